From an optimization exercise on the open Yosys and OpenROAD flow, aimed at small area and a short achievable clock period; shortcuts taken in it are not production practice.
At most, simulation tests tie the RTL to the original design; equivalence was not proved.
The runs stand in the order in which they began. Some may have run side by side, so a run need not build on the results above it, and the first need not be the original design.
Not every run is shown, and edits may drop behaviour that the tests do not exercise.
Only the layout flow was run in runs 3, 7, 8, 10, 11, 14, 15, 18 and 20; the RTL was not checked for function there.
Power is estimated from default activity; no workload was simulated.

==> flow/design.v <==
module d_ff #(
    parameter width = 12,
    parameter reset_value = 0
) (
    input [width-1:0] a,input clk,rst_n,
    output reg [width-1:0] q,
    output [width-1:0]qbar
);
    always @(posedge clk or negedge rst_n) begin
        if (!rst_n) begin
            q <= 0;  
        end else begin
            q <= a;  
        end
    end
    assign qbar = ~q;  
endmodule
module mux2_1 #(
    parameter width = 12
) (
    input [width-1:0] a, b,
    input sel,
    output [width-1:0] out
);
    assign out = sel ? b : a;  
endmodule
module buffer #(
    parameter buffer_size = 8,
    parameter width = 12
) (
    input clk,rst_n,input signed [width-1:0] data_in,
    output signed [width-1:0] data_out
);  
    wire signed [width-1:0] buffer_data[0:buffer_size-1];
    generate
        genvar i;
        for (i = 0; i < buffer_size; i = i + 1) begin : buffer_gen
            if (i==0) begin
                d_ff #(
                .width(width),
                .reset_value(0)
            ) dffi (
                .a(data_in),
                .clk(clk),
                .rst_n(rst_n),
                .q(buffer_data[i]),
                .qbar()  
            );
            end
            else if(i!= buffer_size-1)begin
            d_ff #(
                .width(width),
                .reset_value(0)
            ) dffi (
                .a(buffer_data[i-1]),
                .clk(clk),
                .rst_n(rst_n),
                .q(buffer_data[i]),
                .qbar()  
            );
            end else begin
                d_ff #(
                    .width(width),
                    .reset_value(0)
                ) dffo (
                    .a(buffer_data[i-1]),
                    .clk(clk),
                    .rst_n(rst_n),
                    .q(data_out),
                    .qbar()  
                );
            end
        end
    endgenerate
endmodule
module butterfly #(
    parameter width = 12,
    parameter stage = "stage1"
) (
    input signed [width-1:0]a,b,output reg signed [width-1:0] sum,difference
    );
    wire signed [width:0] s,diff;
    reg signed [width:0] shrs,shrd,rounds,roundd;
    reg rs,rd,ls,ld;
    assign s = a + b;
    assign diff = a - b;
    always @(*) begin
        case (stage)
            "stage1","stage3": begin
                shrs=s>>>1;  
                shrd=diff>>>1;  
                sum = shrs[width-1:0]; 
                difference = shrd[width-1:0];
            end
            "stage2","stage4": begin
                sum = s[width-1:0]; 
                difference = diff[width-1:0]; 
            end
            default: begin
                sum = 0;
                difference = 0;
            end
        endcase
    end
endmodule
module multiplier #(
    parameter width = 12,
    parameter stage = "stage1"
) (
    input signed[width-1:0] a, b,
    output signed [width*2-1:0] product
);
    wire signed [width*2-1:0] p;
    assign product = a * b;
endmodule
module rotator #(
    parameter width = 12,
    parameter stage = "stage1"
)(
    input signed [width-1:0] line1, line2,c,s,
    input sel_1,clk,rst_n,
    output signed [width-1:0] line1_out,
    output reg signed [width-1:0] line2_out
);
    wire signed [2*width-1:0] line2_c, line2_s,line2_s_reg,line2_s_s0,line2_s_s1,line2_s_s00, line2_s_s11,line2_s_s11_reg;
    d_ff #(
        .width(width),
        .reset_value(0)
    ) d1 (
        .a(line1), 
        .clk(clk),
        .rst_n(rst_n),
        .q(line1_out)
    );
    multiplier #(
        .width(width),
        .stage(stage)
    ) mc(
        .a(line2),
        .b(c),
        .product(line2_c)
    );
    multiplier #(
        .width(width),
        .stage(stage)
    ) ms(
        .a(line2),
        .b(s),
        .product(line2_s)
    );
    mux2_1 #(
        .width(2*width)
    ) mux1 (
        .b(line2_c),
        .a(line2_s),
        .sel(sel_1),
        .out(line2_s_s0)
    );
    mux2_1 #(
        .width(2*width)
    ) mux2 (
        .b(line2_s),
        .a(line2_c),
        .sel(sel_1),
        .out(line2_s_s1)
    );
    d_ff #(
        .width(2*width),
        .reset_value(0)
    ) d2 (
        .a(line2_s_s1), 
        .clk(clk),
        .rst_n(rst_n),
        .q(line2_s_reg)
    );
    mux2_1 #(
        .width(2*width)
    ) mux3 (
        .b(line2_s_reg),
        .a(line2_s_s0),
        .sel(sel_1),
        .out(line2_s_s00)
    );
    mux2_1 #(
        .width(2*width)
    ) mux4 (
        .b(line2_s_s0),
        .a(line2_s_reg),
        .sel(sel_1),
        .out(line2_s_s11)
    );
    d_ff #(
        .width(2*width),
        .reset_value(0)
    ) d3 (
        .a(line2_s_s11), 
        .clk(clk),
        .rst_n(rst_n),
        .q(line2_s_s11_reg)
    );
    reg signed [2*width:0]s_ext,sht_ext;
    always @(*) begin
        case (stage)
           "stage1","stage2","stage3":begin
            if (sel_1) begin
                s_ext=line2_s_s11_reg+line2_s_s00;
                sht_ext=s_ext>>>10;
                line2_out=sht_ext[width-1:0];
            end
            else begin
                s_ext=line2_s_s11_reg-line2_s_s00;
                sht_ext=s_ext>>>10;
                line2_out=sht_ext[width-1:0];
            end
           end
        endcase
    end
endmodule
module memc#(
    parameter stage = "stage1",
    parameter width = 12
) (
    input clk,
    input step,  
    input reset,enable,
    output reg signed [width-1:0] mem_out  
);
    reg [2:0] addr;  
    always @(posedge clk or negedge reset) begin
        if (!reset) begin
            addr <= 0;  
        end else if(step && enable)begin
            addr <= addr + 1;  
        end
    end
    always @(*) begin
        case (stage)
            "stage1": begin
                case (addr)
                    3'd0: mem_out = 12'b010000000000;
                    3'd1: mem_out = 12'b001011010100;
                    3'd2: mem_out = 12'b000000000000;
                    3'd3: mem_out = 12'b110100101011;
                    3'd4: mem_out = 12'b001110110010;
                    3'd5: mem_out = 12'b000110000111;
                    3'd6: mem_out = 12'b111001111000;
                    3'd7: mem_out = 12'b110001001101;
                    default: mem_out = 12'b000000000000;
                endcase
            end
            "stage2": begin
                case (addr)
                    3'd0: mem_out = 12'b010000000000;
                    3'd1: mem_out = 12'b000000000000;
                    3'd2: mem_out = 12'b010000000000;
                    3'd3: mem_out = 12'b000000000000;
                    3'd4: mem_out = 12'b001011010100;
                    3'd5: mem_out = 12'b110100101011;
                    3'd6: mem_out = 12'b001011010100;
                    3'd7: mem_out = 12'b110100101011;
                    default: mem_out = 12'b000000000000;
                endcase
            end
            "stage3": begin
                case (addr)
                    3'd0, 3'd1, 3'd2, 3'd3: mem_out = 12'b010000000000;
                    3'd4, 3'd5, 3'd6, 3'd7: mem_out = 12'b000000000000;
                    default: mem_out = 12'b000000000000;
                endcase
            end
            default: mem_out = 12'b000000000000;  
        endcase
    end
endmodule
module mems#(
    parameter stage = "stage1",
    parameter width = 12
) (
    input clk,
    input step,  
    input reset,enable,
    output reg signed [width-1:0] mem_out
);
    reg [2:0] addr;  
    always @(posedge clk or negedge reset) begin
        if (!reset) begin
            addr <= 0;  
        end else if(step && enable) begin
            addr <= addr + 1;  
        end
    end
    always @(*) begin
        case (stage)
            "stage1": begin
                case (addr)
                    3'd0: mem_out = 12'b000000000000;
                    3'd1: mem_out = 12'b110100101011;
                    3'd2: mem_out = 12'b110000000000;
                    3'd3: mem_out = 12'b110100101011;
                    3'd4: mem_out = 12'b111001111000;
                    3'd5: mem_out = 12'b110001001101;
                    3'd6: mem_out = 12'b110001001101;
                    3'd7: mem_out = 12'b111001111000;
                    default: mem_out = 12'b000000000000;
                endcase
            end
            "stage2": begin
                case (addr)
                    3'd0: mem_out = 12'b000000000000;
                    3'd1: mem_out = 12'b110000000000;
                    3'd2: mem_out = 12'b000000000000;
                    3'd3: mem_out = 12'b110000000000;
                    default: mem_out = 12'b110100101011;
                endcase
            end
            "stage3": begin
                case (addr)
                    3'd0: mem_out = 12'b000000000000;
                    3'd1: mem_out = 12'b000000000000;
                    3'd2: mem_out = 12'b000000000000;
                    3'd3: mem_out = 12'b000000000000;
                    default: mem_out = 12'b110000000000;
                endcase
            end
            default: mem_out = 12'b000000000000;
        endcase
    end
endmodule
module control_unit (
    input clk,
    input rst_n,
    output sel_1,
    output reg sel_2,sel_3,sel_4
);
    reg [3:0]counter;
    always @(posedge clk or negedge rst_n) begin
        if (!rst_n) begin
            counter<=0;
        end else begin
            counter<=counter+1;
        end
    end
    always @(posedge clk or negedge rst_n ) begin
        if (!rst_n) begin
            sel_4 <= 0;
            sel_3 <= 0;
            sel_2 <= 0;
        end
        else begin
            sel_4 <= counter[3];  
            sel_3 <= counter[2];  
            sel_2 <= counter[1];  
        end
    end
    assign sel_1 = counter[0];  
endmodule
module input_phase #(
    parameter width = 12  
) (
    input signed [width-1:0] R, I,
    input clk, rst_n,sel_1,
    output signed [width-1:0]  line2,
    output signed [width-1:0]  line1_reg
);
    wire signed [width-1:0] I_reg, line1;
    d_ff #(
        .width(width),
        .reset_value(0)
    ) d1 (
        .a(I), 
        .clk(clk),
        .rst_n(rst_n),
        .q(I_reg)
    );
    mux2_1 #(
        .width(width)
    ) mux1 (
        .a(R),
        .b(I_reg),
        .sel(sel_1),
        .out(line1)
    );
    mux2_1 #(
        .width(width)
    ) mux2 (
        .a(I_reg),
        .b(R),
        .sel(sel_1),
        .out(line2)
    );
    d_ff #(
        .width(width),
        .reset_value(0)
    ) d2 (
        .a(line1), 
        .clk(clk),
        .rst_n(rst_n),
        .q(line1_reg)
    );
endmodule
module output_phase #(
    parameter width = 12  
) (
    input signed [width-1:0] line1, line2,
    input clk, rst_n,sel_1,
    output signed [width-1:0]  I,
    output signed [width-1:0]  R_reg
);
    wire signed [width-1:0] line2_reg, R;
    d_ff #(
        .width(width),
        .reset_value(0)
    ) d1 (
        .a(line2), 
        .clk(clk),
        .rst_n(rst_n),
        .q(line2_reg)
    );
    mux2_1 #(
        .width(width)
    ) mux1 (
        .a(line1),
        .b(line2_reg),
        .sel(sel_1),
        .out(R)
    );
    mux2_1 #(
        .width(width)
    ) mux2 (
        .a(line2_reg),
        .b(line1),
        .sel(sel_1),
        .out(I)
    );
    d_ff #(
        .width(width),
        .reset_value(0)
    ) d2 (
        .a(R), 
        .clk(clk),
        .rst_n(rst_n),
        .q(R_reg)
    );
endmodule
module stage0 #(
    parameter width = 12  
) (
    input clk,rst_n,sel_4,
    input signed [width-1:0] line1,line2,
    output signed [width-1:0] line1_0,line2_0
);
    wire signed [width-1:0] line2_reg,line1_sel;
    buffer #(
        .width(width)
    ) b1 (
        .data_in(line2),
        .data_out(line2_reg),
        .clk(clk),
        .rst_n(rst_n)
    );
    mux2_1 #(
        .width(width)
    ) m1 (
        .a(line1),
        .b(line2_reg),
        .sel(sel_4),
        .out(line1_sel)
    );
    mux2_1 #(
        .width(width)
    ) m2 (
        .a(line2_reg),
        .b(line1),
        .sel(sel_4),
        .out(line2_0)
    );
    buffer #(
        .width(width)
    ) b2 (
        .data_in(line1_sel),
        .data_out(line1_0),
        .clk(clk),
        .rst_n(rst_n)
    );
endmodule
module stage1 #(
    parameter width = 12,
    parameter buffer_size = 4
) (
    input clk,rst_n,sel_3,sel_1,
    input signed [width-1:0] line1,line2,
    output signed [width-1:0] line1_1,line2_1
);
    wire signed [width-1:0] line1_fly,line2_fly;
    wire signed [width-1:0] line1_fly_rot,line2_fly_rot;
    wire signed [width-1:0] line2_fly_rot_reg;
    wire signed [width-1:0] line1_not_reg;
    wire enable;
    wire signed [width-1:0] c,s;
    reg sel;
    always @(posedge clk or negedge rst_n) begin
        if (!rst_n) begin
            sel <= 0;
        end else begin
            sel <= sel_3;
        end
    end
    reg [3:0]counter;
    always @(posedge clk or negedge rst_n) begin
        if (!rst_n) begin
            counter <= 0;
        end else if (counter !=11) begin
            counter <= counter + 1;
        end
    end
    assign enable = counter[3] & counter[1];  
    butterfly #(
        .width(width),
        .stage("stage1")
    ) b1 (
        .a(line1),
        .b(line2),
        .sum(line1_fly),
        .difference(line2_fly)
    );
    memc #(
        .stage("stage1"),
        .width(width)
    ) m1 (
        .clk(clk),
        .step(~sel_1),
        .reset(rst_n),
        .enable(enable),
        .mem_out(c)
    );
    mems #(
        .stage("stage1"),
        .width(width)
    ) m2 (
        .clk(clk),
        .step(~sel_1),
        .reset(rst_n),
        .enable(enable),
        .mem_out(s)
    );
    rotator #(
        .width(width),
        .stage("stage1")
    ) r1 (
        .line1(line1_fly),
        .line2(line2_fly),
        .c(c),
        .s(s),
        .sel_1(sel_1),
        .clk(clk),
        .rst_n(rst_n),
        .line1_out(line1_fly_rot),
        .line2_out(line2_fly_rot)
    );
    buffer #(
        .width(width),
        .buffer_size(buffer_size)
    ) buf1 (
        .data_in(line2_fly_rot),
        .data_out(line2_fly_rot_reg),
        .clk(clk),
        .rst_n(rst_n)
    );
    mux2_1 #(
        .width(width)
    ) mux1 (
        .a(line1_fly_rot),
        .b(line2_fly_rot_reg),
        .sel(sel),
        .out(line1_not_reg)
    );
    mux2_1 #(
        .width(width)
    ) mux2 (
        .a(line2_fly_rot_reg),
        .b(line1_fly_rot),
        .sel(sel),
        .out(line2_1)
    );
    buffer #(
        .width(width),
        .buffer_size(buffer_size)
    ) buf2 (
        .data_in(line1_not_reg),
        .data_out(line1_1),
        .clk(clk),
        .rst_n(rst_n)
    );
endmodule
module stage2 #(
    parameter width = 12,
    parameter buffer_size = 2
) (
    input clk,rst_n,sel_2,sel_1,
    input signed [width-1:0] line1,line2,
    output signed [width-1:0] line1_2,line2_2
);
    wire signed [width-1:0] line1_fly,line2_fly;
    wire signed [width-1:0] line1_fly_rot,line2_fly_rot;
    wire signed [width-1:0] line2_fly_rot_reg;
    wire signed [width-1:0] line1_not_reg;
    reg enable;
    wire signed [width-1:0] c,s;
    reg [3:0]counter;
    always @(posedge clk or negedge rst_n) begin
        if (!rst_n) begin
            counter <= 0;
        end else if (counter !=14) begin
            counter <= counter + 1;
        end
    end
    always @(*) begin
        enable<=counter[3]&counter[2]&counter[1]&!counter[0];
    end
    butterfly #(
        .width(width),
        .stage("stage2")
    ) b1 (
        .a(line1),
        .b(line2),
        .sum(line1_fly),
        .difference(line2_fly)
    );
    memc #(
        .stage("stage2"),
        .width(width)
    ) m1 (
        .clk(clk),
        .step(sel_1),
        .reset(rst_n),
        .enable(enable),
        .mem_out(c)
    );
    mems #(
        .stage("stage2"),
        .width(width)
    ) m2 (
        .clk(clk),
        .step(sel_1),
        .reset(rst_n),
        .enable(enable),
        .mem_out(s)
    );
    rotator #(
        .width(width),
        .stage("stage2")
    ) r1 (
        .line1(line1_fly),
        .line2(line2_fly),
        .c(c),
        .s(s),
        .sel_1(~sel_1),
        .clk(clk),
        .rst_n(rst_n),
        .line1_out(line1_fly_rot),
        .line2_out(line2_fly_rot)
    );
    buffer #(
        .width(width),
        .buffer_size(buffer_size)
    ) buf1 (
        .data_in(line2_fly_rot),
        .data_out(line2_fly_rot_reg),
        .clk(clk),
        .rst_n(rst_n)
    );
    mux2_1 #(
        .width(width)
    ) mux1 (
        .b(line1_fly_rot),
        .a(line2_fly_rot_reg),
        .sel(sel_2),
        .out(line1_not_reg)
    );
    mux2_1 #(
        .width(width)
    ) mux2 (
        .b(line2_fly_rot_reg),
        .a(line1_fly_rot),
        .sel(sel_2),
        .out(line2_2)
    );
    buffer #(
        .width(width),
        .buffer_size(buffer_size)
    ) buf2 (
        .data_in(line1_not_reg),
        .data_out(line1_2),
        .clk(clk),
        .rst_n(rst_n)
    );
endmodule
module stage3 #(
    parameter width = 12,
    parameter buffer_size = 8
) (
    input clk, rst_n,
    input signed [width-1:0] line1_2, line2_2,
    input sel_3,sel_1,
    output signed [width-1:0] line1_3, line2_3
);
    wire signed [width-1:0] line1_fly, line2_fly;
    wire signed [width-1:0] line1_fly_rot, line2_fly_rot;
    wire signed [width-1:0] line2_fly_rot_reg;
    wire signed [width-1:0] line1_not_reg;
    wire signed [width-1:0] c, s;
    reg [4:0]counter;
    reg enable;
    always @(posedge clk or negedge rst_n) begin
        if (!rst_n) begin
            counter <= 0;
        end else if (counter !=17) begin
            counter <= counter + 1;
        end
    end
    always @(*) begin
        enable<=counter[4]&counter[0];
    end
    reg sel_3_reg;
    always @(posedge clk or negedge rst_n) begin
        if (!rst_n) begin
            sel_3_reg<=0;
        end
        else begin
            sel_3_reg<=sel_3;
        end
    end
    butterfly #(
        .width(width),
        .stage("stage3")
    ) b1 (
        .a(line1_2),
        .b(line2_2),
        .sum(line1_fly),
        .difference(line2_fly)
    );
    memc #(
        .stage("stage3"),
        .width(width)
    ) m1 (
        .clk(clk),
        .step(~sel_1),
        .reset(rst_n),
        .mem_out(c),
        .enable(enable)
    );
    mems #(
        .stage("stage3"),
        .width(width)
    ) m2 (
        .clk(clk),
        .step(~sel_1),
        .reset(rst_n),
        .mem_out(s),
        .enable(enable)
    );
    rotator #(
        .width(width)
    ) r1 (
        .line1(line1_fly),
        .line2(line2_fly),
        .c(c),
        .s(s),
        .sel_1(sel_1),
        .clk(clk),
        .rst_n(rst_n),
        .line1_out(line1_fly_rot),
        .line2_out(line2_fly_rot)
    );
    buffer #(
        .width(width)
    ) buf1 (
        .data_in(line2_fly_rot),
        .data_out(line2_fly_rot_reg),
        .clk(clk),
        .rst_n(rst_n)
    );
    mux2_1 #(
        .width(width)
    ) mux1 (
        .a(line1_fly_rot),
        .b(line2_fly_rot_reg),
        .sel(sel_3_reg),
        .out(line1_not_reg)
    );
    mux2_1 #(
        .width(width)
    ) mux2 (
        .a(line2_fly_rot_reg),
        .b(line1_fly_rot),
        .sel(sel_3_reg),
        .out(line2_3)
    );
    buffer #(
        .width(width)
    ) buf2 (
        .data_in(line1_not_reg),
        .data_out(line1_3),
        .clk(clk),
        .rst_n(rst_n)
    );
endmodule
module stage4 #(
    parameter width = 12
) (
    input signed [width-1:0] line1,line2,
    output signed [width-1:0] line1_4,line2_4
);
    butterfly #(
        .width(width),
        .stage("stage4")
    ) b1 (
        .a(line1),
        .b(line2),
        .sum(line1_4),
        .difference(line2_4)
    );
endmodule
module SDC_fft #(
    parameter width = 12
) (
    input clk, rst_n,
    input signed[width-1:0] R,I,
    output signed[width-1:0] R_out, I_out,
    output done
);
    reg [4:0] count;
    always @(posedge clk or negedge rst_n) begin
        if (!rst_n) begin
            count <= 0;
        end
        else if(count!=27 ) begin
            count <= count + 1;
        end
        else begin
            count <= count;
        end
    end
    assign done = count[4]&count[3]&~count[2]&count[1]&count[0];
    wire sel_1,sel_2,sel_3,sel_4;
    control_unit cu (
        .clk(clk),
        .rst_n(rst_n),
        .sel_1(sel_1),
        .sel_4(sel_4),
        .sel_2(sel_2),
        .sel_3(sel_3)
    );
    wire signed [width-1:0] line1,line2;
    wire signed [width-1:0] line1_0,line2_0;
    wire signed [width-1:0] line1_1,line2_1;
    wire signed [width-1:0] line1_2,line2_2;
    wire signed [width-1:0] line1_3,line2_3;
    wire signed [width-1:0] line1_4,line2_4;
    input_phase #(
        .width(width)
    ) ip (
        .R(R),
        .I(I),
        .clk(clk),
        .rst_n(rst_n),
        .sel_1(sel_1),
        .line1_reg(line1),
        .line2(line2)
    );
    stage0 #(
        .width(width)
    ) s0 (
        .clk(clk),
        .rst_n(rst_n),
        .sel_4(sel_4),
        .line1(line1),
        .line2(line2),
        .line1_0(line1_0),
        .line2_0(line2_0)
    );
    stage1 #(
        .width(width),
        .buffer_size(4)
    ) s1 (
        .clk(clk),
        .rst_n(rst_n),
        .sel_1(sel_1),
        .sel_3(sel_3),
        .line1(line1_0),
        .line2(line2_0),
        .line1_1(line1_1),
        .line2_1(line2_1)
    );
    stage2 #(
        .width(width),
        .buffer_size(2)
    ) s2 (
        .clk(clk),
        .rst_n(rst_n),
        .sel_2(sel_2),
        .sel_1(sel_1),
        .line1(line1_1),
        .line2(line2_1),
        .line1_2(line1_2),
        .line2_2(line2_2)
    );
    stage3 #(
        .width(width),
        .buffer_size(8)
    ) s3 (
        .clk(clk),
        .rst_n(rst_n),
        .sel_1(sel_1),
        .sel_3(sel_4),
        .line1_2(line1_2),
        .line2_2(line2_2),
        .line1_3(line1_3),
        .line2_3(line2_3)
    );
    stage4 #(
        .width(width)
    ) s4 (
        .line1(line1_3),
        .line2(line2_3),
        .line1_4(line1_4),
        .line2_4(line2_4)
    );
    output_phase #(
        .width(width)
    ) op (
        .clk(clk),
        .rst_n(rst_n),
        .sel_1(sel_1),
        .line1(line1_4),
        .line2(line2_4),
        .R_reg(R_out),
        .I(I_out)
    );
endmodule
==> flow/run.sh <==
#!/bin/bash
# synth_recipe.tcl (not shown) runs the flow's synth.tcl, then flattens the netlist and writes it again
# the make line also repeats each setting of config.mk as NAME=value (left out here)
make -C /OpenROAD-flow-scripts/flow DESIGN_CONFIG=/design/flow/config.mk WORK_HOME=/design/flow/orfs CLKGATE_MAP_FILE= SYNTH_SCRIPT=/design/flow/synth_recipe.tcl finish
==> flow/config.mk <==
export PLATFORM = sky130hd
export DESIGN_NAME = SDC_fft
export DESIGN_NICKNAME = SDC_fft
export VERILOG_FILES = /design/flow/design.v
export SDC_FILE = /design/flow/constraint.sdc
export NUM_CORES = 4
export LEC_CHECK = 0
export CAP_MARGIN = 20
export CORE_MARGIN = 2
export CORE_UTILIZATION = 40
export SLEW_MARGIN = 20
==> flow/constraint.sdc <==
create_clock -name core_clock -period 10.0 [get_ports {clk}]
set_input_delay 2.0000 -clock core_clock [delete_from_list [all_inputs] [get_ports {clk}]]
set_output_delay 2.0000 -clock core_clock [all_outputs]
set_load 0.01 [all_outputs]
==> results.cfg, run 1 <==
[timing]
slew_headroom_pct = 36.17
period_needed_ns = 9.394
fin_crit_sh_pct = 93.94
rsz0062_at_grt = false
hold_violations = 0
finalMaxSlewViolations = 0
fin_tns_setup_ns = 0
max_clock_freq_mhz = 106.5
setup_viol = 0
tightest_slew_ns = 0.9575
skew_ns = 0.04855

[global_routing]
antenna_found_initial = 3
grt_util_met2_pct = 32.03
busiest_layer = met2
grt_max_degree = 181
grtUsageTotal_pct = 17.28
use_met3_pct = 2.297
grt.met1_usage_pct = 20.31
grt_pass1_wl_mm = 172.8
grt_pass1_vias = 32970
overflow = 0

[floorplan]
fp-row-count = 128
dieArea_um2 = 126000
start_util_pct = 40.38
die_w_um = 355.0
coreArea_um2 = 122000
die_height_um = 355.0
io_pins = 51

[run]
maxCapViolations = 0

[clock_tree]
cts_root_buf = clkbuf_16
cts.clk_slew.worst_paths_ns = 0.06
clkLatencyLatePin_ns = 0.70
cts_tree = done
ctsHoldBuffers = 0
htreeDepth = 3
cts_buffer_depth = 3
cts_inserted_buffers = 84
clock_sinks = 769

[finish]
multi_input_area_um2 = 26870
layout-drive-gt1-share_pct = 9.576
register_area_um2 = 19250
nets = 5500
n_fill_cell = 11380
area_delta_synth_final_pct = 12.17

[synth]
ys_seq_elements = 769
syn_area_per_cell_um2 = 11.05
yosys.area.top_type_share_pct = 39.05
synth-compound-area-share_pct = 6.941
yosys_most_used_dff = dfrtp_1
yosys_warnings = 23
ys_async_sr_fraction_pct = 100.0
synthMostInstantiatedCell = dfrtp_1
synth_nets = 5382
synth_edf_count = 0
seq_area_frac_synth_pct = 39.05
synthCells = 4459
synth_top_family_by_area = adder cells
synth_fa_ha_area_share_pct = 29.08
synth-simple-area-share_pct = 8.195
synth_largest_area_cell = dfrtp_1
synth_area_leaders = dfrtp_1 (39%), fa_1 (17%), ha_1 (12%)
syn_area_um2 = 49280
synthTopCellsByCount = dfrtp_1 (769), inv_1 (746), ha_1 (483)
yosys.cell_types.count = 90
muxShareOfSynthArea_pct = 4.651
yosys.area_share.xor_xnor_pct = 5.459

[drt]
drc = 0
vias = 30300
drtIter0Drc = 1440
first_pass_iters = 5
routed_wl_mm = 104.4
routedWlPerCell_um = 16.64
viasPerCell = 4.830
route.antenna.remaining_nets = 0

[setup_path]
critPathSlowestCell = fa_1
crit_fanout = 19
reg2reg_depth = 38
r2r_setup_slack_ns = 0.61
cp_num_buf_inv = 5
path_delay_family = adder cells
crit_path_end_kind = flip-flop
cp-start-kind = flip-flop
crit_type = flip-flop to flip-flop
reg2reg_from = cu.sel_4
cp.required_ns = 10.63
r2r_end = s1.buf1.buffer_gen[0].genblk1.dffi.q[11]
crit_arrival_ns = 10.02
slowest_delay_ns = 0.53

[hold_path]
hold_end = s0.b1.buffer_gen[3].genblk1.genblk1.dffi.q[9]
hp-start = s0.b1.buffer_gen[2].genblk1.genblk1.dffi.q[9]
hold-path-cell-count = 0
hold_path.class = flip-flop to flip-flop

[placement]
portBuffers = 50
hpwlAfterDp_mm = 82.90
gp_congestion = 0.9236

[status]
status = finished clean
what timing repair did:
item                                    in CTS  in global routing
endpoints found under the setup margin       0                  4
setup buffers                                0                  3
gates resized for setup                      0                 22
how the worst max path moves through the flow:
| stage | end | depth (start not counted) | slack, ns | start |
|---|---|---|---|---|
| after floorplan | s1.buf1.buffer_gen[0].genblk1.dffi.q[11] | 42 | 0.46 | cu.sel_4 |
| after global placement | s1.buf1.buffer_gen[0].genblk1.dffi.q[11] | 41 | 0.22 | cu.sel_4 |
| after detailed placement | s1.buf1.buffer_gen[0].genblk1.dffi.q[11] | 41 | 0.08 | cu.sel_4 |
| after CTS | s1.buf1.buffer_gen[0].genblk1.dffi.q[11] | 41 | 0.07 | cu.sel_4 |
| after global routing | s1.buf1.buffer_gen[0].genblk1.dffi.q[11] | 39 | 0.02 | cu.sel_4 |
| final | s1.buf1.buffer_gen[0].genblk1.dffi.q[11] | 38 | 0.61 | cu.sel_4 |
cell families after synthesis:
group,Yosys count
xor+xnor,305
fa+ha+maj,897
compound gates,518
flops,769
buf+inv,859
simple gates,900
mux,211
routing by layer:
layer  vias up  wire (um)
met5         -          0
met1     15140      42800
met4         0       3486
met2       491      54820
li1      14470          -
met3       195       3279
area by class of cell:
type / count / share of cell area (%)
diodes: 1 / 0.004527
clock buffers: 117 / 4.443
clock inverters: 39 / 1.071
inverters: 749 / 5.090
multi-input cells: 2831 / 48.62
flip-flops and latches: 769 / 34.82
well taps: 1625 / 3.678
repair buffers: 142 / 2.277
stage by stage:
stage          setup slack, ns  area, um^2  hold WS (ns)  std cells  util [%]
3_5_place_dp           0.08017       52110        0.3347       6113     42.70
4_1_cts                0.07011       55160        0.3202       6269     45.20
6_report                0.6062       55280        0.3178       6273     45.30
3_3_place_gp            0.2248       52110        0.3312       6113     42.70
5_1_grt                0.01903       55280        0.3302       6272     45.30
2_1_floorplan           0.4646       49280        0.3312       4459         -
layout by cell type (no fill, tap or decap), drive strengths merged, types with 87 or more instances in the layout:
cell type / instances
nor3: 87
dfrtp: 769
mux2: 141
clkbuf: 117
buf: 93
ha: 483
xnor2: 201
a21oi: 130
inv: 757
fa: 414
nor2: 304
xor2: 104
nand2: 287
o21ai: 135
Power of run 1 is not shown: default switching activity piles up to over one toggle a cycle in this logic, so the estimate is an artifact.
==> run 2: changes to the inputs <==
==> flow/design.v (replaced) <==
module SDC_fft #(
    parameter width = 12
) (
    input clk, rst_n,
    input signed [width-1:0] R, I,
    output signed [width-1:0] R_out, I_out,
    output done
);
    reg [4:0] count;
    always @(posedge clk or negedge rst_n) begin
        if (!rst_n) count <= 0;
        else if (count != 27) count <= count + 1'b1;
    end
    assign done = count[4] & count[3] & ~count[2] & count[1] & count[0];
    reg [3:0] ph;
    always @(posedge clk or negedge rst_n) begin
        if (!rst_n) ph <= 4'hf;
        else ph <= ph + 1'b1;
    end
    reg signed [11:0] xr, xi;
    always @(posedge clk) begin
        xr <= R;
        xi <= I;
    end
    reg signed [11:0] d1r [0:7];
    reg signed [11:0] d1i [0:7];
    wire s1bf = ph[3];
    wire signed [12:0] s1sr = d1r[7] + xr, s1dr = d1r[7] - xr;
    wire signed [12:0] s1si = d1i[7] + xi, s1di = d1i[7] - xi;
    wire signed [11:0] s1or = s1bf ? s1sr[12:1] : d1r[7];
    wire signed [11:0] s1oi = s1bf ? s1si[12:1] : d1i[7];
    wire signed [11:0] d1inr = s1bf ? s1dr[12:1] : xr;
    wire signed [11:0] d1ini = s1bf ? s1di[12:1] : xi;
    wire [3:0] r1w = ph - 4'd15;    
    wire [2:0] r1t = r1w[3] ? 3'd0 : r1w[2:0];
    wire signed [11:0] r1or, r1oi;
    rot16 u_r1 (.vr(d1r[6]), .vi(d1i[6]), .t(r1t), .or_(r1or), .oi(r1oi));
    integer k;
    always @(posedge clk) begin
        d1r[0] <= d1inr; d1i[0] <= d1ini;
        for (k = 1; k < 7; k = k + 1) begin
            d1r[k] <= d1r[k-1]; d1i[k] <= d1i[k-1];
        end
        d1r[7] <= r1or; d1i[7] <= r1oi;
    end
    reg signed [11:0] p1r, p1i;
    always @(posedge clk) begin
        p1r <= s1or; p1i <= s1oi;
    end
    wire [3:0] e2 = ph - 4'd9;
    reg signed [11:0] d2r [0:3];
    reg signed [11:0] d2i [0:3];
    wire s2bf = e2[2];
    wire signed [11:0] s2sr = d2r[3] + p1r, s2dr = d2r[3] - p1r;
    wire signed [11:0] s2si = d2i[3] + p1i, s2di = d2i[3] - p1i;
    wire signed [11:0] s2or = s2bf ? s2sr : d2r[3];
    wire signed [11:0] s2oi = s2bf ? s2si : d2i[3];
    wire signed [11:0] d2inr = s2bf ? s2dr : p1r;
    wire signed [11:0] d2ini = s2bf ? s2di : p1i;
    wire [3:0] r2w = e2 - 4'd3;
    wire [1:0] r2m = r2w[2] ? r2w[1:0] : 2'd0;
    wire signed [11:0] r2or, r2oi;
    rot8 u_r2 (.vr(d2r[2]), .vi(d2i[2]), .m(r2m), .or_(r2or), .oi(r2oi));
    always @(posedge clk) begin
        d2r[0] <= d2inr; d2i[0] <= d2ini;
        d2r[1] <= d2r[0]; d2i[1] <= d2i[0];
        d2r[2] <= d2r[1]; d2i[2] <= d2i[1];
        d2r[3] <= r2or;   d2i[3] <= r2oi;
    end
    reg signed [11:0] p2r, p2i;
    always @(posedge clk) begin
        p2r <= s2or; p2i <= s2oi;
    end
    wire [3:0] e3 = ph - 4'd14;
    reg signed [11:0] d3r [0:1];
    reg signed [11:0] d3i [0:1];
    wire s3bf = e3[1];
    wire signed [12:0] s3sr = d3r[1] + p2r, s3dr = d3r[1] - p2r;
    wire signed [12:0] s3si = d3i[1] + p2i, s3di = d3i[1] - p2i;
    wire signed [11:0] s3or = s3bf ? s3sr[12:1] : d3r[1];
    wire signed [11:0] s3oi = s3bf ? s3si[12:1] : d3i[1];
    wire signed [11:0] d3inr = s3bf ? s3dr[12:1] : p2r;
    wire signed [11:0] d3ini = s3bf ? s3di[12:1] : p2i;
    always @(posedge clk) begin
        d3r[0] <= d3inr; d3i[0] <= d3ini;
        d3r[1] <= d3r[0]; d3i[1] <= d3i[0];
    end
    reg signed [11:0] p3r, p3i;
    always @(posedge clk) begin
        p3r <= s3or; p3i <= s3oi;
    end
    wire [3:0] e4 = ph - 4'd1;
    reg signed [11:0] d4r, d4i;
    wire s4bf = e4[0];
    wire s4j = e4[1];
    wire signed [11:0] br = s4j ? p3i : p3r;
    wire signed [11:0] bi = s4j ? p3r : p3i;
    wire signed [11:0] s4sr = d4r + br;
    wire signed [11:0] s4dr = d4r - br;
    wire signed [11:0] s4si = s4j ? d4i - bi : d4i + bi;
    wire signed [11:0] s4di = s4j ? d4i + bi : d4i - bi;
    wire signed [11:0] s4or = s4bf ? s4sr : d4r;
    wire signed [11:0] s4oi = s4bf ? s4si : d4i;
    always @(posedge clk) begin
        d4r <= s4bf ? s4dr : p3r;
        d4i <= s4bf ? s4di : p3i;
    end
    reg signed [11:0] p4r, p4i;
    always @(posedge clk) begin
        p4r <= s4or; p4i <= s4oi;
    end
    wire [3:0] e5 = ph - 4'd3;
    wire x1 = e5[2] & ~e5[1];
    reg signed [11:0] b1r [0:1];
    reg signed [11:0] b1i [0:1];
    wire signed [11:0] w1r = x1 ? p4r : b1r[1];
    wire signed [11:0] w1i = x1 ? p4i : b1i[1];
    always @(posedge clk) begin
        b1r[0] <= x1 ? b1r[1] : p4r;
        b1i[0] <= x1 ? b1i[1] : p4i;
        b1r[1] <= b1r[0]; b1i[1] <= b1i[0];
    end
    wire [3:0] e6 = ph - 4'd5;
    wire x2 = e6[3] & ~e6[2];
    reg signed [11:0] b2r [0:3];
    reg signed [11:0] b2i [0:3];
    reg signed [11:0] outr, outi;
    always @(posedge clk) begin
        b2r[0] <= x2 ? b2r[3] : w1r;
        b2i[0] <= x2 ? b2i[3] : w1i;
        for (k = 1; k < 4; k = k + 1) begin
            b2r[k] <= b2r[k-1]; b2i[k] <= b2i[k-1];
        end
        outr <= x2 ? w1r : b2r[3];
        outi <= x2 ? w1i : b2i[3];
    end
    assign R_out = outr;
    assign I_out = outi;
endmodule
module rot16 (
    input signed [11:0] vr, vi,
    input [2:0] t,
    output signed [11:0] or_, oi
);
    wire [1:0] tl = t[1:0];
    wire hi = t[2];
    wire sw = (tl == 2'd3);
    wire k7 = (tl == 2'd2);
    wire signed [21:0] p = sw ? vi : vr;
    wire signed [21:0] q = sw ? vr : vi;
    wire signed [21:0] xr = vr, xi = vi;
    function [21:0] mA(input [21:0] x, input s);
        mA = (x << 10) - (x << 4) - (s ? (x << 8) + (x << 5) : (x << 6))
             + (s ? (x << 2) : (x << 1));
    endfunction
    function [21:0] mB(input [21:0] x, input s);
        mB = (((x << 9) - (x << 7)) << s)
             + (s ? (x << 2) - (x << 5) - (x << 4) : (x << 3) - x);
    endfunction
    wire [21:0] E = mA(p, k7) + mB(q, k7);
    wire [21:0] F1 = mA(q, k7) - mB(p, k7);
    reg [21:0] re, im;
    always @(*) begin
        if (!hi) re = E + xi;
        else if (!sw) re = F1 - xr + xi;
        else re = -(F1 + xr - xi);
        if (hi) im = -(E + xr + xi);
        else if (!sw) im = F1 - xr;
        else im = -(F1 + xr);
    end
    assign or_ = (t == 3'd0) ? vr : (t == 3'd4) ? vi : re[21:10];
    assign oi = (t == 3'd0) ? vi : (t == 3'd4) ? -vr : im[21:10];
endmodule
module rot8 (
    input signed [11:0] vr, vi,
    input [1:0] m,
    output signed [11:0] or_, oi
);
    wire signed [21:0] xr = vr, xi = vi;
    wire [21:0] A = xr + xi;
    wire [21:0] B = xi - xr;
    wire [21:0] P = (A << 10) - (A << 8) - (A << 5) - (A << 4) + (A << 2);
    wire [21:0] Q = (B << 10) - (B << 8) - (B << 5) - (B << 4) + (B << 2);
    wire [21:0] re = m[1] ? Q + B : P + xi;
    wire [21:0] im = m[1] ? -(P + A) : Q - xr;
    assign or_ = (m == 2'd0) ? vr : (m == 2'd2) ? vi : re[21:10];
    assign oi = (m == 2'd0) ? vi : (m == 2'd2) ? -vr : im[21:10];
endmodule
==> run 2 against run 1 <==
  * Now fails the layout checks on setup timing
  * Routed wire length up 31%
  * Count of clock-buffer cells in the layout shrank 32
  * Global-route usage is 4.3 points higher
  * Area after synthesis is 1.1% lower
  * Via count rose by 30%
  * Design area increased by 4.9%
  * Core utilization rose by 2.5 points
  * Hold slack lost 0.038 ns
  * Clock skew increased by 0.012 ns
  * Largest cell class unchanged
  * Highest routed layer unchanged
==> results.cfg, run 2 <==
[setup_path]
endpoint = d1r[7][11]
reg2reg_depth = 48
r2r_end = d1r[7][11]
reg2reg_from = ph[0]
crit_type = flip-flop to flip-flop
cp-start-kind = flip-flop
slowest_delay_ns = 0.56
cp.required_ns = 10.57
crit_path_end_kind = flip-flop
crit_fanout = 4
crit_arrival_ns = 10.66
r2r_setup_slack_ns = -0.09
critPathSlowestCell = fa_1
crit_start = ph[0]

[timing]
finalMaxSlewViolations = 0
setup_viol = 1
setup_slack_ns = -0.08728
max_clock_freq_mhz = 99.13
hold_violations = 0
skew_ns = 0.06067
fin_crit_sh_pct = 100.9
slew_headroom_pct = 29.87
tightest_slew_ns = 1.044
holdWs_ns = 0.2793
period_needed_ns = 10.09
rsz0062_at_grt = true

[floorplan]
start_util_pct = 40.13
die_w_um = 353
fp-row-count = 128
io_pins = 51
die_height_um = 353
coreArea_um2 = 121400
dieArea_um2 = 124600

[placement]
gp_congestion = 0.9476
place_inst = 7536
portBuffers = 50
hpwlAfterDp_mm = 110.6

[clock_tree]
clock_sinks = 657
htreeDepth = 3
clkLatencyLatePin_ns = 0.64
cts_root_buf = clkbuf_16
cts_inserted_buffers = 67
cts_buffer_depth = 3
cts_tree = done
cts.clk_slew.worst_paths_ns = 0.07

[synth]
syn_area_um2 = 48720
seq_area_frac_synth_pct = 27.10
syn_area_per_cell_um2 = 8.761
synthCells = 5561
yosys_warnings = 22
yosys.cell_types.count = 100
synth_nets = 6447
synthMostInstantiatedCell = inv_1
synth_largest_area_cell = dfxtp_1
synthTopCellsByCount = inv_1 (675), dfxtp_1 (648), ha_1 (621)
synth_edf_count = 0
synth_area_leaders = dfxtp_1 (27%), ha_1 (16%), fa_1 (9.8%)
ys_async_sr_fraction_pct = 1.370
yosys_most_used_dff = dfxtp_1
ys_seq_elements = 657
yosys.area.top_type_share_pct = 26.63

[finish]
finish.utilization_pct = 47.76
final_cell_mix = inv_1 (664), dfxtp_1 (648), ha_1 (603), buf_4 (477), a21oi_1 (432)
layout_commonest_cell = inv_1
fin_cells = 7694
nets = 6904
layout-drive-gt1-share_pct = 14.99
reg_top3 = d1i (96), d1r (96)
area_delta_synth_final_pct = 19.00

[status]
so_faults = setup timing
status = complete, but fails checks

[global_routing]
grt_pass1_vias = 38460
antenna_found_initial = 4
grt_pass1_wl_mm = 213.4
overflow = 0
grtUsageTotal_pct = 21.58
grt_max_degree = 97

[drt]
first_pass_iters = 5
routedWlPerCell_um = 17.81
vias = 39530
route.antenna.remaining_nets = 0
viasPerCell = 5.137
drtIter0Drc = 2780
drc = 0
routed_wl_mm = 137.0

[hold_path]
hold_path.class = flip-flop to flip-flop
hp-start = d1i[1][9]

[run]
maxCapViolations = 0
-- run 2: worst max-delay path, delay by kind of cell, from the launching register on --
kind / cells / cell delay [ns]
AO/OA/AOI/OAI: 19 / 3.37
XOR/XNOR: 4 / 0.84
adder cells (fa/ha/maj): 9 / 3.00
buffers and inverters: 4 / 0.30
flip-flops: 1 / 0.54
multiplexers: 2 / 0.32
AND/OR/NAND/NOR: 10 / 1.62
-- run 2: cell type report --
| class | count | area, um^2 |
|---|---|---|
| Antenna cell | 3 | 7.507 |
| Fill cell | 11660 | 63420 |
| Timing Repair Buffer | 540 | 4277 |
| Multi-Input combinational cell | 4070 | 33570 |
| Tap cell | 1625 | 2033 |
| Inverter | 682 | 2565 |
| Clock buffer | 85 | 1866 |
| Clock inverter | 32 | 455.4 |
| Sequential cell | 657 | 13210 |
-- run 2: per-stage QoR --
| step | TNS [ns] | setup slack [ns] | area (um^2) |
|---|---|---|---|
| after global routing | -1.589 | -0.4505 | 57970 |
| after floorplan | -0.1367 | -0.1131 | 49090 |
| after CTS | 0 | 0.004879 | 57050 |
| after global placement | -0.6827 | -0.2247 | 54450 |
| final | -0.08728 | -0.08728 | 57980 |
| after detailed placement | -1.441 | -0.3382 | 54450 |
-- run 2: kinds of logic after synthesis --
group | count (synthesis) | share of synthesized area (%)
flip-flops | 657 | 27.10
buffers and inverters | 834 | 6.479
multiplexers | 112 | 2.694
AO/OA/AOI/OAI | 1423 | 18.04
XOR/XNOR | 481 | 8.732
adder cells (fa/ha/maj) | 860 | 25.77
AND/OR/NAND/NOR | 1194 | 11.19
-- run 2: repair_timing --
| action | 4_1_cts | 5_1_grt |
|---|---|---|
| hold buffers | 0 | 0 |
| setup endpoints to repair | 10 | 16 |
| cloned | 0 | 1 |
| pin swaps | 31 | 89 |
| setup buffers | 13 | 24 |
| resized for setup | 38 | 153 |
-- run 2: layer usage --
layer | share of wire (%) | global-route usage (%)
met5 | 0 | 0
met1 | 49 | 31.35
met2 | 43 | 33.12
met4 | 2.4 | 5.991
met3 | 5.4 | 3.256
-- run 2: worst min-delay path by stage --
| stage | to | cells past startpoint |
|---|---|---|
| floorplan | b1i[1][0] | 0 |
| global placement | d1r[3][8] | 0 |
| detailed placement | b1r[1][4] | 0 |
| CTS | d1i[2][9] | 0 |
| global route | d1i[2][9] | 0 |
| finish | d1i[2][9] | 0 |
Power of run 2 is left out for the same reason.
==> run 3: changes to the inputs <==
--- a/flow/design.v
+++ b/flow/design.v
@@ -137,52 +137,1045 @@
     assign R_out = outr;
     assign I_out = outi;
 endmodule
-module rot16 (
-    input signed [11:0] vr, vi,
-    input [2:0] t,
-    output signed [11:0] or_, oi
-);
-    wire [1:0] tl = t[1:0];
-    wire hi = t[2];
-    wire sw = (tl == 2'd3);
-    wire k7 = (tl == 2'd2);
-    wire signed [21:0] p = sw ? vi : vr;
-    wire signed [21:0] q = sw ? vr : vi;
-    wire signed [21:0] xr = vr, xi = vi;
-    function [21:0] mA(input [21:0] x, input s);
-        mA = (x << 10) - (x << 4) - (s ? (x << 8) + (x << 5) : (x << 6))
-             + (s ? (x << 2) : (x << 1));
-    endfunction
-    function [21:0] mB(input [21:0] x, input s);
-        mB = (((x << 9) - (x << 7)) << s)
-             + (s ? (x << 2) - (x << 5) - (x << 4) : (x << 3) - x);
-    endfunction
-    wire [21:0] E = mA(p, k7) + mB(q, k7);
-    wire [21:0] F1 = mA(q, k7) - mB(p, k7);
-    reg [21:0] re, im;
-    always @(*) begin
-        if (!hi) re = E + xi;
-        else if (!sw) re = F1 - xr + xi;
-        else re = -(F1 + xr - xi);
-        if (hi) im = -(E + xr + xi);
-        else if (!sw) im = F1 - xr;
-        else im = -(F1 + xr);
-    end
-    assign or_ = (t == 3'd0) ? vr : (t == 3'd4) ? vi : re[21:10];
-    assign oi = (t == 3'd0) ? vi : (t == 3'd4) ? -vr : im[21:10];
+module rot16 (input signed [11:0] vr, vi, input [2:0] t, output signed [11:0] or_, oi);
+  wire signed [12:0] a = vr + vi;
+  wire signed [12:0] b = vi - vr;
+  wire d0 = (t == 3'd0);
+  wire d1 = (t == 3'd1);
+  wire d2 = (t == 3'd2);
+  wire d3 = (t == 3'd3);
+  wire d4 = (t == 3'd4);
+  wire d5 = (t == 3'd5);
+  wire d6 = (t == 3'd6);
+  wire d7 = (t == 3'd7);
+  wire r1 = (d0 & vr[0]) | (d1 & vr[0]) | (d2 & a[0]) | (d3 & vi[0]) | (d4 & vi[0]) | (d5 & vi[0]) | (d6 & b[0]) | (d7 & ~vr[0]);
+  wire r2 = (d0 & vr[1]) | (d1 & vr[1]) | (d2 & a[1]) | (d3 & vi[1]) | (d4 & vi[1]) | (d5 & vi[1]) | (d6 & b[1]) | (d7 & ~vr[1]);
+  wire r3 = (d0 & vr[2]) | (d1 & vr[2]) | (d2 & a[2]) | (d3 & vi[2]) | (d4 & vi[2]) | (d5 & vi[2]) | (d6 & b[2]) | (d7 & ~vr[2]);
+  wire r4 = (d0 & vr[3]) | (d1 & vr[3]) | (d2 & a[3]) | (d3 & vi[3]) | (d4 & vi[3]) | (d5 & vi[3]) | (d6 & b[3]) | (d7 & ~vr[3]);
+  wire r5 = (d0 & vr[4]) | (d1 & vr[4]) | (d2 & a[4]) | (d3 & vi[4]) | (d4 & vi[4]) | (d5 & vi[4]) | (d6 & b[4]) | (d7 & ~vr[4]);
+  wire r6 = (d0 & vr[5]) | (d1 & vr[5]) | (d2 & a[5]) | (d3 & vi[5]) | (d4 & vi[5]) | (d5 & vi[5]) | (d6 & b[5]) | (d7 & ~vr[5]);
+  wire r7 = (d0 & vr[6]) | (d1 & vr[6]) | (d2 & a[6]) | (d3 & vi[6]) | (d4 & vi[6]) | (d5 & vi[6]) | (d6 & b[6]) | (d7 & ~vr[6]);
+  wire r8 = (d0 & vr[7]) | (d1 & vr[7]) | (d2 & a[7]) | (d3 & vi[7]) | (d4 & vi[7]) | (d5 & vi[7]) | (d6 & b[7]) | (d7 & ~vr[7]);
+  wire r9 = (d0 & vr[8]) | (d1 & vr[8]) | (d2 & a[8]) | (d3 & vi[8]) | (d4 & vi[8]) | (d5 & vi[8]) | (d6 & b[8]) | (d7 & ~vr[8]);
+  wire r10 = (d0 & vr[9]) | (d1 & vr[9]) | (d2 & a[9]) | (d3 & vi[9]) | (d4 & vi[9]) | (d5 & vi[9]) | (d6 & b[9]) | (d7 & ~vr[9]);
+  wire r11 = (d0 & vr[10]) | (d1 & vr[10]) | (d2 & a[10]) | (d3 & vi[10]) | (d4 & vi[10]) | (d5 & vi[10]) | (d6 & b[10]) | (d7 & ~vr[10]);
+  wire r12 = (d0 & ~vr[11]) | (d1 & ~vr[11]) | (d2 & a[11]) | (d3 & ~vi[11]) | (d4 & ~vi[11]) | (d5 & ~vi[11]) | (d6 & b[11]) | (d7 & vr[11]);
+  wire r13 = (d2 & ~a[0]) | (d6 & ~b[0]);
+  wire r14 = (d1 & vi[0]) | (d2 & ~a[1]) | (d3 & vr[0]) | (d5 & ~vr[0]) | (d6 & ~b[1]) | (d7 & vi[0]);
+  wire r15 = (d1 & vi[1]) | (d2 & ~a[2]) | (d3 & vr[1]) | (d5 & ~vr[1]) | (d6 & ~b[2]) | (d7 & vi[1]);
+  wire r16 = (d1 & vi[2]) | (d2 & ~a[3]) | (d3 & vr[2]) | (d5 & ~vr[2]) | (d6 & ~b[3]) | (d7 & vi[2]);
+  wire r17 = (d1 & vi[3]) | (d2 & ~a[4]) | (d3 & vr[3]) | (d5 & ~vr[3]) | (d6 & ~b[4]) | (d7 & vi[3]);
+  wire r18 = (d1 & vi[4]) | (d2 & ~a[5]) | (d3 & vr[4]) | (d5 & ~vr[4]) | (d6 & ~b[5]) | (d7 & vi[4]);
+  wire r19 = (d1 & vi[5]) | (d2 & ~a[6]) | (d3 & vr[5]) | (d5 & ~vr[5]) | (d6 & ~b[6]) | (d7 & vi[5]);
+  wire r20 = (d1 & vi[6]) | (d2 & ~a[7]) | (d3 & vr[6]) | (d5 & ~vr[6]) | (d6 & ~b[7]) | (d7 & vi[6]);
+  wire r21 = (d1 & vi[7]) | (d2 & ~a[8]) | (d3 & vr[7]) | (d5 & ~vr[7]) | (d6 & ~b[8]) | (d7 & vi[7]);
+  wire r22 = (d1 & vi[8]) | (d2 & ~a[9]) | (d3 & vr[8]) | (d5 & ~vr[8]) | (d6 & ~b[9]) | (d7 & vi[8]);
+  wire r23 = (d1 & vi[9]) | (d2 & ~a[10]) | (d3 & vr[9]) | (d5 & ~vr[9]) | (d6 & ~b[10]) | (d7 & vi[9]);
+  wire r24 = (d1 & vi[10]) | (d2 & ~a[11]) | (d3 & vr[10]) | (d5 & ~vr[10]) | (d6 & ~b[11]) | (d7 & vi[10]);
+  wire r25 = (d1 & ~vi[11]) | (d2 & a[12]) | (d3 & ~vr[11]) | (d5 & vr[11]) | (d6 & b[12]) | (d7 & ~vi[11]);
+  wire r26 = (d2 & ~a[0]) | (d6 & ~b[0]);
+  wire r27 = (d1 & ~vi[0]) | (d2 & ~a[1]) | (d3 & ~vr[0]) | (d5 & vr[0]) | (d6 & ~b[1]) | (d7 & ~vi[0]);
+  wire r28 = (d1 & ~vi[1]) | (d2 & ~a[2]) | (d3 & ~vr[1]) | (d5 & vr[1]) | (d6 & ~b[2]) | (d7 & ~vi[1]);
+  wire r29 = (d1 & ~vi[2]) | (d2 & ~a[3]) | (d3 & ~vr[2]) | (d5 & vr[2]) | (d6 & ~b[3]) | (d7 & ~vi[2]);
+  wire r30 = (d1 & ~vi[3]) | (d2 & ~a[4]) | (d3 & ~vr[3]) | (d5 & vr[3]) | (d6 & ~b[4]) | (d7 & ~vi[3]);
+  wire r31 = (d1 & ~vi[4]) | (d2 & ~a[5]) | (d3 & ~vr[4]) | (d5 & vr[4]) | (d6 & ~b[5]) | (d7 & ~vi[4]);
+  wire r32 = (d1 & ~vi[5]) | (d2 & ~a[6]) | (d3 & ~vr[5]) | (d5 & vr[5]) | (d6 & ~b[6]) | (d7 & ~vi[5]);
+  wire r33 = (d1 & ~vi[6]) | (d2 & ~a[7]) | (d3 & ~vr[6]) | (d5 & vr[6]) | (d6 & ~b[7]) | (d7 & ~vi[6]);
+  wire r34 = (d1 & ~vi[7]) | (d2 & ~a[8]) | (d3 & ~vr[7]) | (d5 & vr[7]) | (d6 & ~b[8]) | (d7 & ~vi[7]);
+  wire r35 = (d1 & ~vi[8]) | (d2 & ~a[9]) | (d3 & ~vr[8]) | (d5 & vr[8]) | (d6 & ~b[9]) | (d7 & ~vi[8]);
+  wire r36 = (d1 & ~vi[9]) | (d2 & ~a[10]) | (d3 & ~vr[9]) | (d5 & vr[9]) | (d6 & ~b[10]) | (d7 & ~vi[9]);
+  wire r37 = (d1 & ~vi[10]) | (d2 & ~a[11]) | (d3 & ~vr[10]) | (d5 & vr[10]) | (d6 & ~b[11]) | (d7 & ~vi[10]);
+  wire r38 = (d1 & vi[11]) | (d2 & a[12]) | (d3 & vr[11]) | (d5 & ~vr[11]) | (d6 & b[12]) | (d7 & vi[11]);
+  wire r39 = (d2 & a[0]) | (d6 & b[0]);
+  wire r40 = (d2 & a[1]) | (d6 & b[1]);
+  wire r41 = (d1 & ~vr[0]) | (d2 & a[2]) | (d3 & ~vi[0]) | (d5 & ~vi[0]) | (d6 & b[2]) | (d7 & vr[0]);
+  wire r42 = (d1 & ~vr[1]) | (d2 & a[3]) | (d3 & ~vi[1]) | (d5 & ~vi[1]) | (d6 & b[3]) | (d7 & vr[1]);
+  wire r43 = (d1 & ~vr[2]) | (d2 & a[4]) | (d3 & ~vi[2]) | (d5 & ~vi[2]) | (d6 & b[4]) | (d7 & vr[2]);
+  wire r44 = (d1 & ~vr[3]) | (d2 & a[5]) | (d3 & ~vi[3]) | (d5 & ~vi[3]) | (d6 & b[5]) | (d7 & vr[3]);
+  wire r45 = (d1 & ~vr[4]) | (d2 & a[6]) | (d3 & ~vi[4]) | (d5 & ~vi[4]) | (d6 & b[6]) | (d7 & vr[4]);
+  wire r46 = (d1 & ~vr[5]) | (d2 & a[7]) | (d3 & ~vi[5]) | (d5 & ~vi[5]) | (d6 & b[7]) | (d7 & vr[5]);
+  wire r47 = (d1 & ~vr[6]) | (d2 & a[8]) | (d3 & ~vi[6]) | (d5 & ~vi[6]) | (d6 & b[8]) | (d7 & vr[6]);
+  wire r48 = (d1 & ~vr[7]) | (d2 & a[9]) | (d3 & ~vi[7]) | (d5 & ~vi[7]) | (d6 & b[9]) | (d7 & vr[7]);
+  wire r49 = (d1 & ~vr[8]) | (d2 & a[10]) | (d3 & ~vi[8]) | (d5 & ~vi[8]) | (d6 & b[10]) | (d7 & vr[8]);
+  wire r50 = (d1 & ~vr[9]) | (d2 & a[11]) | (d3 & ~vi[9]) | (d5 & ~vi[9]) | (d6 & b[11]) | (d7 & vr[9]);
+  wire r51 = (d1 & ~vr[10]) | (d2 & ~a[12]) | (d3 & ~vi[10]) | (d5 & ~vi[10]) | (d6 & ~b[12]) | (d7 & vr[10]);
+  wire r52 = (d1 & vr[11]) | (d3 & vi[11]) | (d5 & vi[11]) | (d7 & ~vr[11]);
+  wire r53 = (d2 & a[0]) | (d6 & b[0]);
+  wire r54 = (d2 & a[1]) | (d6 & b[1]);
+  wire r55 = (d1 & ~vr[0]) | (d2 & a[2]) | (d3 & ~vi[0]) | (d5 & ~vi[0]) | (d6 & b[2]) | (d7 & vr[0]);
+  wire r56 = (d1 & ~vr[1]) | (d2 & a[3]) | (d3 & ~vi[1]) | (d5 & ~vi[1]) | (d6 & b[3]) | (d7 & vr[1]);
+  wire r57 = (d1 & ~vr[2]) | (d2 & a[4]) | (d3 & ~vi[2]) | (d5 & ~vi[2]) | (d6 & b[4]) | (d7 & vr[2]);
+  wire r58 = (d1 & ~vr[3]) | (d2 & a[5]) | (d3 & ~vi[3]) | (d5 & ~vi[3]) | (d6 & b[5]) | (d7 & vr[3]);
+  wire r59 = (d1 & ~vr[4]) | (d2 & a[6]) | (d3 & ~vi[4]) | (d5 & ~vi[4]) | (d6 & b[6]) | (d7 & vr[4]);
+  wire r60 = (d1 & ~vr[5]) | (d2 & a[7]) | (d3 & ~vi[5]) | (d5 & ~vi[5]) | (d6 & b[7]) | (d7 & vr[5]);
+  wire r61 = (d1 & ~vr[6]) | (d2 & a[8]) | (d3 & ~vi[6]) | (d5 & ~vi[6]) | (d6 & b[8]) | (d7 & vr[6]);
+  wire r62 = (d1 & ~vr[7]) | (d2 & a[9]) | (d3 & ~vi[7]) | (d5 & ~vi[7]) | (d6 & b[9]) | (d7 & vr[7]);
+  wire r63 = (d1 & ~vr[8]) | (d2 & a[10]) | (d3 & ~vi[8]) | (d5 & ~vi[8]) | (d6 & b[10]) | (d7 & vr[8]);
+  wire r64 = (d1 & ~vr[9]) | (d2 & a[11]) | (d3 & ~vi[9]) | (d5 & ~vi[9]) | (d6 & b[11]) | (d7 & vr[9]);
+  wire r65 = (d1 & ~vr[10]) | (d2 & ~a[12]) | (d3 & ~vi[10]) | (d5 & ~vi[10]) | (d6 & ~b[12]) | (d7 & vr[10]);
+  wire r66 = (d1 & vr[11]) | (d3 & vi[11]) | (d5 & vi[11]) | (d7 & ~vr[11]);
+  wire r67 = (d2 & vi[0]) | (d6 & b[0]);
+  wire r68 = (d2 & vi[1]) | (d6 & b[1]);
+  wire r69 = (d2 & vi[2]) | (d6 & b[2]);
+  wire r70 = (d1 & vi[0]) | (d2 & vi[3]) | (d3 & vr[0]) | (d5 & ~vr[0]) | (d6 & b[3]) | (d7 & vi[0]);
+  wire r71 = (d1 & vi[1]) | (d2 & vi[4]) | (d3 & vr[1]) | (d5 & ~vr[1]) | (d6 & b[4]) | (d7 & vi[1]);
+  wire r72 = (d1 & vi[2]) | (d2 & vi[5]) | (d3 & vr[2]) | (d5 & ~vr[2]) | (d6 & b[5]) | (d7 & vi[2]);
+  wire r73 = (d1 & vi[3]) | (d2 & vi[6]) | (d3 & vr[3]) | (d5 & ~vr[3]) | (d6 & b[6]) | (d7 & vi[3]);
+  wire r74 = (d1 & vi[4]) | (d2 & vi[7]) | (d3 & vr[4]) | (d5 & ~vr[4]) | (d6 & b[7]) | (d7 & vi[4]);
+  wire r75 = (d1 & vi[5]) | (d2 & vi[8]) | (d3 & vr[5]) | (d5 & ~vr[5]) | (d6 & b[8]) | (d7 & vi[5]);
+  wire r76 = (d1 & vi[6]) | (d2 & vi[9]) | (d3 & vr[6]) | (d5 & ~vr[6]) | (d6 & b[9]) | (d7 & vi[6]);
+  wire r77 = (d1 & vi[7]) | (d2 & vi[10]) | (d3 & vr[7]) | (d5 & ~vr[7]) | (d6 & b[10]) | (d7 & vi[7]);
+  wire r78 = (d1 & vi[8]) | (d2 & ~vi[11]) | (d3 & vr[8]) | (d5 & ~vr[8]) | (d6 & b[11]) | (d7 & vi[8]);
+  wire r79 = (d1 & vi[9]) | (d3 & vr[9]) | (d5 & ~vr[9]) | (d6 & ~b[12]) | (d7 & vi[9]);
+  wire r80 = (d1 & vi[10]) | (d3 & vr[10]) | (d5 & ~vr[10]) | (d7 & vi[10]);
+  wire r81 = (d1 & ~vi[11]) | (d3 & ~vr[11]) | (d5 & vr[11]) | (d7 & ~vi[11]);
+  wire r82 = (d1 & vr[0]);
+  wire r83 = (d1 & vr[1]) | (d3 & vi[0]) | (d5 & vi[0]) | (d7 & ~vr[0]);
+  wire r84 = (d1 & vr[2]) | (d3 & vi[1]) | (d5 & vi[1]) | (d7 & ~vr[1]);
+  wire r85 = (d1 & vr[3]) | (d3 & vi[2]) | (d5 & vi[2]) | (d7 & ~vr[2]);
+  wire r86 = (d1 & vr[4]) | (d3 & vi[3]) | (d5 & vi[3]) | (d7 & ~vr[3]);
+  wire r87 = (d1 & vr[5]) | (d3 & vi[4]) | (d5 & vi[4]) | (d7 & ~vr[4]);
+  wire r88 = (d1 & vr[6]) | (d3 & vi[5]) | (d5 & vi[5]) | (d7 & ~vr[5]);
+  wire r89 = (d1 & vr[7]) | (d3 & vi[6]) | (d5 & vi[6]) | (d7 & ~vr[6]);
+  wire r90 = (d1 & vr[8]) | (d3 & vi[7]) | (d5 & vi[7]) | (d7 & ~vr[7]);
+  wire r91 = (d1 & vr[9]) | (d3 & vi[8]) | (d5 & vi[8]) | (d7 & ~vr[8]);
+  wire r92 = (d1 & vr[10]) | (d3 & vi[9]) | (d5 & vi[9]) | (d7 & ~vr[9]);
+  wire r93 = (d1 & ~vr[11]) | (d3 & vi[10]) | (d5 & vi[10]) | (d7 & ~vr[10]);
+  wire r94 = (d3 & ~vi[11]) | (d5 & ~vi[11]) | (d7 & vr[11]);
+  wire r95 = (d3 & ~a[0]) | (d5 & ~vi[0]) | (d7 & vr[0]);
+  wire r96 = (d3 & ~a[1]) | (d5 & ~vi[1]) | (d7 & vr[1]);
+  wire r97 = (d3 & ~a[2]) | (d5 & ~vi[2]) | (d7 & vr[2]);
+  wire r98 = (d3 & ~a[3]) | (d5 & ~vi[3]) | (d7 & vr[3]);
+  wire r99 = (d3 & ~a[4]) | (d5 & ~vi[4]) | (d7 & vr[4]);
+  wire r100 = (d3 & ~a[5]) | (d5 & ~vi[5]) | (d7 & vr[5]);
+  wire r101 = (d3 & ~a[6]) | (d5 & ~vi[6]) | (d7 & vr[6]);
+  wire r102 = (d3 & ~a[7]) | (d5 & ~vi[7]) | (d7 & vr[7]);
+  wire r103 = (d3 & ~a[8]) | (d5 & ~vi[8]) | (d7 & vr[8]);
+  wire r104 = (d3 & ~a[9]) | (d5 & ~vi[9]) | (d7 & vr[9]);
+  wire r105 = (d3 & ~a[10]) | (d5 & ~vi[10]) | (d7 & vr[10]);
+  wire r106 = (d3 & ~a[11]) | (d5 & vi[11]) | (d7 & ~vr[11]);
+  wire r107 = (d3 & a[12]);
+  wire k108 = (d3) | (d5);
+  wire k109 = (d7);
+  wire k110 = (d5);
+  wire k111 = (d1) | (d3) | (d5);
+  wire k112 = (d1) | (d2) | (d3) | (d5) | (d6);
+  wire k113 = (d1) | (d3) | (d7);
+  wire k114 = (d2) | (d6);
+  wire k115 = (d5);
+  wire k116 = (d7);
+  wire k117 = (d2) | (d5) | (d7);
+  wire k118 = (d1) | (d2) | (d3) | (d5) | (d6) | (d7);
+  wire k119 = (d1) | (d2) | (d6);
+  wire k120 = (d2) | (d6);
+  wire k121 = (d1) | (d3) | (d5) | (d7);
+  wire k122 = (d2) | (d6);
+  wire k123 = (d1) | (d2) | (d3) | (d5) | (d6) | (d7);
+  wire k124 = (d0) | (d2) | (d4) | (d6);
+  wire s125 = r67 ^ r95 ^ k108;
+  wire c126 = (r67 & r95) | (r67 & k108) | (r95 & k108);
+  wire s127 = r68 ^ r82 ^ r96;
+  wire c128 = (r68 & r82) | (r68 & r96) | (r82 & r96);
+  wire s129 = r53 ^ r69 ^ r83;
+  wire c130 = (r53 & r69) | (r53 & r83) | (r69 & r83);
+  wire s131 = r54 ^ r70 ^ r84;
+  wire c132 = (r54 & r70) | (r54 & r84) | (r70 & r84);
+  wire s133 = r39 ^ r55 ^ r71;
+  wire c134 = (r39 & r55) | (r39 & r71) | (r55 & r71);
+  wire s135 = r85 ^ r99 ^ k111;
+  wire c136 = (r85 & r99) | (r85 & k111) | (r99 & k111);
+  wire s137 = r40 ^ r56 ^ r72;
+  wire c138 = (r40 & r56) | (r40 & r72) | (r56 & r72);
+  wire s139 = r26 ^ r41 ^ r57;
+  wire c140 = (r26 & r41) | (r26 & r57) | (r41 & r57);
+  wire s141 = r73 ^ r87 ^ r101;
+  wire c142 = (r73 & r87) | (r73 & r101) | (r87 & r101);
+  wire s143 = r27 ^ r42 ^ r58;
+  wire c144 = (r27 & r42) | (r27 & r58) | (r42 & r58);
+  wire s145 = r74 ^ r88 ^ r102;
+  wire c146 = (r74 & r88) | (r74 & r102) | (r88 & r102);
+  wire s147 = r13 ^ r28 ^ r43;
+  wire c148 = (r13 & r28) | (r13 & r43) | (r28 & r43);
+  wire s149 = r59 ^ r75 ^ r89;
+  wire c150 = (r59 & r75) | (r59 & r89) | (r75 & r89);
+  wire s151 = r14 ^ r29 ^ r44;
+  wire c152 = (r14 & r29) | (r14 & r44) | (r29 & r44);
+  wire s153 = r60 ^ r76 ^ r90;
+  wire c154 = (r60 & r76) | (r60 & r90) | (r76 & r90);
+  wire s155 = r1 ^ r15 ^ r30;
+  wire c156 = (r1 & r15) | (r1 & r30) | (r15 & r30);
+  wire s157 = r45 ^ r61 ^ r77;
+  wire c158 = (r45 & r61) | (r45 & r77) | (r61 & r77);
+  wire s159 = r91 ^ r105 ^ k116;
+  wire c160 = (r91 & r105) | (r91 & k116) | (r105 & k116);
+  wire s161 = r2 ^ r16 ^ r31;
+  wire c162 = (r2 & r16) | (r2 & r31) | (r16 & r31);
+  wire s163 = r46 ^ r62 ^ r78;
+  wire c164 = (r46 & r62) | (r46 & r78) | (r62 & r78);
+  wire s165 = r92 ^ r106 ^ k117;
+  wire c166 = (r92 & r106) | (r92 & k117) | (r106 & k117);
+  wire s167 = r3 ^ r17 ^ r32;
+  wire c168 = (r3 & r17) | (r3 & r32) | (r17 & r32);
+  wire s169 = r47 ^ r63 ^ r79;
+  wire c170 = (r47 & r63) | (r47 & r79) | (r63 & r79);
+  wire s171 = r93 ^ r107 ^ k118;
+  wire c172 = (r93 & r107) | (r93 & k118) | (r107 & k118);
+  wire s173 = r4 ^ r18 ^ r33;
+  wire c174 = (r4 & r18) | (r4 & r33) | (r18 & r33);
+  wire s175 = r48 ^ r64 ^ r80;
+  wire c176 = (r48 & r64) | (r48 & r80) | (r64 & r80);
+  wire s177 = r5 ^ r19 ^ r34;
+  wire c178 = (r5 & r19) | (r5 & r34) | (r19 & r34);
+  wire s179 = r49 ^ r65 ^ r81;
+  wire c180 = (r49 & r65) | (r49 & r81) | (r65 & r81);
+  wire s181 = r6 ^ r20 ^ r35;
+  wire c182 = (r6 & r20) | (r6 & r35) | (r20 & r35);
+  wire s183 = r50 ^ r66 ^ k120;
+  wire c184 = (r50 & r66) | (r50 & k120) | (r66 & k120);
+  wire s185 = r7 ^ r21 ^ r36;
+  wire c186 = (r7 & r21) | (r7 & r36) | (r21 & r36);
+  wire s187 = r8 ^ r22 ^ r37;
+  wire c188 = (r8 & r22) | (r8 & r37) | (r22 & r37);
+  wire s189 = r9 ^ r23 ^ r38;
+  wire c190 = (r9 & r23) | (r9 & r38) | (r23 & r38);
+  wire s191 = r10 ^ r24 ^ k123;
+  wire c192 = (r10 & r24) | (r10 & k123) | (r24 & k123);
+  wire s193 = c128 ^ s129 ^ r97;
+  wire c194 = (c128 & s129) | (c128 & r97) | (s129 & r97);
+  wire s195 = c130 ^ s131 ^ r98;
+  wire c196 = (c130 & s131) | (c130 & r98) | (s131 & r98);
+  wire s197 = c132 ^ s133 ^ s135;
+  wire c198 = (c132 & s133) | (c132 & s135) | (s133 & s135);
+  wire s199 = c134 ^ c136 ^ s137;
+  wire c200 = (c134 & c136) | (c134 & s137) | (c136 & s137);
+  wire s201 = c138 ^ s139 ^ s141;
+  wire c202 = (c138 & s139) | (c138 & s141) | (s139 & s141);
+  wire s203 = c140 ^ c142 ^ s143;
+  wire c204 = (c140 & c142) | (c140 & s143) | (c142 & s143);
+  wire s205 = c144 ^ c146 ^ s147;
+  wire c206 = (c144 & c146) | (c144 & s147) | (c146 & s147);
+  wire s207 = s149 ^ r103 ^ k114;
+  wire c208 = (s149 & r103) | (s149 & k114) | (r103 & k114);
+  wire s209 = c148 ^ c150 ^ s151;
+  wire c210 = (c148 & c150) | (c148 & s151) | (c150 & s151);
+  wire s211 = s153 ^ r104 ^ k115;
+  wire c212 = (s153 & r104) | (s153 & k115) | (r104 & k115);
+  wire s213 = c152 ^ c154 ^ s155;
+  wire c214 = (c152 & c154) | (c152 & s155) | (c154 & s155);
+  wire s215 = c156 ^ c158 ^ c160;
+  wire c216 = (c156 & c158) | (c156 & c160) | (c158 & c160);
+  wire s217 = s161 ^ s163 ^ s165;
+  wire c218 = (s161 & s163) | (s161 & s165) | (s163 & s165);
+  wire s219 = c162 ^ c164 ^ c166;
+  wire c220 = (c162 & c164) | (c162 & c166) | (c164 & c166);
+  wire s221 = s167 ^ s169 ^ s171;
+  wire c222 = (s167 & s169) | (s167 & s171) | (s169 & s171);
+  wire s223 = c168 ^ c170 ^ c172;
+  wire c224 = (c168 & c170) | (c168 & c172) | (c170 & c172);
+  wire s225 = s173 ^ s175 ^ r94;
+  wire c226 = (s173 & s175) | (s173 & r94) | (s175 & r94);
+  wire s227 = c174 ^ c176 ^ s177;
+  wire c228 = (c174 & c176) | (c174 & s177) | (c176 & s177);
+  wire s229 = c178 ^ c180 ^ s181;
+  wire c230 = (c178 & c180) | (c178 & s181) | (c180 & s181);
+  wire s231 = c182 ^ c184 ^ s185;
+  wire c232 = (c182 & c184) | (c182 & s185) | (c184 & s185);
+  wire s233 = c186 ^ s187 ^ r52;
+  wire c234 = (c186 & s187) | (c186 & r52) | (s187 & r52);
+  wire s235 = c192 ^ r11 ^ r25;
+  wire c236 = (c192 & r11) | (c192 & r25) | (r11 & r25);
+  wire s237 = c194 ^ s195 ^ k110;
+  wire c238 = (c194 & s195) | (c194 & k110) | (s195 & k110);
+  wire s239 = c198 ^ s199 ^ r86;
+  wire c240 = (c198 & s199) | (c198 & r86) | (s199 & r86);
+  wire s241 = c200 ^ s201 ^ k112;
+  wire c242 = (c200 & s201) | (c200 & k112) | (s201 & k112);
+  wire s243 = c202 ^ s203 ^ s145;
+  wire c244 = (c202 & s203) | (c202 & s145) | (s203 & s145);
+  wire s245 = c204 ^ s205 ^ s207;
+  wire c246 = (c204 & s205) | (c204 & s207) | (s205 & s207);
+  wire s247 = c206 ^ c208 ^ s209;
+  wire c248 = (c206 & c208) | (c206 & s209) | (c208 & s209);
+  wire s249 = c210 ^ c212 ^ s213;
+  wire c250 = (c210 & c212) | (c210 & s213) | (c212 & s213);
+  wire s251 = c214 ^ s215 ^ s217;
+  wire c252 = (c214 & s215) | (c214 & s217) | (s215 & s217);
+  wire s253 = c216 ^ c218 ^ s219;
+  wire c254 = (c216 & c218) | (c216 & s219) | (c218 & s219);
+  wire s255 = c220 ^ c222 ^ s223;
+  wire c256 = (c220 & c222) | (c220 & s223) | (c222 & s223);
+  wire s257 = c224 ^ c226 ^ s227;
+  wire c258 = (c224 & c226) | (c224 & s227) | (c226 & s227);
+  wire s259 = c228 ^ s229 ^ s183;
+  wire c260 = (c228 & s229) | (c228 & s183) | (s229 & s183);
+  wire s261 = c230 ^ s231 ^ r51;
+  wire c262 = (c230 & s231) | (c230 & r51) | (s231 & r51);
+  wire s263 = c232 ^ s233 ^ k122;
+  wire c264 = (c232 & s233) | (c232 & k122) | (s233 & k122);
+  wire s265 = c234 ^ c188 ^ s189;
+  wire c266 = (c234 & c188) | (c234 & s189) | (c188 & s189);
+  wire s267 = c236 ^ r12 ^ k124;
+  wire s269 = c238 ^ c196 ^ s197;
+  wire c270 = (c238 & c196) | (c238 & s197) | (c196 & s197);
+  wire s271 = c242 ^ s243 ^ k113;
+  wire c272 = (c242 & s243) | (c242 & k113) | (s243 & k113);
+  wire s273 = c246 ^ s247 ^ s211;
+  wire c274 = (c246 & s247) | (c246 & s211) | (s247 & s211);
+  wire s275 = c248 ^ s249 ^ s157;
+  wire c276 = (c248 & s249) | (c248 & s157) | (s249 & s157);
+  wire s277 = c252 ^ s253 ^ s221;
+  wire c278 = (c252 & s253) | (c252 & s221) | (s253 & s221);
+  wire s279 = c254 ^ s255 ^ s225;
+  wire c280 = (c254 & s255) | (c254 & s225) | (s255 & s225);
+  wire s281 = c256 ^ s257 ^ s179;
+  wire c282 = (c256 & s257) | (c256 & s179) | (s257 & s179);
+  wire s283 = c260 ^ s261 ^ k121;
+  wire c284 = (c260 & s261) | (c260 & k121) | (s261 & k121);
+  wire s285 = c266 ^ c190 ^ s191;
+  wire c286 = (c266 & c190) | (c266 & s191) | (c190 & s191);
+  wire s287 = c270 ^ s239 ^ r100;
+  wire c288 = (c270 & s239) | (c270 & r100) | (s239 & r100);
+  wire s289 = c272 ^ c244 ^ s245;
+  wire c290 = (c272 & c244) | (c272 & s245) | (c244 & s245);
+  wire s291 = c274 ^ s275 ^ s159;
+  wire c292 = (c274 & s275) | (c274 & s159) | (s275 & s159);
+  wire s293 = c276 ^ c250 ^ s251;
+  wire c294 = (c276 & c250) | (c276 & s251) | (c250 & s251);
+  wire s295 = c278 ^ s279 ^ k119;
+  wire c296 = (c278 & s279) | (c278 & k119) | (s279 & k119);
+  wire s297 = c282 ^ c258 ^ s259;
+  wire c298 = (c282 & c258) | (c282 & s259) | (c258 & s259);
+  wire s299 = c284 ^ c262 ^ s263;
+  wire c300 = (c284 & c262) | (c284 & s263) | (c262 & s263);
+  wire s301 = c288 ^ c240 ^ s241;
+  wire c302 = (c288 & c240) | (c288 & s241) | (c240 & s241);
+  wire s303 = c296 ^ c280 ^ s281;
+  wire c304 = (c296 & c280) | (c296 & s281) | (c280 & s281);
+  wire s305 = c300 ^ c264 ^ s265;
+  wire c306 = (c300 & c264) | (c300 & s265) | (c264 & s265);
+  wire [21:0] A307 = {s267, c286, c306, s305, s299, c298, c304, s303, s295, c294, c292, s291, c290, s289, c302, s301, s287, s269, s237, s193, c126, s125};
+  wire [21:0] B308 = {1'b0, s235, s285, 1'b0, 1'b0, s283, s297, 1'b0, 1'b0, s277, s293, 1'b0, s273, 1'b0, s271, 1'b0, 1'b0, 1'b0, 1'b0, k109, s127, 1'b0};
+  wire [21:0] S309 = A307 + B308;
+  assign or_ = S309[21:10];
+  wire r310 = (d0 & vi[0]) | (d1 & vi[0]) | (d2 & b[0]) | (d3 & ~vr[0]) | (d4 & ~vr[0]) | (d5 & ~vr[0]) | (d6 & ~a[0]) | (d7 & ~vi[0]);
+  wire r311 = (d0 & vi[1]) | (d1 & vi[1]) | (d2 & b[1]) | (d3 & ~vr[1]) | (d4 & ~vr[1]) | (d5 & ~vr[1]) | (d6 & ~a[1]) | (d7 & ~vi[1]);
+  wire r312 = (d0 & vi[2]) | (d1 & vi[2]) | (d2 & b[2]) | (d3 & ~vr[2]) | (d4 & ~vr[2]) | (d5 & ~vr[2]) | (d6 & ~a[2]) | (d7 & ~vi[2]);
+  wire r313 = (d0 & vi[3]) | (d1 & vi[3]) | (d2 & b[3]) | (d3 & ~vr[3]) | (d4 & ~vr[3]) | (d5 & ~vr[3]) | (d6 & ~a[3]) | (d7 & ~vi[3]);
+  wire r314 = (d0 & vi[4]) | (d1 & vi[4]) | (d2 & b[4]) | (d3 & ~vr[4]) | (d4 & ~vr[4]) | (d5 & ~vr[4]) | (d6 & ~a[4]) | (d7 & ~vi[4]);
+  wire r315 = (d0 & vi[5]) | (d1 & vi[5]) | (d2 & b[5]) | (d3 & ~vr[5]) | (d4 & ~vr[5]) | (d5 & ~vr[5]) | (d6 & ~a[5]) | (d7 & ~vi[5]);
+  wire r316 = (d0 & vi[6]) | (d1 & vi[6]) | (d2 & b[6]) | (d3 & ~vr[6]) | (d4 & ~vr[6]) | (d5 & ~vr[6]) | (d6 & ~a[6]) | (d7 & ~vi[6]);
+  wire r317 = (d0 & vi[7]) | (d1 & vi[7]) | (d2 & b[7]) | (d3 & ~vr[7]) | (d4 & ~vr[7]) | (d5 & ~vr[7]) | (d6 & ~a[7]) | (d7 & ~vi[7]);
+  wire r318 = (d0 & vi[8]) | (d1 & vi[8]) | (d2 & b[8]) | (d3 & ~vr[8]) | (d4 & ~vr[8]) | (d5 & ~vr[8]) | (d6 & ~a[8]) | (d7 & ~vi[8]);
+  wire r319 = (d0 & vi[9]) | (d1 & vi[9]) | (d2 & b[9]) | (d3 & ~vr[9]) | (d4 & ~vr[9]) | (d5 & ~vr[9]) | (d6 & ~a[9]) | (d7 & ~vi[9]);
+  wire r320 = (d0 & vi[10]) | (d1 & vi[10]) | (d2 & b[10]) | (d3 & ~vr[10]) | (d4 & ~vr[10]) | (d5 & ~vr[10]) | (d6 & ~a[10]) | (d7 & ~vi[10]);
+  wire r321 = (d0 & ~vi[11]) | (d1 & ~vi[11]) | (d2 & b[11]) | (d3 & vr[11]) | (d4 & vr[11]) | (d5 & vr[11]) | (d6 & ~a[11]) | (d7 & vi[11]);
+  wire r322 = (d2 & ~b[0]) | (d6 & a[0]);
+  wire r323 = (d1 & ~vr[0]) | (d2 & ~b[1]) | (d3 & vi[0]) | (d5 & ~vi[0]) | (d6 & a[1]) | (d7 & ~vr[0]);
+  wire r324 = (d1 & ~vr[1]) | (d2 & ~b[2]) | (d3 & vi[1]) | (d5 & ~vi[1]) | (d6 & a[2]) | (d7 & ~vr[1]);
+  wire r325 = (d1 & ~vr[2]) | (d2 & ~b[3]) | (d3 & vi[2]) | (d5 & ~vi[2]) | (d6 & a[3]) | (d7 & ~vr[2]);
+  wire r326 = (d1 & ~vr[3]) | (d2 & ~b[4]) | (d3 & vi[3]) | (d5 & ~vi[3]) | (d6 & a[4]) | (d7 & ~vr[3]);
+  wire r327 = (d1 & ~vr[4]) | (d2 & ~b[5]) | (d3 & vi[4]) | (d5 & ~vi[4]) | (d6 & a[5]) | (d7 & ~vr[4]);
+  wire r328 = (d1 & ~vr[5]) | (d2 & ~b[6]) | (d3 & vi[5]) | (d5 & ~vi[5]) | (d6 & a[6]) | (d7 & ~vr[5]);
+  wire r329 = (d1 & ~vr[6]) | (d2 & ~b[7]) | (d3 & vi[6]) | (d5 & ~vi[6]) | (d6 & a[7]) | (d7 & ~vr[6]);
+  wire r330 = (d1 & ~vr[7]) | (d2 & ~b[8]) | (d3 & vi[7]) | (d5 & ~vi[7]) | (d6 & a[8]) | (d7 & ~vr[7]);
+  wire r331 = (d1 & ~vr[8]) | (d2 & ~b[9]) | (d3 & vi[8]) | (d5 & ~vi[8]) | (d6 & a[9]) | (d7 & ~vr[8]);
+  wire r332 = (d1 & ~vr[9]) | (d2 & ~b[10]) | (d3 & vi[9]) | (d5 & ~vi[9]) | (d6 & a[10]) | (d7 & ~vr[9]);
+  wire r333 = (d1 & ~vr[10]) | (d2 & ~b[11]) | (d3 & vi[10]) | (d5 & ~vi[10]) | (d6 & a[11]) | (d7 & ~vr[10]);
+  wire r334 = (d1 & vr[11]) | (d2 & b[12]) | (d3 & ~vi[11]) | (d5 & vi[11]) | (d6 & ~a[12]) | (d7 & vr[11]);
+  wire r335 = (d2 & ~b[0]) | (d6 & a[0]);
+  wire r336 = (d1 & vr[0]) | (d2 & ~b[1]) | (d3 & ~vi[0]) | (d5 & vi[0]) | (d6 & a[1]) | (d7 & vr[0]);
+  wire r337 = (d1 & vr[1]) | (d2 & ~b[2]) | (d3 & ~vi[1]) | (d5 & vi[1]) | (d6 & a[2]) | (d7 & vr[1]);
+  wire r338 = (d1 & vr[2]) | (d2 & ~b[3]) | (d3 & ~vi[2]) | (d5 & vi[2]) | (d6 & a[3]) | (d7 & vr[2]);
+  wire r339 = (d1 & vr[3]) | (d2 & ~b[4]) | (d3 & ~vi[3]) | (d5 & vi[3]) | (d6 & a[4]) | (d7 & vr[3]);
+  wire r340 = (d1 & vr[4]) | (d2 & ~b[5]) | (d3 & ~vi[4]) | (d5 & vi[4]) | (d6 & a[5]) | (d7 & vr[4]);
+  wire r341 = (d1 & vr[5]) | (d2 & ~b[6]) | (d3 & ~vi[5]) | (d5 & vi[5]) | (d6 & a[6]) | (d7 & vr[5]);
+  wire r342 = (d1 & vr[6]) | (d2 & ~b[7]) | (d3 & ~vi[6]) | (d5 & vi[6]) | (d6 & a[7]) | (d7 & vr[6]);
+  wire r343 = (d1 & vr[7]) | (d2 & ~b[8]) | (d3 & ~vi[7]) | (d5 & vi[7]) | (d6 & a[8]) | (d7 & vr[7]);
+  wire r344 = (d1 & vr[8]) | (d2 & ~b[9]) | (d3 & ~vi[8]) | (d5 & vi[8]) | (d6 & a[9]) | (d7 & vr[8]);
+  wire r345 = (d1 & vr[9]) | (d2 & ~b[10]) | (d3 & ~vi[9]) | (d5 & vi[9]) | (d6 & a[10]) | (d7 & vr[9]);
+  wire r346 = (d1 & vr[10]) | (d2 & ~b[11]) | (d3 & ~vi[10]) | (d5 & vi[10]) | (d6 & a[11]) | (d7 & vr[10]);
+  wire r347 = (d1 & ~vr[11]) | (d2 & b[12]) | (d3 & vi[11]) | (d5 & ~vi[11]) | (d6 & ~a[12]) | (d7 & ~vr[11]);
+  wire r348 = (d2 & b[0]) | (d6 & ~a[0]);
+  wire r349 = (d2 & b[1]) | (d6 & ~a[1]);
+  wire r350 = (d1 & ~vi[0]) | (d2 & b[2]) | (d3 & vr[0]) | (d5 & vr[0]) | (d6 & ~a[2]) | (d7 & vi[0]);
+  wire r351 = (d1 & ~vi[1]) | (d2 & b[3]) | (d3 & vr[1]) | (d5 & vr[1]) | (d6 & ~a[3]) | (d7 & vi[1]);
+  wire r352 = (d1 & ~vi[2]) | (d2 & b[4]) | (d3 & vr[2]) | (d5 & vr[2]) | (d6 & ~a[4]) | (d7 & vi[2]);
+  wire r353 = (d1 & ~vi[3]) | (d2 & b[5]) | (d3 & vr[3]) | (d5 & vr[3]) | (d6 & ~a[5]) | (d7 & vi[3]);
+  wire r354 = (d1 & ~vi[4]) | (d2 & b[6]) | (d3 & vr[4]) | (d5 & vr[4]) | (d6 & ~a[6]) | (d7 & vi[4]);
+  wire r355 = (d1 & ~vi[5]) | (d2 & b[7]) | (d3 & vr[5]) | (d5 & vr[5]) | (d6 & ~a[7]) | (d7 & vi[5]);
+  wire r356 = (d1 & ~vi[6]) | (d2 & b[8]) | (d3 & vr[6]) | (d5 & vr[6]) | (d6 & ~a[8]) | (d7 & vi[6]);
+  wire r357 = (d1 & ~vi[7]) | (d2 & b[9]) | (d3 & vr[7]) | (d5 & vr[7]) | (d6 & ~a[9]) | (d7 & vi[7]);
+  wire r358 = (d1 & ~vi[8]) | (d2 & b[10]) | (d3 & vr[8]) | (d5 & vr[8]) | (d6 & ~a[10]) | (d7 & vi[8]);
+  wire r359 = (d1 & ~vi[9]) | (d2 & b[11]) | (d3 & vr[9]) | (d5 & vr[9]) | (d6 & ~a[11]) | (d7 & vi[9]);
+  wire r360 = (d1 & ~vi[10]) | (d2 & ~b[12]) | (d3 & vr[10]) | (d5 & vr[10]) | (d6 & a[12]) | (d7 & vi[10]);
+  wire r361 = (d1 & vi[11]) | (d3 & ~vr[11]) | (d5 & ~vr[11]) | (d7 & ~vi[11]);
+  wire r362 = (d2 & b[0]) | (d6 & ~a[0]);
+  wire r363 = (d2 & b[1]) | (d6 & ~a[1]);
+  wire r364 = (d1 & ~vi[0]) | (d2 & b[2]) | (d3 & vr[0]) | (d5 & vr[0]) | (d6 & ~a[2]) | (d7 & vi[0]);
+  wire r365 = (d1 & ~vi[1]) | (d2 & b[3]) | (d3 & vr[1]) | (d5 & vr[1]) | (d6 & ~a[3]) | (d7 & vi[1]);
+  wire r366 = (d1 & ~vi[2]) | (d2 & b[4]) | (d3 & vr[2]) | (d5 & vr[2]) | (d6 & ~a[4]) | (d7 & vi[2]);
+  wire r367 = (d1 & ~vi[3]) | (d2 & b[5]) | (d3 & vr[3]) | (d5 & vr[3]) | (d6 & ~a[5]) | (d7 & vi[3]);
+  wire r368 = (d1 & ~vi[4]) | (d2 & b[6]) | (d3 & vr[4]) | (d5 & vr[4]) | (d6 & ~a[6]) | (d7 & vi[4]);
+  wire r369 = (d1 & ~vi[5]) | (d2 & b[7]) | (d3 & vr[5]) | (d5 & vr[5]) | (d6 & ~a[7]) | (d7 & vi[5]);
+  wire r370 = (d1 & ~vi[6]) | (d2 & b[8]) | (d3 & vr[6]) | (d5 & vr[6]) | (d6 & ~a[8]) | (d7 & vi[6]);
+  wire r371 = (d1 & ~vi[7]) | (d2 & b[9]) | (d3 & vr[7]) | (d5 & vr[7]) | (d6 & ~a[9]) | (d7 & vi[7]);
+  wire r372 = (d1 & ~vi[8]) | (d2 & b[10]) | (d3 & vr[8]) | (d5 & vr[8]) | (d6 & ~a[10]) | (d7 & vi[8]);
+  wire r373 = (d1 & ~vi[9]) | (d2 & b[11]) | (d3 & vr[9]) | (d5 & vr[9]) | (d6 & ~a[11]) | (d7 & vi[9]);
+  wire r374 = (d1 & ~vi[10]) | (d2 & ~b[12]) | (d3 & vr[10]) | (d5 & vr[10]) | (d6 & a[12]) | (d7 & vi[10]);
+  wire r375 = (d1 & vi[11]) | (d3 & ~vr[11]) | (d5 & ~vr[11]) | (d7 & ~vi[11]);
+  wire r376 = (d2 & ~vr[0]) | (d6 & ~a[0]);
+  wire r377 = (d2 & ~vr[1]) | (d6 & ~a[1]);
+  wire r378 = (d2 & ~vr[2]) | (d6 & ~a[2]);
+  wire r379 = (d1 & ~vr[0]) | (d2 & ~vr[3]) | (d3 & vi[0]) | (d5 & ~vi[0]) | (d6 & ~a[3]) | (d7 & ~vr[0]);
+  wire r380 = (d1 & ~vr[1]) | (d2 & ~vr[4]) | (d3 & vi[1]) | (d5 & ~vi[1]) | (d6 & ~a[4]) | (d7 & ~vr[1]);
+  wire r381 = (d1 & ~vr[2]) | (d2 & ~vr[5]) | (d3 & vi[2]) | (d5 & ~vi[2]) | (d6 & ~a[5]) | (d7 & ~vr[2]);
+  wire r382 = (d1 & ~vr[3]) | (d2 & ~vr[6]) | (d3 & vi[3]) | (d5 & ~vi[3]) | (d6 & ~a[6]) | (d7 & ~vr[3]);
+  wire r383 = (d1 & ~vr[4]) | (d2 & ~vr[7]) | (d3 & vi[4]) | (d5 & ~vi[4]) | (d6 & ~a[7]) | (d7 & ~vr[4]);
+  wire r384 = (d1 & ~vr[5]) | (d2 & ~vr[8]) | (d3 & vi[5]) | (d5 & ~vi[5]) | (d6 & ~a[8]) | (d7 & ~vr[5]);
+  wire r385 = (d1 & ~vr[6]) | (d2 & ~vr[9]) | (d3 & vi[6]) | (d5 & ~vi[6]) | (d6 & ~a[9]) | (d7 & ~vr[6]);
+  wire r386 = (d1 & ~vr[7]) | (d2 & ~vr[10]) | (d3 & vi[7]) | (d5 & ~vi[7]) | (d6 & ~a[10]) | (d7 & ~vr[7]);
+  wire r387 = (d1 & ~vr[8]) | (d2 & vr[11]) | (d3 & vi[8]) | (d5 & ~vi[8]) | (d6 & ~a[11]) | (d7 & ~vr[8]);
+  wire r388 = (d1 & ~vr[9]) | (d3 & vi[9]) | (d5 & ~vi[9]) | (d6 & a[12]) | (d7 & ~vr[9]);
+  wire r389 = (d1 & ~vr[10]) | (d3 & vi[10]) | (d5 & ~vi[10]) | (d7 & ~vr[10]);
+  wire r390 = (d1 & vr[11]) | (d3 & ~vi[11]) | (d5 & vi[11]) | (d7 & vr[11]);
+  wire r391 = (d1 & vi[0]);
+  wire r392 = (d1 & vi[1]) | (d3 & ~vr[0]) | (d5 & ~vr[0]) | (d7 & ~vi[0]);
+  wire r393 = (d1 & vi[2]) | (d3 & ~vr[1]) | (d5 & ~vr[1]) | (d7 & ~vi[1]);
+  wire r394 = (d1 & vi[3]) | (d3 & ~vr[2]) | (d5 & ~vr[2]) | (d7 & ~vi[2]);
+  wire r395 = (d1 & vi[4]) | (d3 & ~vr[3]) | (d5 & ~vr[3]) | (d7 & ~vi[3]);
+  wire r396 = (d1 & vi[5]) | (d3 & ~vr[4]) | (d5 & ~vr[4]) | (d7 & ~vi[4]);
+  wire r397 = (d1 & vi[6]) | (d3 & ~vr[5]) | (d5 & ~vr[5]) | (d7 & ~vi[5]);
+  wire r398 = (d1 & vi[7]) | (d3 & ~vr[6]) | (d5 & ~vr[6]) | (d7 & ~vi[6]);
+  wire r399 = (d1 & vi[8]) | (d3 & ~vr[7]) | (d5 & ~vr[7]) | (d7 & ~vi[7]);
+  wire r400 = (d1 & vi[9]) | (d3 & ~vr[8]) | (d5 & ~vr[8]) | (d7 & ~vi[8]);
+  wire r401 = (d1 & vi[10]) | (d3 & ~vr[9]) | (d5 & ~vr[9]) | (d7 & ~vi[9]);
+  wire r402 = (d1 & ~vi[11]) | (d3 & ~vr[10]) | (d5 & ~vr[10]) | (d7 & ~vi[10]);
+  wire r403 = (d3 & vr[11]) | (d5 & vr[11]) | (d7 & vi[11]);
+  wire r404 = (d3 & ~b[0]) | (d5 & vr[0]) | (d7 & vi[0]);
+  wire r405 = (d3 & ~b[1]) | (d5 & vr[1]) | (d7 & vi[1]);
+  wire r406 = (d3 & ~b[2]) | (d5 & vr[2]) | (d7 & vi[2]);
+  wire r407 = (d3 & ~b[3]) | (d5 & vr[3]) | (d7 & vi[3]);
+  wire r408 = (d3 & ~b[4]) | (d5 & vr[4]) | (d7 & vi[4]);
+  wire r409 = (d3 & ~b[5]) | (d5 & vr[5]) | (d7 & vi[5]);
+  wire r410 = (d3 & ~b[6]) | (d5 & vr[6]) | (d7 & vi[6]);
+  wire r411 = (d3 & ~b[7]) | (d5 & vr[7]) | (d7 & vi[7]);
+  wire r412 = (d3 & ~b[8]) | (d5 & vr[8]) | (d7 & vi[8]);
+  wire r413 = (d3 & ~b[9]) | (d5 & vr[9]) | (d7 & vi[9]);
+  wire r414 = (d3 & ~b[10]) | (d5 & vr[10]) | (d7 & vi[10]);
+  wire r415 = (d3 & ~b[11]) | (d5 & ~vr[11]) | (d7 & ~vi[11]);
+  wire r416 = (d3 & b[12]);
+  wire k417 = (d2) | (d3) | (d6);
+  wire k418 = (d3) | (d5) | (d6) | (d7);
+  wire k419 = (d1) | (d5) | (d7);
+  wire k420 = (d1) | (d6);
+  wire k421 = (d1) | (d2);
+  wire k422 = (d3);
+  wire k423 = (d2);
+  wire k424 = (d1) | (d5) | (d7);
+  wire k425 = (d3) | (d4) | (d5) | (d6) | (d7);
+  wire k426 = (d2) | (d5) | (d7);
+  wire k427 = (d1) | (d2) | (d3) | (d5) | (d6) | (d7);
+  wire k428 = (d1) | (d2) | (d6);
+  wire k429 = (d2) | (d6);
+  wire k430 = (d1) | (d3) | (d5) | (d7);
+  wire k431 = (d2) | (d6);
+  wire k432 = (d1) | (d2) | (d3) | (d5) | (d6) | (d7);
+  wire k433 = (d0) | (d2) | (d4) | (d6);
+  wire s434 = r376 ^ r404 ^ k417;
+  wire c435 = (r376 & r404) | (r376 & k417) | (r404 & k417);
+  wire s436 = r377 ^ r391 ^ r405;
+  wire c437 = (r377 & r391) | (r377 & r405) | (r391 & r405);
+  wire s438 = r362 ^ r378 ^ r392;
+  wire c439 = (r362 & r378) | (r362 & r392) | (r378 & r392);
+  wire s440 = r363 ^ r379 ^ r393;
+  wire c441 = (r363 & r379) | (r363 & r393) | (r379 & r393);
+  wire s442 = r348 ^ r364 ^ r380;
+  wire c443 = (r348 & r364) | (r348 & r380) | (r364 & r380);
+  wire s444 = r394 ^ r408 ^ k420;
+  wire c445 = (r394 & r408) | (r394 & k420) | (r408 & k420);
+  wire s446 = r349 ^ r365 ^ r381;
+  wire c447 = (r349 & r365) | (r349 & r381) | (r365 & r381);
+  wire s448 = r335 ^ r350 ^ r366;
+  wire c449 = (r335 & r350) | (r335 & r366) | (r350 & r366);
+  wire s450 = r382 ^ r396 ^ r410;
+  wire c451 = (r382 & r396) | (r382 & r410) | (r396 & r410);
+  wire s452 = r336 ^ r351 ^ r367;
+  wire c453 = (r336 & r351) | (r336 & r367) | (r351 & r367);
+  wire s454 = r383 ^ r397 ^ r411;
+  wire c455 = (r383 & r397) | (r383 & r411) | (r397 & r411);
+  wire s456 = r322 ^ r337 ^ r352;
+  wire c457 = (r322 & r337) | (r322 & r352) | (r337 & r352);
+  wire s458 = r368 ^ r384 ^ r398;
+  wire c459 = (r368 & r384) | (r368 & r398) | (r384 & r398);
+  wire s460 = r323 ^ r338 ^ r353;
+  wire c461 = (r323 & r338) | (r323 & r353) | (r338 & r353);
+  wire s462 = r369 ^ r385 ^ r399;
+  wire c463 = (r369 & r385) | (r369 & r399) | (r385 & r399);
+  wire s464 = r310 ^ r324 ^ r339;
+  wire c465 = (r310 & r324) | (r310 & r339) | (r324 & r339);
+  wire s466 = r354 ^ r370 ^ r386;
+  wire c467 = (r354 & r370) | (r354 & r386) | (r370 & r386);
+  wire s468 = r400 ^ r414 ^ k425;
+  wire c469 = (r400 & r414) | (r400 & k425) | (r414 & k425);
+  wire s470 = r311 ^ r325 ^ r340;
+  wire c471 = (r311 & r325) | (r311 & r340) | (r325 & r340);
+  wire s472 = r355 ^ r371 ^ r387;
+  wire c473 = (r355 & r371) | (r355 & r387) | (r371 & r387);
+  wire s474 = r401 ^ r415 ^ k426;
+  wire c475 = (r401 & r415) | (r401 & k426) | (r415 & k426);
+  wire s476 = r312 ^ r326 ^ r341;
+  wire c477 = (r312 & r326) | (r312 & r341) | (r326 & r341);
+  wire s478 = r356 ^ r372 ^ r388;
+  wire c479 = (r356 & r372) | (r356 & r388) | (r372 & r388);
+  wire s480 = r402 ^ r416 ^ k427;
+  wire c481 = (r402 & r416) | (r402 & k427) | (r416 & k427);
+  wire s482 = r313 ^ r327 ^ r342;
+  wire c483 = (r313 & r327) | (r313 & r342) | (r327 & r342);
+  wire s484 = r357 ^ r373 ^ r389;
+  wire c485 = (r357 & r373) | (r357 & r389) | (r373 & r389);
+  wire s486 = r314 ^ r328 ^ r343;
+  wire c487 = (r314 & r328) | (r314 & r343) | (r328 & r343);
+  wire s488 = r358 ^ r374 ^ r390;
+  wire c489 = (r358 & r374) | (r358 & r390) | (r374 & r390);
+  wire s490 = r315 ^ r329 ^ r344;
+  wire c491 = (r315 & r329) | (r315 & r344) | (r329 & r344);
+  wire s492 = r359 ^ r375 ^ k429;
+  wire c493 = (r359 & r375) | (r359 & k429) | (r375 & k429);
+  wire s494 = r316 ^ r330 ^ r345;
+  wire c495 = (r316 & r330) | (r316 & r345) | (r330 & r345);
+  wire s496 = r317 ^ r331 ^ r346;
+  wire c497 = (r317 & r331) | (r317 & r346) | (r331 & r346);
+  wire s498 = r318 ^ r332 ^ r347;
+  wire c499 = (r318 & r332) | (r318 & r347) | (r332 & r347);
+  wire s500 = r319 ^ r333 ^ k432;
+  wire c501 = (r319 & r333) | (r319 & k432) | (r333 & k432);
+  wire s502 = c437 ^ s438 ^ r406;
+  wire c503 = (c437 & s438) | (c437 & r406) | (s438 & r406);
+  wire s504 = c439 ^ s440 ^ r407;
+  wire c505 = (c439 & s440) | (c439 & r407) | (s440 & r407);
+  wire s506 = c441 ^ s442 ^ s444;
+  wire c507 = (c441 & s442) | (c441 & s444) | (s442 & s444);
+  wire s508 = c443 ^ c445 ^ s446;
+  wire c509 = (c443 & c445) | (c443 & s446) | (c445 & s446);
+  wire s510 = c447 ^ s448 ^ s450;
+  wire c511 = (c447 & s448) | (c447 & s450) | (s448 & s450);
+  wire s512 = c449 ^ c451 ^ s452;
+  wire c513 = (c449 & c451) | (c449 & s452) | (c451 & s452);
+  wire s514 = c453 ^ c455 ^ s456;
+  wire c515 = (c453 & c455) | (c453 & s456) | (c455 & s456);
+  wire s516 = s458 ^ r412 ^ k423;
+  wire c517 = (s458 & r412) | (s458 & k423) | (r412 & k423);
+  wire s518 = c457 ^ c459 ^ s460;
+  wire c519 = (c457 & c459) | (c457 & s460) | (c459 & s460);
+  wire s520 = s462 ^ r413 ^ k424;
+  wire c521 = (s462 & r413) | (s462 & k424) | (r413 & k424);
+  wire s522 = c461 ^ c463 ^ s464;
+  wire c523 = (c461 & c463) | (c461 & s464) | (c463 & s464);
+  wire s524 = c465 ^ c467 ^ c469;
+  wire c525 = (c465 & c467) | (c465 & c469) | (c467 & c469);
+  wire s526 = s470 ^ s472 ^ s474;
+  wire c527 = (s470 & s472) | (s470 & s474) | (s472 & s474);
+  wire s528 = c471 ^ c473 ^ c475;
+  wire c529 = (c471 & c473) | (c471 & c475) | (c473 & c475);
+  wire s530 = s476 ^ s478 ^ s480;
+  wire c531 = (s476 & s478) | (s476 & s480) | (s478 & s480);
+  wire s532 = c477 ^ c479 ^ c481;
+  wire c533 = (c477 & c479) | (c477 & c481) | (c479 & c481);
+  wire s534 = s482 ^ s484 ^ r403;
+  wire c535 = (s482 & s484) | (s482 & r403) | (s484 & r403);
+  wire s536 = c483 ^ c485 ^ s486;
+  wire c537 = (c483 & c485) | (c483 & s486) | (c485 & s486);
+  wire s538 = c487 ^ c489 ^ s490;
+  wire c539 = (c487 & c489) | (c487 & s490) | (c489 & s490);
+  wire s540 = c491 ^ c493 ^ s494;
+  wire c541 = (c491 & c493) | (c491 & s494) | (c493 & s494);
+  wire s542 = c495 ^ s496 ^ r361;
+  wire c543 = (c495 & s496) | (c495 & r361) | (s496 & r361);
+  wire s544 = c501 ^ r320 ^ r334;
+  wire c545 = (c501 & r320) | (c501 & r334) | (r320 & r334);
+  wire s546 = c503 ^ s504 ^ k419;
+  wire c547 = (c503 & s504) | (c503 & k419) | (s504 & k419);
+  wire s548 = c507 ^ s508 ^ r395;
+  wire c549 = (c507 & s508) | (c507 & r395) | (s508 & r395);
+  wire s550 = c509 ^ s510 ^ k421;
+  wire c551 = (c509 & s510) | (c509 & k421) | (s510 & k421);
+  wire s552 = c511 ^ s512 ^ s454;
+  wire c553 = (c511 & s512) | (c511 & s454) | (s512 & s454);
+  wire s554 = c513 ^ s514 ^ s516;
+  wire c555 = (c513 & s514) | (c513 & s516) | (s514 & s516);
+  wire s556 = c515 ^ c517 ^ s518;
+  wire c557 = (c515 & c517) | (c515 & s518) | (c517 & s518);
+  wire s558 = c519 ^ c521 ^ s522;
+  wire c559 = (c519 & c521) | (c519 & s522) | (c521 & s522);
+  wire s560 = c523 ^ s524 ^ s526;
+  wire c561 = (c523 & s524) | (c523 & s526) | (s524 & s526);
+  wire s562 = c525 ^ c527 ^ s528;
+  wire c563 = (c525 & c527) | (c525 & s528) | (c527 & s528);
+  wire s564 = c529 ^ c531 ^ s532;
+  wire c565 = (c529 & c531) | (c529 & s532) | (c531 & s532);
+  wire s566 = c533 ^ c535 ^ s536;
+  wire c567 = (c533 & c535) | (c533 & s536) | (c535 & s536);
+  wire s568 = c537 ^ s538 ^ s492;
+  wire c569 = (c537 & s538) | (c537 & s492) | (s538 & s492);
+  wire s570 = c539 ^ s540 ^ r360;
+  wire c571 = (c539 & s540) | (c539 & r360) | (s540 & r360);
+  wire s572 = c541 ^ s542 ^ k431;
+  wire c573 = (c541 & s542) | (c541 & k431) | (s542 & k431);
+  wire s574 = c543 ^ c497 ^ s498;
+  wire c575 = (c543 & c497) | (c543 & s498) | (c497 & s498);
+  wire s576 = c545 ^ r321 ^ k433;
+  wire s578 = c547 ^ c505 ^ s506;
+  wire c579 = (c547 & c505) | (c547 & s506) | (c505 & s506);
+  wire s580 = c551 ^ s552 ^ k422;
+  wire c581 = (c551 & s552) | (c551 & k422) | (s552 & k422);
+  wire s582 = c555 ^ s556 ^ s520;
+  wire c583 = (c555 & s556) | (c555 & s520) | (s556 & s520);
+  wire s584 = c557 ^ s558 ^ s466;
+  wire c585 = (c557 & s558) | (c557 & s466) | (s558 & s466);
+  wire s586 = c561 ^ s562 ^ s530;
+  wire c587 = (c561 & s562) | (c561 & s530) | (s562 & s530);
+  wire s588 = c563 ^ s564 ^ s534;
+  wire c589 = (c563 & s564) | (c563 & s534) | (s564 & s534);
+  wire s590 = c565 ^ s566 ^ s488;
+  wire c591 = (c565 & s566) | (c565 & s488) | (s566 & s488);
+  wire s592 = c569 ^ s570 ^ k430;
+  wire c593 = (c569 & s570) | (c569 & k430) | (s570 & k430);
+  wire s594 = c575 ^ c499 ^ s500;
+  wire c595 = (c575 & c499) | (c575 & s500) | (c499 & s500);
+  wire s596 = c579 ^ s548 ^ r409;
+  wire c597 = (c579 & s548) | (c579 & r409) | (s548 & r409);
+  wire s598 = c581 ^ c553 ^ s554;
+  wire c599 = (c581 & c553) | (c581 & s554) | (c553 & s554);
+  wire s600 = c583 ^ s584 ^ s468;
+  wire c601 = (c583 & s584) | (c583 & s468) | (s584 & s468);
+  wire s602 = c585 ^ c559 ^ s560;
+  wire c603 = (c585 & c559) | (c585 & s560) | (c559 & s560);
+  wire s604 = c587 ^ s588 ^ k428;
+  wire c605 = (c587 & s588) | (c587 & k428) | (s588 & k428);
+  wire s606 = c591 ^ c567 ^ s568;
+  wire c607 = (c591 & c567) | (c591 & s568) | (c567 & s568);
+  wire s608 = c593 ^ c571 ^ s572;
+  wire c609 = (c593 & c571) | (c593 & s572) | (c571 & s572);
+  wire s610 = c597 ^ c549 ^ s550;
+  wire c611 = (c597 & c549) | (c597 & s550) | (c549 & s550);
+  wire s612 = c605 ^ c589 ^ s590;
+  wire c613 = (c605 & c589) | (c605 & s590) | (c589 & s590);
+  wire s614 = c609 ^ c573 ^ s574;
+  wire c615 = (c609 & c573) | (c609 & s574) | (c573 & s574);
+  wire [21:0] A616 = {s576, c595, c615, s614, s608, c607, c613, s612, s604, c603, c601, s600, c599, s598, c611, s610, s596, s578, s546, s502, c435, s434};
+  wire [21:0] B617 = {1'b0, s544, s594, 1'b0, 1'b0, s592, s606, 1'b0, 1'b0, s586, s602, 1'b0, s582, 1'b0, s580, 1'b0, 1'b0, 1'b0, 1'b0, k418, s436, 1'b0};
+  wire [21:0] S618 = A616 + B617;
+  assign oi = S618[21:10];
 endmodule
-module rot8 (
-    input signed [11:0] vr, vi,
-    input [1:0] m,
-    output signed [11:0] or_, oi
-);
-    wire signed [21:0] xr = vr, xi = vi;
-    wire [21:0] A = xr + xi;
-    wire [21:0] B = xi - xr;
-    wire [21:0] P = (A << 10) - (A << 8) - (A << 5) - (A << 4) + (A << 2);
-    wire [21:0] Q = (B << 10) - (B << 8) - (B << 5) - (B << 4) + (B << 2);
-    wire [21:0] re = m[1] ? Q + B : P + xi;
-    wire [21:0] im = m[1] ? -(P + A) : Q - xr;
-    assign or_ = (m == 2'd0) ? vr : (m == 2'd2) ? vi : re[21:10];
-    assign oi = (m == 2'd0) ? vi : (m == 2'd2) ? -vr : im[21:10];
+module rot8 (input signed [11:0] vr, vi, input [1:0] m, output signed [11:0] or_, oi);
+  wire signed [12:0] a = vr + vi;
+  wire signed [12:0] b = vi - vr;
+  wire d0 = (m == 2'd0);
+  wire d1 = (m == 2'd1);
+  wire d2 = (m == 2'd2);
+  wire d3 = (m == 2'd3);
+  wire r1 = (d0 & vr[0]) | (d1 & a[0]) | (d2 & vi[0]) | (d3 & b[0]);
+  wire r2 = (d0 & vr[1]) | (d1 & a[1]) | (d2 & vi[1]) | (d3 & b[1]);
+  wire r3 = (d0 & vr[2]) | (d1 & a[2]) | (d2 & vi[2]) | (d3 & b[2]);
+  wire r4 = (d0 & vr[3]) | (d1 & a[3]) | (d2 & vi[3]) | (d3 & b[3]);
+  wire r5 = (d0 & vr[4]) | (d1 & a[4]) | (d2 & vi[4]) | (d3 & b[4]);
+  wire r6 = (d0 & vr[5]) | (d1 & a[5]) | (d2 & vi[5]) | (d3 & b[5]);
+  wire r7 = (d0 & vr[6]) | (d1 & a[6]) | (d2 & vi[6]) | (d3 & b[6]);
+  wire r8 = (d0 & vr[7]) | (d1 & a[7]) | (d2 & vi[7]) | (d3 & b[7]);
+  wire r9 = (d0 & vr[8]) | (d1 & a[8]) | (d2 & vi[8]) | (d3 & b[8]);
+  wire r10 = (d0 & vr[9]) | (d1 & a[9]) | (d2 & vi[9]) | (d3 & b[9]);
+  wire r11 = (d0 & vr[10]) | (d1 & a[10]) | (d2 & vi[10]) | (d3 & b[10]);
+  wire r12 = (d0 & ~vr[11]) | (d1 & a[11]) | (d2 & ~vi[11]) | (d3 & b[11]);
+  wire r13 = (d1 & ~a[0]) | (d3 & ~b[0]);
+  wire r14 = (d1 & ~a[1]) | (d3 & ~b[1]);
+  wire r15 = (d1 & ~a[2]) | (d3 & ~b[2]);
+  wire r16 = (d1 & ~a[3]) | (d3 & ~b[3]);
+  wire r17 = (d1 & ~a[4]) | (d3 & ~b[4]);
+  wire r18 = (d1 & ~a[5]) | (d3 & ~b[5]);
+  wire r19 = (d1 & ~a[6]) | (d3 & ~b[6]);
+  wire r20 = (d1 & ~a[7]) | (d3 & ~b[7]);
+  wire r21 = (d1 & ~a[8]) | (d3 & ~b[8]);
+  wire r22 = (d1 & ~a[9]) | (d3 & ~b[9]);
+  wire r23 = (d1 & ~a[10]) | (d3 & ~b[10]);
+  wire r24 = (d1 & ~a[11]) | (d3 & ~b[11]);
+  wire r25 = (d1 & a[12]) | (d3 & b[12]);
+  wire r26 = (d1 & ~a[0]) | (d3 & ~b[0]);
+  wire r27 = (d1 & ~a[1]) | (d3 & ~b[1]);
+  wire r28 = (d1 & ~a[2]) | (d3 & ~b[2]);
+  wire r29 = (d1 & ~a[3]) | (d3 & ~b[3]);
+  wire r30 = (d1 & ~a[4]) | (d3 & ~b[4]);
+  wire r31 = (d1 & ~a[5]) | (d3 & ~b[5]);
+  wire r32 = (d1 & ~a[6]) | (d3 & ~b[6]);
+  wire r33 = (d1 & ~a[7]) | (d3 & ~b[7]);
+  wire r34 = (d1 & ~a[8]) | (d3 & ~b[8]);
+  wire r35 = (d1 & ~a[9]) | (d3 & ~b[9]);
+  wire r36 = (d1 & ~a[10]) | (d3 & ~b[10]);
+  wire r37 = (d1 & ~a[11]) | (d3 & ~b[11]);
+  wire r38 = (d1 & a[12]) | (d3 & b[12]);
+  wire r39 = (d1 & a[0]) | (d3 & b[0]);
+  wire r40 = (d1 & a[1]) | (d3 & b[1]);
+  wire r41 = (d1 & a[2]) | (d3 & b[2]);
+  wire r42 = (d1 & a[3]) | (d3 & b[3]);
+  wire r43 = (d1 & a[4]) | (d3 & b[4]);
+  wire r44 = (d1 & a[5]) | (d3 & b[5]);
+  wire r45 = (d1 & a[6]) | (d3 & b[6]);
+  wire r46 = (d1 & a[7]) | (d3 & b[7]);
+  wire r47 = (d1 & a[8]) | (d3 & b[8]);
+  wire r48 = (d1 & a[9]) | (d3 & b[9]);
+  wire r49 = (d1 & a[10]) | (d3 & b[10]);
+  wire r50 = (d1 & a[11]) | (d3 & b[11]);
+  wire r51 = (d1 & ~a[12]) | (d3 & ~b[12]);
+  wire r52 = (d1 & a[0]) | (d3 & b[0]);
+  wire r53 = (d1 & a[1]) | (d3 & b[1]);
+  wire r54 = (d1 & a[2]) | (d3 & b[2]);
+  wire r55 = (d1 & a[3]) | (d3 & b[3]);
+  wire r56 = (d1 & a[4]) | (d3 & b[4]);
+  wire r57 = (d1 & a[5]) | (d3 & b[5]);
+  wire r58 = (d1 & a[6]) | (d3 & b[6]);
+  wire r59 = (d1 & a[7]) | (d3 & b[7]);
+  wire r60 = (d1 & a[8]) | (d3 & b[8]);
+  wire r61 = (d1 & a[9]) | (d3 & b[9]);
+  wire r62 = (d1 & a[10]) | (d3 & b[10]);
+  wire r63 = (d1 & a[11]) | (d3 & b[11]);
+  wire r64 = (d1 & ~a[12]) | (d3 & ~b[12]);
+  wire r65 = (d1 & vi[0]) | (d3 & b[0]);
+  wire r66 = (d1 & vi[1]) | (d3 & b[1]);
+  wire r67 = (d1 & vi[2]) | (d3 & b[2]);
+  wire r68 = (d1 & vi[3]) | (d3 & b[3]);
+  wire r69 = (d1 & vi[4]) | (d3 & b[4]);
+  wire r70 = (d1 & vi[5]) | (d3 & b[5]);
+  wire r71 = (d1 & vi[6]) | (d3 & b[6]);
+  wire r72 = (d1 & vi[7]) | (d3 & b[7]);
+  wire r73 = (d1 & vi[8]) | (d3 & b[8]);
+  wire r74 = (d1 & vi[9]) | (d3 & b[9]);
+  wire r75 = (d1 & vi[10]) | (d3 & b[10]);
+  wire r76 = (d1 & ~vi[11]) | (d3 & b[11]);
+  wire r77 = (d3 & ~b[12]);
+  wire k78 = (d1) | (d3);
+  wire k79 = (d1) | (d3);
+  wire k80 = (d1);
+  wire k81 = (d1) | (d3);
+  wire k82 = (d1) | (d3);
+  wire k83 = (d1) | (d3);
+  wire k84 = (d1) | (d3);
+  wire k85 = (d1) | (d3);
+  wire k86 = (d0) | (d1) | (d2) | (d3);
+  wire s87 = r39 ^ r54 ^ r69;
+  wire c88 = (r39 & r54) | (r39 & r69) | (r54 & r69);
+  wire s89 = r40 ^ r55 ^ r70;
+  wire c90 = (r40 & r55) | (r40 & r70) | (r55 & r70);
+  wire s91 = r26 ^ r41 ^ r56;
+  wire c92 = (r26 & r41) | (r26 & r56) | (r41 & r56);
+  wire s93 = r27 ^ r42 ^ r57;
+  wire c94 = (r27 & r42) | (r27 & r57) | (r42 & r57);
+  wire s95 = r13 ^ r28 ^ r43;
+  wire c96 = (r13 & r28) | (r13 & r43) | (r28 & r43);
+  wire s97 = r58 ^ r73 ^ k79;
+  wire c98 = (r58 & r73) | (r58 & k79) | (r73 & k79);
+  wire s99 = r14 ^ r29 ^ r44;
+  wire c100 = (r14 & r29) | (r14 & r44) | (r29 & r44);
+  wire s101 = r1 ^ r15 ^ r30;
+  wire c102 = (r1 & r15) | (r1 & r30) | (r15 & r30);
+  wire s103 = r45 ^ r60 ^ r75;
+  wire c104 = (r45 & r60) | (r45 & r75) | (r60 & r75);
+  wire s105 = r2 ^ r16 ^ r31;
+  wire c106 = (r2 & r16) | (r2 & r31) | (r16 & r31);
+  wire s107 = r46 ^ r61 ^ r76;
+  wire c108 = (r46 & r61) | (r46 & r76) | (r61 & r76);
+  wire s109 = r3 ^ r17 ^ r32;
+  wire c110 = (r3 & r17) | (r3 & r32) | (r17 & r32);
+  wire s111 = r47 ^ r62 ^ r77;
+  wire c112 = (r47 & r62) | (r47 & r77) | (r62 & r77);
+  wire s113 = r4 ^ r18 ^ r33;
+  wire c114 = (r4 & r18) | (r4 & r33) | (r18 & r33);
+  wire s115 = r48 ^ r63 ^ k82;
+  wire c116 = (r48 & r63) | (r48 & k82) | (r63 & k82);
+  wire s117 = r5 ^ r19 ^ r34;
+  wire c118 = (r5 & r19) | (r5 & r34) | (r19 & r34);
+  wire s119 = r6 ^ r20 ^ r35;
+  wire c120 = (r6 & r20) | (r6 & r35) | (r20 & r35);
+  wire s121 = r7 ^ r21 ^ r36;
+  wire c122 = (r7 & r21) | (r7 & r36) | (r21 & r36);
+  wire s123 = r8 ^ r22 ^ r37;
+  wire c124 = (r8 & r22) | (r8 & r37) | (r22 & r37);
+  wire s125 = r9 ^ r23 ^ r38;
+  wire c126 = (r9 & r23) | (r9 & r38) | (r23 & r38);
+  wire s127 = r10 ^ r24 ^ k85;
+  wire c128 = (r10 & r24) | (r10 & k85) | (r24 & k85);
+  wire s129 = c90 ^ s91 ^ r71;
+  wire c130 = (c90 & s91) | (c90 & r71) | (s91 & r71);
+  wire s131 = c92 ^ s93 ^ r72;
+  wire c132 = (c92 & s93) | (c92 & r72) | (s93 & r72);
+  wire s133 = c94 ^ s95 ^ s97;
+  wire c134 = (c94 & s95) | (c94 & s97) | (s95 & s97);
+  wire s135 = c96 ^ c98 ^ s99;
+  wire c136 = (c96 & c98) | (c96 & s99) | (c98 & s99);
+  wire s137 = c100 ^ s101 ^ s103;
+  wire c138 = (c100 & s101) | (c100 & s103) | (s101 & s103);
+  wire s139 = c102 ^ c104 ^ s105;
+  wire c140 = (c102 & c104) | (c102 & s105) | (c104 & s105);
+  wire s141 = c106 ^ c108 ^ s109;
+  wire c142 = (c106 & c108) | (c106 & s109) | (c108 & s109);
+  wire s143 = c110 ^ c112 ^ s113;
+  wire c144 = (c110 & c112) | (c110 & s113) | (c112 & s113);
+  wire s145 = c114 ^ c116 ^ s117;
+  wire c146 = (c114 & c116) | (c114 & s117) | (c116 & s117);
+  wire s147 = c118 ^ s119 ^ r50;
+  wire c148 = (c118 & s119) | (c118 & r50) | (s119 & r50);
+  wire s149 = c120 ^ s121 ^ r51;
+  wire c150 = (c120 & s121) | (c120 & r51) | (s121 & r51);
+  wire s151 = c122 ^ s123 ^ k84;
+  wire c152 = (c122 & s123) | (c122 & k84) | (s123 & k84);
+  wire s153 = c128 ^ r11 ^ r25;
+  wire c154 = (c128 & r11) | (c128 & r25) | (r11 & r25);
+  wire s155 = c134 ^ s135 ^ r59;
+  wire c156 = (c134 & s135) | (c134 & r59) | (s135 & r59);
+  wire s157 = c138 ^ s139 ^ s107;
+  wire c158 = (c138 & s139) | (c138 & s107) | (s139 & s107);
+  wire s159 = c140 ^ s141 ^ s111;
+  wire c160 = (c140 & s141) | (c140 & s111) | (s141 & s111);
+  wire s161 = c142 ^ s143 ^ s115;
+  wire c162 = (c142 & s143) | (c142 & s115) | (s143 & s115);
+  wire s163 = c144 ^ s145 ^ r49;
+  wire c164 = (c144 & s145) | (c144 & r49) | (s145 & r49);
+  wire s165 = c146 ^ s147 ^ k83;
+  wire c166 = (c146 & s147) | (c146 & k83) | (s147 & k83);
+  wire s167 = c152 ^ c124 ^ s125;
+  wire c168 = (c152 & c124) | (c152 & s125) | (c124 & s125);
+  wire s169 = c154 ^ r12 ^ k86;
+  wire s171 = c156 ^ c136 ^ s137;
+  wire c172 = (c156 & c136) | (c156 & s137) | (c136 & s137);
+  wire s173 = c158 ^ s159 ^ k81;
+  wire c174 = (c158 & s159) | (c158 & k81) | (s159 & k81);
+  wire s175 = c162 ^ s163 ^ r64;
+  wire c176 = (c162 & s163) | (c162 & r64) | (s163 & r64);
+  wire s177 = c166 ^ c148 ^ s149;
+  wire c178 = (c166 & c148) | (c166 & s149) | (c148 & s149);
+  wire s179 = c168 ^ c126 ^ s127;
+  wire c180 = (c168 & c126) | (c168 & s127) | (c126 & s127);
+  wire s181 = c172 ^ s157 ^ k80;
+  wire c182 = (c172 & s157) | (c172 & k80) | (s157 & k80);
+  wire s183 = c174 ^ c160 ^ s161;
+  wire c184 = (c174 & c160) | (c174 & s161) | (c160 & s161);
+  wire s185 = c176 ^ c164 ^ s165;
+  wire c186 = (c176 & c164) | (c176 & s165) | (c164 & s165);
+  wire s187 = c178 ^ c150 ^ s151;
+  wire c188 = (c178 & c150) | (c178 & s151) | (c150 & s151);
+  wire [21:0] A189 = {s169, c180, s179, c188, s187, c186, s185, c184, s183, c182, s181, s171, s155, c132, c130, s129, c88, s87, r53, r52, r66, r65};
+  wire [21:0] B190 = {1'b0, s153, 1'b0, s167, 1'b0, s177, 1'b0, s175, 1'b0, s173, 1'b0, 1'b0, r74, s133, s131, k78, s89, 1'b0, r68, r67, 1'b0, 1'b0};
+  wire [21:0] S191 = A189 + B190;
+  assign or_ = S191[21:10];
+  wire r192 = (d0 & vi[0]) | (d1 & b[0]) | (d2 & ~vr[0]) | (d3 & ~a[0]);
+  wire r193 = (d0 & vi[1]) | (d1 & b[1]) | (d2 & ~vr[1]) | (d3 & ~a[1]);
+  wire r194 = (d0 & vi[2]) | (d1 & b[2]) | (d2 & ~vr[2]) | (d3 & ~a[2]);
+  wire r195 = (d0 & vi[3]) | (d1 & b[3]) | (d2 & ~vr[3]) | (d3 & ~a[3]);
+  wire r196 = (d0 & vi[4]) | (d1 & b[4]) | (d2 & ~vr[4]) | (d3 & ~a[4]);
+  wire r197 = (d0 & vi[5]) | (d1 & b[5]) | (d2 & ~vr[5]) | (d3 & ~a[5]);
+  wire r198 = (d0 & vi[6]) | (d1 & b[6]) | (d2 & ~vr[6]) | (d3 & ~a[6]);
+  wire r199 = (d0 & vi[7]) | (d1 & b[7]) | (d2 & ~vr[7]) | (d3 & ~a[7]);
+  wire r200 = (d0 & vi[8]) | (d1 & b[8]) | (d2 & ~vr[8]) | (d3 & ~a[8]);
+  wire r201 = (d0 & vi[9]) | (d1 & b[9]) | (d2 & ~vr[9]) | (d3 & ~a[9]);
+  wire r202 = (d0 & vi[10]) | (d1 & b[10]) | (d2 & ~vr[10]) | (d3 & ~a[10]);
+  wire r203 = (d0 & ~vi[11]) | (d1 & b[11]) | (d2 & vr[11]) | (d3 & ~a[11]);
+  wire r204 = (d1 & ~b[0]) | (d3 & a[0]);
+  wire r205 = (d1 & ~b[1]) | (d3 & a[1]);
+  wire r206 = (d1 & ~b[2]) | (d3 & a[2]);
+  wire r207 = (d1 & ~b[3]) | (d3 & a[3]);
+  wire r208 = (d1 & ~b[4]) | (d3 & a[4]);
+  wire r209 = (d1 & ~b[5]) | (d3 & a[5]);
+  wire r210 = (d1 & ~b[6]) | (d3 & a[6]);
+  wire r211 = (d1 & ~b[7]) | (d3 & a[7]);
+  wire r212 = (d1 & ~b[8]) | (d3 & a[8]);
+  wire r213 = (d1 & ~b[9]) | (d3 & a[9]);
+  wire r214 = (d1 & ~b[10]) | (d3 & a[10]);
+  wire r215 = (d1 & ~b[11]) | (d3 & a[11]);
+  wire r216 = (d1 & b[12]) | (d3 & ~a[12]);
+  wire r217 = (d1 & ~b[0]) | (d3 & a[0]);
+  wire r218 = (d1 & ~b[1]) | (d3 & a[1]);
+  wire r219 = (d1 & ~b[2]) | (d3 & a[2]);
+  wire r220 = (d1 & ~b[3]) | (d3 & a[3]);
+  wire r221 = (d1 & ~b[4]) | (d3 & a[4]);
+  wire r222 = (d1 & ~b[5]) | (d3 & a[5]);
+  wire r223 = (d1 & ~b[6]) | (d3 & a[6]);
+  wire r224 = (d1 & ~b[7]) | (d3 & a[7]);
+  wire r225 = (d1 & ~b[8]) | (d3 & a[8]);
+  wire r226 = (d1 & ~b[9]) | (d3 & a[9]);
+  wire r227 = (d1 & ~b[10]) | (d3 & a[10]);
+  wire r228 = (d1 & ~b[11]) | (d3 & a[11]);
+  wire r229 = (d1 & b[12]) | (d3 & ~a[12]);
+  wire r230 = (d1 & b[0]) | (d3 & ~a[0]);
+  wire r231 = (d1 & b[1]) | (d3 & ~a[1]);
+  wire r232 = (d1 & b[2]) | (d3 & ~a[2]);
+  wire r233 = (d1 & b[3]) | (d3 & ~a[3]);
+  wire r234 = (d1 & b[4]) | (d3 & ~a[4]);
+  wire r235 = (d1 & b[5]) | (d3 & ~a[5]);
+  wire r236 = (d1 & b[6]) | (d3 & ~a[6]);
+  wire r237 = (d1 & b[7]) | (d3 & ~a[7]);
+  wire r238 = (d1 & b[8]) | (d3 & ~a[8]);
+  wire r239 = (d1 & b[9]) | (d3 & ~a[9]);
+  wire r240 = (d1 & b[10]) | (d3 & ~a[10]);
+  wire r241 = (d1 & b[11]) | (d3 & ~a[11]);
+  wire r242 = (d1 & ~b[12]) | (d3 & a[12]);
+  wire r243 = (d1 & b[0]) | (d3 & ~a[0]);
+  wire r244 = (d1 & b[1]) | (d3 & ~a[1]);
+  wire r245 = (d1 & b[2]) | (d3 & ~a[2]);
+  wire r246 = (d1 & b[3]) | (d3 & ~a[3]);
+  wire r247 = (d1 & b[4]) | (d3 & ~a[4]);
+  wire r248 = (d1 & b[5]) | (d3 & ~a[5]);
+  wire r249 = (d1 & b[6]) | (d3 & ~a[6]);
+  wire r250 = (d1 & b[7]) | (d3 & ~a[7]);
+  wire r251 = (d1 & b[8]) | (d3 & ~a[8]);
+  wire r252 = (d1 & b[9]) | (d3 & ~a[9]);
+  wire r253 = (d1 & b[10]) | (d3 & ~a[10]);
+  wire r254 = (d1 & b[11]) | (d3 & ~a[11]);
+  wire r255 = (d1 & ~b[12]) | (d3 & a[12]);
+  wire r256 = (d1 & ~vr[0]) | (d3 & ~a[0]);
+  wire r257 = (d1 & ~vr[1]) | (d3 & ~a[1]);
+  wire r258 = (d1 & ~vr[2]) | (d3 & ~a[2]);
+  wire r259 = (d1 & ~vr[3]) | (d3 & ~a[3]);
+  wire r260 = (d1 & ~vr[4]) | (d3 & ~a[4]);
+  wire r261 = (d1 & ~vr[5]) | (d3 & ~a[5]);
+  wire r262 = (d1 & ~vr[6]) | (d3 & ~a[6]);
+  wire r263 = (d1 & ~vr[7]) | (d3 & ~a[7]);
+  wire r264 = (d1 & ~vr[8]) | (d3 & ~a[8]);
+  wire r265 = (d1 & ~vr[9]) | (d3 & ~a[9]);
+  wire r266 = (d1 & ~vr[10]) | (d3 & ~a[10]);
+  wire r267 = (d1 & vr[11]) | (d3 & ~a[11]);
+  wire r268 = (d3 & a[12]);
+  wire k269 = (d1) | (d3);
+  wire k270 = (d3);
+  wire k271 = (d3);
+  wire k272 = (d1);
+  wire k273 = (d1);
+  wire k274 = (d2) | (d3);
+  wire k275 = (d1);
+  wire k276 = (d1) | (d3);
+  wire k277 = (d1) | (d3);
+  wire k278 = (d1) | (d3);
+  wire k279 = (d1) | (d3);
+  wire k280 = (d1) | (d3);
+  wire k281 = (d0) | (d1) | (d2) | (d3);
+  wire s282 = r243 ^ r258 ^ k270;
+  wire c283 = (r243 & r258) | (r243 & k270) | (r258 & k270);
+  wire s284 = r230 ^ r245 ^ r260;
+  wire c285 = (r230 & r245) | (r230 & r260) | (r245 & r260);
+  wire s286 = r231 ^ r246 ^ r261;
+  wire c287 = (r231 & r246) | (r231 & r261) | (r246 & r261);
+  wire s288 = r217 ^ r232 ^ r247;
+  wire c289 = (r217 & r232) | (r217 & r247) | (r232 & r247);
+  wire s290 = r218 ^ r233 ^ r248;
+  wire c291 = (r218 & r233) | (r218 & r248) | (r233 & r248);
+  wire s292 = r204 ^ r219 ^ r234;
+  wire c293 = (r204 & r219) | (r204 & r234) | (r219 & r234);
+  wire s294 = r249 ^ r264 ^ k273;
+  wire c295 = (r249 & r264) | (r249 & k273) | (r264 & k273);
+  wire s296 = r205 ^ r220 ^ r235;
+  wire c297 = (r205 & r220) | (r205 & r235) | (r220 & r235);
+  wire s298 = r192 ^ r206 ^ r221;
+  wire c299 = (r192 & r206) | (r192 & r221) | (r206 & r221);
+  wire s300 = r236 ^ r251 ^ r266;
+  wire c301 = (r236 & r251) | (r236 & r266) | (r251 & r266);
+  wire s302 = r193 ^ r207 ^ r222;
+  wire c303 = (r193 & r207) | (r193 & r222) | (r207 & r222);
+  wire s304 = r237 ^ r252 ^ r267;
+  wire c305 = (r237 & r252) | (r237 & r267) | (r252 & r267);
+  wire s306 = r194 ^ r208 ^ r223;
+  wire c307 = (r194 & r208) | (r194 & r223) | (r208 & r223);
+  wire s308 = r238 ^ r253 ^ r268;
+  wire c309 = (r238 & r253) | (r238 & r268) | (r253 & r268);
+  wire s310 = r195 ^ r209 ^ r224;
+  wire c311 = (r195 & r209) | (r195 & r224) | (r209 & r224);
+  wire s312 = r239 ^ r254 ^ k277;
+  wire c313 = (r239 & r254) | (r239 & k277) | (r254 & k277);
+  wire s314 = r196 ^ r210 ^ r225;
+  wire c315 = (r196 & r210) | (r196 & r225) | (r210 & r225);
+  wire s316 = r197 ^ r211 ^ r226;
+  wire c317 = (r197 & r211) | (r197 & r226) | (r211 & r226);
+  wire s318 = r198 ^ r212 ^ r227;
+  wire c319 = (r198 & r212) | (r198 & r227) | (r212 & r227);
+  wire s320 = r199 ^ r213 ^ r228;
+  wire c321 = (r199 & r213) | (r199 & r228) | (r213 & r228);
+  wire s322 = r200 ^ r214 ^ r229;
+  wire c323 = (r200 & r214) | (r200 & r229) | (r214 & r229);
+  wire s324 = r201 ^ r215 ^ k280;
+  wire c325 = (r201 & r215) | (r201 & k280) | (r215 & k280);
+  wire s326 = c283 ^ r244 ^ r259;
+  wire c327 = (c283 & r244) | (c283 & r259) | (r244 & r259);
+  wire s328 = c287 ^ s288 ^ r262;
+  wire c329 = (c287 & s288) | (c287 & r262) | (s288 & r262);
+  wire s330 = c289 ^ s290 ^ r263;
+  wire c331 = (c289 & s290) | (c289 & r263) | (s290 & r263);
+  wire s332 = c291 ^ s292 ^ s294;
+  wire c333 = (c291 & s292) | (c291 & s294) | (s292 & s294);
+  wire s334 = c293 ^ c295 ^ s296;
+  wire c335 = (c293 & c295) | (c293 & s296) | (c295 & s296);
+  wire s336 = c297 ^ s298 ^ s300;
+  wire c337 = (c297 & s298) | (c297 & s300) | (s298 & s300);
+  wire s338 = c299 ^ c301 ^ s302;
+  wire c339 = (c299 & c301) | (c299 & s302) | (c301 & s302);
+  wire s340 = c303 ^ c305 ^ s306;
+  wire c341 = (c303 & c305) | (c303 & s306) | (c305 & s306);
+  wire s342 = c307 ^ c309 ^ s310;
+  wire c343 = (c307 & c309) | (c307 & s310) | (c309 & s310);
+  wire s344 = c311 ^ c313 ^ s314;
+  wire c345 = (c311 & c313) | (c311 & s314) | (c313 & s314);
+  wire s346 = c315 ^ s316 ^ r241;
+  wire c347 = (c315 & s316) | (c315 & r241) | (s316 & r241);
+  wire s348 = c317 ^ s318 ^ r242;
+  wire c349 = (c317 & s318) | (c317 & r242) | (s318 & r242);
+  wire s350 = c319 ^ s320 ^ k279;
+  wire c351 = (c319 & s320) | (c319 & k279) | (s320 & k279);
+  wire s352 = c325 ^ r202 ^ r216;
+  wire c353 = (c325 & r202) | (c325 & r216) | (r202 & r216);
+  wire s354 = c327 ^ s284 ^ k271;
+  wire c355 = (c327 & s284) | (c327 & k271) | (s284 & k271);
+  wire s356 = c333 ^ s334 ^ r250;
+  wire c357 = (c333 & s334) | (c333 & r250) | (s334 & r250);
+  wire s358 = c335 ^ s336 ^ k274;
+  wire c359 = (c335 & s336) | (c335 & k274) | (s336 & k274);
+  wire s360 = c337 ^ s338 ^ s304;
+  wire c361 = (c337 & s338) | (c337 & s304) | (s338 & s304);
+  wire s362 = c339 ^ s340 ^ s308;
+  wire c363 = (c339 & s340) | (c339 & s308) | (s340 & s308);
+  wire s364 = c341 ^ s342 ^ s312;
+  wire c365 = (c341 & s342) | (c341 & s312) | (s342 & s312);
+  wire s366 = c343 ^ s344 ^ r240;
+  wire c367 = (c343 & s344) | (c343 & r240) | (s344 & r240);
+  wire s368 = c345 ^ s346 ^ k278;
+  wire c369 = (c345 & s346) | (c345 & k278) | (s346 & k278);
+  wire s370 = c351 ^ c321 ^ s322;
+  wire c371 = (c351 & c321) | (c351 & s322) | (c321 & s322);
+  wire s372 = c353 ^ r203 ^ k281;
+  wire s374 = c355 ^ c285 ^ s286;
+  wire c375 = (c355 & c285) | (c355 & s286) | (c285 & s286);
+  wire s376 = c359 ^ s360 ^ k275;
+  wire c377 = (c359 & s360) | (c359 & k275) | (s360 & k275);
+  wire s378 = c361 ^ s362 ^ k276;
+  wire c379 = (c361 & s362) | (c361 & k276) | (s362 & k276);
+  wire s380 = c365 ^ s366 ^ r255;
+  wire c381 = (c365 & s366) | (c365 & r255) | (s366 & r255);
+  wire s382 = c369 ^ c347 ^ s348;
+  wire c383 = (c369 & c347) | (c369 & s348) | (c347 & s348);
+  wire s384 = c371 ^ c323 ^ s324;
+  wire c385 = (c371 & c323) | (c371 & s324) | (c323 & s324);
+  wire s386 = c375 ^ s328 ^ k272;
+  wire c387 = (c375 & s328) | (c375 & k272) | (s328 & k272);
+  wire s388 = c379 ^ c363 ^ s364;
+  wire c389 = (c379 & c363) | (c379 & s364) | (c363 & s364);
+  wire s390 = c381 ^ c367 ^ s368;
+  wire c391 = (c381 & c367) | (c381 & s368) | (c367 & s368);
+  wire s392 = c383 ^ c349 ^ s350;
+  wire c393 = (c383 & c349) | (c383 & s350) | (c349 & s350);
+  wire s394 = c387 ^ c329 ^ s330;
+  wire c395 = (c387 & c329) | (c387 & s330) | (c329 & s330);
+  wire s396 = c395 ^ c331 ^ s332;
+  wire c397 = (c395 & c331) | (c395 & s332) | (c331 & s332);
+  wire s398 = c397 ^ s356 ^ r265;
+  wire c399 = (c397 & s356) | (c397 & r265) | (s356 & r265);
+  wire s400 = c399 ^ c357 ^ s358;
+  wire c401 = (c399 & c357) | (c399 & s358) | (c357 & s358);
+  wire [21:0] A402 = {s372, c385, s384, c393, s392, c391, s390, c389, s388, c377, c401, s400, s398, s396, s394, s386, s374, s354, s326, s282, r257, r256};
+  wire [21:0] B403 = {1'b0, s352, 1'b0, s370, 1'b0, s382, 1'b0, s380, 1'b0, s378, s376, 1'b0, 1'b0, 1'b0, 1'b0, 1'b0, 1'b0, 1'b0, 1'b0, 1'b0, 1'b0, k269};
+  wire [21:0] S404 = A402 + B403;
+  assign oi = S404[21:10];
 endmodule
==> run 3 against run 2 <==
  * Now clean on timing, DRC and antenna
  * Clock skew is 0.021 ns lower
  * Via count is 20% lower
  * Cell count down 23%
  * Design area decreased by 22%
  * Area after synthesis decreased by 16%
  * Setup slack gained 1.1 ns
  * Critical path depth fell by 22
  * Register-to-register slack better by 1.1 ns
  * Core utilization fell by 3.4 points
  * Count of clock-buffer cells in the layout up 13
  * First-iteration DRC count is 22% higher
  * Die area shrank 16%
  * Critical path type unchanged
  * Critical endpoint unchanged
==> results.cfg, run 3 <==
[clock_tree]
cts.clk_slew.worst_paths_ns = 0.06
cts_inserted_buffers = 72
post_cts_buffers = 0
clkLatencyLatePin_ns = 0.65
htreeDepth = 3
cts_tree = done
ctsHoldBuffers = 0
cts_buffer_depth = 3
cts_root_buf = clkbuf_16
post_cts_resized = 0
clock_sinks = 657

[timing]
finalMaxSlewViolations = 0
hold_violations = 0
fin_crit_sh_pct = 89.46
fin_tns_setup_ns = 0
period_needed_ns = 8.946
skew_ns = 0.04005
rsz0062_at_grt = false
setup_viol = 0
tightest_slew_ns = 1.018
max_clock_freq_mhz = 111.8
slew_headroom_pct = 31.95

[global_routing]
grt_pass1_wl_mm = 176.1
grtUsageTotal_pct = 21.47
grt_pass1_vias = 30730
antenna_found_initial = 6
overflow = 0
grt_max_degree = 97

[finish]
nets = 5081
area_delta_synth_final_pct = 10.38
n_fill_cell = 9738
layout-drive-gt1-share_pct = 6.033
reg_top3 = d1i (96), d1r (96)
fin_cells = 5912
layout_commonest_cell = dfxtp_1
multi_input_area_um2 = 24630
register_area_um2 = 13200
final_cell_mix = dfxtp_1 (648), inv_1 (530), nand2_1 (428), nor2_1 (356), a21oi_1 (314)

[synth]
synthTopCellsByCount = dfxtp_1 (648), inv_1 (532), nand2_1 (428)
synth_edf_count = 0
ys_seq_elements = 657
seq_area_frac_synth_pct = 32.41
synth_nets = 5136
synthMostInstantiatedCell = dfxtp_1
syn_area_per_cell_um2 = 8.972
yosys_warnings = 21
syn_area_um2 = 40730
synth_area_leaders = dfxtp_1 (32%), fa_1 (15%), ha_1 (8.2%)
yosys_most_used_dff = dfxtp_1
yosys.area.top_type_share_pct = 31.85
synth_largest_area_cell = dfxtp_1
yosys.cell_types.count = 106
ys_async_sr_fraction_pct = 1.370
synthCells = 4540

[drt]
first_pass_iters = 7
viasPerCell = 5.324
vias = 31470
route.antenna.remaining_nets = 0
routedWlPerCell_um = 18.78
drc = 0
routed_wl_mm = 111.0
drtIter0Drc = 3399

[floorplan]
start_util_pct = 40.15
coreArea_um2 = 101400
fp-row-count = 117
dieArea_um2 = 104400
die_height_um = 323.1
io_pins = 51
die_w_um = 323.1

[placement]
portBuffers = 50
place_inst = 5779
hpwlAfterDp_mm = 83.20
gp_congestion = 0.9398

[run]
maxCapViolations = 0

[setup_path]
crit_arrival_ns = 9.46
crit_path_end_kind = flip-flop
cp-start-kind = flip-flop
cp.required_ns = 10.51
crit_fanout = 43
crit_type = flip-flop to flip-flop

[status]
status = finished clean

[hold_path]
hold_path.class = flip-flop to flip-flop
==> run 3: cell count changes after synthesis, moves of 77 or more <==
cell,delta
ha_1,-355
a21oi_1,-144
xnor2_1,-222
clkbuf_1,+87
o21ai_0,-77
o21bai_1,-81
inv_1,-143
==> run 3: per-layer routing <==
layer,up-vias,routed length [um],global-route usage [%]
met3,259,8279,4.489
met4,2,4027,7.762
li1,15210,-,-
met2,1190,46960,32.14
met1,14820,51740,30.46
met5,-,12,0
==> run 3: final timing paths <==
kind | slack (ns) | to | from | cells past startpoint
min | 0.30 | d1i[4][4] | d1i[3][4] | 0
min in group asynchronous | 1.74 | count[3] | rst_n | 1
max reg2reg | 1.05 | d1r[7][11] | ph[1] | 26
max in group asynchronous | 7.85 | ph[1] | rst_n | 1
max | 1.05 | d1r[7][11] | ph[1] | 26
min reg2reg | 0.30 | d1i[4][4] | d1i[3][4] | 0
==> run 3: metrics by stage <==
stage | util (%) | hold WS (ns) | worst slack [ns] | instance area (um^2)
floorplan | - | 0.3096 | 1.997 | 40730
global placement | 41.95 | 0.3098 | 1.291 | 42560
detailed placement | 41.95 | 0.3121 | 1.109 | 42560
CTS | 44.31 | 0.3037 | 1.139 | 44960
global route | 44.31 | 0.3089 | 0.6008 | 44960
finish | 44.32 | 0.3035 | 1.054 | 44960
==> run 3: logic make-up after synthesis <==
logic type                 count (synthesis)  share of synthesized area, %
adders and majority gates                570                         23.11
muxes                                     77                         1.993
buffers and inverters                    784                         7.304
xor gates and xnor gates                 219                         4.853
and+or+nand+nor                         1071                         11.53
DFF                                      657                         32.41
AOI/OAI and AO/OA                       1162                         18.80
==> run 3: layout make-up <==
cell class	count	area share, %
Tap cell	1368	3.807
Antenna cell	2	0.01113
Clock buffer	98	4.492
Sequential cell	657	29.37
Inverter	542	4.525
Timing Repair Buffer	113	2.165
Clock inverter	33	0.8432
Multi-Input combinational cell	3099	54.79
==> run 3: worst max-delay path, cell delays in order (launching register included) <==
cell and delay, ns:
dfstp_2 0.83, inv_1 0.48, ha_4 0.78, and4bb_2 0.37, a22oi_2 0.09, buf_4 0.31
inv_1 0.53, buf_4 0.54, a22oi_1 0.19, nand2_1 0.16, inv_1 0.07, fa_1 0.53
inv_1 0.05, fa_1 0.41, fa_1 0.51, inv_1 0.05, fa_1 0.50, inv_1 0.05
fa_1 0.61, inv_1 0.07, a2111oi_2 0.33, a22oi_4 0.12, o22ai_2 0.30, a41oi_2 0.20
nor2_2 0.23, a221oi_2 0.10, xnor3_1 0.34
Power of run 3 is left out for the same reason.
## Run 4: large edit since run 3, in outline
flow/design.v: 1181 -> 1198 lines; modules unchanged: 0
  SDC_fft: edited, 139 -> 162 lines
  rot16a: new, 625 lines, shown in part
  rot8a: new, 411 lines, not shown
  removed: rot16, rot8
==> module SDC_fft as of run 4 <==
module SDC_fft #(
    parameter width = 12
) (
    input clk, rst_n,
    input signed [width-1:0] R, I,
    output signed [width-1:0] R_out, I_out,
    output done
);
    reg [4:0] count;
    always @(posedge clk or negedge rst_n) begin
        if (!rst_n) count <= 0;
        else if (count != 27) count <= count + 1'b1;
    end
    assign done = count[4] & count[3] & ~count[2] & count[1] & count[0];
    reg [3:0] ph;
    always @(posedge clk or negedge rst_n) begin
        if (!rst_n) ph <= 4'hf;
        else ph <= ph + 1'b1;
    end
    wire [3:0] pn = ph + 1'b1;
    wire [3:0] t1n = pn - 4'd14;        
    wire [3:0] t2n = pn - 4'd11;        
    wire [3:0] e2n = pn - 4'd9, e3n = pn - 4'd14, e4n = pn - 4'd1;
    wire [3:0] e5n = pn - 4'd3, e6n = pn - 4'd5;
    reg [7:0] sel1;
    reg [3:0] sel2;
    reg s1bf, s2bf, s3bf, s4bf, s4j, x1, x2;
    always @(posedge clk) begin
        sel1 <= t1n[3] ? 8'd1 : (8'd1 << t1n[2:0]);
        sel2 <= t2n[2] ? (4'd1 << t2n[1:0]) : 4'd1;
        s1bf <= pn[3];
        s2bf <= e2n[2];
        s3bf <= e3n[1];
        s4bf <= e4n[0];
        s4j <= e4n[1];
        x1 <= e5n[2] & ~e5n[1];
        x2 <= e6n[3] & ~e6n[2];
    end
    reg signed [11:0] xr, xi;
    always @(posedge clk) begin
        xr <= R;
        xi <= I;
    end
    reg signed [11:0] d1r [0:5];
    reg signed [11:0] d1i [0:5];
    reg signed [12:0] d1a, d1b;           
    reg [11:0] d1rs, d1rc, d1is, d1ic;    
    reg d1rl, d1il;
    reg signed [11:0] d1r7, d1i7;
    wire signed [12:0] s1sr = d1r7 + xr, s1dr = d1r7 - xr;
    wire signed [12:0] s1si = d1i7 + xi, s1di = d1i7 - xi;
    wire signed [11:0] s1or = s1bf ? s1sr[12:1] : d1r7;
    wire signed [11:0] s1oi = s1bf ? s1si[12:1] : d1i7;
    wire signed [11:0] d1inr = s1bf ? s1dr[12:1] : xr;
    wire signed [11:0] d1ini = s1bf ? s1di[12:1] : xi;
    wire [11:0] r1rs, r1rc, r1is, r1ic;
    wire r1rl, r1il;
    rot16a u_r1 (.vr(d1r[5]), .vi(d1i[5]), .a(d1a), .b(d1b), .d(sel1),
                 .res(r1rs), .rec(r1rc), .rel(r1rl), .ims(r1is), .imc(r1ic), .iml(r1il));
    integer k;
    always @(posedge clk) begin
        d1r[0] <= d1inr; d1i[0] <= d1ini;
        for (k = 1; k < 6; k = k + 1) begin
            d1r[k] <= d1r[k-1]; d1i[k] <= d1i[k-1];
        end
        d1a <= d1r[4] + d1i[4];
        d1b <= d1i[4] - d1r[4];
        d1rs <= r1rs; d1rc <= r1rc; d1rl <= r1rl;
        d1is <= r1is; d1ic <= r1ic; d1il <= r1il;
        d1r7 <= d1rs + d1rc + d1rl;
        d1i7 <= d1is + d1ic + d1il;
    end
    reg signed [11:0] p1r, p1i;
    always @(posedge clk) begin
        p1r <= s1or; p1i <= s1oi;
    end
    reg signed [11:0] d2r0, d2i0, d2r1, d2i1;
    reg signed [12:0] d2a, d2b;
    reg [11:0] d2rs, d2rc, d2is, d2ic;
    reg d2rl, d2il;
    reg signed [11:0] d2r3, d2i3;
    wire signed [11:0] s2sr = d2r3 + p1r, s2dr = d2r3 - p1r;
    wire signed [11:0] s2si = d2i3 + p1i, s2di = d2i3 - p1i;
    wire signed [11:0] s2or = s2bf ? s2sr : d2r3;
    wire signed [11:0] s2oi = s2bf ? s2si : d2i3;
    wire signed [11:0] d2inr = s2bf ? s2dr : p1r;
    wire signed [11:0] d2ini = s2bf ? s2di : p1i;
    wire [11:0] r2rs, r2rc, r2is, r2ic;
    wire r2rl, r2il;
    rot8a u_r2 (.vr(d2r1), .vi(d2i1), .a(d2a), .b(d2b), .d(sel2),
                .res(r2rs), .rec(r2rc), .rel(r2rl), .ims(r2is), .imc(r2ic), .iml(r2il));
    always @(posedge clk) begin
        d2r0 <= d2inr; d2i0 <= d2ini;
        d2r1 <= d2r0; d2i1 <= d2i0;
        d2a <= d2r0 + d2i0;
        d2b <= d2i0 - d2r0;
        d2rs <= r2rs; d2rc <= r2rc; d2rl <= r2rl;
        d2is <= r2is; d2ic <= r2ic; d2il <= r2il;
        d2r3 <= d2rs + d2rc + d2rl;
        d2i3 <= d2is + d2ic + d2il;
    end
    reg signed [11:0] p2r, p2i;
    always @(posedge clk) begin
        p2r <= s2or; p2i <= s2oi;
    end
    reg signed [11:0] d3r [0:1];
    reg signed [11:0] d3i [0:1];
    wire signed [12:0] s3sr = d3r[1] + p2r, s3dr = d3r[1] - p2r;
    wire signed [12:0] s3si = d3i[1] + p2i, s3di = d3i[1] - p2i;
    wire signed [11:0] s3or = s3bf ? s3sr[12:1] : d3r[1];
    wire signed [11:0] s3oi = s3bf ? s3si[12:1] : d3i[1];
    wire signed [11:0] d3inr = s3bf ? s3dr[12:1] : p2r;
    wire signed [11:0] d3ini = s3bf ? s3di[12:1] : p2i;
    always @(posedge clk) begin
        d3r[0] <= d3inr; d3i[0] <= d3ini;
        d3r[1] <= d3r[0]; d3i[1] <= d3i[0];
    end
    reg signed [11:0] p3r, p3i;
    always @(posedge clk) begin
        p3r <= s3or; p3i <= s3oi;
    end
    reg signed [11:0] d4r, d4i;
    wire signed [11:0] br = s4j ? p3i : p3r;
    wire signed [11:0] bi = s4j ? p3r : p3i;
    wire signed [11:0] s4sr = d4r + br;
    wire signed [11:0] s4dr = d4r - br;
    wire signed [11:0] s4si = s4j ? d4i - bi : d4i + bi;
    wire signed [11:0] s4di = s4j ? d4i + bi : d4i - bi;
    wire signed [11:0] s4or = s4bf ? s4sr : d4r;
    wire signed [11:0] s4oi = s4bf ? s4si : d4i;
    always @(posedge clk) begin
        d4r <= s4bf ? s4dr : p3r;
        d4i <= s4bf ? s4di : p3i;
    end
    reg signed [11:0] p4r, p4i;
    always @(posedge clk) begin
        p4r <= s4or; p4i <= s4oi;
    end
    reg signed [11:0] b1r [0:1];
    reg signed [11:0] b1i [0:1];
    wire signed [11:0] w1r = x1 ? p4r : b1r[1];
    wire signed [11:0] w1i = x1 ? p4i : b1i[1];
    always @(posedge clk) begin
        b1r[0] <= x1 ? b1r[1] : p4r;
        b1i[0] <= x1 ? b1i[1] : p4i;
        b1r[1] <= b1r[0]; b1i[1] <= b1i[0];
    end
    reg signed [11:0] b2r [0:3];
    reg signed [11:0] b2i [0:3];
    reg signed [11:0] outr, outi;
    always @(posedge clk) begin
        b2r[0] <= x2 ? b2r[3] : w1r;
        b2i[0] <= x2 ? b2i[3] : w1i;
        for (k = 1; k < 4; k = k + 1) begin
            b2r[k] <= b2r[k-1]; b2i[k] <= b2i[k-1];
        end
        outr <= x2 ? w1r : b2r[3];
        outi <= x2 ? w1i : b2i[3];
    end
    assign R_out = outr;
    assign I_out = outi;
endmodule
==> module rot16a as of run 4, first 13 of 625 lines <==
module rot16a (input signed [11:0] vr, vi, input signed [12:0] a, b, input [7:0] d,
    output [11:0] res, rec, ims, imc, output rel, iml);
  wire r1 = (d[0] & vr[0]) | (d[1] & vr[0]) | (d[2] & a[0]) | (d[3] & vi[0]) | (d[4] & vi[0]) | (d[5] & vi[0]) | (d[6] & b[0]) | (d[7] & ~vr[0]);
  wire r2 = (d[0] & vr[1]) | (d[1] & vr[1]) | (d[2] & a[1]) | (d[3] & vi[1]) | (d[4] & vi[1]) | (d[5] & vi[1]) | (d[6] & b[1]) | (d[7] & ~vr[1]);
  wire r3 = (d[0] & vr[2]) | (d[1] & vr[2]) | (d[2] & a[2]) | (d[3] & vi[2]) | (d[4] & vi[2]) | (d[5] & vi[2]) | (d[6] & b[2]) | (d[7] & ~vr[2]);
  wire r4 = (d[0] & vr[3]) | (d[1] & vr[3]) | (d[2] & a[3]) | (d[3] & vi[3]) | (d[4] & vi[3]) | (d[5] & vi[3]) | (d[6] & b[3]) | (d[7] & ~vr[3]);
  wire r5 = (d[0] & vr[4]) | (d[1] & vr[4]) | (d[2] & a[4]) | (d[3] & vi[4]) | (d[4] & vi[4]) | (d[5] & vi[4]) | (d[6] & b[4]) | (d[7] & ~vr[4]);
  wire r6 = (d[0] & vr[5]) | (d[1] & vr[5]) | (d[2] & a[5]) | (d[3] & vi[5]) | (d[4] & vi[5]) | (d[5] & vi[5]) | (d[6] & b[5]) | (d[7] & ~vr[5]);
  wire r7 = (d[0] & vr[6]) | (d[1] & vr[6]) | (d[2] & a[6]) | (d[3] & vi[6]) | (d[4] & vi[6]) | (d[5] & vi[6]) | (d[6] & b[6]) | (d[7] & ~vr[6]);
  wire r8 = (d[0] & vr[7]) | (d[1] & vr[7]) | (d[2] & a[7]) | (d[3] & vi[7]) | (d[4] & vi[7]) | (d[5] & vi[7]) | (d[6] & b[7]) | (d[7] & ~vr[7]);
  wire r9 = (d[0] & vr[8]) | (d[1] & vr[8]) | (d[2] & a[8]) | (d[3] & vi[8]) | (d[4] & vi[8]) | (d[5] & vi[8]) | (d[6] & b[8]) | (d[7] & ~vr[8]);
  wire r10 = (d[0] & vr[9]) | (d[1] & vr[9]) | (d[2] & a[9]) | (d[3] & vi[9]) | (d[4] & vi[9]) | (d[5] & vi[9]) | (d[6] & b[9]) | (d[7] & ~vr[9]);
  wire r11 = (d[0] & vr[10]) | (d[1] & vr[10]) | (d[2] & a[10]) | (d[3] & vi[10]) | (d[4] & vi[10]) | (d[5] & vi[10]) | (d[6] & b[10]) | (d[7] & ~vr[10]);
==> run 4 against run 3 <==
  * Still clean
  * Maximum frequency rose by 46%
  * Die area up 2.8%
  * Critical path depth fell by 13
  * Global-route usage shrank 0.27 points
  * Count of clock-buffer cells in the layout is 10 higher
  * Core utilization grew 0.38 points
  * Clock skew decreased by 0.0010 ns
  * Synthesized cell count fell by 2.7%
  * Register-to-register slack gained 2.8 ns
  * Design area increased by 3.0%
  * Flip-flop and latch count rose by 96
  * Hold slack better by 0.0072 ns
==> results.cfg, run 4 <==
[clock_tree]
cts_inserted_buffers = 81
cts_buffer_depth = 3
cts_root_buf = clkbuf_16
clkLatencyLatePin_ns = 0.66
cts_tree = done
cts.clk_slew.worst_paths_ns = 0.08
ctsHoldBuffers = 0
clock_sinks = 753
htreeDepth = 3
post_cts_buffers = 0
post_cts_resized = 0

[synth]
synth_area_leaders = dfxtp_1 (36%), fa_1 (15%), ha_1 (8.1%)
syn_area_um2 = 41900
ys_async_sr_fraction_pct = 1.195
synthMostInstantiatedCell = dfxtp_1
seq_area_frac_synth_pct = 36.10
synth_edf_count = 0
yosys_warnings = 17
yosys_most_used_dff = dfxtp_1
synth_fa_ha_area_share_pct = 22.89
ys_seq_elements = 753
synth-simple-area-share_pct = 9.836
synth_nets = 5022
yosys.cell_types.count = 91
synth-compound-area-share_pct = 15.90
synthCells = 4416
yosys.area.top_type_share_pct = 35.55
synthTopCellsByCount = dfxtp_1 (744), inv_1 (627), nor2_1 (346)
muxShareOfSynthArea_pct = 3.559
synth_largest_area_cell = dfxtp_1
syn_area_per_cell_um2 = 9.489
synth_top_family_by_area = adder cells
yosys.area_share.xor_xnor_pct = 4.139

[setup_path]
slowest_delay_ns = 1.06
path_delay_family = adder cells
crit_fanout = 55
crit_path_end_kind = flip-flop
cp_num_buf_inv = 3
crit_type = flip-flop to flip-flop
crit_chain = buf_4 -> clkinv_1 -> nand2_1 -> nand2_1 -> o211ai_1 -> nor2_1 -> fa_1 -> fa_1 -> inv_1 -> fa_1 -> fa_1 -> fa_1 -> fa_1
critPathSlowestCell = clkinv_1
cp-start-kind = flip-flop
cp.required_ns = 10.53
worst_path_most_repeated_cell = fa_1
crit_arrival_ns = 6.66

[placement]
gp_congestion = 0.9700
portBuffers = 50
hpwlAfterDp_mm = 85.72

[global_routing]
grt_pass1_wl_mm = 177.5
grt_pass1_vias = 30350
grt_max_degree = 79
overflow = 0
grtUsageTotal_pct = 21.21
antenna_found_initial = 4

[finish]
final_cell_mix = dfxtp_1 (734), inv_1 (627), nor2_1 (344), a21oi_1 (310), fa_1 (308)
nets = 4978
layout_commonest_cell = dfxtp_1
reg_top3 = d1i (72), d1r (72)
area_delta_synth_final_pct = 10.56
layout-drive-gt1-share_pct = 5.978

[floorplan]
io_pins = 51
die_w_um = 327.7
start_util_pct = 40.43
die_height_um = 327.7
coreArea_um2 = 103600
dieArea_um2 = 107400
fp-row-count = 118

[drt]
routed_wl_mm = 112.7
vias = 30670
wl_met3_mm = 8.414
highest_layer = met5
viasPerCell = 5.276
drc = 0
wl_met1_mm = 52.39
routedWlPerCell_um = 19.38
drtIter0Drc = 2581
route.antenna.remaining_nets = 0
met2_length_mm = 46.93
first_pass_iters = 6

[timing]
max_clock_freq_mhz = 163.2
fin_tns_setup_ns = 0
fin_crit_sh_pct = 61.28
setup_viol = 0
tightest_slew_ns = 1.083
rsz0062_at_grt = false
finalMaxSlewViolations = 0
slew_headroom_pct = 27.35
hold_violations = 0
skew_ns = 0.03901
period_needed_ns = 6.128

[run]
maxCapViolations = 0

[hold_path]
hold_path.class = flip-flop to flip-flop

[status]
status = finished clean
==> run 4: changes by cell type after synthesis, sizes merged, moves of 32 or more <==
cell / previous run / this run
clkbuf: 201 / 150
dfxtp: 648 / 744
nand2: 429 / 211
a211oi: 47 / 15
mux2i: 47 / 95
inv: 535 / 627
o21ai: 285 / 172
==> run 4: per-stage QoR <==
step	hold slack [ns]	instances	util, %	cell area, um^2	worst slack [ns]
after detailed placement	0.3121	5669	42.03	43560	4.129
after global routing	0.3222	5813	44.70	46330	3.724
after floorplan	0.3096	4416	-	41900	5.284
final	0.3107	5814	44.70	46330	3.872
after CTS	0.3138	5813	44.70	46320	4.096
after global placement	0.3096	5669	42.03	43560	4.170
==> run 4: metal layers <==
layer / track usage (%) / up-vias
met5: 0 / -
met4: 8.895 / 4
met3: 5.344 / 249
met2: 30.91 / 1033
met1: 29.78 / 14700
li1: - / 14680
==> run 4: final timing paths <==
path	cells after the start	startpoint	slack [ns]	endpoint
hold reg to reg	0	d1r[0][5]	0.31	d1r[1][5]
setup / recovery	13	sel1[7]	3.87	d1rs[8]
setup reg to reg	13	sel1[7]	3.87	d1rs[8]
hold / removal	0	d1r[0][5]	0.31	d1r[1][5]
max in group asynchronous	1	rst_n	7.93	count[2]
min in group asynchronous	1	rst_n	1.72	count[3]
==> run 4: final cells by class <==
cell class | instances | area, um^2
Antenna cell | 1 | 2.502
Clock buffer | 108 | 2322
Clock inverter | 36 | 441.7
Fill cell | 9858 | 57320
Inverter | 630 | 2365
Multi-Input combinational cell | 2826 | 23610
Sequential cell | 753 | 15140
Tap cell | 1380 | 1727
Timing Repair Buffer | 80 | 725.7
==> run 4: kinds of logic (layout without fill, tap and decap cells) <==
| group | count (synthesis) | in the layout |
|---|---|---|
| and+or+nand+nor | 891 | 891 |
| adders and majority gates | 582 | 582 |
| muxes | 143 | 143 |
| buffers and inverters | 837 | 854 |
| DFF | 753 | 753 |
| AOI/OAI and AO/OA | 1012 | 1012 |
| other | 0 | 1 |
| xor gates and xnor gates | 198 | 198 |
Power of run 4 is not shown: the default activity estimate is doubtful for this run.
==> run 5: changes to the inputs <==
--- a/flow/config.mk
+++ b/flow/config.mk
@@ -5,7 +5,9 @@
 export SDC_FILE = /design/flow/constraint.sdc
 export NUM_CORES = 4
 export LEC_CHECK = 0
+export ABC_CLOCK_PERIOD_IN_PS = 3500
 export CAP_MARGIN = 20
 export CORE_MARGIN = 2
 export CORE_UTILIZATION = 40
+export SETUP_SLACK_MARGIN = 5
 export SLEW_MARGIN = 20
==> run 5 against run 4 <==
  * Routed wire length increased by 0.62%
  * Via count up 0.52%
  * Sequential share of layout area shrank 0.21 points
  * Clock skew increased by 0.0014 ns
  * Flip-flop and latch count unchanged
  * Still clean
  * Die area did not move
  * Maximum frequency up 24%
  * Synthesized cell count did not move
  * Area after synthesis did not move
==> results.cfg, run 5 <==
[status]
status = finished clean

[timing]
fin_crit_sh_pct = 49.25
finalMaxSlewViolations = 0
hold_violations = 0
max_clock_freq_mhz = 203.0
tightest_slew_ns = 1.001
fin_tns_setup_ns = 0
period_needed_ns = 4.925
slew_headroom_pct = 33.25
skew_ns = 0.04044
setup_viol = 0
rsz0062_at_grt = true

[floorplan]
fp-row-count = 118
die_w_um = 327.7
coreArea_um2 = 103600
start_util_pct = 40.43
dieArea_um2 = 107400
io_pins = 51
die_height_um = 327.7

[synth]
synthMostInstantiatedCell = dfxtp_1
synth_edf_count = 0
synthCells = 4416
seq_area_frac_synth_pct = 36.10
syn_area_um2 = 41900
yosys_warnings = 17
synth_nets = 5022
ys_seq_elements = 753
yosys.cell_types.count = 91
synth_area_leaders = dfxtp_1 (36%), fa_1 (15%), ha_1 (8.1%)
synth_largest_area_cell = dfxtp_1
yosys.area.top_type_share_pct = 35.55
synthTopCellsByCount = dfxtp_1 (744), inv_1 (627), nor2_1 (346)
ys_async_sr_fraction_pct = 1.195
syn_area_per_cell_um2 = 9.489
yosys_most_used_dff = dfxtp_1

[finish]
n_fill_cell = 9824
area_delta_synth_final_pct = 11.30
register_area_um2 = 15140
final_cell_mix = dfxtp_1 (733), inv_1 (625), nor2_1 (343), a21oi_1 (309), fa_1 (308)
layout-drive-gt1-share_pct = 6.589
nets = 4992
reg_top3 = d1i (72), d1r (72)
multi_input_area_um2 = 23670
layout_commonest_cell = dfxtp_1

[drt]
vias = 30830
drtIter0Drc = 2626
route.antenna.remaining_nets = 0
first_pass_iters = 7
drc = 0
viasPerCell = 5.290
routedWlPerCell_um = 19.45
routed_wl_mm = 113.4

[setup_path]
slowest_delay_ns = 0.54
critPathSlowestCell = fa_1
crit_fanout = 59
crit_type = flip-flop to flip-flop
crit_path_end_kind = flip-flop
worst_path_most_repeated_cell = fa_1
cp-start-kind = flip-flop
crit_chain = buf_8 -> clkinvlp_4 -> buf_4 -> o21ai_0 -> nor3_1 -> fa_1 -> fa_1 -> inv_1 -> fa_1 -> fa_1 -> fa_1 -> fa_1
cp_num_buf_inv = 4
path_delay_family = adder cells
crit_arrival_ns = 5.45
cp.required_ns = 10.52

[run]
maxCapViolations = 0

[clock_tree]
clkLatencyLatePin_ns = 0.66
cts_tree = done
htreeDepth = 3
cts.clk_slew.worst_paths_ns = 0.08
clock_sinks = 753
cts_buffer_depth = 3
cts_root_buf = clkbuf_16
cts_inserted_buffers = 81

[global_routing]
antenna_found_initial = 4
grtUsageTotal_pct = 21.23
grt_pass1_wl_mm = 177.5
overflow = 0
grt_pass1_vias = 30350
grt_max_degree = 79

[placement]
hpwlAfterDp_mm = 85.72
gp_congestion = 0.9700
portBuffers = 50

[hold_path]
hold_path.class = flip-flop to flip-flop
==> run 5: cell counts after synthesis <==
No cell type changed its count.
==> run 5: path summary, 6_finish.rpt <==
path                            startpoint   endpoint  slack, ns  cells past startpoint
worst max-delay path               sel1[2]    d1is[8]       5.07                     12
worst min-delay path             d1r[0][5]  d1r[1][5]       0.31                      0
worst max register to register     sel1[2]    d1is[8]       5.07                     12
worst min register to register   d1r[0][5]  d1r[1][5]       0.31                      0
max in group asynchronous            rst_n   count[2]       7.93                      1
min in group asynchronous            rst_n   count[3]       1.71                      1
==> run 5: worst reg2reg max path: stages (launching register included) <==
cell,delay (ns)
dfxtp_2,0.33
buf_8,0.36
clkinvlp_4,0.29
buf_4,0.25
o21ai_0,0.46
nor3_1,0.21
fa_1,0.49
fa_1,0.54
inv_1,0.05
fa_1,0.46
fa_1,0.41
fa_1,0.46
fa_1,0.48
==> run 5: through the flow <==
| stage | setup slack (ns) | util [%] | area (um^2) | hold slack [ns] | std cells |
|---|---|---|---|---|---|
| after floorplan | 5.284 | - | 41900 | 0.3096 | 4416 |
| after global placement | 4.170 | 42.03 | 43560 | 0.3096 | 5669 |
| after detailed placement | 4.129 | 42.03 | 43560 | 0.3121 | 5669 |
| after CTS | 5.007 | 44.78 | 46410 | 0.3138 | 5817 |
| after global routing | 4.989 | 44.99 | 46630 | 0.3222 | 5827 |
| final | 5.075 | 44.99 | 46630 | 0.3110 | 5828 |
==> run 5: timing repair <==
action / CTS / global route
pin swaps: 1 / 0
setup buffers: 3 / 9
endpoints found under the setup margin: 27 / 12
hold endpoints to repair: 0 / 0
gates cloned: 1 / 1
hold buffers: 0 / 0
resized for setup: 20 / 30
==> run 5: cells by family (layout without fill, tap and decap cells) <==
logic type	Yosys count	in the layout	share of synthesized area (%)
buffers and inverters	837	868	7.582
adder cells (fa/ha/maj)	582	582	22.89
XOR/XNOR	198	198	4.139
other	0	1	0
AO/OA/AOI/OAI	1012	1012	15.90
flip-flops	753	753	36.10
AND/OR/NAND/NOR	891	891	9.836
multiplexers	143	143	3.559
==> run 5: final cells by class <==
class / count / area share (%)
Clock inverter: 36 / 0.9471
Timing Repair Buffer: 93 / 2.010
Tap cell: 1380 / 3.703
Multi-Input combinational cell: 2826 / 50.76
Timing Repair inverter: 1 / 0.01610
Sequential cell: 753 / 32.47
Clock buffer: 108 / 4.980
Inverter: 630 / 5.111
Antenna cell: 1 / 0.005366
==> run 5: routing by layer <==
metal  routed length [um]  GRT usage [%]
met5                   21              0
met4                 4975          9.134
met2                47050          30.87
met3                 8828          5.308
met1                52510          29.82
Power of run 5 is not shown: the default activity estimate is doubtful for this run.
## Run 6: large edit since run 5, in outline
flow/design.v: 1198 -> 1210 lines; modules unchanged: 0
  SDC_fft: edited, 162 -> 168 lines
  rot16a: edited, 625 -> 626 lines, shown in part
  rot8a: edited, 411 -> 416 lines, not shown
==> module SDC_fft, changes in run 6 <==
@@ -22,12 +22,18 @@
     wire [3:0] t2n = pn - 4'd11;        
     wire [3:0] e2n = pn - 4'd9, e3n = pn - 4'd14, e4n = pn - 4'd1;
     wire [3:0] e5n = pn - 4'd3, e6n = pn - 4'd5;
-    reg [7:0] sel1;
-    reg [3:0] sel2;
+    reg [7:0] sel1a, sel1b, sel1c, sel1d;
+    reg [3:0] sel2a, sel2b, sel2c, sel2d;
     reg s1bf, s2bf, s3bf, s4bf, s4j, x1, x2;
     always @(posedge clk) begin
-        sel1 <= t1n[3] ? 8'd1 : (8'd1 << t1n[2:0]);
-        sel2 <= t2n[2] ? (4'd1 << t2n[1:0]) : 4'd1;
+        sel1a <= t1n[3] ? 8'd1 : (8'd1 << t1n[2:0]);
+        sel1b <= t1n[3] ? 8'd1 : (8'd1 << t1n[2:0]);
+        sel1c <= t1n[3] ? 8'd1 : (8'd1 << t1n[2:0]);
+        sel1d <= t1n[3] ? 8'd1 : (8'd1 << t1n[2:0]);
+        sel2a <= t2n[2] ? (4'd1 << t2n[1:0]) : 4'd1;
+        sel2b <= t2n[2] ? (4'd1 << t2n[1:0]) : 4'd1;
+        sel2c <= t2n[2] ? (4'd1 << t2n[1:0]) : 4'd1;
+        sel2d <= t2n[2] ? (4'd1 << t2n[1:0]) : 4'd1;
         s1bf <= pn[3];
         s2bf <= e2n[2];
         s3bf <= e3n[1];
@@ -44,8 +50,7 @@
     reg signed [11:0] d1r [0:5];
     reg signed [11:0] d1i [0:5];
     reg signed [12:0] d1a, d1b;           
-    reg [11:0] d1rs, d1rc, d1is, d1ic;    
-    reg d1rl, d1il;
+    reg [21:0] d1rs, d1rc, d1is, d1ic;    
     reg signed [11:0] d1r7, d1i7;
     wire signed [12:0] s1sr = d1r7 + xr, s1dr = d1r7 - xr;
     wire signed [12:0] s1si = d1i7 + xi, s1di = d1i7 - xi;
@@ -53,10 +58,11 @@
     wire signed [11:0] s1oi = s1bf ? s1si[12:1] : d1i7;
     wire signed [11:0] d1inr = s1bf ? s1dr[12:1] : xr;
     wire signed [11:0] d1ini = s1bf ? s1di[12:1] : xi;
-    wire [11:0] r1rs, r1rc, r1is, r1ic;
-    wire r1rl, r1il;
-    rot16a u_r1 (.vr(d1r[5]), .vi(d1i[5]), .a(d1a), .b(d1b), .d(sel1),
-                 .res(r1rs), .rec(r1rc), .rel(r1rl), .ims(r1is), .imc(r1ic), .iml(r1il));
+    wire [21:0] r1rs, r1rc, r1is, r1ic;
+    rot16a u_r1 (.vr(d1r[5]), .vi(d1i[5]), .a(d1a), .b(d1b),
+                 .d0(sel1a), .d1(sel1b), .d2(sel1c), .d3(sel1d),
+                 .res(r1rs), .rec(r1rc), .ims(r1is), .imc(r1ic));
+    wire [21:0] r1rt = d1rs + d1rc, r1it = d1is + d1ic;
     integer k;
     always @(posedge clk) begin
         d1r[0] <= d1inr; d1i[0] <= d1ini;
@@ -65,10 +71,10 @@
         end
         d1a <= d1r[4] + d1i[4];
         d1b <= d1i[4] - d1r[4];
-        d1rs <= r1rs; d1rc <= r1rc; d1rl <= r1rl;
-        d1is <= r1is; d1ic <= r1ic; d1il <= r1il;
-        d1r7 <= d1rs + d1rc + d1rl;
-        d1i7 <= d1is + d1ic + d1il;
+        d1rs <= r1rs; d1rc <= r1rc;
+        d1is <= r1is; d1ic <= r1ic;
+        d1r7 <= r1rt[21:10];
+        d1i7 <= r1it[21:10];
     end
     reg signed [11:0] p1r, p1i;
     always @(posedge clk) begin
@@ -76,8 +82,7 @@
     end
     reg signed [11:0] d2r0, d2i0, d2r1, d2i1;
     reg signed [12:0] d2a, d2b;
-    reg [11:0] d2rs, d2rc, d2is, d2ic;
-    reg d2rl, d2il;
+    reg [21:0] d2rs, d2rc, d2is, d2ic;
     reg signed [11:0] d2r3, d2i3;
     wire signed [11:0] s2sr = d2r3 + p1r, s2dr = d2r3 - p1r;
     wire signed [11:0] s2si = d2i3 + p1i, s2di = d2i3 - p1i;
@@ -85,19 +90,20 @@
     wire signed [11:0] s2oi = s2bf ? s2si : d2i3;
     wire signed [11:0] d2inr = s2bf ? s2dr : p1r;
     wire signed [11:0] d2ini = s2bf ? s2di : p1i;
-    wire [11:0] r2rs, r2rc, r2is, r2ic;
-    wire r2rl, r2il;
-    rot8a u_r2 (.vr(d2r1), .vi(d2i1), .a(d2a), .b(d2b), .d(sel2),
-                .res(r2rs), .rec(r2rc), .rel(r2rl), .ims(r2is), .imc(r2ic), .iml(r2il));
+    wire [21:0] r2rs, r2rc, r2is, r2ic;
+    rot8a u_r2 (.vr(d2r1), .vi(d2i1), .a(d2a), .b(d2b),
+                .d0(sel2a), .d1(sel2b), .d2(sel2c), .d3(sel2d),
+                .res(r2rs), .rec(r2rc), .ims(r2is), .imc(r2ic));
+    wire [21:0] r2rt = d2rs + d2rc, r2it = d2is + d2ic;
     always @(posedge clk) begin
         d2r0 <= d2inr; d2i0 <= d2ini;
         d2r1 <= d2r0; d2i1 <= d2i0;
         d2a <= d2r0 + d2i0;
         d2b <= d2i0 - d2r0;
-        d2rs <= r2rs; d2rc <= r2rc; d2rl <= r2rl;
-        d2is <= r2is; d2ic <= r2ic; d2il <= r2il;
-        d2r3 <= d2rs + d2rc + d2rl;
-        d2i3 <= d2is + d2ic + d2il;
+        d2rs <= r2rs; d2rc <= r2rc;
+        d2is <= r2is; d2ic <= r2ic;
+        d2r3 <= r2rt[21:10];
+        d2i3 <= r2it[21:10];
     end
     reg signed [11:0] p2r, p2i;
     always @(posedge clk) begin
==> module rot16a as of run 6, first 13 of 626 lines <==
module rot16a (input signed [11:0] vr, vi, input signed [12:0] a, b,
    input [7:0] d0, d1, d2, d3,
    output [21:0] res, rec, ims, imc);
  wire r1 = (d0[0] & vr[0]) | (d0[1] & vr[0]) | (d0[2] & a[0]) | (d0[3] & vi[0]) | (d0[4] & vi[0]) | (d0[5] & vi[0]) | (d0[6] & b[0]) | (d0[7] & ~vr[0]);
  wire r2 = (d0[0] & vr[1]) | (d0[1] & vr[1]) | (d0[2] & a[1]) | (d0[3] & vi[1]) | (d0[4] & vi[1]) | (d0[5] & vi[1]) | (d0[6] & b[1]) | (d0[7] & ~vr[1]);
  wire r3 = (d0[0] & vr[2]) | (d0[1] & vr[2]) | (d0[2] & a[2]) | (d0[3] & vi[2]) | (d0[4] & vi[2]) | (d0[5] & vi[2]) | (d0[6] & b[2]) | (d0[7] & ~vr[2]);
  wire r4 = (d0[0] & vr[3]) | (d0[1] & vr[3]) | (d0[2] & a[3]) | (d0[3] & vi[3]) | (d0[4] & vi[3]) | (d0[5] & vi[3]) | (d0[6] & b[3]) | (d0[7] & ~vr[3]);
  wire r5 = (d0[0] & vr[4]) | (d0[1] & vr[4]) | (d0[2] & a[4]) | (d0[3] & vi[4]) | (d0[4] & vi[4]) | (d0[5] & vi[4]) | (d0[6] & b[4]) | (d0[7] & ~vr[4]);
  wire r6 = (d0[0] & vr[5]) | (d0[1] & vr[5]) | (d0[2] & a[5]) | (d0[3] & vi[5]) | (d0[4] & vi[5]) | (d0[5] & vi[5]) | (d0[6] & b[5]) | (d0[7] & ~vr[5]);
  wire r7 = (d0[0] & vr[6]) | (d0[1] & vr[6]) | (d0[2] & a[6]) | (d0[3] & vi[6]) | (d0[4] & vi[6]) | (d0[5] & vi[6]) | (d0[6] & b[6]) | (d0[7] & ~vr[6]);
  wire r8 = (d0[0] & vr[7]) | (d0[1] & vr[7]) | (d0[2] & a[7]) | (d0[3] & vi[7]) | (d0[4] & vi[7]) | (d0[5] & vi[7]) | (d0[6] & b[7]) | (d0[7] & ~vr[7]);
  wire r9 = (d0[0] & vr[8]) | (d0[1] & vr[8]) | (d0[2] & a[8]) | (d0[3] & vi[8]) | (d0[4] & vi[8]) | (d0[5] & vi[8]) | (d0[6] & b[8]) | (d0[7] & ~vr[8]);
  wire r10 = (d0[0] & vr[9]) | (d0[1] & vr[9]) | (d0[2] & a[9]) | (d0[3] & vi[9]) | (d0[4] & vi[9]) | (d0[5] & vi[9]) | (d0[6] & b[9]) | (d0[7] & ~vr[9]);
==> run 6 against run 5 <==
  * Still clean
  * Area after synthesis grew 4.9%
  * Synthesized cell count increased by 3.4%
  * Non-clock buffer count fell by 16
  * Routed wire length rose by 0.62%
  * Hold slack lost 0.045 ns
  * Count of clock-buffer cells in the layout rose by 18
  * First-iteration DRC count decreased by 2.4%
  * Sequential share of layout area rose by 2.5 points
  * Register-to-register slack better by 0.23 ns
  * Core utilization down 0.19 points
  * Cell count grew 3.7%
  * Design area up 4.7%
  * Largest cell class unchanged
==> results.cfg, run 6 <==
[status]
status = finished clean

[clock_tree]
cts_tree = done
cts.clk_slew.worst_paths_ns = 0.06
clkLatencyLatePin_ns = 0.69
cts_root_buf = clkbuf_16
cts_inserted_buffers = 94
ctsHoldBuffers = 0
clock_sinks = 849
cts_buffer_depth = 3
post_cts_resized = 0
post_cts_buffers = 0
htreeDepth = 3

[timing]
max_clock_freq_mhz = 213.0
holdWs_ns = 0.2660
rsz0062_at_grt = false
finalMaxSlewViolations = 0
tightest_slew_ns = 0.9179
setup_viol = 0
period_needed_ns = 4.694
slew_headroom_pct = 38.81
skew_ns = 0.06808
fin_crit_sh_pct = 46.94
fin_tns_setup_ns = 0
hold_violations = 0

[setup_path]
r2r_setup_slack_ns = 5.31
crit_path_end_kind = flip-flop
crit_arrival_ns = 5.26
cp-start-kind = flip-flop
crit_fanout = 41
cp.required_ns = 10.56
crit_type = flip-flop to flip-flop

[drt]
viasPerCell = 5.215
routed_wl_mm = 114.1
vias = 31520
routedWlPerCell_um = 18.88
first_pass_iters = 9
drc = 0
route.antenna.remaining_nets = 0
drtIter0Drc = 2564

[floorplan]
start_util_pct = 40.34
io_pins = 51
die_w_um = 335.5
die_height_um = 335.5
fp-row-count = 121
dieArea_um2 = 112600
coreArea_um2 = 109000

[finish]
nets = 5202
final_cell_mix = dfxtp_1 (833), inv_1 (609), ha_1 (356), nor2_1 (353), a21oi_1 (331)
diodes = 0
layout-drive-gt1-share_pct = 5.745
layout_commonest_cell = dfxtp_1
fin_area_um2 = 48840
finish.utilization_pct = 44.80
n_fill_cell = 10350
reg_top3 = d1i (72), d1r (72)
area_delta_synth_final_pct = 11.07

[synth]
synthTopCellsByCount = dfxtp_1 (840), inv_1 (610), ha_1 (356)
ys_async_sr_fraction_pct = 1.060
syn_area_um2 = 43970
synth_area_leaders = dfxtp_1 (38%), fa_1 (12%), ha_1 (10%)
seq_area_frac_synth_pct = 38.77
synthCells = 4564
ys_seq_elements = 849
yosys.cell_types.count = 76
yosys_warnings = 17
synth_edf_count = 0
yosys_most_used_dff = dfxtp_1
synthMostInstantiatedCell = dfxtp_1
synth_nets = 5213
syn_area_per_cell_um2 = 9.633
yosys.area.top_type_share_pct = 38.25
synth_largest_area_cell = dfxtp_1

[placement]
gp_congestion = 0.9605
portBuffers = 50
placed_cell_area_um2 = 45760
hpwlAfterDp_mm = 86.93

[global_routing]
antenna_found_initial = 8
grt_pass1_wl_mm = 178.8
grt_pass1_vias = 31170
overflow = 0
grtUsageTotal_pct = 20.28
grt_max_degree = 88

[hold_path]
hold_path.class = flip-flop to flip-flop

[run]
maxCapViolations = 0
[run 6: metal layers]
layer | GRT usage [%] | part of all wire [%]
met3 | 3.332 | 6.1
met5 | 0 | 0
met2 | 31.03 | 43
met1 | 28.77 | 47
met4 | 7.299 | 3.5
[run 6: critical path, cell delays in order, from the launching register on]
cell and delay [ns]:
dfxtp_1 0.29, buf_4 0.28, nor2_1 0.16, buf_4 0.28, inv_1 0.29, nor2_1 0.57
nor2_1 0.09, a2111oi_1 0.64, fa_1 0.54, fa_1 0.47, fa_1 0.51, inv_1 0.05
fa_1 0.44
[run 6: final timing paths]
| path | from | endpoint | cells after the start |
|---|---|---|---|
| min in group asynchronous | rst_n | count[0] | 1 |
| hold / removal | d1i[1][0] | d1i[2][0] | 0 |
| setup reg to reg | sel1d[3] | d1ic[14] | 12 |
| setup / recovery | sel1d[3] | d1ic[14] | 12 |
| hold reg to reg | d1i[1][0] | d1i[2][0] | 0 |
| max in group asynchronous | rst_n | ph[1] | 1 |
[run 6: cells by family after synthesis]
| kind of cell | Yosys count | share of synthesized area, % |
|---|---|---|
| flops | 849 | 38.77 |
| fa+ha+maj | 623 | 22.29 |
| simple gates | 881 | 9.115 |
| buf+inv | 806 | 6.884 |
| mux | 152 | 3.603 |
| xor+xnor | 211 | 4.203 |
| compound gates | 1042 | 15.14 |
[run 6: area by class of cell]
| cell class | count | area, um^2 | area share [%] |
|---|---|---|---|
| multi-input combinational | 2909 | 23900 | 48.93 |
| sequential | 849 | 17060 | 34.93 |
| timing repair buffer | 77 | 703.2 | 1.440 |
| clock inverter | 47 | 498.0 | 1.020 |
| inverter | 622 | 2338 | 4.788 |
| clock buffer | 126 | 2572 | 5.268 |
| tap | 1414 | 1769 | 3.623 |
[run 6: through the flow]
| stage | instances | setup slack (ns) |
|---|---|---|
| 6_report | 6044 | 5.306 |
| 4_1_cts | 6044 | 5.206 |
| 3_5_place_dp | 5871 | 5.145 |
| 2_1_floorplan | 4564 | 6.087 |
| 3_3_place_gp | 5871 | 5.226 |
| 5_1_grt | 6044 | 5.125 |
Power of run 6 is not shown: the default activity estimate is doubtful for this run.
## Run 7: large edit since run 6, in outline
flow/design.v: 1210 -> 1220 lines; modules unchanged: 0
  SDC_fft: edited, 168 -> 170 lines
  rot16a: edited, 626 -> 630 lines, shown in part
  rot8a: edited, 416 -> 420 lines, not shown
==> module SDC_fft, changes in run 7 <==
@@ -50,7 +50,8 @@
     reg signed [11:0] d1r [0:5];
     reg signed [11:0] d1i [0:5];
     reg signed [12:0] d1a, d1b;           
-    reg [21:0] d1rs, d1rc, d1is, d1ic;    
+    reg [11:0] d1rs, d1rc, d1is, d1ic;    
+    reg d1rl, d1il;
     reg signed [11:0] d1r7, d1i7;
     wire signed [12:0] s1sr = d1r7 + xr, s1dr = d1r7 - xr;
     wire signed [12:0] s1si = d1i7 + xi, s1di = d1i7 - xi;
@@ -58,11 +59,11 @@
     wire signed [11:0] s1oi = s1bf ? s1si[12:1] : d1i7;
     wire signed [11:0] d1inr = s1bf ? s1dr[12:1] : xr;
     wire signed [11:0] d1ini = s1bf ? s1di[12:1] : xi;
-    wire [21:0] r1rs, r1rc, r1is, r1ic;
+    wire [11:0] r1rs, r1rc, r1is, r1ic;
+    wire r1rl, r1il;
     rot16a u_r1 (.vr(d1r[5]), .vi(d1i[5]), .a(d1a), .b(d1b),
                  .d0(sel1a), .d1(sel1b), .d2(sel1c), .d3(sel1d),
-                 .res(r1rs), .rec(r1rc), .ims(r1is), .imc(r1ic));
-    wire [21:0] r1rt = d1rs + d1rc, r1it = d1is + d1ic;
+                 .res(r1rs), .rec(r1rc), .rel(r1rl), .ims(r1is), .imc(r1ic), .iml(r1il));
     integer k;
     always @(posedge clk) begin
         d1r[0] <= d1inr; d1i[0] <= d1ini;
@@ -71,10 +72,10 @@
         end
         d1a <= d1r[4] + d1i[4];
         d1b <= d1i[4] - d1r[4];
-        d1rs <= r1rs; d1rc <= r1rc;
-        d1is <= r1is; d1ic <= r1ic;
-        d1r7 <= r1rt[21:10];
-        d1i7 <= r1it[21:10];
+        d1rs <= r1rs; d1rc <= r1rc; d1rl <= r1rl;
+        d1is <= r1is; d1ic <= r1ic; d1il <= r1il;
+        d1r7 <= d1rs + d1rc + d1rl;
+        d1i7 <= d1is + d1ic + d1il;
     end
     reg signed [11:0] p1r, p1i;
     always @(posedge clk) begin
@@ -82,7 +83,8 @@
     end
     reg signed [11:0] d2r0, d2i0, d2r1, d2i1;
     reg signed [12:0] d2a, d2b;
-    reg [21:0] d2rs, d2rc, d2is, d2ic;
+    reg [11:0] d2rs, d2rc, d2is, d2ic;
+    reg d2rl, d2il;
     reg signed [11:0] d2r3, d2i3;
     wire signed [11:0] s2sr = d2r3 + p1r, s2dr = d2r3 - p1r;
     wire signed [11:0] s2si = d2i3 + p1i, s2di = d2i3 - p1i;
@@ -90,20 +92,20 @@
     wire signed [11:0] s2oi = s2bf ? s2si : d2i3;
     wire signed [11:0] d2inr = s2bf ? s2dr : p1r;
     wire signed [11:0] d2ini = s2bf ? s2di : p1i;
-    wire [21:0] r2rs, r2rc, r2is, r2ic;
+    wire [11:0] r2rs, r2rc, r2is, r2ic;
+    wire r2rl, r2il;
     rot8a u_r2 (.vr(d2r1), .vi(d2i1), .a(d2a), .b(d2b),
                 .d0(sel2a), .d1(sel2b), .d2(sel2c), .d3(sel2d),
-                .res(r2rs), .rec(r2rc), .ims(r2is), .imc(r2ic));
-    wire [21:0] r2rt = d2rs + d2rc, r2it = d2is + d2ic;
+                .res(r2rs), .rec(r2rc), .rel(r2rl), .ims(r2is), .imc(r2ic), .iml(r2il));
     always @(posedge clk) begin
         d2r0 <= d2inr; d2i0 <= d2ini;
         d2r1 <= d2r0; d2i1 <= d2i0;
         d2a <= d2r0 + d2i0;
         d2b <= d2i0 - d2r0;
-        d2rs <= r2rs; d2rc <= r2rc;
-        d2is <= r2is; d2ic <= r2ic;
-        d2r3 <= r2rt[21:10];
-        d2i3 <= r2it[21:10];
+        d2rs <= r2rs; d2rc <= r2rc; d2rl <= r2rl;
+        d2is <= r2is; d2ic <= r2ic; d2il <= r2il;
+        d2r3 <= d2rs + d2rc + d2rl;
+        d2i3 <= d2is + d2ic + d2il;
     end
     reg signed [11:0] p2r, p2i;
     always @(posedge clk) begin
==> module rot16a as of run 7, first 13 of 630 lines <==
module rot16a (input signed [11:0] vr, vi, input signed [12:0] a, b,
    input [7:0] d0, d1, d2, d3,
    output [11:0] res, rec, ims, imc, output rel, iml);
  wire r1 = (d0[0] & vr[0]) | (d0[1] & vr[0]) | (d0[2] & a[0]) | (d0[3] & vi[0]) | (d0[4] & vi[0]) | (d0[5] & vi[0]) | (d0[6] & b[0]) | (d0[7] & ~vr[0]);
  wire r2 = (d0[0] & vr[1]) | (d0[1] & vr[1]) | (d0[2] & a[1]) | (d0[3] & vi[1]) | (d0[4] & vi[1]) | (d0[5] & vi[1]) | (d0[6] & b[1]) | (d0[7] & ~vr[1]);
  wire r3 = (d0[0] & vr[2]) | (d0[1] & vr[2]) | (d0[2] & a[2]) | (d0[3] & vi[2]) | (d0[4] & vi[2]) | (d0[5] & vi[2]) | (d0[6] & b[2]) | (d0[7] & ~vr[2]);
  wire r4 = (d0[0] & vr[3]) | (d0[1] & vr[3]) | (d0[2] & a[3]) | (d0[3] & vi[3]) | (d0[4] & vi[3]) | (d0[5] & vi[3]) | (d0[6] & b[3]) | (d0[7] & ~vr[3]);
  wire r5 = (d0[0] & vr[4]) | (d0[1] & vr[4]) | (d0[2] & a[4]) | (d0[3] & vi[4]) | (d0[4] & vi[4]) | (d0[5] & vi[4]) | (d0[6] & b[4]) | (d0[7] & ~vr[4]);
  wire r6 = (d0[0] & vr[5]) | (d0[1] & vr[5]) | (d0[2] & a[5]) | (d0[3] & vi[5]) | (d0[4] & vi[5]) | (d0[5] & vi[5]) | (d0[6] & b[5]) | (d0[7] & ~vr[5]);
  wire r7 = (d0[0] & vr[6]) | (d0[1] & vr[6]) | (d0[2] & a[6]) | (d0[3] & vi[6]) | (d0[4] & vi[6]) | (d0[5] & vi[6]) | (d0[6] & b[6]) | (d0[7] & ~vr[6]);
  wire r8 = (d0[0] & vr[7]) | (d0[1] & vr[7]) | (d0[2] & a[7]) | (d0[3] & vi[7]) | (d0[4] & vi[7]) | (d0[5] & vi[7]) | (d0[6] & b[7]) | (d0[7] & ~vr[7]);
  wire r9 = (d0[0] & vr[8]) | (d0[1] & vr[8]) | (d0[2] & a[8]) | (d0[3] & vi[8]) | (d0[4] & vi[8]) | (d0[5] & vi[8]) | (d0[6] & b[8]) | (d0[7] & ~vr[8]);
  wire r10 = (d0[0] & vr[9]) | (d0[1] & vr[9]) | (d0[2] & a[9]) | (d0[3] & vi[9]) | (d0[4] & vi[9]) | (d0[5] & vi[9]) | (d0[6] & b[9]) | (d0[7] & ~vr[9]);
removed: flow/run.sh
==> flow/flow/run.sh (new file) <==
#!/bin/bash
set -o pipefail
export SETUP_SLACK_MARGIN=6.6
bash standard.sh > standard.log 2>&1
==> flow/standard.sh (new file) <==
#!/bin/bash
# synth_recipe.tcl (not shown) runs the flow's synth.tcl, then flattens the netlist and writes it again
# the make line also repeats each setting of config.mk as NAME=value (left out here)
make -C /OpenROAD-flow-scripts/flow DESIGN_CONFIG=/design/flow/config.mk WORK_HOME=/design/flow/orfs CLKGATE_MAP_FILE= SYNTH_SCRIPT=/design/flow/synth_recipe.tcl "${@:-finish}"
==> flow/config.mk (replaced) <==
export PLATFORM = sky130hd
export DESIGN_NAME = SDC_fft
export DESIGN_NICKNAME = SDC_fft
export VERILOG_FILES = /design/flow/design.v
export SDC_FILE = /design/flow/constraint.sdc
export NUM_CORES = 4
export LEC_CHECK = 0
export ABC_CLOCK_PERIOD_IN_PS = 3400
export CAP_MARGIN = 20
export CORE_MARGIN = 2
export CORE_UTILIZATION = 40
export SLEW_MARGIN = 20
==> run 7 against run 6 <==
  * Highest routed layer unchanged
  * Largest cell class unchanged
  * Register-to-register slack gained 0.82 ns
  * Count of clock-buffer cells in the layout shrank 4
  * Design area up 3.6%
  * Synthesized cell count is 1.1% lower
  * Sequential share of layout area is 3.9 points lower
  * First-iteration DRC count grew 22%
  * Hold slack improved by 0.045 ns
  * Maximum frequency rose by 21%
  * Critical path depth down 1
  * Area after synthesis decreased by 2.7%
  * Core utilization rose by 3.1 points
  * Flip-flop and latch count down 71
==> results.cfg, run 7 <==
[status]
status = finished clean

[setup_path]
cp_num_buf_inv = 2
crit_path_end_kind = flip-flop
critPathSlowestCell = dfxtp_1
crit_chain = inv_1 -> a211oi_2 -> fa_1 -> fa_2 -> inv_1 -> fa_1 -> ha_2 -> a2111oi_4 -> o21ai_1 -> o2111ai_1 -> nand2_1
crit_fanout = 11
cp.required_ns = 10.54
crit_type = flip-flop to flip-flop
cp-start-kind = flip-flop
crit_arrival_ns = 4.41
slowest_delay_ns = 0.67
path_delay_family = adder cells

[global_routing]
antenna_found_initial = 0
overflow = 0
grt_max_degree = 79
grt_pass1_vias = 31520
grt_pass1_wl_mm = 182.3
grtUsageTotal_pct = 21.39

[floorplan]
die_height_um = 331.1
coreArea_um2 = 105700
fp-row-count = 119
die_w_um = 331.1
start_util_pct = 40.49
io_pins = 51
dieArea_um2 = 109600

[clock_tree]
cts_root_buf = clkbuf_16
cts_buffer_depth = 3
clock_sinks = 778
ctsHoldBuffers = 0
htreeDepth = 3
cts_tree = done
clkLatencyLatePin_ns = 0.68
cts.clk_slew.worst_paths_ns = 0.06
cts_inserted_buffers = 87

[synth]
syn_area_per_cell_um2 = 9.479
yosys_most_used_dff = dfxtp_1
ys_async_sr_fraction_pct = 1.157
yosys.area.top_type_share_pct = 35.97
seq_area_frac_synth_pct = 36.51
synth_nets = 5167
ys_seq_elements = 778
yosys.cell_types.count = 92
synth_edf_count = 0
synthTopCellsByCount = dfxtp_1 (769), inv_1 (653), ha_1 (354)
syn_area_um2 = 42800
yosys_warnings = 17
synth_largest_area_cell = dfxtp_1
synthMostInstantiatedCell = dfxtp_1
synth_area_leaders = dfxtp_1 (36%), fa_1 (13%), ha_1 (10%)
synthCells = 4515

[timing]
hold_violations = 0
fin_crit_sh_pct = 38.76
period_needed_ns = 3.876
max_clock_freq_mhz = 258.0
setup_viol = 0
setup_slack_ns = 6.124
finalMaxSlewViolations = 0
fin_tns_setup_ns = 0
slew_headroom_pct = 45.31
skew_ns = 0.03348
tightest_slew_ns = 0.8118
rsz0062_at_grt = true

[placement]
dp_slack_ns = 5.007
hpwlAfterDp_mm = 83.81
gp_congestion = 0.9431
portBuffers = 50

[finish]
n_fill_cell = 9821
reg_top3 = d1i (72), d1r (72)
layout-drive-gt1-share_pct = 14.01
final_cell_mix = dfxtp_1 (730), inv_1 (626), ha_1 (345), nor2_1 (327), a21oi_1 (323)
layout_commonest_cell = dfxtp_1
nets = 5285
area_delta_synth_final_pct = 18.25

[drt]
routedWlPerCell_um = 19.49
vias = 32440
drtIter0Drc = 3139
first_pass_iters = 11
viasPerCell = 5.320
drc = 0
route.antenna.remaining_nets = 0
routed_wl_mm = 118.8

[run]
maxCapViolations = 0

[hold_path]
hold_path.class = flip-flop to flip-flop
run 7: cell types whose count changed in the layout (fill, tap and decap cells not counted), moves of 17 or more:
cell / before / now
nor2_1: 353 / 327
inv_1: 609 / 626
o22ai_1: 63 / 45
buf_12: 0 / 25
clkdlybuf4s50_1: 50 / 25
dlygate4sd2_1: 0 / 24
fa_2: 0 / 27
dfxtp_1: 833 / 730
o21ai_1: 48 / 21
buf_4: 27 / 113
dfxtp_2: 6 / 24
fa_1: 267 / 245
run 7: cell type report:
| cell class | count | area (um^2) | share of cell area, % |
|---|---|---|---|
| multi-input cells | 2884 | 24940 | 49.29 |
| flip-flops and latches | 778 | 15710 | 31.04 |
| repair buffers | 226 | 2676 | 5.288 |
| clock buffers | 122 | 2571 | 5.080 |
| inverters | 656 | 2569 | 5.075 |
| well taps | 1391 | 1740 | 3.439 |
| clock inverters | 39 | 394.1 | 0.7787 |
| diodes | 2 | 5.005 | 0.009889 |
run 7: final timing paths:
path,startpoint,to,depth (start not counted),slack (ns)
max,d1r[5][4],d1il,11,6.12
min,d1r[1][4],d1r[2][4],0,0.31
max reg2reg,d1r[5][4],d1il,11,6.12
min reg2reg,d1r[1][4],d1r[2][4],0,0.31
max in group asynchronous,rst_n,ph[1],1,8.00
min in group asynchronous,rst_n,count[0],1,1.67
run 7: repair_timing:
action / 4_1_cts / 5_1_grt
buffers inserted: 85 / 42
resized for setup: 247 / 128
setup endpoints to repair: 112 / 59
pin swaps: 48 / 67
gates cloned: 18 / 5
run 7: metal layers:
metal  track usage, %  part of all wire (%)  vias up
li1                 -                     -    15350
met1            29.77                    45    15290
met2            32.13                    42     1383
met3            4.670                   8.2      423
met4            8.696                   4.7        0
met5                0                     0        -
run 7: cell families (layout without fill, tap and decap cells):
| group | count (synthesis) | after routing | share of synthesized area [%] |
|---|---|---|---|
| AOI/OAI and AO/OA | 1039 | 1039 | 15.83 |
| muxes | 152 | 152 | 3.701 |
| DFF | 778 | 778 | 36.51 |
| buffers and inverters | 853 | 1043 | 7.592 |
| xor gates and xnor gates | 215 | 215 | 4.417 |
| other | 0 | 2 | 0 |
| adders and majority gates | 627 | 627 | 23.09 |
| and+or+nand+nor | 851 | 851 | 8.861 |
run 7: through the flow:
step / hold WS (ns) / instance area, um^2 / instances / utilization (%)
finish: 0.3106 / 50610 / 6098 / 47.88
global placement: 0.3095 / 44600 / 5785 / 42.19
global route: 0.3281 / 50610 / 6096 / 47.87
CTS: 0.3109 / 49620 / 6049 / 46.93
detailed placement: 0.3121 / 44600 / 5785 / 42.19
floorplan: 0.3096 / 43160 / 4515 / -
Power of run 7 is not shown: the default activity estimate is doubtful for this run.
## Run 8: large edit since run 7, in outline
flow/design.v: 1220 -> 716 lines; modules unchanged: 0
  SDC_fft: edited, 170 -> 182 lines
  rotA16: new, 317 lines, shown in part
  rot8: new, 217 lines, not shown
  removed: rot16a, rot8a
==> module SDC_fft as of run 8 <==
module SDC_fft #(
    parameter width = 12
) (
    input clk, rst_n,
    input signed [width-1:0] R, I,
    output signed [width-1:0] R_out, I_out,
    output done
);
    reg [4:0] count;
    always @(posedge clk or negedge rst_n) begin
        if (!rst_n) count <= 0;
        else if (count != 27) count <= count + 1'b1;
    end
    assign done = count[4] & count[3] & ~count[2] & count[1] & count[0];
    reg [3:0] cu;
    reg sel_2, sel_3, sel_4;
    always @(posedge clk or negedge rst_n) begin
        if (!rst_n) begin
            cu <= 0; sel_2 <= 0; sel_3 <= 0; sel_4 <= 0;
        end else begin
            cu <= cu + 1'b1;
            sel_4 <= cu[3]; sel_3 <= cu[2]; sel_2 <= cu[1];
        end
    end
    wire sel_1 = cu[0];
    reg [3:0] c1; reg [2:0] a1; reg s1sel;
    always @(posedge clk or negedge rst_n) begin
        if (!rst_n) begin
            c1 <= 0; a1 <= 0; s1sel <= 0;
        end else begin
            if (c1 != 11) c1 <= c1 + 1'b1;
            if (~sel_1 & c1[3] & c1[1]) a1 <= a1 + 1'b1;
            s1sel <= sel_3;
        end
    end
    reg [3:0] c2; reg [2:0] a2;
    always @(posedge clk or negedge rst_n) begin
        if (!rst_n) begin
            c2 <= 0; a2 <= 0;
        end else begin
            if (c2 != 14) c2 <= c2 + 1'b1;
            if (sel_1 & (c2 == 4'd14)) a2 <= a2 + 1'b1;
        end
    end
    reg [4:0] c3; reg [2:0] a3; reg s3sel;
    always @(posedge clk or negedge rst_n) begin
        if (!rst_n) begin
            c3 <= 0; a3 <= 0; s3sel <= 0;
        end else begin
            if (c3 != 17) c3 <= c3 + 1'b1;
            if (~sel_1 & c3[4] & c3[0]) a3 <= a3 + 1'b1;
            s3sel <= sel_4;
        end
    end
    integer k;
    reg signed [11:0] ireg, l1reg;
    wire signed [11:0] ip1 = sel_1 ? ireg : R;
    wire signed [11:0] ip2 = sel_1 ? R : ireg;
    always @(posedge clk) begin
        ireg <= I;
        l1reg <= ip1;
    end
    reg signed [11:0] b01 [0:7];
    reg signed [11:0] b02 [0:7];
    wire signed [11:0] s0l1sel = sel_4 ? b01[7] : l1reg;
    wire signed [11:0] line2_0 = sel_4 ? l1reg : b01[7];
    wire signed [11:0] line1_0 = b02[7];
    always @(posedge clk) begin
        b01[0] <= ip2; b02[0] <= s0l1sel;
        for (k = 1; k < 8; k = k + 1) begin
            b01[k] <= b01[k-1]; b02[k] <= b02[k-1];
        end
    end
    wire signed [12:0] s1s = line1_0 + line2_0, s1d = line1_0 - line2_0;
    wire signed [11:0] f11 = s1s[12:1], f12 = s1d[12:1];
    reg signed [11:0] d11;                   
    reg signed [11:0] r1vr;                  
    reg signed [11:0] p1r, p1i;              
    reg signed [12:0] p1a, p1b;              
    reg [2:0] p1t;                           
    reg [15:0] q1a, q1b;                     
    reg [11:0] g1s, g1c; reg g1l;            
    reg signed [11:0] h1, h1d;               
    wire [2:0] t1 = {a1[1:0], a1[2]};        
    wire [15:0] o1re = 16'd1 << t1;
    wire [15:0] o1im = 16'd256 << p1t;
    wire [11:0] r1s, r1c; wire r1l;
    rotA16 u_r1 (.vr(p1r), .vi(p1i), .a(p1a), .b(p1b), .d0(q1a), .d1(q1b),
                 .os(r1s), .oc(r1c), .ol(r1l));
    always @(posedge clk) begin
        d11 <= f11;
        r1vr <= f12;
        if (!sel_1) begin
            p1r <= r1vr; p1i <= f12;
            p1a <= r1vr + f12; p1b <= f12 - r1vr;
            p1t <= t1;
        end
        q1a <= sel_1 ? o1im : o1re;
        q1b <= sel_1 ? o1im : o1re;
        g1s <= r1s; g1c <= r1c; g1l <= r1l;
        h1 <= g1s + g1c + g1l;
        h1d <= h1;
    end
    wire signed [11:0] s1nr = s1sel ? h1d : d11;
    wire signed [11:0] line2_1 = s1sel ? d11 : h1d;
    reg signed [11:0] b12 [0:3];
    always @(posedge clk) begin
        b12[0] <= s1nr;
        for (k = 1; k < 4; k = k + 1) b12[k] <= b12[k-1];
    end
    wire signed [11:0] line1_1 = b12[3];
    wire signed [11:0] f21 = line1_1 + line2_1, f22 = line1_1 - line2_1;
    wire rs2 = ~sel_1;
    reg signed [11:0] d21;
    reg signed [11:0] r2vr;
    reg signed [11:0] p2r, p2i;
    reg signed [12:0] p2a, p2b;
    reg [1:0] p2m;
    reg [7:0] q2a, q2b;
    reg signed [11:0] h2;
    wire [1:0] m2 = {a2[0], a2[2]};          
    wire [7:0] o2re = 8'd1 << m2;
    wire [7:0] o2im = 8'd16 << p2m;
    wire [11:0] r2o;
    rot8 u_r2 (.vr(p2r), .vi(p2i), .a(p2a), .b(p2b), .d0(q2a), .d1(q2b), .o(r2o));
    always @(posedge clk) begin
        d21 <= f21;
        r2vr <= f22;
        if (!rs2) begin
            p2r <= r2vr; p2i <= f22;
            p2a <= r2vr + f22; p2b <= f22 - r2vr;
            p2m <= m2;
        end
        q2a <= rs2 ? o2im : o2re;
        q2b <= rs2 ? o2im : o2re;
        h2 <= r2o;
    end
    wire signed [11:0] s2nr = sel_2 ? d21 : h2;
    wire signed [11:0] line2_2 = sel_2 ? h2 : d21;
    reg signed [11:0] b22 [0:1];
    always @(posedge clk) begin
        b22[0] <= s2nr; b22[1] <= b22[0];
    end
    wire signed [11:0] line1_2 = b22[1];
    wire signed [12:0] s3s = line1_2 + line2_2, s3d = line1_2 - line2_2;
    wire signed [11:0] f31 = s3s[12:1], f32 = s3d[12:1];
    reg signed [11:0] d31;
    reg signed [11:0] r3vr;
    reg signed [11:0] p3r, p3i;
    reg p3j;                                 
    reg signed [11:0] h3 [0:6];
    always @(posedge clk) begin
        d31 <= f31;
        r3vr <= f32;
        if (!sel_1) begin
            p3r <= r3vr; p3i <= f32; p3j <= a3[2];
        end
        h3[0] <= sel_1 ? (p3j ? p3i : p3r) : (p3j ? -p3r : p3i);
        for (k = 1; k < 7; k = k + 1) h3[k] <= h3[k-1];
    end
    wire signed [11:0] s3nr = s3sel ? h3[6] : d31;
    wire signed [11:0] line2_3 = s3sel ? d31 : h3[6];
    reg signed [11:0] b32 [0:7];
    always @(posedge clk) begin
        b32[0] <= s3nr;
        for (k = 1; k < 8; k = k + 1) b32[k] <= b32[k-1];
    end
    wire signed [11:0] line1_3 = b32[7];
    wire signed [11:0] line1_3n = b32[6];
    wire signed [11:0] line2_3n = sel_4 ? f31 : h3[5];
    wire signed [11:0] l14 = line1_3 + line2_3;
    wire signed [11:0] l24 = line1_3 - line2_3;
    wire signed [11:0] l14n = line1_3n + line2_3n;
    reg signed [11:0] l2ro, rreg, ioreg;
    always @(posedge clk) begin
        l2ro <= l24;
        rreg <= sel_1 ? l2ro : l14;
        ioreg <= sel_1 ? l24 : l14n;
    end
    assign R_out = rreg;
    assign I_out = ioreg;
endmodule
==> module rotA16 as of run 8, first 8 of 317 lines <==
module rotA16 (input signed [11:0] vr, vi, input signed [12:0] a, b,
    input [15:0] d0, d1,
    output [11:0] os, oc, output ol);
  wire r1 = (d0[0] & vr[0]) | (d0[8] & vi[0]) | (d0[1] & vr[0]) | (d0[9] & vi[0]) | (d0[2] & a[0]) | (d0[10] & b[0]) | (d0[3] & vi[0]) | (d0[11] & ~vr[0]) | (d0[4] & vi[0]) | (d0[12] & ~vr[0]) | (d0[5] & vi[0]) | (d0[13] & ~vr[0]) | (d0[6] & b[0]) | (d0[14] & ~a[0]) | (d0[7] & ~vr[0]) | (d0[15] & ~vi[0]);
  wire r2 = (d0[0] & vr[1]) | (d0[8] & vi[1]) | (d0[1] & vr[1]) | (d0[9] & vi[1]) | (d0[2] & a[1]) | (d0[10] & b[1]) | (d0[3] & vi[1]) | (d0[11] & ~vr[1]) | (d0[4] & vi[1]) | (d0[12] & ~vr[1]) | (d0[5] & vi[1]) | (d0[13] & ~vr[1]) | (d0[6] & b[1]) | (d0[14] & ~a[1]) | (d0[7] & ~vr[1]) | (d0[15] & ~vi[1]);
  wire r3 = (d0[0] & vr[2]) | (d0[8] & vi[2]) | (d0[1] & vr[2]) | (d0[9] & vi[2]) | (d0[2] & a[2]) | (d0[10] & b[2]) | (d0[3] & vi[2]) | (d0[11] & ~vr[2]) | (d0[4] & vi[2]) | (d0[12] & ~vr[2]) | (d0[5] & vi[2]) | (d0[13] & ~vr[2]) | (d0[6] & b[2]) | (d0[14] & ~a[2]) | (d0[7] & ~vr[2]) | (d0[15] & ~vi[2]);
  wire r4 = (d0[0] & vr[3]) | (d0[8] & vi[3]) | (d0[1] & vr[3]) | (d0[9] & vi[3]) | (d0[2] & a[3]) | (d0[10] & b[3]) | (d0[3] & vi[3]) | (d0[11] & ~vr[3]) | (d0[4] & vi[3]) | (d0[12] & ~vr[3]) | (d0[5] & vi[3]) | (d0[13] & ~vr[3]) | (d0[6] & b[3]) | (d0[14] & ~a[3]) | (d0[7] & ~vr[3]) | (d0[15] & ~vi[3]);
  wire r5 = (d0[0] & vr[4]) | (d0[8] & vi[4]) | (d0[1] & vr[4]) | (d0[9] & vi[4]) | (d0[2] & a[4]) | (d0[10] & b[4]) | (d0[3] & vi[4]) | (d0[11] & ~vr[4]) | (d0[4] & vi[4]) | (d0[12] & ~vr[4]) | (d0[5] & vi[4]) | (d0[13] & ~vr[4]) | (d0[6] & b[4]) | (d0[14] & ~a[4]) | (d0[7] & ~vr[4]) | (d0[15] & ~vi[4]);
removed: flow/flow/run.sh
removed: flow/standard.sh
==> flow/run.sh (new file) <==
#!/bin/bash
# synth_recipe.tcl (not shown) runs the flow's synth.tcl, then flattens the netlist and writes it again
# the make line also repeats each setting of config.mk as NAME=value (left out here)
make -C /OpenROAD-flow-scripts/flow DESIGN_CONFIG=/design/flow/config.mk WORK_HOME=/design/flow/orfs CLKGATE_MAP_FILE= SYNTH_SCRIPT=/design/flow/synth_recipe.tcl finish
--- a/flow/config.mk
+++ b/flow/config.mk
@@ -5,8 +5,9 @@
 export SDC_FILE = /design/flow/constraint.sdc
 export NUM_CORES = 4
 export LEC_CHECK = 0
-export ABC_CLOCK_PERIOD_IN_PS = 3400
+export ABC_CLOCK_PERIOD_IN_PS = 3600
 export CAP_MARGIN = 20
 export CORE_MARGIN = 2
 export CORE_UTILIZATION = 40
+export SETUP_SLACK_MARGIN = 5
 export SLEW_MARGIN = 20
==> run 8 against run 7 <==
  * Setup slack worse by 1.6 ns
  * Area after synthesis fell by 17%
  * Largest cell class is now sequential cells
  * Sequential share of layout area rose by 13 points
  * Via count decreased by 31%
  * Hold slack better by 0.0047 ns
  * Design area fell by 20%
==> results.cfg, run 8 <==
[status]
status = finished clean

[global_routing]
antenna_found_initial = 0
overflow = 0
grt_pass1_vias = 21860
grt_pass1_wl_mm = 117.0
grtUsageTotal_pct = 16.24
grt_max_degree = 85

[timing]
hold_violations = 0
rsz0062_at_grt = true
finalMaxSlewViolations = 0
fin_crit_sh_pct = 55.08
setup_slack_ns = 4.492
slew_headroom_pct = 31.57
period_needed_ns = 5.508
setup_viol = 0
skew_ns = 0.02113
max_clock_freq_mhz = 181.6
fin_tns_setup_ns = 0
tightest_slew_ns = 1.001

[drt]
vias = 22230
viasPerCell = 4.937
route.antenna.remaining_nets = 0
drtIter0Drc = 1400
routed_wl_mm = 73.82
routedWlPerCell_um = 16.40
drc = 0
first_pass_iters = 6

[power_and_ir_drop]
power_w = 0.01195
peakVddDrop_uv = 167.0
power_density_nw_per_um2 = 294.7
leakage_nw = 17.71

[setup_path]
slowest_delay_ns = 0.40
cp_num_buf_inv = 36
cp-start-kind = flip-flop
worst_path_most_repeated_cell = buf_4
path_delay_family = buffers and inverters
crit_fanout = 6
crit_arrival_ns = 6.02
crit_type = flip-flop to flip-flop
reg2reg_from = q2b[3]
critPathSlowestCell = dfxtp_4
crit_start = q2b[3]
cp.required_ns = 10.51
crit_path_end_kind = flip-flop

[synth]
yosys.cell_types.count = 69
ys_async_sr_fraction_pct = 4.369
synth_area_leaders = dfxtp_1 (37%), edfxtp_1 (11%), fa_1 (7.9%)
ys_seq_elements = 824
synth_largest_area_cell = dfxtp_1
synthMostInstantiatedCell = dfxtp_1
synth_edf_count = 128
seq_area_frac_synth_pct = 50.69
syn_area_um2 = 35430
yosys.area.top_type_share_pct = 37.30
syn_area_per_cell_um2 = 11.14
synth_nets = 3570
synthTopCellsByCount = dfxtp_1 (660), inv_1 (360), ha_1 (224)
yosys_warnings = 7
synthCells = 3180
yosys_most_used_dff = dfxtp_1

[clock_tree]
htreeDepth = 3
clkLatencyLatePin_ns = 0.64
cts.clk_slew.worst_paths_ns = 0.06
cts_root_buf = clkbuf_16
cts_buffer_depth = 3
cts_inserted_buffers = 80
clock_sinks = 824
cts_tree = done
ctsHoldBuffers = 0

[placement]
gp_congestion = 0.9295
portBuffers = 50
dp_slack_ns = 3.850
hpwlAfterDp_mm = 54.50

[hold_path]
hp-start = b02[5][2]
hold_path.class = flip-flop to flip-flop

[floorplan]
dieArea_um2 = 90960
coreArea_um2 = 88100
fp-row-count = 109
start_util_pct = 40.21
io_pins = 51
die_height_um = 301.6
die_w_um = 301.6

[finish]
final_cell_mix = dfxtp_1 (654), inv_1 (352), ha_1 (221), nor2_1 (176), nand2_1 (163)
nets = 3659
finish.utilization_pct = 46.02
n_fill_cell = 8144
diodes = 0
layout-drive-gt1-share_pct = 11.69
reg_top3 = b01 (96), b02 (96), b32 (96)
layout_commonest_cell = dfxtp_1
area_delta_synth_final_pct = 14.46

[run]
maxCapViolations = 0
==> run 8: cell count changes after synthesis, sizes merged, moves of 42 or more <==
cell / delta
o21ai: -82
a21oi: -179
buf: -42
nor2: -169
dfxtp: -109
edfxtp: +128
inv: -294
nand2: -63
mux2: +67
ha: -130
xnor2: -50
fa: -132
==> run 8: through the flow <==
stage	hold slack (ns)	cell area [um^2]	std cells
after floorplan	0.3096	35500	3180
after global routing	0.3245	40550	4502
after CTS	0.3105	40290	4485
after detailed placement	0.3121	37130	4293
final	0.3153	40550	4502
after global placement	0.3096	37130	4293
==> run 8: worst register-to-register path: cells and delay by family (launching register included) <==
family | cells | cell delay [ns]
buffers and inverters | 36 | 3.98
AO/OA/AOI/OAI | 3 | 0.45
AND/OR/NAND/NOR | 5 | 0.43
flip-flops | 1 | 0.40
XOR/XNOR | 1 | 0.12
==> run 8: layer usage <==
metal / vias up / share of wire [%] / wire length, um / global-route usage (%)
li1: 11000 / - / - / -
met3: 157 / 4.8 / 3572 / 2.694
met4: 0 / 3.3 / 2445 / 6.271
met5: - / 0 / 0 / 0
met2: 584 / 46 / 34110 / 26.94
met1: 10490 / 46 / 33690 / 21.19
==> run 8: logic make-up after synthesis <==
kind of cell / synth area share [%]
buffers and inverters: 5.139
and+or+nand+nor: 7.502
muxes: 5.997
adders and majority gates: 15.82
AOI/OAI and AO/OA: 10.86
xor gates and xnor gates: 3.994
DFF: 50.69
==> run 8: final cells by class <==
type	instances	area, um^2	share of cell area, %
Multi-Input combinational cell	1872	15820	39.02
Sequential cell	824	17970	44.33
Timing Repair Buffer	129	1164	2.870
Tap cell	1165	1458	3.595
Inverter	362	1375	3.391
Clock inverter	34	384.1	0.9473
Clock buffer	116	2374	5.854
==> run 8: report_power, final <==
group | internal, W | total (W) | leakage [nW] | switching (W)
combinational | 0.00187 | 0.00439 | 9.13 | 0.00252
sequential | 0.00416 | 0.00451 | 7.21 | 0.000354
clock | 0.00178 | 0.00305 | 1.36 | 0.00127
==> run 8: final timing paths <==
| check | depth (start not counted) | slack, ns | to |
|---|---|---|---|
| hold reg to reg | 0 | 0.32 | b02[6][2] |
| hold / removal | 0 | 0.32 | b02[6][2] |
| min in group asynchronous | 1 | 1.50 | count[3] |
| setup / recovery | 45 | 4.49 | h2[5] |
| max in group asynchronous | 1 | 7.83 | cu[0] |
| setup reg to reg | 45 | 4.49 | h2[5] |
==> run 8: repair_timing <==
action / 4_1_cts / 5_1_grt
gates resized for setup: 24 / 35
hold endpoints to repair: 0 / 0
pin swaps: 17 / 12
setup buffers: 42 / 17
setup endpoints to repair: 10 / 23
==> run 9: changes to the inputs <==
==> flow/design.v: back to that of run 6 <==
==> flow/flow/run.sh (new file) <==
#!/bin/bash
set -o pipefail
export SETUP_SLACK_MARGIN=6.6
bash standard.sh > standard.log 2>&1
==> flow/standard.sh (new file) <==
#!/bin/bash
# synth_recipe.tcl (not shown) runs the flow's synth.tcl, then flattens the netlist and writes it again
# the make line also repeats each setting of config.mk as NAME=value (left out here)
make -C /OpenROAD-flow-scripts/flow DESIGN_CONFIG=/design/flow/config.mk WORK_HOME=/design/flow/orfs CLKGATE_MAP_FILE= SYNTH_SCRIPT=/design/flow/synth_recipe.tcl "${@:-finish}"
==> flow/config.mk (replaced) <==
export PLATFORM = sky130hd
export DESIGN_NAME = SDC_fft
export DESIGN_NICKNAME = SDC_fft
export VERILOG_FILES = /design/flow/design.v
export SDC_FILE = /design/flow/constraint.sdc
export NUM_CORES = 4
export LEC_CHECK = 0
export ABC_CLOCK_PERIOD_IN_PS = 3400
export CAP_MARGIN = 20
export CORE_MARGIN = 2
export CORE_UTILIZATION = 40
export SLEW_MARGIN = 20
removed: flow/run.sh
==> run 9 against run 8 <==
  * Non-clock buffer count rose by 53
  * Critical path type unchanged
  * Still clean on timing, DRC and antenna
  * Synthesized cell count rose by 44%
  * Critical path depth fell by 35
  * Hold slack got worse by 0.013 ns
==> results.cfg, run 9 <==
[timing]
finalMaxSlewViolations = 0
holdWs_ns = 0.3025
max_clock_freq_mhz = 277.4
setup_viol = 0
slew_headroom_pct = 39.23
rsz0062_at_grt = true
fin_crit_sh_pct = 36.05
period_needed_ns = 3.605
hold_violations = 0
tightest_slew_ns = 0.9116
skew_ns = 0.03252
fin_tns_setup_ns = 0

[setup_path]
critPathSlowestCell = dfxtp_1
cp.required_ns = 10.57
crit_fanout = 5
r2r_setup_slack_ns = 6.39
crit_path_end_kind = flip-flop
r2r_end = d1ic[15]
reg2reg_from = d1a[5]
crit_arrival_ns = 4.18
crit_type = flip-flop to flip-flop
crit_chain = nor2_4 -> a21oi_2 -> buf_4 -> o211ai_1 -> fa_1 -> inv_2 -> fa_2 -> fa_1 -> inv_2 -> fa_2
cp-start-kind = flip-flop
slowest_delay_ns = 0.82
reg2reg_depth = 10

[synth]
synthCells = 4564
yosys_most_used_dff = dfxtp_1
synth_area_leaders = dfxtp_1 (38%), fa_1 (12%), ha_1 (10%)
synthTopCellsByCount = dfxtp_1 (840), inv_1 (610), ha_1 (356)
syn_area_per_cell_um2 = 9.633
syn_area_um2 = 43970
ys_seq_elements = 849
yosys_warnings = 17
synth_edf_count = 0
ys_async_sr_fraction_pct = 1.060
yosys.cell_types.count = 76
synth_nets = 5213
synth_largest_area_cell = dfxtp_1
seq_area_frac_synth_pct = 38.77
synthMostInstantiatedCell = dfxtp_1
yosys.area.top_type_share_pct = 38.25

[placement]
hpwlAfterDp_mm = 85.30
portBuffers = 50
gp_congestion = 0.9858
placed_cell_area_um2 = 45800

[finish]
layout-drive-gt1-share_pct = 13.05
area_delta_synth_final_pct = 18.22
reg_top3 = d1i (72), d1r (72)
nets = 5308
layout_commonest_cell = dfxtp_1
final_cell_mix = dfxtp_1 (804), inv_1 (584), ha_1 (354), nor2_1 (331), a21oi_1 (322)
n_fill_cell = 10030
fin_area_um2 = 51980
finish.utilization_pct = 47.68

[clock_tree]
htreeDepth = 3
cts_tree = done
cts.clk_slew.worst_paths_ns = 0.06
cts_inserted_buffers = 93
cts_buffer_depth = 3
clock_sinks = 849
cts_root_buf = clkbuf_16
ctsHoldBuffers = 0
clkLatencyLatePin_ns = 0.70

[drt]
vias = 32760
first_pass_iters = 11
route.antenna.remaining_nets = 0
routedWlPerCell_um = 19.86
drtIter0Drc = 3327
drc = 0
routed_wl_mm = 122.2
viasPerCell = 5.325

[floorplan]
fp-row-count = 121
start_util_pct = 40.34
die_w_um = 335.5
die_height_um = 335.5
io_pins = 51
dieArea_um2 = 112600
coreArea_um2 = 109000

[power_and_ir_drop]
power_density_nw_per_um2 = 363.9
leakage_nw = 23.11
power_w = 0.01891
peakVddDrop_uv = 187.9

[status]
status = finished clean

[hold_path]
hp-start = d1r[3][6]
hold_path.class = flip-flop to flip-flop
hold_end = d1r[4][6]
hold-path-cell-count = 0

[global_routing]
grt_max_degree = 88
grt_pass1_vias = 32190
grtUsageTotal_pct = 21.48
grt_pass1_wl_mm = 188.0
overflow = 0
antenna_found_initial = 3

[run]
maxCapViolations = 0
run 9: cell families (layout without fill, tap and decap cells):
kind of cell             after synthesis  count (layout)  share of synthesized area [%]
AO/OA/AOI/OAI                       1042            1042                          15.14
XOR/XNOR                             211             211                          4.203
adder cells (fa/ha/maj)              623             623                          22.29
buffers and inverters                806             977                          6.884
flip-flops                           849             849                          38.77
multiplexers                         152             152                          3.603
other                                  0               3                              0
AND/OR/NAND/NOR                      881             882                          9.115
run 9: metrics by stage:
step	worst slack (ns)	instances
after floorplan	6.600	4564
after CTS	6.439	6121
after global routing	6.372	6150
after global placement	5.499	5868
final	6.395	6153
after detailed placement	5.436	5868
run 9: worst max-delay path by stage:
stage | startpoint | end
2_1_floorplan | sel1d[2] | d1ic[12]
3_3_place_gp | sel1d[1] | d1rc[10]
3_5_place_dp | sel1d[1] | d1rc[10]
4_1_cts | count[3] | done
5_1_grt | sel1d[7] | d1ic[7]
6_report | d1a[5] | d1ic[15]
run 9: power breakdown:
part	leakage, nW	total [W]	internal [W]	switching, W
Clock	1.63	0.00368	0.00218	0.00150
Sequential	7.17	0.00605	0.00496	0.00109
Combinational	14.3	0.00918	0.00398	0.00520
Total	23.1	0.0189	0.0111	0.00779
run 9: critical path, delay by kind of cell, from the launching register on:
family | cells | cell delay [ns]
flops | 1 | 0.82
fa+ha+maj | 4 | 1.96
buf+inv | 3 | 0.28
simple gates | 1 | 0.05
compound gates | 2 | 0.36
run 9: layer usage:
layer	global-route usage, %	up-vias	wire, um
li1	-	15550	-
met1	29.31	15350	54130
met2	31.56	1403	50740
met3	6.329	463	11330
met4	8.988	4	5873
met5	0	-	99
run 9: layout make-up:
type / count / area (um^2) / area share [%]
multi-input cells: 2910 / 24980 / 48.05
flip-flops and latches: 849 / 17110 / 32.92
clock buffers: 113 / 2552 / 4.911
inverters: 622 / 2417 / 4.651
repair buffers: 182 / 2325 / 4.472
well taps: 1414 / 1769 / 3.404
clock inverters: 59 / 808.3 / 1.555
repair inverters: 1 / 8.758 / 0.01685
diodes: 3 / 7.507 / 0.01444
run 9: what timing repair did:
| action | 4_1_cts | 5_1_grt |
|---|---|---|
| buffers inserted | 60 | 26 |
| gates cloned | 21 | 3 |
| resized for setup | 258 | 160 |
| pin swaps | 43 | 74 |
| endpoints found under the setup margin | 144 | 76 |
==> run 10: changes to the inputs <==
==> flow/design.v (replaced) <==
module SDC_fft #(
    parameter width = 12
) (
    input clk, rst_n,
    input signed [width-1:0] R, I,
    output signed [width-1:0] R_out, I_out,
    output done
);
    reg [4:0] count;
    always @(posedge clk or negedge rst_n) begin
        if (!rst_n) count <= 0;
        else if (count != 27) count <= count + 1'b1;
    end
    assign done = count[4] & count[3] & ~count[2] & count[1] & count[0];
    reg [3:0] cu;
    reg sel_2, sel_3, sel_4;
    always @(posedge clk or negedge rst_n) begin
        if (!rst_n) begin
            cu <= 0; sel_2 <= 0; sel_3 <= 0; sel_4 <= 0;
        end else begin
            cu <= cu + 1'b1;
            sel_4 <= cu[3]; sel_3 <= cu[2]; sel_2 <= cu[1];
        end
    end
    wire sel_1 = cu[0];
    reg [3:0] c1; reg [2:0] a1; reg s1sel;
    always @(posedge clk or negedge rst_n) begin
        if (!rst_n) begin
            c1 <= 0; a1 <= 0; s1sel <= 0;
        end else begin
            if (c1 != 11) c1 <= c1 + 1'b1;
            if (~sel_1 & c1[3] & c1[1]) a1 <= a1 + 1'b1;
            s1sel <= sel_3;
        end
    end
    reg [3:0] c2; reg [2:0] a2;
    always @(posedge clk or negedge rst_n) begin
        if (!rst_n) begin
            c2 <= 0; a2 <= 0;
        end else begin
            if (c2 != 14) c2 <= c2 + 1'b1;
            if (sel_1 & (c2 == 4'd14)) a2 <= a2 + 1'b1;
        end
    end
    reg [4:0] c3; reg [2:0] a3; reg s3sel;
    always @(posedge clk or negedge rst_n) begin
        if (!rst_n) begin
            c3 <= 0; a3 <= 0; s3sel <= 0;
        end else begin
            if (c3 != 17) c3 <= c3 + 1'b1;
            if (~sel_1 & c3[4] & c3[0]) a3 <= a3 + 1'b1;
            s3sel <= sel_4;
        end
    end
    integer k;
    reg signed [11:0] ireg, l1reg;
    wire signed [11:0] ip1 = sel_1 ? ireg : R;
    wire signed [11:0] ip2 = sel_1 ? R : ireg;
    always @(posedge clk) begin
        ireg <= I;
        l1reg <= ip1;
    end
    reg signed [11:0] b01 [0:7];
    reg signed [11:0] b02 [0:7];
    wire signed [11:0] s0l1sel = sel_4 ? b01[7] : l1reg;
    wire signed [11:0] line2_0 = sel_4 ? l1reg : b01[7];
    wire signed [11:0] line1_0 = b02[7];
    always @(posedge clk) begin
        b01[0] <= ip2; b02[0] <= s0l1sel;
        for (k = 1; k < 8; k = k + 1) begin
            b01[k] <= b01[k-1]; b02[k] <= b02[k-1];
        end
    end
    wire signed [12:0] s1s = line1_0 + line2_0, s1d = line1_0 - line2_0;
    wire signed [11:0] f11 = s1s[12:1], f12 = s1d[12:1];
    reg signed [11:0] d11;                   
    reg signed [11:0] r1vr;                  
    reg signed [11:0] e1r, e1i;              
    reg [2:0] e1t;                           
    reg signed [11:0] p1r, p1i;              
    reg signed [12:0] p1a, p1b;              
    reg [2:0] p1t;
    reg [15:0] q1a, q1b;                     
    reg [11:0] g1s, g1c; reg g1l;            
    reg signed [11:0] h1;                    
    wire [2:0] t1 = {a1[1:0], a1[2]};        
    wire [15:0] o1re = 16'd1 << e1t;
    wire [15:0] o1im = 16'd256 << p1t;
    wire [11:0] r1s, r1c; wire r1l;
    rotA16 u_r1 (.vr(p1r), .vi(p1i), .a(p1a), .b(p1b), .d0(q1a), .d1(q1b),
                 .os(r1s), .oc(r1c), .ol(r1l));
    always @(posedge clk) begin
        d11 <= f11;
        r1vr <= f12;
        if (!sel_1) begin
            e1r <= r1vr; e1i <= f12; e1t <= t1;
        end
        if (sel_1) begin
            p1r <= e1r; p1i <= e1i; p1t <= e1t;
            p1a <= e1r + e1i; p1b <= e1i - e1r;
        end
        q1a <= sel_1 ? o1re : o1im;
        q1b <= sel_1 ? o1re : o1im;
        g1s <= r1s; g1c <= r1c; g1l <= r1l;
        h1 <= g1s + g1c + g1l;
    end
    wire signed [11:0] s1nr = s1sel ? h1 : d11;
    wire signed [11:0] line2_1 = s1sel ? d11 : h1;
    reg signed [11:0] b12 [0:3];
    always @(posedge clk) begin
        b12[0] <= s1nr;
        for (k = 1; k < 4; k = k + 1) b12[k] <= b12[k-1];
    end
    wire signed [11:0] line1_1 = b12[3];
    wire signed [11:0] f21 = line1_1 + line2_1, f22 = line1_1 - line2_1;
    wire rs2 = ~sel_1;
    reg signed [11:0] d21;
    reg signed [11:0] r2vr;
    reg signed [11:0] p2r, p2i;
    reg signed [12:0] p2a, p2b;
    reg [1:0] p2m;
    reg signed [11:0] h2;
    wire [1:0] m2 = {a2[0], a2[2]};          
    wire nim = rs2;
    wire [1:0] nm = rs2 ? p2m : m2;
    reg xb, ng, ny, byp;
    reg [1:0] ysel, zsel;
    wire [11:0] r2o;
    rot8b u_r2 (.vr(p2r), .vi(p2i), .a(p2a), .b(p2b), .xb(xb), .ng(ng), .ny(ny),
                .ysel(ysel), .byp(byp), .zsel(zsel), .o(r2o));
    always @(posedge clk) begin
        d21 <= f21;
        r2vr <= f22;
        if (!rs2) begin
            p2r <= r2vr; p2i <= f22;
            p2a <= r2vr + f22; p2b <= f22 - r2vr;
            p2m <= m2;
        end
        xb <= (!nim & (nm == 2'd3)) | (nim & (nm == 2'd1));
        ng <= nim & (nm == 2'd3);
        ny <= nim;
        ysel <= !nim ? ((nm == 2'd1) ? 2'd0 : 2'd1) : ((nm == 2'd1) ? 2'd2 : 2'd3);
        byp <= !nm[0];
        zsel <= !nim ? ((nm == 2'd0) ? 2'd0 : 2'd1) : ((nm == 2'd0) ? 2'd1 : 2'd2);
        h2 <= r2o;
    end
    wire signed [11:0] s2nr = sel_2 ? d21 : h2;
    wire signed [11:0] line2_2 = sel_2 ? h2 : d21;
    reg signed [11:0] b22 [0:1];
    always @(posedge clk) begin
        b22[0] <= s2nr; b22[1] <= b22[0];
    end
    wire signed [11:0] line1_2 = b22[1];
    wire signed [12:0] s3s = line1_2 + line2_2, s3d = line1_2 - line2_2;
    wire signed [11:0] f31 = s3s[12:1], f32 = s3d[12:1];
    reg signed [11:0] d31;
    reg signed [11:0] z1, z2;                
    reg jd;
    reg signed [11:0] h3 [0:7];
    wire signed [11:0] rot3 = sel_1 ? (jd ? -z2 : z1) : (a3[2] ? f32 : z1);
    always @(posedge clk) begin
        d31 <= f31;
        z1 <= f32; z2 <= z1; jd <= a3[2];
        h3[0] <= rot3;
        for (k = 1; k < 8; k = k + 1) h3[k] <= h3[k-1];
    end
    wire signed [11:0] s3nr = s3sel ? h3[7] : d31;
    wire signed [11:0] line2_3 = s3sel ? d31 : h3[7];
    reg signed [11:0] b32 [0:7];
    always @(posedge clk) begin
        b32[0] <= s3nr;
        for (k = 1; k < 8; k = k + 1) b32[k] <= b32[k-1];
    end
    wire signed [11:0] line1_3 = b32[7];
    wire signed [11:0] line1_3n = b32[6];
    wire signed [11:0] line2_3n = sel_4 ? f31 : h3[6];
    wire signed [11:0] l14 = line1_3 + line2_3;
    wire signed [11:0] l24 = line1_3 - line2_3;
    wire signed [11:0] l14n = line1_3n + line2_3n;
    reg signed [11:0] l2ro, rreg, ioreg;
    always @(posedge clk) begin
        l2ro <= l24;
        rreg <= sel_1 ? l2ro : l14;
        ioreg <= sel_1 ? l24 : l14n;
    end
    assign R_out = rreg;
    assign I_out = ioreg;
endmodule
module rotA16 (input signed [11:0] vr, vi, input signed [12:0] a, b,
    input [15:0] d0, d1,
    output [11:0] os, oc, output ol);
  wire r1 = (d0[0] & vr[0]) | (d0[8] & vi[0]) | (d0[1] & vr[0]) | (d0[9] & vi[0]) | (d0[2] & a[0]) | (d0[10] & b[0]) | (d0[3] & vi[0]) | (d0[11] & ~vr[0]) | (d0[4] & vi[0]) | (d0[12] & ~vr[0]) | (d0[5] & vi[0]) | (d0[13] & ~vr[0]) | (d0[6] & b[0]) | (d0[14] & ~a[0]) | (d0[7] & ~vr[0]) | (d0[15] & ~vi[0]);
  wire r2 = (d0[0] & vr[1]) | (d0[8] & vi[1]) | (d0[1] & vr[1]) | (d0[9] & vi[1]) | (d0[2] & a[1]) | (d0[10] & b[1]) | (d0[3] & vi[1]) | (d0[11] & ~vr[1]) | (d0[4] & vi[1]) | (d0[12] & ~vr[1]) | (d0[5] & vi[1]) | (d0[13] & ~vr[1]) | (d0[6] & b[1]) | (d0[14] & ~a[1]) | (d0[7] & ~vr[1]) | (d0[15] & ~vi[1]);
  wire r3 = (d0[0] & vr[2]) | (d0[8] & vi[2]) | (d0[1] & vr[2]) | (d0[9] & vi[2]) | (d0[2] & a[2]) | (d0[10] & b[2]) | (d0[3] & vi[2]) | (d0[11] & ~vr[2]) | (d0[4] & vi[2]) | (d0[12] & ~vr[2]) | (d0[5] & vi[2]) | (d0[13] & ~vr[2]) | (d0[6] & b[2]) | (d0[14] & ~a[2]) | (d0[7] & ~vr[2]) | (d0[15] & ~vi[2]);
  wire r4 = (d0[0] & vr[3]) | (d0[8] & vi[3]) | (d0[1] & vr[3]) | (d0[9] & vi[3]) | (d0[2] & a[3]) | (d0[10] & b[3]) | (d0[3] & vi[3]) | (d0[11] & ~vr[3]) | (d0[4] & vi[3]) | (d0[12] & ~vr[3]) | (d0[5] & vi[3]) | (d0[13] & ~vr[3]) | (d0[6] & b[3]) | (d0[14] & ~a[3]) | (d0[7] & ~vr[3]) | (d0[15] & ~vi[3]);
  wire r5 = (d0[0] & vr[4]) | (d0[8] & vi[4]) | (d0[1] & vr[4]) | (d0[9] & vi[4]) | (d0[2] & a[4]) | (d0[10] & b[4]) | (d0[3] & vi[4]) | (d0[11] & ~vr[4]) | (d0[4] & vi[4]) | (d0[12] & ~vr[4]) | (d0[5] & vi[4]) | (d0[13] & ~vr[4]) | (d0[6] & b[4]) | (d0[14] & ~a[4]) | (d0[7] & ~vr[4]) | (d0[15] & ~vi[4]);
  wire r6 = (d0[0] & vr[5]) | (d0[8] & vi[5]) | (d0[1] & vr[5]) | (d0[9] & vi[5]) | (d0[2] & a[5]) | (d0[10] & b[5]) | (d0[3] & vi[5]) | (d0[11] & ~vr[5]) | (d0[4] & vi[5]) | (d0[12] & ~vr[5]) | (d0[5] & vi[5]) | (d0[13] & ~vr[5]) | (d0[6] & b[5]) | (d0[14] & ~a[5]) | (d0[7] & ~vr[5]) | (d0[15] & ~vi[5]);
  wire r7 = (d0[0] & vr[6]) | (d0[8] & vi[6]) | (d0[1] & vr[6]) | (d0[9] & vi[6]) | (d0[2] & a[6]) | (d0[10] & b[6]) | (d0[3] & vi[6]) | (d0[11] & ~vr[6]) | (d0[4] & vi[6]) | (d0[12] & ~vr[6]) | (d0[5] & vi[6]) | (d0[13] & ~vr[6]) | (d0[6] & b[6]) | (d0[14] & ~a[6]) | (d0[7] & ~vr[6]) | (d0[15] & ~vi[6]);
  wire r8 = (d0[0] & vr[7]) | (d0[8] & vi[7]) | (d0[1] & vr[7]) | (d0[9] & vi[7]) | (d0[2] & a[7]) | (d0[10] & b[7]) | (d0[3] & vi[7]) | (d0[11] & ~vr[7]) | (d0[4] & vi[7]) | (d0[12] & ~vr[7]) | (d0[5] & vi[7]) | (d0[13] & ~vr[7]) | (d0[6] & b[7]) | (d0[14] & ~a[7]) | (d0[7] & ~vr[7]) | (d0[15] & ~vi[7]);
  wire r9 = (d0[0] & vr[8]) | (d0[8] & vi[8]) | (d0[1] & vr[8]) | (d0[9] & vi[8]) | (d0[2] & a[8]) | (d0[10] & b[8]) | (d0[3] & vi[8]) | (d0[11] & ~vr[8]) | (d0[4] & vi[8]) | (d0[12] & ~vr[8]) | (d0[5] & vi[8]) | (d0[13] & ~vr[8]) | (d0[6] & b[8]) | (d0[14] & ~a[8]) | (d0[7] & ~vr[8]) | (d0[15] & ~vi[8]);
  wire r10 = (d0[0] & vr[9]) | (d0[8] & vi[9]) | (d0[1] & vr[9]) | (d0[9] & vi[9]) | (d0[2] & a[9]) | (d0[10] & b[9]) | (d0[3] & vi[9]) | (d0[11] & ~vr[9]) | (d0[4] & vi[9]) | (d0[12] & ~vr[9]) | (d0[5] & vi[9]) | (d0[13] & ~vr[9]) | (d0[6] & b[9]) | (d0[14] & ~a[9]) | (d0[7] & ~vr[9]) | (d0[15] & ~vi[9]);
  wire r11 = (d0[0] & vr[10]) | (d0[8] & vi[10]) | (d0[1] & vr[10]) | (d0[9] & vi[10]) | (d0[2] & a[10]) | (d0[10] & b[10]) | (d0[3] & vi[10]) | (d0[11] & ~vr[10]) | (d0[4] & vi[10]) | (d0[12] & ~vr[10]) | (d0[5] & vi[10]) | (d0[13] & ~vr[10]) | (d0[6] & b[10]) | (d0[14] & ~a[10]) | (d0[7] & ~vr[10]) | (d0[15] & ~vi[10]);
  wire r12 = (d0[0] & ~vr[11]) | (d0[8] & ~vi[11]) | (d0[1] & ~vr[11]) | (d0[9] & ~vi[11]) | (d0[2] & a[11]) | (d0[10] & b[11]) | (d0[3] & ~vi[11]) | (d0[11] & vr[11]) | (d0[4] & ~vi[11]) | (d0[12] & vr[11]) | (d0[5] & ~vi[11]) | (d0[13] & vr[11]) | (d0[6] & b[11]) | (d0[14] & ~a[11]) | (d0[7] & vr[11]) | (d0[15] & vi[11]);
  wire r13 = (d0[2] & ~a[0]) | (d0[10] & ~b[0]) | (d0[6] & ~b[0]) | (d0[14] & a[0]);
  wire r14 = (d0[1] & vi[0]) | (d0[9] & ~vr[0]) | (d0[2] & ~a[1]) | (d0[10] & ~b[1]) | (d0[3] & vr[0]) | (d0[11] & vi[0]) | (d0[5] & ~vr[0]) | (d0[13] & ~vi[0]) | (d0[6] & ~b[1]) | (d0[14] & a[1]) | (d0[7] & vi[0]) | (d0[15] & ~vr[0]);
  wire r15 = (d0[1] & vi[1]) | (d0[9] & ~vr[1]) | (d0[2] & ~a[2]) | (d0[10] & ~b[2]) | (d0[3] & vr[1]) | (d0[11] & vi[1]) | (d0[5] & ~vr[1]) | (d0[13] & ~vi[1]) | (d0[6] & ~b[2]) | (d0[14] & a[2]) | (d0[7] & vi[1]) | (d0[15] & ~vr[1]);
  wire r16 = (d0[1] & vi[2]) | (d0[9] & ~vr[2]) | (d0[2] & ~a[3]) | (d0[10] & ~b[3]) | (d0[3] & vr[2]) | (d0[11] & vi[2]) | (d0[5] & ~vr[2]) | (d0[13] & ~vi[2]) | (d0[6] & ~b[3]) | (d0[14] & a[3]) | (d0[7] & vi[2]) | (d0[15] & ~vr[2]);
  wire r17 = (d0[1] & vi[3]) | (d0[9] & ~vr[3]) | (d0[2] & ~a[4]) | (d0[10] & ~b[4]) | (d0[3] & vr[3]) | (d0[11] & vi[3]) | (d0[5] & ~vr[3]) | (d0[13] & ~vi[3]) | (d0[6] & ~b[4]) | (d0[14] & a[4]) | (d0[7] & vi[3]) | (d0[15] & ~vr[3]);
  wire r18 = (d0[1] & vi[4]) | (d0[9] & ~vr[4]) | (d0[2] & ~a[5]) | (d0[10] & ~b[5]) | (d0[3] & vr[4]) | (d0[11] & vi[4]) | (d0[5] & ~vr[4]) | (d0[13] & ~vi[4]) | (d0[6] & ~b[5]) | (d0[14] & a[5]) | (d0[7] & vi[4]) | (d0[15] & ~vr[4]);
  wire r19 = (d0[1] & vi[5]) | (d0[9] & ~vr[5]) | (d0[2] & ~a[6]) | (d0[10] & ~b[6]) | (d0[3] & vr[5]) | (d0[11] & vi[5]) | (d0[5] & ~vr[5]) | (d0[13] & ~vi[5]) | (d0[6] & ~b[6]) | (d0[14] & a[6]) | (d0[7] & vi[5]) | (d0[15] & ~vr[5]);
  wire r20 = (d0[1] & vi[6]) | (d0[9] & ~vr[6]) | (d0[2] & ~a[7]) | (d0[10] & ~b[7]) | (d0[3] & vr[6]) | (d0[11] & vi[6]) | (d0[5] & ~vr[6]) | (d0[13] & ~vi[6]) | (d0[6] & ~b[7]) | (d0[14] & a[7]) | (d0[7] & vi[6]) | (d0[15] & ~vr[6]);
  wire r21 = (d0[1] & vi[7]) | (d0[9] & ~vr[7]) | (d0[2] & ~a[8]) | (d0[10] & ~b[8]) | (d0[3] & vr[7]) | (d0[11] & vi[7]) | (d0[5] & ~vr[7]) | (d0[13] & ~vi[7]) | (d0[6] & ~b[8]) | (d0[14] & a[8]) | (d0[7] & vi[7]) | (d0[15] & ~vr[7]);
  wire r22 = (d0[1] & vi[8]) | (d0[9] & ~vr[8]) | (d0[2] & ~a[9]) | (d0[10] & ~b[9]) | (d0[3] & vr[8]) | (d0[11] & vi[8]) | (d0[5] & ~vr[8]) | (d0[13] & ~vi[8]) | (d0[6] & ~b[9]) | (d0[14] & a[9]) | (d0[7] & vi[8]) | (d0[15] & ~vr[8]);
  wire r23 = (d0[1] & vi[9]) | (d0[9] & ~vr[9]) | (d0[2] & ~a[10]) | (d0[10] & ~b[10]) | (d0[3] & vr[9]) | (d0[11] & vi[9]) | (d0[5] & ~vr[9]) | (d0[13] & ~vi[9]) | (d0[6] & ~b[10]) | (d0[14] & a[10]) | (d0[7] & vi[9]) | (d0[15] & ~vr[9]);
  wire r24 = (d0[1] & vi[10]) | (d0[9] & ~vr[10]) | (d0[2] & ~a[11]) | (d0[10] & ~b[11]) | (d0[3] & vr[10]) | (d0[11] & vi[10]) | (d0[5] & ~vr[10]) | (d0[13] & ~vi[10]) | (d0[6] & ~b[11]) | (d0[14] & a[11]) | (d0[7] & vi[10]) | (d0[15] & ~vr[10]);
  wire r25 = (d0[1] & ~vi[11]) | (d0[9] & vr[11]) | (d0[2] & a[12]) | (d0[10] & b[12]) | (d0[3] & ~vr[11]) | (d0[11] & ~vi[11]) | (d0[5] & vr[11]) | (d0[13] & vi[11]) | (d0[6] & b[12]) | (d0[14] & ~a[12]) | (d0[7] & ~vi[11]) | (d0[15] & vr[11]);
  wire r26 = (d0[2] & ~a[0]) | (d0[10] & ~b[0]) | (d0[6] & ~b[0]) | (d0[14] & a[0]);
  wire r27 = (d0[1] & ~vi[0]) | (d0[9] & vr[0]) | (d0[2] & ~a[1]) | (d0[10] & ~b[1]) | (d0[3] & ~vr[0]) | (d0[11] & ~vi[0]) | (d0[5] & vr[0]) | (d0[13] & vi[0]) | (d0[6] & ~b[1]) | (d0[14] & a[1]) | (d0[7] & ~vi[0]) | (d0[15] & vr[0]);
  wire r28 = (d0[1] & ~vi[1]) | (d0[9] & vr[1]) | (d0[2] & ~a[2]) | (d0[10] & ~b[2]) | (d0[3] & ~vr[1]) | (d0[11] & ~vi[1]) | (d0[5] & vr[1]) | (d0[13] & vi[1]) | (d0[6] & ~b[2]) | (d0[14] & a[2]) | (d0[7] & ~vi[1]) | (d0[15] & vr[1]);
  wire r29 = (d0[1] & ~vi[2]) | (d0[9] & vr[2]) | (d0[2] & ~a[3]) | (d0[10] & ~b[3]) | (d0[3] & ~vr[2]) | (d0[11] & ~vi[2]) | (d0[5] & vr[2]) | (d0[13] & vi[2]) | (d0[6] & ~b[3]) | (d0[14] & a[3]) | (d0[7] & ~vi[2]) | (d0[15] & vr[2]);
  wire r30 = (d0[1] & ~vi[3]) | (d0[9] & vr[3]) | (d0[2] & ~a[4]) | (d0[10] & ~b[4]) | (d0[3] & ~vr[3]) | (d0[11] & ~vi[3]) | (d0[5] & vr[3]) | (d0[13] & vi[3]) | (d0[6] & ~b[4]) | (d0[14] & a[4]) | (d0[7] & ~vi[3]) | (d0[15] & vr[3]);
  wire r31 = (d0[1] & ~vi[4]) | (d0[9] & vr[4]) | (d0[2] & ~a[5]) | (d0[10] & ~b[5]) | (d0[3] & ~vr[4]) | (d0[11] & ~vi[4]) | (d0[5] & vr[4]) | (d0[13] & vi[4]) | (d0[6] & ~b[5]) | (d0[14] & a[5]) | (d0[7] & ~vi[4]) | (d0[15] & vr[4]);
  wire r32 = (d0[1] & ~vi[5]) | (d0[9] & vr[5]) | (d0[2] & ~a[6]) | (d0[10] & ~b[6]) | (d0[3] & ~vr[5]) | (d0[11] & ~vi[5]) | (d0[5] & vr[5]) | (d0[13] & vi[5]) | (d0[6] & ~b[6]) | (d0[14] & a[6]) | (d0[7] & ~vi[5]) | (d0[15] & vr[5]);
  wire r33 = (d0[1] & ~vi[6]) | (d0[9] & vr[6]) | (d0[2] & ~a[7]) | (d0[10] & ~b[7]) | (d0[3] & ~vr[6]) | (d0[11] & ~vi[6]) | (d0[5] & vr[6]) | (d0[13] & vi[6]) | (d0[6] & ~b[7]) | (d0[14] & a[7]) | (d0[7] & ~vi[6]) | (d0[15] & vr[6]);
  wire r34 = (d0[1] & ~vi[7]) | (d0[9] & vr[7]) | (d0[2] & ~a[8]) | (d0[10] & ~b[8]) | (d0[3] & ~vr[7]) | (d0[11] & ~vi[7]) | (d0[5] & vr[7]) | (d0[13] & vi[7]) | (d0[6] & ~b[8]) | (d0[14] & a[8]) | (d0[7] & ~vi[7]) | (d0[15] & vr[7]);
  wire r35 = (d0[1] & ~vi[8]) | (d0[9] & vr[8]) | (d0[2] & ~a[9]) | (d0[10] & ~b[9]) | (d0[3] & ~vr[8]) | (d0[11] & ~vi[8]) | (d0[5] & vr[8]) | (d0[13] & vi[8]) | (d0[6] & ~b[9]) | (d0[14] & a[9]) | (d0[7] & ~vi[8]) | (d0[15] & vr[8]);
  wire r36 = (d0[1] & ~vi[9]) | (d0[9] & vr[9]) | (d0[2] & ~a[10]) | (d0[10] & ~b[10]) | (d0[3] & ~vr[9]) | (d0[11] & ~vi[9]) | (d0[5] & vr[9]) | (d0[13] & vi[9]) | (d0[6] & ~b[10]) | (d0[14] & a[10]) | (d0[7] & ~vi[9]) | (d0[15] & vr[9]);
  wire r37 = (d0[1] & ~vi[10]) | (d0[9] & vr[10]) | (d0[2] & ~a[11]) | (d0[10] & ~b[11]) | (d0[3] & ~vr[10]) | (d0[11] & ~vi[10]) | (d0[5] & vr[10]) | (d0[13] & vi[10]) | (d0[6] & ~b[11]) | (d0[14] & a[11]) | (d0[7] & ~vi[10]) | (d0[15] & vr[10]);
  wire r38 = (d0[1] & vi[11]) | (d0[9] & ~vr[11]) | (d0[2] & a[12]) | (d0[10] & b[12]) | (d0[3] & vr[11]) | (d0[11] & vi[11]) | (d0[5] & ~vr[11]) | (d0[13] & ~vi[11]) | (d0[6] & b[12]) | (d0[14] & ~a[12]) | (d0[7] & vi[11]) | (d0[15] & ~vr[11]);
  wire r39 = (d0[2] & a[0]) | (d0[10] & b[0]) | (d0[6] & b[0]) | (d0[14] & ~a[0]);
  wire r40 = (d0[2] & a[1]) | (d0[10] & b[1]) | (d0[6] & b[1]) | (d0[14] & ~a[1]);
  wire r41 = (d0[1] & ~vr[0]) | (d0[9] & ~vi[0]) | (d0[2] & a[2]) | (d0[10] & b[2]) | (d0[3] & ~vi[0]) | (d0[11] & vr[0]) | (d0[5] & ~vi[0]) | (d0[13] & vr[0]) | (d0[6] & b[2]) | (d0[14] & ~a[2]) | (d0[7] & vr[0]) | (d0[15] & vi[0]);
  wire r42 = (d0[1] & ~vr[1]) | (d0[9] & ~vi[1]) | (d0[2] & a[3]) | (d0[10] & b[3]) | (d0[3] & ~vi[1]) | (d0[11] & vr[1]) | (d0[5] & ~vi[1]) | (d0[13] & vr[1]) | (d0[6] & b[3]) | (d0[14] & ~a[3]) | (d0[7] & vr[1]) | (d0[15] & vi[1]);
  wire r43 = (d0[1] & ~vr[2]) | (d0[9] & ~vi[2]) | (d0[2] & a[4]) | (d0[10] & b[4]) | (d0[3] & ~vi[2]) | (d0[11] & vr[2]) | (d0[5] & ~vi[2]) | (d0[13] & vr[2]) | (d0[6] & b[4]) | (d0[14] & ~a[4]) | (d0[7] & vr[2]) | (d0[15] & vi[2]);
  wire r44 = (d0[1] & ~vr[3]) | (d0[9] & ~vi[3]) | (d0[2] & a[5]) | (d0[10] & b[5]) | (d0[3] & ~vi[3]) | (d0[11] & vr[3]) | (d0[5] & ~vi[3]) | (d0[13] & vr[3]) | (d0[6] & b[5]) | (d0[14] & ~a[5]) | (d0[7] & vr[3]) | (d0[15] & vi[3]);
  wire r45 = (d0[1] & ~vr[4]) | (d0[9] & ~vi[4]) | (d0[2] & a[6]) | (d0[10] & b[6]) | (d0[3] & ~vi[4]) | (d0[11] & vr[4]) | (d0[5] & ~vi[4]) | (d0[13] & vr[4]) | (d0[6] & b[6]) | (d0[14] & ~a[6]) | (d0[7] & vr[4]) | (d0[15] & vi[4]);
  wire r46 = (d0[1] & ~vr[5]) | (d0[9] & ~vi[5]) | (d0[2] & a[7]) | (d0[10] & b[7]) | (d0[3] & ~vi[5]) | (d0[11] & vr[5]) | (d0[5] & ~vi[5]) | (d0[13] & vr[5]) | (d0[6] & b[7]) | (d0[14] & ~a[7]) | (d0[7] & vr[5]) | (d0[15] & vi[5]);
  wire r47 = (d0[1] & ~vr[6]) | (d0[9] & ~vi[6]) | (d0[2] & a[8]) | (d0[10] & b[8]) | (d0[3] & ~vi[6]) | (d0[11] & vr[6]) | (d0[5] & ~vi[6]) | (d0[13] & vr[6]) | (d0[6] & b[8]) | (d0[14] & ~a[8]) | (d0[7] & vr[6]) | (d0[15] & vi[6]);
  wire r48 = (d0[1] & ~vr[7]) | (d0[9] & ~vi[7]) | (d0[2] & a[9]) | (d0[10] & b[9]) | (d0[3] & ~vi[7]) | (d0[11] & vr[7]) | (d0[5] & ~vi[7]) | (d0[13] & vr[7]) | (d0[6] & b[9]) | (d0[14] & ~a[9]) | (d0[7] & vr[7]) | (d0[15] & vi[7]);
  wire r49 = (d0[1] & ~vr[8]) | (d0[9] & ~vi[8]) | (d0[2] & a[10]) | (d0[10] & b[10]) | (d0[3] & ~vi[8]) | (d0[11] & vr[8]) | (d0[5] & ~vi[8]) | (d0[13] & vr[8]) | (d0[6] & b[10]) | (d0[14] & ~a[10]) | (d0[7] & vr[8]) | (d0[15] & vi[8]);
  wire r50 = (d0[1] & ~vr[9]) | (d0[9] & ~vi[9]) | (d0[2] & a[11]) | (d0[10] & b[11]) | (d0[3] & ~vi[9]) | (d0[11] & vr[9]) | (d0[5] & ~vi[9]) | (d0[13] & vr[9]) | (d0[6] & b[11]) | (d0[14] & ~a[11]) | (d0[7] & vr[9]) | (d0[15] & vi[9]);
  wire r51 = (d0[1] & ~vr[10]) | (d0[9] & ~vi[10]) | (d0[2] & ~a[12]) | (d0[10] & ~b[12]) | (d0[3] & ~vi[10]) | (d0[11] & vr[10]) | (d0[5] & ~vi[10]) | (d0[13] & vr[10]) | (d0[6] & ~b[12]) | (d0[14] & a[12]) | (d0[7] & vr[10]) | (d0[15] & vi[10]);
  wire r52 = (d0[1] & vr[11]) | (d0[9] & vi[11]) | (d0[3] & vi[11]) | (d0[11] & ~vr[11]) | (d0[5] & vi[11]) | (d0[13] & ~vr[11]) | (d0[7] & ~vr[11]) | (d0[15] & ~vi[11]);
  wire r53 = (d1[2] & a[0]) | (d1[10] & b[0]) | (d1[6] & b[0]) | (d1[14] & ~a[0]);
  wire r54 = (d1[2] & a[1]) | (d1[10] & b[1]) | (d1[6] & b[1]) | (d1[14] & ~a[1]);
  wire r55 = (d1[1] & ~vr[0]) | (d1[9] & ~vi[0]) | (d1[2] & a[2]) | (d1[10] & b[2]) | (d1[3] & ~vi[0]) | (d1[11] & vr[0]) | (d1[5] & ~vi[0]) | (d1[13] & vr[0]) | (d1[6] & b[2]) | (d1[14] & ~a[2]) | (d1[7] & vr[0]) | (d1[15] & vi[0]);
  wire r56 = (d1[1] & ~vr[1]) | (d1[9] & ~vi[1]) | (d1[2] & a[3]) | (d1[10] & b[3]) | (d1[3] & ~vi[1]) | (d1[11] & vr[1]) | (d1[5] & ~vi[1]) | (d1[13] & vr[1]) | (d1[6] & b[3]) | (d1[14] & ~a[3]) | (d1[7] & vr[1]) | (d1[15] & vi[1]);
  wire r57 = (d1[1] & ~vr[2]) | (d1[9] & ~vi[2]) | (d1[2] & a[4]) | (d1[10] & b[4]) | (d1[3] & ~vi[2]) | (d1[11] & vr[2]) | (d1[5] & ~vi[2]) | (d1[13] & vr[2]) | (d1[6] & b[4]) | (d1[14] & ~a[4]) | (d1[7] & vr[2]) | (d1[15] & vi[2]);
  wire r58 = (d1[1] & ~vr[3]) | (d1[9] & ~vi[3]) | (d1[2] & a[5]) | (d1[10] & b[5]) | (d1[3] & ~vi[3]) | (d1[11] & vr[3]) | (d1[5] & ~vi[3]) | (d1[13] & vr[3]) | (d1[6] & b[5]) | (d1[14] & ~a[5]) | (d1[7] & vr[3]) | (d1[15] & vi[3]);
  wire r59 = (d1[1] & ~vr[4]) | (d1[9] & ~vi[4]) | (d1[2] & a[6]) | (d1[10] & b[6]) | (d1[3] & ~vi[4]) | (d1[11] & vr[4]) | (d1[5] & ~vi[4]) | (d1[13] & vr[4]) | (d1[6] & b[6]) | (d1[14] & ~a[6]) | (d1[7] & vr[4]) | (d1[15] & vi[4]);
  wire r60 = (d1[1] & ~vr[5]) | (d1[9] & ~vi[5]) | (d1[2] & a[7]) | (d1[10] & b[7]) | (d1[3] & ~vi[5]) | (d1[11] & vr[5]) | (d1[5] & ~vi[5]) | (d1[13] & vr[5]) | (d1[6] & b[7]) | (d1[14] & ~a[7]) | (d1[7] & vr[5]) | (d1[15] & vi[5]);
  wire r61 = (d1[1] & ~vr[6]) | (d1[9] & ~vi[6]) | (d1[2] & a[8]) | (d1[10] & b[8]) | (d1[3] & ~vi[6]) | (d1[11] & vr[6]) | (d1[5] & ~vi[6]) | (d1[13] & vr[6]) | (d1[6] & b[8]) | (d1[14] & ~a[8]) | (d1[7] & vr[6]) | (d1[15] & vi[6]);
  wire r62 = (d1[1] & ~vr[7]) | (d1[9] & ~vi[7]) | (d1[2] & a[9]) | (d1[10] & b[9]) | (d1[3] & ~vi[7]) | (d1[11] & vr[7]) | (d1[5] & ~vi[7]) | (d1[13] & vr[7]) | (d1[6] & b[9]) | (d1[14] & ~a[9]) | (d1[7] & vr[7]) | (d1[15] & vi[7]);
  wire r63 = (d1[1] & ~vr[8]) | (d1[9] & ~vi[8]) | (d1[2] & a[10]) | (d1[10] & b[10]) | (d1[3] & ~vi[8]) | (d1[11] & vr[8]) | (d1[5] & ~vi[8]) | (d1[13] & vr[8]) | (d1[6] & b[10]) | (d1[14] & ~a[10]) | (d1[7] & vr[8]) | (d1[15] & vi[8]);
  wire r64 = (d1[1] & ~vr[9]) | (d1[9] & ~vi[9]) | (d1[2] & a[11]) | (d1[10] & b[11]) | (d1[3] & ~vi[9]) | (d1[11] & vr[9]) | (d1[5] & ~vi[9]) | (d1[13] & vr[9]) | (d1[6] & b[11]) | (d1[14] & ~a[11]) | (d1[7] & vr[9]) | (d1[15] & vi[9]);
  wire r65 = (d1[1] & ~vr[10]) | (d1[9] & ~vi[10]) | (d1[2] & ~a[12]) | (d1[10] & ~b[12]) | (d1[3] & ~vi[10]) | (d1[11] & vr[10]) | (d1[5] & ~vi[10]) | (d1[13] & vr[10]) | (d1[6] & ~b[12]) | (d1[14] & a[12]) | (d1[7] & vr[10]) | (d1[15] & vi[10]);
  wire r66 = (d1[1] & vr[11]) | (d1[9] & vi[11]) | (d1[3] & vi[11]) | (d1[11] & ~vr[11]) | (d1[5] & vi[11]) | (d1[13] & ~vr[11]) | (d1[7] & ~vr[11]) | (d1[15] & ~vi[11]);
  wire r67 = (d1[2] & vi[0]) | (d1[10] & ~vr[0]) | (d1[6] & b[0]) | (d1[14] & ~a[0]);
  wire r68 = (d1[2] & vi[1]) | (d1[10] & ~vr[1]) | (d1[6] & b[1]) | (d1[14] & ~a[1]);
  wire r69 = (d1[2] & vi[2]) | (d1[10] & ~vr[2]) | (d1[6] & b[2]) | (d1[14] & ~a[2]);
  wire r70 = (d1[1] & vi[0]) | (d1[9] & ~vr[0]) | (d1[2] & vi[3]) | (d1[10] & ~vr[3]) | (d1[3] & vr[0]) | (d1[11] & vi[0]) | (d1[5] & ~vr[0]) | (d1[13] & ~vi[0]) | (d1[6] & b[3]) | (d1[14] & ~a[3]) | (d1[7] & vi[0]) | (d1[15] & ~vr[0]);
  wire r71 = (d1[1] & vi[1]) | (d1[9] & ~vr[1]) | (d1[2] & vi[4]) | (d1[10] & ~vr[4]) | (d1[3] & vr[1]) | (d1[11] & vi[1]) | (d1[5] & ~vr[1]) | (d1[13] & ~vi[1]) | (d1[6] & b[4]) | (d1[14] & ~a[4]) | (d1[7] & vi[1]) | (d1[15] & ~vr[1]);
  wire r72 = (d1[1] & vi[2]) | (d1[9] & ~vr[2]) | (d1[2] & vi[5]) | (d1[10] & ~vr[5]) | (d1[3] & vr[2]) | (d1[11] & vi[2]) | (d1[5] & ~vr[2]) | (d1[13] & ~vi[2]) | (d1[6] & b[5]) | (d1[14] & ~a[5]) | (d1[7] & vi[2]) | (d1[15] & ~vr[2]);
  wire r73 = (d1[1] & vi[3]) | (d1[9] & ~vr[3]) | (d1[2] & vi[6]) | (d1[10] & ~vr[6]) | (d1[3] & vr[3]) | (d1[11] & vi[3]) | (d1[5] & ~vr[3]) | (d1[13] & ~vi[3]) | (d1[6] & b[6]) | (d1[14] & ~a[6]) | (d1[7] & vi[3]) | (d1[15] & ~vr[3]);
  wire r74 = (d1[1] & vi[4]) | (d1[9] & ~vr[4]) | (d1[2] & vi[7]) | (d1[10] & ~vr[7]) | (d1[3] & vr[4]) | (d1[11] & vi[4]) | (d1[5] & ~vr[4]) | (d1[13] & ~vi[4]) | (d1[6] & b[7]) | (d1[14] & ~a[7]) | (d1[7] & vi[4]) | (d1[15] & ~vr[4]);
  wire r75 = (d1[1] & vi[5]) | (d1[9] & ~vr[5]) | (d1[2] & vi[8]) | (d1[10] & ~vr[8]) | (d1[3] & vr[5]) | (d1[11] & vi[5]) | (d1[5] & ~vr[5]) | (d1[13] & ~vi[5]) | (d1[6] & b[8]) | (d1[14] & ~a[8]) | (d1[7] & vi[5]) | (d1[15] & ~vr[5]);
  wire r76 = (d1[1] & vi[6]) | (d1[9] & ~vr[6]) | (d1[2] & vi[9]) | (d1[10] & ~vr[9]) | (d1[3] & vr[6]) | (d1[11] & vi[6]) | (d1[5] & ~vr[6]) | (d1[13] & ~vi[6]) | (d1[6] & b[9]) | (d1[14] & ~a[9]) | (d1[7] & vi[6]) | (d1[15] & ~vr[6]);
  wire r77 = (d1[1] & vi[7]) | (d1[9] & ~vr[7]) | (d1[2] & vi[10]) | (d1[10] & ~vr[10]) | (d1[3] & vr[7]) | (d1[11] & vi[7]) | (d1[5] & ~vr[7]) | (d1[13] & ~vi[7]) | (d1[6] & b[10]) | (d1[14] & ~a[10]) | (d1[7] & vi[7]) | (d1[15] & ~vr[7]);
  wire r78 = (d1[1] & vi[8]) | (d1[9] & ~vr[8]) | (d1[2] & ~vi[11]) | (d1[10] & vr[11]) | (d1[3] & vr[8]) | (d1[11] & vi[8]) | (d1[5] & ~vr[8]) | (d1[13] & ~vi[8]) | (d1[6] & b[11]) | (d1[14] & ~a[11]) | (d1[7] & vi[8]) | (d1[15] & ~vr[8]);
  wire r79 = (d1[1] & vi[9]) | (d1[9] & ~vr[9]) | (d1[3] & vr[9]) | (d1[11] & vi[9]) | (d1[5] & ~vr[9]) | (d1[13] & ~vi[9]) | (d1[6] & ~b[12]) | (d1[14] & a[12]) | (d1[7] & vi[9]) | (d1[15] & ~vr[9]);
  wire r80 = (d1[1] & vi[10]) | (d1[9] & ~vr[10]) | (d1[3] & vr[10]) | (d1[11] & vi[10]) | (d1[5] & ~vr[10]) | (d1[13] & ~vi[10]) | (d1[7] & vi[10]) | (d1[15] & ~vr[10]);
  wire r81 = (d1[1] & ~vi[11]) | (d1[9] & vr[11]) | (d1[3] & ~vr[11]) | (d1[11] & ~vi[11]) | (d1[5] & vr[11]) | (d1[13] & vi[11]) | (d1[7] & ~vi[11]) | (d1[15] & vr[11]);
  wire r82 = (d1[1] & vr[0]) | (d1[9] & vi[0]);
  wire r83 = (d1[1] & vr[1]) | (d1[9] & vi[1]) | (d1[3] & vi[0]) | (d1[11] & ~vr[0]) | (d1[5] & vi[0]) | (d1[13] & ~vr[0]) | (d1[7] & ~vr[0]) | (d1[15] & ~vi[0]);
  wire r84 = (d1[1] & vr[2]) | (d1[9] & vi[2]) | (d1[3] & vi[1]) | (d1[11] & ~vr[1]) | (d1[5] & vi[1]) | (d1[13] & ~vr[1]) | (d1[7] & ~vr[1]) | (d1[15] & ~vi[1]);
  wire r85 = (d1[1] & vr[3]) | (d1[9] & vi[3]) | (d1[3] & vi[2]) | (d1[11] & ~vr[2]) | (d1[5] & vi[2]) | (d1[13] & ~vr[2]) | (d1[7] & ~vr[2]) | (d1[15] & ~vi[2]);
  wire r86 = (d1[1] & vr[4]) | (d1[9] & vi[4]) | (d1[3] & vi[3]) | (d1[11] & ~vr[3]) | (d1[5] & vi[3]) | (d1[13] & ~vr[3]) | (d1[7] & ~vr[3]) | (d1[15] & ~vi[3]);
  wire r87 = (d1[1] & vr[5]) | (d1[9] & vi[5]) | (d1[3] & vi[4]) | (d1[11] & ~vr[4]) | (d1[5] & vi[4]) | (d1[13] & ~vr[4]) | (d1[7] & ~vr[4]) | (d1[15] & ~vi[4]);
  wire r88 = (d1[1] & vr[6]) | (d1[9] & vi[6]) | (d1[3] & vi[5]) | (d1[11] & ~vr[5]) | (d1[5] & vi[5]) | (d1[13] & ~vr[5]) | (d1[7] & ~vr[5]) | (d1[15] & ~vi[5]);
  wire r89 = (d1[1] & vr[7]) | (d1[9] & vi[7]) | (d1[3] & vi[6]) | (d1[11] & ~vr[6]) | (d1[5] & vi[6]) | (d1[13] & ~vr[6]) | (d1[7] & ~vr[6]) | (d1[15] & ~vi[6]);
  wire r90 = (d1[1] & vr[8]) | (d1[9] & vi[8]) | (d1[3] & vi[7]) | (d1[11] & ~vr[7]) | (d1[5] & vi[7]) | (d1[13] & ~vr[7]) | (d1[7] & ~vr[7]) | (d1[15] & ~vi[7]);
  wire r91 = (d1[1] & vr[9]) | (d1[9] & vi[9]) | (d1[3] & vi[8]) | (d1[11] & ~vr[8]) | (d1[5] & vi[8]) | (d1[13] & ~vr[8]) | (d1[7] & ~vr[8]) | (d1[15] & ~vi[8]);
  wire r92 = (d1[1] & vr[10]) | (d1[9] & vi[10]) | (d1[3] & vi[9]) | (d1[11] & ~vr[9]) | (d1[5] & vi[9]) | (d1[13] & ~vr[9]) | (d1[7] & ~vr[9]) | (d1[15] & ~vi[9]);
  wire r93 = (d1[1] & ~vr[11]) | (d1[9] & ~vi[11]) | (d1[3] & vi[10]) | (d1[11] & ~vr[10]) | (d1[5] & vi[10]) | (d1[13] & ~vr[10]) | (d1[7] & ~vr[10]) | (d1[15] & ~vi[10]);
  wire r94 = (d1[3] & ~vi[11]) | (d1[11] & vr[11]) | (d1[5] & ~vi[11]) | (d1[13] & vr[11]) | (d1[7] & vr[11]) | (d1[15] & vi[11]);
  wire r95 = (d1[3] & ~a[0]) | (d1[11] & ~b[0]) | (d1[5] & ~vi[0]) | (d1[13] & vr[0]) | (d1[7] & vr[0]) | (d1[15] & vi[0]);
  wire r96 = (d1[3] & ~a[1]) | (d1[11] & ~b[1]) | (d1[5] & ~vi[1]) | (d1[13] & vr[1]) | (d1[7] & vr[1]) | (d1[15] & vi[1]);
  wire r97 = (d1[3] & ~a[2]) | (d1[11] & ~b[2]) | (d1[5] & ~vi[2]) | (d1[13] & vr[2]) | (d1[7] & vr[2]) | (d1[15] & vi[2]);
  wire r98 = (d1[3] & ~a[3]) | (d1[11] & ~b[3]) | (d1[5] & ~vi[3]) | (d1[13] & vr[3]) | (d1[7] & vr[3]) | (d1[15] & vi[3]);
  wire r99 = (d1[3] & ~a[4]) | (d1[11] & ~b[4]) | (d1[5] & ~vi[4]) | (d1[13] & vr[4]) | (d1[7] & vr[4]) | (d1[15] & vi[4]);
  wire r100 = (d1[3] & ~a[5]) | (d1[11] & ~b[5]) | (d1[5] & ~vi[5]) | (d1[13] & vr[5]) | (d1[7] & vr[5]) | (d1[15] & vi[5]);
  wire r101 = (d1[3] & ~a[6]) | (d1[11] & ~b[6]) | (d1[5] & ~vi[6]) | (d1[13] & vr[6]) | (d1[7] & vr[6]) | (d1[15] & vi[6]);
  wire r102 = (d1[3] & ~a[7]) | (d1[11] & ~b[7]) | (d1[5] & ~vi[7]) | (d1[13] & vr[7]) | (d1[7] & vr[7]) | (d1[15] & vi[7]);
  wire r103 = (d1[3] & ~a[8]) | (d1[11] & ~b[8]) | (d1[5] & ~vi[8]) | (d1[13] & vr[8]) | (d1[7] & vr[8]) | (d1[15] & vi[8]);
  wire r104 = (d1[3] & ~a[9]) | (d1[11] & ~b[9]) | (d1[5] & ~vi[9]) | (d1[13] & vr[9]) | (d1[7] & vr[9]) | (d1[15] & vi[9]);
  wire r105 = (d1[3] & ~a[10]) | (d1[11] & ~b[10]) | (d1[5] & ~vi[10]) | (d1[13] & vr[10]) | (d1[7] & vr[10]) | (d1[15] & vi[10]);
  wire r106 = (d1[3] & ~a[11]) | (d1[11] & ~b[11]) | (d1[5] & vi[11]) | (d1[13] & ~vr[11]) | (d1[7] & ~vr[11]) | (d1[15] & ~vi[11]);
  wire r107 = (d1[3] & a[12]) | (d1[11] & b[12]);
  wire k108 = (d0[10]) | (d0[3]) | (d0[11]) | (d0[5]) | (d0[14]);
  wire k109 = (d0[11]) | (d0[13]) | (d0[14]) | (d0[7]) | (d0[15]);
  wire k110 = (d0[9]) | (d0[5]) | (d0[13]) | (d0[15]);
  wire k111 = (d0[1]) | (d0[9]) | (d0[3]) | (d0[5]) | (d0[14]);
  wire k112 = (d0[1]) | (d0[9]) | (d0[2]) | (d0[10]) | (d0[3]) | (d0[5]) | (d0[6]);
  wire k113 = (d0[1]) | (d0[3]) | (d0[11]) | (d0[7]);
  wire k114 = (d0[2]) | (d0[10]) | (d0[6]);
  wire k115 = (d0[9]) | (d0[5]) | (d0[13]) | (d0[15]);
  wire k116 = (d0[11]) | (d0[12]) | (d0[13]) | (d0[14]) | (d0[7]) | (d0[15]);
  wire k117 = (d0[2]) | (d0[10]) | (d0[5]) | (d0[13]) | (d0[7]) | (d0[15]);
  wire k118 = (d0[1]) | (d0[9]) | (d0[2]) | (d0[10]) | (d0[3]) | (d0[11]) | (d0[5]) | (d0[13]) | (d0[6]) | (d0[14]) | (d0[7]) | (d0[15]);
  wire k119 = (d0[1]) | (d0[9]) | (d0[2]) | (d0[10]) | (d0[6]) | (d0[14]);
  wire k120 = (d0[2]) | (d0[10]) | (d0[6]) | (d0[14]);
  wire k121 = (d0[1]) | (d0[9]) | (d0[3]) | (d0[11]) | (d0[5]) | (d0[13]) | (d0[7]) | (d0[15]);
  wire k122 = (d0[2]) | (d0[10]) | (d0[6]) | (d0[14]);
  wire k123 = (d0[1]) | (d0[9]) | (d0[2]) | (d0[10]) | (d0[3]) | (d0[11]) | (d0[5]) | (d0[13]) | (d0[6]) | (d0[14]) | (d0[7]) | (d0[15]);
  wire k124 = (d0[0]) | (d0[8]) | (d0[2]) | (d0[10]) | (d0[4]) | (d0[12]) | (d0[6]) | (d0[14]);
  wire s125 = r26 ^ r41;
  wire c126 = r26 & r41;
  wire s127 = r27 ^ r42 ^ r58;
  wire c128 = (r27 & r42) | (r27 & r58) | (r42 & r58);
  wire s129 = r13 ^ r28 ^ r43;
  wire c130 = (r13 & r28) | (r13 & r43) | (r28 & r43);
  wire s131 = r59 ^ r75;
  wire c132 = r59 & r75;
  wire s133 = r14 ^ r29 ^ r44;
  wire c134 = (r14 & r29) | (r14 & r44) | (r29 & r44);
  wire s135 = r60 ^ r76 ^ r90;
  wire c136 = (r60 & r76) | (r60 & r90) | (r76 & r90);
  wire s137 = r1 ^ r15 ^ r30;
  wire c138 = (r1 & r15) | (r1 & r30) | (r15 & r30);
  wire s139 = r45 ^ r61 ^ r77;
  wire c140 = (r45 & r61) | (r45 & r77) | (r61 & r77);
  wire s141 = r91 ^ r105;
  wire c142 = r91 & r105;
  wire s143 = r2 ^ r16 ^ r31;
  wire c144 = (r2 & r16) | (r2 & r31) | (r16 & r31);
  wire s145 = r46 ^ r62 ^ r78;
  wire c146 = (r46 & r62) | (r46 & r78) | (r62 & r78);
  wire s147 = r92 ^ r106 ^ k117;
  wire c148 = (r92 & r106) | (r92 & k117) | (r106 & k117);
  wire s149 = r3 ^ r17 ^ r32;
  wire c150 = (r3 & r17) | (r3 & r32) | (r17 & r32);
  wire s151 = r47 ^ r63 ^ r79;
  wire c152 = (r47 & r63) | (r47 & r79) | (r63 & r79);
  wire s153 = r93 ^ r107 ^ k118;
  wire c154 = (r93 & r107) | (r93 & k118) | (r107 & k118);
  wire s155 = r4 ^ r18 ^ r33;
  wire c156 = (r4 & r18) | (r4 & r33) | (r18 & r33);
  wire s157 = r48 ^ r64 ^ r80;
  wire c158 = (r48 & r64) | (r48 & r80) | (r64 & r80);
  wire s159 = r94 ^ k119;
  wire c160 = r94 & k119;
  wire s161 = r5 ^ r19 ^ r34;
  wire c162 = (r5 & r19) | (r5 & r34) | (r19 & r34);
  wire s163 = r49 ^ r65;
  wire c164 = r49 & r65;
  wire s165 = r6 ^ r20 ^ r35;
  wire c166 = (r6 & r20) | (r6 & r35) | (r20 & r35);
  wire s167 = r53 ^ r69;
  wire c168 = r53 & r69;
  wire s169 = r54 ^ r70 ^ r84;
  wire c170 = (r54 & r70) | (r54 & r84) | (r70 & r84);
  wire s171 = r39 ^ r55 ^ r71;
  wire c172 = (r39 & r55) | (r39 & r71) | (r55 & r71);
  wire s173 = r85 ^ r99;
  wire c174 = r85 & r99;
  wire s175 = r40 ^ r56 ^ r72;
  wire c176 = (r40 & r56) | (r40 & r72) | (r56 & r72);
  wire s177 = r86 ^ r100;
  wire c178 = r86 & r100;
  wire s179 = s125 ^ r57 ^ r73;
  wire c180 = (s125 & r57) | (s125 & r73) | (r57 & r73);
  wire s181 = r87 ^ r101 ^ k112;
  wire c182 = (r87 & r101) | (r87 & k112) | (r101 & k112);
  wire s183 = c126 ^ s127 ^ r74;
  wire c184 = (c126 & s127) | (c126 & r74) | (s127 & r74);
  wire s185 = r88 ^ r102 ^ k113;
  wire c186 = (r88 & r102) | (r88 & k113) | (r102 & k113);
  wire s187 = c128 ^ s129 ^ s131;
  wire c188 = (c128 & s129) | (c128 & s131) | (s129 & s131);
  wire s189 = r89 ^ r103 ^ k114;
  wire c190 = (r89 & r103) | (r89 & k114) | (r103 & k114);
  wire s191 = c130 ^ c132 ^ s133;
  wire c192 = (c130 & c132) | (c130 & s133) | (c132 & s133);
  wire s193 = s135 ^ r104 ^ k115;
  wire c194 = (s135 & r104) | (s135 & k115) | (r104 & k115);
  wire s195 = c134 ^ c136 ^ s137;
  wire c196 = (c134 & c136) | (c134 & s137) | (c136 & s137);
  wire s197 = s139 ^ s141 ^ k116;
  wire c198 = (s139 & s141) | (s139 & k116) | (s141 & k116);
  wire s199 = c138 ^ c140 ^ c142;
  wire c200 = (c138 & c140) | (c138 & c142) | (c140 & c142);
  wire s201 = s143 ^ s145 ^ s147;
  wire c202 = (s143 & s145) | (s143 & s147) | (s145 & s147);
  wire s203 = c144 ^ c146 ^ c148;
  wire c204 = (c144 & c146) | (c144 & c148) | (c146 & c148);
  wire s205 = s149 ^ s151 ^ s153;
  wire c206 = (s149 & s151) | (s149 & s153) | (s151 & s153);
  wire s207 = c150 ^ c152 ^ c154;
  wire c208 = (c150 & c152) | (c150 & c154) | (c152 & c154);
  wire s209 = s155 ^ s157 ^ s159;
  wire c210 = (s155 & s157) | (s155 & s159) | (s157 & s159);
  wire s211 = c156 ^ c158 ^ c160;
  wire c212 = (c156 & c158) | (c156 & c160) | (c158 & c160);
  wire s213 = s161 ^ s163 ^ r81;
  wire c214 = (s161 & s163) | (s161 & r81) | (s163 & r81);
  wire s215 = c162 ^ c164 ^ s165;
  wire c216 = (c162 & c164) | (c162 & s165) | (c164 & s165);
  wire s217 = r50 ^ r66 ^ k120;
  wire c218 = (r50 & r66) | (r50 & k120) | (r66 & k120);
  wire s219 = c166 ^ r7 ^ r21;
  wire c220 = (c166 & r7) | (c166 & r21) | (r7 & r21);
  wire s221 = r36 ^ r51 ^ k121;
  wire c222 = (r36 & r51) | (r36 & k121) | (r51 & k121);
  wire s223 = r8 ^ r22 ^ r37;
  wire c224 = (r8 & r22) | (r8 & r37) | (r22 & r37);
  wire s225 = r52 ^ k122;
  wire c226 = r52 & k122;
  wire s227 = r9 ^ r23;
  wire c228 = r9 & r23;
  wire s229 = s167 ^ r83;
  wire c230 = s167 & r83;
  wire s231 = c168 ^ s169 ^ r98;
  wire c232 = (c168 & s169) | (c168 & r98) | (s169 & r98);
  wire s233 = c170 ^ s171 ^ s173;
  wire c234 = (c170 & s171) | (c170 & s173) | (s171 & s173);
  wire s235 = c172 ^ c174 ^ s175;
  wire c236 = (c172 & c174) | (c172 & s175) | (c174 & s175);
  wire s237 = c176 ^ c178 ^ s179;
  wire c238 = (c176 & c178) | (c176 & s179) | (c178 & s179);
  wire s239 = c180 ^ c182 ^ s183;
  wire c240 = (c180 & c182) | (c180 & s183) | (c182 & s183);
  wire s241 = c184 ^ c186 ^ s187;
  wire c242 = (c184 & c186) | (c184 & s187) | (c186 & s187);
  wire s243 = c188 ^ c190 ^ s191;
  wire c244 = (c188 & c190) | (c188 & s191) | (c190 & s191);
  wire s245 = c192 ^ c194 ^ s195;
  wire c246 = (c192 & c194) | (c192 & s195) | (c194 & s195);
  wire s247 = c196 ^ c198 ^ s199;
  wire c248 = (c196 & c198) | (c196 & s199) | (c198 & s199);
  wire s249 = c200 ^ c202 ^ s203;
  wire c250 = (c200 & c202) | (c200 & s203) | (c202 & s203);
  wire s251 = c204 ^ c206 ^ s207;
  wire c252 = (c204 & c206) | (c204 & s207) | (c206 & s207);
  wire s253 = c208 ^ c210 ^ s211;
  wire c254 = (c208 & c210) | (c208 & s211) | (c210 & s211);
  wire s255 = c212 ^ c214 ^ s215;
  wire c256 = (c212 & c214) | (c212 & s215) | (c214 & s215);
  wire s257 = c216 ^ c218 ^ s219;
  wire c258 = (c216 & c218) | (c216 & s219) | (c218 & s219);
  wire s259 = c220 ^ c222 ^ s223;
  wire c260 = (c220 & c222) | (c220 & s223) | (c222 & s223);
  wire s261 = c224 ^ c226 ^ s227;
  wire c262 = (c224 & c226) | (c224 & s227) | (c226 & s227);
  wire s263 = c228 ^ r10 ^ r24;
  wire c264 = (c228 & r10) | (c228 & r24) | (r10 & r24);
  wire s265 = r67 ^ r95;
  wire c266 = r67 & r95;
  wire s267 = r68 ^ r82 ^ r96;
  wire c268 = (r68 & r82) | (r68 & r96) | (r82 & r96);
  wire s269 = s229 ^ r97 ^ k109;
  wire c270 = (s229 & r97) | (s229 & k109) | (r97 & k109);
  wire s271 = c230 ^ s231 ^ k110;
  wire c272 = (c230 & s231) | (c230 & k110) | (s231 & k110);
  wire s273 = c232 ^ s233 ^ k111;
  wire c274 = (c232 & s233) | (c232 & k111) | (s233 & k111);
  wire s275 = c234 ^ s235 ^ s177;
  wire c276 = (c234 & s235) | (c234 & s177) | (s235 & s177);
  wire s277 = c236 ^ s237 ^ s181;
  wire c278 = (c236 & s237) | (c236 & s181) | (s237 & s181);
  wire s279 = c238 ^ s239 ^ s185;
  wire c280 = (c238 & s239) | (c238 & s185) | (s239 & s185);
  wire s281 = c240 ^ s241 ^ s189;
  wire c282 = (c240 & s241) | (c240 & s189) | (s241 & s189);
  wire s283 = c242 ^ s243 ^ s193;
  wire c284 = (c242 & s243) | (c242 & s193) | (s243 & s193);
  wire s285 = c244 ^ s245 ^ s197;
  wire c286 = (c244 & s245) | (c244 & s197) | (s245 & s197);
  wire s287 = c246 ^ s247 ^ s201;
  wire c288 = (c246 & s247) | (c246 & s201) | (s247 & s201);
  wire s289 = c248 ^ s249 ^ s205;
  wire c290 = (c248 & s249) | (c248 & s205) | (s249 & s205);
  wire s291 = c250 ^ s251 ^ s209;
  wire c292 = (c250 & s251) | (c250 & s209) | (s251 & s209);
  wire s293 = c252 ^ s253 ^ s213;
  wire c294 = (c252 & s253) | (c252 & s213) | (s253 & s213);
  wire s295 = c254 ^ s255 ^ s217;
  wire c296 = (c254 & s255) | (c254 & s217) | (s255 & s217);
  wire s297 = c256 ^ s257 ^ s221;
  wire c298 = (c256 & s257) | (c256 & s221) | (s257 & s221);
  wire s299 = c258 ^ s259 ^ s225;
  wire c300 = (c258 & s259) | (c258 & s225) | (s259 & s225);
  wire s301 = c260 ^ s261 ^ r38;
  wire c302 = (c260 & s261) | (c260 & r38) | (s261 & r38);
  wire s303 = c262 ^ s263 ^ k123;
  wire c304 = (c262 & s263) | (c262 & k123) | (s263 & k123);
  wire s305 = c264 ^ r11 ^ r25;
  wire c306 = (c264 & r11) | (c264 & r25) | (r11 & r25);
  wire s307 = r12 ^ k124;
  wire [21:0] A309 = {c306, c304, c302, c300, c298, c296, c294, c292, c290, c288, c286, c284, c282, c280, c278, c276, c274, c272, c270, c268, c266, s265};
  wire [21:0] B310 = {s307, s305, s303, s301, s299, s297, s295, s293, s291, s289, s287, s285, s283, s281, s279, s277, s275, s273, s271, s269, s267, k108};
  wire [10:0] L312 = A309[9:0] + B310[9:0];
  assign os = A309[21:10];
  assign oc = B310[21:10];
  assign ol = L312[10];
endmodule
module rot8b (input signed [11:0] vr, vi, input signed [12:0] a, b,
    input xb, ng, ny, input [1:0] ysel, input byp, input [1:0] zsel,
    output [11:0] o);
  wire [12:0] xs = xb ? b : a;
  wire [12:0] ys = ysel[1] ? (ysel[0] ? a : {vr[11], vr}) : (ysel[0] ? b : {vi[11], vi});
  wire pg = ~ng;
  wire x1 = (xs[0] ^ ng);
  wire x2 = (xs[1] ^ ng);
  wire x3 = (xs[2] ^ ng);
  wire x4 = (xs[3] ^ ng);
  wire x5 = (xs[4] ^ ng);
  wire x6 = (xs[5] ^ ng);
  wire x7 = (xs[6] ^ ng);
  wire x8 = (xs[7] ^ ng);
  wire x9 = (xs[8] ^ ng);
  wire x10 = (xs[9] ^ ng);
  wire x11 = (xs[10] ^ ng);
  wire x12 = (xs[11] ^ ng);
  wire x13 = (xs[0] ^ pg);
  wire x14 = (xs[1] ^ pg);
  wire x15 = (xs[2] ^ pg);
  wire x16 = (xs[3] ^ pg);
  wire x17 = (xs[4] ^ pg);
  wire x18 = (xs[5] ^ pg);
  wire x19 = (xs[6] ^ pg);
  wire x20 = (xs[7] ^ pg);
  wire x21 = (xs[8] ^ pg);
  wire x22 = (xs[9] ^ pg);
  wire x23 = (xs[10] ^ pg);
  wire x24 = (xs[11] ^ pg);
  wire x25 = ~(xs[12] ^ pg);
  wire x26 = (xs[0] ^ pg);
  wire x27 = (xs[1] ^ pg);
  wire x28 = (xs[2] ^ pg);
  wire x29 = (xs[3] ^ pg);
  wire x30 = (xs[4] ^ pg);
  wire x31 = (xs[5] ^ pg);
  wire x32 = (xs[6] ^ pg);
  wire x33 = (xs[7] ^ pg);
  wire x34 = (xs[8] ^ pg);
  wire x35 = (xs[9] ^ pg);
  wire x36 = (xs[10] ^ pg);
  wire x37 = (xs[11] ^ pg);
  wire x38 = ~(xs[12] ^ pg);
  wire x39 = (xs[0] ^ pg);
  wire x40 = (xs[1] ^ pg);
  wire x41 = (xs[2] ^ pg);
  wire x42 = (xs[3] ^ pg);
  wire x43 = (xs[4] ^ pg);
  wire x44 = (xs[5] ^ pg);
  wire x45 = (xs[6] ^ pg);
  wire x46 = (xs[7] ^ pg);
  wire x47 = (xs[8] ^ pg);
  wire x48 = (xs[9] ^ pg);
  wire x49 = (xs[10] ^ pg);
  wire x50 = (xs[11] ^ pg);
  wire x51 = ~(xs[12] ^ pg);
  wire x52 = (xs[0] ^ ng);
  wire x53 = (xs[1] ^ ng);
  wire x54 = (xs[2] ^ ng);
  wire x55 = (xs[3] ^ ng);
  wire x56 = (xs[4] ^ ng);
  wire x57 = (xs[5] ^ ng);
  wire x58 = (xs[6] ^ ng);
  wire x59 = (xs[7] ^ ng);
  wire x60 = (xs[8] ^ ng);
  wire x61 = (xs[9] ^ ng);
  wire x62 = (xs[10] ^ ng);
  wire x63 = (xs[11] ^ ng);
  wire x64 = ~(xs[12] ^ ng);
  wire y65 = (ys[0] ^ ny);
  wire y66 = (ys[1] ^ ny);
  wire y67 = (ys[2] ^ ny);
  wire y68 = (ys[3] ^ ny);
  wire y69 = (ys[4] ^ ny);
  wire y70 = (ys[5] ^ ny);
  wire y71 = (ys[6] ^ ny);
  wire y72 = (ys[7] ^ ny);
  wire y73 = (ys[8] ^ ny);
  wire y74 = (ys[9] ^ ny);
  wire y75 = (ys[10] ^ ny);
  wire y76 = (ys[11] ^ ny);
  wire y77 = ~(ys[12] ^ ny);
  wire k78 = (~ng & ny) | (ng & ny);
  wire k79 = (ng & ~ny) | (ng & ny);
  wire k80 = (~ng & ~ny) | (~ng & ny);
  wire k81 = (~ng & ~ny) | (~ng & ny);
  wire k82 = (~ng & ~ny) | (~ng & ny);
  wire k83 = (ng & ~ny) | (ng & ny);
  wire k84 = 1'b1;
  wire k85 = 1'b1;
  wire k86 = 1'b1;
  wire k87 = 1'b1;
  wire k88 = 1'b1;
  wire k89 = 1'b1;
  wire s90 = x1 ^ x15;
  wire c91 = x1 & x15;
  wire s92 = x2 ^ x16;
  wire c93 = x2 & x16;
  wire s94 = x3 ^ x17 ^ x33;
  wire c95 = (x3 & x17) | (x3 & x33) | (x17 & x33);
  wire s96 = x4 ^ x18;
  wire c97 = x4 & x18;
  wire s98 = x26 ^ x40;
  wire c99 = x26 & x40;
  wire s100 = x27 ^ x41;
  wire c101 = x27 & x41;
  wire s102 = x28 ^ x42;
  wire c103 = x28 & x42;
  wire s104 = x13 ^ x29 ^ x43;
  wire c105 = (x13 & x29) | (x13 & x43) | (x29 & x43);
  wire s106 = x58 ^ y73;
  wire c107 = x58 & y73;
  wire s108 = x14 ^ x30 ^ x44;
  wire c109 = (x14 & x30) | (x14 & x44) | (x30 & x44);
  wire s110 = x59 ^ y74;
  wire c111 = x59 & y74;
  wire s112 = s90 ^ x31 ^ x45;
  wire c113 = (s90 & x31) | (s90 & x45) | (x31 & x45);
  wire s114 = x60 ^ y75 ^ k83;
  wire c115 = (x60 & y75) | (x60 & k83) | (y75 & k83);
  wire s116 = c91 ^ s92 ^ x32;
  wire c117 = (c91 & s92) | (c91 & x32) | (s92 & x32);
  wire s118 = x46 ^ x61 ^ y76;
  wire c119 = (x46 & x61) | (x46 & y76) | (x61 & y76);
  wire s120 = c93 ^ s94 ^ x47;
  wire c121 = (c93 & s94) | (c93 & x47) | (s94 & x47);
  wire s122 = x62 ^ y77 ^ k84;
  wire c123 = (x62 & y77) | (x62 & k84) | (y77 & k84);
  wire s124 = c95 ^ s96 ^ x34;
  wire c125 = (c95 & s96) | (c95 & x34) | (s96 & x34);
  wire s126 = x48 ^ x63 ^ k85;
  wire c127 = (x48 & x63) | (x48 & k85) | (x63 & k85);
  wire s128 = c97 ^ x5 ^ x19;
  wire c129 = (c97 & x5) | (c97 & x19) | (x5 & x19);
  wire s130 = x35 ^ x49 ^ x64;
  wire c131 = (x35 & x49) | (x35 & x64) | (x49 & x64);
  wire s132 = x6 ^ x20 ^ x36;
  wire c133 = (x6 & x20) | (x6 & x36) | (x20 & x36);
  wire s134 = x50 ^ k86;
  wire c135 = x50 & k86;
  wire s136 = x7 ^ x21 ^ x37;
  wire c137 = (x7 & x21) | (x7 & x37) | (x21 & x37);
  wire s138 = x39 ^ x54;
  wire c139 = x39 & x54;
  wire s140 = s98 ^ x55 ^ y70;
  wire c141 = (s98 & x55) | (s98 & y70) | (x55 & y70);
  wire s142 = c99 ^ s100 ^ x56;
  wire c143 = (c99 & s100) | (c99 & x56) | (s100 & x56);
  wire s144 = c101 ^ s102 ^ x57;
  wire c145 = (c101 & s102) | (c101 & x57) | (s102 & x57);
  wire s146 = c103 ^ s104 ^ s106;
  wire c147 = (c103 & s104) | (c103 & s106) | (s104 & s106);
  wire s148 = c105 ^ c107 ^ s108;
  wire c149 = (c105 & c107) | (c105 & s108) | (c107 & s108);
  wire s150 = c109 ^ c111 ^ s112;
  wire c151 = (c109 & c111) | (c109 & s112) | (c111 & s112);
  wire s152 = c113 ^ c115 ^ s116;
  wire c153 = (c113 & c115) | (c113 & s116) | (c115 & s116);
  wire s154 = c117 ^ c119 ^ s120;
  wire c155 = (c117 & c119) | (c117 & s120) | (c119 & s120);
  wire s156 = c121 ^ c123 ^ s124;
  wire c157 = (c121 & c123) | (c121 & s124) | (c123 & s124);
  wire s158 = c125 ^ c127 ^ s128;
  wire c159 = (c125 & c127) | (c125 & s128) | (c127 & s128);
  wire s160 = c129 ^ c131 ^ s132;
  wire c161 = (c129 & c131) | (c129 & s132) | (c131 & s132);
  wire s162 = c133 ^ c135 ^ s136;
  wire c163 = (c133 & c135) | (c133 & s136) | (c135 & s136);
  wire s164 = c137 ^ x8 ^ x22;
  wire c165 = (c137 & x8) | (c137 & x22) | (x8 & x22);
  wire s166 = x9 ^ x23;
  wire c167 = x9 & x23;
  wire s168 = x10 ^ x24;
  wire c169 = x10 & x24;
  wire s170 = x52 ^ y67;
  wire c171 = x52 & y67;
  wire s172 = x53 ^ y68;
  wire c173 = x53 & y68;
  wire s174 = s138 ^ y69 ^ k80;
  wire c175 = (s138 & y69) | (s138 & k80) | (y69 & k80);
  wire s176 = c139 ^ s140 ^ k81;
  wire c177 = (c139 & s140) | (c139 & k81) | (s140 & k81);
  wire s178 = c141 ^ s142 ^ y71;
  wire c179 = (c141 & s142) | (c141 & y71) | (s142 & y71);
  wire s180 = c143 ^ s144 ^ y72;
  wire c181 = (c143 & s144) | (c143 & y72) | (s144 & y72);
  wire s182 = c145 ^ s146 ^ k82;
  wire c183 = (c145 & s146) | (c145 & k82) | (s146 & k82);
  wire s184 = c147 ^ s148 ^ s110;
  wire c185 = (c147 & s148) | (c147 & s110) | (s148 & s110);
  wire s186 = c149 ^ s150 ^ s114;
  wire c187 = (c149 & s150) | (c149 & s114) | (s150 & s114);
  wire s188 = c151 ^ s152 ^ s118;
  wire c189 = (c151 & s152) | (c151 & s118) | (s152 & s118);
  wire s190 = c153 ^ s154 ^ s122;
  wire c191 = (c153 & s154) | (c153 & s122) | (s154 & s122);
  wire s192 = c155 ^ s156 ^ s126;
  wire c193 = (c155 & s156) | (c155 & s126) | (s156 & s126);
  wire s194 = c157 ^ s158 ^ s130;
  wire c195 = (c157 & s158) | (c157 & s130) | (s158 & s130);
  wire s196 = c159 ^ s160 ^ s134;
  wire c197 = (c159 & s160) | (c159 & s134) | (s160 & s134);
  wire s198 = c161 ^ s162 ^ x51;
  wire c199 = (c161 & s162) | (c161 & x51) | (s162 & x51);
  wire s200 = c163 ^ s164 ^ x38;
  wire c201 = (c163 & s164) | (c163 & x38) | (s164 & x38);
  wire s202 = c165 ^ s166 ^ k87;
  wire c203 = (c165 & s166) | (c165 & k87) | (s166 & k87);
  wire s204 = c167 ^ s168 ^ k88;
  wire c205 = (c167 & s168) | (c167 & k88) | (s168 & k88);
  wire s206 = c169 ^ x11 ^ x25;
  wire c207 = (c169 & x11) | (c169 & x25) | (x11 & x25);
  wire s208 = x12 ^ k89;
  wire [21:0] sa = {c207, c205, c203, c201, c199, c197, c195, c193, c191, c189, c187, c185, c183, c181, c179, c177, c175, c173, c171, s170, y66, y65};
  wire [21:0] sb = {s208, s206, s204, s202, s200, s198, s196, s194, s192, s190, s188, s186, s184, s182, s180, s178, s176, s174, s172, k79, 1'b0, k78};
  wire [21:0] sum = sa + sb;
  wire [11:0] nvr = -vr;
  wire [11:0] z = zsel[1] ? nvr : (zsel[0] ? vi : vr);
  assign o = byp ? z : sum[21:10];
endmodule
==> flow/flow/run.sh (replaced) <==
#!/bin/bash
set -o pipefail
export SETUP_SLACK_MARGIN=6.5
bash standard.sh > standard.log 2>&1
--- a/flow/config.mk
+++ b/flow/config.mk
@@ -5,7 +5,7 @@
 export SDC_FILE = /design/flow/constraint.sdc
 export NUM_CORES = 4
 export LEC_CHECK = 0
-export ABC_CLOCK_PERIOD_IN_PS = 3400
+export ABC_CLOCK_PERIOD_IN_PS = 3500
 export CAP_MARGIN = 20
 export CORE_MARGIN = 2
 export CORE_UTILIZATION = 40
==> run 10 against run 9 <==
  * Still clean on timing, DRC and antenna
  * Clock skew is 0.0066 ns lower
  * Synthesized cell count shrank 29%
  * Core utilization up 1.8 points
  * Maximum frequency decreased by 21%
  * Power decreased by 38%
  * First-iteration DRC count shrank 51%
  * Routed wire length is 33% lower
  * Combinational power decreased by 58%
  * Critical path depth grew 6
==> results.cfg, run 10 <==
[floorplan]
start_util_pct = 40.35
dieArea_um2 = 93090
die_height_um = 305.1
die_w_um = 305.1
io_pins = 51
coreArea_um2 = 89870
fp-row-count = 110

[synth]
ys_seq_elements = 838
seq_area_frac_synth_pct = 50.29
yosys_most_used_dff = dfxtp_1
yosys_warnings = 7
synth_edf_count = 128
synth_nets = 3631
yosys.cell_types.count = 92
synthCells = 3242
synth_area_leaders = dfxtp_1 (37%), edfxtp_1 (11%), ha_1 (8.0%)
ys_async_sr_fraction_pct = 4.296
syn_area_per_cell_um2 = 11.19
synthTopCellsByCount = dfxtp_1 (674), inv_1 (369), ha_1 (232)
yosys.area.top_type_share_pct = 37.21
synthMostInstantiatedCell = dfxtp_1
syn_area_um2 = 36260
synth_largest_area_cell = dfxtp_1

[setup_path]
path_delay_family = adder cells
crit_path_end_kind = flip-flop
crit_fanout = 8
critPathSlowestCell = fa_2
cp-start-kind = flip-flop
cp.depth = 16
cp_num_buf_inv = 1
crit_type = flip-flop to flip-flop
crit_arrival_ns = 5.11
slowest_delay_ns = 0.53
crit_chain = mux2i_4 -> xnor2_4 -> fa_2 -> fa_1 -> inv_1 -> fa_2 -> fa_1 -> ha_4 -> and3_4 -> a221o_1 -> a21oi_2 -> o21ai_1 -> a21oi_2 -> o31ai_4 -> nor4_2 -> nor3_2
reg2reg_depth = 16
cp.required_ns = 10.52

[status]
status = finished clean

[timing]
rsz0062_at_grt = true
slew_headroom_pct = 31.71
fin_tns_setup_ns = 0
finalMaxSlewViolations = 0
max_clock_freq_mhz = 217.8
skew_ns = 0.02594
hold_violations = 0
setup_slack_ns = 5.408
period_needed_ns = 4.592
setup_viol = 0
holdWs_ns = 0.3151
fin_crit_sh_pct = 45.92
tightest_slew_ns = 1.023

[drt]
vias = 23480
drc = 0
routedWlPerCell_um = 17.48
drtIter0Drc = 1619
viasPerCell = 5.029
first_pass_iters = 6
routed_wl_mm = 81.61
route.antenna.remaining_nets = 0

[placement]
place_inst = 4354
hpwlAfterDp_mm = 58.35
portBuffers = 50
dp_slack_ns = 5.132
gp_congestion = 0.9215

[power_and_ir_drop]
seq_power_share_pct = 38.4
power_w = 0.01172
switching_share_pct = 31.39
p_switching_w = 0.003679
p_comb_share_pct = 32.9
peakVddDrop_uv = 164.4
p_clk_share_pct = 28.7
leakage_nw = 19.08
power_density_nw_per_um2 = 263.8
cellInternalPower_w = 0.008041

[clock_tree]
cts_inserted_buffers = 83
cts.clk_slew.worst_paths_ns = 0.07
htreeDepth = 3
clock_sinks = 838
cts_tree = done
clkLatencyLatePin_ns = 0.63
cts_buffer_depth = 3
cts_root_buf = clkbuf_16

[finish]
layout-drive-gt1-share_pct = 22.47
diodes = 0
nets = 3812
final_cell_mix = dfxtp_1 (663), inv_1 (334), ha_1 (200), nor2_1 (163), a21oi_1 (138)
area_delta_synth_final_pct = 22.53
fin_cells = 4669
layout_commonest_cell = dfxtp_1
n_fill_cell = 7956

[global_routing]
antenna_found_initial = 1
grtUsageTotal_pct = 17.18
overflow = 0
grt_pass1_wl_mm = 126.5
grt_max_degree = 76
grt_pass1_vias = 22880

[hold_path]
hold-path-cell-count = 0
hold_path.class = flip-flop to flip-flop

[run]
maxCapViolations = 0
[run 10: cell count changes in the layout (fill, tap and decap cells not counted), moves of 129 or more]
cell / before / now
a21oi_1: 322 / 138
dfxtp_1: 804 / 663
fa_1: 226 / 97
ha_1: 354 / 200
inv_1: 584 / 334
nor2_1: 331 / 163
[run 10: cell families (layout without fill, tap and decap cells)]
group	Yosys count	after routing	synth area share, %
fa+ha+maj	364	364	15.26
buf+inv	503	753	5.272
flops	838	838	50.29
xor+xnor	193	193	4.723
compound gates	600	600	11.11
mux	202	202	6.255
simple gates	542	543	7.083
[run 10: area by class of cell]
| class | count | area (um^2) | area share (%) |
|---|---|---|---|
| clock buffers | 124 | 2670 | 6.009 |
| clock inverters | 31 | 404.1 | 0.9095 |
| inverters | 374 | 1464 | 3.295 |
| multi-input cells | 1902 | 17970 | 40.43 |
| flip-flops and latches | 838 | 18280 | 41.14 |
| well taps | 1176 | 1471 | 3.311 |
| repair buffers | 224 | 2180 | 4.905 |
[run 10: path summary, 6_finish.rpt]
| path | start | endpoint | slack [ns] |
|---|---|---|---|
| min in group asynchronous | rst_n | a2[2] | 1.43 |
| hold reg to reg | b02[3][10] | b02[4][10] | 0.32 |
| setup / recovery | xb | h2[11] | 5.41 |
| hold / removal | b02[3][10] | b02[4][10] | 0.32 |
| setup reg to reg | xb | h2[11] | 5.41 |
| max in group asynchronous | rst_n | cu[0] | 8.09 |
[run 10: power groups by stage]
stage / clock network [W] / logic, W / registers [W]
detailed placement: 0 / 0.00305 / 0.00456
global route: 0.00360 / 0.00425 / 0.00457
CTS: 0.00346 / 0.00348 / 0.00449
floorplan: 0 / 0.00232 / 0.00445
global placement: 0 / 0.00302 / 0.00454
finish: 0.00336 / 0.00386 / 0.00450
[run 10: timing repair]
action,CTS,global route
cloned,5,2
gates resized for setup,251,170
pin swaps,101,97
buffers inserted,90,63
setup endpoints to repair,81,58
hold buffers,0,0
[run 10: per-layer routing]
layer	vias to the layer above	GRT usage (%)	share of wire, %	routed length [um]
met4	0	6.758	3.3	2729
met3	172	3.171	6.1	4980
met1	11200	23.58	46	37350
li1	11450	-	-	-
met5	-	0	0	0
met2	665	26.84	45	36560
[run 10: stage by stage]
stage / util (%) / area, um^2
floorplan: - / 36850
global placement: 42.55 / 38240
detailed placement: 42.55 / 38240
CTS: 47.94 / 43090
global route: 49.44 / 44430
finish: 49.44 / 44430
==> run 11: changes to the inputs <==
--- a/flow/design.v
+++ b/flow/design.v
@@ -95,10 +95,8 @@
         if (!sel_1) begin
             e1r <= r1vr; e1i <= f12; e1t <= t1;
         end
-        if (sel_1) begin
-            p1r <= e1r; p1i <= e1i; p1t <= e1t;
-            p1a <= e1r + e1i; p1b <= e1i - e1r;
-        end
+        p1r <= e1r; p1i <= e1i; p1t <= e1t;
+        p1a <= e1r + e1i; p1b <= e1i - e1r;
         q1a <= sel_1 ? o1re : o1im;
         q1b <= sel_1 ? o1re : o1im;
         g1s <= r1s; g1c <= r1c; g1l <= r1l;
==> flow/run.sh (new file) <==
#!/bin/bash
# synth_recipe.tcl (not shown) runs the flow's synth.tcl, then flattens the netlist and writes it again
# the make line also repeats each setting of config.mk as NAME=value (left out here)
make -C /OpenROAD-flow-scripts/flow DESIGN_CONFIG=/design/flow/config.mk WORK_HOME=/design/flow/orfs CLKGATE_MAP_FILE= SYNTH_SCRIPT=/design/flow/synth_recipe.tcl finish
--- a/flow/config.mk
+++ b/flow/config.mk
@@ -5,8 +5,9 @@
 export SDC_FILE = /design/flow/constraint.sdc
 export NUM_CORES = 4
 export LEC_CHECK = 0
-export ABC_CLOCK_PERIOD_IN_PS = 3500
+export ABC_CLOCK_PERIOD_IN_PS = 4000
 export CAP_MARGIN = 20
 export CORE_MARGIN = 2
 export CORE_UTILIZATION = 40
+export SETUP_SLACK_MARGIN = 5
 export SLEW_MARGIN = 20
removed: flow/flow/run.sh
removed: flow/standard.sh
==> run 11 against run 10 <==
  * Register-to-register slack worse by 0.25 ns
  * Combinational power is 26% lower
  * Core utilization is 3.4 points lower
  * Area after synthesis is 1.7% lower
  * Power fell by 9.2%
  * Largest cell class unchanged
  * Clock skew about the same
  * Clock power barely moved
  * Critical path type unchanged
  * Sequential power fell by 2%
==> results.cfg, run 11 <==
[status]
status = finished clean

[floorplan]
io_pins = 51
coreArea_um2 = 88370
dieArea_um2 = 91560
fp-row-count = 109
start_util_pct = 40.35
die_w_um = 302.6
die_height_um = 302.6

[setup_path]
crit_arrival_ns = 5.34
cp.required_ns = 10.49
crit_fanout = 7
cp-start-kind = flip-flop
crit_type = flip-flop to flip-flop
crit_path_end_kind = flip-flop
crit_start = xb
reg2reg_from = xb

[placement]
dp_slack_ns = 4.354
gp_congestion = 0.8949
placed_cell_area_um2 = 37240
portBuffers = 50
hpwlAfterDp_mm = 55.65

[synth]
yosys.area.top_type_share_pct = 40.75
synth_area_leaders = dfxtp_1 (41%), ha_1 (8.1%), fa_1 (7.4%)
synth_nets = 3603
syn_area_per_cell_um2 = 11.10
yosys.cell_types.count = 93
synth_largest_area_cell = dfxtp_1
synthTopCellsByCount = dfxtp_1 (726), inv_1 (361), ha_1 (232)
syn_area_um2 = 35660
yosys_warnings = 7
ys_seq_elements = 838
ys_async_sr_fraction_pct = 4.296
yosys_most_used_dff = dfxtp_1
synthCells = 3214
synth_edf_count = 76
synthMostInstantiatedCell = dfxtp_1
seq_area_frac_synth_pct = 49.68

[drt]
vias = 22100
viasPerCell = 4.913
routed_wl_mm = 74.25
first_pass_iters = 5
drtIter0Drc = 1203
route.antenna.remaining_nets = 0
routedWlPerCell_um = 16.51
drc = 0

[timing]
rsz0062_at_grt = true
setup_viol = 0
setup_slack_ns = 5.154
max_clock_freq_mhz = 206.4
slew_headroom_pct = 34.81
skew_ns = 0.02549
holdWs_ns = 0.3113
tightest_slew_ns = 0.9766
finalMaxSlewViolations = 0
hold_violations = 0
fin_crit_sh_pct = 48.46
period_needed_ns = 4.846
fin_tns_setup_ns = 0

[clock_tree]
htreeDepth = 3
clkLatencyLatePin_ns = 0.65
cts.clk_slew.worst_paths_ns = 0.07
ctsHoldBuffers = 0
cts_inserted_buffers = 88
cts_buffer_depth = 3
cts_root_buf = clkbuf_16
clock_sinks = 838
cts_tree = done

[power_and_ir_drop]
p_comb_share_pct = 26.7
leakage_nw = 17.80
power_density_nw_per_um2 = 261.9
seq_power_share_pct = 41.4
cellInternalPower_w = 0.007425
p_clk_share_pct = 31.9
peakVddDrop_uv = 181.4
switching_share_pct = 30.26
p_switching_w = 0.003221

[finish]
layout-drive-gt1-share_pct = 10.80
layout_commonest_cell = dfxtp_1
diodes = 0
nets = 3648
fin_area_um2 = 40650
final_cell_mix = dfxtp_1 (724), inv_1 (359), ha_1 (231), nor2_1 (182), a21oi_1 (148)
n_fill_cell = 8213
area_delta_synth_final_pct = 13.98

[hold_path]
hp-start = h3[0][7]
hold_path.class = flip-flop to flip-flop

[global_routing]
overflow = 0
grt_pass1_wl_mm = 118.2
grtUsageTotal_pct = 16.40
grt_pass1_vias = 22230
grt_max_degree = 65
antenna_found_initial = 2

[run]
maxCapViolations = 0
[run 11: cell types whose count changed after synthesis, sizes merged, moves of 7 or more]
cell / previous run / this run
a21oi: 165 / 149
dfxtp: 674 / 726
edfxtp: 128 / 76
inv: 370 / 363
mux2: 104 / 113
mux2i: 89 / 96
nand2: 126 / 133
nand3: 35 / 25
nor3: 67 / 56
o21bai: 34 / 27
or3: 13 / 25
xnor2: 152 / 144
xor2: 40 / 48
[run 11: power groups by stage]
stage          logic [W]  registers (W)  clock network [W]
6_report         0.00284        0.00441            0.00339
4_1_cts          0.00287        0.00443            0.00350
3_3_place_gp     0.00283        0.00448                  0
5_1_grt          0.00321        0.00448            0.00364
2_1_floorplan    0.00215        0.00440                  0
3_5_place_dp     0.00285        0.00450                  0
[run 11: kinds of logic (layout without fill, tap and decap cells)]
group | count (synthesis) | after routing | synth area share (%)
compound gates | 570 | 570 | 10.84
xor+xnor | 192 | 192 | 4.736
fa+ha+maj | 364 | 364 | 15.52
buf+inv | 491 | 609 | 5.273
flops | 838 | 838 | 49.68
mux | 218 | 218 | 6.873
simple gates | 541 | 541 | 7.076
[run 11: layout make-up]
class	count	area [um^2]	area share, %
Timing Repair Buffer	83	744.5	1.831
Inverter	363	1363	3.352
Tap cell	1165	1458	3.586
Multi-Input combinational cell	1885	16220	39.90
Clock inverter	40	540.5	1.330
Clock buffer	123	2597	6.390
Sequential cell	838	17730	43.61
[run 11: final timing paths]
path	to	slack [ns]	cells past startpoint
setup / recovery	h2[10]	5.15	16
hold / removal	h3[1][7]	0.31	0
setup reg to reg	h2[10]	5.15	16
hold reg to reg	h3[1][7]	0.31	0
max in group asynchronous	cu[0]	7.83	1
min in group asynchronous	count[3]	1.48	1
[run 11: worst max-delay path: stages (launching register included)]
cell and delay [ns]:
dfxtp_4 0.46, mux2i_4 0.34, xnor2_4 0.17, fa_2 0.47
fa_1 0.49, inv_1 0.05, fa_1 0.45, fa_1 0.47
ha_1 0.25, a21o_1 0.16, a21o_1 0.17, a21o_1 0.19
a31oi_2 0.21, o31ai_4 0.13, o41ai_4 0.44, xor2_1 0.17
mux2i_1 0.08
[run 11: layer usage]
metal / global-route usage (%) / vias up / part of all wire (%)
met5: 0 / - / 0
met4: 7.213 / 0 / 4.2
met2: 28.55 / 545 / 48
met1: 19.73 / 10390 / 43
li1: - / 10980 / -
met3: 3.086 / 189 / 4.9
[run 11: repair_timing]
item,CTS,global route
resized for setup,8,20
hold endpoints to repair,0,0
pin swaps,0,7
endpoints found under the setup margin,9,8
setup buffers,0,15
cloned,0,0
[run 11: per-stage QoR]
step	util, %	power (W)	cells
2_1_floorplan	-	0.006550	3214
3_3_place_gp	42.14	0.007308	4319
3_5_place_dp	42.14	0.007350	4319
4_1_cts	45.74	0.01080	4482
5_1_grt	46.00	0.01133	4497
6_report	46.00	0.01065	4497
--- run 12: outline of the changes from run 11 ---
flow/design.v: 724 -> 1221 lines; modules unchanged: 0
  SDC_fft: edited, 186 -> 178 lines
  rot16a: new, 627 lines, shown in part
  rot8a: new, 416 lines, not shown
  removed: rotA16, rot8b
==> module SDC_fft as of run 12 <==
module SDC_fft #(
    parameter width = 12
) (
    input clk, rst_n,
    input signed [width-1:0] R, I,
    output signed [width-1:0] R_out, I_out,
    output done
);
    reg [4:0] count;
    reg done_r;                   
    always @(posedge clk or negedge rst_n) begin
        if (!rst_n) begin
            count <= 0;
            done_r <= 1'b0;
        end else begin
            if (count != 27) count <= count + 1'b1;
            done_r <= count[4] & count[3] & ~count[2] & count[1];    
        end
    end
    assign done = done_r;
    reg [3:0] ph;
    always @(posedge clk or negedge rst_n) begin
        if (!rst_n) ph <= 4'hf;
        else ph <= ph + 1'b1;
    end
    wire [3:0] pn = ph + 1'b1;
    wire [3:0] t1n = pn - 4'd14;        
    wire [3:0] t2n = pn - 4'd11;        
    wire [3:0] e2n = pn - 4'd9, e3n = pn - 4'd14, e4n = pn - 4'd1;
    wire [3:0] e5n = pn - 4'd3, e6n = pn - 4'd5;
    reg [7:0] sel1a, sel1n;       
    reg [3:0] sel2a, sel2b, sel2c, sel2d;
    reg s1bf, s2bf, s3bf, s4bf, s4j, x1, x2;
    always @(posedge clk) begin
        sel1a <= t1n[3] ? 8'd1 : (8'd1 << t1n[2:0]);
        sel1n <= ~(t1n[3] ? 8'd1 : (8'd1 << t1n[2:0]));
        sel2a <= t2n[2] ? (4'd1 << t2n[1:0]) : 4'd1;
        sel2b <= t2n[2] ? (4'd1 << t2n[1:0]) : 4'd1;
        sel2c <= t2n[2] ? (4'd1 << t2n[1:0]) : 4'd1;
        sel2d <= t2n[2] ? (4'd1 << t2n[1:0]) : 4'd1;
        s1bf <= pn[3];
        s2bf <= e2n[2];
        s3bf <= e3n[1];
        s4bf <= e4n[0];
        s4j <= e4n[1];
        x1 <= e5n[2] & ~e5n[1];
        x2 <= e6n[3] & ~e6n[2];
    end
    reg signed [11:0] xr, xi;
    always @(posedge clk) begin
        xr <= R;
        xi <= I;
    end
    reg signed [11:0] d1r [0:5];
    reg signed [11:0] d1i [0:5];
    reg signed [12:0] d1a, d1b;           
    reg [11:0] d1rn, d1in;                
    reg [12:0] d1an, d1bn;                
    reg [21:0] d1rs, d1rc, d1is, d1ic;    
    reg signed [11:0] d1r7, d1i7;
    wire signed [12:0] s1sr = d1r7 + xr, s1dr = d1r7 - xr;
    wire signed [12:0] s1si = d1i7 + xi, s1di = d1i7 - xi;
    wire signed [11:0] s1or = s1bf ? s1sr[12:1] : d1r7;
    wire signed [11:0] s1oi = s1bf ? s1si[12:1] : d1i7;
    wire signed [11:0] d1inr = s1bf ? s1dr[12:1] : xr;
    wire signed [11:0] d1ini = s1bf ? s1di[12:1] : xi;
    wire [21:0] r1rs, r1rc, r1is, r1ic;
    rot16a u_r1 (.vr(d1r[5]), .vi(d1i[5]), .a(d1a), .b(d1b),
                 .vr2(~d1rn), .vi2(~d1in), .a2(~d1an), .b2(~d1bn),
                 .d0(sel1a), .d1(sel1a), .d2(~sel1n), .d3(~sel1n),
                 .res(r1rs), .rec(r1rc), .ims(r1is), .imc(r1ic));
    wire [21:0] r1rt = d1rs + d1rc, r1it = d1is + d1ic;
    integer k;
    always @(posedge clk) begin
        d1r[0] <= d1inr; d1i[0] <= d1ini;
        for (k = 1; k < 6; k = k + 1) begin
            d1r[k] <= d1r[k-1]; d1i[k] <= d1i[k-1];
        end
        d1a <= d1r[4] + d1i[4];
        d1b <= d1i[4] - d1r[4];
        d1rn <= ~d1r[4]; d1in <= ~d1i[4];
        d1an <= ~(d1r[4] + d1i[4]);
        d1bn <= ~(d1i[4] - d1r[4]);
        d1rs <= r1rs; d1rc <= r1rc;
        d1is <= r1is; d1ic <= r1ic;
        d1r7 <= r1rt[21:10];
        d1i7 <= r1it[21:10];
    end
    reg signed [11:0] p1r, p1i;
    always @(posedge clk) begin
        p1r <= s1or; p1i <= s1oi;
    end
    reg signed [11:0] d2r0, d2i0, d2r1, d2i1;
    reg signed [12:0] d2a, d2b;
    reg [21:0] d2rs, d2rc, d2is, d2ic;
    reg signed [11:0] d2r3, d2i3;
    wire signed [11:0] s2sr = d2r3 + p1r, s2dr = d2r3 - p1r;
    wire signed [11:0] s2si = d2i3 + p1i, s2di = d2i3 - p1i;
    wire signed [11:0] s2or = s2bf ? s2sr : d2r3;
    wire signed [11:0] s2oi = s2bf ? s2si : d2i3;
    wire signed [11:0] d2inr = s2bf ? s2dr : p1r;
    wire signed [11:0] d2ini = s2bf ? s2di : p1i;
    wire [21:0] r2rs, r2rc, r2is, r2ic;
    rot8a u_r2 (.vr(d2r1), .vi(d2i1), .a(d2a), .b(d2b),
                .d0(sel2a), .d1(sel2b), .d2(sel2c), .d3(sel2d),
                .res(r2rs), .rec(r2rc), .ims(r2is), .imc(r2ic));
    wire [21:0] r2rt = d2rs + d2rc, r2it = d2is + d2ic;
    always @(posedge clk) begin
        d2r0 <= d2inr; d2i0 <= d2ini;
        d2r1 <= d2r0; d2i1 <= d2i0;
        d2a <= d2r0 + d2i0;
        d2b <= d2i0 - d2r0;
        d2rs <= r2rs; d2rc <= r2rc;
        d2is <= r2is; d2ic <= r2ic;
        d2r3 <= r2rt[21:10];
        d2i3 <= r2it[21:10];
    end
    reg signed [11:0] p2r, p2i;
    always @(posedge clk) begin
        p2r <= s2or; p2i <= s2oi;
    end
    reg signed [11:0] d3r [0:1];
    reg signed [11:0] d3i [0:1];
    wire signed [12:0] s3sr = d3r[1] + p2r, s3dr = d3r[1] - p2r;
    wire signed [12:0] s3si = d3i[1] + p2i, s3di = d3i[1] - p2i;
    wire signed [11:0] s3or = s3bf ? s3sr[12:1] : d3r[1];
    wire signed [11:0] s3oi = s3bf ? s3si[12:1] : d3i[1];
    wire signed [11:0] d3inr = s3bf ? s3dr[12:1] : p2r;
    wire signed [11:0] d3ini = s3bf ? s3di[12:1] : p2i;
    always @(posedge clk) begin
        d3r[0] <= d3inr; d3i[0] <= d3ini;
        d3r[1] <= d3r[0]; d3i[1] <= d3i[0];
    end
    reg signed [11:0] p3r, p3i;
    always @(posedge clk) begin
        p3r <= s3or; p3i <= s3oi;
    end
    reg signed [11:0] d4r, d4i;
    wire signed [11:0] br = s4j ? p3i : p3r;
    wire signed [11:0] bi = s4j ? p3r : p3i;
    wire signed [11:0] s4sr = d4r + br;
    wire signed [11:0] s4dr = d4r - br;
    wire signed [11:0] s4si = s4j ? d4i - bi : d4i + bi;
    wire signed [11:0] s4di = s4j ? d4i + bi : d4i - bi;
    wire signed [11:0] s4or = s4bf ? s4sr : d4r;
    wire signed [11:0] s4oi = s4bf ? s4si : d4i;
    always @(posedge clk) begin
        d4r <= s4bf ? s4dr : p3r;
        d4i <= s4bf ? s4di : p3i;
    end
    reg signed [11:0] p4r, p4i;
    always @(posedge clk) begin
        p4r <= s4or; p4i <= s4oi;
    end
    reg signed [11:0] b1r [0:1];
    reg signed [11:0] b1i [0:1];
    wire signed [11:0] w1r = x1 ? p4r : b1r[1];
    wire signed [11:0] w1i = x1 ? p4i : b1i[1];
    always @(posedge clk) begin
        b1r[0] <= x1 ? b1r[1] : p4r;
        b1i[0] <= x1 ? b1i[1] : p4i;
        b1r[1] <= b1r[0]; b1i[1] <= b1i[0];
    end
    reg signed [11:0] b2r [0:3];
    reg signed [11:0] b2i [0:3];
    reg signed [11:0] outr, outi;
    always @(posedge clk) begin
        b2r[0] <= x2 ? b2r[3] : w1r;
        b2i[0] <= x2 ? b2i[3] : w1i;
        for (k = 1; k < 4; k = k + 1) begin
            b2r[k] <= b2r[k-1]; b2i[k] <= b2i[k-1];
        end
        outr <= x2 ? w1r : b2r[3];
        outi <= x2 ? w1i : b2i[3];
    end
    assign R_out = outr;
    assign I_out = outi;
endmodule
==> module rot16a as of run 12, first 14 of 627 lines <==
module rot16a (input signed [11:0] vr, vi, input signed [12:0] a, b,
    input signed [11:0] vr2, vi2, input signed [12:0] a2, b2,
    input [7:0] d0, d1, d2, d3,
    output [21:0] res, rec, ims, imc);
  wire r1 = (d0[0] & vr[0]) | (d0[1] & vr[0]) | (d0[2] & a[0]) | (d0[3] & vi[0]) | (d0[4] & vi[0]) | (d0[5] & vi[0]) | (d0[6] & b[0]) | (d0[7] & ~vr[0]);
  wire r2 = (d0[0] & vr[1]) | (d0[1] & vr[1]) | (d0[2] & a[1]) | (d0[3] & vi[1]) | (d0[4] & vi[1]) | (d0[5] & vi[1]) | (d0[6] & b[1]) | (d0[7] & ~vr[1]);
  wire r3 = (d0[0] & vr[2]) | (d0[1] & vr[2]) | (d0[2] & a[2]) | (d0[3] & vi[2]) | (d0[4] & vi[2]) | (d0[5] & vi[2]) | (d0[6] & b[2]) | (d0[7] & ~vr[2]);
  wire r4 = (d0[0] & vr[3]) | (d0[1] & vr[3]) | (d0[2] & a[3]) | (d0[3] & vi[3]) | (d0[4] & vi[3]) | (d0[5] & vi[3]) | (d0[6] & b[3]) | (d0[7] & ~vr[3]);
  wire r5 = (d0[0] & vr[4]) | (d0[1] & vr[4]) | (d0[2] & a[4]) | (d0[3] & vi[4]) | (d0[4] & vi[4]) | (d0[5] & vi[4]) | (d0[6] & b[4]) | (d0[7] & ~vr[4]);
  wire r6 = (d0[0] & vr[5]) | (d0[1] & vr[5]) | (d0[2] & a[5]) | (d0[3] & vi[5]) | (d0[4] & vi[5]) | (d0[5] & vi[5]) | (d0[6] & b[5]) | (d0[7] & ~vr[5]);
  wire r7 = (d0[0] & vr[6]) | (d0[1] & vr[6]) | (d0[2] & a[6]) | (d0[3] & vi[6]) | (d0[4] & vi[6]) | (d0[5] & vi[6]) | (d0[6] & b[6]) | (d0[7] & ~vr[6]);
  wire r8 = (d0[0] & vr[7]) | (d0[1] & vr[7]) | (d0[2] & a[7]) | (d0[3] & vi[7]) | (d0[4] & vi[7]) | (d0[5] & vi[7]) | (d0[6] & b[7]) | (d0[7] & ~vr[7]);
  wire r9 = (d0[0] & vr[8]) | (d0[1] & vr[8]) | (d0[2] & a[8]) | (d0[3] & vi[8]) | (d0[4] & vi[8]) | (d0[5] & vi[8]) | (d0[6] & b[8]) | (d0[7] & ~vr[8]);
  wire r10 = (d0[0] & vr[9]) | (d0[1] & vr[9]) | (d0[2] & a[9]) | (d0[3] & vi[9]) | (d0[4] & vi[9]) | (d0[5] & vi[9]) | (d0[6] & b[9]) | (d0[7] & ~vr[9]);
removed: flow/run.sh
==> flow/flow/run.sh (new file) <==
#!/bin/bash
set -o pipefail
export SETUP_SLACK_MARGIN=6.6
bash standard.sh > standard.log 2>&1
==> flow/standard.sh (new file) <==
#!/bin/bash
# synth_recipe.tcl (not shown) runs the flow's synth.tcl, then flattens the netlist and writes it again
# the make line also repeats each setting of config.mk as NAME=value (left out here)
make -C /OpenROAD-flow-scripts/flow DESIGN_CONFIG=/design/flow/config.mk WORK_HOME=/design/flow/orfs CLKGATE_MAP_FILE= SYNTH_SCRIPT=/design/flow/synth_recipe.tcl "${@:-finish}"
==> flow/config.mk (replaced) <==
export PLATFORM = sky130hd
export DESIGN_NAME = SDC_fft
export DESIGN_NICKNAME = SDC_fft
export VERILOG_FILES = /design/flow/design.v
export SDC_FILE = /design/flow/constraint.sdc
export NUM_CORES = 4
export LEC_CHECK = 0
export ABC_CLOCK_PERIOD_IN_PS = 3400
export CAP_MARGIN = 20
export CORE_MARGIN = 2
export CORE_UTILIZATION = 40
export SLEW_MARGIN = 20
==> run 12 against run 11 <==
  * Register-to-register slack gained 1.3 ns
  * Setup slack better by 1.3 ns
  * Count of clock-buffer cells in the layout stayed put
  * Sequential share of layout area fell by 9.3 points
  * Routed wire length grew 56%
  * Non-clock buffer count up 110
  * Critical path type unchanged
==> results.cfg, run 12 <==
[floorplan]
dieArea_um2 = 116000
die_height_um = 340.6
io_pins = 51
start_util_pct = 40.29
fp-row-count = 123
coreArea_um2 = 112500
die_w_um = 340.6

[drt]
vias = 32600
routed_wl_mm = 116.1
drtIter0Drc = 2805
drc = 0
routedWlPerCell_um = 18.24
first_pass_iters = 8
route.antenna.remaining_nets = 0
viasPerCell = 5.122

[clock_tree]
ctsHoldBuffers = 0
htreeDepth = 3
clkLatencyLatePin_ns = 0.69
cts.clk_slew.worst_paths_ns = 0.06
cts_tree = done
cts_inserted_buffers = 100
cts_root_buf = clkbuf_16
cts_buffer_depth = 3
clock_sinks = 907

[timing]
fin_tns_setup_ns = 0
fin_crit_sh_pct = 35.40
holdWs_ns = 0.3134
skew_ns = 0.03915
hold_violations = 0
period_needed_ns = 3.540
max_clock_freq_mhz = 282.5
setup_viol = 0
finalMaxSlewViolations = 0
rsz0062_at_grt = true
slew_headroom_pct = 31.52
tightest_slew_ns = 1.001

[setup_path]
crit_fanout = 6
crit_type = flip-flop to flip-flop
cp.required_ns = 10.53
crit_path_end_kind = flip-flop
crit_arrival_ns = 4.07
cp-start-kind = flip-flop

[power_and_ir_drop]
power_w = 0.01883
switching_share_pct = 39.76
peakVddDrop_uv = 174.8
cellInternalPower_w = 0.01134
p_clk_share_pct = 20.3
p_switching_w = 0.007487
p_comb_share_pct = 45.8
leakage_nw = 23.93
seq_power_share_pct = 33.9
power_density_nw_per_um2 = 354.1

[hold_path]
hold_path.class = flip-flop to flip-flop

[synth]
yosys.cell_types.count = 72
seq_area_frac_synth_pct = 40.18
syn_area_um2 = 45330
synthMostInstantiatedCell = dfxtp_1
synth_area_leaders = dfxtp_1 (40%), fa_1 (12%), ha_1 (9.9%)
synth-compound-area-share_pct = 14.44
yosys.area_share.xor_xnor_pct = 3.961
synth_fa_ha_area_share_pct = 21.73
synth-simple-area-share_pct = 9.208
yosys.area.top_type_share_pct = 39.61
yosys_most_used_dff = dfxtp_1
ys_async_sr_fraction_pct = 1.103
ys_seq_elements = 907
yosys_warnings = 17
syn_area_per_cell_um2 = 9.696
synth_edf_count = 0
synth_nets = 5328
synthTopCellsByCount = dfxtp_1 (897), inv_1 (661), nor2_1 (361)
synthCells = 4675
muxShareOfSynthArea_pct = 3.362
synth_top_family_by_area = adder cells
synth_largest_area_cell = dfxtp_1

[global_routing]
busiest_layer = met2
overflow = 0
grt_max_degree = 91
grt_pass1_wl_mm = 180.6
grt_pass1_vias = 31990
antenna_found_initial = 7
grt_util_met2_pct = 30.30
grt.met1_usage_pct = 27.45
use_met3_pct = 3.448
grtUsageTotal_pct = 19.56

[finish]
reg_top3 = d1i (72), d1r (72)
nets = 5432
fin_area_um2 = 53180
layout_commonest_cell = dfxtp_1
finish.utilization_pct = 47.28
final_cell_mix = dfxtp_1 (876), inv_1 (638), ha_1 (360), nor2_1 (349), a21oi_1 (286)
multi_input_area_um2 = 24770
layout-drive-gt1-share_pct = 12.05
area_delta_synth_final_pct = 17.33
n_fill_cell = 10380
register_area_um2 = 18270

[run]
maxCapViolations = 0

[placement]
portBuffers = 50
gp_congestion = 0.9215
placed_cell_area_um2 = 47190
hpwlAfterDp_mm = 84.49

[status]
status = finished clean
run 12: final timing paths:
path / startpoint / endpoint / slack [ns] / depth (start not counted)
min: d1r[2][5] / d1r[3][5] / 0.31 / 0
max: sel1a[3] / d1rc[10] / 6.46 / 9
max in group asynchronous: rst_n / count[3] / 7.86 / 1
min in group asynchronous: rst_n / count[1] / 1.72 / 1
max reg2reg: sel1a[3] / d1rc[10] / 6.46 / 9
min reg2reg: d1r[2][5] / d1r[3][5] / 0.31 / 0
run 12: power by group through the flow:
| stage | logic (W) | clock network, W | registers (W) |
|---|---|---|---|
| floorplan | 0.00659 | 0 | 0.00590 |
| global placement | 0.00835 | 0 | 0.00640 |
| detailed placement | 0.00847 | 0 | 0.00641 |
| CTS | 0.00860 | 0.00392 | 0.00636 |
| global route | 0.00989 | 0.00407 | 0.00655 |
| finish | 0.00863 | 0.00381 | 0.00639 |
run 12: per-stage QoR:
step	std cells	setup WS, ns
2_1_floorplan	4675	6.603
3_3_place_gp	6054	5.731
3_5_place_dp	6054	5.584
4_1_cts	6300	6.530
5_1_grt	6362	6.414
6_report	6364	6.460
run 12: logic make-up after synthesis:
kind of cell,Yosys count
AO/OA/AOI/OAI,1014
AND/OR/NAND/NOR,916
flip-flops,907
buffers and inverters,859
adder cells (fa/ha/maj),627
XOR/XNOR,205
multiplexers,147
run 12: timing repair:
action / 4_1_cts / 5_1_grt
setup buffers: 50 / 53
setup endpoints to repair: 132 / 68
resized for setup: 185 / 172
cloned: 11 / 9
pin swaps: 27 / 79
run 12: worst max-delay path: stages, from the launching register on:
cell and delay (ns):
dfxtp_4 0.35, buf_12 0.13, buf_8 0.12, or3_4 0.46, a211oi_4 0.32, fa_2 0.51
fa_2 0.56, fa_1 0.42, inv_2 0.07, fa_2 0.43
run 12: final cells by class:
type | instances | area share (%)
antenna | 2 | 0.009410
timing repair buffer | 193 | 4.150
multi-input combinational | 2910 | 46.57
timing repair inverter | 3 | 0.03999
clock buffer | 123 | 5.117
sequential | 907 | 34.35
inverter | 664 | 4.811
tap | 1500 | 3.529
clock inverter | 62 | 1.423
run 12: per-layer routing:
metal	part of all wire (%)	vias up
met4	3.7	2
met5	0.011	-
met3	6.7	304
met1	46	15390
li1	-	15780
met2	43	1127
==> run 13: changes to the inputs <==
==> flow/design.v: back to that of run 6 <==
--- a/flow/config.mk
+++ b/flow/config.mk
@@ -10,3 +10,4 @@
 export CORE_MARGIN = 2
 export CORE_UTILIZATION = 40
 export SLEW_MARGIN = 20
+export TNS_END_PERCENT = 10
==> run 13 against run 12 <==
  * Routed wire length grew 2.7%
  * Synthesized cell count shrank 2.4%
  * Design area shrank 4.5%
  * Critical endpoint is now d1rc[12]
  * Largest cell class unchanged
==> results.cfg, run 13 <==
[drt]
route.antenna.remaining_nets = 0
routedWlPerCell_um = 19.52
viasPerCell = 5.332
drtIter0Drc = 2900
drc = 0
routed_wl_mm = 119.2
vias = 32560
first_pass_iters = 12

[synth]
synth_nets = 5213
yosys_warnings = 17
yosys.cell_types.count = 76
synth_area_leaders = dfxtp_1 (38%), fa_1 (12%), ha_1 (10%)
seq_area_frac_synth_pct = 38.77
ys_async_sr_fraction_pct = 1.060
yosys_most_used_dff = dfxtp_1
yosys.area.top_type_share_pct = 38.25
syn_area_per_cell_um2 = 9.633
synthCells = 4564
synthMostInstantiatedCell = dfxtp_1
synth-simple-area-share_pct = 9.115
muxShareOfSynthArea_pct = 3.603
synth_edf_count = 0
ys_seq_elements = 849
synth_top_family_by_area = adder cells
synthTopCellsByCount = dfxtp_1 (840), inv_1 (610), ha_1 (356)
synth_fa_ha_area_share_pct = 22.29
syn_area_um2 = 43970
synth-compound-area-share_pct = 15.14
yosys.area_share.xor_xnor_pct = 4.203
synth_largest_area_cell = dfxtp_1

[finish]
reg_top3 = d1i (72), d1r (72)
final_cell_mix = dfxtp_1 (810), inv_1 (605), ha_1 (356), nor2_1 (343), a21oi_1 (320)
area_delta_synth_final_pct = 15.57
layout-drive-gt1-share_pct = 9.533
nets = 5266
layout_commonest_cell = dfxtp_1
finish.utilization_pct = 46.62

[setup_path]
cp.required_ns = 10.54
crit_fanout = 12
worst_path_most_repeated_cell = fa_1
crit_path_end_kind = flip-flop
slowest_delay_ns = 0.77
crit_chain = inv_1 -> a21oi_1 -> nand3_1 -> fa_1 -> inv_1 -> fa_1 -> fa_1 -> inv_1 -> fa_1
critPathSlowestCell = dfxtp_1
crit_type = flip-flop to flip-flop
crit_arrival_ns = 4.13
r2r_setup_slack_ns = 6.41
cp-start-kind = flip-flop

[floorplan]
fp-row-count = 121
die_height_um = 335.5
dieArea_um2 = 112600
die_w_um = 335.5
start_util_pct = 40.34
io_pins = 51
coreArea_um2 = 109000

[global_routing]
grt_pass1_wl_mm = 184.3
grt.met1_usage_pct = 28.91
antenna_found_initial = 7
grt_max_degree = 88
grt_util_met2_pct = 30.72
overflow = 0
grtUsageTotal_pct = 21.00
use_met3_pct = 5.584
busiest_layer = met2
grt_pass1_vias = 31750

[clock_tree]
cts_tree = done
ctsHoldBuffers = 0
cts_inserted_buffers = 92
clock_sinks = 849
htreeDepth = 3
clkLatencyLatePin_ns = 0.67
cts.clk_slew.worst_paths_ns = 0.06
cts_root_buf = clkbuf_16
cts_buffer_depth = 3

[timing]
tightest_slew_ns = 0.9152
rsz0062_at_grt = true
slew_headroom_pct = 38.99
setup_viol = 0
max_clock_freq_mhz = 278.6
fin_crit_sh_pct = 35.89
skew_ns = 0.04875
hold_violations = 0
finalMaxSlewViolations = 0
period_needed_ns = 3.589
fin_tns_setup_ns = 0

[placement]
portBuffers = 50
gp_congestion = 0.9634
hpwlAfterDp_mm = 85.58

[hold_path]
hold_path.class = flip-flop to flip-flop

[run]
maxCapViolations = 0

[status]
status = finished clean
-- run 13: cell count changes after synthesis, sizes merged, moves of 17 or more --
cell / previous run / this run
nand2b: 67 / 47
a21oi: 293 / 332
dfxtp: 897 / 840
a221oi: 17 / 34
o221ai: 40 / 16
o211ai: 19 / 40
inv: 661 / 616
-- run 13: worst max-delay path: cells and delay by family, from the launching register on --
kind / cells / cell delay (ns)
buffers and inverters: 3 / 0.37
AND/OR/NAND/NOR: 1 / 0.19
AO/OA/AOI/OAI: 1 / 0.21
flip-flops: 1 / 0.77
adder cells (fa/ha/maj): 4 / 1.91
-- run 13: timing repair --
action / 4_1_cts / 5_1_grt
setup buffers: 33 / 18
resized for setup: 148 / 70
cloned: 16 / 0
endpoints found under the setup margin: 154 / 111
pin swaps: 18 / 16
-- run 13: metal layers --
layer / share of wire [%] / vias to the layer above
met1: 45 / 15290
met4: 4.8 / 0
met2: 42 / 1398
met5: 0 / -
met3: 9.1 / 421
li1: - / 15450
-- run 13: area by class of cell --
class	instances	area (um^2)
fill	10150	58190
timing repair buffer	142	1836
clock inverter	45	738.2
antenna	3	7.507
tap	1414	1769
multi-input combinational	2909	24370
inverter	622	2410
timing repair inverter	1	7.507
sequential	849	17100
clock buffer	121	2572
-- run 13: kinds of logic (layout without fill, tap and decap cells) --
group / after synthesis / count (layout)
compound gates: 1042 / 1042
xor+xnor: 211 / 211
flops: 849 / 849
fa+ha+maj: 623 / 623
other cells: 0 / 3
simple gates: 881 / 881
mux: 152 / 152
buf+inv: 806 / 931
-- run 13: path summary, 6_finish.rpt --
path | end | cells after the start | start
min | d1i[3][0] | 0 | d1i[2][0]
min in group asynchronous | count[1] | 1 | rst_n
max reg2reg | d1rc[12] | 9 | d1r[5][7]
max | d1rc[12] | 9 | d1r[5][7]
min reg2reg | d1i[3][0] | 0 | d1i[2][0]
max in group asynchronous | ph[3] | 1 | rst_n
-- run 13: through the flow --
stage / worst slack [ns] / instances / cell area, um^2 / hold slack, ns
2_1_floorplan: 6.502 / 4564 / 44030 / 0.3096
3_3_place_gp: 5.272 / 5870 / 45800 / 0.3095
3_5_place_dp: 5.225 / 5870 / 45800 / 0.3121
4_1_cts: 6.405 / 6085 / 50410 / 0.2804
5_1_grt: 6.369 / 6105 / 50810 / 0.2846
6_report: 6.411 / 6106 / 50810 / 0.2841
Power of run 13 is not shown: the default activity estimate is doubtful for this run.
==> run 14: changes to the inputs <==
==> flow/design.v: back to that of run 11 <==
==> flow/flow/run.sh (replaced) <==
#!/bin/bash
set -o pipefail
export SETUP_SLACK_MARGIN=5.7
bash standard.sh > standard.log 2>&1
--- a/flow/config.mk
+++ b/flow/config.mk
@@ -5,9 +5,8 @@
 export SDC_FILE = /design/flow/constraint.sdc
 export NUM_CORES = 4
 export LEC_CHECK = 0
-export ABC_CLOCK_PERIOD_IN_PS = 3400
+export ABC_CLOCK_PERIOD_IN_PS = 4300
 export CAP_MARGIN = 20
 export CORE_MARGIN = 2
 export CORE_UTILIZATION = 40
 export SLEW_MARGIN = 20
-export TNS_END_PERCENT = 10
==> run 14 against run 13 <==
  * Still clean
  * Synthesized cell count fell by 30%
  * Global-route usage shrank 4.2 points
  * Routed wire length down 35%
  * Maximum frequency decreased by 24%
  * Setup slack got worse by 1.1 ns
  * Critical path depth increased by 10
  * Core utilization up 0.57 points
  * First-iteration DRC count is 47% lower
  * Via count decreased by 31%
==> results.cfg, run 14 <==
[global_routing]
grt_max_degree = 109
grt_pass1_vias = 22480
use_met3_pct = 2.886
busiest_layer = met2
grt_pass1_wl_mm = 120.8
overflow = 0
antenna_found_initial = 2
grt.met1_usage_pct = 20.47
grt_util_met2_pct = 29.37
grtUsageTotal_pct = 16.76

[floorplan]
io_pins = 51
die_w_um = 302.6
start_util_pct = 40.35
dieArea_um2 = 91560
fp-row-count = 109
die_height_um = 302.6
coreArea_um2 = 88370

[setup_path]
crit_arrival_ns = 5.28
crit_type = flip-flop to flip-flop
path_delay_family = adder cells
cp_num_buf_inv = 4
crit_chain = mux2i_4 -> xnor2_2 -> inv_2 -> ha_4 -> inv_2 -> fa_1 -> inv_1 -> fa_1 -> fa_1 -> ha_4 -> a21o_1 -> a21o_1 -> a21o_1 -> a31oi_2 -> o31ai_4 -> buf_4 -> o21a_1 -> o21a_1 -> o31ai_2
slowest_delay_ns = 0.58
cp.required_ns = 10.55
crit_path_end_kind = flip-flop
crit_fanout = 8
cp-start-kind = flip-flop
critPathSlowestCell = fa_1

[timing]
tightest_slew_ns = 1.034
setup_viol = 0
skew_ns = 0.05730
max_clock_freq_mhz = 211.7
period_needed_ns = 4.724
fin_crit_sh_pct = 47.24
finalMaxSlewViolations = 0
fin_tns_setup_ns = 0
slew_headroom_pct = 30.98
holdWs_ns = 0.2745
rsz0062_at_grt = true
hold_violations = 0

[synth]
syn_area_per_cell_um2 = 11.10
synth_largest_area_cell = dfxtp_1
ys_seq_elements = 838
synthTopCellsByCount = dfxtp_1 (726), inv_1 (361), ha_1 (232)
syn_area_um2 = 35660
synth_edf_count = 76
synth_area_leaders = dfxtp_1 (41%), ha_1 (8.1%), fa_1 (7.4%)
synthCells = 3214
yosys_warnings = 7
seq_area_frac_synth_pct = 49.68
yosys.cell_types.count = 93
synthMostInstantiatedCell = dfxtp_1
yosys.area.top_type_share_pct = 40.75
ys_async_sr_fraction_pct = 4.296
synth_nets = 3603
yosys_most_used_dff = dfxtp_1

[run]
maxCapViolations = 0

[clock_tree]
htreeDepth = 3
cts_buffer_depth = 3
clkLatencyLatePin_ns = 0.66
cts_root_buf = clkbuf_16
cts_inserted_buffers = 87
cts_tree = done
clock_sinks = 838
ctsHoldBuffers = 0
cts.clk_slew.worst_paths_ns = 0.07

[finish]
nets = 3691
diodes = 0
n_fill_cell = 8079
final_cell_mix = dfxtp_1 (721), inv_1 (353), ha_1 (216), nor2_1 (178), a21oi_1 (139)
finish.utilization_pct = 47.19
area_delta_synth_final_pct = 16.93
layout_commonest_cell = dfxtp_1
multi_input_area_um2 = 16830
layout-drive-gt1-share_pct = 14.42
register_area_um2 = 17740

[drt]
routedWlPerCell_um = 16.92
routed_wl_mm = 76.86
viasPerCell = 4.955
drtIter0Drc = 1549
route.antenna.remaining_nets = 0
first_pass_iters = 8
drc = 0
vias = 22510

[power_and_ir_drop]
leakage_nw = 18.16
peakVddDrop_uv = 178.5
power_density_nw_per_um2 = 259.9

[placement]
portBuffers = 50
gp_congestion = 0.9296
hpwlAfterDp_mm = 56.04

[hold_path]
hold_path.class = flip-flop to flip-flop

[status]
status = finished clean
[run 14: changes by cell type in the layout (fill, tap and decap cells not counted), moves of 84 or more]
| cell | previous run | this run |
|---|---|---|
| a21oi_1 | 320 | 139 |
| fa_1 | 257 | 127 |
| nor2_1 | 343 | 178 |
| inv_1 | 605 | 353 |
| ha_1 | 356 | 216 |
| dfxtp_1 | 810 | 721 |
| nand2_1 | 215 | 131 |
[run 14: cell type report]
class / count / share of cell area, %
Clock inverter: 39 / 1.236
Clock buffer: 125 / 6.097
Sequential cell: 838 / 42.54
Tap cell: 1165 / 3.496
Timing Repair Buffer: 127 / 2.982
Multi-Input combinational cell: 1885 / 40.36
Inverter: 363 / 3.292
[run 14: kinds of logic (layout without fill, tap and decap cells)]
kind of cell | after synthesis | in the layout | synth area share (%)
AOI/OAI and AO/OA | 570 | 570 | 10.84
xor gates and xnor gates | 192 | 192 | 4.736
adders and majority gates | 364 | 364 | 15.52
buffers and inverters | 491 | 654 | 5.273
DFF | 838 | 838 | 49.68
muxes | 218 | 218 | 6.873
and+or+nand+nor | 541 | 541 | 7.076
[run 14: through the flow]
stage	instance area [um^2]	cells	total power, W	worst slack, ns
after CTS	40930	4510	0.01074	5.282
after global placement	37370	4322	0.007292	4.919
after detailed placement	37370	4322	0.007338	4.832
final	41700	4542	0.01084	5.276
after global routing	41700	4542	0.01152	5.100
after floorplan	35780	3214	0.006549	5.248
[run 14: where the power goes]
group	switching (W)	leakage (nW)	internal [W]	total [W]
logic	0.00172	9.36	0.00139	0.00311
clock network	0.00136	1.50	0.00196	0.00332
registers	0.000259	7.29	0.00415	0.00441
[run 14: routing by layer]
metal / routed length (um) / part of all wire (%) / up-vias
li1: - / - / 11050
met1: 32710 / 43 / 10700
met2: 37600 / 49 / 576
met3: 3591 / 4.7 / 173
met4: 2938 / 3.8 / 2
met5: 13 / 0.017 / -
[run 14: final timing paths]
| check | depth (start not counted) | slack (ns) | endpoint | from |
|---|---|---|---|---|
| max | 19 | 5.28 | h2[9] | xb |
| min reg2reg | 0 | 0.27 | b12[2][1] | b12[1][1] |
| max reg2reg | 19 | 5.28 | h2[9] | xb |
| min in group asynchronous | 1 | 1.45 | s3sel | rst_n |
| min | 0 | 0.27 | b12[2][1] | b12[1][1] |
| max in group asynchronous | 1 | 7.87 | cu[0] | rst_n |
[run 14: worst reg2reg max path: stages, from the launching register on]
cell	delay, ns
dfxtp_4	0.48
mux2i_4	0.33
xnor2_2	0.17
inv_2	0.08
ha_4	0.26
inv_2	0.03
fa_1	0.53
inv_1	0.05
fa_1	0.46
fa_1	0.58
ha_4	0.22
a21o_1	0.15
a21o_1	0.15
a21o_1	0.17
a31oi_2	0.17
o31ai_4	0.13
buf_4	0.16
o21a_1	0.18
o21a_1	0.18
o31ai_2	0.17
[run 14: what timing repair did]
item,CTS,global route
resized for setup,68,88
gates cloned,1,3
pin swaps,34,40
endpoints found under the setup margin,37,28
setup buffers,23,29
==> run 15: changes to the inputs <==
--- a/flow/design.v
+++ b/flow/design.v
@@ -81,14 +81,15 @@
     reg signed [12:0] p1a, p1b;              
     reg [2:0] p1t;
     reg [15:0] q1a, q1b;                     
-    reg [11:0] g1s, g1c; reg g1l;            
+    reg [21:0] g1s, g1c;                     
     reg signed [11:0] h1;                    
     wire [2:0] t1 = {a1[1:0], a1[2]};        
     wire [15:0] o1re = 16'd1 << e1t;
     wire [15:0] o1im = 16'd256 << p1t;
-    wire [11:0] r1s, r1c; wire r1l;
+    wire [21:0] r1s, r1c;
+    wire [21:0] g1t = g1s + g1c;
     rotA16 u_r1 (.vr(p1r), .vi(p1i), .a(p1a), .b(p1b), .d0(q1a), .d1(q1b),
-                 .os(r1s), .oc(r1c), .ol(r1l));
+                 .os(r1s), .oc(r1c));
     always @(posedge clk) begin
         d11 <= f11;
         r1vr <= f12;
@@ -99,8 +100,8 @@
         p1a <= e1r + e1i; p1b <= e1i - e1r;
         q1a <= sel_1 ? o1re : o1im;
         q1b <= sel_1 ? o1re : o1im;
-        g1s <= r1s; g1c <= r1c; g1l <= r1l;
-        h1 <= g1s + g1c + g1l;
+        g1s <= r1s; g1c <= r1c;
+        h1 <= g1t[21:10];
     end
     wire signed [11:0] s1nr = s1sel ? h1 : d11;
     wire signed [11:0] line2_1 = s1sel ? d11 : h1;
@@ -111,6 +112,15 @@
     end
     wire signed [11:0] line1_1 = b12[3];
     wire signed [11:0] f21 = line1_1 + line2_1, f22 = line1_1 - line2_1;
+    wire ov2 = (line1_1[11] != line2_1[11]) & (f22[11] != line1_1[11]);
+    wire [12:0] x2a = {r2vr[11], r2vr}, x2b = {line1_1[11], line1_1}, x2c = ~{line2_1[11], line2_1};
+    wire [12:0] a2s = x2a ^ x2b ^ x2c;
+    wire [12:0] a2c = (x2a & x2b) | (x2a & x2c) | (x2b & x2c);
+    wire [12:0] a3s = a2s + {a2c[11:0], 1'b1};
+    wire [12:0] y2a = ~{r2vr[11], r2vr};
+    wire [12:0] b2s = y2a ^ x2b ^ x2c;
+    wire [12:0] b2c = (y2a & x2b) | (y2a & x2c) | (x2b & x2c);
+    wire [12:0] b3s = b2s + {b2c[11:0], 1'b1} + 13'd1;
     wire rs2 = ~sel_1;
     reg signed [11:0] d21;
     reg signed [11:0] r2vr;
@@ -131,7 +141,8 @@
         r2vr <= f22;
         if (!rs2) begin
             p2r <= r2vr; p2i <= f22;
-            p2a <= r2vr + f22; p2b <= f22 - r2vr;
+            p2a <= {a3s[12] ^ ov2, a3s[11:0]};
+            p2b <= {b3s[12] ^ ov2, b3s[11:0]};
             p2m <= m2;
         end
         xb <= (!nim & (nm == 2'd3)) | (nim & (nm == 2'd1));
@@ -174,7 +185,12 @@
     wire signed [11:0] line2_3n = sel_4 ? f31 : h3[6];
     wire signed [11:0] l14 = line1_3 + line2_3;
     wire signed [11:0] l24 = line1_3 - line2_3;
-    wire signed [11:0] l14n = line1_3n + line2_3n;
+    wire [13:0] u1 = {{2{line1_2[11]}}, line1_2}, u2 = {{2{line2_2[11]}}, line2_2};
+    wire [13:0] u3 = {line1_3n[11], line1_3n, 1'b0};
+    wire [13:0] us = u1 ^ u2 ^ u3;
+    wire [13:0] uc = (u1 & u2) | (u1 & u3) | (u2 & u3);
+    wire [13:0] ut = us + {uc[12:0], 1'b0};
+    wire signed [11:0] l14n = sel_4 ? ut[12:1] : line1_3n + h3[6];
     reg signed [11:0] l2ro, rreg, ioreg;
     always @(posedge clk) begin
         l2ro <= l24;
@@ -186,7 +202,7 @@
 endmodule
 module rotA16 (input signed [11:0] vr, vi, input signed [12:0] a, b,
     input [15:0] d0, d1,
-    output [11:0] os, oc, output ol);
+    output [21:0] os, oc);
   wire r1 = (d0[0] & vr[0]) | (d0[8] & vi[0]) | (d0[1] & vr[0]) | (d0[9] & vi[0]) | (d0[2] & a[0]) | (d0[10] & b[0]) | (d0[3] & vi[0]) | (d0[11] & ~vr[0]) | (d0[4] & vi[0]) | (d0[12] & ~vr[0]) | (d0[5] & vi[0]) | (d0[13] & ~vr[0]) | (d0[6] & b[0]) | (d0[14] & ~a[0]) | (d0[7] & ~vr[0]) | (d0[15] & ~vi[0]);
   wire r2 = (d0[0] & vr[1]) | (d0[8] & vi[1]) | (d0[1] & vr[1]) | (d0[9] & vi[1]) | (d0[2] & a[1]) | (d0[10] & b[1]) | (d0[3] & vi[1]) | (d0[11] & ~vr[1]) | (d0[4] & vi[1]) | (d0[12] & ~vr[1]) | (d0[5] & vi[1]) | (d0[13] & ~vr[1]) | (d0[6] & b[1]) | (d0[14] & ~a[1]) | (d0[7] & ~vr[1]) | (d0[15] & ~vi[1]);
   wire r3 = (d0[0] & vr[2]) | (d0[8] & vi[2]) | (d0[1] & vr[2]) | (d0[9] & vi[2]) | (d0[2] & a[2]) | (d0[10] & b[2]) | (d0[3] & vi[2]) | (d0[11] & ~vr[2]) | (d0[4] & vi[2]) | (d0[12] & ~vr[2]) | (d0[5] & vi[2]) | (d0[13] & ~vr[2]) | (d0[6] & b[2]) | (d0[14] & ~a[2]) | (d0[7] & ~vr[2]) | (d0[15] & ~vi[2]);
@@ -496,10 +512,8 @@
   wire s307 = r12 ^ k124;
   wire [21:0] A309 = {c306, c304, c302, c300, c298, c296, c294, c292, c290, c288, c286, c284, c282, c280, c278, c276, c274, c272, c270, c268, c266, s265};
   wire [21:0] B310 = {s307, s305, s303, s301, s299, s297, s295, s293, s291, s289, s287, s285, s283, s281, s279, s277, s275, s273, s271, s269, s267, k108};
-  wire [10:0] L312 = A309[9:0] + B310[9:0];
-  assign os = A309[21:10];
-  assign oc = B310[21:10];
-  assign ol = L312[10];
+  assign os = A309;
+  assign oc = B310;
 endmodule
 module rot8b (input signed [11:0] vr, vi, input signed [12:0] a, b,
     input xb, ng, ny, input [1:0] ysel, input byp, input [1:0] zsel,
--- a/flow/config.mk
+++ b/flow/config.mk
@@ -5,7 +5,7 @@
 export SDC_FILE = /design/flow/constraint.sdc
 export NUM_CORES = 4
 export LEC_CHECK = 0
-export ABC_CLOCK_PERIOD_IN_PS = 4300
+export ABC_CLOCK_PERIOD_IN_PS = 4000
 export CAP_MARGIN = 20
 export CORE_MARGIN = 2
 export CORE_UTILIZATION = 40
==> run 15 against run 14 <==
  * Hold slack improved by 0.040 ns
  * Die area rose by 4.3%
  * Clock power fell by 2%
  * Count of clock-buffer cells in the layout is 5 lower
  * Register-to-register slack worse by 0.05 ns
  * Sequential power is 4% higher
  * Area after synthesis is 4.3% higher
  * Routed wire length increased by 5.2%
  * Sequential share of layout area about the same
  * Design area is 2.0% higher
==> results.cfg, run 15 <==
[status]
status = finished clean

[setup_path]
cp.required_ns = 10.53
crit_path_end_kind = flip-flop
r2r_end = h2[11]
reg2reg_from = xb
cp-start-kind = flip-flop
crit_arrival_ns = 5.31
crit_fanout = 5
r2r_setup_slack_ns = 5.22
reg2reg_depth = 17
critPathSlowestCell = fa_2
worst_path_most_repeated_cell = fa_1
crit_start = xb
slowest_delay_ns = 0.52
crit_chain = buf_12 -> mux2i_4 -> xnor2_4 -> fa_1 -> fa_1 -> inv_1 -> fa_2 -> fa_1 -> ha_4 -> nand3_2 -> or2_1 -> o22a_1 -> a311oi_4 -> a211oi_2 -> o21bai_1 -> xnor2_1 -> o21a_1
crit_type = flip-flop to flip-flop

[placement]
portBuffers = 50
hpwlAfterDp_mm = 60.26
gp_congestion = 0.9322
place_inst = 4563

[hold_path]
hp-start = b01[1][2]
hold_path.class = flip-flop to flip-flop
hold_end = b01[2][2]
hold-path-cell-count = 0

[synth]
syn_area_um2 = 37210
ys_async_sr_fraction_pct = 4.201
synthCells = 3356
seq_area_frac_synth_pct = 48.64
yosys_warnings = 7
yosys.area.top_type_share_pct = 40.08
synthTopCellsByCount = dfxtp_1 (745), inv_1 (400), ha_1 (242)
synthMostInstantiatedCell = dfxtp_1
synth_largest_area_cell = dfxtp_1
syn_area_per_cell_um2 = 11.09
yosys_most_used_dff = dfxtp_1
synth_nets = 3792
synth_area_leaders = dfxtp_1 (40%), fa_1 (9.0%), ha_1 (8.1%)
synth_edf_count = 76
yosys.cell_types.count = 87
ys_seq_elements = 857

[finish]
register_area_um2 = 18110
final_cell_mix = dfxtp_1 (741), inv_1 (396), ha_1 (237), nor2_1 (215), fa_1 (166)
layout-drive-gt1-share_pct = 11.25
diodes = 0
nets = 3865
multi_input_area_um2 = 17510
fin_cells = 4746
area_delta_synth_final_pct = 14.33
n_fill_cell = 8600
layout_commonest_cell = dfxtp_1
finish.utilization_pct = 46.27

[drt]
drc = 0
vias = 23560
first_pass_iters = 7
drtIter0Drc = 1652
route.antenna.remaining_nets = 0
routed_wl_mm = 80.85
routedWlPerCell_um = 17.04
viasPerCell = 4.963

[floorplan]
dieArea_um2 = 95480
coreArea_um2 = 91940
fp-row-count = 111
start_util_pct = 40.47
die_w_um = 309.0
io_pins = 51
die_height_um = 309.0

[power_and_ir_drop]
peakVddDrop_uv = 169.6
p_comb_share_pct = 32.3
power_density_nw_per_um2 = 272.0
cellInternalPower_w = 0.007770
leakage_nw = 18.64
seq_power_share_pct = 39.5
p_switching_w = 0.003802
p_clk_share_pct = 28.2
power_w = 0.01157
switching_share_pct = 32.86

[timing]
finalMaxSlewViolations = 0
setup_viol = 0
hold_violations = 0
rsz0062_at_grt = true
tightest_slew_ns = 0.9069
fin_tns_setup_ns = 0
holdWs_ns = 0.3142
fin_crit_sh_pct = 47.78
max_clock_freq_mhz = 209.3
slew_headroom_pct = 37.98
period_needed_ns = 4.778
skew_ns = 0.02787

[clock_tree]
ctsHoldBuffers = 0
cts_inserted_buffers = 88
cts_root_buf = clkbuf_16
clkLatencyLatePin_ns = 0.64
clock_sinks = 857
htreeDepth = 3
cts_buffer_depth = 3
cts_tree = done
cts.clk_slew.worst_paths_ns = 0.06

[global_routing]
overflow = 0
grt_pass1_vias = 23540
antenna_found_initial = 2
grt_max_degree = 69
grt_pass1_wl_mm = 129.6
grtUsageTotal_pct = 17.26

[run]
maxCapViolations = 0
-- run 15: changes by cell type after synthesis, moves of 13 or more --
| cell | before | now |
|---|---|---|
| o22ai_1 | 18 | 31 |
| nor2_1 | 182 | 217 |
| inv_1 | 361 | 400 |
| o21ai_0 | 103 | 89 |
| nand2_1 | 133 | 112 |
| o211ai_1 | 24 | 11 |
| clkbuf_1 | 98 | 81 |
| and3_1 | 9 | 23 |
| dfxtp_1 | 726 | 745 |
| a21oi_1 | 148 | 162 |
| fa_1 | 131 | 168 |
| nor3_1 | 55 | 74 |
| mux2_2 | 111 | 96 |
-- run 15: cells by family (layout without fill, tap and decap cells) --
family,count (synthesis),after routing,share of synthesized area (%)
DFF,857,857,48.64
and+or+nand+nor,599,599,7.606
AOI/OAI and AO/OA,576,576,10.65
buffers and inverters,516,663,5.239
adders and majority gates,410,410,17.18
muxes,201,201,6.056
xor gates and xnor gates,197,197,4.637
-- run 15: timing repair --
action	4_1_cts	5_1_grt
setup buffers	16	3
pin swaps	18	6
setup endpoints to repair	30	35
endpoints found under the hold margin	0	0
gates resized for setup	42	21
gates cloned	0	0
-- run 15: critical path, delay by kind of cell, from the launching register on --
family	cells	cell delay, ns
adder cells (fa/ha/maj)	5	2.22
AO/OA/AOI/OAI	5	1.00
flip-flops	1	0.42
multiplexers	1	0.30
AND/OR/NAND/NOR	2	0.29
XOR/XNOR	2	0.25
buffers and inverters	2	0.19
-- run 15: worst max-delay path by stage --
stage / end / slack [ns] / cells past startpoint
floorplan: h2[11] / 5.41 / 17
global route: h2[11] / 5.02 / 17
CTS: h2[11] / 5.10 / 17
detailed placement: h2[11] / 4.88 / 19
global placement: h2[11] / 4.90 / 15
finish: h2[11] / 5.22 / 17
-- run 15: final cells by class --
| class | instances | area share, % |
|---|---|---|
| Clock buffer | 120 | 5.912 |
| Inverter | 404 | 3.591 |
| Tap cell | 1243 | 3.656 |
| Timing Repair Buffer | 95 | 2.032 |
| Multi-Input combinational cell | 1983 | 41.15 |
| Sequential cell | 857 | 42.57 |
| Clock inverter | 44 | 1.085 |
-- run 15: routing by layer --
layer / routed length, um / vias to the layer above / track usage (%)
li1: - / 11520 / -
met1: 38750 / 11170 / 24.67
met2: 34850 / 703 / 26.67
met3: 5136 / 171 / 2.706
met4: 2122 / 0 / 5.701
met5: 0 / - / 0
-- run 15: stage by stage --
step	instance area (um^2)	setup WS, ns
after floorplan	37270	5.411
after CTS	42430	5.103
final	42540	5.222
after detailed placement	39090	4.878
after global placement	39090	4.899
after global routing	42540	5.024
-- run 15: power by group through the flow --
stage / sequential, W / combinational (W) / clock, W
floorplan: 0.00451 / 0.00282 / 0
global placement: 0.00463 / 0.00367 / 0
detailed placement: 0.00464 / 0.00370 / 0
CTS: 0.00458 / 0.00375 / 0.00337
global route: 0.00464 / 0.00426 / 0.00351
finish: 0.00457 / 0.00374 / 0.00327
==> run 16: changes to the inputs <==
==> flow/design.v: back to that of run 6 <==
==> flow/flow/run.sh (replaced) <==
#!/bin/bash
set -o pipefail
export SETUP_SLACK_MARGIN=6.6
bash standard.sh > standard.log 2>&1
==> flow/config.mk (replaced) <==
export PLATFORM = sky130hd
export DESIGN_NAME = SDC_fft
export DESIGN_NICKNAME = SDC_fft
export VERILOG_FILES = /design/flow/design.v
export SDC_FILE = /design/flow/constraint.sdc
export NUM_CORES = 4
export LEC_CHECK = 0
export ABC_CLOCK_PERIOD_IN_PS = 3400
export CAP_MARGIN = 20
export CORE_MARGIN = 2
export CORE_UTILIZATION = 55
export SLEW_MARGIN = 20
==> run 16 against run 15 <==
  * Routed wire length grew 56%
  * First-iteration DRC count increased by 110%
  * Global-route usage increased by 14 points
  * Sequential share of layout area is 8.8 points lower
  * Hold slack worse by 0.046 ns
  * Critical endpoint is now d1rc[11]
==> results.cfg, run 16 <==
[drt]
routed_wl_mm = 126.3
drc = 0
drtIter0Drc = 3403
vias = 33050
first_pass_iters = 15
viasPerCell = 5.729
routedWlPerCell_um = 21.90
route.antenna.remaining_nets = 0

[synth]
yosys.area.top_type_share_pct = 38.25
synth_largest_area_cell = dfxtp_1
seq_area_frac_synth_pct = 38.77
synthTopCellsByCount = dfxtp_1 (840), inv_1 (610), ha_1 (356)
synth_nets = 5213
yosys_most_used_dff = dfxtp_1
syn_area_per_cell_um2 = 9.633
ys_seq_elements = 849
synth_edf_count = 0
synthMostInstantiatedCell = dfxtp_1
yosys.cell_types.count = 76
synthCells = 4564
synth_area_leaders = dfxtp_1 (38%), fa_1 (12%), ha_1 (10%)
yosys_warnings = 17
syn_area_um2 = 43970
ys_async_sr_fraction_pct = 1.060

[timing]
max_clock_freq_mhz = 280.6
tightest_slew_ns = 1.076
slew_headroom_pct = 27.51
fin_tns_setup_ns = 0
finalMaxSlewViolations = 0
period_needed_ns = 3.564
setup_viol = 0
rsz0062_at_grt = true
skew_ns = 0.07050
hold_violations = 0
fin_crit_sh_pct = 35.64

[floorplan]
coreArea_um2 = 79000
die_w_um = 286.7
start_util_pct = 55.65
die_height_um = 286.7
fp-row-count = 103
dieArea_um2 = 82220
io_pins = 51

[global_routing]
grt.met1_usage_pct = 39.98
use_met3_pct = 7.234
grt_max_degree = 88
busiest_layer = met2
overflow = 0
grt_pass1_vias = 32250
grtUsageTotal_pct = 30.78
grt_pass1_wl_mm = 191.9
grt_util_met2_pct = 47.90
antenna_found_initial = 7

[placement]
hpwlAfterDp_mm = 91.27
portBuffers = 50
gp_congestion = 0.9755

[setup_path]
crit_chain = buf_12 -> bufbuf_16 -> a22oi_1 -> nand3_2 -> fa_1 -> fa_1 -> inv_1 -> fa_1 -> inv_1 -> fa_1
crit_path_end_kind = flip-flop
cp-start-kind = flip-flop
crit_fanout = 10
slowest_delay_ns = 0.54
worst_path_most_repeated_cell = fa_1
crit_arrival_ns = 4.12
crit_type = flip-flop to flip-flop
cp.required_ns = 10.55
critPathSlowestCell = fa_1

[clock_tree]
cts_root_buf = clkbuf_16
cts_tree = done
cts.clk_slew.worst_paths_ns = 0.06
cts_inserted_buffers = 87
clkLatencyLatePin_ns = 0.68
clock_sinks = 849
htreeDepth = 3
cts_buffer_depth = 3

[finish]
multi_input_area_um2 = 24770
register_area_um2 = 17120
reg_top3 = d1i (72), d1r (72)
final_cell_mix = dfxtp_1 (800), inv_1 (593), ha_1 (356), nor2_1 (335), a21oi_1 (322)
nets = 5295
layout-drive-gt1-share_pct = 11.79
layout_commonest_cell = dfxtp_1
n_fill_cell = 6609
area_delta_synth_final_pct = 15.21

[status]
status = finished clean

[run]
maxCapViolations = 0

[hold_path]
hold_path.class = flip-flop to flip-flop
==> run 16: cell count changes in the layout (fill, tap and decap cells not counted), moves of 71 or more <==
| cell | delta |
|---|---|
| ha_1 | +119 |
| edfxtp_1 | -76 |
| nand2_1 | +102 |
| nor2_1 | +120 |
| inv_1 | +197 |
| fa_1 | +71 |
| a21oi_1 | +165 |
==> run 16: final cells by class <==
class / count / area share, %
clock buffer: 117 / 4.757
tap: 1050 / 2.593
antenna: 1 / 0.004940
timing repair buffer: 174 / 4.140
clock inverter: 43 / 0.9337
sequential: 849 / 33.80
inverter: 622 / 4.829
timing repair inverter: 3 / 0.05434
multi-input combinational: 2909 / 48.89
==> run 16: metal layers <==
metal	vias to the layer above	part of all wire [%]
met5	-	0.045
met4	6	6.4
met3	576	8.3
met2	1495	44
met1	15480	41
li1	15490	-
==> run 16: what timing repair did <==
item                                   CTS  global route
setup endpoints to repair              138            71
gates resized for setup                221           149
pin swaps                               35            55
gates cloned                            17             4
hold buffers                             0             0
buffers inserted                        47            33
endpoints found under the hold margin    0             0
==> run 16: kinds of logic (layout without fill, tap and decap cells) <==
logic type,count (synthesis),in the layout,synth area share [%]
AOI/OAI and AO/OA,1042,1042,15.14
and+or+nand+nor,881,881,9.115
adders and majority gates,623,623,22.29
buffers and inverters,806,959,6.884
xor gates and xnor gates,211,211,4.203
other,0,1,0
muxes,152,152,3.603
DFF,849,849,38.77
==> run 16: critical path: cells and delay by family, from the launching register on <==
kind	cells	cell delay [ns]
buffers and inverters	4	0.52
flip-flops	1	0.36
AND/OR/NAND/NOR	1	0.32
AO/OA/AOI/OAI	1	0.33
adder cells (fa/ha/maj)	4	1.96
==> run 16: metrics by stage <==
step	setup WS, ns	area [um^2]	hold WS (ns)	cells	util [%]
final	6.436	50660	0.2684	5768	64.12
after CTS	6.432	49750	0.2618	5730	62.97
after floorplan	6.600	44060	0.3096	4564	-
after global placement	5.388	45360	0.3098	5506	57.42
after detailed placement	5.244	45360	0.3121	5506	57.42
after global routing	6.374	50650	0.2720	5767	64.12
==> run 16: path summary, 6_finish.rpt <==
kind,startpoint,endpoint,slack (ns),cells past startpoint
max,sel1d[6],d1rc[11],6.44,10
min,b2r[1][7],b2r[2][7],0.27,0
max reg2reg,sel1d[6],d1rc[11],6.44,10
min reg2reg,b2r[1][7],b2r[2][7],0.27,0
max in group asynchronous,rst_n,count[3],7.50,1
min in group asynchronous,rst_n,count[0],1.90,1
Power of run 16 is not shown: the default activity estimate is doubtful for this run.
==> run 17: changes to the inputs <==
==> flow/design.v: back to that of run 12 <==
--- a/flow/config.mk
+++ b/flow/config.mk
@@ -10,3 +10,4 @@
 export CORE_MARGIN = 2
 export CORE_UTILIZATION = 55
 export SLEW_MARGIN = 20
+export TNS_END_PERCENT = 10
==> run 17 against run 16 <==
  * Global-route usage down 3.8 points
  * Register-to-register slack improved by 0.05 ns
  * Design area up 2.0%
  * First-iteration DRC count is 10% lower
==> results.cfg, run 17 <==
[setup_path]
cp.required_ns = 10.53
endpoint = d1rc[15]
crit_arrival_ns = 4.04
reg2reg_depth = 10
crit_chain = buf_12 -> clkinvlp_4 -> buf_6 -> o22ai_1 -> nor2_1 -> fa_1 -> fa_1 -> fa_1 -> inv_1 -> fa_1
path_delay_family = adder cells
cp-start-kind = flip-flop
crit_fanout = 15
crit_path_end_kind = flip-flop
slowest_delay_ns = 0.52
worst_path_most_repeated_cell = fa_1
reg2reg_from = sel1a[6]
r2r_end = d1rc[15]
crit_start = sel1a[6]
cp_num_buf_inv = 4
crit_type = flip-flop to flip-flop
cp.depth = 10
r2r_setup_slack_ns = 6.49
critPathSlowestCell = fa_1

[global_routing]
antenna_found_initial = 7
grt_pass1_wl_mm = 179.3
grt_pass1_vias = 31360
grt_max_degree = 86
overflow = 0
grtUsageTotal_pct = 27.00

[timing]
max_clock_freq_mhz = 285.0
skew_ns = 0.02546
tightest_slew_ns = 1.109
period_needed_ns = 3.509
holdWs_ns = 0.3127
slew_headroom_pct = 25.53
fin_tns_setup_ns = 0
hold_violations = 0
rsz0062_at_grt = true
setup_viol = 0
fin_crit_sh_pct = 35.09
finalMaxSlewViolations = 0

[floorplan]
dieArea_um2 = 84730
io_pins = 51
die_height_um = 291.1
fp-row-count = 105
coreArea_um2 = 81850
die_w_um = 291.1
start_util_pct = 55.38

[clock_tree]
cts_tree = done
cts.clk_slew.worst_paths_ns = 0.07
clock_sinks = 907
cts_buffer_depth = 3
htreeDepth = 3
clkLatencyLatePin_ns = 0.66
cts_inserted_buffers = 93
cts_root_buf = clkbuf_16

[finish]
fin_cells = 5871
area_delta_synth_final_pct = 13.98
layout-drive-gt1-share_pct = 9.629
layout_commonest_cell = dfxtp_1
n_fill_cell = 6863
reg_top3 = d1i (72), d1r (72)
final_cell_mix = dfxtp_1 (876), inv_1 (650), ha_1 (360), nor2_1 (355), a21oi_1 (290)
nets = 5374

[synth]
yosys.cell_types.count = 72
synth_nets = 5328
ys_seq_elements = 907
yosys_warnings = 17
synth_edf_count = 0
synthMostInstantiatedCell = dfxtp_1
syn_area_um2 = 45330
synth_largest_area_cell = dfxtp_1
ys_async_sr_fraction_pct = 1.103
yosys.area.top_type_share_pct = 39.61
synth_area_leaders = dfxtp_1 (40%), fa_1 (12%), ha_1 (9.9%)
synthTopCellsByCount = dfxtp_1 (897), inv_1 (661), nor2_1 (361)
yosys_most_used_dff = dfxtp_1
seq_area_frac_synth_pct = 40.18
syn_area_per_cell_um2 = 9.696
synthCells = 4675

[drt]
vias = 32400
routedWlPerCell_um = 19.83
routed_wl_mm = 116.4
viasPerCell = 5.518
route.antenna.remaining_nets = 0
drc = 0
first_pass_iters = 9
drtIter0Drc = 3046

[hold_path]
hold_path.class = flip-flop to flip-flop
hold-path-cell-count = 0

[placement]
gp_congestion = 0.9562
portBuffers = 50
place_inst = 5626
hpwlAfterDp_mm = 86.29

[run]
maxCapViolations = 0

[status]
status = finished clean

[power_and_ir_drop]
power_density_nw_per_um2 = 363.8
peakVddDrop_uv = 229.1
leakage_nw = 23.54
[run 17: cell count changes after synthesis, sizes merged, moves of 17 or more]
| cell | change |
|---|---|
| o221ai | +24 |
| o211ai | -21 |
| dfxtp | +57 |
| a221oi | -17 |
| a21oi | -39 |
| nand2b | +20 |
| inv | +45 |
[run 17: kinds of logic (layout without fill, tap and decap cells)]
group | count (synthesis) | after routing | share of synthesized area, %
AOI/OAI and AO/OA | 1014 | 1014 | 14.44
xor gates and xnor gates | 205 | 205 | 3.961
adders and majority gates | 627 | 627 | 21.73
buffers and inverters | 859 | 981 | 7.121
DFF | 907 | 907 | 40.18
muxes | 147 | 147 | 3.362
other | 0 | 3 | 0
and+or+nand+nor | 916 | 917 | 9.208
[run 17: how the worst min path moves through the flow]
| stage | from | slack (ns) | endpoint |
|---|---|---|---|
| global route | d1i[1][6] | 0.33 | d1i[2][6] |
| global placement | b2i[0][6] | 0.31 | b2i[1][6] |
| floorplan | b1i[0][0] | 0.31 | b1i[1][0] |
| detailed placement | b1r[0][8] | 0.31 | b1r[1][8] |
| CTS | d1i[0][11] | 0.32 | d1i[1][11] |
| finish | b2r[2][5] | 0.31 | b2r[3][5] |
[run 17: through the flow]
step | setup WS [ns] | power (W) | instance area (um^2) | utilization, %
2_1_floorplan | 6.514 | 0.01250 | 45350 | -
3_3_place_gp | 5.574 | 0.01481 | 46650 | 57.00
3_5_place_dp | 5.564 | 0.01491 | 46650 | 57.00
4_1_cts | 6.360 | 0.01884 | 50720 | 61.96
5_1_grt | 6.413 | 0.02041 | 51660 | 63.12
6_report | 6.491 | 0.01880 | 51670 | 63.13
[run 17: routing by layer]
layer,global-route usage [%],vias to the layer above,share of wire [%]
met2,41.89,1203,43
met3,5.207,281,7.6
met5,0,-,0.010
met4,6.976,2,2.9
met1,38.65,15260,46
li1,-,15650,-
[run 17: area by class of cell]
cell class | count | area [um^2] | share of cell area [%]
Clock buffer | 119 | 2606 | 5.044
Timing Repair Buffer | 143 | 1640 | 3.175
Inverter | 664 | 2540 | 4.916
Tap cell | 1070 | 1339 | 2.591
Clock inverter | 53 | 812.0 | 1.572
Timing Repair inverter | 2 | 10.01 | 0.01937
Sequential cell | 907 | 18260 | 35.34
Antenna cell | 3 | 7.507 | 0.01453
Multi-Input combinational cell | 2910 | 24450 | 47.33
[run 17: repair_timing]
item | CTS | global route
endpoints found under the setup margin | 126 | 117
resized for setup | 89 | 133
hold buffers | 0 | 0
pin swaps | 12 | 28
gates cloned | 4 | 12
setup buffers | 33 | 21
[run 17: power breakdown]
| group | leakage [nW] | switching [W] | internal (W) |
|---|---|---|---|
| sequential | 7.66 | 0.00113 | 0.00525 |
| clock | 1.65 | 0.00150 | 0.00230 |
| combinational | 14.2 | 0.00477 | 0.00384 |
| total | 23.5 | 0.00741 | 0.0114 |
==> run 18: changes to the inputs <==
--- a/flow/design.v
+++ b/flow/design.v
@@ -28,12 +28,14 @@
     wire [3:0] t2n = pn - 4'd11;        
     wire [3:0] e2n = pn - 4'd9, e3n = pn - 4'd14, e4n = pn - 4'd1;
     wire [3:0] e5n = pn - 4'd3, e6n = pn - 4'd5;
-    reg [7:0] sel1a, sel1n;       
+    reg [7:0] sel1a, sel1b, sel1c, sel1d;
     reg [3:0] sel2a, sel2b, sel2c, sel2d;
     reg s1bf, s2bf, s3bf, s4bf, s4j, x1, x2;
     always @(posedge clk) begin
         sel1a <= t1n[3] ? 8'd1 : (8'd1 << t1n[2:0]);
-        sel1n <= ~(t1n[3] ? 8'd1 : (8'd1 << t1n[2:0]));
+        sel1b <= t1n[3] ? 8'd1 : (8'd1 << t1n[2:0]);
+        sel1c <= t1n[3] ? 8'd1 : (8'd1 << t1n[2:0]);
+        sel1d <= t1n[3] ? 8'd1 : (8'd1 << t1n[2:0]);
         sel2a <= t2n[2] ? (4'd1 << t2n[1:0]) : 4'd1;
         sel2b <= t2n[2] ? (4'd1 << t2n[1:0]) : 4'd1;
         sel2c <= t2n[2] ? (4'd1 << t2n[1:0]) : 4'd1;
@@ -54,8 +56,6 @@
     reg signed [11:0] d1r [0:5];
     reg signed [11:0] d1i [0:5];
     reg signed [12:0] d1a, d1b;           
-    reg [11:0] d1rn, d1in;                
-    reg [12:0] d1an, d1bn;                
     reg [21:0] d1rs, d1rc, d1is, d1ic;    
     reg signed [11:0] d1r7, d1i7;
     wire signed [12:0] s1sr = d1r7 + xr, s1dr = d1r7 - xr;
@@ -66,8 +66,7 @@
     wire signed [11:0] d1ini = s1bf ? s1di[12:1] : xi;
     wire [21:0] r1rs, r1rc, r1is, r1ic;
     rot16a u_r1 (.vr(d1r[5]), .vi(d1i[5]), .a(d1a), .b(d1b),
-                 .vr2(~d1rn), .vi2(~d1in), .a2(~d1an), .b2(~d1bn),
-                 .d0(sel1a), .d1(sel1a), .d2(~sel1n), .d3(~sel1n),
+                 .d0(sel1a), .d1(sel1b), .d2(sel1c), .d3(sel1d),
                  .res(r1rs), .rec(r1rc), .ims(r1is), .imc(r1ic));
     wire [21:0] r1rt = d1rs + d1rc, r1it = d1is + d1ic;
     integer k;
@@ -78,9 +77,6 @@
         end
         d1a <= d1r[4] + d1i[4];
         d1b <= d1i[4] - d1r[4];
-        d1rn <= ~d1r[4]; d1in <= ~d1i[4];
-        d1an <= ~(d1r[4] + d1i[4]);
-        d1bn <= ~(d1i[4] - d1r[4]);
         d1rs <= r1rs; d1rc <= r1rc;
         d1is <= r1is; d1ic <= r1ic;
         d1r7 <= r1rt[21:10];
@@ -177,7 +173,6 @@
     assign I_out = outi;
 endmodule
 module rot16a (input signed [11:0] vr, vi, input signed [12:0] a, b,
-    input signed [11:0] vr2, vi2, input signed [12:0] a2, b2,
     input [7:0] d0, d1, d2, d3,
     output [21:0] res, rec, ims, imc);
   wire r1 = (d0[0] & vr[0]) | (d0[1] & vr[0]) | (d0[2] & a[0]) | (d0[3] & vi[0]) | (d0[4] & vi[0]) | (d0[5] & vi[0]) | (d0[6] & b[0]) | (d0[7] & ~vr[0]);
@@ -491,113 +486,113 @@
   wire [21:0] B310 = {s307, s305, s303, s301, s299, s297, s295, s293, s291, s289, s287, s285, s283, s281, s279, s277, s275, s273, s271, s269, s267, k108};
   assign res = A309;
   assign rec = B310;
-  wire r312 = (d2[0] & vi2[0]) | (d2[1] & vi2[0]) | (d2[2] & b2[0]) | (d2[3] & ~vr2[0]) | (d2[4] & ~vr2[0]) | (d2[5] & ~vr2[0]) | (d2[6] & ~a2[0]) | (d2[7] & ~vi2[0]);
-  wire r313 = (d2[0] & vi2[1]) | (d2[1] & vi2[1]) | (d2[2] & b2[1]) | (d2[3] & ~vr2[1]) | (d2[4] & ~vr2[1]) | (d2[5] & ~vr2[1]) | (d2[6] & ~a2[1]) | (d2[7] & ~vi2[1]);
-  wire r314 = (d2[0] & vi2[2]) | (d2[1] & vi2[2]) | (d2[2] & b2[2]) | (d2[3] & ~vr2[2]) | (d2[4] & ~vr2[2]) | (d2[5] & ~vr2[2]) | (d2[6] & ~a2[2]) | (d2[7] & ~vi2[2]);
-  wire r315 = (d2[0] & vi2[3]) | (d2[1] & vi2[3]) | (d2[2] & b2[3]) | (d2[3] & ~vr2[3]) | (d2[4] & ~vr2[3]) | (d2[5] & ~vr2[3]) | (d2[6] & ~a2[3]) | (d2[7] & ~vi2[3]);
-  wire r316 = (d2[0] & vi2[4]) | (d2[1] & vi2[4]) | (d2[2] & b2[4]) | (d2[3] & ~vr2[4]) | (d2[4] & ~vr2[4]) | (d2[5] & ~vr2[4]) | (d2[6] & ~a2[4]) | (d2[7] & ~vi2[4]);
-  wire r317 = (d2[0] & vi2[5]) | (d2[1] & vi2[5]) | (d2[2] & b2[5]) | (d2[3] & ~vr2[5]) | (d2[4] & ~vr2[5]) | (d2[5] & ~vr2[5]) | (d2[6] & ~a2[5]) | (d2[7] & ~vi2[5]);
-  wire r318 = (d2[0] & vi2[6]) | (d2[1] & vi2[6]) | (d2[2] & b2[6]) | (d2[3] & ~vr2[6]) | (d2[4] & ~vr2[6]) | (d2[5] & ~vr2[6]) | (d2[6] & ~a2[6]) | (d2[7] & ~vi2[6]);
-  wire r319 = (d2[0] & vi2[7]) | (d2[1] & vi2[7]) | (d2[2] & b2[7]) | (d2[3] & ~vr2[7]) | (d2[4] & ~vr2[7]) | (d2[5] & ~vr2[7]) | (d2[6] & ~a2[7]) | (d2[7] & ~vi2[7]);
-  wire r320 = (d2[0] & vi2[8]) | (d2[1] & vi2[8]) | (d2[2] & b2[8]) | (d2[3] & ~vr2[8]) | (d2[4] & ~vr2[8]) | (d2[5] & ~vr2[8]) | (d2[6] & ~a2[8]) | (d2[7] & ~vi2[8]);
-  wire r321 = (d2[0] & vi2[9]) | (d2[1] & vi2[9]) | (d2[2] & b2[9]) | (d2[3] & ~vr2[9]) | (d2[4] & ~vr2[9]) | (d2[5] & ~vr2[9]) | (d2[6] & ~a2[9]) | (d2[7] & ~vi2[9]);
-  wire r322 = (d2[0] & vi2[10]) | (d2[1] & vi2[10]) | (d2[2] & b2[10]) | (d2[3] & ~vr2[10]) | (d2[4] & ~vr2[10]) | (d2[5] & ~vr2[10]) | (d2[6] & ~a2[10]) | (d2[7] & ~vi2[10]);
-  wire r323 = (d2[0] & ~vi2[11]) | (d2[1] & ~vi2[11]) | (d2[2] & b2[11]) | (d2[3] & vr2[11]) | (d2[4] & vr2[11]) | (d2[5] & vr2[11]) | (d2[6] & ~a2[11]) | (d2[7] & vi2[11]);
-  wire r324 = (d2[2] & ~b2[0]) | (d2[6] & a2[0]);
-  wire r325 = (d2[1] & ~vr2[0]) | (d2[2] & ~b2[1]) | (d2[3] & vi2[0]) | (d2[5] & ~vi2[0]) | (d2[6] & a2[1]) | (d2[7] & ~vr2[0]);
-  wire r326 = (d2[1] & ~vr2[1]) | (d2[2] & ~b2[2]) | (d2[3] & vi2[1]) | (d2[5] & ~vi2[1]) | (d2[6] & a2[2]) | (d2[7] & ~vr2[1]);
-  wire r327 = (d2[1] & ~vr2[2]) | (d2[2] & ~b2[3]) | (d2[3] & vi2[2]) | (d2[5] & ~vi2[2]) | (d2[6] & a2[3]) | (d2[7] & ~vr2[2]);
-  wire r328 = (d2[1] & ~vr2[3]) | (d2[2] & ~b2[4]) | (d2[3] & vi2[3]) | (d2[5] & ~vi2[3]) | (d2[6] & a2[4]) | (d2[7] & ~vr2[3]);
-  wire r329 = (d2[1] & ~vr2[4]) | (d2[2] & ~b2[5]) | (d2[3] & vi2[4]) | (d2[5] & ~vi2[4]) | (d2[6] & a2[5]) | (d2[7] & ~vr2[4]);
-  wire r330 = (d2[1] & ~vr2[5]) | (d2[2] & ~b2[6]) | (d2[3] & vi2[5]) | (d2[5] & ~vi2[5]) | (d2[6] & a2[6]) | (d2[7] & ~vr2[5]);
-  wire r331 = (d2[1] & ~vr2[6]) | (d2[2] & ~b2[7]) | (d2[3] & vi2[6]) | (d2[5] & ~vi2[6]) | (d2[6] & a2[7]) | (d2[7] & ~vr2[6]);
-  wire r332 = (d2[1] & ~vr2[7]) | (d2[2] & ~b2[8]) | (d2[3] & vi2[7]) | (d2[5] & ~vi2[7]) | (d2[6] & a2[8]) | (d2[7] & ~vr2[7]);
-  wire r333 = (d2[1] & ~vr2[8]) | (d2[2] & ~b2[9]) | (d2[3] & vi2[8]) | (d2[5] & ~vi2[8]) | (d2[6] & a2[9]) | (d2[7] & ~vr2[8]);
-  wire r334 = (d2[1] & ~vr2[9]) | (d2[2] & ~b2[10]) | (d2[3] & vi2[9]) | (d2[5] & ~vi2[9]) | (d2[6] & a2[10]) | (d2[7] & ~vr2[9]);
-  wire r335 = (d2[1] & ~vr2[10]) | (d2[2] & ~b2[11]) | (d2[3] & vi2[10]) | (d2[5] & ~vi2[10]) | (d2[6] & a2[11]) | (d2[7] & ~vr2[10]);
-  wire r336 = (d2[1] & vr2[11]) | (d2[2] & b2[12]) | (d2[3] & ~vi2[11]) | (d2[5] & vi2[11]) | (d2[6] & ~a2[12]) | (d2[7] & vr2[11]);
-  wire r337 = (d2[2] & ~b2[0]) | (d2[6] & a2[0]);
-  wire r338 = (d2[1] & vr2[0]) | (d2[2] & ~b2[1]) | (d2[3] & ~vi2[0]) | (d2[5] & vi2[0]) | (d2[6] & a2[1]) | (d2[7] & vr2[0]);
-  wire r339 = (d2[1] & vr2[1]) | (d2[2] & ~b2[2]) | (d2[3] & ~vi2[1]) | (d2[5] & vi2[1]) | (d2[6] & a2[2]) | (d2[7] & vr2[1]);
-  wire r340 = (d2[1] & vr2[2]) | (d2[2] & ~b2[3]) | (d2[3] & ~vi2[2]) | (d2[5] & vi2[2]) | (d2[6] & a2[3]) | (d2[7] & vr2[2]);
-  wire r341 = (d2[1] & vr2[3]) | (d2[2] & ~b2[4]) | (d2[3] & ~vi2[3]) | (d2[5] & vi2[3]) | (d2[6] & a2[4]) | (d2[7] & vr2[3]);
-  wire r342 = (d2[1] & vr2[4]) | (d2[2] & ~b2[5]) | (d2[3] & ~vi2[4]) | (d2[5] & vi2[4]) | (d2[6] & a2[5]) | (d2[7] & vr2[4]);
-  wire r343 = (d2[1] & vr2[5]) | (d2[2] & ~b2[6]) | (d2[3] & ~vi2[5]) | (d2[5] & vi2[5]) | (d2[6] & a2[6]) | (d2[7] & vr2[5]);
-  wire r344 = (d2[1] & vr2[6]) | (d2[2] & ~b2[7]) | (d2[3] & ~vi2[6]) | (d2[5] & vi2[6]) | (d2[6] & a2[7]) | (d2[7] & vr2[6]);
-  wire r345 = (d2[1] & vr2[7]) | (d2[2] & ~b2[8]) | (d2[3] & ~vi2[7]) | (d2[5] & vi2[7]) | (d2[6] & a2[8]) | (d2[7] & vr2[7]);
-  wire r346 = (d2[1] & vr2[8]) | (d2[2] & ~b2[9]) | (d2[3] & ~vi2[8]) | (d2[5] & vi2[8]) | (d2[6] & a2[9]) | (d2[7] & vr2[8]);
-  wire r347 = (d2[1] & vr2[9]) | (d2[2] & ~b2[10]) | (d2[3] & ~vi2[9]) | (d2[5] & vi2[9]) | (d2[6] & a2[10]) | (d2[7] & vr2[9]);
-  wire r348 = (d2[1] & vr2[10]) | (d2[2] & ~b2[11]) | (d2[3] & ~vi2[10]) | (d2[5] & vi2[10]) | (d2[6] & a2[11]) | (d2[7] & vr2[10]);
-  wire r349 = (d2[1] & ~vr2[11]) | (d2[2] & b2[12]) | (d2[3] & vi2[11]) | (d2[5] & ~vi2[11]) | (d2[6] & ~a2[12]) | (d2[7] & ~vr2[11]);
-  wire r350 = (d2[2] & b2[0]) | (d2[6] & ~a2[0]);
-  wire r351 = (d2[2] & b2[1]) | (d2[6] & ~a2[1]);
-  wire r352 = (d2[1] & ~vi2[0]) | (d2[2] & b2[2]) | (d2[3] & vr2[0]) | (d2[5] & vr2[0]) | (d2[6] & ~a2[2]) | (d2[7] & vi2[0]);
-  wire r353 = (d2[1] & ~vi2[1]) | (d2[2] & b2[3]) | (d2[3] & vr2[1]) | (d2[5] & vr2[1]) | (d2[6] & ~a2[3]) | (d2[7] & vi2[1]);
-  wire r354 = (d2[1] & ~vi2[2]) | (d2[2] & b2[4]) | (d2[3] & vr2[2]) | (d2[5] & vr2[2]) | (d2[6] & ~a2[4]) | (d2[7] & vi2[2]);
-  wire r355 = (d2[1] & ~vi2[3]) | (d2[2] & b2[5]) | (d2[3] & vr2[3]) | (d2[5] & vr2[3]) | (d2[6] & ~a2[5]) | (d2[7] & vi2[3]);
-  wire r356 = (d2[1] & ~vi2[4]) | (d2[2] & b2[6]) | (d2[3] & vr2[4]) | (d2[5] & vr2[4]) | (d2[6] & ~a2[6]) | (d2[7] & vi2[4]);
-  wire r357 = (d2[1] & ~vi2[5]) | (d2[2] & b2[7]) | (d2[3] & vr2[5]) | (d2[5] & vr2[5]) | (d2[6] & ~a2[7]) | (d2[7] & vi2[5]);
-  wire r358 = (d2[1] & ~vi2[6]) | (d2[2] & b2[8]) | (d2[3] & vr2[6]) | (d2[5] & vr2[6]) | (d2[6] & ~a2[8]) | (d2[7] & vi2[6]);
-  wire r359 = (d2[1] & ~vi2[7]) | (d2[2] & b2[9]) | (d2[3] & vr2[7]) | (d2[5] & vr2[7]) | (d2[6] & ~a2[9]) | (d2[7] & vi2[7]);
-  wire r360 = (d2[1] & ~vi2[8]) | (d2[2] & b2[10]) | (d2[3] & vr2[8]) | (d2[5] & vr2[8]) | (d2[6] & ~a2[10]) | (d2[7] & vi2[8]);
-  wire r361 = (d2[1] & ~vi2[9]) | (d2[2] & b2[11]) | (d2[3] & vr2[9]) | (d2[5] & vr2[9]) | (d2[6] & ~a2[11]) | (d2[7] & vi2[9]);
-  wire r362 = (d2[1] & ~vi2[10]) | (d2[2] & ~b2[12]) | (d2[3] & vr2[10]) | (d2[5] & vr2[10]) | (d2[6] & a2[12]) | (d2[7] & vi2[10]);
-  wire r363 = (d2[1] & vi2[11]) | (d2[3] & ~vr2[11]) | (d2[5] & ~vr2[11]) | (d2[7] & ~vi2[11]);
-  wire r364 = (d3[2] & b2[0]) | (d3[6] & ~a2[0]);
-  wire r365 = (d3[2] & b2[1]) | (d3[6] & ~a2[1]);
-  wire r366 = (d3[1] & ~vi2[0]) | (d3[2] & b2[2]) | (d3[3] & vr2[0]) | (d3[5] & vr2[0]) | (d3[6] & ~a2[2]) | (d3[7] & vi2[0]);
-  wire r367 = (d3[1] & ~vi2[1]) | (d3[2] & b2[3]) | (d3[3] & vr2[1]) | (d3[5] & vr2[1]) | (d3[6] & ~a2[3]) | (d3[7] & vi2[1]);
-  wire r368 = (d3[1] & ~vi2[2]) | (d3[2] & b2[4]) | (d3[3] & vr2[2]) | (d3[5] & vr2[2]) | (d3[6] & ~a2[4]) | (d3[7] & vi2[2]);
-  wire r369 = (d3[1] & ~vi2[3]) | (d3[2] & b2[5]) | (d3[3] & vr2[3]) | (d3[5] & vr2[3]) | (d3[6] & ~a2[5]) | (d3[7] & vi2[3]);
-  wire r370 = (d3[1] & ~vi2[4]) | (d3[2] & b2[6]) | (d3[3] & vr2[4]) | (d3[5] & vr2[4]) | (d3[6] & ~a2[6]) | (d3[7] & vi2[4]);
-  wire r371 = (d3[1] & ~vi2[5]) | (d3[2] & b2[7]) | (d3[3] & vr2[5]) | (d3[5] & vr2[5]) | (d3[6] & ~a2[7]) | (d3[7] & vi2[5]);
-  wire r372 = (d3[1] & ~vi2[6]) | (d3[2] & b2[8]) | (d3[3] & vr2[6]) | (d3[5] & vr2[6]) | (d3[6] & ~a2[8]) | (d3[7] & vi2[6]);
-  wire r373 = (d3[1] & ~vi2[7]) | (d3[2] & b2[9]) | (d3[3] & vr2[7]) | (d3[5] & vr2[7]) | (d3[6] & ~a2[9]) | (d3[7] & vi2[7]);
-  wire r374 = (d3[1] & ~vi2[8]) | (d3[2] & b2[10]) | (d3[3] & vr2[8]) | (d3[5] & vr2[8]) | (d3[6] & ~a2[10]) | (d3[7] & vi2[8]);
-  wire r375 = (d3[1] & ~vi2[9]) | (d3[2] & b2[11]) | (d3[3] & vr2[9]) | (d3[5] & vr2[9]) | (d3[6] & ~a2[11]) | (d3[7] & vi2[9]);
-  wire r376 = (d3[1] & ~vi2[10]) | (d3[2] & ~b2[12]) | (d3[3] & vr2[10]) | (d3[5] & vr2[10]) | (d3[6] & a2[12]) | (d3[7] & vi2[10]);
-  wire r377 = (d3[1] & vi2[11]) | (d3[3] & ~vr2[11]) | (d3[5] & ~vr2[11]) | (d3[7] & ~vi2[11]);
-  wire r378 = (d3[2] & ~vr2[0]) | (d3[6] & ~a2[0]);
-  wire r379 = (d3[2] & ~vr2[1]) | (d3[6] & ~a2[1]);
-  wire r380 = (d3[2] & ~vr2[2]) | (d3[6] & ~a2[2]);
-  wire r381 = (d3[1] & ~vr2[0]) | (d3[2] & ~vr2[3]) | (d3[3] & vi2[0]) | (d3[5] & ~vi2[0]) | (d3[6] & ~a2[3]) | (d3[7] & ~vr2[0]);
-  wire r382 = (d3[1] & ~vr2[1]) | (d3[2] & ~vr2[4]) | (d3[3] & vi2[1]) | (d3[5] & ~vi2[1]) | (d3[6] & ~a2[4]) | (d3[7] & ~vr2[1]);
-  wire r383 = (d3[1] & ~vr2[2]) | (d3[2] & ~vr2[5]) | (d3[3] & vi2[2]) | (d3[5] & ~vi2[2]) | (d3[6] & ~a2[5]) | (d3[7] & ~vr2[2]);
-  wire r384 = (d3[1] & ~vr2[3]) | (d3[2] & ~vr2[6]) | (d3[3] & vi2[3]) | (d3[5] & ~vi2[3]) | (d3[6] & ~a2[6]) | (d3[7] & ~vr2[3]);
-  wire r385 = (d3[1] & ~vr2[4]) | (d3[2] & ~vr2[7]) | (d3[3] & vi2[4]) | (d3[5] & ~vi2[4]) | (d3[6] & ~a2[7]) | (d3[7] & ~vr2[4]);
-  wire r386 = (d3[1] & ~vr2[5]) | (d3[2] & ~vr2[8]) | (d3[3] & vi2[5]) | (d3[5] & ~vi2[5]) | (d3[6] & ~a2[8]) | (d3[7] & ~vr2[5]);
-  wire r387 = (d3[1] & ~vr2[6]) | (d3[2] & ~vr2[9]) | (d3[3] & vi2[6]) | (d3[5] & ~vi2[6]) | (d3[6] & ~a2[9]) | (d3[7] & ~vr2[6]);
-  wire r388 = (d3[1] & ~vr2[7]) | (d3[2] & ~vr2[10]) | (d3[3] & vi2[7]) | (d3[5] & ~vi2[7]) | (d3[6] & ~a2[10]) | (d3[7] & ~vr2[7]);
-  wire r389 = (d3[1] & ~vr2[8]) | (d3[2] & vr2[11]) | (d3[3] & vi2[8]) | (d3[5] & ~vi2[8]) | (d3[6] & ~a2[11]) | (d3[7] & ~vr2[8]);
-  wire r390 = (d3[1] & ~vr2[9]) | (d3[3] & vi2[9]) | (d3[5] & ~vi2[9]) | (d3[6] & a2[12]) | (d3[7] & ~vr2[9]);
-  wire r391 = (d3[1] & ~vr2[10]) | (d3[3] & vi2[10]) | (d3[5] & ~vi2[10]) | (d3[7] & ~vr2[10]);
-  wire r392 = (d3[1] & vr2[11]) | (d3[3] & ~vi2[11]) | (d3[5] & vi2[11]) | (d3[7] & vr2[11]);
-  wire r393 = (d3[1] & vi2[0]);
-  wire r394 = (d3[1] & vi2[1]) | (d3[3] & ~vr2[0]) | (d3[5] & ~vr2[0]) | (d3[7] & ~vi2[0]);
-  wire r395 = (d3[1] & vi2[2]) | (d3[3] & ~vr2[1]) | (d3[5] & ~vr2[1]) | (d3[7] & ~vi2[1]);
-  wire r396 = (d3[1] & vi2[3]) | (d3[3] & ~vr2[2]) | (d3[5] & ~vr2[2]) | (d3[7] & ~vi2[2]);
-  wire r397 = (d3[1] & vi2[4]) | (d3[3] & ~vr2[3]) | (d3[5] & ~vr2[3]) | (d3[7] & ~vi2[3]);
-  wire r398 = (d3[1] & vi2[5]) | (d3[3] & ~vr2[4]) | (d3[5] & ~vr2[4]) | (d3[7] & ~vi2[4]);
-  wire r399 = (d3[1] & vi2[6]) | (d3[3] & ~vr2[5]) | (d3[5] & ~vr2[5]) | (d3[7] & ~vi2[5]);
-  wire r400 = (d3[1] & vi2[7]) | (d3[3] & ~vr2[6]) | (d3[5] & ~vr2[6]) | (d3[7] & ~vi2[6]);
-  wire r401 = (d3[1] & vi2[8]) | (d3[3] & ~vr2[7]) | (d3[5] & ~vr2[7]) | (d3[7] & ~vi2[7]);
-  wire r402 = (d3[1] & vi2[9]) | (d3[3] & ~vr2[8]) | (d3[5] & ~vr2[8]) | (d3[7] & ~vi2[8]);
-  wire r403 = (d3[1] & vi2[10]) | (d3[3] & ~vr2[9]) | (d3[5] & ~vr2[9]) | (d3[7] & ~vi2[9]);
-  wire r404 = (d3[1] & ~vi2[11]) | (d3[3] & ~vr2[10]) | (d3[5] & ~vr2[10]) | (d3[7] & ~vi2[10]);
-  wire r405 = (d3[3] & vr2[11]) | (d3[5] & vr2[11]) | (d3[7] & vi2[11]);
-  wire r406 = (d3[3] & ~b2[0]) | (d3[5] & vr2[0]) | (d3[7] & vi2[0]);
-  wire r407 = (d3[3] & ~b2[1]) | (d3[5] & vr2[1]) | (d3[7] & vi2[1]);
-  wire r408 = (d3[3] & ~b2[2]) | (d3[5] & vr2[2]) | (d3[7] & vi2[2]);
-  wire r409 = (d3[3] & ~b2[3]) | (d3[5] & vr2[3]) | (d3[7] & vi2[3]);
-  wire r410 = (d3[3] & ~b2[4]) | (d3[5] & vr2[4]) | (d3[7] & vi2[4]);
-  wire r411 = (d3[3] & ~b2[5]) | (d3[5] & vr2[5]) | (d3[7] & vi2[5]);
-  wire r412 = (d3[3] & ~b2[6]) | (d3[5] & vr2[6]) | (d3[7] & vi2[6]);
-  wire r413 = (d3[3] & ~b2[7]) | (d3[5] & vr2[7]) | (d3[7] & vi2[7]);
-  wire r414 = (d3[3] & ~b2[8]) | (d3[5] & vr2[8]) | (d3[7] & vi2[8]);
-  wire r415 = (d3[3] & ~b2[9]) | (d3[5] & vr2[9]) | (d3[7] & vi2[9]);
-  wire r416 = (d3[3] & ~b2[10]) | (d3[5] & vr2[10]) | (d3[7] & vi2[10]);
-  wire r417 = (d3[3] & ~b2[11]) | (d3[5] & ~vr2[11]) | (d3[7] & ~vi2[11]);
-  wire r418 = (d3[3] & b2[12]);
+  wire r312 = (d2[0] & vi[0]) | (d2[1] & vi[0]) | (d2[2] & b[0]) | (d2[3] & ~vr[0]) | (d2[4] & ~vr[0]) | (d2[5] & ~vr[0]) | (d2[6] & ~a[0]) | (d2[7] & ~vi[0]);
+  wire r313 = (d2[0] & vi[1]) | (d2[1] & vi[1]) | (d2[2] & b[1]) | (d2[3] & ~vr[1]) | (d2[4] & ~vr[1]) | (d2[5] & ~vr[1]) | (d2[6] & ~a[1]) | (d2[7] & ~vi[1]);
+  wire r314 = (d2[0] & vi[2]) | (d2[1] & vi[2]) | (d2[2] & b[2]) | (d2[3] & ~vr[2]) | (d2[4] & ~vr[2]) | (d2[5] & ~vr[2]) | (d2[6] & ~a[2]) | (d2[7] & ~vi[2]);
+  wire r315 = (d2[0] & vi[3]) | (d2[1] & vi[3]) | (d2[2] & b[3]) | (d2[3] & ~vr[3]) | (d2[4] & ~vr[3]) | (d2[5] & ~vr[3]) | (d2[6] & ~a[3]) | (d2[7] & ~vi[3]);
+  wire r316 = (d2[0] & vi[4]) | (d2[1] & vi[4]) | (d2[2] & b[4]) | (d2[3] & ~vr[4]) | (d2[4] & ~vr[4]) | (d2[5] & ~vr[4]) | (d2[6] & ~a[4]) | (d2[7] & ~vi[4]);
+  wire r317 = (d2[0] & vi[5]) | (d2[1] & vi[5]) | (d2[2] & b[5]) | (d2[3] & ~vr[5]) | (d2[4] & ~vr[5]) | (d2[5] & ~vr[5]) | (d2[6] & ~a[5]) | (d2[7] & ~vi[5]);
+  wire r318 = (d2[0] & vi[6]) | (d2[1] & vi[6]) | (d2[2] & b[6]) | (d2[3] & ~vr[6]) | (d2[4] & ~vr[6]) | (d2[5] & ~vr[6]) | (d2[6] & ~a[6]) | (d2[7] & ~vi[6]);
+  wire r319 = (d2[0] & vi[7]) | (d2[1] & vi[7]) | (d2[2] & b[7]) | (d2[3] & ~vr[7]) | (d2[4] & ~vr[7]) | (d2[5] & ~vr[7]) | (d2[6] & ~a[7]) | (d2[7] & ~vi[7]);
+  wire r320 = (d2[0] & vi[8]) | (d2[1] & vi[8]) | (d2[2] & b[8]) | (d2[3] & ~vr[8]) | (d2[4] & ~vr[8]) | (d2[5] & ~vr[8]) | (d2[6] & ~a[8]) | (d2[7] & ~vi[8]);
+  wire r321 = (d2[0] & vi[9]) | (d2[1] & vi[9]) | (d2[2] & b[9]) | (d2[3] & ~vr[9]) | (d2[4] & ~vr[9]) | (d2[5] & ~vr[9]) | (d2[6] & ~a[9]) | (d2[7] & ~vi[9]);
+  wire r322 = (d2[0] & vi[10]) | (d2[1] & vi[10]) | (d2[2] & b[10]) | (d2[3] & ~vr[10]) | (d2[4] & ~vr[10]) | (d2[5] & ~vr[10]) | (d2[6] & ~a[10]) | (d2[7] & ~vi[10]);
+  wire r323 = (d2[0] & ~vi[11]) | (d2[1] & ~vi[11]) | (d2[2] & b[11]) | (d2[3] & vr[11]) | (d2[4] & vr[11]) | (d2[5] & vr[11]) | (d2[6] & ~a[11]) | (d2[7] & vi[11]);
+  wire r324 = (d2[2] & ~b[0]) | (d2[6] & a[0]);
+  wire r325 = (d2[1] & ~vr[0]) | (d2[2] & ~b[1]) | (d2[3] & vi[0]) | (d2[5] & ~vi[0]) | (d2[6] & a[1]) | (d2[7] & ~vr[0]);
+  wire r326 = (d2[1] & ~vr[1]) | (d2[2] & ~b[2]) | (d2[3] & vi[1]) | (d2[5] & ~vi[1]) | (d2[6] & a[2]) | (d2[7] & ~vr[1]);
+  wire r327 = (d2[1] & ~vr[2]) | (d2[2] & ~b[3]) | (d2[3] & vi[2]) | (d2[5] & ~vi[2]) | (d2[6] & a[3]) | (d2[7] & ~vr[2]);
+  wire r328 = (d2[1] & ~vr[3]) | (d2[2] & ~b[4]) | (d2[3] & vi[3]) | (d2[5] & ~vi[3]) | (d2[6] & a[4]) | (d2[7] & ~vr[3]);
+  wire r329 = (d2[1] & ~vr[4]) | (d2[2] & ~b[5]) | (d2[3] & vi[4]) | (d2[5] & ~vi[4]) | (d2[6] & a[5]) | (d2[7] & ~vr[4]);
+  wire r330 = (d2[1] & ~vr[5]) | (d2[2] & ~b[6]) | (d2[3] & vi[5]) | (d2[5] & ~vi[5]) | (d2[6] & a[6]) | (d2[7] & ~vr[5]);
+  wire r331 = (d2[1] & ~vr[6]) | (d2[2] & ~b[7]) | (d2[3] & vi[6]) | (d2[5] & ~vi[6]) | (d2[6] & a[7]) | (d2[7] & ~vr[6]);
+  wire r332 = (d2[1] & ~vr[7]) | (d2[2] & ~b[8]) | (d2[3] & vi[7]) | (d2[5] & ~vi[7]) | (d2[6] & a[8]) | (d2[7] & ~vr[7]);
+  wire r333 = (d2[1] & ~vr[8]) | (d2[2] & ~b[9]) | (d2[3] & vi[8]) | (d2[5] & ~vi[8]) | (d2[6] & a[9]) | (d2[7] & ~vr[8]);
+  wire r334 = (d2[1] & ~vr[9]) | (d2[2] & ~b[10]) | (d2[3] & vi[9]) | (d2[5] & ~vi[9]) | (d2[6] & a[10]) | (d2[7] & ~vr[9]);
+  wire r335 = (d2[1] & ~vr[10]) | (d2[2] & ~b[11]) | (d2[3] & vi[10]) | (d2[5] & ~vi[10]) | (d2[6] & a[11]) | (d2[7] & ~vr[10]);
+  wire r336 = (d2[1] & vr[11]) | (d2[2] & b[12]) | (d2[3] & ~vi[11]) | (d2[5] & vi[11]) | (d2[6] & ~a[12]) | (d2[7] & vr[11]);
+  wire r337 = (d2[2] & ~b[0]) | (d2[6] & a[0]);
+  wire r338 = (d2[1] & vr[0]) | (d2[2] & ~b[1]) | (d2[3] & ~vi[0]) | (d2[5] & vi[0]) | (d2[6] & a[1]) | (d2[7] & vr[0]);
+  wire r339 = (d2[1] & vr[1]) | (d2[2] & ~b[2]) | (d2[3] & ~vi[1]) | (d2[5] & vi[1]) | (d2[6] & a[2]) | (d2[7] & vr[1]);
+  wire r340 = (d2[1] & vr[2]) | (d2[2] & ~b[3]) | (d2[3] & ~vi[2]) | (d2[5] & vi[2]) | (d2[6] & a[3]) | (d2[7] & vr[2]);
+  wire r341 = (d2[1] & vr[3]) | (d2[2] & ~b[4]) | (d2[3] & ~vi[3]) | (d2[5] & vi[3]) | (d2[6] & a[4]) | (d2[7] & vr[3]);
+  wire r342 = (d2[1] & vr[4]) | (d2[2] & ~b[5]) | (d2[3] & ~vi[4]) | (d2[5] & vi[4]) | (d2[6] & a[5]) | (d2[7] & vr[4]);
+  wire r343 = (d2[1] & vr[5]) | (d2[2] & ~b[6]) | (d2[3] & ~vi[5]) | (d2[5] & vi[5]) | (d2[6] & a[6]) | (d2[7] & vr[5]);
+  wire r344 = (d2[1] & vr[6]) | (d2[2] & ~b[7]) | (d2[3] & ~vi[6]) | (d2[5] & vi[6]) | (d2[6] & a[7]) | (d2[7] & vr[6]);
+  wire r345 = (d2[1] & vr[7]) | (d2[2] & ~b[8]) | (d2[3] & ~vi[7]) | (d2[5] & vi[7]) | (d2[6] & a[8]) | (d2[7] & vr[7]);
+  wire r346 = (d2[1] & vr[8]) | (d2[2] & ~b[9]) | (d2[3] & ~vi[8]) | (d2[5] & vi[8]) | (d2[6] & a[9]) | (d2[7] & vr[8]);
+  wire r347 = (d2[1] & vr[9]) | (d2[2] & ~b[10]) | (d2[3] & ~vi[9]) | (d2[5] & vi[9]) | (d2[6] & a[10]) | (d2[7] & vr[9]);
+  wire r348 = (d2[1] & vr[10]) | (d2[2] & ~b[11]) | (d2[3] & ~vi[10]) | (d2[5] & vi[10]) | (d2[6] & a[11]) | (d2[7] & vr[10]);
+  wire r349 = (d2[1] & ~vr[11]) | (d2[2] & b[12]) | (d2[3] & vi[11]) | (d2[5] & ~vi[11]) | (d2[6] & ~a[12]) | (d2[7] & ~vr[11]);
+  wire r350 = (d2[2] & b[0]) | (d2[6] & ~a[0]);
+  wire r351 = (d2[2] & b[1]) | (d2[6] & ~a[1]);
+  wire r352 = (d2[1] & ~vi[0]) | (d2[2] & b[2]) | (d2[3] & vr[0]) | (d2[5] & vr[0]) | (d2[6] & ~a[2]) | (d2[7] & vi[0]);
+  wire r353 = (d2[1] & ~vi[1]) | (d2[2] & b[3]) | (d2[3] & vr[1]) | (d2[5] & vr[1]) | (d2[6] & ~a[3]) | (d2[7] & vi[1]);
+  wire r354 = (d2[1] & ~vi[2]) | (d2[2] & b[4]) | (d2[3] & vr[2]) | (d2[5] & vr[2]) | (d2[6] & ~a[4]) | (d2[7] & vi[2]);
+  wire r355 = (d2[1] & ~vi[3]) | (d2[2] & b[5]) | (d2[3] & vr[3]) | (d2[5] & vr[3]) | (d2[6] & ~a[5]) | (d2[7] & vi[3]);
+  wire r356 = (d2[1] & ~vi[4]) | (d2[2] & b[6]) | (d2[3] & vr[4]) | (d2[5] & vr[4]) | (d2[6] & ~a[6]) | (d2[7] & vi[4]);
+  wire r357 = (d2[1] & ~vi[5]) | (d2[2] & b[7]) | (d2[3] & vr[5]) | (d2[5] & vr[5]) | (d2[6] & ~a[7]) | (d2[7] & vi[5]);
+  wire r358 = (d2[1] & ~vi[6]) | (d2[2] & b[8]) | (d2[3] & vr[6]) | (d2[5] & vr[6]) | (d2[6] & ~a[8]) | (d2[7] & vi[6]);
+  wire r359 = (d2[1] & ~vi[7]) | (d2[2] & b[9]) | (d2[3] & vr[7]) | (d2[5] & vr[7]) | (d2[6] & ~a[9]) | (d2[7] & vi[7]);
+  wire r360 = (d2[1] & ~vi[8]) | (d2[2] & b[10]) | (d2[3] & vr[8]) | (d2[5] & vr[8]) | (d2[6] & ~a[10]) | (d2[7] & vi[8]);
+  wire r361 = (d2[1] & ~vi[9]) | (d2[2] & b[11]) | (d2[3] & vr[9]) | (d2[5] & vr[9]) | (d2[6] & ~a[11]) | (d2[7] & vi[9]);
+  wire r362 = (d2[1] & ~vi[10]) | (d2[2] & ~b[12]) | (d2[3] & vr[10]) | (d2[5] & vr[10]) | (d2[6] & a[12]) | (d2[7] & vi[10]);
+  wire r363 = (d2[1] & vi[11]) | (d2[3] & ~vr[11]) | (d2[5] & ~vr[11]) | (d2[7] & ~vi[11]);
+  wire r364 = (d3[2] & b[0]) | (d3[6] & ~a[0]);
+  wire r365 = (d3[2] & b[1]) | (d3[6] & ~a[1]);
+  wire r366 = (d3[1] & ~vi[0]) | (d3[2] & b[2]) | (d3[3] & vr[0]) | (d3[5] & vr[0]) | (d3[6] & ~a[2]) | (d3[7] & vi[0]);
+  wire r367 = (d3[1] & ~vi[1]) | (d3[2] & b[3]) | (d3[3] & vr[1]) | (d3[5] & vr[1]) | (d3[6] & ~a[3]) | (d3[7] & vi[1]);
+  wire r368 = (d3[1] & ~vi[2]) | (d3[2] & b[4]) | (d3[3] & vr[2]) | (d3[5] & vr[2]) | (d3[6] & ~a[4]) | (d3[7] & vi[2]);
+  wire r369 = (d3[1] & ~vi[3]) | (d3[2] & b[5]) | (d3[3] & vr[3]) | (d3[5] & vr[3]) | (d3[6] & ~a[5]) | (d3[7] & vi[3]);
+  wire r370 = (d3[1] & ~vi[4]) | (d3[2] & b[6]) | (d3[3] & vr[4]) | (d3[5] & vr[4]) | (d3[6] & ~a[6]) | (d3[7] & vi[4]);
+  wire r371 = (d3[1] & ~vi[5]) | (d3[2] & b[7]) | (d3[3] & vr[5]) | (d3[5] & vr[5]) | (d3[6] & ~a[7]) | (d3[7] & vi[5]);
+  wire r372 = (d3[1] & ~vi[6]) | (d3[2] & b[8]) | (d3[3] & vr[6]) | (d3[5] & vr[6]) | (d3[6] & ~a[8]) | (d3[7] & vi[6]);
+  wire r373 = (d3[1] & ~vi[7]) | (d3[2] & b[9]) | (d3[3] & vr[7]) | (d3[5] & vr[7]) | (d3[6] & ~a[9]) | (d3[7] & vi[7]);
+  wire r374 = (d3[1] & ~vi[8]) | (d3[2] & b[10]) | (d3[3] & vr[8]) | (d3[5] & vr[8]) | (d3[6] & ~a[10]) | (d3[7] & vi[8]);
+  wire r375 = (d3[1] & ~vi[9]) | (d3[2] & b[11]) | (d3[3] & vr[9]) | (d3[5] & vr[9]) | (d3[6] & ~a[11]) | (d3[7] & vi[9]);
+  wire r376 = (d3[1] & ~vi[10]) | (d3[2] & ~b[12]) | (d3[3] & vr[10]) | (d3[5] & vr[10]) | (d3[6] & a[12]) | (d3[7] & vi[10]);
+  wire r377 = (d3[1] & vi[11]) | (d3[3] & ~vr[11]) | (d3[5] & ~vr[11]) | (d3[7] & ~vi[11]);
+  wire r378 = (d3[2] & ~vr[0]) | (d3[6] & ~a[0]);
+  wire r379 = (d3[2] & ~vr[1]) | (d3[6] & ~a[1]);
+  wire r380 = (d3[2] & ~vr[2]) | (d3[6] & ~a[2]);
+  wire r381 = (d3[1] & ~vr[0]) | (d3[2] & ~vr[3]) | (d3[3] & vi[0]) | (d3[5] & ~vi[0]) | (d3[6] & ~a[3]) | (d3[7] & ~vr[0]);
+  wire r382 = (d3[1] & ~vr[1]) | (d3[2] & ~vr[4]) | (d3[3] & vi[1]) | (d3[5] & ~vi[1]) | (d3[6] & ~a[4]) | (d3[7] & ~vr[1]);
+  wire r383 = (d3[1] & ~vr[2]) | (d3[2] & ~vr[5]) | (d3[3] & vi[2]) | (d3[5] & ~vi[2]) | (d3[6] & ~a[5]) | (d3[7] & ~vr[2]);
+  wire r384 = (d3[1] & ~vr[3]) | (d3[2] & ~vr[6]) | (d3[3] & vi[3]) | (d3[5] & ~vi[3]) | (d3[6] & ~a[6]) | (d3[7] & ~vr[3]);
+  wire r385 = (d3[1] & ~vr[4]) | (d3[2] & ~vr[7]) | (d3[3] & vi[4]) | (d3[5] & ~vi[4]) | (d3[6] & ~a[7]) | (d3[7] & ~vr[4]);
+  wire r386 = (d3[1] & ~vr[5]) | (d3[2] & ~vr[8]) | (d3[3] & vi[5]) | (d3[5] & ~vi[5]) | (d3[6] & ~a[8]) | (d3[7] & ~vr[5]);
+  wire r387 = (d3[1] & ~vr[6]) | (d3[2] & ~vr[9]) | (d3[3] & vi[6]) | (d3[5] & ~vi[6]) | (d3[6] & ~a[9]) | (d3[7] & ~vr[6]);
+  wire r388 = (d3[1] & ~vr[7]) | (d3[2] & ~vr[10]) | (d3[3] & vi[7]) | (d3[5] & ~vi[7]) | (d3[6] & ~a[10]) | (d3[7] & ~vr[7]);
+  wire r389 = (d3[1] & ~vr[8]) | (d3[2] & vr[11]) | (d3[3] & vi[8]) | (d3[5] & ~vi[8]) | (d3[6] & ~a[11]) | (d3[7] & ~vr[8]);
+  wire r390 = (d3[1] & ~vr[9]) | (d3[3] & vi[9]) | (d3[5] & ~vi[9]) | (d3[6] & a[12]) | (d3[7] & ~vr[9]);
+  wire r391 = (d3[1] & ~vr[10]) | (d3[3] & vi[10]) | (d3[5] & ~vi[10]) | (d3[7] & ~vr[10]);
+  wire r392 = (d3[1] & vr[11]) | (d3[3] & ~vi[11]) | (d3[5] & vi[11]) | (d3[7] & vr[11]);
+  wire r393 = (d3[1] & vi[0]);
+  wire r394 = (d3[1] & vi[1]) | (d3[3] & ~vr[0]) | (d3[5] & ~vr[0]) | (d3[7] & ~vi[0]);
+  wire r395 = (d3[1] & vi[2]) | (d3[3] & ~vr[1]) | (d3[5] & ~vr[1]) | (d3[7] & ~vi[1]);
+  wire r396 = (d3[1] & vi[3]) | (d3[3] & ~vr[2]) | (d3[5] & ~vr[2]) | (d3[7] & ~vi[2]);
+  wire r397 = (d3[1] & vi[4]) | (d3[3] & ~vr[3]) | (d3[5] & ~vr[3]) | (d3[7] & ~vi[3]);
+  wire r398 = (d3[1] & vi[5]) | (d3[3] & ~vr[4]) | (d3[5] & ~vr[4]) | (d3[7] & ~vi[4]);
+  wire r399 = (d3[1] & vi[6]) | (d3[3] & ~vr[5]) | (d3[5] & ~vr[5]) | (d3[7] & ~vi[5]);
+  wire r400 = (d3[1] & vi[7]) | (d3[3] & ~vr[6]) | (d3[5] & ~vr[6]) | (d3[7] & ~vi[6]);
+  wire r401 = (d3[1] & vi[8]) | (d3[3] & ~vr[7]) | (d3[5] & ~vr[7]) | (d3[7] & ~vi[7]);
+  wire r402 = (d3[1] & vi[9]) | (d3[3] & ~vr[8]) | (d3[5] & ~vr[8]) | (d3[7] & ~vi[8]);
+  wire r403 = (d3[1] & vi[10]) | (d3[3] & ~vr[9]) | (d3[5] & ~vr[9]) | (d3[7] & ~vi[9]);
+  wire r404 = (d3[1] & ~vi[11]) | (d3[3] & ~vr[10]) | (d3[5] & ~vr[10]) | (d3[7] & ~vi[10]);
+  wire r405 = (d3[3] & vr[11]) | (d3[5] & vr[11]) | (d3[7] & vi[11]);
+  wire r406 = (d3[3] & ~b[0]) | (d3[5] & vr[0]) | (d3[7] & vi[0]);
+  wire r407 = (d3[3] & ~b[1]) | (d3[5] & vr[1]) | (d3[7] & vi[1]);
+  wire r408 = (d3[3] & ~b[2]) | (d3[5] & vr[2]) | (d3[7] & vi[2]);
+  wire r409 = (d3[3] & ~b[3]) | (d3[5] & vr[3]) | (d3[7] & vi[3]);
+  wire r410 = (d3[3] & ~b[4]) | (d3[5] & vr[4]) | (d3[7] & vi[4]);
+  wire r411 = (d3[3] & ~b[5]) | (d3[5] & vr[5]) | (d3[7] & vi[5]);
+  wire r412 = (d3[3] & ~b[6]) | (d3[5] & vr[6]) | (d3[7] & vi[6]);
+  wire r413 = (d3[3] & ~b[7]) | (d3[5] & vr[7]) | (d3[7] & vi[7]);
+  wire r414 = (d3[3] & ~b[8]) | (d3[5] & vr[8]) | (d3[7] & vi[8]);
+  wire r415 = (d3[3] & ~b[9]) | (d3[5] & vr[9]) | (d3[7] & vi[9]);
+  wire r416 = (d3[3] & ~b[10]) | (d3[5] & vr[10]) | (d3[7] & vi[10]);
+  wire r417 = (d3[3] & ~b[11]) | (d3[5] & ~vr[11]) | (d3[7] & ~vi[11]);
+  wire r418 = (d3[3] & b[12]);
   wire k419 = (d0[2]) | (d0[3]) | (d0[6]);
   wire k420 = (d0[3]) | (d0[5]) | (d0[6]) | (d0[7]);
   wire k421 = (d0[1]) | (d0[5]) | (d0[7]);
==> run 18 against run 17 <==
  * Critical path depth up 3
  * Via count down 1.3%
  * Count of clock-buffer cells in the layout up 2
  * Register-to-register slack worse by 0.10 ns
  * Core utilization up 0.057 points
  * Routed wire length up 0.48%
  * Global-route usage up 1.8 points
==> results.cfg, run 18 <==
[synth]
synthMostInstantiatedCell = dfxtp_1
syn_area_per_cell_um2 = 9.628
synthTopCellsByCount = dfxtp_1 (840), inv_1 (588), nor2_1 (371)
yosys.cell_types.count = 77
yosys_most_used_dff = dfxtp_1
syn_area_um2 = 43820
ys_async_sr_fraction_pct = 1.176
yosys_warnings = 17
yosys.area.top_type_share_pct = 38.38
synthCells = 4551
synth_largest_area_cell = dfxtp_1
synth_edf_count = 0
seq_area_frac_synth_pct = 38.96
ys_seq_elements = 850
synth_area_leaders = dfxtp_1 (38%), fa_1 (12%), ha_1 (10%)
synth_nets = 5200

[timing]
slew_headroom_pct = 29.01
finalMaxSlewViolations = 0
period_needed_ns = 3.612
setup_viol = 0
hold_violations = 0
max_clock_freq_mhz = 276.9
skew_ns = 0.03433
rsz0062_at_grt = true
holdWs_ns = 0.3177
fin_crit_sh_pct = 36.12
tightest_slew_ns = 1.058
fin_tns_setup_ns = 0

[clock_tree]
clkLatencyLatePin_ns = 0.66
cts_inserted_buffers = 88
htreeDepth = 3
clock_sinks = 850
cts.clk_slew.worst_paths_ns = 0.06
cts_tree = done
cts_buffer_depth = 3
ctsHoldBuffers = 0
cts_root_buf = clkbuf_16

[finish]
layout_commonest_cell = dfxtp_1
area_delta_synth_final_pct = 13.73
nets = 5234
layout-drive-gt1-share_pct = 9.347
fin_area_um2 = 49830
reg_top3 = d1i (72), d1r (72)
diodes = 0
final_cell_mix = dfxtp_1 (813), inv_1 (580), nor2_1 (360), ha_1 (356), a21oi_1 (305)

[setup_path]
r2r_end = d1ic[15]
crit_arrival_ns = 4.13
cp.required_ns = 10.52
critPathSlowestCell = fa_1
crit_path_end_kind = flip-flop
cp-start-kind = flip-flop
crit_start = sel1d[3]
slowest_delay_ns = 0.51
crit_chain = buf_12 -> buf_16 -> clkinvlp_4 -> buf_12 -> o22ai_2 -> a21oi_1 -> o211ai_1 -> fa_1 -> inv_2 -> fa_2 -> fa_1 -> inv_1 -> fa_1
reg2reg_depth = 13
crit_fanout = 6
crit_type = flip-flop to flip-flop
worst_path_most_repeated_cell = fa_1
reg2reg_from = sel1d[3]
r2r_setup_slack_ns = 6.39

[floorplan]
fp-row-count = 103
die_w_um = 286.3
dieArea_um2 = 81940
io_pins = 51
die_height_um = 286.3
start_util_pct = 55.56
coreArea_um2 = 78870

[drt]
routed_wl_mm = 117.0
drtIter0Drc = 3303
vias = 31980
routedWlPerCell_um = 20.50
route.antenna.remaining_nets = 0
first_pass_iters = 12
drc = 0
viasPerCell = 5.607

[hold_path]
hold_path.class = flip-flop to flip-flop
hp-start = b1r[0][11]
hold_end = b1r[1][11]
hold-path-cell-count = 0

[placement]
portBuffers = 50
placed_cell_area_um2 = 45160
gp_congestion = 0.9775
hpwlAfterDp_mm = 85.94

[global_routing]
antenna_found_initial = 5
grt_max_degree = 85
overflow = 0
grt_pass1_vias = 31920
grtUsageTotal_pct = 28.76
grt_pass1_wl_mm = 183.3

[run]
maxCapViolations = 0

[status]
status = finished clean
run 18: cell types whose count changed after synthesis, moves of 14 or more:
cell and delta:
a211oi_1 -15, a21oi_1 +22, clkbuf_1 -16, dfxtp_1 -57, inv_1 -73, mux2i_1 -14, nand2_1 +17, nand2b_1 -16
nor3_1 +21, o21ai_0 -14, o221ai_1 -18, o22ai_1 -15
run 18: metrics by stage:
| step | util (%) | setup slack (ns) | std cells |
|---|---|---|---|
| finish | 63.18 | 6.388 | 5704 |
| global route | 63.18 | 6.356 | 5704 |
| global placement | 57.26 | 5.429 | 5493 |
| CTS | 62.70 | 6.389 | 5692 |
| detailed placement | 57.26 | 5.329 | 5493 |
| floorplan | - | 6.570 | 4551 |
run 18: kinds of logic after synthesis:
logic type                 after synthesis  synth area share (%)
DFF                                    850                 38.96
xor gates and xnor gates               213                 4.257
AOI/OAI and AO/OA                      995                 14.64
buffers and inverters                  782                 6.710
muxes                                  135                 3.210
adders and majority gates              623                 22.36
and+or+nand+nor                        953                 9.860
run 18: cell type report:
class,count,area (um^2)
Inverter,594,2313
Sequential cell,850,17120
Multi-Input combinational cell,2919,24350
Clock inverter,38,535.5
Timing Repair Buffer,131,1687
Clock buffer,121,2507
Tap cell,1050,1314
Timing Repair inverter,1,8.758
Fill cell,6690,29040
run 18: worst max-delay path by stage:
stage | endpoint | slack (ns) | cells after the start
final | d1ic[15] | 6.39 | 13
after global routing | d1ic[12] | 6.36 | 12
after CTS | R_out[8] | 6.39 | 1
after detailed placement | d1rc[13] | 5.33 | 11
after global placement | d1rc[13] | 5.43 | 11
after floorplan | d1ic[13] | 6.57 | 12
run 18: worst max-delay path, delay by kind of cell, from the launching register on:
family | cells | cell delay [ns]
adder cells (fa/ha/maj) | 4 | 1.87
buffers and inverters | 6 | 0.82
AO/OA/AOI/OAI | 3 | 0.42
flip-flops | 1 | 0.36
run 18: timing repair:
item,CTS,global route
resized for setup,177,65
pin swaps,20,10
gates cloned,13,3
setup buffers,27,9
endpoints found under the setup margin,142,123
run 18: per-layer routing:
metal	part of all wire (%)	wire length, um	track usage, %	vias up
li1	-	-	-	15330
met1	45	52710	39.92	15020
met2	43	50800	44.88	1259
met3	7.7	9013	5.898	369
met4	3.8	4438	9.607	0
met5	0	0	0	-
Power of run 18 is not shown: the default activity estimate is doubtful for this run.
==> run 19: changes to the inputs <==
==> flow/design.v: back to that of run 12 <==
--- a/flow/config.mk
+++ b/flow/config.mk
@@ -9,5 +9,7 @@
 export CAP_MARGIN = 20
 export CORE_MARGIN = 2
 export CORE_UTILIZATION = 55
+export CTS_CLUSTER_DIAMETER = 80
+export CTS_CLUSTER_SIZE = 30
 export SLEW_MARGIN = 20
 export TNS_END_PERCENT = 10
==> run 19 against run 18 <==
  * Setup slack improved by 0.12 ns
  * Sequential share of layout area increased by 2.5 points
  * Routed wire length decreased by 2.6%
  * Critical path depth decreased by 1
  * Synthesized cell count increased by 2.7%
  * Area after synthesis increased by 3.4%
  * Hold slack improved by 0.013 ns
  * Cell count increased by 1.0%
  * Count of clock-buffer cells in the layout decreased by 72
  * Flip-flop and latch count increased by 57
  * Still clean
  * Highest routed layer is now met5
==> results.cfg, run 19 <==
[placement]
gp_congestion = 0.9562
portBuffers = 50
hpwlAfterDp_mm = 86.29
dp_slack_ns = 5.564
place_inst = 5626

[drt]
first_pass_iters = 9
drc = 0
routed_wl_mm = 113.9
viasPerCell = 5.509
drtIter0Drc = 2855
route.antenna.remaining_nets = 0
vias = 31750
routedWlPerCell_um = 19.77

[global_routing]
grtUsageTotal_pct = 26.34
grt_pass1_vias = 30700
grt_pass1_wl_mm = 175.5
overflow = 0
antenna_found_initial = 4
grt_max_degree = 86

[timing]
setup_slack_ns = 6.505
skew_ns = 0.03260
slew_headroom_pct = 27.90
tightest_slew_ns = 1.073
rsz0062_at_grt = true
fin_tns_setup_ns = 0
hold_violations = 0
period_needed_ns = 3.495
fin_crit_sh_pct = 34.95
setup_viol = 0
max_clock_freq_mhz = 286.1
finalMaxSlewViolations = 0

[setup_path]
r2r_setup_slack_ns = 6.51
r2r_end = d1rc[7]
crit_arrival_ns = 4.02
reg2reg_depth = 12
cp.required_ns = 10.52
cp-start-kind = flip-flop
crit_start = sel1a[6]
crit_fanout = 15
crit_type = flip-flop to flip-flop
crit_path_end_kind = flip-flop
reg2reg_from = sel1a[6]

[synth]
yosys.area.top_type_share_pct = 39.61
synth_edf_count = 0
yosys.cell_types.count = 72
synthCells = 4675
synthTopCellsByCount = dfxtp_1 (897), inv_1 (661), nor2_1 (361)
syn_area_um2 = 45330
synth_nets = 5328
synth_largest_area_cell = dfxtp_1
synthMostInstantiatedCell = dfxtp_1
yosys_most_used_dff = dfxtp_1
syn_area_per_cell_um2 = 9.696
ys_async_sr_fraction_pct = 1.103
yosys_warnings = 17
ys_seq_elements = 907
synth_area_leaders = dfxtp_1 (40%), fa_1 (12%), ha_1 (9.9%)
seq_area_frac_synth_pct = 40.18

[floorplan]
fp-row-count = 105
die_height_um = 291.1
io_pins = 51
die_w_um = 291.1
coreArea_um2 = 81850
start_util_pct = 55.38
dieArea_um2 = 84730

[power_and_ir_drop]
leakage_nw = 22.56
power_w = 0.01716
p_switching_w = 0.007149
seq_power_share_pct = 37.1
switching_share_pct = 41.66
p_clk_share_pct = 12.9
cellInternalPower_w = 0.01001
power_density_nw_per_um2 = 346.1
p_comb_share_pct = 50.0
peakVddDrop_uv = 221.5

[status]
status = finished clean

[hold_path]
hold_path.class = flip-flop to flip-flop
hold-path-cell-count = 0
hp-start = d1r[1][4]
hold_end = d1r[2][4]

[run]
maxCapViolations = 0

[finish]
finish.utilization_pct = 60.58
final_cell_mix = dfxtp_1 (878), inv_1 (652), ha_1 (360), nor2_1 (354), a21oi_1 (292)
n_fill_cell = 7118
layout-drive-gt1-share_pct = 7.504
multi_input_area_um2 = 24400
nets = 5316
area_delta_synth_final_pct = 9.379
reg_top3 = d1i (72), d1r (72)
fin_cells = 5763
layout_commonest_cell = dfxtp_1
register_area_um2 = 18260

[clock_tree]
ctsHoldBuffers = 0
cts.clk_slew.worst_paths_ns = 0.11
clkLatencyLatePin_ns = 0.64
cts_tree = done
htreeDepth = 2
cts_root_buf = clkbuf_16
cts_buffer_depth = 3
cts_inserted_buffers = 45
clock_sinks = 907
[run 19: changes by cell type in the layout (fill, tap and decap cells not counted), sizes merged, moves of 13 or more]
cell and change:
inv +76, a221oi -13, nand2 -17, nor3 -20, o22ai +15, mux2i +14, clkbuf -64, dfxtp +57
nand2b +16, a21oi -21, o221ai +18, o21ai +15, a211oi +16
[run 19: critical path, stage by stage, from the launching register on]
cell and delay, ns:
dfxtp_4 0.41, buf_12 0.17, clkinvlp_4 0.16, buf_6 0.19
o22ai_2 0.24, nor2_1 0.12, fa_1 0.51, inv_1 0.05
fa_1 0.49, inv_1 0.05, fa_1 0.47, inv_1 0.05
fa_1 0.45
[run 19: logic make-up (layout without fill, tap and decap cells)]
group / Yosys count / after routing / synth area share, %
adders and majority gates: 627 / 627 / 21.73
buffers and inverters: 859 / 874 / 7.121
DFF: 907 / 907 / 40.18
AOI/OAI and AO/OA: 1014 / 1014 / 14.44
muxes: 147 / 147 / 3.362
and+or+nand+nor: 916 / 917 / 9.208
xor gates and xnor gates: 205 / 205 / 3.961
other: 0 / 2 / 0
[run 19: cell type report]
| type | instances | area share [%] |
|---|---|---|
| antenna | 2 | 0.01009 |
| clock buffer | 49 | 2.387 |
| clock inverter | 26 | 0.7015 |
| inverter | 664 | 5.115 |
| multi-input combinational | 2910 | 49.22 |
| sequential | 907 | 36.83 |
| tap | 1070 | 2.700 |
| timing repair buffer | 132 | 3.003 |
| timing repair inverter | 3 | 0.03028 |
[run 19: what timing repair did]
item,4_1_cts,5_1_grt
cloned,3,11
resized for setup,95,113
setup buffers,24,22
setup endpoints to repair,126,117
pin swaps,8,18
[run 19: through the flow]
stage	hold WS [ns]	cell area, um^2
3_5_place_dp	0.3121	46650
2_1_floorplan	0.3096	45350
3_3_place_gp	0.3095	46650
5_1_grt	0.3284	49580
6_report	0.3306	49580
4_1_cts	0.3291	48710
[run 19: power groups by stage]
stage	clock network (W)	logic (W)	registers, W
final	0.00221	0.00858	0.00637
after detailed placement	0	0.00850	0.00641
after global routing	0.00240	0.00982	0.00652
after global placement	0	0.00840	0.00641
after floorplan	0	0.00659	0.00590
after CTS	0.00228	0.00859	0.00634
[run 19: per-layer routing]
metal / vias up / wire, um / global-route usage, %
met5: - / 43 / 0
met4: 6 / 3134 / 6.369
met3: 230 / 7722 / 4.123
met2: 1039 / 49430 / 40.93
met1: 14990 / 53620 / 38.45
li1: 15480 / - / -
[run 19: worst max-delay path by stage]
stage / endpoint / depth (start not counted) / slack (ns)
final: d1rc[7] / 12 / 6.51
after global routing: d1rc[8] / 12 / 6.42
after CTS: d1ic[11] / 9 / 6.39
after detailed placement: d1rc[11] / 9 / 5.56
after global placement: d1rc[15] / 9 / 5.57
after floorplan: d1rc[15] / 11 / 6.51
==> run 20: changes to the inputs <==
==> flow/design.v: back to that of run 18 <==
==> run 20 against run 19 <==
  * Clock skew up 0.0030 ns
  * Sequential share of layout area down 1.1 points
  * Die area down 3.3%
  * Count of clock-buffer cells in the layout down 3
  * Flip-flop and latch count down 57
  * First-iteration DRC count up 1.8%
  * Design area down 3.5%
  * Critical path type unchanged
  * Critical endpoint is now d1ic[12]
  * Largest cell class unchanged
==> results.cfg, run 20 <==
[global_routing]
overflow = 0
antenna_found_initial = 5
grt_pass1_wl_mm = 179.7
grtUsageTotal_pct = 28.11
grt_pass1_vias = 31160
grt_max_degree = 85

[synth]
syn_area_per_cell_um2 = 9.628
synthCells = 4551
synth_edf_count = 0
synth_area_leaders = dfxtp_1 (38%), fa_1 (12%), ha_1 (10%)
synth_largest_area_cell = dfxtp_1
synth-compound-area-share_pct = 14.64
yosys.cell_types.count = 77
synthTopCellsByCount = dfxtp_1 (840), inv_1 (588), nor2_1 (371)
synth-simple-area-share_pct = 9.860
synth_fa_ha_area_share_pct = 22.36
ys_seq_elements = 850
muxShareOfSynthArea_pct = 3.210
yosys_warnings = 17
yosys.area_share.xor_xnor_pct = 4.257
synth_nets = 5200
synthMostInstantiatedCell = dfxtp_1
synth_top_family_by_area = adder cells
ys_async_sr_fraction_pct = 1.176
seq_area_frac_synth_pct = 38.96
yosys.area.top_type_share_pct = 38.38
yosys_most_used_dff = dfxtp_1
syn_area_um2 = 43820

[clock_tree]
cts_tree = done
cts_buffer_depth = 3
cts.clk_slew.worst_paths_ns = 0.10
htreeDepth = 2
cts_root_buf = clkbuf_16
cts_inserted_buffers = 41
ctsHoldBuffers = 0
clock_sinks = 850
clkLatencyLatePin_ns = 0.63

[placement]
hpwlAfterDp_mm = 85.94
gp_congestion = 0.9775
dp_slack_ns = 5.329
placed_cell_area_um2 = 45160
portBuffers = 50

[timing]
finalMaxSlewViolations = 0
max_clock_freq_mhz = 271.4
slew_headroom_pct = 33.68
fin_crit_sh_pct = 36.85
setup_viol = 0
period_needed_ns = 3.685
holdWs_ns = 0.3134
setup_slack_ns = 6.315
skew_ns = 0.03557
fin_tns_setup_ns = 0
tightest_slew_ns = 0.9888
rsz0062_at_grt = true
hold_violations = 0

[drt]
drc = 0
first_pass_iters = 11
drtIter0Drc = 2905
routedWlPerCell_um = 20.37
vias = 31320
routed_wl_mm = 114.1
route.antenna.remaining_nets = 0
viasPerCell = 5.588

[setup_path]
crit_type = flip-flop to flip-flop
crit_arrival_ns = 4.20
cp-start-kind = flip-flop
crit_path_end_kind = flip-flop
crit_fanout = 16
cp.required_ns = 10.52

[finish]
reg_top3 = d1i (72), d1r (72)
final_cell_mix = dfxtp_1 (815), inv_1 (580), nor2_1 (361), ha_1 (356), a21oi_1 (306)
layout-drive-gt1-share_pct = 6.831
area_delta_synth_final_pct = 9.149
nets = 5178
layout_commonest_cell = dfxtp_1
fin_area_um2 = 47830

[hold_path]
hold_path.class = flip-flop to flip-flop

[status]
status = finished clean

[floorplan]
die_w_um = 286.3
fp-row-count = 103
die_height_um = 286.3
coreArea_um2 = 78870
dieArea_um2 = 81940
io_pins = 51
start_util_pct = 55.56

[run]
maxCapViolations = 0
==> run 20: cell types whose count changed after synthesis, moves of 15 or more <==
cell and change:
o22ai_1 -15, nand2b_1 -16, nor3_1 +21, dfxtp_1 -57, o221ai_1 -18, nand2_1 +17
a211oi_1 -15, a21oi_1 +22, inv_1 -73, clkbuf_1 -16
==> run 20: cells by family after synthesis <==
group	count (synthesis)
flops	850
mux	135
simple gates	953
fa+ha+maj	623
compound gates	995
buf+inv	782
xor+xnor	213
==> run 20: what timing repair did <==
action / 4_1_cts / 5_1_grt
pin swaps: 13 / 9
endpoints found under the setup margin: 144 / 117
cloned: 11 / 3
buffers inserted: 24 / 5
gates resized for setup: 149 / 34
==> run 20: area by class of cell <==
cell class	count	area, um^2
Fill cell	6902	31040
Tap cell	1050	1314
Timing Repair inverter	1	8.758
Clock buffer	46	1086
Sequential cell	850	17110
Clock inverter	21	286.5
Timing Repair Buffer	122	1559
Inverter	594	2307
Antenna cell	1	2.502
Multi-Input combinational cell	2919	24150
==> run 20: stage by stage <==
| step | cells | util (%) |
|---|---|---|
| detailed placement | 5493 | 57.26 |
| global placement | 5493 | 57.26 |
| finish | 5604 | 60.64 |
| CTS | 5595 | 60.35 |
| global route | 5603 | 60.64 |
| floorplan | 4551 | - |
==> run 20: metal layers <==
| metal | up-vias | track usage [%] | share of wire, % |
|---|---|---|---|
| met5 | - | 0 | 0 |
| met4 | 0 | 8.377 | 3.4 |
| met3 | 301 | 4.579 | 7.1 |
| met2 | 1149 | 44.29 | 44 |
| met1 | 14700 | 39.82 | 46 |
| li1 | 15170 | - | - |
==> run 20: path summary, 6_finish.rpt <==
kind	endpoint	depth (start not counted)	start	slack, ns
max	d1ic[12]	8	d1r[5][8]	6.32
min	d1r[4][0]	0	d1r[3][0]	0.31
max reg2reg	d1ic[12]	8	d1r[5][8]	6.32
min reg2reg	d1r[4][0]	0	d1r[3][0]	0.31
max in group asynchronous	count[1]	1	rst_n	7.80
min in group asynchronous	done_r	1	rst_n	1.77
==> run 20: critical path, cell delays in order (launching register included) <==
cell,delay (ns)
dfxtp_1,0.88
o21ai_0,0.39
a211o_1,0.40
fa_1,0.49
inv_1,0.05
fa_2,0.35
fa_1,0.51
inv_1,0.05
fa_1,0.43
Power of run 20 is not shown: the default activity estimate is doubtful for this run.
==> run 21: changes to the inputs <==
==> flow/design.v: back to that of run 12 <==
--- a/flow/config.mk
+++ b/flow/config.mk
@@ -9,7 +9,7 @@
 export CAP_MARGIN = 20
 export CORE_MARGIN = 2
 export CORE_UTILIZATION = 55
-export CTS_CLUSTER_DIAMETER = 80
-export CTS_CLUSTER_SIZE = 30
+export CTS_CLUSTER_DIAMETER = 90
+export CTS_CLUSTER_SIZE = 36
 export SLEW_MARGIN = 20
 export TNS_END_PERCENT = 10
==> run 21 against run 20 <==
  * Register-to-register slack improved by 0.21 ns
  * Via count rose by 1.7%
  * Still clean
  * Routed wire length barely moved
  * Core utilization fell by 0.070 points
  * First-iteration DRC count fell by 3.6%
  * Global-route usage fell by 1.7 points
  * Critical path type is now flip-flop to primary output
==> results.cfg, run 21 <==
[status]
status = finished clean

[setup_path]
cp.required_ns = 8.00
crit_path_end_kind = primary output
cp_num_buf_inv = 1
crit_type = flip-flop to primary output
critPathSlowestCell = clkdlybuf4s50_1
cp-start-kind = flip-flop
path_delay_family = buffers and inverters
crit_fanout = 1
crit_chain = clkdlybuf4s50_1
slowest_delay_ns = 0.52
crit_arrival_ns = 1.49

[clock_tree]
cts_tree = done
clkLatencyLatePin_ns = 0.63
cts_buffer_depth = 3
cts_inserted_buffers = 39
htreeDepth = 2
cts_root_buf = clkbuf_16
ctsHoldBuffers = 0
clock_sinks = 907
cts.clk_slew.worst_paths_ns = 0.12

[synth]
synth_largest_area_cell = dfxtp_1
synthTopCellsByCount = dfxtp_1 (897), inv_1 (661), nor2_1 (361)
synth_nets = 5328
yosys_warnings = 17
synth_edf_count = 0
yosys.area.top_type_share_pct = 39.61
synth_area_leaders = dfxtp_1 (40%), fa_1 (12%), ha_1 (9.9%)
seq_area_frac_synth_pct = 40.18
synthMostInstantiatedCell = dfxtp_1
syn_area_per_cell_um2 = 9.696
synthCells = 4675
syn_area_um2 = 45330
ys_async_sr_fraction_pct = 1.103
yosys.cell_types.count = 72
ys_seq_elements = 907
yosys_most_used_dff = dfxtp_1

[timing]
rsz0062_at_grt = true
tightest_slew_ns = 1.078
skew_ns = 0.04041
slew_headroom_pct = 27.58
finalMaxSlewViolations = 0
holdWs_ns = 0.3250
setup_viol = 0
period_needed_ns = 3.489
fin_tns_setup_ns = 0
fin_crit_sh_pct = 34.89
hold_violations = 0
max_clock_freq_mhz = 286.6

[placement]
gp_congestion = 0.9562
portBuffers = 50
hpwlAfterDp_mm = 86.29
place_inst = 5626

[drt]
vias = 31850
first_pass_iters = 9
routed_wl_mm = 114.1
viasPerCell = 5.522
drc = 0
drtIter0Drc = 2801
routedWlPerCell_um = 19.78
route.antenna.remaining_nets = 0

[floorplan]
io_pins = 51
coreArea_um2 = 81850
dieArea_um2 = 84730
start_util_pct = 55.38
fp-row-count = 105
die_w_um = 291.1
die_height_um = 291.1

[run]
maxCapViolations = 0

[global_routing]
grtUsageTotal_pct = 26.40
grt_pass1_wl_mm = 175.4
overflow = 0
grt_pass1_vias = 30610
antenna_found_initial = 4
grt_max_degree = 86

[finish]
fin_cells = 5769
reg_top3 = d1i (72), d1r (72)
multi_input_area_um2 = 24390
layout_commonest_cell = dfxtp_1
nets = 5323
final_cell_mix = dfxtp_1 (874), inv_1 (653), ha_1 (360), nor2_1 (356), a21oi_1 (291)
n_fill_cell = 7092
register_area_um2 = 18270
layout-drive-gt1-share_pct = 7.601
area_delta_synth_final_pct = 9.365

[power_and_ir_drop]
peakVddDrop_uv = 228.6
leakage_nw = 22.54
power_density_nw_per_um2 = 343.5

[hold_path]
hold_path.class = flip-flop to flip-flop
## run 21: path summary, 6_finish.rpt
kind	start	endpoint	slack, ns	depth (start not counted)
min reg2reg	d1i[3][7]	d1i[4][7]	0.32	0
min	d1i[3][7]	d1i[4][7]	0.32	0
min in group asynchronous	rst_n	done_r	1.79	1
max	outi[9]	I_out[9]	6.51	1
max reg2reg	sel1n[2]	d1ic[14]	6.53	9
max in group asynchronous	rst_n	count[2]	7.74	1
## run 21: layer usage
| layer | track usage (%) | wire length (um) |
|---|---|---|
| met5 | 0 | 26 |
| met1 | 38.30 | 53390 |
| met4 | 6.445 | 3194 |
| met2 | 41.03 | 49260 |
| met3 | 4.444 | 8252 |
## run 21: what timing repair did
item	4_1_cts	5_1_grt
endpoints found under the setup margin	131	118
pin swaps	12	17
gates cloned	4	9
gates resized for setup	103	100
buffers inserted	28	32
## run 21: area by class of cell
class | count | area share [%]
antenna | 2 | 0.01010
clock inverter | 27 | 0.8076
multi-input combinational | 2909 | 49.20
sequential | 907 | 36.86
timing repair buffer | 147 | 3.304
timing repair inverter | 2 | 0.02019
tap | 1070 | 2.701
inverter | 664 | 5.116
clock buffer | 41 | 1.984
## run 21: cell families (layout without fill, tap and decap cells)
| group | count (synthesis) | after routing | share of synthesized area, % |
|---|---|---|---|
| fa+ha+maj | 627 | 627 | 21.73 |
| xor+xnor | 205 | 205 | 3.961 |
| other cells | 0 | 2 | 0 |
| simple gates | 916 | 916 | 9.208 |
| compound gates | 1014 | 1014 | 14.44 |
| mux | 147 | 147 | 3.362 |
| buf+inv | 859 | 881 | 7.121 |
| flops | 907 | 907 | 40.18 |
## run 21: stage by stage
step	area (um^2)	total power [W]	util [%]	setup slack (ns)
after CTS	48700	0.01708	59.50	6.375
after global placement	46650	0.01481	57.00	5.574
after floorplan	45350	0.01250	-	6.514
after detailed placement	46650	0.01491	57.00	5.564
final	49580	0.01703	60.57	6.511
after global routing	49570	0.01863	60.56	6.420
## run 21: where the power goes
| group | switching (W) | internal (W) | leakage (nW) |
|---|---|---|---|
| Combinational | 0.00475 | 0.00383 | 14.2 |
| Sequential | 0.00113 | 0.00524 | 7.66 |
| Clock | 0.00124 | 0.000842 | 0.665 |
| Total | 0.00712 | 0.00991 | 22.5 |
==> run 22: changes to the inputs <==
==> flow/flow/run.sh (replaced) <==
#!/bin/bash
set -o pipefail
export SETUP_SLACK_MARGIN=6.9
bash standard.sh > standard.log 2>&1
--- a/flow/config.mk
+++ b/flow/config.mk
@@ -9,7 +9,7 @@
 export CAP_MARGIN = 20
 export CORE_MARGIN = 2
 export CORE_UTILIZATION = 55
-export CTS_CLUSTER_DIAMETER = 90
-export CTS_CLUSTER_SIZE = 36
+export CTS_CLUSTER_DIAMETER = 80
+export CTS_CLUSTER_SIZE = 30
 export SLEW_MARGIN = 20
 export TNS_END_PERCENT = 10
==> run 22 against run 21 <==
  * Synthesized cell count did not move
  * Global-route usage grew 0.93 points
  * Critical path depth rose by 9
  * Non-clock buffer count is 61 higher
  * Flip-flop and latch count unchanged
  * Setup slack better by 0.082 ns
  * Power grew 2.3%
  * Count of clock-buffer cells in the layout increased by 10
  * Highest routed layer unchanged
  * Hold slack got worse by 0.0057 ns
  * Critical path type is now flip-flop to flip-flop
  * Maximum frequency rose by 2.4%
  * Combinational power up 2%
  * Via count rose by 1.6%
==> results.cfg, run 22 <==
[status]
status = finished clean

[floorplan]
die_w_um = 291.1
start_util_pct = 55.38
coreArea_um2 = 81850
io_pins = 51
die_height_um = 291.1
dieArea_um2 = 84730
fp-row-count = 105

[timing]
tightest_slew_ns = 1.018
holdWs_ns = 0.3193
hold_violations = 0
max_clock_freq_mhz = 293.5
period_needed_ns = 3.407
setup_viol = 0
fin_tns_setup_ns = 0
skew_ns = 0.03662
slew_headroom_pct = 30.39
rsz0062_at_grt = true
fin_crit_sh_pct = 34.07
finalMaxSlewViolations = 0

[setup_path]
r2r_end = d1ic[11]
crit_start = sel1n[6]
r2r_setup_slack_ns = 6.59
cp.required_ns = 10.51
reg2reg_depth = 10
crit_type = flip-flop to flip-flop
crit_arrival_ns = 3.91
reg2reg_from = sel1n[6]
crit_path_end_kind = flip-flop
cp-start-kind = flip-flop
crit_fanout = 10
endpoint = d1ic[11]

[global_routing]
grtUsageTotal_pct = 27.32
antenna_found_initial = 7
grt_pass1_vias = 31790
grt_max_degree = 91
grt_pass1_wl_mm = 181.7
overflow = 0

[finish]
layout-drive-gt1-share_pct = 11.04
diodes = 0
multi_input_area_um2 = 24910
layout_commonest_cell = dfxtp_1
area_delta_synth_final_pct = 12.60
reg_top3 = d1i (72), d1r (72)
n_fill_cell = 6962
nets = 5395
final_cell_mix = dfxtp_1 (874), inv_1 (640), ha_1 (356), nor2_1 (347), a21oi_1 (281)
register_area_um2 = 18270

[synth]
synthMostInstantiatedCell = dfxtp_1
synthTopCellsByCount = dfxtp_1 (897), inv_1 (661), nor2_1 (361)
synth_nets = 5328
syn_area_per_cell_um2 = 9.696
yosys.cell_types.count = 72
synth_largest_area_cell = dfxtp_1
syn_area_um2 = 45330
synthCells = 4675
yosys_most_used_dff = dfxtp_1
yosys.area.top_type_share_pct = 39.61
seq_area_frac_synth_pct = 40.18
synth_area_leaders = dfxtp_1 (40%), fa_1 (12%), ha_1 (9.9%)
yosys_warnings = 17
ys_seq_elements = 907
synth_edf_count = 0
ys_async_sr_fraction_pct = 1.103

[run]
maxCapViolations = 0

[drt]
vias = 32370
routedWlPerCell_um = 19.88
drtIter0Drc = 2727
viasPerCell = 5.542
drc = 0
first_pass_iters = 10
routed_wl_mm = 116.1
route.antenna.remaining_nets = 0

[clock_tree]
cts_root_buf = clkbuf_16
cts_inserted_buffers = 46
clkLatencyLatePin_ns = 0.64
htreeDepth = 2
cts_tree = done
cts_buffer_depth = 3
cts.clk_slew.worst_paths_ns = 0.11
clock_sinks = 907

[power_and_ir_drop]
power_density_nw_per_um2 = 341.3
leakage_nw = 23.20
peakVddDrop_uv = 221.0

[hold_path]
hold_path.class = flip-flop to flip-flop

[placement]
gp_congestion = 0.9622
hpwlAfterDp_mm = 85.54
portBuffers = 50
## run 22: cell counts after synthesis
No cell type changed its count.
## run 22: metal layers
metal	GRT usage, %	part of all wire, %
met4	8.429	3.5
met5	0	0.011
met2	41.76	43
met1	39.19	46
met3	5.177	7.3
## run 22: final cells by class
type | instances | share of cell area, %
multi-input combinational | 2913 | 48.79
tap | 1070 | 2.623
clock inverter | 27 | 0.7991
inverter | 664 | 5.003
sequential | 907 | 35.80
timing repair inverter | 2 | 0.01961
timing repair buffer | 208 | 4.542
clock buffer | 51 | 2.417
## run 22: repair_timing
| item | in CTS | in global routing |
|---|---|---|
| cloned | 18 | 2 |
| endpoints found under the setup margin | 174 | 159 |
| hold endpoints to repair | 0 | 0 |
| pin swaps | 60 | 45 |
| setup buffers | 87 | 33 |
| gates resized for setup | 247 | 98 |
| hold buffers | 0 | 0 |
## run 22: how the worst min path moves through the flow
stage	end	startpoint	cells after the start
floorplan	b1i[1][0]	b1i[0][0]	0
detailed placement	b1i[1][2]	b1i[0][2]	0
global route	b2i[1][9]	b2i[0][9]	0
finish	b2i[1][9]	b2i[0][9]	0
global placement	b2i[3][11]	b2i[2][11]	0
CTS	b2i[1][9]	b2i[0][9]	0
## run 22: per-stage QoR
| step | instance area (um^2) | setup WS [ns] | instances | util, % | power [W] |
|---|---|---|---|---|---|
| global route | 51040 | 6.523 | 5842 | 62.36 | 0.01904 |
| CTS | 50300 | 6.652 | 5807 | 61.45 | 0.01734 |
| floorplan | 45580 | 6.704 | 4675 | - | 0.01251 |
| global placement | 46740 | 5.754 | 5624 | 57.10 | 0.01480 |
| finish | 51040 | 6.593 | 5842 | 62.36 | 0.01742 |
| detailed placement | 46740 | 5.688 | 5624 | 57.10 | 0.01488 |
## run 22: report_power, final
part	internal, W	switching (W)
logic	0.00392	0.00483
registers	0.00524	0.00114
clock network	0.000994	0.00131
total	0.0102	0.00727
## run 22: logic make-up (layout without fill, tap and decap cells)
| kind of cell | after synthesis | count (layout) | share of synthesized area, % |
|---|---|---|---|
| compound gates | 1014 | 1014 | 14.44 |
| mux | 147 | 147 | 3.362 |
| fa+ha+maj | 627 | 627 | 21.73 |
| simple gates | 916 | 920 | 9.208 |
| xor+xnor | 205 | 205 | 3.961 |
| buf+inv | 859 | 952 | 7.121 |
| flops | 907 | 907 | 40.18 |
## run 22: critical path, cell delays in order, from the launching register on
cell and delay (ns):
dfxtp_4 0.40, buf_12 0.15, nand2b_1 0.14, o21ai_0 0.13, a2111o_1 0.37, fa_2 0.43, fa_1 0.52, inv_1 0.05
fa_1 0.56, inv_1 0.07, fa_1 0.44
==> run 23: changes to the inputs <==
==> flow/flow/run.sh (replaced) <==
#!/bin/bash
set -o pipefail
export SETUP_SLACK_MARGIN=6.6
bash standard.sh > standard.log 2>&1
--- a/flow/config.mk
+++ b/flow/config.mk
@@ -8,7 +8,7 @@
 export ABC_CLOCK_PERIOD_IN_PS = 3400
 export CAP_MARGIN = 20
 export CORE_MARGIN = 2
-export CORE_UTILIZATION = 55
+export CORE_UTILIZATION = 60
 export CTS_CLUSTER_DIAMETER = 80
 export CTS_CLUSTER_SIZE = 30
 export SLEW_MARGIN = 20
==> run 23 against run 22 <==
  * Critical endpoint is now R_out[8]
  * Still clean on timing, DRC and antenna
  * Count of clock-buffer cells in the layout down 5
  * Critical path depth down 9
  * Maximum frequency down 2.5%
  * Flip-flop and latch count unchanged
  * Register-to-register slack worse by 0.09 ns
  * Combinational power down 1%
==> results.cfg, run 23 <==
[status]
status = finished clean

[timing]
rsz0062_at_grt = true
fin_tns_setup_ns = 0
finalMaxSlewViolations = 0
period_needed_ns = 3.495
setup_viol = 0
hold_violations = 0
tightest_slew_ns = 0.8949
slew_headroom_pct = 38.80
max_clock_freq_mhz = 286.1
fin_crit_sh_pct = 34.95
skew_ns = 0.02277

[clock_tree]
cts_root_buf = clkbuf_16
htreeDepth = 2
cts.clk_slew.worst_paths_ns = 0.11
cts_inserted_buffers = 43
ctsHoldBuffers = 0
cts_buffer_depth = 3
clkLatencyLatePin_ns = 0.61
cts_tree = done
clock_sinks = 907

[floorplan]
die_w_um = 278.9
dieArea_um2 = 77760
die_height_um = 278.9
io_pins = 51
fp-row-count = 100
coreArea_um2 = 74570
start_util_pct = 60.79

[finish]
layout-drive-gt1-share_pct = 7.126
reg_top3 = d1i (72), d1r (72)
nets = 5302
layout_commonest_cell = dfxtp_1
area_delta_synth_final_pct = 8.631
fin_area_um2 = 49240
final_cell_mix = dfxtp_1 (878), inv_1 (652), ha_1 (360), nor2_1 (354), a21oi_1 (290)

[global_routing]
grtUsageTotal_pct = 28.85
grt_max_degree = 91
grt_pass1_wl_mm = 175.7
grt_pass1_vias = 31010
overflow = 0
antenna_found_initial = 4

[placement]
portBuffers = 50
placed_cell_area_um2 = 46530
gp_congestion = 0.9936
hpwlAfterDp_mm = 84.77

[setup_path]
crit_type = flip-flop to primary output
critPathSlowestCell = clkdlybuf4s50_1
crit_arrival_ns = 1.49
crit_fanout = 1
slowest_delay_ns = 0.54
crit_path_end_kind = primary output
cp_num_buf_inv = 1
crit_chain = clkdlybuf4s50_1
cp.required_ns = 8.00
path_delay_family = buffers and inverters
cp-start-kind = flip-flop
r2r_setup_slack_ns = 6.51

[drt]
viasPerCell = 5.658
routedWlPerCell_um = 19.86
drc = 0
routed_wl_mm = 112.1
drtIter0Drc = 3208
route.antenna.remaining_nets = 0
vias = 31930
first_pass_iters = 7

[synth]
yosys_most_used_dff = dfxtp_1
synthTopCellsByCount = dfxtp_1 (897), inv_1 (661), nor2_1 (361)
yosys_warnings = 17
synthMostInstantiatedCell = dfxtp_1
ys_async_sr_fraction_pct = 1.103
synth_area_leaders = dfxtp_1 (40%), fa_1 (12%), ha_1 (9.9%)
yosys.cell_types.count = 72
synth_edf_count = 0
syn_area_per_cell_um2 = 9.696
synthCells = 4675
ys_seq_elements = 907
yosys.area.top_type_share_pct = 39.61
seq_area_frac_synth_pct = 40.18
synth_largest_area_cell = dfxtp_1
syn_area_um2 = 45330
synth_nets = 5328

[power_and_ir_drop]
leakage_nw = 22.41
power_density_nw_per_um2 = 347.7
peakVddDrop_uv = 278.2
power_w = 0.01712

[run]
maxCapViolations = 0

[hold_path]
hold_path.class = flip-flop to flip-flop
[run 23: cell counts after synthesis]
Identical to the previous run, type by type.
[run 23: cell families after synthesis]
| family | after synthesis | synth area share (%) |
|---|---|---|
| compound gates | 1014 | 14.44 |
| flops | 907 | 40.18 |
| fa+ha+maj | 627 | 21.73 |
| mux | 147 | 3.362 |
| simple gates | 916 | 9.208 |
| xor+xnor | 205 | 3.961 |
| buf+inv | 859 | 7.121 |
[run 23: stage by stage]
step                util (%)  worst slack [ns]  hold WS [ns]  std cells
floorplan                  -             6.514        0.3096       4675
global placement       62.40             5.669        0.3096       5526
detailed placement     62.40             5.638        0.3121       5526
CTS                    65.24             6.371        0.3274       5627
global route           66.03             6.417        0.3264       5642
finish                 66.03             6.505        0.3212       5644
[run 23: where the power goes]
group | switching [W] | internal (W)
logic | 0.00480 | 0.00383
clock network | 0.00124 | 0.000901
registers | 0.00111 | 0.00524
total | 0.00715 | 0.00997
[run 23: path summary, 6_finish.rpt]
path | from | endpoint | cells after the start
min | b2i[0][10] | b2i[1][10] | 0
min in group asynchronous | rst_n | count[3] | 1
max | outr[8] | R_out[8] | 1
min reg2reg | b2i[0][10] | b2i[1][10] | 0
max reg2reg | sel1n[1] | d1ic[15] | 11
max in group asynchronous | rst_n | count[0] | 1
[run 23: layer usage]
layer | GRT usage, % | routed length [um]
met1 | 42.03 | 52070
met5 | 0 | 46
met3 | 5.129 | 8203
met2 | 44.45 | 48650
met4 | 7.389 | 3110
[run 23: cell type report]
| type | instances | area, um^2 |
|---|---|---|
| Inverter | 664 | 2527 |
| Clock inverter | 23 | 324.1 |
| Clock buffer | 46 | 1130 |
| Fill cell | 6022 | 25330 |
| Sequential cell | 907 | 18260 |
| Tap cell | 969 | 1212 |
| Timing Repair inverter | 2 | 10.01 |
| Timing Repair Buffer | 121 | 1370 |
| Multi-Input combinational cell | 2910 | 24400 |
| Antenna cell | 2 | 5.005 |
[run 23: timing repair]
item | 4_1_cts | 5_1_grt
pin swaps | 4 | 11
endpoints found under the setup margin | 128 | 117
gates cloned | 4 | 7
setup buffers | 28 | 8
resized for setup | 92 | 100
==> run 24: changes to the inputs <==
--- a/flow/config.mk
+++ b/flow/config.mk
@@ -8,7 +8,7 @@
 export ABC_CLOCK_PERIOD_IN_PS = 3400
 export CAP_MARGIN = 20
 export CORE_MARGIN = 2
-export CORE_UTILIZATION = 60
+export CORE_UTILIZATION = 65
 export CTS_CLUSTER_DIAMETER = 80
 export CTS_CLUSTER_SIZE = 30
 export SLEW_MARGIN = 20
==> run 24 against run 23 <==
  * Sequential share of layout area decreased by 0.22 points
  * Flip-flop and latch count unchanged
  * Routed wire length decreased by 0.23%
  * Clock power increased by 2%
  * Critical path depth increased by 10
  * First-iteration DRC count increased by 13%
  * Largest power group unchanged
==> results.cfg, run 24 <==
[finish]
nets = 5327
n_fill_cell = 5185
diodes = 0
reg_top3 = d1i (72), d1r (72)
layout_commonest_cell = dfxtp_1
area_delta_synth_final_pct = 9.335
fin_area_um2 = 49560
layout-drive-gt1-share_pct = 7.599
finish.utilization_pct = 72.01
final_cell_mix = dfxtp_1 (874), inv_1 (653), ha_1 (360), nor2_1 (356), a21oi_1 (289)

[setup_path]
crit_fanout = 15
crit_chain = buf_12 -> clkinvlp_4 -> buf_12 -> o22ai_1 -> a211o_1 -> fa_1 -> inv_1 -> fa_2 -> fa_1 -> inv_1 -> fa_1
crit_path_end_kind = flip-flop
slowest_delay_ns = 0.49
crit_type = flip-flop to flip-flop
cp-start-kind = flip-flop
path_delay_family = adder cells
cp.required_ns = 10.49
r2r_setup_slack_ns = 6.50
worst_path_most_repeated_cell = fa_1
crit_arrival_ns = 4.00
cp_num_buf_inv = 5
critPathSlowestCell = fa_1

[timing]
rsz0062_at_grt = true
skew_ns = 0.02548
setup_viol = 0
max_clock_freq_mhz = 285.5
slew_headroom_pct = 41.84
hold_violations = 0
fin_tns_setup_ns = 0
period_needed_ns = 3.503
finalMaxSlewViolations = 0
tightest_slew_ns = 0.8724
fin_crit_sh_pct = 35.03
setup_slack_ns = 6.497

[drt]
routed_wl_mm = 111.8
drc = 0
drtIter0Drc = 3614
viasPerCell = 5.792
route.antenna.remaining_nets = 0
vias = 32600
first_pass_iters = 12
routedWlPerCell_um = 19.86

[clock_tree]
cts_root_buf = clkbuf_16
clkLatencyLatePin_ns = 0.61
cts_buffer_depth = 3
cts_inserted_buffers = 42
cts_tree = done
ctsHoldBuffers = 0
cts.clk_slew.worst_paths_ns = 0.11
htreeDepth = 2
clock_sinks = 907

[run]
maxCapViolations = 0

[synth]
synthTopCellsByCount = dfxtp_1 (897), inv_1 (661), nor2_1 (361)
synthMostInstantiatedCell = dfxtp_1
ys_async_sr_fraction_pct = 1.103
syn_area_um2 = 45330
synth_edf_count = 0
synth_area_leaders = dfxtp_1 (40%), fa_1 (12%), ha_1 (9.9%)
seq_area_frac_synth_pct = 40.18
synth_largest_area_cell = dfxtp_1
synth_nets = 5328
yosys_warnings = 17
yosys_most_used_dff = dfxtp_1
syn_area_per_cell_um2 = 9.696
synthCells = 4675
yosys.cell_types.count = 72
ys_seq_elements = 907
yosys.area.top_type_share_pct = 39.61

[global_routing]
antenna_found_initial = 6
overflow = 0
grt_max_degree = 91
grt_pass1_vias = 30920
grtUsageTotal_pct = 30.51
grt_pass1_wl_mm = 171.2

[placement]
portBuffers = 50
gp_congestion = 0.9949
hpwlAfterDp_mm = 82.99
placed_cell_area_um2 = 46520
dp_slack_ns = 5.596

[status]
status = finished clean

[floorplan]
fp-row-count = 96
coreArea_um2 = 68830
dieArea_um2 = 71870
die_w_um = 268.1
die_height_um = 268.1
start_util_pct = 65.86
io_pins = 51

[hold_path]
hold_path.class = flip-flop to flip-flop

[power_and_ir_drop]
p_switching_w = 0.007166
seq_power_share_pct = 36.7
power_density_nw_per_um2 = 347.9
power_w = 0.01724
cellInternalPower_w = 0.01007
peakVddDrop_uv = 276.9
p_comb_share_pct = 50.6
leakage_nw = 22.66
p_clk_share_pct = 12.6
switching_share_pct = 41.56
run 24: path summary, 6_finish.rpt:
check | from | end | cells after the start
worst max-delay path | sel1a[2] | d1rc[15] | 11
worst min-delay path | d3i[0][4] | d3i[1][4] | 0
worst max register to register | sel1a[2] | d1rc[15] | 11
worst min register to register | d3i[0][4] | d3i[1][4] | 0
max in group asynchronous | rst_n | count[4] | 1
min in group asynchronous | rst_n | count[3] | 1
run 24: cell families after synthesis:
family	after synthesis	synth area share (%)
flip-flops	907	40.18
buffers and inverters	859	7.121
adder cells (fa/ha/maj)	627	21.73
multiplexers	147	3.362
XOR/XNOR	205	3.961
AND/OR/NAND/NOR	916	9.208
AO/OA/AOI/OAI	1014	14.44
run 24: layout make-up:
cell class,instances,area [um^2],area share [%]
Sequential cell,907,18270,36.87
Tap cell,931,1165,2.350
Timing Repair Buffer,148,1720,3.471
Clock inverter,21,342.8,0.6917
Inverter,664,2535,5.115
Timing Repair inverter,1,5.005,0.01010
Multi-Input combinational cell,2910,24380,49.19
Clock buffer,47,1144,2.307
run 24: through the flow:
| stage | instances | hold WS (ns) |
|---|---|---|
| after floorplan | 4675 | 0.3096 |
| after global placement | 5492 | 0.3095 |
| after detailed placement | 5492 | 0.3121 |
| final | 5629 | 0.3149 |
| after CTS | 5585 | 0.3188 |
| after global routing | 5629 | 0.3203 |
run 24: timing repair:
item | 4_1_cts | 5_1_grt
cloned | 4 | 12
resized for setup | 104 | 103
endpoints found under the setup margin | 133 | 110
pin swaps | 15 | 29
setup buffers | 21 | 32
run 24: metal layers:
metal	share of wire (%)	vias up	global-route usage (%)
met5	0.062	-	0
met4	4.2	10	10.03
met3	8.8	368	6.359
met2	43	1402	47.13
met1	44	15340	42.88
li1	-	15480	-
run 24: power groups by stage:
stage	Combinational, W	Sequential (W)	Clock (W)
finish	0.00873	0.00633	0.00218
global route	0.00991	0.00647	0.00235
CTS	0.00867	0.00629	0.00223
detailed placement	0.00854	0.00636	0
global placement	0.00831	0.00635	0
floorplan	0.00659	0.00590	0
run 24: worst register-to-register path: cells and delay by family (launching register included):
kind / cells / cell delay [ns]
AOI/OAI and AO/OA: 2 / 0.45
adders and majority gates: 4 / 1.79
buffers and inverters: 5 / 0.73
DFF: 1 / 0.42

separate check: timing with driven ports:
The flow's constraints put no driver on any port. The routed layouts listed below were extracted and timed again, unchanged, in two steps. Step 1, drivers: a clkbuf_16 drives clk and a buf_2 each remaining input, both assumed. Step 2 also shifts input and output timing later by t, the mid clock arrival at the registers, as if the neighbouring blocks saw the same clock. Three values: ideal, step 1, step 2; two values: the first two.
run | t, ns | setup WS [ns] | worst slew at a driven data input, ns
run 1 | 0.739 | 0.606 / 0.606 / 0.606 | 0.07
run 2 | 0.684 | -0.087 / -0.087 / -0.087 | 0.04
run 3 | 0.693 | 1.054 / 1.054 / 1.054 | 0.05
run 4 | 0.706 | 3.872 / 3.872 / 3.872 | 0.09
run 5 | 0.707 | 5.075 / 5.075 / 5.075 | 0.09
run 6 | 0.720 | 5.306 / 5.306 / 5.306 | 0.06
run 7 | 0.725 | 6.124 / 6.124 / 6.124 | 0.07
run 8 | 0.689 | 4.492 / 4.492 / 4.492 | 0.04
run 9 | 0.747 | 6.395 / 6.395 / 6.395 | 0.05
run 10 | 0.680 | 5.408 / 5.408 / 5.408 | 0.05
run 11 | 0.697 | 5.154 / 5.154 / 5.154 | 0.04
run 12 | 0.736 | 6.460 / 6.460 / 6.460 | 0.10
run 13 | 0.716 | 6.411 / 6.400 / 6.411 | 0.05
run 14 | 0.695 | 5.276 / 5.276 / 5.276 | 0.04
run 15 | 0.691 | 5.222 / 5.222 / 5.222 | 0.05
run 16 | 0.713 | 6.436 / 6.383 / 6.436 | 0.05
run 17 | 0.717 | 6.491 / 6.434 / 6.491 | 0.06
run 18 | 0.703 | 6.388 / 6.385 / 6.388 | 0.04
run 19 | 0.686 | 6.505 / 6.458 / 6.505 | 0.06
run 20 | 0.674 | 6.315 / 6.315 / 6.315 | 0.04
run 21 | 0.678 | 6.511 / 6.444 / 6.526 | 0.06
run 22 | 0.688 | 6.593 / 6.593 / 6.593 | 0.06
run 23 | 0.674 | 6.505 / 6.440 / 6.507 | 0.07
run 24 | 0.667 | 6.497 / 6.468 / 6.497 | 0.07
